Context: an optimization exercise on an open-source flow, tuned for small area, a short achievable clock period and few clock cycles. The choices shown serve that exercise and are no tape-out recipe.
Function was checked by simulation only, so behaviour that the tests miss may differ from the original.
Runs are listed by start time; runs that overlapped did not see each other's results, and the first one shown may already differ from the original design.
Not every run is shown, and edits may drop behaviour that the tests do not exercise.

**run.sh**
```bash
#!/bin/bash
# synth_recipe.tcl (not shown) runs the flow's synth.tcl, then flattens the netlist and writes it again
# the make line also repeats each setting of config.mk as NAME=value (left out here)
make -C /OpenROAD-flow-scripts/flow DESIGN_CONFIG=/design/flow/config.mk WORK_HOME=/design/flow/orfs CLKGATE_MAP_FILE= SYNTH_SCRIPT=/design/flow/synth_recipe.tcl finish
```
**constraint.sdc**
```tcl
create_clock -name core_clock -period 8.0 [get_ports {clk}]
set_input_delay 1.6000 -clock core_clock [delete_from_list [all_inputs] [get_ports {clk}]]
set_output_delay 1.6000 -clock core_clock [all_outputs]
set_load 0.01 [all_outputs]
```
**config.mk**
```make
export PLATFORM = sky130hd
export DESIGN_NAME = mul_datapath
export DESIGN_NICKNAME = mul_datapath
export VERILOG_FILES = /design/flow/design.v
export SDC_FILE = /design/flow/constraint.sdc
export NUM_CORES = 4
export LEC_CHECK = 0
export ABC_AREA = 1
export CAP_MARGIN = 20
export CORE_MARGIN = 2
export CORE_UTILIZATION = 40
export SLEW_MARGIN = 20
export SYNTH_HIERARCHICAL = 1
export SYNTH_MINIMUM_KEEP_SIZE = 0
```
**design.v**
```verilog
 package mul_pkg;
  localparam int FpuMultiplier = 0;   
  localparam int WIDTH = 52;   
  localparam int MULCYCLES = (WIDTH+3)/4;   
  localparam int COUNTERWIDTH = $clog2(MULCYCLES)+1;   
  typedef enum logic [3:0] {
    PP_0,
    PP_A,
    PP_2A,
    PP_3A,
    PP_4A,
    PP_5A,
    PP_6A,
    PP_7A,
    PP_8A
  } booth_sel_t;
endpackage
 module FA (
    input logic a,
    input logic b,
    input logic cin,
    output logic sum,
    output logic cout
 );
 assign sum = a ^ b ^ cin;
 assign cout = (a & b) | (cin & (a ^ b));
 endmodule
module csa #(
    parameter int WIDTH = 8
)(
    input  logic [WIDTH+2:0] multiplicand_in,
    input  logic [WIDTH+2:0] pp_in,
    input  logic [WIDTH+2:0] carry_in,
    output logic [WIDTH+2:0] sum_out,
    output logic [WIDTH+2:0] carry_out
);
  generate
    for (genvar i = 0; i < WIDTH + 3; i++) begin : g_FA_instantiation
      FA fa (
          .a(multiplicand_in[i]),
          .b(pp_in[i]),
          .cin(carry_in[i]),
          .sum(sum_out[i]),
          .cout(carry_out[i])
      );
    end
  endgenerate
endmodule
 import mul_pkg::*;
module counter #(
    parameter int WIDTH = 4
)(
    input  logic clk,
    input  logic rst_n,
    input  logic start,
    output logic done
);
  logic [WIDTH-1:0] counter;
  always_ff @(posedge clk or negedge rst_n) begin
    if (!rst_n) begin
      counter <= 'h0;
    end else begin
      if (start) begin
        counter <= 'h0;
      end else begin
        counter <= counter + 'b1;
      end
    end
  end
  assign done = (int'(counter) == MULCYCLES+1) ? 1'b1 : 1'b0;
endmodule
import mul_pkg::*;
module booth_encoder (
    input logic [4:0] multiplier_in,
    output mul_pkg::booth_sel_t pp_sel,  
    output logic neg  
);
  always_comb begin
    neg = multiplier_in[4];
    unique case (multiplier_in)
      5'b00000: pp_sel = PP_0;
      5'b00001: pp_sel = PP_A;
      5'b00010: pp_sel = PP_A;
      5'b00011: pp_sel = PP_2A;
      5'b00100: pp_sel = PP_2A;
      5'b00101: pp_sel = PP_3A;
      5'b00110: pp_sel = PP_3A;
      5'b00111: pp_sel = PP_4A;
      5'b01000: pp_sel = PP_4A;
      5'b01001: pp_sel = PP_5A;
      5'b01010: pp_sel = PP_5A;
      5'b01011: pp_sel = PP_6A;
      5'b01100: pp_sel = PP_6A;
      5'b01101: pp_sel = PP_7A;
      5'b01110: pp_sel = PP_7A;
      5'b01111: pp_sel = PP_8A;
      5'b10000: pp_sel = PP_8A;
      5'b10001: pp_sel = PP_7A;
      5'b10010: pp_sel = PP_7A;
      5'b10011: pp_sel = PP_6A;
      5'b10100: pp_sel = PP_6A;
      5'b10101: pp_sel = PP_5A;
      5'b10110: pp_sel = PP_5A;
      5'b10111: pp_sel = PP_4A;
      5'b11000: pp_sel = PP_4A;
      5'b11001: pp_sel = PP_3A;
      5'b11010: pp_sel = PP_3A;
      5'b11011: pp_sel = PP_2A;
      5'b11100: pp_sel = PP_2A;
      5'b11101: pp_sel = PP_A;
      5'b11110: pp_sel = PP_A;
      5'b11111: pp_sel = PP_0;
      default:  pp_sel = PP_0;
    endcase
  end
endmodule
 import mul_pkg::*;
 module multiplicand_reg (
     input  logic clk,
     input  logic rst_n,
     input  logic load,
     input  logic signed [WIDTH-1:0] din,
     output logic signed [WIDTH-1:0] dout
 );
   reg signed [WIDTH-1:0] multiplicand;
   always_ff @(posedge clk or negedge rst_n) begin
     if (!rst_n) begin
       multiplicand <= 'h0;
     end else begin
         if (load) multiplicand <= din;
         else multiplicand <= multiplicand;
     end
   end
   assign dout = multiplicand;
endmodule
import mul_pkg::*;
 module multiplier_shift_reg (
    input logic clk,
    input logic rst_n,
    input logic load,
    input logic signed [WIDTH-1:0] din,
    output logic [3:0] dout,
    output logic last_bit
 );
    reg signed [WIDTH-1:0] multiplier;
    reg last_bit_reg;
    always_ff @(posedge clk or negedge rst_n) begin
        if (!rst_n) begin
            multiplier <= 'h0;
            last_bit_reg <= 1'b0;
        end else begin
            if(load) begin
                multiplier <= din;
                last_bit_reg <= 1'b0;
            end else begin
                multiplier <= {4'b0, multiplier[WIDTH-1:4]};
                last_bit_reg <= multiplier[3];
            end
        end
    end
    assign dout = multiplier[3:0];
    assign last_bit = last_bit_reg;
 endmodule
import mul_pkg::*;
module pp_carry_shift_reg (
    input logic clk,
    input logic rst_n,
    input logic load,
    input logic [WIDTH+2:0] pp_din,
    input logic [WIDTH+2:0] carry_din,
    output logic [(WIDTH<<1)-1:0] pp_dout,
    output logic [(WIDTH<<1)-1:0] carry_dout
);
  reg [(WIDTH<<1)-1:0] pp;   
  reg [(WIDTH<<1)-1:0] carry;
  always_ff @(posedge clk or negedge rst_n) begin
    if (!rst_n) begin
      pp <= 'h0;
      carry <= 'h0;
    end else begin
      if (load) begin
        pp <= 'h0;
        carry <= 'h0;
      end else begin
        pp <= {pp_din[WIDTH+2], pp_din, pp[WIDTH-1:4]};
        carry <= {carry_din, 1'b0, carry[WIDTH-1:4]};
      end
    end
  end
  assign pp_dout = pp;
  assign carry_dout = carry;
endmodule
import mul_pkg::*;
module pp_gen (
    input logic signed [WIDTH-1:0] multiplicand_in,
    input mul_pkg::booth_sel_t booth_sel,
    input logic neg_value,
    output logic signed [WIDTH+2:0] pp_out
);
  logic signed [WIDTH-1:0] not_PP;
  logic signed [WIDTH:0] PP_2, not_PP_2;
  logic signed [WIDTH+1:0] PP_3, PP_4, not_PP_3, not_PP_4;
  logic signed [WIDTH+2:0] PP_5, PP_6, PP_7, PP_8, not_PP_5, not_PP_6, not_PP_7, not_PP_8;
  always_comb begin
    not_PP = ~multiplicand_in + 1;
    PP_2 = multiplicand_in << 1;
    not_PP_2 = ~PP_2 + 1;
    PP_3 = PP_2 + multiplicand_in;
    not_PP_3 = ~PP_3 + 1;
    PP_4 = multiplicand_in << 2;
    not_PP_4 = ~PP_4 + 1;
    PP_5 = PP_4 + multiplicand_in;
    not_PP_5 = ~PP_5 + 1;
    PP_6 = PP_4 + PP_2;
    not_PP_6 = ~PP_6 + 1;
    PP_7 = PP_4 + PP_3;
    not_PP_7 = ~PP_7 + 1;
    PP_8 = multiplicand_in << 3;
    not_PP_8 = ~PP_8 + 1;
    case ({booth_sel, neg_value})
      {PP_0, 1'b0}, {PP_0, 1'b1} : pp_out = 'h0;
      {PP_A, 1'b0} : pp_out = {{3{multiplicand_in[WIDTH-1]}}, multiplicand_in};
      {PP_2A, 1'b0} : pp_out = {{2{PP_2[WIDTH]}}, PP_2};
      {PP_3A, 1'b0} : pp_out = {PP_3[WIDTH+1], PP_3};
      {PP_4A, 1'b0} : pp_out = {PP_4[WIDTH+1], PP_4};
      {PP_5A, 1'b0} : pp_out = PP_5;
      {PP_6A, 1'b0} : pp_out = PP_6;
      {PP_7A, 1'b0} : pp_out = PP_7;
      {PP_8A, 1'b0} : pp_out = PP_8;
      {PP_A, 1'b1} : pp_out = {{3{not_PP[WIDTH-1]}}, not_PP};
      {PP_2A, 1'b1} : pp_out = {{2{not_PP_2[WIDTH]}}, not_PP_2};
      {PP_3A, 1'b1} : pp_out = {not_PP_3[WIDTH+1], not_PP_3};
      {PP_4A, 1'b1} : pp_out = {not_PP_4[WIDTH+1], not_PP_4};
      {PP_5A, 1'b1} : pp_out = not_PP_5;
      {PP_6A, 1'b1} : pp_out = not_PP_6;
      {PP_7A, 1'b1} : pp_out = not_PP_7;
      {PP_8A, 1'b1} : pp_out = not_PP_8;
      default: pp_out = 'h0;
    endcase
  end
endmodule
module mul_datapath (
    input  logic clk,
    input  logic rst_n,
    input  logic start,
    input  logic signed [51:0] multiplicand_i,
    input  logic signed [51:0] multiplier_i,
    output logic signed [103:0] product_o,
    output logic signed [51:0] product_rounded_o,
    output logic done
);
  logic [51:0] a, b;
  assign a = multiplicand_i;
  assign b = multiplier_i;
  logic [25:0] one, two, neg;
  logic [52:0] pp0;
  logic [52:0] pp1;
  logic [52:0] pp2;
  logic [52:0] pp3;
  logic [52:0] pp4;
  logic [52:0] pp5;
  logic [52:0] pp6;
  logic [52:0] pp7;
  logic [52:0] pp8;
  logic [52:0] pp9;
  logic [52:0] pp10;
  logic [52:0] pp11;
  logic [52:0] pp12;
  logic [52:0] pp13;
  logic [52:0] pp14;
  logic [52:0] pp15;
  logic [52:0] pp16;
  logic [52:0] pp17;
  logic [52:0] pp18;
  logic [52:0] pp19;
  logic [52:0] pp20;
  logic [52:0] pp21;
  logic [52:0] pp22;
  logic [52:0] pp23;
  logic [52:0] pp24;
  logic [52:0] pp25;
  logic [392:0] cut_d, cut_q;
  logic [52:0] b_ext;
  assign b_ext = {b, 1'b0};
  logic [53:0] a_ext;   
  assign a_ext = {a[51], a, 1'b0};
  always_comb begin
    for (int i = 0; i < 26; i++) begin
      one[i] = b_ext[2*i+1] ^ b_ext[2*i];
      two[i] = (b_ext[2*i+2] & ~b_ext[2*i+1] & ~b_ext[2*i]) | (~b_ext[2*i+2] & b_ext[2*i+1] & b_ext[2*i]);
      neg[i] = b_ext[2*i+2];
    end
  end
  always_comb begin
    for (int j = 0; j < 52; j++)
      pp0[j] = ((one[0] & a_ext[j+1]) | (two[0] & a_ext[j])) ^ neg[0];
    pp0[52] = ~(((one[0] & a_ext[53]) | (two[0] & a_ext[52])) ^ neg[0]);
  end
  always_comb begin
    for (int j = 0; j < 52; j++)
      pp1[j] = ((one[1] & a_ext[j+1]) | (two[1] & a_ext[j])) ^ neg[1];
    pp1[52] = ~(((one[1] & a_ext[53]) | (two[1] & a_ext[52])) ^ neg[1]);
  end
  always_comb begin
    for (int j = 0; j < 52; j++)
      pp2[j] = ((one[2] & a_ext[j+1]) | (two[2] & a_ext[j])) ^ neg[2];
    pp2[52] = ~(((one[2] & a_ext[53]) | (two[2] & a_ext[52])) ^ neg[2]);
  end
  always_comb begin
    for (int j = 0; j < 52; j++)
      pp3[j] = ((one[3] & a_ext[j+1]) | (two[3] & a_ext[j])) ^ neg[3];
    pp3[52] = ~(((one[3] & a_ext[53]) | (two[3] & a_ext[52])) ^ neg[3]);
  end
  always_comb begin
    for (int j = 0; j < 52; j++)
      pp4[j] = ((one[4] & a_ext[j+1]) | (two[4] & a_ext[j])) ^ neg[4];
    pp4[52] = ~(((one[4] & a_ext[53]) | (two[4] & a_ext[52])) ^ neg[4]);
  end
  always_comb begin
    for (int j = 0; j < 52; j++)
      pp5[j] = ((one[5] & a_ext[j+1]) | (two[5] & a_ext[j])) ^ neg[5];
    pp5[52] = ~(((one[5] & a_ext[53]) | (two[5] & a_ext[52])) ^ neg[5]);
  end
  always_comb begin
    for (int j = 0; j < 52; j++)
      pp6[j] = ((one[6] & a_ext[j+1]) | (two[6] & a_ext[j])) ^ neg[6];
    pp6[52] = ~(((one[6] & a_ext[53]) | (two[6] & a_ext[52])) ^ neg[6]);
  end
  always_comb begin
    for (int j = 0; j < 52; j++)
      pp7[j] = ((one[7] & a_ext[j+1]) | (two[7] & a_ext[j])) ^ neg[7];
    pp7[52] = ~(((one[7] & a_ext[53]) | (two[7] & a_ext[52])) ^ neg[7]);
  end
  always_comb begin
    for (int j = 0; j < 52; j++)
      pp8[j] = ((one[8] & a_ext[j+1]) | (two[8] & a_ext[j])) ^ neg[8];
    pp8[52] = ~(((one[8] & a_ext[53]) | (two[8] & a_ext[52])) ^ neg[8]);
  end
  always_comb begin
    for (int j = 0; j < 52; j++)
      pp9[j] = ((one[9] & a_ext[j+1]) | (two[9] & a_ext[j])) ^ neg[9];
    pp9[52] = ~(((one[9] & a_ext[53]) | (two[9] & a_ext[52])) ^ neg[9]);
  end
  always_comb begin
    for (int j = 0; j < 52; j++)
      pp10[j] = ((one[10] & a_ext[j+1]) | (two[10] & a_ext[j])) ^ neg[10];
    pp10[52] = ~(((one[10] & a_ext[53]) | (two[10] & a_ext[52])) ^ neg[10]);
  end
  always_comb begin
    for (int j = 0; j < 52; j++)
      pp11[j] = ((one[11] & a_ext[j+1]) | (two[11] & a_ext[j])) ^ neg[11];
    pp11[52] = ~(((one[11] & a_ext[53]) | (two[11] & a_ext[52])) ^ neg[11]);
  end
  always_comb begin
    for (int j = 0; j < 52; j++)
      pp12[j] = ((one[12] & a_ext[j+1]) | (two[12] & a_ext[j])) ^ neg[12];
    pp12[52] = ~(((one[12] & a_ext[53]) | (two[12] & a_ext[52])) ^ neg[12]);
  end
  always_comb begin
    for (int j = 0; j < 52; j++)
      pp13[j] = ((one[13] & a_ext[j+1]) | (two[13] & a_ext[j])) ^ neg[13];
    pp13[52] = ~(((one[13] & a_ext[53]) | (two[13] & a_ext[52])) ^ neg[13]);
  end
  always_comb begin
    for (int j = 0; j < 52; j++)
      pp14[j] = ((one[14] & a_ext[j+1]) | (two[14] & a_ext[j])) ^ neg[14];
    pp14[52] = ~(((one[14] & a_ext[53]) | (two[14] & a_ext[52])) ^ neg[14]);
  end
  always_comb begin
    for (int j = 0; j < 52; j++)
      pp15[j] = ((one[15] & a_ext[j+1]) | (two[15] & a_ext[j])) ^ neg[15];
    pp15[52] = ~(((one[15] & a_ext[53]) | (two[15] & a_ext[52])) ^ neg[15]);
  end
  always_comb begin
    for (int j = 0; j < 52; j++)
      pp16[j] = ((one[16] & a_ext[j+1]) | (two[16] & a_ext[j])) ^ neg[16];
    pp16[52] = ~(((one[16] & a_ext[53]) | (two[16] & a_ext[52])) ^ neg[16]);
  end
  always_comb begin
    for (int j = 0; j < 52; j++)
      pp17[j] = ((one[17] & a_ext[j+1]) | (two[17] & a_ext[j])) ^ neg[17];
    pp17[52] = ~(((one[17] & a_ext[53]) | (two[17] & a_ext[52])) ^ neg[17]);
  end
  always_comb begin
    for (int j = 0; j < 52; j++)
      pp18[j] = ((one[18] & a_ext[j+1]) | (two[18] & a_ext[j])) ^ neg[18];
    pp18[52] = ~(((one[18] & a_ext[53]) | (two[18] & a_ext[52])) ^ neg[18]);
  end
  always_comb begin
    for (int j = 0; j < 52; j++)
      pp19[j] = ((one[19] & a_ext[j+1]) | (two[19] & a_ext[j])) ^ neg[19];
    pp19[52] = ~(((one[19] & a_ext[53]) | (two[19] & a_ext[52])) ^ neg[19]);
  end
  always_comb begin
    for (int j = 0; j < 52; j++)
      pp20[j] = ((one[20] & a_ext[j+1]) | (two[20] & a_ext[j])) ^ neg[20];
    pp20[52] = ~(((one[20] & a_ext[53]) | (two[20] & a_ext[52])) ^ neg[20]);
  end
  always_comb begin
    for (int j = 0; j < 52; j++)
      pp21[j] = ((one[21] & a_ext[j+1]) | (two[21] & a_ext[j])) ^ neg[21];
    pp21[52] = ~(((one[21] & a_ext[53]) | (two[21] & a_ext[52])) ^ neg[21]);
  end
  always_comb begin
    for (int j = 0; j < 52; j++)
      pp22[j] = ((one[22] & a_ext[j+1]) | (two[22] & a_ext[j])) ^ neg[22];
    pp22[52] = ~(((one[22] & a_ext[53]) | (two[22] & a_ext[52])) ^ neg[22]);
  end
  always_comb begin
    for (int j = 0; j < 52; j++)
      pp23[j] = ((one[23] & a_ext[j+1]) | (two[23] & a_ext[j])) ^ neg[23];
    pp23[52] = ~(((one[23] & a_ext[53]) | (two[23] & a_ext[52])) ^ neg[23]);
  end
  always_comb begin
    for (int j = 0; j < 52; j++)
      pp24[j] = ((one[24] & a_ext[j+1]) | (two[24] & a_ext[j])) ^ neg[24];
    pp24[52] = ~(((one[24] & a_ext[53]) | (two[24] & a_ext[52])) ^ neg[24]);
  end
  always_comb begin
    for (int j = 0; j < 52; j++)
      pp25[j] = ((one[25] & a_ext[j+1]) | (two[25] & a_ext[j])) ^ neg[25];
    pp25[52] = ~(((one[25] & a_ext[53]) | (two[25] & a_ext[52])) ^ neg[25]);
  end
  logic hs0, hc0;
  logic hs1, hc1;
  logic fs0, fc0;
  logic hs2, hc2;
  logic fs1, fc1;
  logic hs3, hc3;
  logic fs2, fc2;
  logic fs3, fc3;
  logic hs4, hc4;
  logic fs4, fc4;
  logic fs5, fc5;
  logic hs5, hc5;
  logic fs6, fc6;
  logic fs7, fc7;
  logic fs8, fc8;
  logic hs6, hc6;
  logic fs9, fc9;
  logic fs10, fc10;
  logic fs11, fc11;
  logic hs7, hc7;
  logic fs12, fc12;
  logic fs13, fc13;
  logic fs14, fc14;
  logic fs15, fc15;
  logic hs8, hc8;
  logic fs16, fc16;
  logic fs17, fc17;
  logic fs18, fc18;
  logic fs19, fc19;
  logic hs9, hc9;
  logic fs20, fc20;
  logic fs21, fc21;
  logic fs22, fc22;
  logic fs23, fc23;
  logic fs24, fc24;
  logic hs10, hc10;
  logic fs25, fc25;
  logic fs26, fc26;
  logic fs27, fc27;
  logic fs28, fc28;
  logic fs29, fc29;
  logic hs11, hc11;
  logic fs30, fc30;
  logic fs31, fc31;
  logic fs32, fc32;
  logic fs33, fc33;
  logic fs34, fc34;
  logic fs35, fc35;
  logic hs12, hc12;
  logic fs36, fc36;
  logic fs37, fc37;
  logic fs38, fc38;
  logic fs39, fc39;
  logic fs40, fc40;
  logic fs41, fc41;
  logic hs13, hc13;
  logic fs42, fc42;
  logic fs43, fc43;
  logic fs44, fc44;
  logic fs45, fc45;
  logic fs46, fc46;
  logic fs47, fc47;
  logic fs48, fc48;
  logic hs14, hc14;
  logic fs49, fc49;
  logic fs50, fc50;
  logic fs51, fc51;
  logic fs52, fc52;
  logic fs53, fc53;
  logic fs54, fc54;
  logic fs55, fc55;
  logic hs15, hc15;
  logic fs56, fc56;
  logic fs57, fc57;
  logic fs58, fc58;
  logic fs59, fc59;
  logic fs60, fc60;
  logic fs61, fc61;
  logic fs62, fc62;
  logic fs63, fc63;
  logic fs64, fc64;
  logic fs65, fc65;
  logic fs66, fc66;
  logic fs67, fc67;
  logic fs68, fc68;
  logic fs69, fc69;
  logic fs70, fc70;
  logic hs16, hc16;
  logic fs71, fc71;
  logic fs72, fc72;
  logic fs73, fc73;
  logic fs74, fc74;
  logic fs75, fc75;
  logic fs76, fc76;
  logic fs77, fc77;
  logic fs78, fc78;
  logic fs79, fc79;
  logic fs80, fc80;
  logic fs81, fc81;
  logic fs82, fc82;
  logic fs83, fc83;
  logic hs17, hc17;
  logic fs84, fc84;
  logic fs85, fc85;
  logic fs86, fc86;
  logic fs87, fc87;
  logic fs88, fc88;
  logic fs89, fc89;
  logic fs90, fc90;
  logic fs91, fc91;
  logic fs92, fc92;
  logic fs93, fc93;
  logic fs94, fc94;
  logic hs18, hc18;
  logic fs95, fc95;
  logic fs96, fc96;
  logic fs97, fc97;
  logic fs98, fc98;
  logic fs99, fc99;
  logic fs100, fc100;
  logic fs101, fc101;
  logic fs102, fc102;
  logic fs103, fc103;
  logic hs19, hc19;
  logic fs104, fc104;
  logic fs105, fc105;
  logic fs106, fc106;
  logic fs107, fc107;
  logic fs108, fc108;
  logic fs109, fc109;
  logic fs110, fc110;
  logic hs20, hc20;
  logic fs111, fc111;
  logic fs112, fc112;
  logic fs113, fc113;
  logic fs114, fc114;
  logic fs115, fc115;
  logic hs21, hc21;
  logic fs116, fc116;
  logic fs117, fc117;
  logic fs118, fc118;
  logic hs22, hc22;
  logic fs119, fc119;
  logic hs23, hc23;
  logic hs24, hc24;
  logic hs25, hc25;
  logic fs120, fc120;
  logic hs26, hc26;
  logic fs121, fc121;
  logic hs27, hc27;
  logic fs122, fc122;
  logic fs123, fc123;
  logic hs28, hc28;
  logic fs124, fc124;
  logic fs125, fc125;
  logic hs29, hc29;
  logic fs126, fc126;
  logic fs127, fc127;
  logic fs128, fc128;
  logic hs30, hc30;
  logic fs129, fc129;
  logic fs130, fc130;
  logic fs131, fc131;
  logic hs31, hc31;
  logic fs132, fc132;
  logic fs133, fc133;
  logic fs134, fc134;
  logic fs135, fc135;
  logic hs32, hc32;
  logic fs136, fc136;
  logic fs137, fc137;
  logic fs138, fc138;
  logic fs139, fc139;
  logic hs33, hc33;
  logic fs140, fc140;
  logic fs141, fc141;
  logic fs142, fc142;
  logic fs143, fc143;
  logic fs144, fc144;
  logic hs34, hc34;
  logic fs145, fc145;
  logic fs146, fc146;
  logic fs147, fc147;
  logic fs148, fc148;
  logic fs149, fc149;
  logic hs35, hc35;
  logic fs150, fc150;
  logic fs151, fc151;
  logic fs152, fc152;
  logic fs153, fc153;
  logic fs154, fc154;
  logic fs155, fc155;
  logic fs156, fc156;
  logic fs157, fc157;
  logic fs158, fc158;
  logic fs159, fc159;
  logic fs160, fc160;
  logic fs161, fc161;
  logic fs162, fc162;
  logic fs163, fc163;
  logic fs164, fc164;
  logic fs165, fc165;
  logic fs166, fc166;
  logic fs167, fc167;
  logic fs168, fc168;
  logic fs169, fc169;
  logic fs170, fc170;
  logic fs171, fc171;
  logic fs172, fc172;
  logic fs173, fc173;
  logic fs174, fc174;
  logic fs175, fc175;
  logic fs176, fc176;
  logic fs177, fc177;
  logic fs178, fc178;
  logic fs179, fc179;
  logic fs180, fc180;
  logic fs181, fc181;
  logic fs182, fc182;
  logic fs183, fc183;
  logic fs184, fc184;
  logic fs185, fc185;
  logic fs186, fc186;
  logic fs187, fc187;
  logic fs188, fc188;
  logic fs189, fc189;
  logic fs190, fc190;
  logic fs191, fc191;
  logic fs192, fc192;
  logic fs193, fc193;
  logic fs194, fc194;
  logic fs195, fc195;
  logic fs196, fc196;
  logic fs197, fc197;
  logic fs198, fc198;
  logic fs199, fc199;
  logic fs200, fc200;
  logic fs201, fc201;
  logic fs202, fc202;
  logic fs203, fc203;
  logic fs204, fc204;
  logic fs205, fc205;
  logic fs206, fc206;
  logic fs207, fc207;
  logic fs208, fc208;
  logic fs209, fc209;
  logic fs210, fc210;
  logic fs211, fc211;
  logic fs212, fc212;
  logic fs213, fc213;
  logic fs214, fc214;
  logic fs215, fc215;
  logic fs216, fc216;
  logic fs217, fc217;
  logic fs218, fc218;
  logic fs219, fc219;
  logic fs220, fc220;
  logic fs221, fc221;
  logic fs222, fc222;
  logic fs223, fc223;
  logic fs224, fc224;
  logic fs225, fc225;
  logic fs226, fc226;
  logic fs227, fc227;
  logic fs228, fc228;
  logic fs229, fc229;
  logic fs230, fc230;
  logic fs231, fc231;
  logic fs232, fc232;
  logic fs233, fc233;
  logic fs234, fc234;
  logic fs235, fc235;
  logic fs236, fc236;
  logic fs237, fc237;
  logic fs238, fc238;
  logic fs239, fc239;
  logic fs240, fc240;
  logic fs241, fc241;
  logic fs242, fc242;
  logic fs243, fc243;
  logic fs244, fc244;
  logic fs245, fc245;
  logic fs246, fc246;
  logic fs247, fc247;
  logic fs248, fc248;
  logic fs249, fc249;
  logic fs250, fc250;
  logic fs251, fc251;
  logic fs252, fc252;
  logic fs253, fc253;
  logic fs254, fc254;
  logic fs255, fc255;
  logic fs256, fc256;
  logic fs257, fc257;
  logic fs258, fc258;
  logic fs259, fc259;
  logic fs260, fc260;
  logic fs261, fc261;
  logic fs262, fc262;
  logic fs263, fc263;
  logic fs264, fc264;
  logic fs265, fc265;
  logic fs266, fc266;
  logic fs267, fc267;
  logic fs268, fc268;
  logic fs269, fc269;
  logic fs270, fc270;
  logic fs271, fc271;
  logic fs272, fc272;
  logic fs273, fc273;
  logic fs274, fc274;
  logic fs275, fc275;
  logic fs276, fc276;
  logic fs277, fc277;
  logic fs278, fc278;
  logic fs279, fc279;
  logic fs280, fc280;
  logic fs281, fc281;
  logic fs282, fc282;
  logic fs283, fc283;
  logic fs284, fc284;
  logic fs285, fc285;
  logic fs286, fc286;
  logic fs287, fc287;
  logic fs288, fc288;
  logic fs289, fc289;
  logic fs290, fc290;
  logic fs291, fc291;
  logic fs292, fc292;
  logic fs293, fc293;
  logic fs294, fc294;
  logic fs295, fc295;
  logic fs296, fc296;
  logic fs297, fc297;
  logic fs298, fc298;
  logic fs299, fc299;
  logic fs300, fc300;
  logic fs301, fc301;
  logic fs302, fc302;
  logic fs303, fc303;
  logic fs304, fc304;
  logic fs305, fc305;
  logic fs306, fc306;
  logic fs307, fc307;
  logic fs308, fc308;
  logic fs309, fc309;
  logic fs310, fc310;
  logic fs311, fc311;
  logic fs312, fc312;
  logic fs313, fc313;
  logic fs314, fc314;
  logic fs315, fc315;
  logic fs316, fc316;
  logic fs317, fc317;
  logic fs318, fc318;
  logic fs319, fc319;
  logic fs320, fc320;
  logic fs321, fc321;
  logic fs322, fc322;
  logic fs323, fc323;
  logic fs324, fc324;
  logic fs325, fc325;
  logic fs326, fc326;
  logic fs327, fc327;
  logic fs328, fc328;
  logic fs329, fc329;
  logic fs330, fc330;
  logic fs331, fc331;
  logic fs332, fc332;
  logic fs333, fc333;
  logic fs334, fc334;
  logic fs335, fc335;
  logic fs336, fc336;
  logic fs337, fc337;
  logic fs338, fc338;
  logic fs339, fc339;
  logic fs340, fc340;
  logic fs341, fc341;
  logic fs342, fc342;
  logic fs343, fc343;
  logic fs344, fc344;
  logic fs345, fc345;
  logic fs346, fc346;
  logic fs347, fc347;
  logic fs348, fc348;
  logic fs349, fc349;
  logic fs350, fc350;
  logic fs351, fc351;
  logic fs352, fc352;
  logic hs36, hc36;
  logic fs353, fc353;
  logic fs354, fc354;
  logic fs355, fc355;
  logic fs356, fc356;
  logic fs357, fc357;
  logic fs358, fc358;
  logic fs359, fc359;
  logic fs360, fc360;
  logic fs361, fc361;
  logic hs37, hc37;
  logic fs362, fc362;
  logic fs363, fc363;
  logic fs364, fc364;
  logic fs365, fc365;
  logic fs366, fc366;
  logic fs367, fc367;
  logic fs368, fc368;
  logic hs38, hc38;
  logic fs369, fc369;
  logic fs370, fc370;
  logic fs371, fc371;
  logic fs372, fc372;
  logic fs373, fc373;
  logic hs39, hc39;
  logic fs374, fc374;
  logic fs375, fc375;
  logic fs376, fc376;
  logic hs40, hc40;
  logic fs377, fc377;
  logic hs41, hc41;
  logic hs42, hc42;
  logic hs43, hc43;
  logic fs378, fc378;
  logic hs44, hc44;
  logic fs379, fc379;
  logic hs45, hc45;
  logic fs380, fc380;
  logic fs381, fc381;
  logic hs46, hc46;
  logic fs382, fc382;
  logic fs383, fc383;
  logic hs47, hc47;
  logic fs384, fc384;
  logic fs385, fc385;
  logic fs386, fc386;
  logic hs48, hc48;
  logic fs387, fc387;
  logic fs388, fc388;
  logic fs389, fc389;
  logic hs49, hc49;
  logic fs390, fc390;
  logic fs391, fc391;
  logic fs392, fc392;
  logic fs393, fc393;
  logic fs394, fc394;
  logic fs395, fc395;
  logic fs396, fc396;
  logic fs397, fc397;
  logic fs398, fc398;
  logic fs399, fc399;
  logic fs400, fc400;
  logic fs401, fc401;
  logic fs402, fc402;
  logic fs403, fc403;
  logic fs404, fc404;
  logic fs405, fc405;
  logic fs406, fc406;
  logic fs407, fc407;
  logic fs408, fc408;
  logic fs409, fc409;
  logic fs410, fc410;
  logic fs411, fc411;
  logic fs412, fc412;
  logic fs413, fc413;
  logic fs414, fc414;
  logic fs415, fc415;
  logic fs416, fc416;
  logic fs417, fc417;
  logic fs418, fc418;
  logic fs419, fc419;
  logic fs420, fc420;
  logic fs421, fc421;
  logic fs422, fc422;
  logic fs423, fc423;
  logic fs424, fc424;
  logic fs425, fc425;
  logic fs426, fc426;
  logic fs427, fc427;
  logic fs428, fc428;
  logic fs429, fc429;
  logic fs430, fc430;
  logic fs431, fc431;
  logic fs432, fc432;
  logic fs433, fc433;
  logic fs434, fc434;
  logic fs435, fc435;
  logic fs436, fc436;
  logic fs437, fc437;
  logic fs438, fc438;
  logic fs439, fc439;
  logic fs440, fc440;
  logic fs441, fc441;
  logic fs442, fc442;
  logic fs443, fc443;
  logic fs444, fc444;
  logic fs445, fc445;
  logic fs446, fc446;
  logic fs447, fc447;
  logic fs448, fc448;
  logic fs449, fc449;
  logic fs450, fc450;
  logic fs451, fc451;
  logic fs452, fc452;
  logic fs453, fc453;
  logic fs454, fc454;
  logic fs455, fc455;
  logic fs456, fc456;
  logic fs457, fc457;
  logic fs458, fc458;
  logic fs459, fc459;
  logic fs460, fc460;
  logic fs461, fc461;
  logic fs462, fc462;
  logic fs463, fc463;
  logic fs464, fc464;
  logic fs465, fc465;
  logic fs466, fc466;
  logic fs467, fc467;
  logic fs468, fc468;
  logic fs469, fc469;
  logic fs470, fc470;
  logic fs471, fc471;
  logic fs472, fc472;
  logic fs473, fc473;
  logic fs474, fc474;
  logic fs475, fc475;
  logic fs476, fc476;
  logic fs477, fc477;
  logic fs478, fc478;
  logic fs479, fc479;
  logic fs480, fc480;
  logic fs481, fc481;
  logic fs482, fc482;
  logic fs483, fc483;
  logic fs484, fc484;
  logic fs485, fc485;
  logic fs486, fc486;
  logic fs487, fc487;
  logic fs488, fc488;
  logic fs489, fc489;
  logic fs490, fc490;
  logic fs491, fc491;
  logic fs492, fc492;
  logic fs493, fc493;
  logic fs494, fc494;
  logic fs495, fc495;
  logic fs496, fc496;
  logic fs497, fc497;
  logic fs498, fc498;
  logic fs499, fc499;
  logic fs500, fc500;
  logic fs501, fc501;
  logic fs502, fc502;
  logic fs503, fc503;
  logic fs504, fc504;
  logic fs505, fc505;
  logic fs506, fc506;
  logic fs507, fc507;
  logic fs508, fc508;
  logic fs509, fc509;
  logic fs510, fc510;
  logic fs511, fc511;
  logic fs512, fc512;
  logic fs513, fc513;
  logic fs514, fc514;
  logic fs515, fc515;
  logic fs516, fc516;
  logic fs517, fc517;
  logic fs518, fc518;
  logic fs519, fc519;
  logic fs520, fc520;
  logic fs521, fc521;
  logic fs522, fc522;
  logic fs523, fc523;
  logic fs524, fc524;
  logic fs525, fc525;
  logic fs526, fc526;
  logic fs527, fc527;
  logic fs528, fc528;
  logic fs529, fc529;
  logic fs530, fc530;
  logic fs531, fc531;
  logic fs532, fc532;
  logic fs533, fc533;
  logic fs534, fc534;
  logic fs535, fc535;
  logic fs536, fc536;
  logic fs537, fc537;
  logic fs538, fc538;
  logic fs539, fc539;
  logic fs540, fc540;
  logic fs541, fc541;
  logic fs542, fc542;
  logic fs543, fc543;
  logic fs544, fc544;
  logic fs545, fc545;
  logic fs546, fc546;
  logic fs547, fc547;
  logic fs548, fc548;
  logic fs549, fc549;
  logic fs550, fc550;
  logic fs551, fc551;
  logic fs552, fc552;
  logic fs553, fc553;
  logic fs554, fc554;
  logic fs555, fc555;
  logic fs556, fc556;
  logic fs557, fc557;
  logic fs558, fc558;
  logic fs559, fc559;
  logic fs560, fc560;
  logic fs561, fc561;
  logic fs562, fc562;
  logic fs563, fc563;
  logic fs564, fc564;
  logic fs565, fc565;
  logic fs566, fc566;
  logic fs567, fc567;
  logic fs568, fc568;
  logic fs569, fc569;
  logic fs570, fc570;
  logic fs571, fc571;
  logic fs572, fc572;
  logic fs573, fc573;
  logic fs574, fc574;
  logic fs575, fc575;
  logic fs576, fc576;
  logic fs577, fc577;
  logic fs578, fc578;
  logic fs579, fc579;
  logic fs580, fc580;
  logic fs581, fc581;
  logic fs582, fc582;
  logic fs583, fc583;
  logic fs584, fc584;
  logic fs585, fc585;
  logic fs586, fc586;
  logic fs587, fc587;
  logic fs588, fc588;
  logic fs589, fc589;
  logic fs590, fc590;
  logic fs591, fc591;
  logic fs592, fc592;
  logic fs593, fc593;
  logic fs594, fc594;
  logic fs595, fc595;
  logic fs596, fc596;
  logic fs597, fc597;
  logic fs598, fc598;
  logic fs599, fc599;
  logic fs600, fc600;
  logic fs601, fc601;
  logic fs602, fc602;
  logic fs603, fc603;
  logic fs604, fc604;
  logic fs605, fc605;
  logic fs606, fc606;
  logic fs607, fc607;
  logic fs608, fc608;
  logic fs609, fc609;
  logic fs610, fc610;
  logic fs611, fc611;
  logic fs612, fc612;
  logic fs613, fc613;
  logic fs614, fc614;
  logic fs615, fc615;
  logic fs616, fc616;
  logic fs617, fc617;
  logic fs618, fc618;
  logic fs619, fc619;
  logic fs620, fc620;
  logic hs50, hc50;
  logic fs621, fc621;
  logic fs622, fc622;
  logic fs623, fc623;
  logic fs624, fc624;
  logic fs625, fc625;
  logic hs51, hc51;
  logic fs626, fc626;
  logic fs627, fc627;
  logic fs628, fc628;
  logic hs52, hc52;
  logic fs629, fc629;
  logic hs53, hc53;
  logic hs54, hc54;
  logic hs55, hc55;
  logic fs630, fc630;
  logic hs56, hc56;
  logic fs631, fc631;
  logic hs57, hc57;
  logic fs632, fc632;
  logic fs633, fc633;
  logic hs58, hc58;
  logic fs634, fc634;
  logic fs635, fc635;
  logic hs59, hc59;
  logic fs636, fc636;
  logic fs637, fc637;
  logic fs638, fc638;
  logic fs639, fc639;
  logic fs640, fc640;
  logic fs641, fc641;
  logic fs642, fc642;
  logic fs643, fc643;
  logic fs644, fc644;
  logic fs645, fc645;
  logic fs646, fc646;
  logic fs647, fc647;
  logic fs648, fc648;
  logic fs649, fc649;
  logic fs650, fc650;
  logic fs651, fc651;
  logic fs652, fc652;
  logic fs653, fc653;
  logic fs654, fc654;
  logic fs655, fc655;
  logic fs656, fc656;
  logic fs657, fc657;
  logic fs658, fc658;
  logic fs659, fc659;
  logic fs660, fc660;
  logic fs661, fc661;
  logic fs662, fc662;
  logic fs663, fc663;
  logic fs664, fc664;
  logic fs665, fc665;
  logic fs666, fc666;
  logic fs667, fc667;
  logic fs668, fc668;
  logic fs669, fc669;
  logic fs670, fc670;
  logic fs671, fc671;
  logic fs672, fc672;
  logic fs673, fc673;
  logic fs674, fc674;
  logic fs675, fc675;
  logic fs676, fc676;
  logic fs677, fc677;
  logic fs678, fc678;
  logic fs679, fc679;
  logic fs680, fc680;
  logic fs681, fc681;
  logic fs682, fc682;
  logic fs683, fc683;
  logic fs684, fc684;
  logic fs685, fc685;
  logic fs686, fc686;
  logic fs687, fc687;
  logic fs688, fc688;
  logic fs689, fc689;
  logic fs690, fc690;
  logic fs691, fc691;
  logic fs692, fc692;
  logic fs693, fc693;
  logic fs694, fc694;
  logic fs695, fc695;
  logic fs696, fc696;
  logic fs697, fc697;
  logic fs698, fc698;
  logic fs699, fc699;
  logic fs700, fc700;
  logic fs701, fc701;
  logic fs702, fc702;
  logic fs703, fc703;
  logic fs704, fc704;
  logic fs705, fc705;
  logic fs706, fc706;
  logic fs707, fc707;
  logic fs708, fc708;
  logic fs709, fc709;
  logic fs710, fc710;
  logic fs711, fc711;
  logic fs712, fc712;
  logic fs713, fc713;
  logic fs714, fc714;
  logic fs715, fc715;
  logic fs716, fc716;
  logic fs717, fc717;
  logic fs718, fc718;
  logic fs719, fc719;
  logic fs720, fc720;
  logic fs721, fc721;
  logic fs722, fc722;
  logic fs723, fc723;
  logic fs724, fc724;
  logic fs725, fc725;
  logic fs726, fc726;
  logic fs727, fc727;
  logic fs728, fc728;
  logic fs729, fc729;
  logic fs730, fc730;
  logic fs731, fc731;
  logic fs732, fc732;
  logic fs733, fc733;
  logic fs734, fc734;
  logic fs735, fc735;
  logic fs736, fc736;
  logic fs737, fc737;
  logic fs738, fc738;
  logic fs739, fc739;
  logic fs740, fc740;
  logic fs741, fc741;
  logic fs742, fc742;
  logic fs743, fc743;
  logic fs744, fc744;
  logic fs745, fc745;
  logic fs746, fc746;
  logic fs747, fc747;
  logic fs748, fc748;
  logic fs749, fc749;
  logic fs750, fc750;
  logic fs751, fc751;
  logic fs752, fc752;
  logic fs753, fc753;
  logic fs754, fc754;
  logic fs755, fc755;
  logic fs756, fc756;
  logic fs757, fc757;
  logic fs758, fc758;
  logic fs759, fc759;
  logic fs760, fc760;
  logic fs761, fc761;
  logic fs762, fc762;
  logic fs763, fc763;
  logic fs764, fc764;
  logic fs765, fc765;
  logic fs766, fc766;
  logic fs767, fc767;
  logic fs768, fc768;
  logic fs769, fc769;
  logic fs770, fc770;
  logic fs771, fc771;
  logic fs772, fc772;
  logic fs773, fc773;
  logic fs774, fc774;
  logic fs775, fc775;
  logic fs776, fc776;
  logic fs777, fc777;
  logic fs778, fc778;
  logic fs779, fc779;
  logic fs780, fc780;
  logic fs781, fc781;
  logic fs782, fc782;
  logic fs783, fc783;
  logic fs784, fc784;
  logic fs785, fc785;
  logic fs786, fc786;
  logic fs787, fc787;
  logic fs788, fc788;
  logic fs789, fc789;
  logic fs790, fc790;
  logic fs791, fc791;
  logic fs792, fc792;
  logic fs793, fc793;
  logic fs794, fc794;
  logic fs795, fc795;
  logic fs796, fc796;
  logic fs797, fc797;
  logic fs798, fc798;
  logic fs799, fc799;
  logic fs800, fc800;
  logic fs801, fc801;
  logic fs802, fc802;
  logic fs803, fc803;
  logic fs804, fc804;
  logic fs805, fc805;
  logic fs806, fc806;
  logic fs807, fc807;
  logic fs808, fc808;
  logic fs809, fc809;
  logic fs810, fc810;
  logic fs811, fc811;
  logic fs812, fc812;
  logic fs813, fc813;
  logic fs814, fc814;
  logic fs815, fc815;
  logic fs816, fc816;
  logic fs817, fc817;
  logic fs818, fc818;
  logic fs819, fc819;
  logic fs820, fc820;
  logic fs821, fc821;
  logic fs822, fc822;
  logic fs823, fc823;
  logic fs824, fc824;
  logic fs825, fc825;
  logic fs826, fc826;
  logic fs827, fc827;
  logic fs828, fc828;
  logic fs829, fc829;
  logic fs830, fc830;
  logic fs831, fc831;
  logic fs832, fc832;
  logic fs833, fc833;
  logic fs834, fc834;
  logic fs835, fc835;
  logic fs836, fc836;
  logic fs837, fc837;
  logic fs838, fc838;
  logic fs839, fc839;
  logic fs840, fc840;
  logic fs841, fc841;
  logic fs842, fc842;
  logic fs843, fc843;
  logic fs844, fc844;
  logic fs845, fc845;
  logic fs846, fc846;
  logic fs847, fc847;
  logic fs848, fc848;
  logic fs849, fc849;
  logic fs850, fc850;
  logic fs851, fc851;
  logic fs852, fc852;
  logic fs853, fc853;
  logic fs854, fc854;
  logic fs855, fc855;
  logic fs856, fc856;
  logic hs60, hc60;
  logic fs857, fc857;
  logic fs858, fc858;
  logic fs859, fc859;
  logic hs61, hc61;
  logic fs860, fc860;
  logic hs62, hc62;
  logic hs63, hc63;
  logic hs64, hc64;
  logic fs861, fc861;
  logic hs65, hc65;
  logic fs862, fc862;
  logic hs66, hc66;
  logic fs863, fc863;
  logic fs864, fc864;
  logic fs865, fc865;
  logic fs866, fc866;
  logic fs867, fc867;
  logic fs868, fc868;
  logic fs869, fc869;
  logic fs870, fc870;
  logic fs871, fc871;
  logic fs872, fc872;
  logic fs873, fc873;
  logic fs874, fc874;
  logic fs875, fc875;
  logic fs876, fc876;
  logic fs877, fc877;
  logic fs878, fc878;
  logic fs879, fc879;
  logic fs880, fc880;
  logic fs881, fc881;
  logic fs882, fc882;
  logic fs883, fc883;
  logic fs884, fc884;
  logic fs885, fc885;
  logic fs886, fc886;
  logic fs887, fc887;
  logic fs888, fc888;
  logic fs889, fc889;
  logic fs890, fc890;
  logic fs891, fc891;
  logic fs892, fc892;
  logic fs893, fc893;
  logic fs894, fc894;
  logic fs895, fc895;
  logic fs896, fc896;
  logic fs897, fc897;
  logic fs898, fc898;
  logic fs899, fc899;
  logic fs900, fc900;
  logic fs901, fc901;
  logic fs902, fc902;
  logic fs903, fc903;
  logic fs904, fc904;
  logic fs905, fc905;
  logic fs906, fc906;
  logic fs907, fc907;
  logic fs908, fc908;
  logic fs909, fc909;
  logic fs910, fc910;
  logic fs911, fc911;
  logic fs912, fc912;
  logic fs913, fc913;
  logic fs914, fc914;
  logic fs915, fc915;
  logic fs916, fc916;
  logic fs917, fc917;
  logic fs918, fc918;
  logic fs919, fc919;
  logic fs920, fc920;
  logic fs921, fc921;
  logic fs922, fc922;
  logic fs923, fc923;
  logic fs924, fc924;
  logic fs925, fc925;
  logic fs926, fc926;
  logic fs927, fc927;
  logic fs928, fc928;
  logic fs929, fc929;
  logic fs930, fc930;
  logic fs931, fc931;
  logic fs932, fc932;
  logic fs933, fc933;
  logic fs934, fc934;
  logic fs935, fc935;
  logic fs936, fc936;
  logic fs937, fc937;
  logic fs938, fc938;
  logic fs939, fc939;
  logic fs940, fc940;
  logic fs941, fc941;
  logic fs942, fc942;
  logic fs943, fc943;
  logic fs944, fc944;
  logic fs945, fc945;
  logic fs946, fc946;
  logic fs947, fc947;
  logic fs948, fc948;
  logic fs949, fc949;
  logic fs950, fc950;
  logic fs951, fc951;
  logic fs952, fc952;
  logic fs953, fc953;
  logic fs954, fc954;
  logic fs955, fc955;
  logic fs956, fc956;
  logic fs957, fc957;
  logic fs958, fc958;
  logic fs959, fc959;
  logic fs960, fc960;
  logic fs961, fc961;
  logic fs962, fc962;
  logic fs963, fc963;
  logic fs964, fc964;
  logic fs965, fc965;
  logic fs966, fc966;
  logic fs967, fc967;
  logic fs968, fc968;
  logic fs969, fc969;
  logic fs970, fc970;
  logic fs971, fc971;
  logic fs972, fc972;
  logic fs973, fc973;
  logic fs974, fc974;
  logic fs975, fc975;
  logic fs976, fc976;
  logic fs977, fc977;
  logic fs978, fc978;
  logic fs979, fc979;
  logic fs980, fc980;
  logic fs981, fc981;
  logic fs982, fc982;
  logic fs983, fc983;
  logic fs984, fc984;
  logic fs985, fc985;
  logic fs986, fc986;
  logic fs987, fc987;
  logic fs988, fc988;
  logic fs989, fc989;
  logic fs990, fc990;
  logic fs991, fc991;
  logic fs992, fc992;
  logic fs993, fc993;
  logic fs994, fc994;
  logic fs995, fc995;
  logic fs996, fc996;
  logic fs997, fc997;
  logic fs998, fc998;
  logic fs999, fc999;
  logic fs1000, fc1000;
  logic fs1001, fc1001;
  logic fs1002, fc1002;
  logic fs1003, fc1003;
  logic fs1004, fc1004;
  logic fs1005, fc1005;
  logic fs1006, fc1006;
  logic fs1007, fc1007;
  logic fs1008, fc1008;
  logic fs1009, fc1009;
  logic fs1010, fc1010;
  logic fs1011, fc1011;
  logic fs1012, fc1012;
  logic fs1013, fc1013;
  logic fs1014, fc1014;
  logic fs1015, fc1015;
  logic fs1016, fc1016;
  logic fs1017, fc1017;
  logic fs1018, fc1018;
  logic fs1019, fc1019;
  logic fs1020, fc1020;
  logic fs1021, fc1021;
  logic fs1022, fc1022;
  logic fs1023, fc1023;
  logic fs1024, fc1024;
  logic fs1025, fc1025;
  logic fs1026, fc1026;
  logic fs1027, fc1027;
  logic fs1028, fc1028;
  logic fs1029, fc1029;
  logic fs1030, fc1030;
  logic fs1031, fc1031;
  logic fs1032, fc1032;
  logic fs1033, fc1033;
  logic hs67, hc67;
  logic fs1034, fc1034;
  logic hs68, hc68;
  logic hs69, hc69;
  logic hs70, hc70;
  logic fs1035, fc1035;
  logic fs1036, fc1036;
  logic fs1037, fc1037;
  logic fs1038, fc1038;
  logic fs1039, fc1039;
  logic fs1040, fc1040;
  logic fs1041, fc1041;
  logic fs1042, fc1042;
  logic fs1043, fc1043;
  logic fs1044, fc1044;
  logic fs1045, fc1045;
  logic fs1046, fc1046;
  logic fs1047, fc1047;
  logic fs1048, fc1048;
  logic fs1049, fc1049;
  logic fs1050, fc1050;
  logic fs1051, fc1051;
  logic fs1052, fc1052;
  logic fs1053, fc1053;
  logic fs1054, fc1054;
  logic fs1055, fc1055;
  logic fs1056, fc1056;
  logic fs1057, fc1057;
  logic fs1058, fc1058;
  logic fs1059, fc1059;
  logic fs1060, fc1060;
  logic fs1061, fc1061;
  logic fs1062, fc1062;
  logic fs1063, fc1063;
  logic fs1064, fc1064;
  logic fs1065, fc1065;
  logic fs1066, fc1066;
  logic fs1067, fc1067;
  logic fs1068, fc1068;
  logic fs1069, fc1069;
  logic fs1070, fc1070;
  logic fs1071, fc1071;
  logic fs1072, fc1072;
  logic fs1073, fc1073;
  logic fs1074, fc1074;
  logic fs1075, fc1075;
  logic fs1076, fc1076;
  logic fs1077, fc1077;
  logic fs1078, fc1078;
  logic fs1079, fc1079;
  logic fs1080, fc1080;
  logic fs1081, fc1081;
  logic fs1082, fc1082;
  logic fs1083, fc1083;
  logic fs1084, fc1084;
  logic fs1085, fc1085;
  logic fs1086, fc1086;
  logic fs1087, fc1087;
  logic fs1088, fc1088;
  logic fs1089, fc1089;
  logic fs1090, fc1090;
  logic fs1091, fc1091;
  logic fs1092, fc1092;
  logic fs1093, fc1093;
  logic fs1094, fc1094;
  logic fs1095, fc1095;
  logic fs1096, fc1096;
  logic fs1097, fc1097;
  logic fs1098, fc1098;
  logic fs1099, fc1099;
  logic fs1100, fc1100;
  logic fs1101, fc1101;
  logic fs1102, fc1102;
  logic fs1103, fc1103;
  logic fs1104, fc1104;
  logic fs1105, fc1105;
  logic fs1106, fc1106;
  logic fs1107, fc1107;
  logic fs1108, fc1108;
  logic fs1109, fc1109;
  logic fs1110, fc1110;
  logic fs1111, fc1111;
  logic fs1112, fc1112;
  logic fs1113, fc1113;
  logic fs1114, fc1114;
  logic fs1115, fc1115;
  logic fs1116, fc1116;
  logic fs1117, fc1117;
  logic fs1118, fc1118;
  logic fs1119, fc1119;
  logic fs1120, fc1120;
  logic fs1121, fc1121;
  logic fs1122, fc1122;
  logic fs1123, fc1123;
  logic fs1124, fc1124;
  logic fs1125, fc1125;
  logic fs1126, fc1126;
  logic fs1127, fc1127;
  logic hs71, hc71;
  logic hs72, hc72;
  logic hs73, hc73;
  logic fs1128, fc1128;
  logic fs1129, fc1129;
  logic fs1130, fc1130;
  logic fs1131, fc1131;
  logic fs1132, fc1132;
  logic fs1133, fc1133;
  logic fs1134, fc1134;
  logic fs1135, fc1135;
  logic fs1136, fc1136;
  logic fs1137, fc1137;
  logic fs1138, fc1138;
  logic fs1139, fc1139;
  logic fs1140, fc1140;
  logic fs1141, fc1141;
  logic fs1142, fc1142;
  logic fs1143, fc1143;
  logic fs1144, fc1144;
  logic fs1145, fc1145;
  logic fs1146, fc1146;
  logic fs1147, fc1147;
  logic fs1148, fc1148;
  logic fs1149, fc1149;
  logic fs1150, fc1150;
  logic fs1151, fc1151;
  logic fs1152, fc1152;
  logic fs1153, fc1153;
  logic fs1154, fc1154;
  logic fs1155, fc1155;
  logic fs1156, fc1156;
  logic fs1157, fc1157;
  logic fs1158, fc1158;
  logic fs1159, fc1159;
  logic fs1160, fc1160;
  logic fs1161, fc1161;
  logic fs1162, fc1162;
  logic fs1163, fc1163;
  logic fs1164, fc1164;
  logic fs1165, fc1165;
  logic fs1166, fc1166;
  logic fs1167, fc1167;
  logic fs1168, fc1168;
  logic fs1169, fc1169;
  logic fs1170, fc1170;
  logic fs1171, fc1171;
  logic fs1172, fc1172;
  logic fs1173, fc1173;
  logic fs1174, fc1174;
  logic fs1175, fc1175;
  logic fs1176, fc1176;
  logic fs1177, fc1177;
  logic fs1178, fc1178;
  logic fs1179, fc1179;
  logic fs1180, fc1180;
  logic fs1181, fc1181;
  logic fs1182, fc1182;
  logic fs1183, fc1183;
  logic fs1184, fc1184;
  logic fs1185, fc1185;
  logic fs1186, fc1186;
  logic fs1187, fc1187;
  logic fs1188, fc1188;
  logic fs1189, fc1189;
  logic fs1190, fc1190;
  logic fs1191, fc1191;
  logic fs1192, fc1192;
  logic fs1193, fc1193;
  logic fs1194, fc1194;
  logic fs1195, fc1195;
  logic fs1196, fc1196;
  logic fs1197, fc1197;
  logic fs1198, fc1198;
  logic fs1199, fc1199;
  logic fs1200, fc1200;
  logic fs1201, fc1201;
  logic fs1202, fc1202;
  logic fs1203, fc1203;
  logic fs1204, fc1204;
  logic fs1205, fc1205;
  logic fs1206, fc1206;
  logic fs1207, fc1207;
  logic fs1208, fc1208;
  logic fs1209, fc1209;
  logic fs1210, fc1210;
  logic fs1211, fc1211;
  logic fs1212, fc1212;
  logic fs1213, fc1213;
  logic fs1214, fc1214;
  logic fs1215, fc1215;
  logic fs1216, fc1216;
  logic fs1217, fc1217;
  logic fs1218, fc1218;
  logic fs1219, fc1219;
  logic fs1220, fc1220;
  logic fs1221, fc1221;
  logic fs1222, fc1222;
  logic fs1223, fc1223;
  logic fs1224, fc1224;
  logic hs74, hc74;
  assign hs0 = neg[18] ^ pp0[36];
  assign hc0 = neg[18] & pp0[36];
  assign hs1 = pp0[37] ^ pp1[35];
  assign hc1 = pp0[37] & pp1[35];
  FA u_fa0 (.a(neg[19]), .b(pp0[38]), .cin(pp1[36]), .sum(fs0), .cout(fc0));
  assign hs2 = pp2[34] ^ pp3[32];
  assign hc2 = pp2[34] & pp3[32];
  FA u_fa1 (.a(pp0[39]), .b(pp1[37]), .cin(pp2[35]), .sum(fs1), .cout(fc1));
  assign hs3 = pp3[33] ^ pp4[31];
  assign hc3 = pp3[33] & pp4[31];
  FA u_fa2 (.a(neg[20]), .b(pp0[40]), .cin(pp1[38]), .sum(fs2), .cout(fc2));
  FA u_fa3 (.a(pp2[36]), .b(pp3[34]), .cin(pp4[32]), .sum(fs3), .cout(fc3));
  assign hs4 = pp5[30] ^ pp6[28];
  assign hc4 = pp5[30] & pp6[28];
  FA u_fa4 (.a(pp0[41]), .b(pp1[39]), .cin(pp2[37]), .sum(fs4), .cout(fc4));
  FA u_fa5 (.a(pp3[35]), .b(pp4[33]), .cin(pp5[31]), .sum(fs5), .cout(fc5));
  assign hs5 = pp6[29] ^ pp7[27];
  assign hc5 = pp6[29] & pp7[27];
  FA u_fa6 (.a(neg[21]), .b(pp0[42]), .cin(pp1[40]), .sum(fs6), .cout(fc6));
  FA u_fa7 (.a(pp2[38]), .b(pp3[36]), .cin(pp4[34]), .sum(fs7), .cout(fc7));
  FA u_fa8 (.a(pp5[32]), .b(pp6[30]), .cin(pp7[28]), .sum(fs8), .cout(fc8));
  assign hs6 = pp8[26] ^ pp9[24];
  assign hc6 = pp8[26] & pp9[24];
  FA u_fa9 (.a(pp0[43]), .b(pp1[41]), .cin(pp2[39]), .sum(fs9), .cout(fc9));
  FA u_fa10 (.a(pp3[37]), .b(pp4[35]), .cin(pp5[33]), .sum(fs10), .cout(fc10));
  FA u_fa11 (.a(pp6[31]), .b(pp7[29]), .cin(pp8[27]), .sum(fs11), .cout(fc11));
  assign hs7 = pp9[25] ^ pp10[23];
  assign hc7 = pp9[25] & pp10[23];
  FA u_fa12 (.a(neg[22]), .b(pp0[44]), .cin(pp1[42]), .sum(fs12), .cout(fc12));
  FA u_fa13 (.a(pp2[40]), .b(pp3[38]), .cin(pp4[36]), .sum(fs13), .cout(fc13));
  FA u_fa14 (.a(pp5[34]), .b(pp6[32]), .cin(pp7[30]), .sum(fs14), .cout(fc14));
  FA u_fa15 (.a(pp8[28]), .b(pp9[26]), .cin(pp10[24]), .sum(fs15), .cout(fc15));
  assign hs8 = pp11[22] ^ pp12[20];
  assign hc8 = pp11[22] & pp12[20];
  FA u_fa16 (.a(pp0[45]), .b(pp1[43]), .cin(pp2[41]), .sum(fs16), .cout(fc16));
  FA u_fa17 (.a(pp3[39]), .b(pp4[37]), .cin(pp5[35]), .sum(fs17), .cout(fc17));
  FA u_fa18 (.a(pp6[33]), .b(pp7[31]), .cin(pp8[29]), .sum(fs18), .cout(fc18));
  FA u_fa19 (.a(pp9[27]), .b(pp10[25]), .cin(pp11[23]), .sum(fs19), .cout(fc19));
  assign hs9 = pp12[21] ^ pp13[19];
  assign hc9 = pp12[21] & pp13[19];
  FA u_fa20 (.a(neg[23]), .b(pp0[46]), .cin(pp1[44]), .sum(fs20), .cout(fc20));
  FA u_fa21 (.a(pp2[42]), .b(pp3[40]), .cin(pp4[38]), .sum(fs21), .cout(fc21));
  FA u_fa22 (.a(pp5[36]), .b(pp6[34]), .cin(pp7[32]), .sum(fs22), .cout(fc22));
  FA u_fa23 (.a(pp8[30]), .b(pp9[28]), .cin(pp10[26]), .sum(fs23), .cout(fc23));
  FA u_fa24 (.a(pp11[24]), .b(pp12[22]), .cin(pp13[20]), .sum(fs24), .cout(fc24));
  assign hs10 = pp14[18] ^ pp15[16];
  assign hc10 = pp14[18] & pp15[16];
  FA u_fa25 (.a(pp0[47]), .b(pp1[45]), .cin(pp2[43]), .sum(fs25), .cout(fc25));
  FA u_fa26 (.a(pp3[41]), .b(pp4[39]), .cin(pp5[37]), .sum(fs26), .cout(fc26));
  FA u_fa27 (.a(pp6[35]), .b(pp7[33]), .cin(pp8[31]), .sum(fs27), .cout(fc27));
  FA u_fa28 (.a(pp9[29]), .b(pp10[27]), .cin(pp11[25]), .sum(fs28), .cout(fc28));
  FA u_fa29 (.a(pp12[23]), .b(pp13[21]), .cin(pp14[19]), .sum(fs29), .cout(fc29));
  assign hs11 = pp15[17] ^ pp16[15];
  assign hc11 = pp15[17] & pp16[15];
  FA u_fa30 (.a(neg[24]), .b(pp0[48]), .cin(pp1[46]), .sum(fs30), .cout(fc30));
  FA u_fa31 (.a(pp2[44]), .b(pp3[42]), .cin(pp4[40]), .sum(fs31), .cout(fc31));
  FA u_fa32 (.a(pp5[38]), .b(pp6[36]), .cin(pp7[34]), .sum(fs32), .cout(fc32));
  FA u_fa33 (.a(pp8[32]), .b(pp9[30]), .cin(pp10[28]), .sum(fs33), .cout(fc33));
  FA u_fa34 (.a(pp11[26]), .b(pp12[24]), .cin(pp13[22]), .sum(fs34), .cout(fc34));
  FA u_fa35 (.a(pp14[20]), .b(pp15[18]), .cin(pp16[16]), .sum(fs35), .cout(fc35));
  assign hs12 = pp17[14] ^ pp18[12];
  assign hc12 = pp17[14] & pp18[12];
  FA u_fa36 (.a(pp0[49]), .b(pp1[47]), .cin(pp2[45]), .sum(fs36), .cout(fc36));
  FA u_fa37 (.a(pp3[43]), .b(pp4[41]), .cin(pp5[39]), .sum(fs37), .cout(fc37));
  FA u_fa38 (.a(pp6[37]), .b(pp7[35]), .cin(pp8[33]), .sum(fs38), .cout(fc38));
  FA u_fa39 (.a(pp9[31]), .b(pp10[29]), .cin(pp11[27]), .sum(fs39), .cout(fc39));
  FA u_fa40 (.a(pp12[25]), .b(pp13[23]), .cin(pp14[21]), .sum(fs40), .cout(fc40));
  FA u_fa41 (.a(pp15[19]), .b(pp16[17]), .cin(pp17[15]), .sum(fs41), .cout(fc41));
  assign hs13 = pp18[13] ^ pp19[11];
  assign hc13 = pp18[13] & pp19[11];
  FA u_fa42 (.a(neg[25]), .b(pp0[50]), .cin(pp1[48]), .sum(fs42), .cout(fc42));
  FA u_fa43 (.a(pp2[46]), .b(pp3[44]), .cin(pp4[42]), .sum(fs43), .cout(fc43));
  FA u_fa44 (.a(pp5[40]), .b(pp6[38]), .cin(pp7[36]), .sum(fs44), .cout(fc44));
  FA u_fa45 (.a(pp8[34]), .b(pp9[32]), .cin(pp10[30]), .sum(fs45), .cout(fc45));
  FA u_fa46 (.a(pp11[28]), .b(pp12[26]), .cin(pp13[24]), .sum(fs46), .cout(fc46));
  FA u_fa47 (.a(pp14[22]), .b(pp15[20]), .cin(pp16[18]), .sum(fs47), .cout(fc47));
  FA u_fa48 (.a(pp17[16]), .b(pp18[14]), .cin(pp19[12]), .sum(fs48), .cout(fc48));
  assign hs14 = pp20[10] ^ pp21[8];
  assign hc14 = pp20[10] & pp21[8];
  FA u_fa49 (.a(pp0[51]), .b(pp1[49]), .cin(pp2[47]), .sum(fs49), .cout(fc49));
  FA u_fa50 (.a(pp3[45]), .b(pp4[43]), .cin(pp5[41]), .sum(fs50), .cout(fc50));
  FA u_fa51 (.a(pp6[39]), .b(pp7[37]), .cin(pp8[35]), .sum(fs51), .cout(fc51));
  FA u_fa52 (.a(pp9[33]), .b(pp10[31]), .cin(pp11[29]), .sum(fs52), .cout(fc52));
  FA u_fa53 (.a(pp12[27]), .b(pp13[25]), .cin(pp14[23]), .sum(fs53), .cout(fc53));
  FA u_fa54 (.a(pp15[21]), .b(pp16[19]), .cin(pp17[17]), .sum(fs54), .cout(fc54));
  FA u_fa55 (.a(pp18[15]), .b(pp19[13]), .cin(pp20[11]), .sum(fs55), .cout(fc55));
  assign hs15 = pp21[9] ^ pp22[7];
  assign hc15 = pp21[9] & pp22[7];
  assign fs56 = ~(pp0[52] ^ pp1[50]);
  assign fc56 = pp0[52] | pp1[50];
  FA u_fa57 (.a(pp2[48]), .b(pp3[46]), .cin(pp4[44]), .sum(fs57), .cout(fc57));
  FA u_fa58 (.a(pp5[42]), .b(pp6[40]), .cin(pp7[38]), .sum(fs58), .cout(fc58));
  FA u_fa59 (.a(pp8[36]), .b(pp9[34]), .cin(pp10[32]), .sum(fs59), .cout(fc59));
  FA u_fa60 (.a(pp11[30]), .b(pp12[28]), .cin(pp13[26]), .sum(fs60), .cout(fc60));
  FA u_fa61 (.a(pp14[24]), .b(pp15[22]), .cin(pp16[20]), .sum(fs61), .cout(fc61));
  FA u_fa62 (.a(pp17[18]), .b(pp18[16]), .cin(pp19[14]), .sum(fs62), .cout(fc62));
  FA u_fa63 (.a(pp20[12]), .b(pp21[10]), .cin(pp22[8]), .sum(fs63), .cout(fc63));
  assign fs64 = ~(pp1[51] ^ pp2[49]);
  assign fc64 = pp1[51] | pp2[49];
  FA u_fa65 (.a(pp3[47]), .b(pp4[45]), .cin(pp5[43]), .sum(fs65), .cout(fc65));
  FA u_fa66 (.a(pp6[41]), .b(pp7[39]), .cin(pp8[37]), .sum(fs66), .cout(fc66));
  FA u_fa67 (.a(pp9[35]), .b(pp10[33]), .cin(pp11[31]), .sum(fs67), .cout(fc67));
  FA u_fa68 (.a(pp12[29]), .b(pp13[27]), .cin(pp14[25]), .sum(fs68), .cout(fc68));
  FA u_fa69 (.a(pp15[23]), .b(pp16[21]), .cin(pp17[19]), .sum(fs69), .cout(fc69));
  FA u_fa70 (.a(pp18[17]), .b(pp19[15]), .cin(pp20[13]), .sum(fs70), .cout(fc70));
  assign hs16 = pp21[11] ^ pp22[9];
  assign hc16 = pp21[11] & pp22[9];
  FA u_fa71 (.a(pp1[52]), .b(pp2[50]), .cin(pp3[48]), .sum(fs71), .cout(fc71));
  FA u_fa72 (.a(pp4[46]), .b(pp5[44]), .cin(pp6[42]), .sum(fs72), .cout(fc72));
  FA u_fa73 (.a(pp7[40]), .b(pp8[38]), .cin(pp9[36]), .sum(fs73), .cout(fc73));
  FA u_fa74 (.a(pp10[34]), .b(pp11[32]), .cin(pp12[30]), .sum(fs74), .cout(fc74));
  FA u_fa75 (.a(pp13[28]), .b(pp14[26]), .cin(pp15[24]), .sum(fs75), .cout(fc75));
  FA u_fa76 (.a(pp16[22]), .b(pp17[20]), .cin(pp18[18]), .sum(fs76), .cout(fc76));
  FA u_fa77 (.a(pp19[16]), .b(pp20[14]), .cin(pp21[12]), .sum(fs77), .cout(fc77));
  assign fs78 = ~(pp2[51] ^ pp3[49]);
  assign fc78 = pp2[51] | pp3[49];
  FA u_fa79 (.a(pp4[47]), .b(pp5[45]), .cin(pp6[43]), .sum(fs79), .cout(fc79));
  FA u_fa80 (.a(pp7[41]), .b(pp8[39]), .cin(pp9[37]), .sum(fs80), .cout(fc80));
  FA u_fa81 (.a(pp10[35]), .b(pp11[33]), .cin(pp12[31]), .sum(fs81), .cout(fc81));
  FA u_fa82 (.a(pp13[29]), .b(pp14[27]), .cin(pp15[25]), .sum(fs82), .cout(fc82));
  FA u_fa83 (.a(pp16[23]), .b(pp17[21]), .cin(pp18[19]), .sum(fs83), .cout(fc83));
  assign hs17 = pp19[17] ^ pp20[15];
  assign hc17 = pp19[17] & pp20[15];
  FA u_fa84 (.a(pp2[52]), .b(pp3[50]), .cin(pp4[48]), .sum(fs84), .cout(fc84));
  FA u_fa85 (.a(pp5[46]), .b(pp6[44]), .cin(pp7[42]), .sum(fs85), .cout(fc85));
  FA u_fa86 (.a(pp8[40]), .b(pp9[38]), .cin(pp10[36]), .sum(fs86), .cout(fc86));
  FA u_fa87 (.a(pp11[34]), .b(pp12[32]), .cin(pp13[30]), .sum(fs87), .cout(fc87));
  FA u_fa88 (.a(pp14[28]), .b(pp15[26]), .cin(pp16[24]), .sum(fs88), .cout(fc88));
  FA u_fa89 (.a(pp17[22]), .b(pp18[20]), .cin(pp19[18]), .sum(fs89), .cout(fc89));
  assign fs90 = ~(pp3[51] ^ pp4[49]);
  assign fc90 = pp3[51] | pp4[49];
  FA u_fa91 (.a(pp5[47]), .b(pp6[45]), .cin(pp7[43]), .sum(fs91), .cout(fc91));
  FA u_fa92 (.a(pp8[41]), .b(pp9[39]), .cin(pp10[37]), .sum(fs92), .cout(fc92));
  FA u_fa93 (.a(pp11[35]), .b(pp12[33]), .cin(pp13[31]), .sum(fs93), .cout(fc93));
  FA u_fa94 (.a(pp14[29]), .b(pp15[27]), .cin(pp16[25]), .sum(fs94), .cout(fc94));
  assign hs18 = pp17[23] ^ pp18[21];
  assign hc18 = pp17[23] & pp18[21];
  FA u_fa95 (.a(pp3[52]), .b(pp4[50]), .cin(pp5[48]), .sum(fs95), .cout(fc95));
  FA u_fa96 (.a(pp6[46]), .b(pp7[44]), .cin(pp8[42]), .sum(fs96), .cout(fc96));
  FA u_fa97 (.a(pp9[40]), .b(pp10[38]), .cin(pp11[36]), .sum(fs97), .cout(fc97));
  FA u_fa98 (.a(pp12[34]), .b(pp13[32]), .cin(pp14[30]), .sum(fs98), .cout(fc98));
  FA u_fa99 (.a(pp15[28]), .b(pp16[26]), .cin(pp17[24]), .sum(fs99), .cout(fc99));
  assign fs100 = ~(pp4[51] ^ pp5[49]);
  assign fc100 = pp4[51] | pp5[49];
  FA u_fa101 (.a(pp6[47]), .b(pp7[45]), .cin(pp8[43]), .sum(fs101), .cout(fc101));
  FA u_fa102 (.a(pp9[41]), .b(pp10[39]), .cin(pp11[37]), .sum(fs102), .cout(fc102));
  FA u_fa103 (.a(pp12[35]), .b(pp13[33]), .cin(pp14[31]), .sum(fs103), .cout(fc103));
  assign hs19 = pp15[29] ^ pp16[27];
  assign hc19 = pp15[29] & pp16[27];
  FA u_fa104 (.a(pp4[52]), .b(pp5[50]), .cin(pp6[48]), .sum(fs104), .cout(fc104));
  FA u_fa105 (.a(pp7[46]), .b(pp8[44]), .cin(pp9[42]), .sum(fs105), .cout(fc105));
  FA u_fa106 (.a(pp10[40]), .b(pp11[38]), .cin(pp12[36]), .sum(fs106), .cout(fc106));
  FA u_fa107 (.a(pp13[34]), .b(pp14[32]), .cin(pp15[30]), .sum(fs107), .cout(fc107));
  assign fs108 = ~(pp5[51] ^ pp6[49]);
  assign fc108 = pp5[51] | pp6[49];
  FA u_fa109 (.a(pp7[47]), .b(pp8[45]), .cin(pp9[43]), .sum(fs109), .cout(fc109));
  FA u_fa110 (.a(pp10[41]), .b(pp11[39]), .cin(pp12[37]), .sum(fs110), .cout(fc110));
  assign hs20 = pp13[35] ^ pp14[33];
  assign hc20 = pp13[35] & pp14[33];
  FA u_fa111 (.a(pp5[52]), .b(pp6[50]), .cin(pp7[48]), .sum(fs111), .cout(fc111));
  FA u_fa112 (.a(pp8[46]), .b(pp9[44]), .cin(pp10[42]), .sum(fs112), .cout(fc112));
  FA u_fa113 (.a(pp11[40]), .b(pp12[38]), .cin(pp13[36]), .sum(fs113), .cout(fc113));
  assign fs114 = ~(pp6[51] ^ pp7[49]);
  assign fc114 = pp6[51] | pp7[49];
  FA u_fa115 (.a(pp8[47]), .b(pp9[45]), .cin(pp10[43]), .sum(fs115), .cout(fc115));
  assign hs21 = pp11[41] ^ pp12[39];
  assign hc21 = pp11[41] & pp12[39];
  FA u_fa116 (.a(pp6[52]), .b(pp7[50]), .cin(pp8[48]), .sum(fs116), .cout(fc116));
  FA u_fa117 (.a(pp9[46]), .b(pp10[44]), .cin(pp11[42]), .sum(fs117), .cout(fc117));
  assign fs118 = ~(pp7[51] ^ pp8[49]);
  assign fc118 = pp7[51] | pp8[49];
  assign hs22 = pp9[47] ^ pp10[45];
  assign hc22 = pp9[47] & pp10[45];
  FA u_fa119 (.a(pp7[52]), .b(pp8[50]), .cin(pp9[48]), .sum(fs119), .cout(fc119));
  assign hs23 = ~pp8[51];
  assign hc23 = pp8[51];
  assign hs24 = neg[12] ^ pp0[24];
  assign hc24 = neg[12] & pp0[24];
  assign hs25 = pp0[25] ^ pp1[23];
  assign hc25 = pp0[25] & pp1[23];
  FA u_fa120 (.a(neg[13]), .b(pp0[26]), .cin(pp1[24]), .sum(fs120), .cout(fc120));
  assign hs26 = pp2[22] ^ pp3[20];
  assign hc26 = pp2[22] & pp3[20];
  FA u_fa121 (.a(pp0[27]), .b(pp1[25]), .cin(pp2[23]), .sum(fs121), .cout(fc121));
  assign hs27 = pp3[21] ^ pp4[19];
  assign hc27 = pp3[21] & pp4[19];
  FA u_fa122 (.a(neg[14]), .b(pp0[28]), .cin(pp1[26]), .sum(fs122), .cout(fc122));
  FA u_fa123 (.a(pp2[24]), .b(pp3[22]), .cin(pp4[20]), .sum(fs123), .cout(fc123));
  assign hs28 = pp5[18] ^ pp6[16];
  assign hc28 = pp5[18] & pp6[16];
  FA u_fa124 (.a(pp0[29]), .b(pp1[27]), .cin(pp2[25]), .sum(fs124), .cout(fc124));
  FA u_fa125 (.a(pp3[23]), .b(pp4[21]), .cin(pp5[19]), .sum(fs125), .cout(fc125));
  assign hs29 = pp6[17] ^ pp7[15];
  assign hc29 = pp6[17] & pp7[15];
  FA u_fa126 (.a(neg[15]), .b(pp0[30]), .cin(pp1[28]), .sum(fs126), .cout(fc126));
  FA u_fa127 (.a(pp2[26]), .b(pp3[24]), .cin(pp4[22]), .sum(fs127), .cout(fc127));
  FA u_fa128 (.a(pp5[20]), .b(pp6[18]), .cin(pp7[16]), .sum(fs128), .cout(fc128));
  assign hs30 = pp8[14] ^ pp9[12];
  assign hc30 = pp8[14] & pp9[12];
  FA u_fa129 (.a(pp0[31]), .b(pp1[29]), .cin(pp2[27]), .sum(fs129), .cout(fc129));
  FA u_fa130 (.a(pp3[25]), .b(pp4[23]), .cin(pp5[21]), .sum(fs130), .cout(fc130));
  FA u_fa131 (.a(pp6[19]), .b(pp7[17]), .cin(pp8[15]), .sum(fs131), .cout(fc131));
  assign hs31 = pp9[13] ^ pp10[11];
  assign hc31 = pp9[13] & pp10[11];
  FA u_fa132 (.a(neg[16]), .b(pp0[32]), .cin(pp1[30]), .sum(fs132), .cout(fc132));
  FA u_fa133 (.a(pp2[28]), .b(pp3[26]), .cin(pp4[24]), .sum(fs133), .cout(fc133));
  FA u_fa134 (.a(pp5[22]), .b(pp6[20]), .cin(pp7[18]), .sum(fs134), .cout(fc134));
  FA u_fa135 (.a(pp8[16]), .b(pp9[14]), .cin(pp10[12]), .sum(fs135), .cout(fc135));
  assign hs32 = pp11[10] ^ pp12[8];
  assign hc32 = pp11[10] & pp12[8];
  FA u_fa136 (.a(pp0[33]), .b(pp1[31]), .cin(pp2[29]), .sum(fs136), .cout(fc136));
  FA u_fa137 (.a(pp3[27]), .b(pp4[25]), .cin(pp5[23]), .sum(fs137), .cout(fc137));
  FA u_fa138 (.a(pp6[21]), .b(pp7[19]), .cin(pp8[17]), .sum(fs138), .cout(fc138));
  FA u_fa139 (.a(pp9[15]), .b(pp10[13]), .cin(pp11[11]), .sum(fs139), .cout(fc139));
  assign hs33 = pp12[9] ^ pp13[7];
  assign hc33 = pp12[9] & pp13[7];
  FA u_fa140 (.a(neg[17]), .b(pp0[34]), .cin(pp1[32]), .sum(fs140), .cout(fc140));
  FA u_fa141 (.a(pp2[30]), .b(pp3[28]), .cin(pp4[26]), .sum(fs141), .cout(fc141));
  FA u_fa142 (.a(pp5[24]), .b(pp6[22]), .cin(pp7[20]), .sum(fs142), .cout(fc142));
  FA u_fa143 (.a(pp8[18]), .b(pp9[16]), .cin(pp10[14]), .sum(fs143), .cout(fc143));
  FA u_fa144 (.a(pp11[12]), .b(pp12[10]), .cin(pp13[8]), .sum(fs144), .cout(fc144));
  assign hs34 = pp14[6] ^ pp15[4];
  assign hc34 = pp14[6] & pp15[4];
  FA u_fa145 (.a(pp0[35]), .b(pp1[33]), .cin(pp2[31]), .sum(fs145), .cout(fc145));
  FA u_fa146 (.a(pp3[29]), .b(pp4[27]), .cin(pp5[25]), .sum(fs146), .cout(fc146));
  FA u_fa147 (.a(pp6[23]), .b(pp7[21]), .cin(pp8[19]), .sum(fs147), .cout(fc147));
  FA u_fa148 (.a(pp9[17]), .b(pp10[15]), .cin(pp11[13]), .sum(fs148), .cout(fc148));
  FA u_fa149 (.a(pp12[11]), .b(pp13[9]), .cin(pp14[7]), .sum(fs149), .cout(fc149));
  assign hs35 = pp15[5] ^ pp16[3];
  assign hc35 = pp15[5] & pp16[3];
  FA u_fa150 (.a(pp1[34]), .b(pp2[32]), .cin(pp3[30]), .sum(fs150), .cout(fc150));
  FA u_fa151 (.a(pp4[28]), .b(pp5[26]), .cin(pp6[24]), .sum(fs151), .cout(fc151));
  FA u_fa152 (.a(pp7[22]), .b(pp8[20]), .cin(pp9[18]), .sum(fs152), .cout(fc152));
  FA u_fa153 (.a(pp10[16]), .b(pp11[14]), .cin(pp12[12]), .sum(fs153), .cout(fc153));
  FA u_fa154 (.a(pp13[10]), .b(pp14[8]), .cin(pp15[6]), .sum(fs154), .cout(fc154));
  FA u_fa155 (.a(pp16[4]), .b(pp17[2]), .cin(pp18[0]), .sum(fs155), .cout(fc155));
  FA u_fa156 (.a(pp2[33]), .b(pp3[31]), .cin(pp4[29]), .sum(fs156), .cout(fc156));
  FA u_fa157 (.a(pp5[27]), .b(pp6[25]), .cin(pp7[23]), .sum(fs157), .cout(fc157));
  FA u_fa158 (.a(pp8[21]), .b(pp9[19]), .cin(pp10[17]), .sum(fs158), .cout(fc158));
  FA u_fa159 (.a(pp11[15]), .b(pp12[13]), .cin(pp13[11]), .sum(fs159), .cout(fc159));
  FA u_fa160 (.a(pp14[9]), .b(pp15[7]), .cin(pp16[5]), .sum(fs160), .cout(fc160));
  FA u_fa161 (.a(pp17[3]), .b(pp18[1]), .cin(hc0), .sum(fs161), .cout(fc161));
  FA u_fa162 (.a(pp4[30]), .b(pp5[28]), .cin(pp6[26]), .sum(fs162), .cout(fc162));
  FA u_fa163 (.a(pp7[24]), .b(pp8[22]), .cin(pp9[20]), .sum(fs163), .cout(fc163));
  FA u_fa164 (.a(pp10[18]), .b(pp11[16]), .cin(pp12[14]), .sum(fs164), .cout(fc164));
  FA u_fa165 (.a(pp13[12]), .b(pp14[10]), .cin(pp15[8]), .sum(fs165), .cout(fc165));
  FA u_fa166 (.a(pp16[6]), .b(pp17[4]), .cin(pp18[2]), .sum(fs166), .cout(fc166));
  FA u_fa167 (.a(pp19[0]), .b(hc1), .cin(hs2), .sum(fs167), .cout(fc167));
  FA u_fa168 (.a(pp5[29]), .b(pp6[27]), .cin(pp7[25]), .sum(fs168), .cout(fc168));
  FA u_fa169 (.a(pp8[23]), .b(pp9[21]), .cin(pp10[19]), .sum(fs169), .cout(fc169));
  FA u_fa170 (.a(pp11[17]), .b(pp12[15]), .cin(pp13[13]), .sum(fs170), .cout(fc170));
  FA u_fa171 (.a(pp14[11]), .b(pp15[9]), .cin(pp16[7]), .sum(fs171), .cout(fc171));
  FA u_fa172 (.a(pp17[5]), .b(pp18[3]), .cin(pp19[1]), .sum(fs172), .cout(fc172));
  FA u_fa173 (.a(hc2), .b(hs3), .cin(fc0), .sum(fs173), .cout(fc173));
  FA u_fa174 (.a(pp7[26]), .b(pp8[24]), .cin(pp9[22]), .sum(fs174), .cout(fc174));
  FA u_fa175 (.a(pp10[20]), .b(pp11[18]), .cin(pp12[16]), .sum(fs175), .cout(fc175));
  FA u_fa176 (.a(pp13[14]), .b(pp14[12]), .cin(pp15[10]), .sum(fs176), .cout(fc176));
  FA u_fa177 (.a(pp16[8]), .b(pp17[6]), .cin(pp18[4]), .sum(fs177), .cout(fc177));
  FA u_fa178 (.a(pp19[2]), .b(pp20[0]), .cin(hc3), .sum(fs178), .cout(fc178));
  FA u_fa179 (.a(hs4), .b(fc1), .cin(fs2), .sum(fs179), .cout(fc179));
  FA u_fa180 (.a(pp8[25]), .b(pp9[23]), .cin(pp10[21]), .sum(fs180), .cout(fc180));
  FA u_fa181 (.a(pp11[19]), .b(pp12[17]), .cin(pp13[15]), .sum(fs181), .cout(fc181));
  FA u_fa182 (.a(pp14[13]), .b(pp15[11]), .cin(pp16[9]), .sum(fs182), .cout(fc182));
  FA u_fa183 (.a(pp17[7]), .b(pp18[5]), .cin(pp19[3]), .sum(fs183), .cout(fc183));
  FA u_fa184 (.a(pp20[1]), .b(hc4), .cin(hs5), .sum(fs184), .cout(fc184));
  FA u_fa185 (.a(fc2), .b(fc3), .cin(fs4), .sum(fs185), .cout(fc185));
  FA u_fa186 (.a(pp10[22]), .b(pp11[20]), .cin(pp12[18]), .sum(fs186), .cout(fc186));
  FA u_fa187 (.a(pp13[16]), .b(pp14[14]), .cin(pp15[12]), .sum(fs187), .cout(fc187));
  FA u_fa188 (.a(pp16[10]), .b(pp17[8]), .cin(pp18[6]), .sum(fs188), .cout(fc188));
  FA u_fa189 (.a(pp19[4]), .b(pp20[2]), .cin(pp21[0]), .sum(fs189), .cout(fc189));
  FA u_fa190 (.a(hc5), .b(hs6), .cin(fc4), .sum(fs190), .cout(fc190));
  FA u_fa191 (.a(fc5), .b(fs6), .cin(fs7), .sum(fs191), .cout(fc191));
  FA u_fa192 (.a(pp11[21]), .b(pp12[19]), .cin(pp13[17]), .sum(fs192), .cout(fc192));
  FA u_fa193 (.a(pp14[15]), .b(pp15[13]), .cin(pp16[11]), .sum(fs193), .cout(fc193));
  FA u_fa194 (.a(pp17[9]), .b(pp18[7]), .cin(pp19[5]), .sum(fs194), .cout(fc194));
  FA u_fa195 (.a(pp20[3]), .b(pp21[1]), .cin(hc6), .sum(fs195), .cout(fc195));
  FA u_fa196 (.a(hs7), .b(fc6), .cin(fc7), .sum(fs196), .cout(fc196));
  FA u_fa197 (.a(fc8), .b(fs9), .cin(fs10), .sum(fs197), .cout(fc197));
  FA u_fa198 (.a(pp13[18]), .b(pp14[16]), .cin(pp15[14]), .sum(fs198), .cout(fc198));
  FA u_fa199 (.a(pp16[12]), .b(pp17[10]), .cin(pp18[8]), .sum(fs199), .cout(fc199));
  FA u_fa200 (.a(pp19[6]), .b(pp20[4]), .cin(pp21[2]), .sum(fs200), .cout(fc200));
  FA u_fa201 (.a(pp22[0]), .b(hc7), .cin(hs8), .sum(fs201), .cout(fc201));
  FA u_fa202 (.a(fc9), .b(fc10), .cin(fc11), .sum(fs202), .cout(fc202));
  FA u_fa203 (.a(fs12), .b(fs13), .cin(fs14), .sum(fs203), .cout(fc203));
  FA u_fa204 (.a(pp14[17]), .b(pp15[15]), .cin(pp16[13]), .sum(fs204), .cout(fc204));
  FA u_fa205 (.a(pp17[11]), .b(pp18[9]), .cin(pp19[7]), .sum(fs205), .cout(fc205));
  FA u_fa206 (.a(pp20[5]), .b(pp21[3]), .cin(pp22[1]), .sum(fs206), .cout(fc206));
  FA u_fa207 (.a(hc8), .b(hs9), .cin(fc12), .sum(fs207), .cout(fc207));
  FA u_fa208 (.a(fc13), .b(fc14), .cin(fc15), .sum(fs208), .cout(fc208));
  FA u_fa209 (.a(fs16), .b(fs17), .cin(fs18), .sum(fs209), .cout(fc209));
  FA u_fa210 (.a(pp16[14]), .b(pp17[12]), .cin(pp18[10]), .sum(fs210), .cout(fc210));
  FA u_fa211 (.a(pp19[8]), .b(pp20[6]), .cin(pp21[4]), .sum(fs211), .cout(fc211));
  FA u_fa212 (.a(pp22[2]), .b(pp23[0]), .cin(hc9), .sum(fs212), .cout(fc212));
  FA u_fa213 (.a(hs10), .b(fc16), .cin(fc17), .sum(fs213), .cout(fc213));
  FA u_fa214 (.a(fc18), .b(fc19), .cin(fs20), .sum(fs214), .cout(fc214));
  FA u_fa215 (.a(fs21), .b(fs22), .cin(fs23), .sum(fs215), .cout(fc215));
  FA u_fa216 (.a(pp17[13]), .b(pp18[11]), .cin(pp19[9]), .sum(fs216), .cout(fc216));
  FA u_fa217 (.a(pp20[7]), .b(pp21[5]), .cin(pp22[3]), .sum(fs217), .cout(fc217));
  FA u_fa218 (.a(pp23[1]), .b(hc10), .cin(hs11), .sum(fs218), .cout(fc218));
  FA u_fa219 (.a(fc20), .b(fc21), .cin(fc22), .sum(fs219), .cout(fc219));
  FA u_fa220 (.a(fc23), .b(fc24), .cin(fs25), .sum(fs220), .cout(fc220));
  FA u_fa221 (.a(fs26), .b(fs27), .cin(fs28), .sum(fs221), .cout(fc221));
  FA u_fa222 (.a(pp19[10]), .b(pp20[8]), .cin(pp21[6]), .sum(fs222), .cout(fc222));
  FA u_fa223 (.a(pp22[4]), .b(pp23[2]), .cin(pp24[0]), .sum(fs223), .cout(fc223));
  FA u_fa224 (.a(hc11), .b(hs12), .cin(fc25), .sum(fs224), .cout(fc224));
  FA u_fa225 (.a(fc26), .b(fc27), .cin(fc28), .sum(fs225), .cout(fc225));
  FA u_fa226 (.a(fc29), .b(fs30), .cin(fs31), .sum(fs226), .cout(fc226));
  FA u_fa227 (.a(fs32), .b(fs33), .cin(fs34), .sum(fs227), .cout(fc227));
  FA u_fa228 (.a(pp20[9]), .b(pp21[7]), .cin(pp22[5]), .sum(fs228), .cout(fc228));
  FA u_fa229 (.a(pp23[3]), .b(pp24[1]), .cin(hc12), .sum(fs229), .cout(fc229));
  FA u_fa230 (.a(hs13), .b(fc30), .cin(fc31), .sum(fs230), .cout(fc230));
  FA u_fa231 (.a(fc32), .b(fc33), .cin(fc34), .sum(fs231), .cout(fc231));
  FA u_fa232 (.a(fc35), .b(fs36), .cin(fs37), .sum(fs232), .cout(fc232));
  FA u_fa233 (.a(fs38), .b(fs39), .cin(fs40), .sum(fs233), .cout(fc233));
  FA u_fa234 (.a(pp22[6]), .b(pp23[4]), .cin(pp24[2]), .sum(fs234), .cout(fc234));
  FA u_fa235 (.a(pp25[0]), .b(hc13), .cin(hs14), .sum(fs235), .cout(fc235));
  FA u_fa236 (.a(fc36), .b(fc37), .cin(fc38), .sum(fs236), .cout(fc236));
  FA u_fa237 (.a(fc39), .b(fc40), .cin(fc41), .sum(fs237), .cout(fc237));
  FA u_fa238 (.a(fs42), .b(fs43), .cin(fs44), .sum(fs238), .cout(fc238));
  FA u_fa239 (.a(fs45), .b(fs46), .cin(fs47), .sum(fs239), .cout(fc239));
  FA u_fa240 (.a(pp23[5]), .b(pp24[3]), .cin(pp25[1]), .sum(fs240), .cout(fc240));
  FA u_fa241 (.a(hc14), .b(hs15), .cin(fc42), .sum(fs241), .cout(fc241));
  FA u_fa242 (.a(fc43), .b(fc44), .cin(fc45), .sum(fs242), .cout(fc242));
  FA u_fa243 (.a(fc46), .b(fc47), .cin(fc48), .sum(fs243), .cout(fc243));
  FA u_fa244 (.a(fs49), .b(fs50), .cin(fs51), .sum(fs244), .cout(fc244));
  FA u_fa245 (.a(fs52), .b(fs53), .cin(fs54), .sum(fs245), .cout(fc245));
  FA u_fa246 (.a(pp23[6]), .b(pp24[4]), .cin(pp25[2]), .sum(fs246), .cout(fc246));
  FA u_fa247 (.a(hc15), .b(fc49), .cin(fc50), .sum(fs247), .cout(fc247));
  FA u_fa248 (.a(fc51), .b(fc52), .cin(fc53), .sum(fs248), .cout(fc248));
  FA u_fa249 (.a(fc54), .b(fc55), .cin(fs56), .sum(fs249), .cout(fc249));
  FA u_fa250 (.a(fs57), .b(fs58), .cin(fs59), .sum(fs250), .cout(fc250));
  FA u_fa251 (.a(fs60), .b(fs61), .cin(fs62), .sum(fs251), .cout(fc251));
  FA u_fa252 (.a(pp23[7]), .b(pp24[5]), .cin(pp25[3]), .sum(fs252), .cout(fc252));
  FA u_fa253 (.a(hs16), .b(fc56), .cin(fc57), .sum(fs253), .cout(fc253));
  FA u_fa254 (.a(fc58), .b(fc59), .cin(fc60), .sum(fs254), .cout(fc254));
  FA u_fa255 (.a(fc61), .b(fc62), .cin(fc63), .sum(fs255), .cout(fc255));
  FA u_fa256 (.a(fs64), .b(fs65), .cin(fs66), .sum(fs256), .cout(fc256));
  FA u_fa257 (.a(fs67), .b(fs68), .cin(fs69), .sum(fs257), .cout(fc257));
  FA u_fa258 (.a(pp22[10]), .b(pp23[8]), .cin(pp24[6]), .sum(fs258), .cout(fc258));
  FA u_fa259 (.a(pp25[4]), .b(hc16), .cin(fc64), .sum(fs259), .cout(fc259));
  FA u_fa260 (.a(fc65), .b(fc66), .cin(fc67), .sum(fs260), .cout(fc260));
  FA u_fa261 (.a(fc68), .b(fc69), .cin(fc70), .sum(fs261), .cout(fc261));
  FA u_fa262 (.a(fs71), .b(fs72), .cin(fs73), .sum(fs262), .cout(fc262));
  FA u_fa263 (.a(fs74), .b(fs75), .cin(fs76), .sum(fs263), .cout(fc263));
  FA u_fa264 (.a(pp21[13]), .b(pp22[11]), .cin(pp23[9]), .sum(fs264), .cout(fc264));
  FA u_fa265 (.a(pp24[7]), .b(pp25[5]), .cin(hs17), .sum(fs265), .cout(fc265));
  FA u_fa266 (.a(fc71), .b(fc72), .cin(fc73), .sum(fs266), .cout(fc266));
  FA u_fa267 (.a(fc74), .b(fc75), .cin(fc76), .sum(fs267), .cout(fc267));
  FA u_fa268 (.a(fc77), .b(fs78), .cin(fs79), .sum(fs268), .cout(fc268));
  FA u_fa269 (.a(fs80), .b(fs81), .cin(fs82), .sum(fs269), .cout(fc269));
  FA u_fa270 (.a(pp20[16]), .b(pp21[14]), .cin(pp22[12]), .sum(fs270), .cout(fc270));
  FA u_fa271 (.a(pp23[10]), .b(pp24[8]), .cin(pp25[6]), .sum(fs271), .cout(fc271));
  FA u_fa272 (.a(hc17), .b(fc78), .cin(fc79), .sum(fs272), .cout(fc272));
  FA u_fa273 (.a(fc80), .b(fc81), .cin(fc82), .sum(fs273), .cout(fc273));
  FA u_fa274 (.a(fc83), .b(fs84), .cin(fs85), .sum(fs274), .cout(fc274));
  FA u_fa275 (.a(fs86), .b(fs87), .cin(fs88), .sum(fs275), .cout(fc275));
  FA u_fa276 (.a(pp19[19]), .b(pp20[17]), .cin(pp21[15]), .sum(fs276), .cout(fc276));
  FA u_fa277 (.a(pp22[13]), .b(pp23[11]), .cin(pp24[9]), .sum(fs277), .cout(fc277));
  FA u_fa278 (.a(pp25[7]), .b(hs18), .cin(fc84), .sum(fs278), .cout(fc278));
  FA u_fa279 (.a(fc85), .b(fc86), .cin(fc87), .sum(fs279), .cout(fc279));
  FA u_fa280 (.a(fc88), .b(fc89), .cin(fs90), .sum(fs280), .cout(fc280));
  FA u_fa281 (.a(fs91), .b(fs92), .cin(fs93), .sum(fs281), .cout(fc281));
  FA u_fa282 (.a(pp18[22]), .b(pp19[20]), .cin(pp20[18]), .sum(fs282), .cout(fc282));
  FA u_fa283 (.a(pp21[16]), .b(pp22[14]), .cin(pp23[12]), .sum(fs283), .cout(fc283));
  FA u_fa284 (.a(pp24[10]), .b(pp25[8]), .cin(hc18), .sum(fs284), .cout(fc284));
  FA u_fa285 (.a(fc90), .b(fc91), .cin(fc92), .sum(fs285), .cout(fc285));
  FA u_fa286 (.a(fc93), .b(fc94), .cin(fs95), .sum(fs286), .cout(fc286));
  FA u_fa287 (.a(fs96), .b(fs97), .cin(fs98), .sum(fs287), .cout(fc287));
  FA u_fa288 (.a(pp17[25]), .b(pp18[23]), .cin(pp19[21]), .sum(fs288), .cout(fc288));
  FA u_fa289 (.a(pp20[19]), .b(pp21[17]), .cin(pp22[15]), .sum(fs289), .cout(fc289));
  FA u_fa290 (.a(pp23[13]), .b(pp24[11]), .cin(pp25[9]), .sum(fs290), .cout(fc290));
  FA u_fa291 (.a(hs19), .b(fc95), .cin(fc96), .sum(fs291), .cout(fc291));
  FA u_fa292 (.a(fc97), .b(fc98), .cin(fc99), .sum(fs292), .cout(fc292));
  FA u_fa293 (.a(fs100), .b(fs101), .cin(fs102), .sum(fs293), .cout(fc293));
  FA u_fa294 (.a(pp16[28]), .b(pp17[26]), .cin(pp18[24]), .sum(fs294), .cout(fc294));
  FA u_fa295 (.a(pp19[22]), .b(pp20[20]), .cin(pp21[18]), .sum(fs295), .cout(fc295));
  FA u_fa296 (.a(pp22[16]), .b(pp23[14]), .cin(pp24[12]), .sum(fs296), .cout(fc296));
  FA u_fa297 (.a(pp25[10]), .b(hc19), .cin(fc100), .sum(fs297), .cout(fc297));
  FA u_fa298 (.a(fc101), .b(fc102), .cin(fc103), .sum(fs298), .cout(fc298));
  FA u_fa299 (.a(fs104), .b(fs105), .cin(fs106), .sum(fs299), .cout(fc299));
  FA u_fa300 (.a(pp15[31]), .b(pp16[29]), .cin(pp17[27]), .sum(fs300), .cout(fc300));
  FA u_fa301 (.a(pp18[25]), .b(pp19[23]), .cin(pp20[21]), .sum(fs301), .cout(fc301));
  FA u_fa302 (.a(pp21[19]), .b(pp22[17]), .cin(pp23[15]), .sum(fs302), .cout(fc302));
  FA u_fa303 (.a(pp24[13]), .b(pp25[11]), .cin(hs20), .sum(fs303), .cout(fc303));
  FA u_fa304 (.a(fc104), .b(fc105), .cin(fc106), .sum(fs304), .cout(fc304));
  FA u_fa305 (.a(fc107), .b(fs108), .cin(fs109), .sum(fs305), .cout(fc305));
  FA u_fa306 (.a(pp14[34]), .b(pp15[32]), .cin(pp16[30]), .sum(fs306), .cout(fc306));
  FA u_fa307 (.a(pp17[28]), .b(pp18[26]), .cin(pp19[24]), .sum(fs307), .cout(fc307));
  FA u_fa308 (.a(pp20[22]), .b(pp21[20]), .cin(pp22[18]), .sum(fs308), .cout(fc308));
  FA u_fa309 (.a(pp23[16]), .b(pp24[14]), .cin(pp25[12]), .sum(fs309), .cout(fc309));
  FA u_fa310 (.a(hc20), .b(fc108), .cin(fc109), .sum(fs310), .cout(fc310));
  FA u_fa311 (.a(fc110), .b(fs111), .cin(fs112), .sum(fs311), .cout(fc311));
  FA u_fa312 (.a(pp13[37]), .b(pp14[35]), .cin(pp15[33]), .sum(fs312), .cout(fc312));
  FA u_fa313 (.a(pp16[31]), .b(pp17[29]), .cin(pp18[27]), .sum(fs313), .cout(fc313));
  FA u_fa314 (.a(pp19[25]), .b(pp20[23]), .cin(pp21[21]), .sum(fs314), .cout(fc314));
  FA u_fa315 (.a(pp22[19]), .b(pp23[17]), .cin(pp24[15]), .sum(fs315), .cout(fc315));
  FA u_fa316 (.a(pp25[13]), .b(hs21), .cin(fc111), .sum(fs316), .cout(fc316));
  FA u_fa317 (.a(fc112), .b(fc113), .cin(fs114), .sum(fs317), .cout(fc317));
  FA u_fa318 (.a(pp12[40]), .b(pp13[38]), .cin(pp14[36]), .sum(fs318), .cout(fc318));
  FA u_fa319 (.a(pp15[34]), .b(pp16[32]), .cin(pp17[30]), .sum(fs319), .cout(fc319));
  FA u_fa320 (.a(pp18[28]), .b(pp19[26]), .cin(pp20[24]), .sum(fs320), .cout(fc320));
  FA u_fa321 (.a(pp21[22]), .b(pp22[20]), .cin(pp23[18]), .sum(fs321), .cout(fc321));
  FA u_fa322 (.a(pp24[16]), .b(pp25[14]), .cin(hc21), .sum(fs322), .cout(fc322));
  FA u_fa323 (.a(fc114), .b(fc115), .cin(fs116), .sum(fs323), .cout(fc323));
  FA u_fa324 (.a(pp11[43]), .b(pp12[41]), .cin(pp13[39]), .sum(fs324), .cout(fc324));
  FA u_fa325 (.a(pp14[37]), .b(pp15[35]), .cin(pp16[33]), .sum(fs325), .cout(fc325));
  FA u_fa326 (.a(pp17[31]), .b(pp18[29]), .cin(pp19[27]), .sum(fs326), .cout(fc326));
  FA u_fa327 (.a(pp20[25]), .b(pp21[23]), .cin(pp22[21]), .sum(fs327), .cout(fc327));
  FA u_fa328 (.a(pp23[19]), .b(pp24[17]), .cin(pp25[15]), .sum(fs328), .cout(fc328));
  FA u_fa329 (.a(hs22), .b(fc116), .cin(fc117), .sum(fs329), .cout(fc329));
  FA u_fa330 (.a(pp10[46]), .b(pp11[44]), .cin(pp12[42]), .sum(fs330), .cout(fc330));
  FA u_fa331 (.a(pp13[40]), .b(pp14[38]), .cin(pp15[36]), .sum(fs331), .cout(fc331));
  FA u_fa332 (.a(pp16[34]), .b(pp17[32]), .cin(pp18[30]), .sum(fs332), .cout(fc332));
  FA u_fa333 (.a(pp19[28]), .b(pp20[26]), .cin(pp21[24]), .sum(fs333), .cout(fc333));
  FA u_fa334 (.a(pp22[22]), .b(pp23[20]), .cin(pp24[18]), .sum(fs334), .cout(fc334));
  FA u_fa335 (.a(pp25[16]), .b(hc22), .cin(fc118), .sum(fs335), .cout(fc335));
  FA u_fa336 (.a(pp9[49]), .b(pp10[47]), .cin(pp11[45]), .sum(fs336), .cout(fc336));
  FA u_fa337 (.a(pp12[43]), .b(pp13[41]), .cin(pp14[39]), .sum(fs337), .cout(fc337));
  FA u_fa338 (.a(pp15[37]), .b(pp16[35]), .cin(pp17[33]), .sum(fs338), .cout(fc338));
  FA u_fa339 (.a(pp18[31]), .b(pp19[29]), .cin(pp20[27]), .sum(fs339), .cout(fc339));
  FA u_fa340 (.a(pp21[25]), .b(pp22[23]), .cin(pp23[21]), .sum(fs340), .cout(fc340));
  FA u_fa341 (.a(pp24[19]), .b(pp25[17]), .cin(hs23), .sum(fs341), .cout(fc341));
  FA u_fa342 (.a(pp8[52]), .b(pp9[50]), .cin(pp10[48]), .sum(fs342), .cout(fc342));
  FA u_fa343 (.a(pp11[46]), .b(pp12[44]), .cin(pp13[42]), .sum(fs343), .cout(fc343));
  FA u_fa344 (.a(pp14[40]), .b(pp15[38]), .cin(pp16[36]), .sum(fs344), .cout(fc344));
  FA u_fa345 (.a(pp17[34]), .b(pp18[32]), .cin(pp19[30]), .sum(fs345), .cout(fc345));
  FA u_fa346 (.a(pp20[28]), .b(pp21[26]), .cin(pp22[24]), .sum(fs346), .cout(fc346));
  FA u_fa347 (.a(pp23[22]), .b(pp24[20]), .cin(pp25[18]), .sum(fs347), .cout(fc347));
  assign fs348 = ~(pp9[51] ^ pp10[49]);
  assign fc348 = pp9[51] | pp10[49];
  FA u_fa349 (.a(pp11[47]), .b(pp12[45]), .cin(pp13[43]), .sum(fs349), .cout(fc349));
  FA u_fa350 (.a(pp14[41]), .b(pp15[39]), .cin(pp16[37]), .sum(fs350), .cout(fc350));
  FA u_fa351 (.a(pp17[35]), .b(pp18[33]), .cin(pp19[31]), .sum(fs351), .cout(fc351));
  FA u_fa352 (.a(pp20[29]), .b(pp21[27]), .cin(pp22[25]), .sum(fs352), .cout(fc352));
  assign hs36 = pp23[23] ^ pp24[21];
  assign hc36 = pp23[23] & pp24[21];
  FA u_fa353 (.a(pp9[52]), .b(pp10[50]), .cin(pp11[48]), .sum(fs353), .cout(fc353));
  FA u_fa354 (.a(pp12[46]), .b(pp13[44]), .cin(pp14[42]), .sum(fs354), .cout(fc354));
  FA u_fa355 (.a(pp15[40]), .b(pp16[38]), .cin(pp17[36]), .sum(fs355), .cout(fc355));
  FA u_fa356 (.a(pp18[34]), .b(pp19[32]), .cin(pp20[30]), .sum(fs356), .cout(fc356));
  FA u_fa357 (.a(pp21[28]), .b(pp22[26]), .cin(pp23[24]), .sum(fs357), .cout(fc357));
  assign fs358 = ~(pp10[51] ^ pp11[49]);
  assign fc358 = pp10[51] | pp11[49];
  FA u_fa359 (.a(pp12[47]), .b(pp13[45]), .cin(pp14[43]), .sum(fs359), .cout(fc359));
  FA u_fa360 (.a(pp15[41]), .b(pp16[39]), .cin(pp17[37]), .sum(fs360), .cout(fc360));
  FA u_fa361 (.a(pp18[35]), .b(pp19[33]), .cin(pp20[31]), .sum(fs361), .cout(fc361));
  assign hs37 = pp21[29] ^ pp22[27];
  assign hc37 = pp21[29] & pp22[27];
  FA u_fa362 (.a(pp10[52]), .b(pp11[50]), .cin(pp12[48]), .sum(fs362), .cout(fc362));
  FA u_fa363 (.a(pp13[46]), .b(pp14[44]), .cin(pp15[42]), .sum(fs363), .cout(fc363));
  FA u_fa364 (.a(pp16[40]), .b(pp17[38]), .cin(pp18[36]), .sum(fs364), .cout(fc364));
  FA u_fa365 (.a(pp19[34]), .b(pp20[32]), .cin(pp21[30]), .sum(fs365), .cout(fc365));
  assign fs366 = ~(pp11[51] ^ pp12[49]);
  assign fc366 = pp11[51] | pp12[49];
  FA u_fa367 (.a(pp13[47]), .b(pp14[45]), .cin(pp15[43]), .sum(fs367), .cout(fc367));
  FA u_fa368 (.a(pp16[41]), .b(pp17[39]), .cin(pp18[37]), .sum(fs368), .cout(fc368));
  assign hs38 = pp19[35] ^ pp20[33];
  assign hc38 = pp19[35] & pp20[33];
  FA u_fa369 (.a(pp11[52]), .b(pp12[50]), .cin(pp13[48]), .sum(fs369), .cout(fc369));
  FA u_fa370 (.a(pp14[46]), .b(pp15[44]), .cin(pp16[42]), .sum(fs370), .cout(fc370));
  FA u_fa371 (.a(pp17[40]), .b(pp18[38]), .cin(pp19[36]), .sum(fs371), .cout(fc371));
  assign fs372 = ~(pp12[51] ^ pp13[49]);
  assign fc372 = pp12[51] | pp13[49];
  FA u_fa373 (.a(pp14[47]), .b(pp15[45]), .cin(pp16[43]), .sum(fs373), .cout(fc373));
  assign hs39 = pp17[41] ^ pp18[39];
  assign hc39 = pp17[41] & pp18[39];
  FA u_fa374 (.a(pp12[52]), .b(pp13[50]), .cin(pp14[48]), .sum(fs374), .cout(fc374));
  FA u_fa375 (.a(pp15[46]), .b(pp16[44]), .cin(pp17[42]), .sum(fs375), .cout(fc375));
  assign fs376 = ~(pp13[51] ^ pp14[49]);
  assign fc376 = pp13[51] | pp14[49];
  assign hs40 = pp15[47] ^ pp16[45];
  assign hc40 = pp15[47] & pp16[45];
  FA u_fa377 (.a(pp13[52]), .b(pp14[50]), .cin(pp15[48]), .sum(fs377), .cout(fc377));
  assign hs41 = ~pp14[51];
  assign hc41 = pp14[51];
  assign hs42 = neg[8] ^ pp0[16];
  assign hc42 = neg[8] & pp0[16];
  assign hs43 = pp0[17] ^ pp1[15];
  assign hc43 = pp0[17] & pp1[15];
  FA u_fa378 (.a(neg[9]), .b(pp0[18]), .cin(pp1[16]), .sum(fs378), .cout(fc378));
  assign hs44 = pp2[14] ^ pp3[12];
  assign hc44 = pp2[14] & pp3[12];
  FA u_fa379 (.a(pp0[19]), .b(pp1[17]), .cin(pp2[15]), .sum(fs379), .cout(fc379));
  assign hs45 = pp3[13] ^ pp4[11];
  assign hc45 = pp3[13] & pp4[11];
  FA u_fa380 (.a(neg[10]), .b(pp0[20]), .cin(pp1[18]), .sum(fs380), .cout(fc380));
  FA u_fa381 (.a(pp2[16]), .b(pp3[14]), .cin(pp4[12]), .sum(fs381), .cout(fc381));
  assign hs46 = pp5[10] ^ pp6[8];
  assign hc46 = pp5[10] & pp6[8];
  FA u_fa382 (.a(pp0[21]), .b(pp1[19]), .cin(pp2[17]), .sum(fs382), .cout(fc382));
  FA u_fa383 (.a(pp3[15]), .b(pp4[13]), .cin(pp5[11]), .sum(fs383), .cout(fc383));
  assign hs47 = pp6[9] ^ pp7[7];
  assign hc47 = pp6[9] & pp7[7];
  FA u_fa384 (.a(neg[11]), .b(pp0[22]), .cin(pp1[20]), .sum(fs384), .cout(fc384));
  FA u_fa385 (.a(pp2[18]), .b(pp3[16]), .cin(pp4[14]), .sum(fs385), .cout(fc385));
  FA u_fa386 (.a(pp5[12]), .b(pp6[10]), .cin(pp7[8]), .sum(fs386), .cout(fc386));
  assign hs48 = pp8[6] ^ pp9[4];
  assign hc48 = pp8[6] & pp9[4];
  FA u_fa387 (.a(pp0[23]), .b(pp1[21]), .cin(pp2[19]), .sum(fs387), .cout(fc387));
  FA u_fa388 (.a(pp3[17]), .b(pp4[15]), .cin(pp5[13]), .sum(fs388), .cout(fc388));
  FA u_fa389 (.a(pp6[11]), .b(pp7[9]), .cin(pp8[7]), .sum(fs389), .cout(fc389));
  assign hs49 = pp9[5] ^ pp10[3];
  assign hc49 = pp9[5] & pp10[3];
  FA u_fa390 (.a(pp1[22]), .b(pp2[20]), .cin(pp3[18]), .sum(fs390), .cout(fc390));
  FA u_fa391 (.a(pp4[16]), .b(pp5[14]), .cin(pp6[12]), .sum(fs391), .cout(fc391));
  FA u_fa392 (.a(pp7[10]), .b(pp8[8]), .cin(pp9[6]), .sum(fs392), .cout(fc392));
  FA u_fa393 (.a(pp10[4]), .b(pp11[2]), .cin(pp12[0]), .sum(fs393), .cout(fc393));
  FA u_fa394 (.a(pp2[21]), .b(pp3[19]), .cin(pp4[17]), .sum(fs394), .cout(fc394));
  FA u_fa395 (.a(pp5[15]), .b(pp6[13]), .cin(pp7[11]), .sum(fs395), .cout(fc395));
  FA u_fa396 (.a(pp8[9]), .b(pp9[7]), .cin(pp10[5]), .sum(fs396), .cout(fc396));
  FA u_fa397 (.a(pp11[3]), .b(pp12[1]), .cin(hc24), .sum(fs397), .cout(fc397));
  FA u_fa398 (.a(pp4[18]), .b(pp5[16]), .cin(pp6[14]), .sum(fs398), .cout(fc398));
  FA u_fa399 (.a(pp7[12]), .b(pp8[10]), .cin(pp9[8]), .sum(fs399), .cout(fc399));
  FA u_fa400 (.a(pp10[6]), .b(pp11[4]), .cin(pp12[2]), .sum(fs400), .cout(fc400));
  FA u_fa401 (.a(pp13[0]), .b(hc25), .cin(hs26), .sum(fs401), .cout(fc401));
  FA u_fa402 (.a(pp5[17]), .b(pp6[15]), .cin(pp7[13]), .sum(fs402), .cout(fc402));
  FA u_fa403 (.a(pp8[11]), .b(pp9[9]), .cin(pp10[7]), .sum(fs403), .cout(fc403));
  FA u_fa404 (.a(pp11[5]), .b(pp12[3]), .cin(pp13[1]), .sum(fs404), .cout(fc404));
  FA u_fa405 (.a(hc26), .b(hs27), .cin(fc120), .sum(fs405), .cout(fc405));
  FA u_fa406 (.a(pp7[14]), .b(pp8[12]), .cin(pp9[10]), .sum(fs406), .cout(fc406));
  FA u_fa407 (.a(pp10[8]), .b(pp11[6]), .cin(pp12[4]), .sum(fs407), .cout(fc407));
  FA u_fa408 (.a(pp13[2]), .b(pp14[0]), .cin(hc27), .sum(fs408), .cout(fc408));
  FA u_fa409 (.a(hs28), .b(fc121), .cin(fs122), .sum(fs409), .cout(fc409));
  FA u_fa410 (.a(pp8[13]), .b(pp9[11]), .cin(pp10[9]), .sum(fs410), .cout(fc410));
  FA u_fa411 (.a(pp11[7]), .b(pp12[5]), .cin(pp13[3]), .sum(fs411), .cout(fc411));
  FA u_fa412 (.a(pp14[1]), .b(hc28), .cin(hs29), .sum(fs412), .cout(fc412));
  FA u_fa413 (.a(fc122), .b(fc123), .cin(fs124), .sum(fs413), .cout(fc413));
  FA u_fa414 (.a(pp10[10]), .b(pp11[8]), .cin(pp12[6]), .sum(fs414), .cout(fc414));
  FA u_fa415 (.a(pp13[4]), .b(pp14[2]), .cin(pp15[0]), .sum(fs415), .cout(fc415));
  FA u_fa416 (.a(hc29), .b(hs30), .cin(fc124), .sum(fs416), .cout(fc416));
  FA u_fa417 (.a(fc125), .b(fs126), .cin(fs127), .sum(fs417), .cout(fc417));
  FA u_fa418 (.a(pp11[9]), .b(pp12[7]), .cin(pp13[5]), .sum(fs418), .cout(fc418));
  FA u_fa419 (.a(pp14[3]), .b(pp15[1]), .cin(hc30), .sum(fs419), .cout(fc419));
  FA u_fa420 (.a(hs31), .b(fc126), .cin(fc127), .sum(fs420), .cout(fc420));
  FA u_fa421 (.a(fc128), .b(fs129), .cin(fs130), .sum(fs421), .cout(fc421));
  FA u_fa422 (.a(pp13[6]), .b(pp14[4]), .cin(pp15[2]), .sum(fs422), .cout(fc422));
  FA u_fa423 (.a(pp16[0]), .b(hc31), .cin(hs32), .sum(fs423), .cout(fc423));
  FA u_fa424 (.a(fc129), .b(fc130), .cin(fc131), .sum(fs424), .cout(fc424));
  FA u_fa425 (.a(fs132), .b(fs133), .cin(fs134), .sum(fs425), .cout(fc425));
  FA u_fa426 (.a(pp14[5]), .b(pp15[3]), .cin(pp16[1]), .sum(fs426), .cout(fc426));
  FA u_fa427 (.a(hc32), .b(hs33), .cin(fc132), .sum(fs427), .cout(fc427));
  FA u_fa428 (.a(fc133), .b(fc134), .cin(fc135), .sum(fs428), .cout(fc428));
  FA u_fa429 (.a(fs136), .b(fs137), .cin(fs138), .sum(fs429), .cout(fc429));
  FA u_fa430 (.a(pp16[2]), .b(pp17[0]), .cin(hc33), .sum(fs430), .cout(fc430));
  FA u_fa431 (.a(hs34), .b(fc136), .cin(fc137), .sum(fs431), .cout(fc431));
  FA u_fa432 (.a(fc138), .b(fc139), .cin(fs140), .sum(fs432), .cout(fc432));
  FA u_fa433 (.a(fs141), .b(fs142), .cin(fs143), .sum(fs433), .cout(fc433));
  FA u_fa434 (.a(pp17[1]), .b(hc34), .cin(hs35), .sum(fs434), .cout(fc434));
  FA u_fa435 (.a(fc140), .b(fc141), .cin(fc142), .sum(fs435), .cout(fc435));
  FA u_fa436 (.a(fc143), .b(fc144), .cin(fs145), .sum(fs436), .cout(fc436));
  FA u_fa437 (.a(fs146), .b(fs147), .cin(fs148), .sum(fs437), .cout(fc437));
  FA u_fa438 (.a(hc35), .b(hs0), .cin(fc145), .sum(fs438), .cout(fc438));
  FA u_fa439 (.a(fc146), .b(fc147), .cin(fc148), .sum(fs439), .cout(fc439));
  FA u_fa440 (.a(fc149), .b(fs150), .cin(fs151), .sum(fs440), .cout(fc440));
  FA u_fa441 (.a(fs152), .b(fs153), .cin(fs154), .sum(fs441), .cout(fc441));
  FA u_fa442 (.a(hs1), .b(fc150), .cin(fc151), .sum(fs442), .cout(fc442));
  FA u_fa443 (.a(fc152), .b(fc153), .cin(fc154), .sum(fs443), .cout(fc443));
  FA u_fa444 (.a(fc155), .b(fs156), .cin(fs157), .sum(fs444), .cout(fc444));
  FA u_fa445 (.a(fs158), .b(fs159), .cin(fs160), .sum(fs445), .cout(fc445));
  FA u_fa446 (.a(fc156), .b(fc157), .cin(fc158), .sum(fs446), .cout(fc446));
  FA u_fa447 (.a(fc159), .b(fc160), .cin(fs162), .sum(fs447), .cout(fc447));
  FA u_fa448 (.a(fs163), .b(fs164), .cin(fs165), .sum(fs448), .cout(fc448));
  FA u_fa449 (.a(fs166), .b(fs0), .cin(fc161), .sum(fs449), .cout(fc449));
  FA u_fa450 (.a(fc162), .b(fc163), .cin(fc164), .sum(fs450), .cout(fc450));
  FA u_fa451 (.a(fc165), .b(fc166), .cin(fs168), .sum(fs451), .cout(fc451));
  FA u_fa452 (.a(fs169), .b(fs170), .cin(fs171), .sum(fs452), .cout(fc452));
  FA u_fa453 (.a(fs172), .b(fs1), .cin(fc167), .sum(fs453), .cout(fc453));
  FA u_fa454 (.a(fc168), .b(fc169), .cin(fc170), .sum(fs454), .cout(fc454));
  FA u_fa455 (.a(fc171), .b(fc172), .cin(fs174), .sum(fs455), .cout(fc455));
  FA u_fa456 (.a(fs175), .b(fs176), .cin(fs177), .sum(fs456), .cout(fc456));
  FA u_fa457 (.a(fs3), .b(fs178), .cin(fc173), .sum(fs457), .cout(fc457));
  FA u_fa458 (.a(fc174), .b(fc175), .cin(fc176), .sum(fs458), .cout(fc458));
  FA u_fa459 (.a(fc177), .b(fs180), .cin(fs181), .sum(fs459), .cout(fc459));
  FA u_fa460 (.a(fs182), .b(fs183), .cin(fs5), .sum(fs460), .cout(fc460));
  FA u_fa461 (.a(fc178), .b(fs184), .cin(fc179), .sum(fs461), .cout(fc461));
  FA u_fa462 (.a(fc180), .b(fc181), .cin(fc182), .sum(fs462), .cout(fc462));
  FA u_fa463 (.a(fc183), .b(fs186), .cin(fs187), .sum(fs463), .cout(fc463));
  FA u_fa464 (.a(fs188), .b(fs189), .cin(fs8), .sum(fs464), .cout(fc464));
  FA u_fa465 (.a(fc184), .b(fc185), .cin(fs190), .sum(fs465), .cout(fc465));
  FA u_fa466 (.a(fc186), .b(fc187), .cin(fc188), .sum(fs466), .cout(fc466));
  FA u_fa467 (.a(fc189), .b(fs192), .cin(fs193), .sum(fs467), .cout(fc467));
  FA u_fa468 (.a(fs194), .b(fs11), .cin(fs195), .sum(fs468), .cout(fc468));
  FA u_fa469 (.a(fc190), .b(fc191), .cin(fs196), .sum(fs469), .cout(fc469));
  FA u_fa470 (.a(fc192), .b(fc193), .cin(fc194), .sum(fs470), .cout(fc470));
  FA u_fa471 (.a(fs198), .b(fs199), .cin(fs200), .sum(fs471), .cout(fc471));
  FA u_fa472 (.a(fs15), .b(fc195), .cin(fs201), .sum(fs472), .cout(fc472));
  FA u_fa473 (.a(fc196), .b(fc197), .cin(fs202), .sum(fs473), .cout(fc473));
  FA u_fa474 (.a(fc198), .b(fc199), .cin(fc200), .sum(fs474), .cout(fc474));
  FA u_fa475 (.a(fs204), .b(fs205), .cin(fs206), .sum(fs475), .cout(fc475));
  FA u_fa476 (.a(fs19), .b(fc201), .cin(fc202), .sum(fs476), .cout(fc476));
  FA u_fa477 (.a(fs207), .b(fc203), .cin(fs208), .sum(fs477), .cout(fc477));
  FA u_fa478 (.a(fc204), .b(fc205), .cin(fc206), .sum(fs478), .cout(fc478));
  FA u_fa479 (.a(fs210), .b(fs211), .cin(fs24), .sum(fs479), .cout(fc479));
  FA u_fa480 (.a(fs212), .b(fc207), .cin(fc208), .sum(fs480), .cout(fc480));
  FA u_fa481 (.a(fc209), .b(fs213), .cin(fs214), .sum(fs481), .cout(fc481));
  FA u_fa482 (.a(fc210), .b(fc211), .cin(fs216), .sum(fs482), .cout(fc482));
  FA u_fa483 (.a(fs217), .b(fs29), .cin(fc212), .sum(fs483), .cout(fc483));
  FA u_fa484 (.a(fs218), .b(fc213), .cin(fc214), .sum(fs484), .cout(fc484));
  FA u_fa485 (.a(fc215), .b(fs219), .cin(fs220), .sum(fs485), .cout(fc485));
  FA u_fa486 (.a(fc216), .b(fc217), .cin(fs222), .sum(fs486), .cout(fc486));
  FA u_fa487 (.a(fs223), .b(fs35), .cin(fc218), .sum(fs487), .cout(fc487));
  FA u_fa488 (.a(fc219), .b(fc220), .cin(fs224), .sum(fs488), .cout(fc488));
  FA u_fa489 (.a(fc221), .b(fs225), .cin(fs226), .sum(fs489), .cout(fc489));
  FA u_fa490 (.a(fc222), .b(fc223), .cin(fs228), .sum(fs490), .cout(fc490));
  FA u_fa491 (.a(fs41), .b(fs229), .cin(fc224), .sum(fs491), .cout(fc491));
  FA u_fa492 (.a(fc225), .b(fc226), .cin(fc227), .sum(fs492), .cout(fc492));
  FA u_fa493 (.a(fs230), .b(fs231), .cin(fs232), .sum(fs493), .cout(fc493));
  FA u_fa494 (.a(fc228), .b(fs234), .cin(fs48), .sum(fs494), .cout(fc494));
  FA u_fa495 (.a(fc229), .b(fs235), .cin(fc230), .sum(fs495), .cout(fc495));
  FA u_fa496 (.a(fc231), .b(fc232), .cin(fc233), .sum(fs496), .cout(fc496));
  FA u_fa497 (.a(fs236), .b(fs237), .cin(fs238), .sum(fs497), .cout(fc497));
  FA u_fa498 (.a(fc234), .b(fs240), .cin(fs55), .sum(fs498), .cout(fc498));
  FA u_fa499 (.a(fc235), .b(fc236), .cin(fc237), .sum(fs499), .cout(fc499));
  FA u_fa500 (.a(fs241), .b(fc238), .cin(fc239), .sum(fs500), .cout(fc500));
  FA u_fa501 (.a(fs242), .b(fs243), .cin(fs244), .sum(fs501), .cout(fc501));
  FA u_fa502 (.a(fc240), .b(fs246), .cin(fs63), .sum(fs502), .cout(fc502));
  FA u_fa503 (.a(fc241), .b(fc242), .cin(fc243), .sum(fs503), .cout(fc503));
  FA u_fa504 (.a(fc244), .b(fc245), .cin(fs247), .sum(fs504), .cout(fc504));
  FA u_fa505 (.a(fs248), .b(fs249), .cin(fs250), .sum(fs505), .cout(fc505));
  FA u_fa506 (.a(fc246), .b(fs252), .cin(fs70), .sum(fs506), .cout(fc506));
  FA u_fa507 (.a(fc247), .b(fc248), .cin(fc249), .sum(fs507), .cout(fc507));
  FA u_fa508 (.a(fc250), .b(fc251), .cin(fs253), .sum(fs508), .cout(fc508));
  FA u_fa509 (.a(fs254), .b(fs255), .cin(fs256), .sum(fs509), .cout(fc509));
  FA u_fa510 (.a(fc252), .b(fs258), .cin(fs77), .sum(fs510), .cout(fc510));
  FA u_fa511 (.a(fc253), .b(fc254), .cin(fc255), .sum(fs511), .cout(fc511));
  FA u_fa512 (.a(fs259), .b(fc256), .cin(fc257), .sum(fs512), .cout(fc512));
  FA u_fa513 (.a(fs260), .b(fs261), .cin(fs262), .sum(fs513), .cout(fc513));
  FA u_fa514 (.a(fc258), .b(fs264), .cin(fs83), .sum(fs514), .cout(fc514));
  FA u_fa515 (.a(fs265), .b(fc259), .cin(fc260), .sum(fs515), .cout(fc515));
  FA u_fa516 (.a(fc261), .b(fc262), .cin(fc263), .sum(fs516), .cout(fc516));
  FA u_fa517 (.a(fs266), .b(fs267), .cin(fs268), .sum(fs517), .cout(fc517));
  FA u_fa518 (.a(fc264), .b(fs270), .cin(fs271), .sum(fs518), .cout(fc518));
  FA u_fa519 (.a(fs89), .b(fc265), .cin(fc266), .sum(fs519), .cout(fc519));
  FA u_fa520 (.a(fc267), .b(fc268), .cin(fc269), .sum(fs520), .cout(fc520));
  FA u_fa521 (.a(fs272), .b(fs273), .cin(fs274), .sum(fs521), .cout(fc521));
  FA u_fa522 (.a(fc270), .b(fc271), .cin(fs276), .sum(fs522), .cout(fc522));
  FA u_fa523 (.a(fs277), .b(fs94), .cin(fc272), .sum(fs523), .cout(fc523));
  FA u_fa524 (.a(fc273), .b(fs278), .cin(fc274), .sum(fs524), .cout(fc524));
  FA u_fa525 (.a(fc275), .b(fs279), .cin(fs280), .sum(fs525), .cout(fc525));
  FA u_fa526 (.a(fc276), .b(fc277), .cin(fs282), .sum(fs526), .cout(fc526));
  FA u_fa527 (.a(fs283), .b(fs99), .cin(fs284), .sum(fs527), .cout(fc527));
  FA u_fa528 (.a(fc278), .b(fc279), .cin(fc280), .sum(fs528), .cout(fc528));
  FA u_fa529 (.a(fc281), .b(fs285), .cin(fs286), .sum(fs529), .cout(fc529));
  FA u_fa530 (.a(fc282), .b(fc283), .cin(fs288), .sum(fs530), .cout(fc530));
  FA u_fa531 (.a(fs289), .b(fs290), .cin(fs103), .sum(fs531), .cout(fc531));
  FA u_fa532 (.a(fc284), .b(fc285), .cin(fc286), .sum(fs532), .cout(fc532));
  FA u_fa533 (.a(fc287), .b(fs291), .cin(fs292), .sum(fs533), .cout(fc533));
  FA u_fa534 (.a(fc288), .b(fc289), .cin(fc290), .sum(fs534), .cout(fc534));
  FA u_fa535 (.a(fs294), .b(fs295), .cin(fs296), .sum(fs535), .cout(fc535));
  FA u_fa536 (.a(fs107), .b(fc291), .cin(fc292), .sum(fs536), .cout(fc536));
  FA u_fa537 (.a(fs297), .b(fc293), .cin(fs298), .sum(fs537), .cout(fc537));
  FA u_fa538 (.a(fc294), .b(fc295), .cin(fc296), .sum(fs538), .cout(fc538));
  FA u_fa539 (.a(fs300), .b(fs301), .cin(fs302), .sum(fs539), .cout(fc539));
  FA u_fa540 (.a(fs110), .b(fs303), .cin(fc297), .sum(fs540), .cout(fc540));
  FA u_fa541 (.a(fc298), .b(fc299), .cin(fs304), .sum(fs541), .cout(fc541));
  FA u_fa542 (.a(fc300), .b(fc301), .cin(fc302), .sum(fs542), .cout(fc542));
  FA u_fa543 (.a(fs306), .b(fs307), .cin(fs308), .sum(fs543), .cout(fc543));
  FA u_fa544 (.a(fs309), .b(fs113), .cin(fc303), .sum(fs544), .cout(fc544));
  FA u_fa545 (.a(fc304), .b(fc305), .cin(fs310), .sum(fs545), .cout(fc545));
  FA u_fa546 (.a(fc306), .b(fc307), .cin(fc308), .sum(fs546), .cout(fc546));
  FA u_fa547 (.a(fc309), .b(fs312), .cin(fs313), .sum(fs547), .cout(fc547));
  FA u_fa548 (.a(fs314), .b(fs315), .cin(fs115), .sum(fs548), .cout(fc548));
  FA u_fa549 (.a(fc310), .b(fs316), .cin(fc311), .sum(fs549), .cout(fc549));
  FA u_fa550 (.a(fc312), .b(fc313), .cin(fc314), .sum(fs550), .cout(fc550));
  FA u_fa551 (.a(fc315), .b(fs318), .cin(fs319), .sum(fs551), .cout(fc551));
  FA u_fa552 (.a(fs320), .b(fs321), .cin(fs117), .sum(fs552), .cout(fc552));
  FA u_fa553 (.a(fs322), .b(fc316), .cin(fc317), .sum(fs553), .cout(fc553));
  FA u_fa554 (.a(fc318), .b(fc319), .cin(fc320), .sum(fs554), .cout(fc554));
  FA u_fa555 (.a(fc321), .b(fs324), .cin(fs325), .sum(fs555), .cout(fc555));
  FA u_fa556 (.a(fs326), .b(fs327), .cin(fs328), .sum(fs556), .cout(fc556));
  FA u_fa557 (.a(fs118), .b(fc322), .cin(fc323), .sum(fs557), .cout(fc557));
  FA u_fa558 (.a(fc324), .b(fc325), .cin(fc326), .sum(fs558), .cout(fc558));
  FA u_fa559 (.a(fc327), .b(fc328), .cin(fs330), .sum(fs559), .cout(fc559));
  FA u_fa560 (.a(fs331), .b(fs332), .cin(fs333), .sum(fs560), .cout(fc560));
  FA u_fa561 (.a(fs334), .b(fs119), .cin(fc329), .sum(fs561), .cout(fc561));
  FA u_fa562 (.a(fc330), .b(fc331), .cin(fc332), .sum(fs562), .cout(fc562));
  FA u_fa563 (.a(fc333), .b(fc334), .cin(fc119), .sum(fs563), .cout(fc563));
  FA u_fa564 (.a(fs336), .b(fs337), .cin(fs338), .sum(fs564), .cout(fc564));
  FA u_fa565 (.a(fs339), .b(fs340), .cin(fs341), .sum(fs565), .cout(fc565));
  FA u_fa566 (.a(hc23), .b(fc336), .cin(fc337), .sum(fs566), .cout(fc566));
  FA u_fa567 (.a(fc338), .b(fc339), .cin(fc340), .sum(fs567), .cout(fc567));
  FA u_fa568 (.a(fs342), .b(fs343), .cin(fs344), .sum(fs568), .cout(fc568));
  FA u_fa569 (.a(fs345), .b(fs346), .cin(fs347), .sum(fs569), .cout(fc569));
  FA u_fa570 (.a(pp25[19]), .b(hs36), .cin(fc342), .sum(fs570), .cout(fc570));
  FA u_fa571 (.a(fc343), .b(fc344), .cin(fc345), .sum(fs571), .cout(fc571));
  FA u_fa572 (.a(fc346), .b(fc347), .cin(fs348), .sum(fs572), .cout(fc572));
  FA u_fa573 (.a(fs349), .b(fs350), .cin(fs351), .sum(fs573), .cout(fc573));
  FA u_fa574 (.a(pp24[22]), .b(pp25[20]), .cin(hc36), .sum(fs574), .cout(fc574));
  FA u_fa575 (.a(fc348), .b(fc349), .cin(fc350), .sum(fs575), .cout(fc575));
  FA u_fa576 (.a(fc351), .b(fc352), .cin(fs353), .sum(fs576), .cout(fc576));
  FA u_fa577 (.a(fs354), .b(fs355), .cin(fs356), .sum(fs577), .cout(fc577));
  FA u_fa578 (.a(pp23[25]), .b(pp24[23]), .cin(pp25[21]), .sum(fs578), .cout(fc578));
  FA u_fa579 (.a(hs37), .b(fc353), .cin(fc354), .sum(fs579), .cout(fc579));
  FA u_fa580 (.a(fc355), .b(fc356), .cin(fc357), .sum(fs580), .cout(fc580));
  FA u_fa581 (.a(fs358), .b(fs359), .cin(fs360), .sum(fs581), .cout(fc581));
  FA u_fa582 (.a(pp22[28]), .b(pp23[26]), .cin(pp24[24]), .sum(fs582), .cout(fc582));
  FA u_fa583 (.a(pp25[22]), .b(hc37), .cin(fc358), .sum(fs583), .cout(fc583));
  FA u_fa584 (.a(fc359), .b(fc360), .cin(fc361), .sum(fs584), .cout(fc584));
  FA u_fa585 (.a(fs362), .b(fs363), .cin(fs364), .sum(fs585), .cout(fc585));
  FA u_fa586 (.a(pp21[31]), .b(pp22[29]), .cin(pp23[27]), .sum(fs586), .cout(fc586));
  FA u_fa587 (.a(pp24[25]), .b(pp25[23]), .cin(hs38), .sum(fs587), .cout(fc587));
  FA u_fa588 (.a(fc362), .b(fc363), .cin(fc364), .sum(fs588), .cout(fc588));
  FA u_fa589 (.a(fc365), .b(fs366), .cin(fs367), .sum(fs589), .cout(fc589));
  FA u_fa590 (.a(pp20[34]), .b(pp21[32]), .cin(pp22[30]), .sum(fs590), .cout(fc590));
  FA u_fa591 (.a(pp23[28]), .b(pp24[26]), .cin(pp25[24]), .sum(fs591), .cout(fc591));
  FA u_fa592 (.a(hc38), .b(fc366), .cin(fc367), .sum(fs592), .cout(fc592));
  FA u_fa593 (.a(fc368), .b(fs369), .cin(fs370), .sum(fs593), .cout(fc593));
  FA u_fa594 (.a(pp19[37]), .b(pp20[35]), .cin(pp21[33]), .sum(fs594), .cout(fc594));
  FA u_fa595 (.a(pp22[31]), .b(pp23[29]), .cin(pp24[27]), .sum(fs595), .cout(fc595));
  FA u_fa596 (.a(pp25[25]), .b(hs39), .cin(fc369), .sum(fs596), .cout(fc596));
  FA u_fa597 (.a(fc370), .b(fc371), .cin(fs372), .sum(fs597), .cout(fc597));
  FA u_fa598 (.a(pp18[40]), .b(pp19[38]), .cin(pp20[36]), .sum(fs598), .cout(fc598));
  FA u_fa599 (.a(pp21[34]), .b(pp22[32]), .cin(pp23[30]), .sum(fs599), .cout(fc599));
  FA u_fa600 (.a(pp24[28]), .b(pp25[26]), .cin(hc39), .sum(fs600), .cout(fc600));
  FA u_fa601 (.a(fc372), .b(fc373), .cin(fs374), .sum(fs601), .cout(fc601));
  FA u_fa602 (.a(pp17[43]), .b(pp18[41]), .cin(pp19[39]), .sum(fs602), .cout(fc602));
  FA u_fa603 (.a(pp20[37]), .b(pp21[35]), .cin(pp22[33]), .sum(fs603), .cout(fc603));
  FA u_fa604 (.a(pp23[31]), .b(pp24[29]), .cin(pp25[27]), .sum(fs604), .cout(fc604));
  FA u_fa605 (.a(hs40), .b(fc374), .cin(fc375), .sum(fs605), .cout(fc605));
  FA u_fa606 (.a(pp16[46]), .b(pp17[44]), .cin(pp18[42]), .sum(fs606), .cout(fc606));
  FA u_fa607 (.a(pp19[40]), .b(pp20[38]), .cin(pp21[36]), .sum(fs607), .cout(fc607));
  FA u_fa608 (.a(pp22[34]), .b(pp23[32]), .cin(pp24[30]), .sum(fs608), .cout(fc608));
  FA u_fa609 (.a(pp25[28]), .b(hc40), .cin(fc376), .sum(fs609), .cout(fc609));
  FA u_fa610 (.a(pp15[49]), .b(pp16[47]), .cin(pp17[45]), .sum(fs610), .cout(fc610));
  FA u_fa611 (.a(pp18[43]), .b(pp19[41]), .cin(pp20[39]), .sum(fs611), .cout(fc611));
  FA u_fa612 (.a(pp21[37]), .b(pp22[35]), .cin(pp23[33]), .sum(fs612), .cout(fc612));
  FA u_fa613 (.a(pp24[31]), .b(pp25[29]), .cin(hs41), .sum(fs613), .cout(fc613));
  FA u_fa614 (.a(pp14[52]), .b(pp15[50]), .cin(pp16[48]), .sum(fs614), .cout(fc614));
  FA u_fa615 (.a(pp17[46]), .b(pp18[44]), .cin(pp19[42]), .sum(fs615), .cout(fc615));
  FA u_fa616 (.a(pp20[40]), .b(pp21[38]), .cin(pp22[36]), .sum(fs616), .cout(fc616));
  FA u_fa617 (.a(pp23[34]), .b(pp24[32]), .cin(pp25[30]), .sum(fs617), .cout(fc617));
  assign fs618 = ~(pp15[51] ^ pp16[49]);
  assign fc618 = pp15[51] | pp16[49];
  FA u_fa619 (.a(pp17[47]), .b(pp18[45]), .cin(pp19[43]), .sum(fs619), .cout(fc619));
  FA u_fa620 (.a(pp20[41]), .b(pp21[39]), .cin(pp22[37]), .sum(fs620), .cout(fc620));
  assign hs50 = pp23[35] ^ pp24[33];
  assign hc50 = pp23[35] & pp24[33];
  FA u_fa621 (.a(pp15[52]), .b(pp16[50]), .cin(pp17[48]), .sum(fs621), .cout(fc621));
  FA u_fa622 (.a(pp18[46]), .b(pp19[44]), .cin(pp20[42]), .sum(fs622), .cout(fc622));
  FA u_fa623 (.a(pp21[40]), .b(pp22[38]), .cin(pp23[36]), .sum(fs623), .cout(fc623));
  assign fs624 = ~(pp16[51] ^ pp17[49]);
  assign fc624 = pp16[51] | pp17[49];
  FA u_fa625 (.a(pp18[47]), .b(pp19[45]), .cin(pp20[43]), .sum(fs625), .cout(fc625));
  assign hs51 = pp21[41] ^ pp22[39];
  assign hc51 = pp21[41] & pp22[39];
  FA u_fa626 (.a(pp16[52]), .b(pp17[50]), .cin(pp18[48]), .sum(fs626), .cout(fc626));
  FA u_fa627 (.a(pp19[46]), .b(pp20[44]), .cin(pp21[42]), .sum(fs627), .cout(fc627));
  assign fs628 = ~(pp17[51] ^ pp18[49]);
  assign fc628 = pp17[51] | pp18[49];
  assign hs52 = pp19[47] ^ pp20[45];
  assign hc52 = pp19[47] & pp20[45];
  FA u_fa629 (.a(pp17[52]), .b(pp18[50]), .cin(pp19[48]), .sum(fs629), .cout(fc629));
  assign hs53 = ~pp18[51];
  assign hc53 = pp18[51];
  assign hs54 = neg[5] ^ pp0[10];
  assign hc54 = neg[5] & pp0[10];
  assign hs55 = pp0[11] ^ pp1[9];
  assign hc55 = pp0[11] & pp1[9];
  FA u_fa630 (.a(neg[6]), .b(pp0[12]), .cin(pp1[10]), .sum(fs630), .cout(fc630));
  assign hs56 = pp2[8] ^ pp3[6];
  assign hc56 = pp2[8] & pp3[6];
  FA u_fa631 (.a(pp0[13]), .b(pp1[11]), .cin(pp2[9]), .sum(fs631), .cout(fc631));
  assign hs57 = pp3[7] ^ pp4[5];
  assign hc57 = pp3[7] & pp4[5];
  FA u_fa632 (.a(neg[7]), .b(pp0[14]), .cin(pp1[12]), .sum(fs632), .cout(fc632));
  FA u_fa633 (.a(pp2[10]), .b(pp3[8]), .cin(pp4[6]), .sum(fs633), .cout(fc633));
  assign hs58 = pp5[4] ^ pp6[2];
  assign hc58 = pp5[4] & pp6[2];
  FA u_fa634 (.a(pp0[15]), .b(pp1[13]), .cin(pp2[11]), .sum(fs634), .cout(fc634));
  FA u_fa635 (.a(pp3[9]), .b(pp4[7]), .cin(pp5[5]), .sum(fs635), .cout(fc635));
  assign hs59 = pp6[3] ^ pp7[1];
  assign hc59 = pp6[3] & pp7[1];
  FA u_fa636 (.a(pp1[14]), .b(pp2[12]), .cin(pp3[10]), .sum(fs636), .cout(fc636));
  FA u_fa637 (.a(pp4[8]), .b(pp5[6]), .cin(pp6[4]), .sum(fs637), .cout(fc637));
  FA u_fa638 (.a(pp7[2]), .b(pp8[0]), .cin(hs42), .sum(fs638), .cout(fc638));
  FA u_fa639 (.a(pp2[13]), .b(pp3[11]), .cin(pp4[9]), .sum(fs639), .cout(fc639));
  FA u_fa640 (.a(pp5[7]), .b(pp6[5]), .cin(pp7[3]), .sum(fs640), .cout(fc640));
  FA u_fa641 (.a(pp8[1]), .b(hc42), .cin(hs43), .sum(fs641), .cout(fc641));
  FA u_fa642 (.a(pp4[10]), .b(pp5[8]), .cin(pp6[6]), .sum(fs642), .cout(fc642));
  FA u_fa643 (.a(pp7[4]), .b(pp8[2]), .cin(pp9[0]), .sum(fs643), .cout(fc643));
  FA u_fa644 (.a(hc43), .b(hs44), .cin(fs378), .sum(fs644), .cout(fc644));
  FA u_fa645 (.a(pp5[9]), .b(pp6[7]), .cin(pp7[5]), .sum(fs645), .cout(fc645));
  FA u_fa646 (.a(pp8[3]), .b(pp9[1]), .cin(hc44), .sum(fs646), .cout(fc646));
  FA u_fa647 (.a(hs45), .b(fc378), .cin(fs379), .sum(fs647), .cout(fc647));
  FA u_fa648 (.a(pp7[6]), .b(pp8[4]), .cin(pp9[2]), .sum(fs648), .cout(fc648));
  FA u_fa649 (.a(pp10[0]), .b(hc45), .cin(hs46), .sum(fs649), .cout(fc649));
  FA u_fa650 (.a(fc379), .b(fs380), .cin(fs381), .sum(fs650), .cout(fc650));
  FA u_fa651 (.a(pp8[5]), .b(pp9[3]), .cin(pp10[1]), .sum(fs651), .cout(fc651));
  FA u_fa652 (.a(hc46), .b(hs47), .cin(fc380), .sum(fs652), .cout(fc652));
  FA u_fa653 (.a(fc381), .b(fs382), .cin(fs383), .sum(fs653), .cout(fc653));
  FA u_fa654 (.a(pp10[2]), .b(pp11[0]), .cin(hc47), .sum(fs654), .cout(fc654));
  FA u_fa655 (.a(hs48), .b(fc382), .cin(fc383), .sum(fs655), .cout(fc655));
  FA u_fa656 (.a(fs384), .b(fs385), .cin(fs386), .sum(fs656), .cout(fc656));
  FA u_fa657 (.a(pp11[1]), .b(hc48), .cin(hs49), .sum(fs657), .cout(fc657));
  FA u_fa658 (.a(fc384), .b(fc385), .cin(fc386), .sum(fs658), .cout(fc658));
  FA u_fa659 (.a(fs387), .b(fs388), .cin(fs389), .sum(fs659), .cout(fc659));
  FA u_fa660 (.a(hc49), .b(hs24), .cin(fc387), .sum(fs660), .cout(fc660));
  FA u_fa661 (.a(fc388), .b(fc389), .cin(fs390), .sum(fs661), .cout(fc661));
  FA u_fa662 (.a(fs391), .b(fs392), .cin(fs393), .sum(fs662), .cout(fc662));
  FA u_fa663 (.a(hs25), .b(fc390), .cin(fc391), .sum(fs663), .cout(fc663));
  FA u_fa664 (.a(fc392), .b(fc393), .cin(fs394), .sum(fs664), .cout(fc664));
  FA u_fa665 (.a(fs395), .b(fs396), .cin(fs397), .sum(fs665), .cout(fc665));
  FA u_fa666 (.a(fc394), .b(fc395), .cin(fc396), .sum(fs666), .cout(fc666));
  FA u_fa667 (.a(fs398), .b(fs399), .cin(fs400), .sum(fs667), .cout(fc667));
  FA u_fa668 (.a(fs120), .b(fc397), .cin(fs401), .sum(fs668), .cout(fc668));
  FA u_fa669 (.a(fc398), .b(fc399), .cin(fc400), .sum(fs669), .cout(fc669));
  FA u_fa670 (.a(fs402), .b(fs403), .cin(fs404), .sum(fs670), .cout(fc670));
  FA u_fa671 (.a(fs121), .b(fc401), .cin(fs405), .sum(fs671), .cout(fc671));
  FA u_fa672 (.a(fc402), .b(fc403), .cin(fc404), .sum(fs672), .cout(fc672));
  FA u_fa673 (.a(fs406), .b(fs407), .cin(fs123), .sum(fs673), .cout(fc673));
  FA u_fa674 (.a(fs408), .b(fc405), .cin(fs409), .sum(fs674), .cout(fc674));
  FA u_fa675 (.a(fc406), .b(fc407), .cin(fs410), .sum(fs675), .cout(fc675));
  FA u_fa676 (.a(fs411), .b(fs125), .cin(fc408), .sum(fs676), .cout(fc676));
  FA u_fa677 (.a(fs412), .b(fc409), .cin(fs413), .sum(fs677), .cout(fc677));
  FA u_fa678 (.a(fc410), .b(fc411), .cin(fs414), .sum(fs678), .cout(fc678));
  FA u_fa679 (.a(fs415), .b(fs128), .cin(fc412), .sum(fs679), .cout(fc679));
  FA u_fa680 (.a(fc413), .b(fs416), .cin(fs417), .sum(fs680), .cout(fc680));
  FA u_fa681 (.a(fc414), .b(fc415), .cin(fs418), .sum(fs681), .cout(fc681));
  FA u_fa682 (.a(fs131), .b(fs419), .cin(fc416), .sum(fs682), .cout(fc682));
  FA u_fa683 (.a(fc417), .b(fs420), .cin(fs421), .sum(fs683), .cout(fc683));
  FA u_fa684 (.a(fc418), .b(fs422), .cin(fs135), .sum(fs684), .cout(fc684));
  FA u_fa685 (.a(fc419), .b(fs423), .cin(fc420), .sum(fs685), .cout(fc685));
  FA u_fa686 (.a(fc421), .b(fs424), .cin(fs425), .sum(fs686), .cout(fc686));
  FA u_fa687 (.a(fc422), .b(fs426), .cin(fs139), .sum(fs687), .cout(fc687));
  FA u_fa688 (.a(fc423), .b(fc424), .cin(fs427), .sum(fs688), .cout(fc688));
  FA u_fa689 (.a(fc425), .b(fs428), .cin(fs429), .sum(fs689), .cout(fc689));
  FA u_fa690 (.a(fc426), .b(fs144), .cin(fs430), .sum(fs690), .cout(fc690));
  FA u_fa691 (.a(fc427), .b(fc428), .cin(fc429), .sum(fs691), .cout(fc691));
  FA u_fa692 (.a(fs431), .b(fs432), .cin(fs433), .sum(fs692), .cout(fc692));
  FA u_fa693 (.a(fs149), .b(fc430), .cin(fs434), .sum(fs693), .cout(fc693));
  FA u_fa694 (.a(fc431), .b(fc432), .cin(fc433), .sum(fs694), .cout(fc694));
  FA u_fa695 (.a(fs435), .b(fs436), .cin(fs437), .sum(fs695), .cout(fc695));
  FA u_fa696 (.a(fs155), .b(fc434), .cin(fc435), .sum(fs696), .cout(fc696));
  FA u_fa697 (.a(fc436), .b(fs438), .cin(fc437), .sum(fs697), .cout(fc697));
  FA u_fa698 (.a(fs439), .b(fs440), .cin(fs441), .sum(fs698), .cout(fc698));
  FA u_fa699 (.a(fs161), .b(fc438), .cin(fc439), .sum(fs699), .cout(fc699));
  FA u_fa700 (.a(fc440), .b(fc441), .cin(fs442), .sum(fs700), .cout(fc700));
  FA u_fa701 (.a(fs443), .b(fs444), .cin(fs445), .sum(fs701), .cout(fc701));
  FA u_fa702 (.a(fs167), .b(fc442), .cin(fc443), .sum(fs702), .cout(fc702));
  FA u_fa703 (.a(fc444), .b(fc445), .cin(fs446), .sum(fs703), .cout(fc703));
  FA u_fa704 (.a(fs447), .b(fs448), .cin(fs449), .sum(fs704), .cout(fc704));
  FA u_fa705 (.a(fc446), .b(fc447), .cin(fs173), .sum(fs705), .cout(fc705));
  FA u_fa706 (.a(fc448), .b(fs450), .cin(fs451), .sum(fs706), .cout(fc706));
  FA u_fa707 (.a(fs452), .b(fc449), .cin(fs453), .sum(fs707), .cout(fc707));
  FA u_fa708 (.a(fc450), .b(fc451), .cin(fc452), .sum(fs708), .cout(fc708));
  FA u_fa709 (.a(fs454), .b(fs455), .cin(fs179), .sum(fs709), .cout(fc709));
  FA u_fa710 (.a(fs456), .b(fc453), .cin(fs457), .sum(fs710), .cout(fc710));
  FA u_fa711 (.a(fc454), .b(fc455), .cin(fc456), .sum(fs711), .cout(fc711));
  FA u_fa712 (.a(fs458), .b(fs185), .cin(fs459), .sum(fs712), .cout(fc712));
  FA u_fa713 (.a(fs460), .b(fc457), .cin(fs461), .sum(fs713), .cout(fc713));
  FA u_fa714 (.a(fc458), .b(fc459), .cin(fc460), .sum(fs714), .cout(fc714));
  FA u_fa715 (.a(fs462), .b(fs463), .cin(fs464), .sum(fs715), .cout(fc715));
  FA u_fa716 (.a(fs191), .b(fc461), .cin(fs465), .sum(fs716), .cout(fc716));
  FA u_fa717 (.a(fc462), .b(fc463), .cin(fc464), .sum(fs717), .cout(fc717));
  FA u_fa718 (.a(fs466), .b(fs467), .cin(fs197), .sum(fs718), .cout(fc718));
  FA u_fa719 (.a(fs468), .b(fc465), .cin(fs469), .sum(fs719), .cout(fc719));
  FA u_fa720 (.a(fc466), .b(fc467), .cin(fs470), .sum(fs720), .cout(fc720));
  FA u_fa721 (.a(fs471), .b(fs203), .cin(fc468), .sum(fs721), .cout(fc721));
  FA u_fa722 (.a(fs472), .b(fc469), .cin(fs473), .sum(fs722), .cout(fc722));
  FA u_fa723 (.a(fc470), .b(fc471), .cin(fs474), .sum(fs723), .cout(fc723));
  FA u_fa724 (.a(fs475), .b(fs209), .cin(fc472), .sum(fs724), .cout(fc724));
  FA u_fa725 (.a(fs476), .b(fc473), .cin(fs477), .sum(fs725), .cout(fc725));
  FA u_fa726 (.a(fc474), .b(fc475), .cin(fs478), .sum(fs726), .cout(fc726));
  FA u_fa727 (.a(fs479), .b(fs215), .cin(fc476), .sum(fs727), .cout(fc727));
  FA u_fa728 (.a(fs480), .b(fc477), .cin(fs481), .sum(fs728), .cout(fc728));
  FA u_fa729 (.a(fc478), .b(fc479), .cin(fs482), .sum(fs729), .cout(fc729));
  FA u_fa730 (.a(fs221), .b(fs483), .cin(fc480), .sum(fs730), .cout(fc730));
  FA u_fa731 (.a(fc481), .b(fs484), .cin(fs485), .sum(fs731), .cout(fc731));
  FA u_fa732 (.a(fc482), .b(fs486), .cin(fs227), .sum(fs732), .cout(fc732));
  FA u_fa733 (.a(fc483), .b(fs487), .cin(fc484), .sum(fs733), .cout(fc733));
  FA u_fa734 (.a(fc485), .b(fs488), .cin(fs489), .sum(fs734), .cout(fc734));
  FA u_fa735 (.a(fc486), .b(fs490), .cin(fs233), .sum(fs735), .cout(fc735));
  FA u_fa736 (.a(fc487), .b(fs491), .cin(fc488), .sum(fs736), .cout(fc736));
  FA u_fa737 (.a(fc489), .b(fs492), .cin(fs493), .sum(fs737), .cout(fc737));
  FA u_fa738 (.a(fc490), .b(fs494), .cin(fs239), .sum(fs738), .cout(fc738));
  FA u_fa739 (.a(fc491), .b(fs495), .cin(fc492), .sum(fs739), .cout(fc739));
  FA u_fa740 (.a(fc493), .b(fs496), .cin(fs497), .sum(fs740), .cout(fc740));
  FA u_fa741 (.a(fc494), .b(fs498), .cin(fs245), .sum(fs741), .cout(fc741));
  FA u_fa742 (.a(fc495), .b(fc496), .cin(fc497), .sum(fs742), .cout(fc742));
  FA u_fa743 (.a(fs499), .b(fs500), .cin(fs501), .sum(fs743), .cout(fc743));
  FA u_fa744 (.a(fc498), .b(fs502), .cin(fs251), .sum(fs744), .cout(fc744));
  FA u_fa745 (.a(fc499), .b(fc500), .cin(fc501), .sum(fs745), .cout(fc745));
  FA u_fa746 (.a(fs503), .b(fs504), .cin(fs505), .sum(fs746), .cout(fc746));
  FA u_fa747 (.a(fc502), .b(fs506), .cin(fs257), .sum(fs747), .cout(fc747));
  FA u_fa748 (.a(fc503), .b(fc504), .cin(fc505), .sum(fs748), .cout(fc748));
  FA u_fa749 (.a(fs507), .b(fs508), .cin(fs509), .sum(fs749), .cout(fc749));
  FA u_fa750 (.a(fc506), .b(fs510), .cin(fs263), .sum(fs750), .cout(fc750));
  FA u_fa751 (.a(fc507), .b(fc508), .cin(fc509), .sum(fs751), .cout(fc751));
  FA u_fa752 (.a(fs511), .b(fs512), .cin(fs513), .sum(fs752), .cout(fc752));
  FA u_fa753 (.a(fc510), .b(fs514), .cin(fs269), .sum(fs753), .cout(fc753));
  FA u_fa754 (.a(fc511), .b(fs515), .cin(fc512), .sum(fs754), .cout(fc754));
  FA u_fa755 (.a(fc513), .b(fs516), .cin(fs517), .sum(fs755), .cout(fc755));
  FA u_fa756 (.a(fc514), .b(fs518), .cin(fs275), .sum(fs756), .cout(fc756));
  FA u_fa757 (.a(fc515), .b(fs519), .cin(fc516), .sum(fs757), .cout(fc757));
  FA u_fa758 (.a(fc517), .b(fs520), .cin(fs521), .sum(fs758), .cout(fc758));
  FA u_fa759 (.a(fc518), .b(fs522), .cin(fs281), .sum(fs759), .cout(fc759));
  FA u_fa760 (.a(fc519), .b(fs523), .cin(fc520), .sum(fs760), .cout(fc760));
  FA u_fa761 (.a(fc521), .b(fs524), .cin(fs525), .sum(fs761), .cout(fc761));
  FA u_fa762 (.a(fc522), .b(fs526), .cin(fs287), .sum(fs762), .cout(fc762));
  FA u_fa763 (.a(fs527), .b(fc523), .cin(fc524), .sum(fs763), .cout(fc763));
  FA u_fa764 (.a(fc525), .b(fs528), .cin(fs529), .sum(fs764), .cout(fc764));
  FA u_fa765 (.a(fc526), .b(fs530), .cin(fs531), .sum(fs765), .cout(fc765));
  FA u_fa766 (.a(fs293), .b(fc527), .cin(fc528), .sum(fs766), .cout(fc766));
  FA u_fa767 (.a(fc529), .b(fs532), .cin(fs533), .sum(fs767), .cout(fc767));
  FA u_fa768 (.a(fc530), .b(fc531), .cin(fs534), .sum(fs768), .cout(fc768));
  FA u_fa769 (.a(fs535), .b(fs299), .cin(fc532), .sum(fs769), .cout(fc769));
  FA u_fa770 (.a(fc533), .b(fs536), .cin(fs537), .sum(fs770), .cout(fc770));
  FA u_fa771 (.a(fc534), .b(fc535), .cin(fs538), .sum(fs771), .cout(fc771));
  FA u_fa772 (.a(fs539), .b(fs305), .cin(fs540), .sum(fs772), .cout(fc772));
  FA u_fa773 (.a(fc536), .b(fc537), .cin(fs541), .sum(fs773), .cout(fc773));
  FA u_fa774 (.a(fc538), .b(fc539), .cin(fs542), .sum(fs774), .cout(fc774));
  FA u_fa775 (.a(fs543), .b(fs311), .cin(fs544), .sum(fs775), .cout(fc775));
  FA u_fa776 (.a(fc540), .b(fc541), .cin(fs545), .sum(fs776), .cout(fc776));
  FA u_fa777 (.a(fc542), .b(fc543), .cin(fs546), .sum(fs777), .cout(fc777));
  FA u_fa778 (.a(fs317), .b(fs547), .cin(fs548), .sum(fs778), .cout(fc778));
  FA u_fa779 (.a(fc544), .b(fc545), .cin(fs549), .sum(fs779), .cout(fc779));
  FA u_fa780 (.a(fc546), .b(fc547), .cin(fc548), .sum(fs780), .cout(fc780));
  FA u_fa781 (.a(fs550), .b(fs323), .cin(fs551), .sum(fs781), .cout(fc781));
  FA u_fa782 (.a(fs552), .b(fc549), .cin(fs553), .sum(fs782), .cout(fc782));
  FA u_fa783 (.a(fc550), .b(fc551), .cin(fc552), .sum(fs783), .cout(fc783));
  FA u_fa784 (.a(fs554), .b(fs329), .cin(fs555), .sum(fs784), .cout(fc784));
  FA u_fa785 (.a(fs556), .b(fc553), .cin(fs557), .sum(fs785), .cout(fc785));
  FA u_fa786 (.a(fc554), .b(fs335), .cin(fc555), .sum(fs786), .cout(fc786));
  FA u_fa787 (.a(fc556), .b(fs558), .cin(fs559), .sum(fs787), .cout(fc787));
  FA u_fa788 (.a(fs560), .b(fc557), .cin(fs561), .sum(fs788), .cout(fc788));
  FA u_fa789 (.a(fc335), .b(fc558), .cin(fc559), .sum(fs789), .cout(fc789));
  FA u_fa790 (.a(fc560), .b(fs562), .cin(fs563), .sum(fs790), .cout(fc790));
  FA u_fa791 (.a(fs564), .b(fs565), .cin(fc561), .sum(fs791), .cout(fc791));
  FA u_fa792 (.a(fc341), .b(fc562), .cin(fc563), .sum(fs792), .cout(fc792));
  FA u_fa793 (.a(fc564), .b(fs566), .cin(fs567), .sum(fs793), .cout(fc793));
  FA u_fa794 (.a(fs568), .b(fs569), .cin(fc565), .sum(fs794), .cout(fc794));
  FA u_fa795 (.a(fs352), .b(fc566), .cin(fc567), .sum(fs795), .cout(fc795));
  FA u_fa796 (.a(fs570), .b(fc568), .cin(fc569), .sum(fs796), .cout(fc796));
  FA u_fa797 (.a(fs571), .b(fs572), .cin(fs573), .sum(fs797), .cout(fc797));
  FA u_fa798 (.a(fs357), .b(fs574), .cin(fc570), .sum(fs798), .cout(fc798));
  FA u_fa799 (.a(fc571), .b(fc572), .cin(fc573), .sum(fs799), .cout(fc799));
  FA u_fa800 (.a(fs575), .b(fs576), .cin(fs577), .sum(fs800), .cout(fc800));
  FA u_fa801 (.a(fs578), .b(fs361), .cin(fc574), .sum(fs801), .cout(fc801));
  FA u_fa802 (.a(fc575), .b(fc576), .cin(fc577), .sum(fs802), .cout(fc802));
  FA u_fa803 (.a(fs579), .b(fs580), .cin(fs581), .sum(fs803), .cout(fc803));
  FA u_fa804 (.a(fc578), .b(fs582), .cin(fs365), .sum(fs804), .cout(fc804));
  FA u_fa805 (.a(fc579), .b(fc580), .cin(fs583), .sum(fs805), .cout(fc805));
  FA u_fa806 (.a(fc581), .b(fs584), .cin(fs585), .sum(fs806), .cout(fc806));
  FA u_fa807 (.a(fc582), .b(fs586), .cin(fs368), .sum(fs807), .cout(fc807));
  FA u_fa808 (.a(fs587), .b(fc583), .cin(fc584), .sum(fs808), .cout(fc808));
  FA u_fa809 (.a(fc585), .b(fs588), .cin(fs589), .sum(fs809), .cout(fc809));
  FA u_fa810 (.a(fc586), .b(fs590), .cin(fs591), .sum(fs810), .cout(fc810));
  FA u_fa811 (.a(fs371), .b(fc587), .cin(fc588), .sum(fs811), .cout(fc811));
  FA u_fa812 (.a(fc589), .b(fs592), .cin(fs593), .sum(fs812), .cout(fc812));
  FA u_fa813 (.a(fc590), .b(fc591), .cin(fs594), .sum(fs813), .cout(fc813));
  FA u_fa814 (.a(fs595), .b(fs373), .cin(fc592), .sum(fs814), .cout(fc814));
  FA u_fa815 (.a(fs596), .b(fc593), .cin(fs597), .sum(fs815), .cout(fc815));
  FA u_fa816 (.a(fc594), .b(fc595), .cin(fs598), .sum(fs816), .cout(fc816));
  FA u_fa817 (.a(fs599), .b(fs375), .cin(fs600), .sum(fs817), .cout(fc817));
  FA u_fa818 (.a(fc596), .b(fc597), .cin(fs601), .sum(fs818), .cout(fc818));
  FA u_fa819 (.a(fc598), .b(fc599), .cin(fs602), .sum(fs819), .cout(fc819));
  FA u_fa820 (.a(fs603), .b(fs604), .cin(fs376), .sum(fs820), .cout(fc820));
  FA u_fa821 (.a(fc600), .b(fc601), .cin(fs605), .sum(fs821), .cout(fc821));
  FA u_fa822 (.a(fc602), .b(fc603), .cin(fc604), .sum(fs822), .cout(fc822));
  FA u_fa823 (.a(fs606), .b(fs607), .cin(fs608), .sum(fs823), .cout(fc823));
  FA u_fa824 (.a(fs377), .b(fc605), .cin(fs609), .sum(fs824), .cout(fc824));
  FA u_fa825 (.a(fc606), .b(fc607), .cin(fc608), .sum(fs825), .cout(fc825));
  FA u_fa826 (.a(fc377), .b(fs610), .cin(fs611), .sum(fs826), .cout(fc826));
  FA u_fa827 (.a(fs612), .b(fs613), .cin(fc609), .sum(fs827), .cout(fc827));
  FA u_fa828 (.a(hc41), .b(fc610), .cin(fc611), .sum(fs828), .cout(fc828));
  FA u_fa829 (.a(fc612), .b(fs614), .cin(fs615), .sum(fs829), .cout(fc829));
  FA u_fa830 (.a(fs616), .b(fs617), .cin(fc613), .sum(fs830), .cout(fc830));
  FA u_fa831 (.a(pp25[31]), .b(hs50), .cin(fc614), .sum(fs831), .cout(fc831));
  FA u_fa832 (.a(fc615), .b(fc616), .cin(fc617), .sum(fs832), .cout(fc832));
  FA u_fa833 (.a(fs618), .b(fs619), .cin(fs620), .sum(fs833), .cout(fc833));
  FA u_fa834 (.a(pp24[34]), .b(pp25[32]), .cin(hc50), .sum(fs834), .cout(fc834));
  FA u_fa835 (.a(fc618), .b(fc619), .cin(fc620), .sum(fs835), .cout(fc835));
  FA u_fa836 (.a(fs621), .b(fs622), .cin(fs623), .sum(fs836), .cout(fc836));
  FA u_fa837 (.a(pp23[37]), .b(pp24[35]), .cin(pp25[33]), .sum(fs837), .cout(fc837));
  FA u_fa838 (.a(hs51), .b(fc621), .cin(fc622), .sum(fs838), .cout(fc838));
  FA u_fa839 (.a(fc623), .b(fs624), .cin(fs625), .sum(fs839), .cout(fc839));
  FA u_fa840 (.a(pp22[40]), .b(pp23[38]), .cin(pp24[36]), .sum(fs840), .cout(fc840));
  FA u_fa841 (.a(pp25[34]), .b(hc51), .cin(fc624), .sum(fs841), .cout(fc841));
  FA u_fa842 (.a(fc625), .b(fs626), .cin(fs627), .sum(fs842), .cout(fc842));
  FA u_fa843 (.a(pp21[43]), .b(pp22[41]), .cin(pp23[39]), .sum(fs843), .cout(fc843));
  FA u_fa844 (.a(pp24[37]), .b(pp25[35]), .cin(hs52), .sum(fs844), .cout(fc844));
  FA u_fa845 (.a(fc626), .b(fc627), .cin(fs628), .sum(fs845), .cout(fc845));
  FA u_fa846 (.a(pp20[46]), .b(pp21[44]), .cin(pp22[42]), .sum(fs846), .cout(fc846));
  FA u_fa847 (.a(pp23[40]), .b(pp24[38]), .cin(pp25[36]), .sum(fs847), .cout(fc847));
  FA u_fa848 (.a(hc52), .b(fc628), .cin(fs629), .sum(fs848), .cout(fc848));
  FA u_fa849 (.a(pp19[49]), .b(pp20[47]), .cin(pp21[45]), .sum(fs849), .cout(fc849));
  FA u_fa850 (.a(pp22[43]), .b(pp23[41]), .cin(pp24[39]), .sum(fs850), .cout(fc850));
  FA u_fa851 (.a(pp25[37]), .b(hs53), .cin(fc629), .sum(fs851), .cout(fc851));
  FA u_fa852 (.a(pp18[52]), .b(pp19[50]), .cin(pp20[48]), .sum(fs852), .cout(fc852));
  FA u_fa853 (.a(pp21[46]), .b(pp22[44]), .cin(pp23[42]), .sum(fs853), .cout(fc853));
  FA u_fa854 (.a(pp24[40]), .b(pp25[38]), .cin(hc53), .sum(fs854), .cout(fc854));
  assign fs855 = ~(pp19[51] ^ pp20[49]);
  assign fc855 = pp19[51] | pp20[49];
  FA u_fa856 (.a(pp21[47]), .b(pp22[45]), .cin(pp23[43]), .sum(fs856), .cout(fc856));
  assign hs60 = pp24[41] ^ pp25[39];
  assign hc60 = pp24[41] & pp25[39];
  FA u_fa857 (.a(pp19[52]), .b(pp20[50]), .cin(pp21[48]), .sum(fs857), .cout(fc857));
  FA u_fa858 (.a(pp22[46]), .b(pp23[44]), .cin(pp24[42]), .sum(fs858), .cout(fc858));
  assign fs859 = ~(pp20[51] ^ pp21[49]);
  assign fc859 = pp20[51] | pp21[49];
  assign hs61 = pp22[47] ^ pp23[45];
  assign hc61 = pp22[47] & pp23[45];
  FA u_fa860 (.a(pp20[52]), .b(pp21[50]), .cin(pp22[48]), .sum(fs860), .cout(fc860));
  assign hs62 = ~pp21[51];
  assign hc62 = pp21[51];
  assign hs63 = neg[3] ^ pp0[6];
  assign hc63 = neg[3] & pp0[6];
  assign hs64 = pp0[7] ^ pp1[5];
  assign hc64 = pp0[7] & pp1[5];
  FA u_fa861 (.a(neg[4]), .b(pp0[8]), .cin(pp1[6]), .sum(fs861), .cout(fc861));
  assign hs65 = pp2[4] ^ pp3[2];
  assign hc65 = pp2[4] & pp3[2];
  FA u_fa862 (.a(pp0[9]), .b(pp1[7]), .cin(pp2[5]), .sum(fs862), .cout(fc862));
  assign hs66 = pp3[3] ^ pp4[1];
  assign hc66 = pp3[3] & pp4[1];
  FA u_fa863 (.a(pp1[8]), .b(pp2[6]), .cin(pp3[4]), .sum(fs863), .cout(fc863));
  FA u_fa864 (.a(pp4[2]), .b(pp5[0]), .cin(hs54), .sum(fs864), .cout(fc864));
  FA u_fa865 (.a(pp2[7]), .b(pp3[5]), .cin(pp4[3]), .sum(fs865), .cout(fc865));
  FA u_fa866 (.a(pp5[1]), .b(hc54), .cin(hs55), .sum(fs866), .cout(fc866));
  FA u_fa867 (.a(pp4[4]), .b(pp5[2]), .cin(pp6[0]), .sum(fs867), .cout(fc867));
  FA u_fa868 (.a(hc55), .b(hs56), .cin(fs630), .sum(fs868), .cout(fc868));
  FA u_fa869 (.a(pp5[3]), .b(pp6[1]), .cin(hc56), .sum(fs869), .cout(fc869));
  FA u_fa870 (.a(hs57), .b(fc630), .cin(fs631), .sum(fs870), .cout(fc870));
  FA u_fa871 (.a(pp7[0]), .b(hc57), .cin(hs58), .sum(fs871), .cout(fc871));
  FA u_fa872 (.a(fc631), .b(fs632), .cin(fs633), .sum(fs872), .cout(fc872));
  FA u_fa873 (.a(hc58), .b(hs59), .cin(fc632), .sum(fs873), .cout(fc873));
  FA u_fa874 (.a(fc633), .b(fs634), .cin(fs635), .sum(fs874), .cout(fc874));
  FA u_fa875 (.a(hc59), .b(fc634), .cin(fc635), .sum(fs875), .cout(fc875));
  FA u_fa876 (.a(fs636), .b(fs637), .cin(fs638), .sum(fs876), .cout(fc876));
  FA u_fa877 (.a(fc636), .b(fc637), .cin(fs639), .sum(fs877), .cout(fc877));
  FA u_fa878 (.a(fs640), .b(fc638), .cin(fs641), .sum(fs878), .cout(fc878));
  FA u_fa879 (.a(fc639), .b(fc640), .cin(fs642), .sum(fs879), .cout(fc879));
  FA u_fa880 (.a(fs643), .b(fc641), .cin(fs644), .sum(fs880), .cout(fc880));
  FA u_fa881 (.a(fc642), .b(fc643), .cin(fs645), .sum(fs881), .cout(fc881));
  FA u_fa882 (.a(fs646), .b(fc644), .cin(fs647), .sum(fs882), .cout(fc882));
  FA u_fa883 (.a(fc645), .b(fs648), .cin(fc646), .sum(fs883), .cout(fc883));
  FA u_fa884 (.a(fs649), .b(fc647), .cin(fs650), .sum(fs884), .cout(fc884));
  FA u_fa885 (.a(fc648), .b(fs651), .cin(fc649), .sum(fs885), .cout(fc885));
  FA u_fa886 (.a(fs652), .b(fc650), .cin(fs653), .sum(fs886), .cout(fc886));
  FA u_fa887 (.a(fc651), .b(fs654), .cin(fc652), .sum(fs887), .cout(fc887));
  FA u_fa888 (.a(fc653), .b(fs655), .cin(fs656), .sum(fs888), .cout(fc888));
  FA u_fa889 (.a(fc654), .b(fs657), .cin(fc655), .sum(fs889), .cout(fc889));
  FA u_fa890 (.a(fc656), .b(fs658), .cin(fs659), .sum(fs890), .cout(fc890));
  FA u_fa891 (.a(fc657), .b(fc658), .cin(fs660), .sum(fs891), .cout(fc891));
  FA u_fa892 (.a(fc659), .b(fs661), .cin(fs662), .sum(fs892), .cout(fc892));
  FA u_fa893 (.a(fc660), .b(fc661), .cin(fc662), .sum(fs893), .cout(fc893));
  FA u_fa894 (.a(fs663), .b(fs664), .cin(fs665), .sum(fs894), .cout(fc894));
  FA u_fa895 (.a(fc663), .b(fc664), .cin(fs666), .sum(fs895), .cout(fc895));
  FA u_fa896 (.a(fs667), .b(fc665), .cin(fs668), .sum(fs896), .cout(fc896));
  FA u_fa897 (.a(fc666), .b(fc667), .cin(fs669), .sum(fs897), .cout(fc897));
  FA u_fa898 (.a(fs670), .b(fc668), .cin(fs671), .sum(fs898), .cout(fc898));
  FA u_fa899 (.a(fc669), .b(fc670), .cin(fs672), .sum(fs899), .cout(fc899));
  FA u_fa900 (.a(fs673), .b(fc671), .cin(fs674), .sum(fs900), .cout(fc900));
  FA u_fa901 (.a(fc672), .b(fc673), .cin(fs675), .sum(fs901), .cout(fc901));
  FA u_fa902 (.a(fs676), .b(fc674), .cin(fs677), .sum(fs902), .cout(fc902));
  FA u_fa903 (.a(fc675), .b(fs678), .cin(fc676), .sum(fs903), .cout(fc903));
  FA u_fa904 (.a(fs679), .b(fc677), .cin(fs680), .sum(fs904), .cout(fc904));
  FA u_fa905 (.a(fc678), .b(fs681), .cin(fc679), .sum(fs905), .cout(fc905));
  FA u_fa906 (.a(fs682), .b(fc680), .cin(fs683), .sum(fs906), .cout(fc906));
  FA u_fa907 (.a(fc681), .b(fs684), .cin(fc682), .sum(fs907), .cout(fc907));
  FA u_fa908 (.a(fs685), .b(fc683), .cin(fs686), .sum(fs908), .cout(fc908));
  FA u_fa909 (.a(fc684), .b(fs687), .cin(fc685), .sum(fs909), .cout(fc909));
  FA u_fa910 (.a(fc686), .b(fs688), .cin(fs689), .sum(fs910), .cout(fc910));
  FA u_fa911 (.a(fc687), .b(fs690), .cin(fc688), .sum(fs911), .cout(fc911));
  FA u_fa912 (.a(fc689), .b(fs691), .cin(fs692), .sum(fs912), .cout(fc912));
  FA u_fa913 (.a(fc690), .b(fs693), .cin(fc691), .sum(fs913), .cout(fc913));
  FA u_fa914 (.a(fc692), .b(fs694), .cin(fs695), .sum(fs914), .cout(fc914));
  FA u_fa915 (.a(fc693), .b(fc694), .cin(fs696), .sum(fs915), .cout(fc915));
  FA u_fa916 (.a(fc695), .b(fs697), .cin(fs698), .sum(fs916), .cout(fc916));
  FA u_fa917 (.a(fc696), .b(fc697), .cin(fs699), .sum(fs917), .cout(fc917));
  FA u_fa918 (.a(fc698), .b(fs700), .cin(fs701), .sum(fs918), .cout(fc918));
  FA u_fa919 (.a(fc699), .b(fc700), .cin(fs702), .sum(fs919), .cout(fc919));
  FA u_fa920 (.a(fc701), .b(fs703), .cin(fs704), .sum(fs920), .cout(fc920));
  FA u_fa921 (.a(fc702), .b(fc703), .cin(fs705), .sum(fs921), .cout(fc921));
  FA u_fa922 (.a(fc704), .b(fs706), .cin(fs707), .sum(fs922), .cout(fc922));
  FA u_fa923 (.a(fc705), .b(fc706), .cin(fs708), .sum(fs923), .cout(fc923));
  FA u_fa924 (.a(fs709), .b(fc707), .cin(fs710), .sum(fs924), .cout(fc924));
  FA u_fa925 (.a(fc708), .b(fc709), .cin(fs711), .sum(fs925), .cout(fc925));
  FA u_fa926 (.a(fs712), .b(fc710), .cin(fs713), .sum(fs926), .cout(fc926));
  FA u_fa927 (.a(fc711), .b(fc712), .cin(fs714), .sum(fs927), .cout(fc927));
  FA u_fa928 (.a(fs715), .b(fc713), .cin(fs716), .sum(fs928), .cout(fc928));
  FA u_fa929 (.a(fc714), .b(fc715), .cin(fs717), .sum(fs929), .cout(fc929));
  FA u_fa930 (.a(fs718), .b(fc716), .cin(fs719), .sum(fs930), .cout(fc930));
  FA u_fa931 (.a(fc717), .b(fc718), .cin(fs720), .sum(fs931), .cout(fc931));
  FA u_fa932 (.a(fs721), .b(fc719), .cin(fs722), .sum(fs932), .cout(fc932));
  FA u_fa933 (.a(fc720), .b(fc721), .cin(fs723), .sum(fs933), .cout(fc933));
  FA u_fa934 (.a(fs724), .b(fc722), .cin(fs725), .sum(fs934), .cout(fc934));
  FA u_fa935 (.a(fc723), .b(fs726), .cin(fc724), .sum(fs935), .cout(fc935));
  FA u_fa936 (.a(fs727), .b(fc725), .cin(fs728), .sum(fs936), .cout(fc936));
  FA u_fa937 (.a(fc726), .b(fs729), .cin(fc727), .sum(fs937), .cout(fc937));
  FA u_fa938 (.a(fs730), .b(fc728), .cin(fs731), .sum(fs938), .cout(fc938));
  FA u_fa939 (.a(fc729), .b(fs732), .cin(fc730), .sum(fs939), .cout(fc939));
  FA u_fa940 (.a(fs733), .b(fc731), .cin(fs734), .sum(fs940), .cout(fc940));
  FA u_fa941 (.a(fc732), .b(fs735), .cin(fc733), .sum(fs941), .cout(fc941));
  FA u_fa942 (.a(fs736), .b(fc734), .cin(fs737), .sum(fs942), .cout(fc942));
  FA u_fa943 (.a(fc735), .b(fs738), .cin(fc736), .sum(fs943), .cout(fc943));
  FA u_fa944 (.a(fs739), .b(fc737), .cin(fs740), .sum(fs944), .cout(fc944));
  FA u_fa945 (.a(fc738), .b(fs741), .cin(fc739), .sum(fs945), .cout(fc945));
  FA u_fa946 (.a(fc740), .b(fs742), .cin(fs743), .sum(fs946), .cout(fc946));
  FA u_fa947 (.a(fc741), .b(fs744), .cin(fc742), .sum(fs947), .cout(fc947));
  FA u_fa948 (.a(fc743), .b(fs745), .cin(fs746), .sum(fs948), .cout(fc948));
  FA u_fa949 (.a(fc744), .b(fs747), .cin(fc745), .sum(fs949), .cout(fc949));
  FA u_fa950 (.a(fc746), .b(fs748), .cin(fs749), .sum(fs950), .cout(fc950));
  FA u_fa951 (.a(fc747), .b(fs750), .cin(fc748), .sum(fs951), .cout(fc951));
  FA u_fa952 (.a(fc749), .b(fs751), .cin(fs752), .sum(fs952), .cout(fc952));
  FA u_fa953 (.a(fc750), .b(fs753), .cin(fc751), .sum(fs953), .cout(fc953));
  FA u_fa954 (.a(fs754), .b(fc752), .cin(fs755), .sum(fs954), .cout(fc954));
  FA u_fa955 (.a(fc753), .b(fs756), .cin(fc754), .sum(fs955), .cout(fc955));
  FA u_fa956 (.a(fs757), .b(fc755), .cin(fs758), .sum(fs956), .cout(fc956));
  FA u_fa957 (.a(fc756), .b(fs759), .cin(fc757), .sum(fs957), .cout(fc957));
  FA u_fa958 (.a(fs760), .b(fc758), .cin(fs761), .sum(fs958), .cout(fc958));
  FA u_fa959 (.a(fc759), .b(fs762), .cin(fc760), .sum(fs959), .cout(fc959));
  FA u_fa960 (.a(fs763), .b(fc761), .cin(fs764), .sum(fs960), .cout(fc960));
  FA u_fa961 (.a(fc762), .b(fs765), .cin(fc763), .sum(fs961), .cout(fc961));
  FA u_fa962 (.a(fs766), .b(fc764), .cin(fs767), .sum(fs962), .cout(fc962));
  FA u_fa963 (.a(fc765), .b(fs768), .cin(fc766), .sum(fs963), .cout(fc963));
  FA u_fa964 (.a(fs769), .b(fc767), .cin(fs770), .sum(fs964), .cout(fc964));
  FA u_fa965 (.a(fc768), .b(fs771), .cin(fs772), .sum(fs965), .cout(fc965));
  FA u_fa966 (.a(fc769), .b(fc770), .cin(fs773), .sum(fs966), .cout(fc966));
  FA u_fa967 (.a(fc771), .b(fs774), .cin(fs775), .sum(fs967), .cout(fc967));
  FA u_fa968 (.a(fc772), .b(fc773), .cin(fs776), .sum(fs968), .cout(fc968));
  FA u_fa969 (.a(fc774), .b(fs777), .cin(fc775), .sum(fs969), .cout(fc969));
  FA u_fa970 (.a(fs778), .b(fc776), .cin(fs779), .sum(fs970), .cout(fc970));
  FA u_fa971 (.a(fc777), .b(fc778), .cin(fs780), .sum(fs971), .cout(fc971));
  FA u_fa972 (.a(fs781), .b(fc779), .cin(fs782), .sum(fs972), .cout(fc972));
  FA u_fa973 (.a(fc780), .b(fc781), .cin(fs783), .sum(fs973), .cout(fc973));
  FA u_fa974 (.a(fs784), .b(fc782), .cin(fs785), .sum(fs974), .cout(fc974));
  FA u_fa975 (.a(fc783), .b(fc784), .cin(fs786), .sum(fs975), .cout(fc975));
  FA u_fa976 (.a(fs787), .b(fc785), .cin(fs788), .sum(fs976), .cout(fc976));
  FA u_fa977 (.a(fc786), .b(fc787), .cin(fs789), .sum(fs977), .cout(fc977));
  FA u_fa978 (.a(fs790), .b(fc788), .cin(fs791), .sum(fs978), .cout(fc978));
  FA u_fa979 (.a(fc789), .b(fc790), .cin(fs792), .sum(fs979), .cout(fc979));
  FA u_fa980 (.a(fs793), .b(fs794), .cin(fc791), .sum(fs980), .cout(fc980));
  FA u_fa981 (.a(fc792), .b(fc793), .cin(fs795), .sum(fs981), .cout(fc981));
  FA u_fa982 (.a(fs796), .b(fs797), .cin(fc794), .sum(fs982), .cout(fc982));
  FA u_fa983 (.a(fs798), .b(fc795), .cin(fc796), .sum(fs983), .cout(fc983));
  FA u_fa984 (.a(fc797), .b(fs799), .cin(fs800), .sum(fs984), .cout(fc984));
  FA u_fa985 (.a(fs801), .b(fc798), .cin(fc799), .sum(fs985), .cout(fc985));
  FA u_fa986 (.a(fc800), .b(fs802), .cin(fs803), .sum(fs986), .cout(fc986));
  FA u_fa987 (.a(fs804), .b(fc801), .cin(fc802), .sum(fs987), .cout(fc987));
  FA u_fa988 (.a(fc803), .b(fs805), .cin(fs806), .sum(fs988), .cout(fc988));
  FA u_fa989 (.a(fc804), .b(fs807), .cin(fc805), .sum(fs989), .cout(fc989));
  FA u_fa990 (.a(fs808), .b(fc806), .cin(fs809), .sum(fs990), .cout(fc990));
  FA u_fa991 (.a(fc807), .b(fs810), .cin(fc808), .sum(fs991), .cout(fc991));
  FA u_fa992 (.a(fs811), .b(fc809), .cin(fs812), .sum(fs992), .cout(fc992));
  FA u_fa993 (.a(fc810), .b(fs813), .cin(fc811), .sum(fs993), .cout(fc993));
  FA u_fa994 (.a(fs814), .b(fc812), .cin(fs815), .sum(fs994), .cout(fc994));
  FA u_fa995 (.a(fc813), .b(fs816), .cin(fs817), .sum(fs995), .cout(fc995));
  FA u_fa996 (.a(fc814), .b(fc815), .cin(fs818), .sum(fs996), .cout(fc996));
  FA u_fa997 (.a(fc816), .b(fs819), .cin(fs820), .sum(fs997), .cout(fc997));
  FA u_fa998 (.a(fc817), .b(fc818), .cin(fs821), .sum(fs998), .cout(fc998));
  FA u_fa999 (.a(fc819), .b(fc820), .cin(fs822), .sum(fs999), .cout(fc999));
  FA u_fa1000 (.a(fs823), .b(fc821), .cin(fs824), .sum(fs1000), .cout(fc1000));
  FA u_fa1001 (.a(fc822), .b(fc823), .cin(fs825), .sum(fs1001), .cout(fc1001));
  FA u_fa1002 (.a(fs826), .b(fs827), .cin(fc824), .sum(fs1002), .cout(fc1002));
  FA u_fa1003 (.a(fc825), .b(fc826), .cin(fs828), .sum(fs1003), .cout(fc1003));
  FA u_fa1004 (.a(fs829), .b(fs830), .cin(fc827), .sum(fs1004), .cout(fc1004));
  FA u_fa1005 (.a(fc828), .b(fs831), .cin(fc829), .sum(fs1005), .cout(fc1005));
  FA u_fa1006 (.a(fs832), .b(fs833), .cin(fc830), .sum(fs1006), .cout(fc1006));
  FA u_fa1007 (.a(fs834), .b(fc831), .cin(fc832), .sum(fs1007), .cout(fc1007));
  FA u_fa1008 (.a(fc833), .b(fs835), .cin(fs836), .sum(fs1008), .cout(fc1008));
  FA u_fa1009 (.a(fs837), .b(fc834), .cin(fc835), .sum(fs1009), .cout(fc1009));
  FA u_fa1010 (.a(fc836), .b(fs838), .cin(fs839), .sum(fs1010), .cout(fc1010));
  FA u_fa1011 (.a(fc837), .b(fs840), .cin(fc838), .sum(fs1011), .cout(fc1011));
  FA u_fa1012 (.a(fs841), .b(fc839), .cin(fs842), .sum(fs1012), .cout(fc1012));
  FA u_fa1013 (.a(fc840), .b(fs843), .cin(fs844), .sum(fs1013), .cout(fc1013));
  FA u_fa1014 (.a(fc841), .b(fc842), .cin(fs845), .sum(fs1014), .cout(fc1014));
  FA u_fa1015 (.a(fc843), .b(fs846), .cin(fs847), .sum(fs1015), .cout(fc1015));
  FA u_fa1016 (.a(fc844), .b(fc845), .cin(fs848), .sum(fs1016), .cout(fc1016));
  FA u_fa1017 (.a(fc846), .b(fc847), .cin(fs849), .sum(fs1017), .cout(fc1017));
  FA u_fa1018 (.a(fs850), .b(fc848), .cin(fs851), .sum(fs1018), .cout(fc1018));
  FA u_fa1019 (.a(fc849), .b(fc850), .cin(fs852), .sum(fs1019), .cout(fc1019));
  FA u_fa1020 (.a(fs853), .b(fs854), .cin(fc851), .sum(fs1020), .cout(fc1020));
  FA u_fa1021 (.a(hs60), .b(fc852), .cin(fc853), .sum(fs1021), .cout(fc1021));
  FA u_fa1022 (.a(fs855), .b(fs856), .cin(fc854), .sum(fs1022), .cout(fc1022));
  FA u_fa1023 (.a(pp25[40]), .b(hc60), .cin(fc855), .sum(fs1023), .cout(fc1023));
  FA u_fa1024 (.a(fc856), .b(fs857), .cin(fs858), .sum(fs1024), .cout(fc1024));
  FA u_fa1025 (.a(pp24[43]), .b(pp25[41]), .cin(hs61), .sum(fs1025), .cout(fc1025));
  FA u_fa1026 (.a(fc857), .b(fc858), .cin(fs859), .sum(fs1026), .cout(fc1026));
  FA u_fa1027 (.a(pp23[46]), .b(pp24[44]), .cin(pp25[42]), .sum(fs1027), .cout(fc1027));
  FA u_fa1028 (.a(hc61), .b(fc859), .cin(fs860), .sum(fs1028), .cout(fc1028));
  FA u_fa1029 (.a(pp22[49]), .b(pp23[47]), .cin(pp24[45]), .sum(fs1029), .cout(fc1029));
  FA u_fa1030 (.a(pp25[43]), .b(hs62), .cin(fc860), .sum(fs1030), .cout(fc1030));
  FA u_fa1031 (.a(pp21[52]), .b(pp22[50]), .cin(pp23[48]), .sum(fs1031), .cout(fc1031));
  FA u_fa1032 (.a(pp24[46]), .b(pp25[44]), .cin(hc62), .sum(fs1032), .cout(fc1032));
  assign fs1033 = ~(pp22[51] ^ pp23[49]);
  assign fc1033 = pp22[51] | pp23[49];
  assign hs67 = pp24[47] ^ pp25[45];
  assign hc67 = pp24[47] & pp25[45];
  FA u_fa1034 (.a(pp22[52]), .b(pp23[50]), .cin(pp24[48]), .sum(fs1034), .cout(fc1034));
  assign hs68 = ~pp23[51];
  assign hc68 = pp23[51];
  assign cut_d[0] = neg[0];
  assign cut_d[1] = pp0[0];
  assign cut_d[2] = pp0[1];
  assign cut_d[3] = neg[1];
  assign cut_d[4] = pp0[2];
  assign cut_d[5] = pp1[0];
  assign cut_d[6] = pp0[3];
  assign cut_d[7] = pp1[1];
  assign cut_d[8] = neg[2];
  assign cut_d[9] = pp0[4];
  assign cut_d[10] = pp1[2];
  assign cut_d[11] = pp2[0];
  assign cut_d[12] = pp0[5];
  assign cut_d[13] = pp1[3];
  assign cut_d[14] = pp2[1];
  assign cut_d[15] = hs63;
  assign cut_d[16] = pp1[4];
  assign cut_d[17] = pp2[2];
  assign cut_d[18] = pp3[0];
  assign cut_d[19] = hc63;
  assign cut_d[20] = hs64;
  assign cut_d[21] = pp2[3];
  assign cut_d[22] = pp3[1];
  assign cut_d[23] = hc64;
  assign cut_d[24] = fs861;
  assign cut_d[25] = hs65;
  assign cut_d[26] = pp4[0];
  assign cut_d[27] = fc861;
  assign cut_d[28] = hc65;
  assign cut_d[29] = fs862;
  assign cut_d[30] = hs66;
  assign cut_d[31] = fc862;
  assign cut_d[32] = hc66;
  assign cut_d[33] = fs863;
  assign cut_d[34] = fs864;
  assign cut_d[35] = fc863;
  assign cut_d[36] = fc864;
  assign cut_d[37] = fs865;
  assign cut_d[38] = fs866;
  assign cut_d[39] = fc865;
  assign cut_d[40] = fc866;
  assign cut_d[41] = fs867;
  assign cut_d[42] = fs868;
  assign cut_d[43] = fc867;
  assign cut_d[44] = fc868;
  assign cut_d[45] = fs869;
  assign cut_d[46] = fs870;
  assign cut_d[47] = fc869;
  assign cut_d[48] = fc870;
  assign cut_d[49] = fs871;
  assign cut_d[50] = fs872;
  assign cut_d[51] = fc871;
  assign cut_d[52] = fc872;
  assign cut_d[53] = fs873;
  assign cut_d[54] = fs874;
  assign cut_d[55] = fc873;
  assign cut_d[56] = fc874;
  assign cut_d[57] = fs875;
  assign cut_d[58] = fs876;
  assign cut_d[59] = fc875;
  assign cut_d[60] = fc876;
  assign cut_d[61] = fs877;
  assign cut_d[62] = fs878;
  assign cut_d[63] = fc877;
  assign cut_d[64] = fc878;
  assign cut_d[65] = fs879;
  assign cut_d[66] = fs880;
  assign cut_d[67] = fc879;
  assign cut_d[68] = fc880;
  assign cut_d[69] = fs881;
  assign cut_d[70] = fs882;
  assign cut_d[71] = fc881;
  assign cut_d[72] = fc882;
  assign cut_d[73] = fs883;
  assign cut_d[74] = fs884;
  assign cut_d[75] = fc883;
  assign cut_d[76] = fc884;
  assign cut_d[77] = fs885;
  assign cut_d[78] = fs886;
  assign cut_d[79] = fc885;
  assign cut_d[80] = fc886;
  assign cut_d[81] = fs887;
  assign cut_d[82] = fs888;
  assign cut_d[83] = fc887;
  assign cut_d[84] = fc888;
  assign cut_d[85] = fs889;
  assign cut_d[86] = fs890;
  assign cut_d[87] = fc889;
  assign cut_d[88] = fc890;
  assign cut_d[89] = fs891;
  assign cut_d[90] = fs892;
  assign cut_d[91] = fc891;
  assign cut_d[92] = fc892;
  assign cut_d[93] = fs893;
  assign cut_d[94] = fs894;
  assign cut_d[95] = fc893;
  assign cut_d[96] = fc894;
  assign cut_d[97] = fs895;
  assign cut_d[98] = fs896;
  assign cut_d[99] = fc895;
  assign cut_d[100] = fc896;
  assign cut_d[101] = fs897;
  assign cut_d[102] = fs898;
  assign cut_d[103] = fc897;
  assign cut_d[104] = fc898;
  assign cut_d[105] = fs899;
  assign cut_d[106] = fs900;
  assign cut_d[107] = fc899;
  assign cut_d[108] = fc900;
  assign cut_d[109] = fs901;
  assign cut_d[110] = fs902;
  assign cut_d[111] = fc901;
  assign cut_d[112] = fc902;
  assign cut_d[113] = fs903;
  assign cut_d[114] = fs904;
  assign cut_d[115] = fc903;
  assign cut_d[116] = fc904;
  assign cut_d[117] = fs905;
  assign cut_d[118] = fs906;
  assign cut_d[119] = fc905;
  assign cut_d[120] = fc906;
  assign cut_d[121] = fs907;
  assign cut_d[122] = fs908;
  assign cut_d[123] = fc907;
  assign cut_d[124] = fc908;
  assign cut_d[125] = fs909;
  assign cut_d[126] = fs910;
  assign cut_d[127] = fc909;
  assign cut_d[128] = fc910;
  assign cut_d[129] = fs911;
  assign cut_d[130] = fs912;
  assign cut_d[131] = fc911;
  assign cut_d[132] = fc912;
  assign cut_d[133] = fs913;
  assign cut_d[134] = fs914;
  assign cut_d[135] = fc913;
  assign cut_d[136] = fc914;
  assign cut_d[137] = fs915;
  assign cut_d[138] = fs916;
  assign cut_d[139] = fc915;
  assign cut_d[140] = fc916;
  assign cut_d[141] = fs917;
  assign cut_d[142] = fs918;
  assign cut_d[143] = fc917;
  assign cut_d[144] = fc918;
  assign cut_d[145] = fs919;
  assign cut_d[146] = fs920;
  assign cut_d[147] = fc919;
  assign cut_d[148] = fc920;
  assign cut_d[149] = fs921;
  assign cut_d[150] = fs922;
  assign cut_d[151] = fc921;
  assign cut_d[152] = fc922;
  assign cut_d[153] = fs923;
  assign cut_d[154] = fs924;
  assign cut_d[155] = fc923;
  assign cut_d[156] = fc924;
  assign cut_d[157] = fs925;
  assign cut_d[158] = fs926;
  assign cut_d[159] = fc925;
  assign cut_d[160] = fc926;
  assign cut_d[161] = fs927;
  assign cut_d[162] = fs928;
  assign cut_d[163] = fc927;
  assign cut_d[164] = fc928;
  assign cut_d[165] = fs929;
  assign cut_d[166] = fs930;
  assign cut_d[167] = fc929;
  assign cut_d[168] = fc930;
  assign cut_d[169] = fs931;
  assign cut_d[170] = fs932;
  assign cut_d[171] = fc931;
  assign cut_d[172] = fc932;
  assign cut_d[173] = fs933;
  assign cut_d[174] = fs934;
  assign cut_d[175] = fc933;
  assign cut_d[176] = fc934;
  assign cut_d[177] = fs935;
  assign cut_d[178] = fs936;
  assign cut_d[179] = fc935;
  assign cut_d[180] = fc936;
  assign cut_d[181] = fs937;
  assign cut_d[182] = fs938;
  assign cut_d[183] = fc937;
  assign cut_d[184] = fc938;
  assign cut_d[185] = fs939;
  assign cut_d[186] = fs940;
  assign cut_d[187] = fc939;
  assign cut_d[188] = fc940;
  assign cut_d[189] = fs941;
  assign cut_d[190] = fs942;
  assign cut_d[191] = fc941;
  assign cut_d[192] = fc942;
  assign cut_d[193] = fs943;
  assign cut_d[194] = fs944;
  assign cut_d[195] = fc943;
  assign cut_d[196] = fc944;
  assign cut_d[197] = fs945;
  assign cut_d[198] = fs946;
  assign cut_d[199] = fc945;
  assign cut_d[200] = fc946;
  assign cut_d[201] = fs947;
  assign cut_d[202] = fs948;
  assign cut_d[203] = fc947;
  assign cut_d[204] = fc948;
  assign cut_d[205] = fs949;
  assign cut_d[206] = fs950;
  assign cut_d[207] = fc949;
  assign cut_d[208] = fc950;
  assign cut_d[209] = fs951;
  assign cut_d[210] = fs952;
  assign cut_d[211] = fc951;
  assign cut_d[212] = fc952;
  assign cut_d[213] = fs953;
  assign cut_d[214] = fs954;
  assign cut_d[215] = fc953;
  assign cut_d[216] = fc954;
  assign cut_d[217] = fs955;
  assign cut_d[218] = fs956;
  assign cut_d[219] = fc955;
  assign cut_d[220] = fc956;
  assign cut_d[221] = fs957;
  assign cut_d[222] = fs958;
  assign cut_d[223] = fc957;
  assign cut_d[224] = fc958;
  assign cut_d[225] = fs959;
  assign cut_d[226] = fs960;
  assign cut_d[227] = fc959;
  assign cut_d[228] = fc960;
  assign cut_d[229] = fs961;
  assign cut_d[230] = fs962;
  assign cut_d[231] = fc961;
  assign cut_d[232] = fc962;
  assign cut_d[233] = fs963;
  assign cut_d[234] = fs964;
  assign cut_d[235] = fc963;
  assign cut_d[236] = fc964;
  assign cut_d[237] = fs965;
  assign cut_d[238] = fs966;
  assign cut_d[239] = fc965;
  assign cut_d[240] = fc966;
  assign cut_d[241] = fs967;
  assign cut_d[242] = fs968;
  assign cut_d[243] = fc967;
  assign cut_d[244] = fc968;
  assign cut_d[245] = fs969;
  assign cut_d[246] = fs970;
  assign cut_d[247] = fc969;
  assign cut_d[248] = fc970;
  assign cut_d[249] = fs971;
  assign cut_d[250] = fs972;
  assign cut_d[251] = fc971;
  assign cut_d[252] = fc972;
  assign cut_d[253] = fs973;
  assign cut_d[254] = fs974;
  assign cut_d[255] = fc973;
  assign cut_d[256] = fc974;
  assign cut_d[257] = fs975;
  assign cut_d[258] = fs976;
  assign cut_d[259] = fc975;
  assign cut_d[260] = fc976;
  assign cut_d[261] = fs977;
  assign cut_d[262] = fs978;
  assign cut_d[263] = fc977;
  assign cut_d[264] = fc978;
  assign cut_d[265] = fs979;
  assign cut_d[266] = fs980;
  assign cut_d[267] = fc979;
  assign cut_d[268] = fc980;
  assign cut_d[269] = fs981;
  assign cut_d[270] = fs982;
  assign cut_d[271] = fc981;
  assign cut_d[272] = fc982;
  assign cut_d[273] = fs983;
  assign cut_d[274] = fs984;
  assign cut_d[275] = fc983;
  assign cut_d[276] = fc984;
  assign cut_d[277] = fs985;
  assign cut_d[278] = fs986;
  assign cut_d[279] = fc985;
  assign cut_d[280] = fc986;
  assign cut_d[281] = fs987;
  assign cut_d[282] = fs988;
  assign cut_d[283] = fc987;
  assign cut_d[284] = fc988;
  assign cut_d[285] = fs989;
  assign cut_d[286] = fs990;
  assign cut_d[287] = fc989;
  assign cut_d[288] = fc990;
  assign cut_d[289] = fs991;
  assign cut_d[290] = fs992;
  assign cut_d[291] = fc991;
  assign cut_d[292] = fc992;
  assign cut_d[293] = fs993;
  assign cut_d[294] = fs994;
  assign cut_d[295] = fc993;
  assign cut_d[296] = fc994;
  assign cut_d[297] = fs995;
  assign cut_d[298] = fs996;
  assign cut_d[299] = fc995;
  assign cut_d[300] = fc996;
  assign cut_d[301] = fs997;
  assign cut_d[302] = fs998;
  assign cut_d[303] = fc997;
  assign cut_d[304] = fc998;
  assign cut_d[305] = fs999;
  assign cut_d[306] = fs1000;
  assign cut_d[307] = fc999;
  assign cut_d[308] = fc1000;
  assign cut_d[309] = fs1001;
  assign cut_d[310] = fs1002;
  assign cut_d[311] = fc1001;
  assign cut_d[312] = fc1002;
  assign cut_d[313] = fs1003;
  assign cut_d[314] = fs1004;
  assign cut_d[315] = fc1003;
  assign cut_d[316] = fc1004;
  assign cut_d[317] = fs1005;
  assign cut_d[318] = fs1006;
  assign cut_d[319] = fc1005;
  assign cut_d[320] = fc1006;
  assign cut_d[321] = fs1007;
  assign cut_d[322] = fs1008;
  assign cut_d[323] = fc1007;
  assign cut_d[324] = fc1008;
  assign cut_d[325] = fs1009;
  assign cut_d[326] = fs1010;
  assign cut_d[327] = fc1009;
  assign cut_d[328] = fc1010;
  assign cut_d[329] = fs1011;
  assign cut_d[330] = fs1012;
  assign cut_d[331] = fc1011;
  assign cut_d[332] = fc1012;
  assign cut_d[333] = fs1013;
  assign cut_d[334] = fs1014;
  assign cut_d[335] = fc1013;
  assign cut_d[336] = fc1014;
  assign cut_d[337] = fs1015;
  assign cut_d[338] = fs1016;
  assign cut_d[339] = fc1015;
  assign cut_d[340] = fc1016;
  assign cut_d[341] = fs1017;
  assign cut_d[342] = fs1018;
  assign cut_d[343] = fc1017;
  assign cut_d[344] = fc1018;
  assign cut_d[345] = fs1019;
  assign cut_d[346] = fs1020;
  assign cut_d[347] = fc1019;
  assign cut_d[348] = fc1020;
  assign cut_d[349] = fs1021;
  assign cut_d[350] = fs1022;
  assign cut_d[351] = fc1021;
  assign cut_d[352] = fc1022;
  assign cut_d[353] = fs1023;
  assign cut_d[354] = fs1024;
  assign cut_d[355] = fc1023;
  assign cut_d[356] = fc1024;
  assign cut_d[357] = fs1025;
  assign cut_d[358] = fs1026;
  assign cut_d[359] = fc1025;
  assign cut_d[360] = fc1026;
  assign cut_d[361] = fs1027;
  assign cut_d[362] = fs1028;
  assign cut_d[363] = fc1027;
  assign cut_d[364] = fc1028;
  assign cut_d[365] = fs1029;
  assign cut_d[366] = fs1030;
  assign cut_d[367] = fc1029;
  assign cut_d[368] = fc1030;
  assign cut_d[369] = fs1031;
  assign cut_d[370] = fs1032;
  assign cut_d[371] = fc1031;
  assign cut_d[372] = fc1032;
  assign cut_d[373] = fs1033;
  assign cut_d[374] = hs67;
  assign cut_d[375] = fc1033;
  assign cut_d[376] = hc67;
  assign cut_d[377] = fs1034;
  assign cut_d[378] = pp25[46];
  assign cut_d[379] = fc1034;
  assign cut_d[380] = hs68;
  assign cut_d[381] = pp24[49];
  assign cut_d[382] = pp25[47];
  assign cut_d[383] = hc68;
  assign cut_d[384] = pp23[52];
  assign cut_d[385] = pp24[50];
  assign cut_d[386] = pp25[48];
  assign cut_d[387] = pp24[51];
  assign cut_d[388] = pp25[49];
  assign cut_d[389] = pp24[52];
  assign cut_d[390] = pp25[50];
  assign cut_d[391] = pp25[51];
  assign cut_d[392] = pp25[52];
  assign hs69 = cut_q[8] ^ cut_q[9];
  assign hc69 = cut_q[8] & cut_q[9];
  assign hs70 = cut_q[12] ^ cut_q[13];
  assign hc70 = cut_q[12] & cut_q[13];
  FA u_fa1035 (.a(cut_q[15]), .b(cut_q[16]), .cin(cut_q[17]), .sum(fs1035), .cout(fc1035));
  FA u_fa1036 (.a(cut_q[19]), .b(cut_q[20]), .cin(cut_q[21]), .sum(fs1036), .cout(fc1036));
  FA u_fa1037 (.a(cut_q[23]), .b(cut_q[24]), .cin(cut_q[25]), .sum(fs1037), .cout(fc1037));
  FA u_fa1038 (.a(cut_q[27]), .b(cut_q[28]), .cin(cut_q[29]), .sum(fs1038), .cout(fc1038));
  FA u_fa1039 (.a(cut_q[31]), .b(cut_q[32]), .cin(cut_q[33]), .sum(fs1039), .cout(fc1039));
  FA u_fa1040 (.a(cut_q[35]), .b(cut_q[36]), .cin(cut_q[37]), .sum(fs1040), .cout(fc1040));
  FA u_fa1041 (.a(cut_q[39]), .b(cut_q[40]), .cin(cut_q[41]), .sum(fs1041), .cout(fc1041));
  FA u_fa1042 (.a(cut_q[43]), .b(cut_q[44]), .cin(cut_q[45]), .sum(fs1042), .cout(fc1042));
  FA u_fa1043 (.a(cut_q[47]), .b(cut_q[48]), .cin(cut_q[49]), .sum(fs1043), .cout(fc1043));
  FA u_fa1044 (.a(cut_q[51]), .b(cut_q[52]), .cin(cut_q[53]), .sum(fs1044), .cout(fc1044));
  FA u_fa1045 (.a(cut_q[55]), .b(cut_q[56]), .cin(cut_q[57]), .sum(fs1045), .cout(fc1045));
  FA u_fa1046 (.a(cut_q[59]), .b(cut_q[60]), .cin(cut_q[61]), .sum(fs1046), .cout(fc1046));
  FA u_fa1047 (.a(cut_q[63]), .b(cut_q[64]), .cin(cut_q[65]), .sum(fs1047), .cout(fc1047));
  FA u_fa1048 (.a(cut_q[67]), .b(cut_q[68]), .cin(cut_q[69]), .sum(fs1048), .cout(fc1048));
  FA u_fa1049 (.a(cut_q[71]), .b(cut_q[72]), .cin(cut_q[73]), .sum(fs1049), .cout(fc1049));
  FA u_fa1050 (.a(cut_q[75]), .b(cut_q[76]), .cin(cut_q[77]), .sum(fs1050), .cout(fc1050));
  FA u_fa1051 (.a(cut_q[79]), .b(cut_q[80]), .cin(cut_q[81]), .sum(fs1051), .cout(fc1051));
  FA u_fa1052 (.a(cut_q[83]), .b(cut_q[84]), .cin(cut_q[85]), .sum(fs1052), .cout(fc1052));
  FA u_fa1053 (.a(cut_q[87]), .b(cut_q[88]), .cin(cut_q[89]), .sum(fs1053), .cout(fc1053));
  FA u_fa1054 (.a(cut_q[91]), .b(cut_q[92]), .cin(cut_q[93]), .sum(fs1054), .cout(fc1054));
  FA u_fa1055 (.a(cut_q[95]), .b(cut_q[96]), .cin(cut_q[97]), .sum(fs1055), .cout(fc1055));
  FA u_fa1056 (.a(cut_q[99]), .b(cut_q[100]), .cin(cut_q[101]), .sum(fs1056), .cout(fc1056));
  FA u_fa1057 (.a(cut_q[103]), .b(cut_q[104]), .cin(cut_q[105]), .sum(fs1057), .cout(fc1057));
  FA u_fa1058 (.a(cut_q[107]), .b(cut_q[108]), .cin(cut_q[109]), .sum(fs1058), .cout(fc1058));
  FA u_fa1059 (.a(cut_q[111]), .b(cut_q[112]), .cin(cut_q[113]), .sum(fs1059), .cout(fc1059));
  FA u_fa1060 (.a(cut_q[115]), .b(cut_q[116]), .cin(cut_q[117]), .sum(fs1060), .cout(fc1060));
  FA u_fa1061 (.a(cut_q[119]), .b(cut_q[120]), .cin(cut_q[121]), .sum(fs1061), .cout(fc1061));
  FA u_fa1062 (.a(cut_q[123]), .b(cut_q[124]), .cin(cut_q[125]), .sum(fs1062), .cout(fc1062));
  FA u_fa1063 (.a(cut_q[127]), .b(cut_q[128]), .cin(cut_q[129]), .sum(fs1063), .cout(fc1063));
  FA u_fa1064 (.a(cut_q[131]), .b(cut_q[132]), .cin(cut_q[133]), .sum(fs1064), .cout(fc1064));
  FA u_fa1065 (.a(cut_q[135]), .b(cut_q[136]), .cin(cut_q[137]), .sum(fs1065), .cout(fc1065));
  FA u_fa1066 (.a(cut_q[139]), .b(cut_q[140]), .cin(cut_q[141]), .sum(fs1066), .cout(fc1066));
  FA u_fa1067 (.a(cut_q[143]), .b(cut_q[144]), .cin(cut_q[145]), .sum(fs1067), .cout(fc1067));
  FA u_fa1068 (.a(cut_q[147]), .b(cut_q[148]), .cin(cut_q[149]), .sum(fs1068), .cout(fc1068));
  FA u_fa1069 (.a(cut_q[151]), .b(cut_q[152]), .cin(cut_q[153]), .sum(fs1069), .cout(fc1069));
  FA u_fa1070 (.a(cut_q[155]), .b(cut_q[156]), .cin(cut_q[157]), .sum(fs1070), .cout(fc1070));
  FA u_fa1071 (.a(cut_q[159]), .b(cut_q[160]), .cin(cut_q[161]), .sum(fs1071), .cout(fc1071));
  FA u_fa1072 (.a(cut_q[163]), .b(cut_q[164]), .cin(cut_q[165]), .sum(fs1072), .cout(fc1072));
  FA u_fa1073 (.a(cut_q[167]), .b(cut_q[168]), .cin(cut_q[169]), .sum(fs1073), .cout(fc1073));
  FA u_fa1074 (.a(cut_q[171]), .b(cut_q[172]), .cin(cut_q[173]), .sum(fs1074), .cout(fc1074));
  FA u_fa1075 (.a(cut_q[175]), .b(cut_q[176]), .cin(cut_q[177]), .sum(fs1075), .cout(fc1075));
  FA u_fa1076 (.a(cut_q[179]), .b(cut_q[180]), .cin(cut_q[181]), .sum(fs1076), .cout(fc1076));
  FA u_fa1077 (.a(cut_q[183]), .b(cut_q[184]), .cin(cut_q[185]), .sum(fs1077), .cout(fc1077));
  FA u_fa1078 (.a(cut_q[187]), .b(cut_q[188]), .cin(cut_q[189]), .sum(fs1078), .cout(fc1078));
  FA u_fa1079 (.a(cut_q[191]), .b(cut_q[192]), .cin(cut_q[193]), .sum(fs1079), .cout(fc1079));
  FA u_fa1080 (.a(cut_q[195]), .b(cut_q[196]), .cin(cut_q[197]), .sum(fs1080), .cout(fc1080));
  FA u_fa1081 (.a(cut_q[199]), .b(cut_q[200]), .cin(cut_q[201]), .sum(fs1081), .cout(fc1081));
  FA u_fa1082 (.a(cut_q[203]), .b(cut_q[204]), .cin(cut_q[205]), .sum(fs1082), .cout(fc1082));
  FA u_fa1083 (.a(cut_q[207]), .b(cut_q[208]), .cin(cut_q[209]), .sum(fs1083), .cout(fc1083));
  FA u_fa1084 (.a(cut_q[211]), .b(cut_q[212]), .cin(cut_q[213]), .sum(fs1084), .cout(fc1084));
  FA u_fa1085 (.a(cut_q[215]), .b(cut_q[216]), .cin(cut_q[217]), .sum(fs1085), .cout(fc1085));
  FA u_fa1086 (.a(cut_q[219]), .b(cut_q[220]), .cin(cut_q[221]), .sum(fs1086), .cout(fc1086));
  FA u_fa1087 (.a(cut_q[223]), .b(cut_q[224]), .cin(cut_q[225]), .sum(fs1087), .cout(fc1087));
  FA u_fa1088 (.a(cut_q[227]), .b(cut_q[228]), .cin(cut_q[229]), .sum(fs1088), .cout(fc1088));
  FA u_fa1089 (.a(cut_q[231]), .b(cut_q[232]), .cin(cut_q[233]), .sum(fs1089), .cout(fc1089));
  FA u_fa1090 (.a(cut_q[235]), .b(cut_q[236]), .cin(cut_q[237]), .sum(fs1090), .cout(fc1090));
  FA u_fa1091 (.a(cut_q[239]), .b(cut_q[240]), .cin(cut_q[241]), .sum(fs1091), .cout(fc1091));
  FA u_fa1092 (.a(cut_q[243]), .b(cut_q[244]), .cin(cut_q[245]), .sum(fs1092), .cout(fc1092));
  FA u_fa1093 (.a(cut_q[247]), .b(cut_q[248]), .cin(cut_q[249]), .sum(fs1093), .cout(fc1093));
  FA u_fa1094 (.a(cut_q[251]), .b(cut_q[252]), .cin(cut_q[253]), .sum(fs1094), .cout(fc1094));
  FA u_fa1095 (.a(cut_q[255]), .b(cut_q[256]), .cin(cut_q[257]), .sum(fs1095), .cout(fc1095));
  FA u_fa1096 (.a(cut_q[259]), .b(cut_q[260]), .cin(cut_q[261]), .sum(fs1096), .cout(fc1096));
  FA u_fa1097 (.a(cut_q[263]), .b(cut_q[264]), .cin(cut_q[265]), .sum(fs1097), .cout(fc1097));
  FA u_fa1098 (.a(cut_q[267]), .b(cut_q[268]), .cin(cut_q[269]), .sum(fs1098), .cout(fc1098));
  FA u_fa1099 (.a(cut_q[271]), .b(cut_q[272]), .cin(cut_q[273]), .sum(fs1099), .cout(fc1099));
  FA u_fa1100 (.a(cut_q[275]), .b(cut_q[276]), .cin(cut_q[277]), .sum(fs1100), .cout(fc1100));
  FA u_fa1101 (.a(cut_q[279]), .b(cut_q[280]), .cin(cut_q[281]), .sum(fs1101), .cout(fc1101));
  FA u_fa1102 (.a(cut_q[283]), .b(cut_q[284]), .cin(cut_q[285]), .sum(fs1102), .cout(fc1102));
  FA u_fa1103 (.a(cut_q[287]), .b(cut_q[288]), .cin(cut_q[289]), .sum(fs1103), .cout(fc1103));
  FA u_fa1104 (.a(cut_q[291]), .b(cut_q[292]), .cin(cut_q[293]), .sum(fs1104), .cout(fc1104));
  FA u_fa1105 (.a(cut_q[295]), .b(cut_q[296]), .cin(cut_q[297]), .sum(fs1105), .cout(fc1105));
  FA u_fa1106 (.a(cut_q[299]), .b(cut_q[300]), .cin(cut_q[301]), .sum(fs1106), .cout(fc1106));
  FA u_fa1107 (.a(cut_q[303]), .b(cut_q[304]), .cin(cut_q[305]), .sum(fs1107), .cout(fc1107));
  FA u_fa1108 (.a(cut_q[307]), .b(cut_q[308]), .cin(cut_q[309]), .sum(fs1108), .cout(fc1108));
  FA u_fa1109 (.a(cut_q[311]), .b(cut_q[312]), .cin(cut_q[313]), .sum(fs1109), .cout(fc1109));
  FA u_fa1110 (.a(cut_q[315]), .b(cut_q[316]), .cin(cut_q[317]), .sum(fs1110), .cout(fc1110));
  FA u_fa1111 (.a(cut_q[319]), .b(cut_q[320]), .cin(cut_q[321]), .sum(fs1111), .cout(fc1111));
  FA u_fa1112 (.a(cut_q[323]), .b(cut_q[324]), .cin(cut_q[325]), .sum(fs1112), .cout(fc1112));
  FA u_fa1113 (.a(cut_q[327]), .b(cut_q[328]), .cin(cut_q[329]), .sum(fs1113), .cout(fc1113));
  FA u_fa1114 (.a(cut_q[331]), .b(cut_q[332]), .cin(cut_q[333]), .sum(fs1114), .cout(fc1114));
  FA u_fa1115 (.a(cut_q[335]), .b(cut_q[336]), .cin(cut_q[337]), .sum(fs1115), .cout(fc1115));
  FA u_fa1116 (.a(cut_q[339]), .b(cut_q[340]), .cin(cut_q[341]), .sum(fs1116), .cout(fc1116));
  FA u_fa1117 (.a(cut_q[343]), .b(cut_q[344]), .cin(cut_q[345]), .sum(fs1117), .cout(fc1117));
  FA u_fa1118 (.a(cut_q[347]), .b(cut_q[348]), .cin(cut_q[349]), .sum(fs1118), .cout(fc1118));
  FA u_fa1119 (.a(cut_q[351]), .b(cut_q[352]), .cin(cut_q[353]), .sum(fs1119), .cout(fc1119));
  FA u_fa1120 (.a(cut_q[355]), .b(cut_q[356]), .cin(cut_q[357]), .sum(fs1120), .cout(fc1120));
  FA u_fa1121 (.a(cut_q[359]), .b(cut_q[360]), .cin(cut_q[361]), .sum(fs1121), .cout(fc1121));
  FA u_fa1122 (.a(cut_q[363]), .b(cut_q[364]), .cin(cut_q[365]), .sum(fs1122), .cout(fc1122));
  FA u_fa1123 (.a(cut_q[367]), .b(cut_q[368]), .cin(cut_q[369]), .sum(fs1123), .cout(fc1123));
  FA u_fa1124 (.a(cut_q[371]), .b(cut_q[372]), .cin(cut_q[373]), .sum(fs1124), .cout(fc1124));
  FA u_fa1125 (.a(cut_q[375]), .b(cut_q[376]), .cin(cut_q[377]), .sum(fs1125), .cout(fc1125));
  FA u_fa1126 (.a(cut_q[379]), .b(cut_q[380]), .cin(cut_q[381]), .sum(fs1126), .cout(fc1126));
  FA u_fa1127 (.a(cut_q[383]), .b(cut_q[384]), .cin(cut_q[385]), .sum(fs1127), .cout(fc1127));
  assign hs71 = ~cut_q[387];
  assign hc71 = cut_q[387];
  assign hs72 = cut_q[3] ^ cut_q[4];
  assign hc72 = cut_q[3] & cut_q[4];
  assign hs73 = cut_q[6] ^ cut_q[7];
  assign hc73 = cut_q[6] & cut_q[7];
  FA u_fa1128 (.a(cut_q[10]), .b(cut_q[11]), .cin(hs69), .sum(fs1128), .cout(fc1128));
  FA u_fa1129 (.a(cut_q[14]), .b(hc69), .cin(hs70), .sum(fs1129), .cout(fc1129));
  FA u_fa1130 (.a(cut_q[18]), .b(hc70), .cin(fs1035), .sum(fs1130), .cout(fc1130));
  FA u_fa1131 (.a(cut_q[22]), .b(fc1035), .cin(fs1036), .sum(fs1131), .cout(fc1131));
  FA u_fa1132 (.a(cut_q[26]), .b(fc1036), .cin(fs1037), .sum(fs1132), .cout(fc1132));
  FA u_fa1133 (.a(cut_q[30]), .b(fc1037), .cin(fs1038), .sum(fs1133), .cout(fc1133));
  FA u_fa1134 (.a(cut_q[34]), .b(fc1038), .cin(fs1039), .sum(fs1134), .cout(fc1134));
  FA u_fa1135 (.a(cut_q[38]), .b(fc1039), .cin(fs1040), .sum(fs1135), .cout(fc1135));
  FA u_fa1136 (.a(cut_q[42]), .b(fc1040), .cin(fs1041), .sum(fs1136), .cout(fc1136));
  FA u_fa1137 (.a(cut_q[46]), .b(fc1041), .cin(fs1042), .sum(fs1137), .cout(fc1137));
  FA u_fa1138 (.a(cut_q[50]), .b(fc1042), .cin(fs1043), .sum(fs1138), .cout(fc1138));
  FA u_fa1139 (.a(cut_q[54]), .b(fc1043), .cin(fs1044), .sum(fs1139), .cout(fc1139));
  FA u_fa1140 (.a(cut_q[58]), .b(fc1044), .cin(fs1045), .sum(fs1140), .cout(fc1140));
  FA u_fa1141 (.a(cut_q[62]), .b(fc1045), .cin(fs1046), .sum(fs1141), .cout(fc1141));
  FA u_fa1142 (.a(cut_q[66]), .b(fc1046), .cin(fs1047), .sum(fs1142), .cout(fc1142));
  FA u_fa1143 (.a(cut_q[70]), .b(fc1047), .cin(fs1048), .sum(fs1143), .cout(fc1143));
  FA u_fa1144 (.a(cut_q[74]), .b(fc1048), .cin(fs1049), .sum(fs1144), .cout(fc1144));
  FA u_fa1145 (.a(cut_q[78]), .b(fc1049), .cin(fs1050), .sum(fs1145), .cout(fc1145));
  FA u_fa1146 (.a(cut_q[82]), .b(fc1050), .cin(fs1051), .sum(fs1146), .cout(fc1146));
  FA u_fa1147 (.a(cut_q[86]), .b(fc1051), .cin(fs1052), .sum(fs1147), .cout(fc1147));
  FA u_fa1148 (.a(cut_q[90]), .b(fc1052), .cin(fs1053), .sum(fs1148), .cout(fc1148));
  FA u_fa1149 (.a(cut_q[94]), .b(fc1053), .cin(fs1054), .sum(fs1149), .cout(fc1149));
  FA u_fa1150 (.a(cut_q[98]), .b(fc1054), .cin(fs1055), .sum(fs1150), .cout(fc1150));
  FA u_fa1151 (.a(cut_q[102]), .b(fc1055), .cin(fs1056), .sum(fs1151), .cout(fc1151));
  FA u_fa1152 (.a(cut_q[106]), .b(fc1056), .cin(fs1057), .sum(fs1152), .cout(fc1152));
  FA u_fa1153 (.a(cut_q[110]), .b(fc1057), .cin(fs1058), .sum(fs1153), .cout(fc1153));
  FA u_fa1154 (.a(cut_q[114]), .b(fc1058), .cin(fs1059), .sum(fs1154), .cout(fc1154));
  FA u_fa1155 (.a(cut_q[118]), .b(fc1059), .cin(fs1060), .sum(fs1155), .cout(fc1155));
  FA u_fa1156 (.a(cut_q[122]), .b(fc1060), .cin(fs1061), .sum(fs1156), .cout(fc1156));
  FA u_fa1157 (.a(cut_q[126]), .b(fc1061), .cin(fs1062), .sum(fs1157), .cout(fc1157));
  FA u_fa1158 (.a(cut_q[130]), .b(fc1062), .cin(fs1063), .sum(fs1158), .cout(fc1158));
  FA u_fa1159 (.a(cut_q[134]), .b(fc1063), .cin(fs1064), .sum(fs1159), .cout(fc1159));
  FA u_fa1160 (.a(cut_q[138]), .b(fc1064), .cin(fs1065), .sum(fs1160), .cout(fc1160));
  FA u_fa1161 (.a(cut_q[142]), .b(fc1065), .cin(fs1066), .sum(fs1161), .cout(fc1161));
  FA u_fa1162 (.a(cut_q[146]), .b(fc1066), .cin(fs1067), .sum(fs1162), .cout(fc1162));
  FA u_fa1163 (.a(cut_q[150]), .b(fc1067), .cin(fs1068), .sum(fs1163), .cout(fc1163));
  FA u_fa1164 (.a(cut_q[154]), .b(fc1068), .cin(fs1069), .sum(fs1164), .cout(fc1164));
  FA u_fa1165 (.a(cut_q[158]), .b(fc1069), .cin(fs1070), .sum(fs1165), .cout(fc1165));
  FA u_fa1166 (.a(cut_q[162]), .b(fc1070), .cin(fs1071), .sum(fs1166), .cout(fc1166));
  FA u_fa1167 (.a(cut_q[166]), .b(fc1071), .cin(fs1072), .sum(fs1167), .cout(fc1167));
  FA u_fa1168 (.a(cut_q[170]), .b(fc1072), .cin(fs1073), .sum(fs1168), .cout(fc1168));
  FA u_fa1169 (.a(cut_q[174]), .b(fc1073), .cin(fs1074), .sum(fs1169), .cout(fc1169));
  FA u_fa1170 (.a(cut_q[178]), .b(fc1074), .cin(fs1075), .sum(fs1170), .cout(fc1170));
  FA u_fa1171 (.a(cut_q[182]), .b(fc1075), .cin(fs1076), .sum(fs1171), .cout(fc1171));
  FA u_fa1172 (.a(cut_q[186]), .b(fc1076), .cin(fs1077), .sum(fs1172), .cout(fc1172));
  FA u_fa1173 (.a(cut_q[190]), .b(fc1077), .cin(fs1078), .sum(fs1173), .cout(fc1173));
  FA u_fa1174 (.a(cut_q[194]), .b(fc1078), .cin(fs1079), .sum(fs1174), .cout(fc1174));
  FA u_fa1175 (.a(cut_q[198]), .b(fc1079), .cin(fs1080), .sum(fs1175), .cout(fc1175));
  FA u_fa1176 (.a(cut_q[202]), .b(fc1080), .cin(fs1081), .sum(fs1176), .cout(fc1176));
  FA u_fa1177 (.a(cut_q[206]), .b(fc1081), .cin(fs1082), .sum(fs1177), .cout(fc1177));
  FA u_fa1178 (.a(cut_q[210]), .b(fc1082), .cin(fs1083), .sum(fs1178), .cout(fc1178));
  FA u_fa1179 (.a(cut_q[214]), .b(fc1083), .cin(fs1084), .sum(fs1179), .cout(fc1179));
  FA u_fa1180 (.a(cut_q[218]), .b(fc1084), .cin(fs1085), .sum(fs1180), .cout(fc1180));
  FA u_fa1181 (.a(cut_q[222]), .b(fc1085), .cin(fs1086), .sum(fs1181), .cout(fc1181));
  FA u_fa1182 (.a(cut_q[226]), .b(fc1086), .cin(fs1087), .sum(fs1182), .cout(fc1182));
  FA u_fa1183 (.a(cut_q[230]), .b(fc1087), .cin(fs1088), .sum(fs1183), .cout(fc1183));
  FA u_fa1184 (.a(cut_q[234]), .b(fc1088), .cin(fs1089), .sum(fs1184), .cout(fc1184));
  FA u_fa1185 (.a(cut_q[238]), .b(fc1089), .cin(fs1090), .sum(fs1185), .cout(fc1185));
  FA u_fa1186 (.a(cut_q[242]), .b(fc1090), .cin(fs1091), .sum(fs1186), .cout(fc1186));
  FA u_fa1187 (.a(cut_q[246]), .b(fc1091), .cin(fs1092), .sum(fs1187), .cout(fc1187));
  FA u_fa1188 (.a(cut_q[250]), .b(fc1092), .cin(fs1093), .sum(fs1188), .cout(fc1188));
  FA u_fa1189 (.a(cut_q[254]), .b(fc1093), .cin(fs1094), .sum(fs1189), .cout(fc1189));
  FA u_fa1190 (.a(cut_q[258]), .b(fc1094), .cin(fs1095), .sum(fs1190), .cout(fc1190));
  FA u_fa1191 (.a(cut_q[262]), .b(fc1095), .cin(fs1096), .sum(fs1191), .cout(fc1191));
  FA u_fa1192 (.a(cut_q[266]), .b(fc1096), .cin(fs1097), .sum(fs1192), .cout(fc1192));
  FA u_fa1193 (.a(cut_q[270]), .b(fc1097), .cin(fs1098), .sum(fs1193), .cout(fc1193));
  FA u_fa1194 (.a(cut_q[274]), .b(fc1098), .cin(fs1099), .sum(fs1194), .cout(fc1194));
  FA u_fa1195 (.a(cut_q[278]), .b(fc1099), .cin(fs1100), .sum(fs1195), .cout(fc1195));
  FA u_fa1196 (.a(cut_q[282]), .b(fc1100), .cin(fs1101), .sum(fs1196), .cout(fc1196));
  FA u_fa1197 (.a(cut_q[286]), .b(fc1101), .cin(fs1102), .sum(fs1197), .cout(fc1197));
  FA u_fa1198 (.a(cut_q[290]), .b(fc1102), .cin(fs1103), .sum(fs1198), .cout(fc1198));
  FA u_fa1199 (.a(cut_q[294]), .b(fc1103), .cin(fs1104), .sum(fs1199), .cout(fc1199));
  FA u_fa1200 (.a(cut_q[298]), .b(fc1104), .cin(fs1105), .sum(fs1200), .cout(fc1200));
  FA u_fa1201 (.a(cut_q[302]), .b(fc1105), .cin(fs1106), .sum(fs1201), .cout(fc1201));
  FA u_fa1202 (.a(cut_q[306]), .b(fc1106), .cin(fs1107), .sum(fs1202), .cout(fc1202));
  FA u_fa1203 (.a(cut_q[310]), .b(fc1107), .cin(fs1108), .sum(fs1203), .cout(fc1203));
  FA u_fa1204 (.a(cut_q[314]), .b(fc1108), .cin(fs1109), .sum(fs1204), .cout(fc1204));
  FA u_fa1205 (.a(cut_q[318]), .b(fc1109), .cin(fs1110), .sum(fs1205), .cout(fc1205));
  FA u_fa1206 (.a(cut_q[322]), .b(fc1110), .cin(fs1111), .sum(fs1206), .cout(fc1206));
  FA u_fa1207 (.a(cut_q[326]), .b(fc1111), .cin(fs1112), .sum(fs1207), .cout(fc1207));
  FA u_fa1208 (.a(cut_q[330]), .b(fc1112), .cin(fs1113), .sum(fs1208), .cout(fc1208));
  FA u_fa1209 (.a(cut_q[334]), .b(fc1113), .cin(fs1114), .sum(fs1209), .cout(fc1209));
  FA u_fa1210 (.a(cut_q[338]), .b(fc1114), .cin(fs1115), .sum(fs1210), .cout(fc1210));
  FA u_fa1211 (.a(cut_q[342]), .b(fc1115), .cin(fs1116), .sum(fs1211), .cout(fc1211));
  FA u_fa1212 (.a(cut_q[346]), .b(fc1116), .cin(fs1117), .sum(fs1212), .cout(fc1212));
  FA u_fa1213 (.a(cut_q[350]), .b(fc1117), .cin(fs1118), .sum(fs1213), .cout(fc1213));
  FA u_fa1214 (.a(cut_q[354]), .b(fc1118), .cin(fs1119), .sum(fs1214), .cout(fc1214));
  FA u_fa1215 (.a(cut_q[358]), .b(fc1119), .cin(fs1120), .sum(fs1215), .cout(fc1215));
  FA u_fa1216 (.a(cut_q[362]), .b(fc1120), .cin(fs1121), .sum(fs1216), .cout(fc1216));
  FA u_fa1217 (.a(cut_q[366]), .b(fc1121), .cin(fs1122), .sum(fs1217), .cout(fc1217));
  FA u_fa1218 (.a(cut_q[370]), .b(fc1122), .cin(fs1123), .sum(fs1218), .cout(fc1218));
  FA u_fa1219 (.a(cut_q[374]), .b(fc1123), .cin(fs1124), .sum(fs1219), .cout(fc1219));
  FA u_fa1220 (.a(cut_q[378]), .b(fc1124), .cin(fs1125), .sum(fs1220), .cout(fc1220));
  FA u_fa1221 (.a(cut_q[382]), .b(fc1125), .cin(fs1126), .sum(fs1221), .cout(fc1221));
  FA u_fa1222 (.a(cut_q[386]), .b(fc1126), .cin(fs1127), .sum(fs1222), .cout(fc1222));
  FA u_fa1223 (.a(cut_q[388]), .b(hs71), .cin(fc1127), .sum(fs1223), .cout(fc1223));
  FA u_fa1224 (.a(cut_q[389]), .b(cut_q[390]), .cin(hc71), .sum(fs1224), .cout(fc1224));
  assign hs74 = ~cut_q[391];
  assign hc74 = cut_q[391];
  logic [103:0] opx, opy;
  assign opx = {1'b1, cut_q[392], hs74, fs1224, fc1222, fc1221, fc1220, fc1219, fc1218, fc1217, fc1216, fc1215, fc1214, fc1213, fc1212, fc1211, fc1210, fc1209, fc1208, fc1207, fc1206, fc1205, fc1204, fc1203, fc1202, fc1201, fc1200, fc1199, fc1198, fc1197, fc1196, fc1195, fc1194, fc1193, fc1192, fc1191, fc1190, fc1189, fc1188, fc1187, fc1186, fc1185, fc1184, fc1183, fc1182, fc1181, fc1180, fc1179, fc1178, fc1177, fc1176, fc1175, fc1174, fc1173, fc1172, fc1171, fc1170, fc1169, fc1168, fc1167, fc1166, fc1165, fc1164, fc1163, fc1162, fc1161, fc1160, fc1159, fc1158, fc1157, fc1156, fc1155, fc1154, fc1153, fc1152, fc1151, fc1150, fc1149, fc1148, fc1147, fc1146, fc1145, fc1144, fc1143, fc1142, fc1141, fc1140, fc1139, fc1138, fc1137, fc1136, fc1135, fc1134, fc1133, fc1132, fc1131, fc1130, fc1129, fc1128, hc73, hc72, cut_q[5], cut_q[2], cut_q[0]};
  assign opy = {1'b0, hc74, fc1224, fc1223, fs1223, fs1222, fs1221, fs1220, fs1219, fs1218, fs1217, fs1216, fs1215, fs1214, fs1213, fs1212, fs1211, fs1210, fs1209, fs1208, fs1207, fs1206, fs1205, fs1204, fs1203, fs1202, fs1201, fs1200, fs1199, fs1198, fs1197, fs1196, fs1195, fs1194, fs1193, fs1192, fs1191, fs1190, fs1189, fs1188, fs1187, fs1186, fs1185, fs1184, fs1183, fs1182, fs1181, fs1180, fs1179, fs1178, fs1177, fs1176, fs1175, fs1174, fs1173, fs1172, fs1171, fs1170, fs1169, fs1168, fs1167, fs1166, fs1165, fs1164, fs1163, fs1162, fs1161, fs1160, fs1159, fs1158, fs1157, fs1156, fs1155, fs1154, fs1153, fs1152, fs1151, fs1150, fs1149, fs1148, fs1147, fs1146, fs1145, fs1144, fs1143, fs1142, fs1141, fs1140, fs1139, fs1138, fs1137, fs1136, fs1135, fs1134, fs1133, fs1132, fs1131, fs1130, fs1129, fs1128, hs73, hs72, 1'b0, cut_q[1]};
  always_ff @(posedge clk) cut_q <= cut_d;
  logic done_q;
  always_ff @(posedge clk or negedge rst_n) begin
    if (!rst_n) done_q <= 1'b0;
    else done_q <= start;
  end
  assign product_o = opx + opy;
  assign product_rounded_o = '0;
  assign done = done_q;
endmodule
```
==> run notes, run 1 <==
outcome=timing/DRC/antenna clean; largest net degree at the start of global routing=53; Ports=264; max_slew headroom=14.3%; drt pass-1 iters=7; Die X=418 um; Crit path arrival time=5.40 ns; total number of vias=62900; first-pass GRT wire length=467 mm; initial drt markers=9552; Largest stage delay, worst path=0.79 ns; layout cells sized above 1=7.77%; crit path max fanout=4; Mean Syn Cell Area=8.88 sq um; starting density of the core=40.4%; synthesis-to-layout area growth=8.30%; Non-Filler Instances=9792; HPWL Detailed=240 mm; Total Die Area=0.175 sq mm; Setup Buffers After CTS=0; initial antenna violation count=15; cell count after synthesis=7725; Routed WL per cell=33.9 um; area of the core=0.170 sq mm; Tot GR Track Use=37.4%; TritonCTS Buffers=48; crit path cell chain=fa_1, fa_1, ha_1, nand2_1, nor2_1, nand2_1, nor2_1, inv_1, nor2_1, nand3_1, nand3_1, nand2_1, nand2_1, clkdlybuf4s50_1; Setup-failing EPs final=0; Yosys warning count=7; chip height=418 um; Critical Path RT=6.40 ns; Placed Cells=9688; DR DRC count=0; TritonCTS clock tree=built; PortBufs=211; RSZ-0062 raised after global routing=false; HP Class=primary input to asynchronous set/reset pin; Seq/Total Area, Yosys=11.5%; Worst Tran Pin Value=1.29 ns; Sink Count=394; final worst path period share=87.5%; most used cell, CP=nand2_1; CP Launch Type=flop; total congestion overflow=0; Synth cell types=41; Setup CP Type=flop to output port; Reg area=0.00789 sq mm; WL met1=114 mm; Hold Buf Count CTS=0; critical path's slowest cell=ha_1; Core Rows=151; Max Slew Vio Count=0; nets=9026; crit end category=output port; fmax=143 MHz; vias in the first global route=64100; gpl congestion=1.02; Max Used Layer=met5; root buf cell=clkbuf_16; Max H-tree Level=2; CTS Buffer Depth=3; final wirelength=332 mm; #FFs+latches synth=394; CTS resizes=0; Fillers=16500; setup TNS=0 ns; CTS clk-pin slew, worst paths=0.06 ns; routed wl met2=138 mm; final hold violation count=0; Multi-input gate area=0.0554 sq mm; max capacitance violation total=0; synthesized area=0.0686 sq mm; DR vias/cell=6.42; routed wl met3=49.6 mm; remaining antenna violation count=0; post-layout min period=7.00 ns
## layer usage
metal	vias to the layer above	global-route usage (%)
met1	30800	43.3
met5	-	0.528
li1	24800	-
met3	1693	16.8
met4	14	26.8
met2	5605	54.6
## logic make-up (layout without fill, tap and decap cells)
logic type | count (synthesis) | count (layout) | share of synthesized area [%]
simple gates | 1543 | 1543 | 9.40
compound gates | 1543 | 1543 | 13.9
flops | 394 | 394 | 11.5
buf+inv | 1434 | 1221 | 8.49
xor+xnor | 1414 | 1414 | 18.1
fa+ha+maj | 1396 | 1396 | 38.7
other cells | 1 | 63 | 0.00547
## through the flow
step	instance area (sq um)	setup WS, ns	utilization (%)	hold slack [ns]
final	74300	1.00	43.7	1.10
after global routing	74300	0.880	43.7	1.09
after global placement	72400	1.51	42.6	1.75
after floorplan	68800	2.85	-	1.30
after detailed placement	72500	1.49	42.7	1.75
after CTS	74200	1.26	43.7	1.08
## modules after synthesis (local to each module, per instance)
module | times used | cells inside
FA | 1206 | 1
mul_datapath | 1 | 6519
## synthesized netlist by cell type, drive strengths merged
master / instances / area, sq um
and2: 10 / 65.1
a21oi: 120 / 604
nor2: 299 / 1300
buf: 268 / 1440
o21ai: 44 / 220
nor3: 20 / 170
o31ai: 1 / 7.51
dfrtp: 1 / 25.0
conb: 1 / 3.75
o22ai: 1325 / 8290
nand3: 105 / 586
clkinv: 53 / 199
clkbuf: 463 / 1740
ha: 190 / 2380
nand3b: 5 / 48.8
xnor2: 10 / 87.6
and3: 1 / 6.26
dfxtp: 393 / 7870
inv: 650 / 2440
nand2: 1076 / 4100
nand4: 22 / 138
nor4: 4 / 25.0
or2: 1 / 6.26
o21bai: 20 / 150
fa: 1206 / 24100
xor2: 1404 / 12300
a21boi: 8 / 60.1
a211oi: 25 / 188
## registers in the layout, summed over array words and instances, names as in the netlist
register  count
cut_q       393
done_q        1
## critical path: cells and delay by family (launching register included)
kind          cells  cell delay [ns]
flops             1             0.31
buf+inv           2             0.64
fa+ha+maj         3             1.97
simple gates      9             1.75
## layout by cell type, fill, tap and decap left out, types with 17 or more instances in the layout
| cell type | instances |
|---|---|
| o22ai_1 | 1325 |
| inv_1 | 600 |
| nand2_1 | 1040 |
| o21ai_0 | 20 |
| clkbuf_16 | 48 |
| conb_1 | 52 |
| nand2_2 | 33 |
| clkinv_2 | 17 |
| dfxtp_1 | 393 |
| o21bai_1 | 20 |
| fa_1 | 1206 |
| inv_2 | 89 |
| nor2_1 | 237 |
| buf_4 | 232 |
| nand3_1 | 93 |
| a21oi_1 | 115 |
| o21ai_4 | 23 |
| ha_1 | 190 |
| a211oi_1 | 24 |
| clkdlybuf4s50_1 | 185 |
| nand4_1 | 22 |
| xor2_1 | 1401 |
| nor2_2 | 57 |
## final cells by class
cell class              count  area share (%)
clock inverters            29           0.468
multi-input cells        5948            74.6
diodes                     11          0.0371
flip-flops and latches    394            10.6
repair buffers            428            5.14
well taps                2218            3.74
clock buffers              61            1.80
inverters                 703            3.57
## how the worst max path moves through the flow
stage                     startpoint             to  depth (start not counted)
finish                    cut_q[211]  product_o[87]                         14
global route              cut_q[211]  product_o[87]                         14
CTS                       cut_q[211]  product_o[87]                         14
detailed placement  multiplier_i[25]     cut_q[242]                         11
global placement    multiplier_i[25]     cut_q[198]                         11
floorplan            multiplier_i[9]     cut_q[230]                         12
Testbench counts, summed over its fixed seeds: cycles 1,608.
Power of run 1 is left out: the tool's default activity adds up to more than one toggle a clock period on the data nets, which glitch-free logic cannot reach.
==> run 2, diff against run 1 <==
==> flow/run.sh (new file) <==
#!/bin/bash
# The standard layout, with plain buffers (buf_4) on the ports instead of the
# delay cells buffer_ports picks by default.
set -euo pipefail
export BUFFER_PORTS_ARGS="-buffer_cell sky130_fd_sc_hd__buf_4"
bash standard.sh finish > standard_flow.log 2>&1
==> standard.sh (new file) <==
#!/bin/bash
# synth_recipe.tcl (not shown) runs the flow's synth.tcl, then flattens the netlist and writes it again
# the make line also repeats each setting of config.mk as NAME=value (left out here)
make -C /OpenROAD-flow-scripts/flow DESIGN_CONFIG=/design/flow/config.mk WORK_HOME=/design/flow/orfs CLKGATE_MAP_FILE= SYNTH_SCRIPT=/design/flow/synth_recipe.tcl "${@:-finish}"
removed: run.sh
==> run 2 against run 1 <==
Via count shrank 0.57%. Fmax rose by 2.9%. Core utilization is 0.26 points lower. Flip-flop and latch count did not move. Sequential share of layout area increased by 0.064 points. Final area fell by 0.60%. Synthesized cell count unchanged. Non-clock buffer count is 1 higher. Critical path depth stayed put. Count of clock-buffer cells in the layout did not move. Cell count hardly changed. Area after synthesis unchanged.
==> run notes, run 2 <==
TritonCTS clock tree=built; cell count after synthesis=7725 (unchanged); setup TNS=0 ns (unchanged); outcome=timing/DRC/antenna clean; number of flops mapped to enable cells by yosys=0 (unchanged); Core Util, Final=43.5% (-0.26 points); Seq/Total Area, Yosys=11.5% (unchanged); Setup Buffers After CTS=0 (unchanged); Max H-tree Level=2 (unchanged); compound-cell area share of the yosys netlist=13.9% (unchanged); biggest regs=cut_q x393, done_q x1; HP Class=primary input to asynchronous set/reset pin; crit path cell chain=fa_1, fa_1, ha_1, nand2_1, nor2_1, nand2_1, nor2_1, inv_1, nor2_1, nand3_1, nand3_1, nand2_1, nand2_1, buf_4; nets=9029 (+0.033%); max_slew headroom=21.9% (+7.6 points); most numerous cell in the Yosys netlist=xor2_1; post-route cell area=0.0738 sq mm (-0.60%); drt pass-1 iters=10 (+3); CTS resizes=0 (unchanged); Worst Tran Pin Value=1.17 ns (-0.115 ns); main combinational cell family by area after synthesis=adder cells; Hold Buf Count CTS=0 (unchanged); Setup CP Type=flop to output port; Crit path arrival time=5.20 ns (-0.20 ns); Sink Count=394 (unchanged); Synth Area in Simple Gates=9.40% (unchanged); Synth Area in XOR/XNOR=18.1% (unchanged); mux cell area share after synthesis=0% (unchanged); Setup-failing EPs final=0 (unchanged); gpl congestion=1.08 (+5.2%); prevailing post-synth register cell=dfxtp_1; largest reg by FF count=cut_q; vias in the first global route=63800 (-0.47%); HPWL Detailed=241 mm (+0.35%); most frequent cells in the layout=1399 x xor2_1, 1325 x o22ai_1, 1206 x fa_1; TritonCTS Buffers=50 (+4.2%); Max Slew Vio Count=0 (unchanged); most common cell after layout, fill and taps aside=xor2_1; fmax=147 MHz (+2.9%); final wirelength=332 mm (about the same); crit path max fanout=4 (unchanged); Synth cell types=41 (unchanged); initial antenna violation count=24 (+9); DP Area=0.0719 sq mm (-0.73%); first-pass GRT wire length=468 mm (+0.17%); most used cell, CP=nand2_1; area of the core=0.170 sq mm (unchanged); #FFs+latches synth=394 (unchanged); Tot GR Track Use=37.5% (+0.12 points); initial drt markers=8646 (-9.5%); DR DRC count=0 (unchanged); crit end category=output port; post-layout min period=6.80 ns (-0.200 ns); final worst path period share=85.0% (-2.5 points); PortBufs=211 (unchanged); remaining antenna violation count=0 (unchanged); total number of vias=62500 (-0.57%); top post-synthesis cells by area=fa_1 35%, xor2_1 18%, o22ai_1 12%; layout cells sized above 1=10.3% (+2.5 points); flip-flop count of the largest register after layout=393 (unchanged); Critical Path RT=6.40 ns (about the same); RSZ-0062 raised after global routing=false; Routed WL per cell=33.9 um (about the same); total congestion overflow=0 (unchanged); final hold violation count=0 (unchanged); Total Die Area=0.175 sq mm (unchanged); adder-cell share of the synthesized area=38.7% (unchanged); critical path's slowest cell=fa_1; root buf cell=clkbuf_16; share of the synthesized area in the top cell type=35.2% (unchanged); CTS clk-pin slew, worst paths=0.06 ns (about the same); chip height=418 um (unchanged); Synth top cells by count=1404 x xor2_1, 1325 x o22ai_1, 1206 x fa_1, 1051 x nand2_1, 601 x inv_1; Die X=418 um (unchanged); starting density of the core=40.4% (unchanged); Ports=264 (unchanged); CTS Buffer Depth=3 (unchanged); Largest stage delay, worst path=0.94 ns (+0.15 ns); CP bufs+invs=2 (unchanged); largest net degree at the start of global routing=51 (-3.8%); Mean Syn Cell Area=8.88 sq um (unchanged); share of async-settable or async-resettable flops after synthesis=0.254% (unchanged); max capacitance violation total=0 (unchanged); CP delay by family, top=adder cells; DR vias/cell=6.38 (-0.64%); Yosys top cell by area=fa_1; Core Rows=151 (unchanged); synthesized area=0.0686 sq mm (unchanged); Yosys warning count=7 (unchanged); CP Launch Type=flop; synthesis-to-layout area growth=7.65%
==> run 2: cell count changes in the layout (fill, tap and decap cells not counted), moves of 3 or more <==
cell and change:
clkdlybuf4s50_1 -185, nand2_2 +3, clkbuf_8 -3, inv_6 +5, buf_4 +193, clkinvlp_4 -4, nand2_4 -3, clkinv_8 -3
buf_12 -4
==> run 2: stage by stage <==
stage / std cells / hold WS (ns) / setup slack [ns]
floorplan: 7776 / 1.30 / 2.85
global placement: 9690 / 1.37 / 1.56
detailed placement: 9690 / 1.38 / 1.50
CTS: 9784 / 0.671 / 1.60
global route: 9791 / 0.689 / 1.18
finish: 9799 / 0.689 / 1.20
==> run 2: final timing paths <==
kind / start / to / slack (ns) / depth (start not counted)
max: cut_q[212] / product_o[87] / 1.20 / 14
min: rst_n / done_q / 0.69 / 1
max in group asynchronous: rst_n / done_q / 7.23 / 1
min in group core_clock: start / done_q / 1.03 / 1
==> run 2: modules after synthesis (local to each module, per instance) <==
module / cell area (sq um) / cells inside / times used / flip-flops and latches
FA: 20.0 / 1 / 1206 / 0
mul_datapath: 44400 / 6519 / 1 / 394
==> run 2: metal layers <==
layer	global-route usage [%]	part of all wire (%)	up-vias
li1	-	-	24800
met1	43.6	35	30700
met5	0.250	0.051	-
met3	16.2	14	1648
met4	28.4	9.6	24
met2	54.5	41	5350
==> run 2: kinds of logic after synthesis <==
logic type / count (synthesis)
AO/OA/AOI/OAI: 1543
AND/OR/NAND/NOR: 1543
buffers and inverters: 1434
XOR/XNOR: 1414
adder cells (fa/ha/maj): 1396
flip-flops: 394
other: 1
==> run 2: layout make-up <==
type,count,area [sq um]
Inverter,703,2650
Tap cell,2218,2780
Multi-Input combinational cell,5948,55400
Antenna cell,13,32.5
Fill cell,16700,96000
Clock inverter,33,435
Clock buffer,61,1350
Sequential cell,394,7890
Timing Repair Buffer,429,3270
Power of run 2 is left out for the same reason.
==> run 3, diff against run 2 <==
--- a/design.v
+++ b/design.v
@@ -280,5 +280,5 @@
   logic [52:0] pp24;
   logic [52:0] pp25;
-  logic [392:0] cut_d, cut_q;
+  logic [300:0] cut_d, cut_q;
   logic [52:0] b_ext;
   assign b_ext = {b, 1'b0};
@@ -2914,4 +2914,103 @@
   assign hs68 = ~pp23[51];
   assign hc68 = pp23[51];
+  assign hs69 = neg[2] ^ pp0[4];
+  assign hc69 = neg[2] & pp0[4];
+  assign hs70 = pp0[5] ^ pp1[3];
+  assign hc70 = pp0[5] & pp1[3];
+  FA u_fa1035 (.a(pp1[4]), .b(pp2[2]), .cin(pp3[0]), .sum(fs1035), .cout(fc1035));
+  FA u_fa1036 (.a(pp2[3]), .b(pp3[1]), .cin(hc63), .sum(fs1036), .cout(fc1036));
+  FA u_fa1037 (.a(pp4[0]), .b(hc64), .cin(hs65), .sum(fs1037), .cout(fc1037));
+  FA u_fa1038 (.a(hc65), .b(hs66), .cin(fc861), .sum(fs1038), .cout(fc1038));
+  FA u_fa1039 (.a(hc66), .b(fc862), .cin(fs863), .sum(fs1039), .cout(fc1039));
+  FA u_fa1040 (.a(fc863), .b(fs865), .cin(fc864), .sum(fs1040), .cout(fc1040));
+  FA u_fa1041 (.a(fc865), .b(fs867), .cin(fc866), .sum(fs1041), .cout(fc1041));
+  FA u_fa1042 (.a(fc867), .b(fs869), .cin(fc868), .sum(fs1042), .cout(fc1042));
+  FA u_fa1043 (.a(fc869), .b(fs871), .cin(fc870), .sum(fs1043), .cout(fc1043));
+  FA u_fa1044 (.a(fc871), .b(fs873), .cin(fc872), .sum(fs1044), .cout(fc1044));
+  FA u_fa1045 (.a(fc873), .b(fc874), .cin(fs875), .sum(fs1045), .cout(fc1045));
+  FA u_fa1046 (.a(fc875), .b(fs877), .cin(fc876), .sum(fs1046), .cout(fc1046));
+  FA u_fa1047 (.a(fc877), .b(fs879), .cin(fc878), .sum(fs1047), .cout(fc1047));
+  FA u_fa1048 (.a(fc879), .b(fs881), .cin(fc880), .sum(fs1048), .cout(fc1048));
+  FA u_fa1049 (.a(fc881), .b(fs883), .cin(fc882), .sum(fs1049), .cout(fc1049));
+  FA u_fa1050 (.a(fc883), .b(fs885), .cin(fc884), .sum(fs1050), .cout(fc1050));
+  FA u_fa1051 (.a(fc885), .b(fs887), .cin(fc886), .sum(fs1051), .cout(fc1051));
+  FA u_fa1052 (.a(fc887), .b(fs889), .cin(fc888), .sum(fs1052), .cout(fc1052));
+  FA u_fa1053 (.a(fc889), .b(fc890), .cin(fs891), .sum(fs1053), .cout(fc1053));
+  FA u_fa1054 (.a(fc891), .b(fc892), .cin(fs893), .sum(fs1054), .cout(fc1054));
+  FA u_fa1055 (.a(fc893), .b(fs895), .cin(fc894), .sum(fs1055), .cout(fc1055));
+  FA u_fa1056 (.a(fc895), .b(fs897), .cin(fc896), .sum(fs1056), .cout(fc1056));
+  FA u_fa1057 (.a(fc897), .b(fs899), .cin(fc898), .sum(fs1057), .cout(fc1057));
+  FA u_fa1058 (.a(fc899), .b(fs901), .cin(fc900), .sum(fs1058), .cout(fc1058));
+  FA u_fa1059 (.a(fc901), .b(fs903), .cin(fc902), .sum(fs1059), .cout(fc1059));
+  FA u_fa1060 (.a(fc903), .b(fs905), .cin(fc904), .sum(fs1060), .cout(fc1060));
+  FA u_fa1061 (.a(fc905), .b(fs907), .cin(fc906), .sum(fs1061), .cout(fc1061));
+  FA u_fa1062 (.a(fc907), .b(fs909), .cin(fc908), .sum(fs1062), .cout(fc1062));
+  FA u_fa1063 (.a(fc909), .b(fs911), .cin(fc910), .sum(fs1063), .cout(fc1063));
+  FA u_fa1064 (.a(fc911), .b(fs913), .cin(fc912), .sum(fs1064), .cout(fc1064));
+  FA u_fa1065 (.a(fc913), .b(fc914), .cin(fs915), .sum(fs1065), .cout(fc1065));
+  FA u_fa1066 (.a(fc915), .b(fs917), .cin(fc916), .sum(fs1066), .cout(fc1066));
+  FA u_fa1067 (.a(fc917), .b(fc918), .cin(fs919), .sum(fs1067), .cout(fc1067));
+  FA u_fa1068 (.a(fc919), .b(fc920), .cin(fs921), .sum(fs1068), .cout(fc1068));
+  FA u_fa1069 (.a(fc921), .b(fs923), .cin(fc922), .sum(fs1069), .cout(fc1069));
+  FA u_fa1070 (.a(fc923), .b(fs925), .cin(fc924), .sum(fs1070), .cout(fc1070));
+  FA u_fa1071 (.a(fc925), .b(fs927), .cin(fc926), .sum(fs1071), .cout(fc1071));
+  FA u_fa1072 (.a(fc927), .b(fs929), .cin(fc928), .sum(fs1072), .cout(fc1072));
+  FA u_fa1073 (.a(fc929), .b(fs931), .cin(fc930), .sum(fs1073), .cout(fc1073));
+  FA u_fa1074 (.a(fc931), .b(fs933), .cin(fc932), .sum(fs1074), .cout(fc1074));
+  FA u_fa1075 (.a(fc933), .b(fs935), .cin(fc934), .sum(fs1075), .cout(fc1075));
+  FA u_fa1076 (.a(fc935), .b(fs937), .cin(fc936), .sum(fs1076), .cout(fc1076));
+  FA u_fa1077 (.a(fc937), .b(fs939), .cin(fc938), .sum(fs1077), .cout(fc1077));
+  FA u_fa1078 (.a(fc939), .b(fs941), .cin(fc940), .sum(fs1078), .cout(fc1078));
+  FA u_fa1079 (.a(fc941), .b(fs943), .cin(fc942), .sum(fs1079), .cout(fc1079));
+  FA u_fa1080 (.a(fc943), .b(fs945), .cin(fc944), .sum(fs1080), .cout(fc1080));
+  FA u_fa1081 (.a(fc945), .b(fs947), .cin(fc946), .sum(fs1081), .cout(fc1081));
+  FA u_fa1082 (.a(fc947), .b(fs949), .cin(fc948), .sum(fs1082), .cout(fc1082));
+  FA u_fa1083 (.a(fc949), .b(fs951), .cin(fc950), .sum(fs1083), .cout(fc1083));
+  FA u_fa1084 (.a(fc951), .b(fs953), .cin(fc952), .sum(fs1084), .cout(fc1084));
+  FA u_fa1085 (.a(fc953), .b(fs955), .cin(fc954), .sum(fs1085), .cout(fc1085));
+  FA u_fa1086 (.a(fc955), .b(fs957), .cin(fc956), .sum(fs1086), .cout(fc1086));
+  FA u_fa1087 (.a(fc957), .b(fs959), .cin(fc958), .sum(fs1087), .cout(fc1087));
+  FA u_fa1088 (.a(fc959), .b(fs961), .cin(fc960), .sum(fs1088), .cout(fc1088));
+  FA u_fa1089 (.a(fc961), .b(fs963), .cin(fc962), .sum(fs1089), .cout(fc1089));
+  FA u_fa1090 (.a(fc963), .b(fs965), .cin(fc964), .sum(fs1090), .cout(fc1090));
+  FA u_fa1091 (.a(fs967), .b(fc965), .cin(fc966), .sum(fs1091), .cout(fc1091));
+  FA u_fa1092 (.a(fc967), .b(fs969), .cin(fc968), .sum(fs1092), .cout(fc1092));
+  FA u_fa1093 (.a(fc969), .b(fs971), .cin(fc970), .sum(fs1093), .cout(fc1093));
+  FA u_fa1094 (.a(fc971), .b(fs973), .cin(fc972), .sum(fs1094), .cout(fc1094));
+  FA u_fa1095 (.a(fc973), .b(fs975), .cin(fc974), .sum(fs1095), .cout(fc1095));
+  FA u_fa1096 (.a(fc975), .b(fs977), .cin(fc976), .sum(fs1096), .cout(fc1096));
+  FA u_fa1097 (.a(fc977), .b(fs979), .cin(fs980), .sum(fs1097), .cout(fc1097));
+  FA u_fa1098 (.a(fc979), .b(fs981), .cin(fs982), .sum(fs1098), .cout(fc1098));
+  FA u_fa1099 (.a(fc981), .b(fs983), .cin(fc982), .sum(fs1099), .cout(fc1099));
+  FA u_fa1100 (.a(fc983), .b(fs985), .cin(fc984), .sum(fs1100), .cout(fc1100));
+  FA u_fa1101 (.a(fc985), .b(fs987), .cin(fc986), .sum(fs1101), .cout(fc1101));
+  FA u_fa1102 (.a(fc987), .b(fs989), .cin(fc988), .sum(fs1102), .cout(fc1102));
+  FA u_fa1103 (.a(fc989), .b(fs991), .cin(fc990), .sum(fs1103), .cout(fc1103));
+  FA u_fa1104 (.a(fc991), .b(fs993), .cin(fc992), .sum(fs1104), .cout(fc1104));
+  FA u_fa1105 (.a(fs995), .b(fc993), .cin(fc994), .sum(fs1105), .cout(fc1105));
+  FA u_fa1106 (.a(fs997), .b(fc995), .cin(fc996), .sum(fs1106), .cout(fc1106));
+  FA u_fa1107 (.a(fc997), .b(fs999), .cin(fc998), .sum(fs1107), .cout(fc1107));
+  FA u_fa1108 (.a(fc999), .b(fs1001), .cin(fs1002), .sum(fs1108), .cout(fc1108));
+  FA u_fa1109 (.a(fc1001), .b(fs1003), .cin(fs1004), .sum(fs1109), .cout(fc1109));
+  FA u_fa1110 (.a(fc1003), .b(fs1005), .cin(fs1006), .sum(fs1110), .cout(fc1110));
+  FA u_fa1111 (.a(fc1005), .b(fs1007), .cin(fc1006), .sum(fs1111), .cout(fc1111));
+  FA u_fa1112 (.a(fc1007), .b(fs1009), .cin(fc1008), .sum(fs1112), .cout(fc1112));
+  FA u_fa1113 (.a(fc1009), .b(fs1011), .cin(fc1010), .sum(fs1113), .cout(fc1113));
+  FA u_fa1114 (.a(fs1013), .b(fc1011), .cin(fc1012), .sum(fs1114), .cout(fc1114));
+  FA u_fa1115 (.a(fs1015), .b(fc1013), .cin(fc1014), .sum(fs1115), .cout(fc1115));
+  FA u_fa1116 (.a(fc1015), .b(fs1017), .cin(fc1016), .sum(fs1116), .cout(fc1116));
+  FA u_fa1117 (.a(fc1017), .b(fs1019), .cin(fs1020), .sum(fs1117), .cout(fc1117));
+  FA u_fa1118 (.a(fc1019), .b(fs1021), .cin(fs1022), .sum(fs1118), .cout(fc1118));
+  FA u_fa1119 (.a(fc1021), .b(fs1023), .cin(fs1024), .sum(fs1119), .cout(fc1119));
+  FA u_fa1120 (.a(fs1025), .b(fc1023), .cin(fc1024), .sum(fs1120), .cout(fc1120));
+  FA u_fa1121 (.a(fs1027), .b(fc1025), .cin(fc1026), .sum(fs1121), .cout(fc1121));
+  FA u_fa1122 (.a(fc1027), .b(fs1029), .cin(fc1028), .sum(fs1122), .cout(fc1122));
+  FA u_fa1123 (.a(fc1029), .b(fs1031), .cin(fs1032), .sum(fs1123), .cout(fc1123));
+  FA u_fa1124 (.a(hs67), .b(fc1031), .cin(fs1033), .sum(fs1124), .cout(fc1124));
+  FA u_fa1125 (.a(pp25[46]), .b(hc67), .cin(fc1033), .sum(fs1125), .cout(fc1125));
+  FA u_fa1126 (.a(pp24[49]), .b(pp25[47]), .cin(hs68), .sum(fs1126), .cout(fc1126));
+  FA u_fa1127 (.a(pp23[52]), .b(pp24[50]), .cin(pp25[48]), .sum(fs1127), .cout(fc1127));
+  assign hs71 = ~pp24[51];
+  assign hc71 = pp24[51];
   assign cut_d[0] = neg[0];
   assign cut_d[1] = pp0[0];
@@ -2922,594 +3021,403 @@
   assign cut_d[6] = pp0[3];
   assign cut_d[7] = pp1[1];
-  assign cut_d[8] = neg[2];
-  assign cut_d[9] = pp0[4];
-  assign cut_d[10] = pp1[2];
-  assign cut_d[11] = pp2[0];
-  assign cut_d[12] = pp0[5];
-  assign cut_d[13] = pp1[3];
-  assign cut_d[14] = pp2[1];
-  assign cut_d[15] = hs63;
-  assign cut_d[16] = pp1[4];
-  assign cut_d[17] = pp2[2];
-  assign cut_d[18] = pp3[0];
-  assign cut_d[19] = hc63;
-  assign cut_d[20] = hs64;
-  assign cut_d[21] = pp2[3];
-  assign cut_d[22] = pp3[1];
-  assign cut_d[23] = hc64;
-  assign cut_d[24] = fs861;
-  assign cut_d[25] = hs65;
-  assign cut_d[26] = pp4[0];
-  assign cut_d[27] = fc861;
-  assign cut_d[28] = hc65;
-  assign cut_d[29] = fs862;
-  assign cut_d[30] = hs66;
-  assign cut_d[31] = fc862;
-  assign cut_d[32] = hc66;
-  assign cut_d[33] = fs863;
-  assign cut_d[34] = fs864;
-  assign cut_d[35] = fc863;
-  assign cut_d[36] = fc864;
-  assign cut_d[37] = fs865;
-  assign cut_d[38] = fs866;
-  assign cut_d[39] = fc865;
-  assign cut_d[40] = fc866;
-  assign cut_d[41] = fs867;
-  assign cut_d[42] = fs868;
-  assign cut_d[43] = fc867;
-  assign cut_d[44] = fc868;
-  assign cut_d[45] = fs869;
-  assign cut_d[46] = fs870;
-  assign cut_d[47] = fc869;
-  assign cut_d[48] = fc870;
-  assign cut_d[49] = fs871;
-  assign cut_d[50] = fs872;
-  assign cut_d[51] = fc871;
-  assign cut_d[52] = fc872;
-  assign cut_d[53] = fs873;
-  assign cut_d[54] = fs874;
-  assign cut_d[55] = fc873;
-  assign cut_d[56] = fc874;
-  assign cut_d[57] = fs875;
-  assign cut_d[58] = fs876;
-  assign cut_d[59] = fc875;
-  assign cut_d[60] = fc876;
-  assign cut_d[61] = fs877;
-  assign cut_d[62] = fs878;
-  assign cut_d[63] = fc877;
-  assign cut_d[64] = fc878;
-  assign cut_d[65] = fs879;
-  assign cut_d[66] = fs880;
-  assign cut_d[67] = fc879;
-  assign cut_d[68] = fc880;
-  assign cut_d[69] = fs881;
-  assign cut_d[70] = fs882;
-  assign cut_d[71] = fc881;
-  assign cut_d[72] = fc882;
-  assign cut_d[73] = fs883;
-  assign cut_d[74] = fs884;
-  assign cut_d[75] = fc883;
-  assign cut_d[76] = fc884;
-  assign cut_d[77] = fs885;
-  assign cut_d[78] = fs886;
-  assign cut_d[79] = fc885;
-  assign cut_d[80] = fc886;
-  assign cut_d[81] = fs887;
-  assign cut_d[82] = fs888;
-  assign cut_d[83] = fc887;
-  assign cut_d[84] = fc888;
-  assign cut_d[85] = fs889;
-  assign cut_d[86] = fs890;
-  assign cut_d[87] = fc889;
-  assign cut_d[88] = fc890;
-  assign cut_d[89] = fs891;
-  assign cut_d[90] = fs892;
-  assign cut_d[91] = fc891;
-  assign cut_d[92] = fc892;
-  assign cut_d[93] = fs893;
-  assign cut_d[94] = fs894;
-  assign cut_d[95] = fc893;
-  assign cut_d[96] = fc894;
-  assign cut_d[97] = fs895;
-  assign cut_d[98] = fs896;
-  assign cut_d[99] = fc895;
-  assign cut_d[100] = fc896;
-  assign cut_d[101] = fs897;
-  assign cut_d[102] = fs898;
-  assign cut_d[103] = fc897;
-  assign cut_d[104] = fc898;
-  assign cut_d[105] = fs899;
-  assign cut_d[106] = fs900;
-  assign cut_d[107] = fc899;
-  assign cut_d[108] = fc900;
-  assign cut_d[109] = fs901;
-  assign cut_d[110] = fs902;
-  assign cut_d[111] = fc901;
-  assign cut_d[112] = fc902;
-  assign cut_d[113] = fs903;
-  assign cut_d[114] = fs904;
-  assign cut_d[115] = fc903;
-  assign cut_d[116] = fc904;
-  assign cut_d[117] = fs905;
-  assign cut_d[118] = fs906;
-  assign cut_d[119] = fc905;
-  assign cut_d[120] = fc906;
-  assign cut_d[121] = fs907;
-  assign cut_d[122] = fs908;
-  assign cut_d[123] = fc907;
-  assign cut_d[124] = fc908;
-  assign cut_d[125] = fs909;
-  assign cut_d[126] = fs910;
-  assign cut_d[127] = fc909;
-  assign cut_d[128] = fc910;
-  assign cut_d[129] = fs911;
-  assign cut_d[130] = fs912;
-  assign cut_d[131] = fc911;
-  assign cut_d[132] = fc912;
-  assign cut_d[133] = fs913;
-  assign cut_d[134] = fs914;
-  assign cut_d[135] = fc913;
-  assign cut_d[136] = fc914;
-  assign cut_d[137] = fs915;
-  assign cut_d[138] = fs916;
-  assign cut_d[139] = fc915;
-  assign cut_d[140] = fc916;
-  assign cut_d[141] = fs917;
-  assign cut_d[142] = fs918;
-  assign cut_d[143] = fc917;
-  assign cut_d[144] = fc918;
-  assign cut_d[145] = fs919;
-  assign cut_d[146] = fs920;
-  assign cut_d[147] = fc919;
-  assign cut_d[148] = fc920;
-  assign cut_d[149] = fs921;
-  assign cut_d[150] = fs922;
-  assign cut_d[151] = fc921;
-  assign cut_d[152] = fc922;
-  assign cut_d[153] = fs923;
-  assign cut_d[154] = fs924;
-  assign cut_d[155] = fc923;
-  assign cut_d[156] = fc924;
-  assign cut_d[157] = fs925;
-  assign cut_d[158] = fs926;
-  assign cut_d[159] = fc925;
-  assign cut_d[160] = fc926;
-  assign cut_d[161] = fs927;
-  assign cut_d[162] = fs928;
-  assign cut_d[163] = fc927;
-  assign cut_d[164] = fc928;
-  assign cut_d[165] = fs929;
-  assign cut_d[166] = fs930;
-  assign cut_d[167] = fc929;
-  assign cut_d[168] = fc930;
-  assign cut_d[169] = fs931;
-  assign cut_d[170] = fs932;
-  assign cut_d[171] = fc931;
-  assign cut_d[172] = fc932;
-  assign cut_d[173] = fs933;
-  assign cut_d[174] = fs934;
-  assign cut_d[175] = fc933;
-  assign cut_d[176] = fc934;
-  assign cut_d[177] = fs935;
-  assign cut_d[178] = fs936;
-  assign cut_d[179] = fc935;
-  assign cut_d[180] = fc936;
-  assign cut_d[181] = fs937;
-  assign cut_d[182] = fs938;
-  assign cut_d[183] = fc937;
-  assign cut_d[184] = fc938;
-  assign cut_d[185] = fs939;
-  assign cut_d[186] = fs940;
-  assign cut_d[187] = fc939;
-  assign cut_d[188] = fc940;
-  assign cut_d[189] = fs941;
-  assign cut_d[190] = fs942;
-  assign cut_d[191] = fc941;
-  assign cut_d[192] = fc942;
-  assign cut_d[193] = fs943;
-  assign cut_d[194] = fs944;
-  assign cut_d[195] = fc943;
-  assign cut_d[196] = fc944;
-  assign cut_d[197] = fs945;
-  assign cut_d[198] = fs946;
-  assign cut_d[199] = fc945;
-  assign cut_d[200] = fc946;
-  assign cut_d[201] = fs947;
-  assign cut_d[202] = fs948;
-  assign cut_d[203] = fc947;
-  assign cut_d[204] = fc948;
-  assign cut_d[205] = fs949;
-  assign cut_d[206] = fs950;
-  assign cut_d[207] = fc949;
-  assign cut_d[208] = fc950;
-  assign cut_d[209] = fs951;
-  assign cut_d[210] = fs952;
-  assign cut_d[211] = fc951;
-  assign cut_d[212] = fc952;
-  assign cut_d[213] = fs953;
-  assign cut_d[214] = fs954;
-  assign cut_d[215] = fc953;
-  assign cut_d[216] = fc954;
-  assign cut_d[217] = fs955;
-  assign cut_d[218] = fs956;
-  assign cut_d[219] = fc955;
-  assign cut_d[220] = fc956;
-  assign cut_d[221] = fs957;
-  assign cut_d[222] = fs958;
-  assign cut_d[223] = fc957;
-  assign cut_d[224] = fc958;
-  assign cut_d[225] = fs959;
-  assign cut_d[226] = fs960;
-  assign cut_d[227] = fc959;
-  assign cut_d[228] = fc960;
-  assign cut_d[229] = fs961;
-  assign cut_d[230] = fs962;
-  assign cut_d[231] = fc961;
-  assign cut_d[232] = fc962;
-  assign cut_d[233] = fs963;
-  assign cut_d[234] = fs964;
-  assign cut_d[235] = fc963;
-  assign cut_d[236] = fc964;
-  assign cut_d[237] = fs965;
-  assign cut_d[238] = fs966;
-  assign cut_d[239] = fc965;
-  assign cut_d[240] = fc966;
-  assign cut_d[241] = fs967;
-  assign cut_d[242] = fs968;
-  assign cut_d[243] = fc967;
-  assign cut_d[244] = fc968;
-  assign cut_d[245] = fs969;
-  assign cut_d[246] = fs970;
-  assign cut_d[247] = fc969;
-  assign cut_d[248] = fc970;
-  assign cut_d[249] = fs971;
-  assign cut_d[250] = fs972;
-  assign cut_d[251] = fc971;
-  assign cut_d[252] = fc972;
-  assign cut_d[253] = fs973;
-  assign cut_d[254] = fs974;
-  assign cut_d[255] = fc973;
-  assign cut_d[256] = fc974;
-  assign cut_d[257] = fs975;
-  assign cut_d[258] = fs976;
-  assign cut_d[259] = fc975;
-  assign cut_d[260] = fc976;
-  assign cut_d[261] = fs977;
-  assign cut_d[262] = fs978;
-  assign cut_d[263] = fc977;
-  assign cut_d[264] = fc978;
-  assign cut_d[265] = fs979;
-  assign cut_d[266] = fs980;
-  assign cut_d[267] = fc979;
-  assign cut_d[268] = fc980;
-  assign cut_d[269] = fs981;
-  assign cut_d[270] = fs982;
-  assign cut_d[271] = fc981;
-  assign cut_d[272] = fc982;
-  assign cut_d[273] = fs983;
-  assign cut_d[274] = fs984;
-  assign cut_d[275] = fc983;
-  assign cut_d[276] = fc984;
-  assign cut_d[277] = fs985;
-  assign cut_d[278] = fs986;
-  assign cut_d[279] = fc985;
-  assign cut_d[280] = fc986;
-  assign cut_d[281] = fs987;
-  assign cut_d[282] = fs988;
-  assign cut_d[283] = fc987;
-  assign cut_d[284] = fc988;
-  assign cut_d[285] = fs989;
-  assign cut_d[286] = fs990;
-  assign cut_d[287] = fc989;
-  assign cut_d[288] = fc990;
-  assign cut_d[289] = fs991;
-  assign cut_d[290] = fs992;
-  assign cut_d[291] = fc991;
-  assign cut_d[292] = fc992;
-  assign cut_d[293] = fs993;
-  assign cut_d[294] = fs994;
-  assign cut_d[295] = fc993;
-  assign cut_d[296] = fc994;
-  assign cut_d[297] = fs995;
-  assign cut_d[298] = fs996;
-  assign cut_d[299] = fc995;
-  assign cut_d[300] = fc996;
-  assign cut_d[301] = fs997;
-  assign cut_d[302] = fs998;
-  assign cut_d[303] = fc997;
-  assign cut_d[304] = fc998;
-  assign cut_d[305] = fs999;
-  assign cut_d[306] = fs1000;
-  assign cut_d[307] = fc999;
-  assign cut_d[308] = fc1000;
-  assign cut_d[309] = fs1001;
-  assign cut_d[310] = fs1002;
-  assign cut_d[311] = fc1001;
-  assign cut_d[312] = fc1002;
-  assign cut_d[313] = fs1003;
-  assign cut_d[314] = fs1004;
-  assign cut_d[315] = fc1003;
-  assign cut_d[316] = fc1004;
-  assign cut_d[317] = fs1005;
-  assign cut_d[318] = fs1006;
-  assign cut_d[319] = fc1005;
-  assign cut_d[320] = fc1006;
-  assign cut_d[321] = fs1007;
-  assign cut_d[322] = fs1008;
-  assign cut_d[323] = fc1007;
-  assign cut_d[324] = fc1008;
-  assign cut_d[325] = fs1009;
-  assign cut_d[326] = fs1010;
-  assign cut_d[327] = fc1009;
-  assign cut_d[328] = fc1010;
-  assign cut_d[329] = fs1011;
-  assign cut_d[330] = fs1012;
-  assign cut_d[331] = fc1011;
-  assign cut_d[332] = fc1012;
-  assign cut_d[333] = fs1013;
-  assign cut_d[334] = fs1014;
-  assign cut_d[335] = fc1013;
-  assign cut_d[336] = fc1014;
-  assign cut_d[337] = fs1015;
-  assign cut_d[338] = fs1016;
-  assign cut_d[339] = fc1015;
-  assign cut_d[340] = fc1016;
-  assign cut_d[341] = fs1017;
-  assign cut_d[342] = fs1018;
-  assign cut_d[343] = fc1017;
-  assign cut_d[344] = fc1018;
-  assign cut_d[345] = fs1019;
-  assign cut_d[346] = fs1020;
-  assign cut_d[347] = fc1019;
-  assign cut_d[348] = fc1020;
-  assign cut_d[349] = fs1021;
-  assign cut_d[350] = fs1022;
-  assign cut_d[351] = fc1021;
-  assign cut_d[352] = fc1022;
-  assign cut_d[353] = fs1023;
-  assign cut_d[354] = fs1024;
-  assign cut_d[355] = fc1023;
-  assign cut_d[356] = fc1024;
-  assign cut_d[357] = fs1025;
-  assign cut_d[358] = fs1026;
-  assign cut_d[359] = fc1025;
-  assign cut_d[360] = fc1026;
-  assign cut_d[361] = fs1027;
-  assign cut_d[362] = fs1028;
-  assign cut_d[363] = fc1027;
-  assign cut_d[364] = fc1028;
-  assign cut_d[365] = fs1029;
-  assign cut_d[366] = fs1030;
-  assign cut_d[367] = fc1029;
-  assign cut_d[368] = fc1030;
-  assign cut_d[369] = fs1031;
-  assign cut_d[370] = fs1032;
-  assign cut_d[371] = fc1031;
-  assign cut_d[372] = fc1032;
-  assign cut_d[373] = fs1033;
-  assign cut_d[374] = hs67;
-  assign cut_d[375] = fc1033;
-  assign cut_d[376] = hc67;
-  assign cut_d[377] = fs1034;
-  assign cut_d[378] = pp25[46];
-  assign cut_d[379] = fc1034;
-  assign cut_d[380] = hs68;
-  assign cut_d[381] = pp24[49];
-  assign cut_d[382] = pp25[47];
-  assign cut_d[383] = hc68;
-  assign cut_d[384] = pp23[52];
-  assign cut_d[385] = pp24[50];
-  assign cut_d[386] = pp25[48];
-  assign cut_d[387] = pp24[51];
-  assign cut_d[388] = pp25[49];
-  assign cut_d[389] = pp24[52];
-  assign cut_d[390] = pp25[50];
-  assign cut_d[391] = pp25[51];
-  assign cut_d[392] = pp25[52];
-  assign hs69 = cut_q[8] ^ cut_q[9];
-  assign hc69 = cut_q[8] & cut_q[9];
-  assign hs70 = cut_q[12] ^ cut_q[13];
-  assign hc70 = cut_q[12] & cut_q[13];
-  FA u_fa1035 (.a(cut_q[15]), .b(cut_q[16]), .cin(cut_q[17]), .sum(fs1035), .cout(fc1035));
-  FA u_fa1036 (.a(cut_q[19]), .b(cut_q[20]), .cin(cut_q[21]), .sum(fs1036), .cout(fc1036));
-  FA u_fa1037 (.a(cut_q[23]), .b(cut_q[24]), .cin(cut_q[25]), .sum(fs1037), .cout(fc1037));
-  FA u_fa1038 (.a(cut_q[27]), .b(cut_q[28]), .cin(cut_q[29]), .sum(fs1038), .cout(fc1038));
-  FA u_fa1039 (.a(cut_q[31]), .b(cut_q[32]), .cin(cut_q[33]), .sum(fs1039), .cout(fc1039));
-  FA u_fa1040 (.a(cut_q[35]), .b(cut_q[36]), .cin(cut_q[37]), .sum(fs1040), .cout(fc1040));
-  FA u_fa1041 (.a(cut_q[39]), .b(cut_q[40]), .cin(cut_q[41]), .sum(fs1041), .cout(fc1041));
-  FA u_fa1042 (.a(cut_q[43]), .b(cut_q[44]), .cin(cut_q[45]), .sum(fs1042), .cout(fc1042));
-  FA u_fa1043 (.a(cut_q[47]), .b(cut_q[48]), .cin(cut_q[49]), .sum(fs1043), .cout(fc1043));
-  FA u_fa1044 (.a(cut_q[51]), .b(cut_q[52]), .cin(cut_q[53]), .sum(fs1044), .cout(fc1044));
-  FA u_fa1045 (.a(cut_q[55]), .b(cut_q[56]), .cin(cut_q[57]), .sum(fs1045), .cout(fc1045));
-  FA u_fa1046 (.a(cut_q[59]), .b(cut_q[60]), .cin(cut_q[61]), .sum(fs1046), .cout(fc1046));
-  FA u_fa1047 (.a(cut_q[63]), .b(cut_q[64]), .cin(cut_q[65]), .sum(fs1047), .cout(fc1047));
-  FA u_fa1048 (.a(cut_q[67]), .b(cut_q[68]), .cin(cut_q[69]), .sum(fs1048), .cout(fc1048));
-  FA u_fa1049 (.a(cut_q[71]), .b(cut_q[72]), .cin(cut_q[73]), .sum(fs1049), .cout(fc1049));
-  FA u_fa1050 (.a(cut_q[75]), .b(cut_q[76]), .cin(cut_q[77]), .sum(fs1050), .cout(fc1050));
-  FA u_fa1051 (.a(cut_q[79]), .b(cut_q[80]), .cin(cut_q[81]), .sum(fs1051), .cout(fc1051));
-  FA u_fa1052 (.a(cut_q[83]), .b(cut_q[84]), .cin(cut_q[85]), .sum(fs1052), .cout(fc1052));
-  FA u_fa1053 (.a(cut_q[87]), .b(cut_q[88]), .cin(cut_q[89]), .sum(fs1053), .cout(fc1053));
-  FA u_fa1054 (.a(cut_q[91]), .b(cut_q[92]), .cin(cut_q[93]), .sum(fs1054), .cout(fc1054));
-  FA u_fa1055 (.a(cut_q[95]), .b(cut_q[96]), .cin(cut_q[97]), .sum(fs1055), .cout(fc1055));
-  FA u_fa1056 (.a(cut_q[99]), .b(cut_q[100]), .cin(cut_q[101]), .sum(fs1056), .cout(fc1056));
-  FA u_fa1057 (.a(cut_q[103]), .b(cut_q[104]), .cin(cut_q[105]), .sum(fs1057), .cout(fc1057));
-  FA u_fa1058 (.a(cut_q[107]), .b(cut_q[108]), .cin(cut_q[109]), .sum(fs1058), .cout(fc1058));
-  FA u_fa1059 (.a(cut_q[111]), .b(cut_q[112]), .cin(cut_q[113]), .sum(fs1059), .cout(fc1059));
-  FA u_fa1060 (.a(cut_q[115]), .b(cut_q[116]), .cin(cut_q[117]), .sum(fs1060), .cout(fc1060));
-  FA u_fa1061 (.a(cut_q[119]), .b(cut_q[120]), .cin(cut_q[121]), .sum(fs1061), .cout(fc1061));
-  FA u_fa1062 (.a(cut_q[123]), .b(cut_q[124]), .cin(cut_q[125]), .sum(fs1062), .cout(fc1062));
-  FA u_fa1063 (.a(cut_q[127]), .b(cut_q[128]), .cin(cut_q[129]), .sum(fs1063), .cout(fc1063));
-  FA u_fa1064 (.a(cut_q[131]), .b(cut_q[132]), .cin(cut_q[133]), .sum(fs1064), .cout(fc1064));
-  FA u_fa1065 (.a(cut_q[135]), .b(cut_q[136]), .cin(cut_q[137]), .sum(fs1065), .cout(fc1065));
-  FA u_fa1066 (.a(cut_q[139]), .b(cut_q[140]), .cin(cut_q[141]), .sum(fs1066), .cout(fc1066));
-  FA u_fa1067 (.a(cut_q[143]), .b(cut_q[144]), .cin(cut_q[145]), .sum(fs1067), .cout(fc1067));
-  FA u_fa1068 (.a(cut_q[147]), .b(cut_q[148]), .cin(cut_q[149]), .sum(fs1068), .cout(fc1068));
-  FA u_fa1069 (.a(cut_q[151]), .b(cut_q[152]), .cin(cut_q[153]), .sum(fs1069), .cout(fc1069));
-  FA u_fa1070 (.a(cut_q[155]), .b(cut_q[156]), .cin(cut_q[157]), .sum(fs1070), .cout(fc1070));
-  FA u_fa1071 (.a(cut_q[159]), .b(cut_q[160]), .cin(cut_q[161]), .sum(fs1071), .cout(fc1071));
-  FA u_fa1072 (.a(cut_q[163]), .b(cut_q[164]), .cin(cut_q[165]), .sum(fs1072), .cout(fc1072));
-  FA u_fa1073 (.a(cut_q[167]), .b(cut_q[168]), .cin(cut_q[169]), .sum(fs1073), .cout(fc1073));
-  FA u_fa1074 (.a(cut_q[171]), .b(cut_q[172]), .cin(cut_q[173]), .sum(fs1074), .cout(fc1074));
-  FA u_fa1075 (.a(cut_q[175]), .b(cut_q[176]), .cin(cut_q[177]), .sum(fs1075), .cout(fc1075));
-  FA u_fa1076 (.a(cut_q[179]), .b(cut_q[180]), .cin(cut_q[181]), .sum(fs1076), .cout(fc1076));
-  FA u_fa1077 (.a(cut_q[183]), .b(cut_q[184]), .cin(cut_q[185]), .sum(fs1077), .cout(fc1077));
-  FA u_fa1078 (.a(cut_q[187]), .b(cut_q[188]), .cin(cut_q[189]), .sum(fs1078), .cout(fc1078));
-  FA u_fa1079 (.a(cut_q[191]), .b(cut_q[192]), .cin(cut_q[193]), .sum(fs1079), .cout(fc1079));
-  FA u_fa1080 (.a(cut_q[195]), .b(cut_q[196]), .cin(cut_q[197]), .sum(fs1080), .cout(fc1080));
-  FA u_fa1081 (.a(cut_q[199]), .b(cut_q[200]), .cin(cut_q[201]), .sum(fs1081), .cout(fc1081));
-  FA u_fa1082 (.a(cut_q[203]), .b(cut_q[204]), .cin(cut_q[205]), .sum(fs1082), .cout(fc1082));
-  FA u_fa1083 (.a(cut_q[207]), .b(cut_q[208]), .cin(cut_q[209]), .sum(fs1083), .cout(fc1083));
-  FA u_fa1084 (.a(cut_q[211]), .b(cut_q[212]), .cin(cut_q[213]), .sum(fs1084), .cout(fc1084));
-  FA u_fa1085 (.a(cut_q[215]), .b(cut_q[216]), .cin(cut_q[217]), .sum(fs1085), .cout(fc1085));
-  FA u_fa1086 (.a(cut_q[219]), .b(cut_q[220]), .cin(cut_q[221]), .sum(fs1086), .cout(fc1086));
-  FA u_fa1087 (.a(cut_q[223]), .b(cut_q[224]), .cin(cut_q[225]), .sum(fs1087), .cout(fc1087));
-  FA u_fa1088 (.a(cut_q[227]), .b(cut_q[228]), .cin(cut_q[229]), .sum(fs1088), .cout(fc1088));
-  FA u_fa1089 (.a(cut_q[231]), .b(cut_q[232]), .cin(cut_q[233]), .sum(fs1089), .cout(fc1089));
-  FA u_fa1090 (.a(cut_q[235]), .b(cut_q[236]), .cin(cut_q[237]), .sum(fs1090), .cout(fc1090));
-  FA u_fa1091 (.a(cut_q[239]), .b(cut_q[240]), .cin(cut_q[241]), .sum(fs1091), .cout(fc1091));
-  FA u_fa1092 (.a(cut_q[243]), .b(cut_q[244]), .cin(cut_q[245]), .sum(fs1092), .cout(fc1092));
-  FA u_fa1093 (.a(cut_q[247]), .b(cut_q[248]), .cin(cut_q[249]), .sum(fs1093), .cout(fc1093));
-  FA u_fa1094 (.a(cut_q[251]), .b(cut_q[252]), .cin(cut_q[253]), .sum(fs1094), .cout(fc1094));
-  FA u_fa1095 (.a(cut_q[255]), .b(cut_q[256]), .cin(cut_q[257]), .sum(fs1095), .cout(fc1095));
-  FA u_fa1096 (.a(cut_q[259]), .b(cut_q[260]), .cin(cut_q[261]), .sum(fs1096), .cout(fc1096));
-  FA u_fa1097 (.a(cut_q[263]), .b(cut_q[264]), .cin(cut_q[265]), .sum(fs1097), .cout(fc1097));
-  FA u_fa1098 (.a(cut_q[267]), .b(cut_q[268]), .cin(cut_q[269]), .sum(fs1098), .cout(fc1098));
-  FA u_fa1099 (.a(cut_q[271]), .b(cut_q[272]), .cin(cut_q[273]), .sum(fs1099), .cout(fc1099));
-  FA u_fa1100 (.a(cut_q[275]), .b(cut_q[276]), .cin(cut_q[277]), .sum(fs1100), .cout(fc1100));
-  FA u_fa1101 (.a(cut_q[279]), .b(cut_q[280]), .cin(cut_q[281]), .sum(fs1101), .cout(fc1101));
-  FA u_fa1102 (.a(cut_q[283]), .b(cut_q[284]), .cin(cut_q[285]), .sum(fs1102), .cout(fc1102));
-  FA u_fa1103 (.a(cut_q[287]), .b(cut_q[288]), .cin(cut_q[289]), .sum(fs1103), .cout(fc1103));
-  FA u_fa1104 (.a(cut_q[291]), .b(cut_q[292]), .cin(cut_q[293]), .sum(fs1104), .cout(fc1104));
-  FA u_fa1105 (.a(cut_q[295]), .b(cut_q[296]), .cin(cut_q[297]), .sum(fs1105), .cout(fc1105));
-  FA u_fa1106 (.a(cut_q[299]), .b(cut_q[300]), .cin(cut_q[301]), .sum(fs1106), .cout(fc1106));
-  FA u_fa1107 (.a(cut_q[303]), .b(cut_q[304]), .cin(cut_q[305]), .sum(fs1107), .cout(fc1107));
-  FA u_fa1108 (.a(cut_q[307]), .b(cut_q[308]), .cin(cut_q[309]), .sum(fs1108), .cout(fc1108));
-  FA u_fa1109 (.a(cut_q[311]), .b(cut_q[312]), .cin(cut_q[313]), .sum(fs1109), .cout(fc1109));
-  FA u_fa1110 (.a(cut_q[315]), .b(cut_q[316]), .cin(cut_q[317]), .sum(fs1110), .cout(fc1110));
-  FA u_fa1111 (.a(cut_q[319]), .b(cut_q[320]), .cin(cut_q[321]), .sum(fs1111), .cout(fc1111));
-  FA u_fa1112 (.a(cut_q[323]), .b(cut_q[324]), .cin(cut_q[325]), .sum(fs1112), .cout(fc1112));
-  FA u_fa1113 (.a(cut_q[327]), .b(cut_q[328]), .cin(cut_q[329]), .sum(fs1113), .cout(fc1113));
-  FA u_fa1114 (.a(cut_q[331]), .b(cut_q[332]), .cin(cut_q[333]), .sum(fs1114), .cout(fc1114));
-  FA u_fa1115 (.a(cut_q[335]), .b(cut_q[336]), .cin(cut_q[337]), .sum(fs1115), .cout(fc1115));
-  FA u_fa1116 (.a(cut_q[339]), .b(cut_q[340]), .cin(cut_q[341]), .sum(fs1116), .cout(fc1116));
-  FA u_fa1117 (.a(cut_q[343]), .b(cut_q[344]), .cin(cut_q[345]), .sum(fs1117), .cout(fc1117));
-  FA u_fa1118 (.a(cut_q[347]), .b(cut_q[348]), .cin(cut_q[349]), .sum(fs1118), .cout(fc1118));
-  FA u_fa1119 (.a(cut_q[351]), .b(cut_q[352]), .cin(cut_q[353]), .sum(fs1119), .cout(fc1119));
-  FA u_fa1120 (.a(cut_q[355]), .b(cut_q[356]), .cin(cut_q[357]), .sum(fs1120), .cout(fc1120));
-  FA u_fa1121 (.a(cut_q[359]), .b(cut_q[360]), .cin(cut_q[361]), .sum(fs1121), .cout(fc1121));
-  FA u_fa1122 (.a(cut_q[363]), .b(cut_q[364]), .cin(cut_q[365]), .sum(fs1122), .cout(fc1122));
-  FA u_fa1123 (.a(cut_q[367]), .b(cut_q[368]), .cin(cut_q[369]), .sum(fs1123), .cout(fc1123));
-  FA u_fa1124 (.a(cut_q[371]), .b(cut_q[372]), .cin(cut_q[373]), .sum(fs1124), .cout(fc1124));
-  FA u_fa1125 (.a(cut_q[375]), .b(cut_q[376]), .cin(cut_q[377]), .sum(fs1125), .cout(fc1125));
-  FA u_fa1126 (.a(cut_q[379]), .b(cut_q[380]), .cin(cut_q[381]), .sum(fs1126), .cout(fc1126));
-  FA u_fa1127 (.a(cut_q[383]), .b(cut_q[384]), .cin(cut_q[385]), .sum(fs1127), .cout(fc1127));
-  assign hs71 = ~cut_q[387];
-  assign hc71 = cut_q[387];
+  assign cut_d[8] = hs69;
+  assign cut_d[9] = pp1[2];
+  assign cut_d[10] = pp2[0];
+  assign cut_d[11] = hc69;
+  assign cut_d[12] = hs70;
+  assign cut_d[13] = pp2[1];
+  assign cut_d[14] = hc70;
+  assign cut_d[15] = fs1035;
+  assign cut_d[16] = hs63;
+  assign cut_d[17] = fc1035;
+  assign cut_d[18] = fs1036;
+  assign cut_d[19] = hs64;
+  assign cut_d[20] = fc1036;
+  assign cut_d[21] = fs1037;
+  assign cut_d[22] = fs861;
+  assign cut_d[23] = fc1037;
+  assign cut_d[24] = fs1038;
+  assign cut_d[25] = fs862;
+  assign cut_d[26] = fc1038;
+  assign cut_d[27] = fs1039;
+  assign cut_d[28] = fs864;
+  assign cut_d[29] = fc1039;
+  assign cut_d[30] = fs1040;
+  assign cut_d[31] = fs866;
+  assign cut_d[32] = fc1040;
+  assign cut_d[33] = fs1041;
+  assign cut_d[34] = fs868;
+  assign cut_d[35] = fc1041;
+  assign cut_d[36] = fs1042;
+  assign cut_d[37] = fs870;
+  assign cut_d[38] = fc1042;
+  assign cut_d[39] = fs1043;
+  assign cut_d[40] = fs872;
+  assign cut_d[41] = fc1043;
+  assign cut_d[42] = fs1044;
+  assign cut_d[43] = fs874;
+  assign cut_d[44] = fc1044;
+  assign cut_d[45] = fs1045;
+  assign cut_d[46] = fs876;
+  assign cut_d[47] = fc1045;
+  assign cut_d[48] = fs1046;
+  assign cut_d[49] = fs878;
+  assign cut_d[50] = fc1046;
+  assign cut_d[51] = fs1047;
+  assign cut_d[52] = fs880;
+  assign cut_d[53] = fc1047;
+  assign cut_d[54] = fs1048;
+  assign cut_d[55] = fs882;
+  assign cut_d[56] = fc1048;
+  assign cut_d[57] = fs1049;
+  assign cut_d[58] = fs884;
+  assign cut_d[59] = fc1049;
+  assign cut_d[60] = fs1050;
+  assign cut_d[61] = fs886;
+  assign cut_d[62] = fc1050;
+  assign cut_d[63] = fs1051;
+  assign cut_d[64] = fs888;
+  assign cut_d[65] = fc1051;
+  assign cut_d[66] = fs1052;
+  assign cut_d[67] = fs890;
+  assign cut_d[68] = fc1052;
+  assign cut_d[69] = fs1053;
+  assign cut_d[70] = fs892;
+  assign cut_d[71] = fc1053;
+  assign cut_d[72] = fs1054;
+  assign cut_d[73] = fs894;
+  assign cut_d[74] = fc1054;
+  assign cut_d[75] = fs1055;
+  assign cut_d[76] = fs896;
+  assign cut_d[77] = fc1055;
+  assign cut_d[78] = fs1056;
+  assign cut_d[79] = fs898;
+  assign cut_d[80] = fc1056;
+  assign cut_d[81] = fs1057;
+  assign cut_d[82] = fs900;
+  assign cut_d[83] = fc1057;
+  assign cut_d[84] = fs1058;
+  assign cut_d[85] = fs902;
+  assign cut_d[86] = fc1058;
+  assign cut_d[87] = fs1059;
+  assign cut_d[88] = fs904;
+  assign cut_d[89] = fc1059;
+  assign cut_d[90] = fs1060;
+  assign cut_d[91] = fs906;
+  assign cut_d[92] = fc1060;
+  assign cut_d[93] = fs1061;
+  assign cut_d[94] = fs908;
+  assign cut_d[95] = fc1061;
+  assign cut_d[96] = fs1062;
+  assign cut_d[97] = fs910;
+  assign cut_d[98] = fc1062;
+  assign cut_d[99] = fs1063;
+  assign cut_d[100] = fs912;
+  assign cut_d[101] = fc1063;
+  assign cut_d[102] = fs1064;
+  assign cut_d[103] = fs914;
+  assign cut_d[104] = fc1064;
+  assign cut_d[105] = fs1065;
+  assign cut_d[106] = fs916;
+  assign cut_d[107] = fc1065;
+  assign cut_d[108] = fs1066;
+  assign cut_d[109] = fs918;
+  assign cut_d[110] = fc1066;
+  assign cut_d[111] = fs1067;
+  assign cut_d[112] = fs920;
+  assign cut_d[113] = fc1067;
+  assign cut_d[114] = fs1068;
+  assign cut_d[115] = fs922;
+  assign cut_d[116] = fc1068;
+  assign cut_d[117] = fs1069;
+  assign cut_d[118] = fs924;
+  assign cut_d[119] = fc1069;
+  assign cut_d[120] = fs1070;
+  assign cut_d[121] = fs926;
+  assign cut_d[122] = fc1070;
+  assign cut_d[123] = fs1071;
+  assign cut_d[124] = fs928;
+  assign cut_d[125] = fc1071;
+  assign cut_d[126] = fs1072;
+  assign cut_d[127] = fs930;
+  assign cut_d[128] = fc1072;
+  assign cut_d[129] = fs1073;
+  assign cut_d[130] = fs932;
+  assign cut_d[131] = fc1073;
+  assign cut_d[132] = fs1074;
+  assign cut_d[133] = fs934;
+  assign cut_d[134] = fc1074;
+  assign cut_d[135] = fs1075;
+  assign cut_d[136] = fs936;
+  assign cut_d[137] = fc1075;
+  assign cut_d[138] = fs1076;
+  assign cut_d[139] = fs938;
+  assign cut_d[140] = fc1076;
+  assign cut_d[141] = fs1077;
+  assign cut_d[142] = fs940;
+  assign cut_d[143] = fc1077;
+  assign cut_d[144] = fs1078;
+  assign cut_d[145] = fs942;
+  assign cut_d[146] = fc1078;
+  assign cut_d[147] = fs1079;
+  assign cut_d[148] = fs944;
+  assign cut_d[149] = fc1079;
+  assign cut_d[150] = fs1080;
+  assign cut_d[151] = fs946;
+  assign cut_d[152] = fc1080;
+  assign cut_d[153] = fs1081;
+  assign cut_d[154] = fs948;
+  assign cut_d[155] = fc1081;
+  assign cut_d[156] = fs1082;
+  assign cut_d[157] = fs950;
+  assign cut_d[158] = fc1082;
+  assign cut_d[159] = fs1083;
+  assign cut_d[160] = fs952;
+  assign cut_d[161] = fc1083;
+  assign cut_d[162] = fs1084;
+  assign cut_d[163] = fs954;
+  assign cut_d[164] = fc1084;
+  assign cut_d[165] = fs1085;
+  assign cut_d[166] = fs956;
+  assign cut_d[167] = fc1085;
+  assign cut_d[168] = fs1086;
+  assign cut_d[169] = fs958;
+  assign cut_d[170] = fc1086;
+  assign cut_d[171] = fs1087;
+  assign cut_d[172] = fs960;
+  assign cut_d[173] = fc1087;
+  assign cut_d[174] = fs1088;
+  assign cut_d[175] = fs962;
+  assign cut_d[176] = fc1088;
+  assign cut_d[177] = fs1089;
+  assign cut_d[178] = fs964;
+  assign cut_d[179] = fc1089;
+  assign cut_d[180] = fs1090;
+  assign cut_d[181] = fs966;
+  assign cut_d[182] = fc1090;
+  assign cut_d[183] = fs1091;
+  assign cut_d[184] = fs968;
+  assign cut_d[185] = fc1091;
+  assign cut_d[186] = fs1092;
+  assign cut_d[187] = fs970;
+  assign cut_d[188] = fc1092;
+  assign cut_d[189] = fs1093;
+  assign cut_d[190] = fs972;
+  assign cut_d[191] = fc1093;
+  assign cut_d[192] = fs1094;
+  assign cut_d[193] = fs974;
+  assign cut_d[194] = fc1094;
+  assign cut_d[195] = fs1095;
+  assign cut_d[196] = fs976;
+  assign cut_d[197] = fc1095;
+  assign cut_d[198] = fs1096;
+  assign cut_d[199] = fs978;
+  assign cut_d[200] = fc1096;
+  assign cut_d[201] = fs1097;
+  assign cut_d[202] = fc978;
+  assign cut_d[203] = fc1097;
+  assign cut_d[204] = fs1098;
+  assign cut_d[205] = fc980;
+  assign cut_d[206] = fc1098;
+  assign cut_d[207] = fs1099;
+  assign cut_d[208] = fs984;
+  assign cut_d[209] = fc1099;
+  assign cut_d[210] = fs1100;
+  assign cut_d[211] = fs986;
+  assign cut_d[212] = fc1100;
+  assign cut_d[213] = fs1101;
+  assign cut_d[214] = fs988;
+  assign cut_d[215] = fc1101;
+  assign cut_d[216] = fs1102;
+  assign cut_d[217] = fs990;
+  assign cut_d[218] = fc1102;
+  assign cut_d[219] = fs1103;
+  assign cut_d[220] = fs992;
+  assign cut_d[221] = fc1103;
+  assign cut_d[222] = fs1104;
+  assign cut_d[223] = fs994;
+  assign cut_d[224] = fc1104;
+  assign cut_d[225] = fs1105;
+  assign cut_d[226] = fs996;
+  assign cut_d[227] = fc1105;
+  assign cut_d[228] = fs1106;
+  assign cut_d[229] = fs998;
+  assign cut_d[230] = fc1106;
+  assign cut_d[231] = fs1107;
+  assign cut_d[232] = fs1000;
+  assign cut_d[233] = fc1107;
+  assign cut_d[234] = fs1108;
+  assign cut_d[235] = fc1000;
+  assign cut_d[236] = fc1108;
+  assign cut_d[237] = fs1109;
+  assign cut_d[238] = fc1002;
+  assign cut_d[239] = fc1109;
+  assign cut_d[240] = fs1110;
+  assign cut_d[241] = fc1004;
+  assign cut_d[242] = fc1110;
+  assign cut_d[243] = fs1111;
+  assign cut_d[244] = fs1008;
+  assign cut_d[245] = fc1111;
+  assign cut_d[246] = fs1112;
+  assign cut_d[247] = fs1010;
+  assign cut_d[248] = fc1112;
+  assign cut_d[249] = fs1113;
+  assign cut_d[250] = fs1012;
+  assign cut_d[251] = fc1113;
+  assign cut_d[252] = fs1114;
+  assign cut_d[253] = fs1014;
+  assign cut_d[254] = fc1114;
+  assign cut_d[255] = fs1115;
+  assign cut_d[256] = fs1016;
+  assign cut_d[257] = fc1115;
+  assign cut_d[258] = fs1116;
+  assign cut_d[259] = fs1018;
+  assign cut_d[260] = fc1116;
+  assign cut_d[261] = fs1117;
+  assign cut_d[262] = fc1018;
+  assign cut_d[263] = fc1117;
+  assign cut_d[264] = fs1118;
+  assign cut_d[265] = fc1020;
+  assign cut_d[266] = fc1118;
+  assign cut_d[267] = fs1119;
+  assign cut_d[268] = fc1022;
+  assign cut_d[269] = fc1119;
+  assign cut_d[270] = fs1120;
+  assign cut_d[271] = fs1026;
+  assign cut_d[272] = fc1120;
+  assign cut_d[273] = fs1121;
+  assign cut_d[274] = fs1028;
+  assign cut_d[275] = fc1121;
+  assign cut_d[276] = fs1122;
+  assign cut_d[277] = fs1030;
+  assign cut_d[278] = fc1122;
+  assign cut_d[279] = fs1123;
+  assign cut_d[280] = fc1030;
+  assign cut_d[281] = fc1123;
+  assign cut_d[282] = fs1124;
+  assign cut_d[283] = fc1032;
+  assign cut_d[284] = fc1124;
+  assign cut_d[285] = fs1125;
+  assign cut_d[286] = fs1034;
+  assign cut_d[287] = fc1125;
+  assign cut_d[288] = fs1126;
+  assign cut_d[289] = fc1034;
+  assign cut_d[290] = fc1126;
+  assign cut_d[291] = fs1127;
+  assign cut_d[292] = hc68;
+  assign cut_d[293] = fc1127;
+  assign cut_d[294] = hs71;
+  assign cut_d[295] = pp25[49];
+  assign cut_d[296] = hc71;
+  assign cut_d[297] = pp24[52];
+  assign cut_d[298] = pp25[50];
+  assign cut_d[299] = pp25[51];
+  assign cut_d[300] = pp25[52];
   assign hs72 = cut_q[3] ^ cut_q[4];
   assign hc72 = cut_q[3] & cut_q[4];
   assign hs73 = cut_q[6] ^ cut_q[7];
   assign hc73 = cut_q[6] & cut_q[7];
-  FA u_fa1128 (.a(cut_q[10]), .b(cut_q[11]), .cin(hs69), .sum(fs1128), .cout(fc1128));
-  FA u_fa1129 (.a(cut_q[14]), .b(hc69), .cin(hs70), .sum(fs1129), .cout(fc1129));
-  FA u_fa1130 (.a(cut_q[18]), .b(hc70), .cin(fs1035), .sum(fs1130), .cout(fc1130));
-  FA u_fa1131 (.a(cut_q[22]), .b(fc1035), .cin(fs1036), .sum(fs1131), .cout(fc1131));
-  FA u_fa1132 (.a(cut_q[26]), .b(fc1036), .cin(fs1037), .sum(fs1132), .cout(fc1132));
-  FA u_fa1133 (.a(cut_q[30]), .b(fc1037), .cin(fs1038), .sum(fs1133), .cout(fc1133));
-  FA u_fa1134 (.a(cut_q[34]), .b(fc1038), .cin(fs1039), .sum(fs1134), .cout(fc1134));
-  FA u_fa1135 (.a(cut_q[38]), .b(fc1039), .cin(fs1040), .sum(fs1135), .cout(fc1135));
-  FA u_fa1136 (.a(cut_q[42]), .b(fc1040), .cin(fs1041), .sum(fs1136), .cout(fc1136));
-  FA u_fa1137 (.a(cut_q[46]), .b(fc1041), .cin(fs1042), .sum(fs1137), .cout(fc1137));
-  FA u_fa1138 (.a(cut_q[50]), .b(fc1042), .cin(fs1043), .sum(fs1138), .cout(fc1138));
-  FA u_fa1139 (.a(cut_q[54]), .b(fc1043), .cin(fs1044), .sum(fs1139), .cout(fc1139));
-  FA u_fa1140 (.a(cut_q[58]), .b(fc1044), .cin(fs1045), .sum(fs1140), .cout(fc1140));
-  FA u_fa1141 (.a(cut_q[62]), .b(fc1045), .cin(fs1046), .sum(fs1141), .cout(fc1141));
-  FA u_fa1142 (.a(cut_q[66]), .b(fc1046), .cin(fs1047), .sum(fs1142), .cout(fc1142));
-  FA u_fa1143 (.a(cut_q[70]), .b(fc1047), .cin(fs1048), .sum(fs1143), .cout(fc1143));
-  FA u_fa1144 (.a(cut_q[74]), .b(fc1048), .cin(fs1049), .sum(fs1144), .cout(fc1144));
-  FA u_fa1145 (.a(cut_q[78]), .b(fc1049), .cin(fs1050), .sum(fs1145), .cout(fc1145));
-  FA u_fa1146 (.a(cut_q[82]), .b(fc1050), .cin(fs1051), .sum(fs1146), .cout(fc1146));
-  FA u_fa1147 (.a(cut_q[86]), .b(fc1051), .cin(fs1052), .sum(fs1147), .cout(fc1147));
-  FA u_fa1148 (.a(cut_q[90]), .b(fc1052), .cin(fs1053), .sum(fs1148), .cout(fc1148));
-  FA u_fa1149 (.a(cut_q[94]), .b(fc1053), .cin(fs1054), .sum(fs1149), .cout(fc1149));
-  FA u_fa1150 (.a(cut_q[98]), .b(fc1054), .cin(fs1055), .sum(fs1150), .cout(fc1150));
-  FA u_fa1151 (.a(cut_q[102]), .b(fc1055), .cin(fs1056), .sum(fs1151), .cout(fc1151));
-  FA u_fa1152 (.a(cut_q[106]), .b(fc1056), .cin(fs1057), .sum(fs1152), .cout(fc1152));
-  FA u_fa1153 (.a(cut_q[110]), .b(fc1057), .cin(fs1058), .sum(fs1153), .cout(fc1153));
-  FA u_fa1154 (.a(cut_q[114]), .b(fc1058), .cin(fs1059), .sum(fs1154), .cout(fc1154));
-  FA u_fa1155 (.a(cut_q[118]), .b(fc1059), .cin(fs1060), .sum(fs1155), .cout(fc1155));
-  FA u_fa1156 (.a(cut_q[122]), .b(fc1060), .cin(fs1061), .sum(fs1156), .cout(fc1156));
-  FA u_fa1157 (.a(cut_q[126]), .b(fc1061), .cin(fs1062), .sum(fs1157), .cout(fc1157));
-  FA u_fa1158 (.a(cut_q[130]), .b(fc1062), .cin(fs1063), .sum(fs1158), .cout(fc1158));
-  FA u_fa1159 (.a(cut_q[134]), .b(fc1063), .cin(fs1064), .sum(fs1159), .cout(fc1159));
-  FA u_fa1160 (.a(cut_q[138]), .b(fc1064), .cin(fs1065), .sum(fs1160), .cout(fc1160));
-  FA u_fa1161 (.a(cut_q[142]), .b(fc1065), .cin(fs1066), .sum(fs1161), .cout(fc1161));
-  FA u_fa1162 (.a(cut_q[146]), .b(fc1066), .cin(fs1067), .sum(fs1162), .cout(fc1162));
-  FA u_fa1163 (.a(cut_q[150]), .b(fc1067), .cin(fs1068), .sum(fs1163), .cout(fc1163));
-  FA u_fa1164 (.a(cut_q[154]), .b(fc1068), .cin(fs1069), .sum(fs1164), .cout(fc1164));
-  FA u_fa1165 (.a(cut_q[158]), .b(fc1069), .cin(fs1070), .sum(fs1165), .cout(fc1165));
-  FA u_fa1166 (.a(cut_q[162]), .b(fc1070), .cin(fs1071), .sum(fs1166), .cout(fc1166));
-  FA u_fa1167 (.a(cut_q[166]), .b(fc1071), .cin(fs1072), .sum(fs1167), .cout(fc1167));
-  FA u_fa1168 (.a(cut_q[170]), .b(fc1072), .cin(fs1073), .sum(fs1168), .cout(fc1168));
-  FA u_fa1169 (.a(cut_q[174]), .b(fc1073), .cin(fs1074), .sum(fs1169), .cout(fc1169));
-  FA u_fa1170 (.a(cut_q[178]), .b(fc1074), .cin(fs1075), .sum(fs1170), .cout(fc1170));
-  FA u_fa1171 (.a(cut_q[182]), .b(fc1075), .cin(fs1076), .sum(fs1171), .cout(fc1171));
-  FA u_fa1172 (.a(cut_q[186]), .b(fc1076), .cin(fs1077), .sum(fs1172), .cout(fc1172));
-  FA u_fa1173 (.a(cut_q[190]), .b(fc1077), .cin(fs1078), .sum(fs1173), .cout(fc1173));
-  FA u_fa1174 (.a(cut_q[194]), .b(fc1078), .cin(fs1079), .sum(fs1174), .cout(fc1174));
-  FA u_fa1175 (.a(cut_q[198]), .b(fc1079), .cin(fs1080), .sum(fs1175), .cout(fc1175));
-  FA u_fa1176 (.a(cut_q[202]), .b(fc1080), .cin(fs1081), .sum(fs1176), .cout(fc1176));
-  FA u_fa1177 (.a(cut_q[206]), .b(fc1081), .cin(fs1082), .sum(fs1177), .cout(fc1177));
-  FA u_fa1178 (.a(cut_q[210]), .b(fc1082), .cin(fs1083), .sum(fs1178), .cout(fc1178));
-  FA u_fa1179 (.a(cut_q[214]), .b(fc1083), .cin(fs1084), .sum(fs1179), .cout(fc1179));
-  FA u_fa1180 (.a(cut_q[218]), .b(fc1084), .cin(fs1085), .sum(fs1180), .cout(fc1180));
-  FA u_fa1181 (.a(cut_q[222]), .b(fc1085), .cin(fs1086), .sum(fs1181), .cout(fc1181));
-  FA u_fa1182 (.a(cut_q[226]), .b(fc1086), .cin(fs1087), .sum(fs1182), .cout(fc1182));
-  FA u_fa1183 (.a(cut_q[230]), .b(fc1087), .cin(fs1088), .sum(fs1183), .cout(fc1183));
-  FA u_fa1184 (.a(cut_q[234]), .b(fc1088), .cin(fs1089), .sum(fs1184), .cout(fc1184));
-  FA u_fa1185 (.a(cut_q[238]), .b(fc1089), .cin(fs1090), .sum(fs1185), .cout(fc1185));
-  FA u_fa1186 (.a(cut_q[242]), .b(fc1090), .cin(fs1091), .sum(fs1186), .cout(fc1186));
-  FA u_fa1187 (.a(cut_q[246]), .b(fc1091), .cin(fs1092), .sum(fs1187), .cout(fc1187));
-  FA u_fa1188 (.a(cut_q[250]), .b(fc1092), .cin(fs1093), .sum(fs1188), .cout(fc1188));
-  FA u_fa1189 (.a(cut_q[254]), .b(fc1093), .cin(fs1094), .sum(fs1189), .cout(fc1189));
-  FA u_fa1190 (.a(cut_q[258]), .b(fc1094), .cin(fs1095), .sum(fs1190), .cout(fc1190));
-  FA u_fa1191 (.a(cut_q[262]), .b(fc1095), .cin(fs1096), .sum(fs1191), .cout(fc1191));
-  FA u_fa1192 (.a(cut_q[266]), .b(fc1096), .cin(fs1097), .sum(fs1192), .cout(fc1192));
-  FA u_fa1193 (.a(cut_q[270]), .b(fc1097), .cin(fs1098), .sum(fs1193), .cout(fc1193));
-  FA u_fa1194 (.a(cut_q[274]), .b(fc1098), .cin(fs1099), .sum(fs1194), .cout(fc1194));
-  FA u_fa1195 (.a(cut_q[278]), .b(fc1099), .cin(fs1100), .sum(fs1195), .cout(fc1195));
-  FA u_fa1196 (.a(cut_q[282]), .b(fc1100), .cin(fs1101), .sum(fs1196), .cout(fc1196));
-  FA u_fa1197 (.a(cut_q[286]), .b(fc1101), .cin(fs1102), .sum(fs1197), .cout(fc1197));
-  FA u_fa1198 (.a(cut_q[290]), .b(fc1102), .cin(fs1103), .sum(fs1198), .cout(fc1198));
-  FA u_fa1199 (.a(cut_q[294]), .b(fc1103), .cin(fs1104), .sum(fs1199), .cout(fc1199));
-  FA u_fa1200 (.a(cut_q[298]), .b(fc1104), .cin(fs1105), .sum(fs1200), .cout(fc1200));
-  FA u_fa1201 (.a(cut_q[302]), .b(fc1105), .cin(fs1106), .sum(fs1201), .cout(fc1201));
-  FA u_fa1202 (.a(cut_q[306]), .b(fc1106), .cin(fs1107), .sum(fs1202), .cout(fc1202));
-  FA u_fa1203 (.a(cut_q[310]), .b(fc1107), .cin(fs1108), .sum(fs1203), .cout(fc1203));
-  FA u_fa1204 (.a(cut_q[314]), .b(fc1108), .cin(fs1109), .sum(fs1204), .cout(fc1204));
-  FA u_fa1205 (.a(cut_q[318]), .b(fc1109), .cin(fs1110), .sum(fs1205), .cout(fc1205));
-  FA u_fa1206 (.a(cut_q[322]), .b(fc1110), .cin(fs1111), .sum(fs1206), .cout(fc1206));
-  FA u_fa1207 (.a(cut_q[326]), .b(fc1111), .cin(fs1112), .sum(fs1207), .cout(fc1207));
-  FA u_fa1208 (.a(cut_q[330]), .b(fc1112), .cin(fs1113), .sum(fs1208), .cout(fc1208));
-  FA u_fa1209 (.a(cut_q[334]), .b(fc1113), .cin(fs1114), .sum(fs1209), .cout(fc1209));
-  FA u_fa1210 (.a(cut_q[338]), .b(fc1114), .cin(fs1115), .sum(fs1210), .cout(fc1210));
-  FA u_fa1211 (.a(cut_q[342]), .b(fc1115), .cin(fs1116), .sum(fs1211), .cout(fc1211));
-  FA u_fa1212 (.a(cut_q[346]), .b(fc1116), .cin(fs1117), .sum(fs1212), .cout(fc1212));
-  FA u_fa1213 (.a(cut_q[350]), .b(fc1117), .cin(fs1118), .sum(fs1213), .cout(fc1213));
-  FA u_fa1214 (.a(cut_q[354]), .b(fc1118), .cin(fs1119), .sum(fs1214), .cout(fc1214));
-  FA u_fa1215 (.a(cut_q[358]), .b(fc1119), .cin(fs1120), .sum(fs1215), .cout(fc1215));
-  FA u_fa1216 (.a(cut_q[362]), .b(fc1120), .cin(fs1121), .sum(fs1216), .cout(fc1216));
-  FA u_fa1217 (.a(cut_q[366]), .b(fc1121), .cin(fs1122), .sum(fs1217), .cout(fc1217));
-  FA u_fa1218 (.a(cut_q[370]), .b(fc1122), .cin(fs1123), .sum(fs1218), .cout(fc1218));
-  FA u_fa1219 (.a(cut_q[374]), .b(fc1123), .cin(fs1124), .sum(fs1219), .cout(fc1219));
-  FA u_fa1220 (.a(cut_q[378]), .b(fc1124), .cin(fs1125), .sum(fs1220), .cout(fc1220));
-  FA u_fa1221 (.a(cut_q[382]), .b(fc1125), .cin(fs1126), .sum(fs1221), .cout(fc1221));
-  FA u_fa1222 (.a(cut_q[386]), .b(fc1126), .cin(fs1127), .sum(fs1222), .cout(fc1222));
-  FA u_fa1223 (.a(cut_q[388]), .b(hs71), .cin(fc1127), .sum(fs1223), .cout(fc1223));
-  FA u_fa1224 (.a(cut_q[389]), .b(cut_q[390]), .cin(hc71), .sum(fs1224), .cout(fc1224));
-  assign hs74 = ~cut_q[391];
-  assign hc74 = cut_q[391];
+  FA u_fa1128 (.a(cut_q[8]), .b(cut_q[9]), .cin(cut_q[10]), .sum(fs1128), .cout(fc1128));
+  FA u_fa1129 (.a(cut_q[11]), .b(cut_q[12]), .cin(cut_q[13]), .sum(fs1129), .cout(fc1129));
+  FA u_fa1130 (.a(cut_q[14]), .b(cut_q[15]), .cin(cut_q[16]), .sum(fs1130), .cout(fc1130));
+  FA u_fa1131 (.a(cut_q[17]), .b(cut_q[18]), .cin(cut_q[19]), .sum(fs1131), .cout(fc1131));
+  FA u_fa1132 (.a(cut_q[20]), .b(cut_q[21]), .cin(cut_q[22]), .sum(fs1132), .cout(fc1132));
+  FA u_fa1133 (.a(cut_q[23]), .b(cut_q[24]), .cin(cut_q[25]), .sum(fs1133), .cout(fc1133));
+  FA u_fa1134 (.a(cut_q[26]), .b(cut_q[27]), .cin(cut_q[28]), .sum(fs1134), .cout(fc1134));
+  FA u_fa1135 (.a(cut_q[29]), .b(cut_q[30]), .cin(cut_q[31]), .sum(fs1135), .cout(fc1135));
+  FA u_fa1136 (.a(cut_q[32]), .b(cut_q[33]), .cin(cut_q[34]), .sum(fs1136), .cout(fc1136));
+  FA u_fa1137 (.a(cut_q[35]), .b(cut_q[36]), .cin(cut_q[37]), .sum(fs1137), .cout(fc1137));
+  FA u_fa1138 (.a(cut_q[38]), .b(cut_q[39]), .cin(cut_q[40]), .sum(fs1138), .cout(fc1138));
+  FA u_fa1139 (.a(cut_q[41]), .b(cut_q[42]), .cin(cut_q[43]), .sum(fs1139), .cout(fc1139));
+  FA u_fa1140 (.a(cut_q[44]), .b(cut_q[45]), .cin(cut_q[46]), .sum(fs1140), .cout(fc1140));
+  FA u_fa1141 (.a(cut_q[47]), .b(cut_q[48]), .cin(cut_q[49]), .sum(fs1141), .cout(fc1141));
+  FA u_fa1142 (.a(cut_q[50]), .b(cut_q[51]), .cin(cut_q[52]), .sum(fs1142), .cout(fc1142));
+  FA u_fa1143 (.a(cut_q[53]), .b(cut_q[54]), .cin(cut_q[55]), .sum(fs1143), .cout(fc1143));
+  FA u_fa1144 (.a(cut_q[56]), .b(cut_q[57]), .cin(cut_q[58]), .sum(fs1144), .cout(fc1144));
+  FA u_fa1145 (.a(cut_q[59]), .b(cut_q[60]), .cin(cut_q[61]), .sum(fs1145), .cout(fc1145));
+  FA u_fa1146 (.a(cut_q[62]), .b(cut_q[63]), .cin(cut_q[64]), .sum(fs1146), .cout(fc1146));
+  FA u_fa1147 (.a(cut_q[65]), .b(cut_q[66]), .cin(cut_q[67]), .sum(fs1147), .cout(fc1147));
+  FA u_fa1148 (.a(cut_q[68]), .b(cut_q[69]), .cin(cut_q[70]), .sum(fs1148), .cout(fc1148));
+  FA u_fa1149 (.a(cut_q[71]), .b(cut_q[72]), .cin(cut_q[73]), .sum(fs1149), .cout(fc1149));
+  FA u_fa1150 (.a(cut_q[74]), .b(cut_q[75]), .cin(cut_q[76]), .sum(fs1150), .cout(fc1150));
+  FA u_fa1151 (.a(cut_q[77]), .b(cut_q[78]), .cin(cut_q[79]), .sum(fs1151), .cout(fc1151));
+  FA u_fa1152 (.a(cut_q[80]), .b(cut_q[81]), .cin(cut_q[82]), .sum(fs1152), .cout(fc1152));
+  FA u_fa1153 (.a(cut_q[83]), .b(cut_q[84]), .cin(cut_q[85]), .sum(fs1153), .cout(fc1153));
+  FA u_fa1154 (.a(cut_q[86]), .b(cut_q[87]), .cin(cut_q[88]), .sum(fs1154), .cout(fc1154));
+  FA u_fa1155 (.a(cut_q[89]), .b(cut_q[90]), .cin(cut_q[91]), .sum(fs1155), .cout(fc1155));
+  FA u_fa1156 (.a(cut_q[92]), .b(cut_q[93]), .cin(cut_q[94]), .sum(fs1156), .cout(fc1156));
+  FA u_fa1157 (.a(cut_q[95]), .b(cut_q[96]), .cin(cut_q[97]), .sum(fs1157), .cout(fc1157));
+  FA u_fa1158 (.a(cut_q[98]), .b(cut_q[99]), .cin(cut_q[100]), .sum(fs1158), .cout(fc1158));
+  FA u_fa1159 (.a(cut_q[101]), .b(cut_q[102]), .cin(cut_q[103]), .sum(fs1159), .cout(fc1159));
+  FA u_fa1160 (.a(cut_q[104]), .b(cut_q[105]), .cin(cut_q[106]), .sum(fs1160), .cout(fc1160));
+  FA u_fa1161 (.a(cut_q[107]), .b(cut_q[108]), .cin(cut_q[109]), .sum(fs1161), .cout(fc1161));
+  FA u_fa1162 (.a(cut_q[110]), .b(cut_q[111]), .cin(cut_q[112]), .sum(fs1162), .cout(fc1162));
+  FA u_fa1163 (.a(cut_q[113]), .b(cut_q[114]), .cin(cut_q[115]), .sum(fs1163), .cout(fc1163));
+  FA u_fa1164 (.a(cut_q[116]), .b(cut_q[117]), .cin(cut_q[118]), .sum(fs1164), .cout(fc1164));
+  FA u_fa1165 (.a(cut_q[119]), .b(cut_q[120]), .cin(cut_q[121]), .sum(fs1165), .cout(fc1165));
+  FA u_fa1166 (.a(cut_q[122]), .b(cut_q[123]), .cin(cut_q[124]), .sum(fs1166), .cout(fc1166));
+  FA u_fa1167 (.a(cut_q[125]), .b(cut_q[126]), .cin(cut_q[127]), .sum(fs1167), .cout(fc1167));
+  FA u_fa1168 (.a(cut_q[128]), .b(cut_q[129]), .cin(cut_q[130]), .sum(fs1168), .cout(fc1168));
+  FA u_fa1169 (.a(cut_q[131]), .b(cut_q[132]), .cin(cut_q[133]), .sum(fs1169), .cout(fc1169));
+  FA u_fa1170 (.a(cut_q[134]), .b(cut_q[135]), .cin(cut_q[136]), .sum(fs1170), .cout(fc1170));
+  FA u_fa1171 (.a(cut_q[137]), .b(cut_q[138]), .cin(cut_q[139]), .sum(fs1171), .cout(fc1171));
+  FA u_fa1172 (.a(cut_q[140]), .b(cut_q[141]), .cin(cut_q[142]), .sum(fs1172), .cout(fc1172));
+  FA u_fa1173 (.a(cut_q[143]), .b(cut_q[144]), .cin(cut_q[145]), .sum(fs1173), .cout(fc1173));
+  FA u_fa1174 (.a(cut_q[146]), .b(cut_q[147]), .cin(cut_q[148]), .sum(fs1174), .cout(fc1174));
+  FA u_fa1175 (.a(cut_q[149]), .b(cut_q[150]), .cin(cut_q[151]), .sum(fs1175), .cout(fc1175));
+  FA u_fa1176 (.a(cut_q[152]), .b(cut_q[153]), .cin(cut_q[154]), .sum(fs1176), .cout(fc1176));
+  FA u_fa1177 (.a(cut_q[155]), .b(cut_q[156]), .cin(cut_q[157]), .sum(fs1177), .cout(fc1177));
+  FA u_fa1178 (.a(cut_q[158]), .b(cut_q[159]), .cin(cut_q[160]), .sum(fs1178), .cout(fc1178));
+  FA u_fa1179 (.a(cut_q[161]), .b(cut_q[162]), .cin(cut_q[163]), .sum(fs1179), .cout(fc1179));
+  FA u_fa1180 (.a(cut_q[164]), .b(cut_q[165]), .cin(cut_q[166]), .sum(fs1180), .cout(fc1180));
+  FA u_fa1181 (.a(cut_q[167]), .b(cut_q[168]), .cin(cut_q[169]), .sum(fs1181), .cout(fc1181));
+  FA u_fa1182 (.a(cut_q[170]), .b(cut_q[171]), .cin(cut_q[172]), .sum(fs1182), .cout(fc1182));
+  FA u_fa1183 (.a(cut_q[173]), .b(cut_q[174]), .cin(cut_q[175]), .sum(fs1183), .cout(fc1183));
+  FA u_fa1184 (.a(cut_q[176]), .b(cut_q[177]), .cin(cut_q[178]), .sum(fs1184), .cout(fc1184));
+  FA u_fa1185 (.a(cut_q[179]), .b(cut_q[180]), .cin(cut_q[181]), .sum(fs1185), .cout(fc1185));
+  FA u_fa1186 (.a(cut_q[182]), .b(cut_q[183]), .cin(cut_q[184]), .sum(fs1186), .cout(fc1186));
+  FA u_fa1187 (.a(cut_q[185]), .b(cut_q[186]), .cin(cut_q[187]), .sum(fs1187), .cout(fc1187));
+  FA u_fa1188 (.a(cut_q[188]), .b(cut_q[189]), .cin(cut_q[190]), .sum(fs1188), .cout(fc1188));
+  FA u_fa1189 (.a(cut_q[191]), .b(cut_q[192]), .cin(cut_q[193]), .sum(fs1189), .cout(fc1189));
+  FA u_fa1190 (.a(cut_q[194]), .b(cut_q[195]), .cin(cut_q[196]), .sum(fs1190), .cout(fc1190));
+  FA u_fa1191 (.a(cut_q[197]), .b(cut_q[198]), .cin(cut_q[199]), .sum(fs1191), .cout(fc1191));
+  FA u_fa1192 (.a(cut_q[200]), .b(cut_q[201]), .cin(cut_q[202]), .sum(fs1192), .cout(fc1192));
+  FA u_fa1193 (.a(cut_q[203]), .b(cut_q[204]), .cin(cut_q[205]), .sum(fs1193), .cout(fc1193));
+  FA u_fa1194 (.a(cut_q[206]), .b(cut_q[207]), .cin(cut_q[208]), .sum(fs1194), .cout(fc1194));
+  FA u_fa1195 (.a(cut_q[209]), .b(cut_q[210]), .cin(cut_q[211]), .sum(fs1195), .cout(fc1195));
+  FA u_fa1196 (.a(cut_q[212]), .b(cut_q[213]), .cin(cut_q[214]), .sum(fs1196), .cout(fc1196));
+  FA u_fa1197 (.a(cut_q[215]), .b(cut_q[216]), .cin(cut_q[217]), .sum(fs1197), .cout(fc1197));
+  FA u_fa1198 (.a(cut_q[218]), .b(cut_q[219]), .cin(cut_q[220]), .sum(fs1198), .cout(fc1198));
+  FA u_fa1199 (.a(cut_q[221]), .b(cut_q[222]), .cin(cut_q[223]), .sum(fs1199), .cout(fc1199));
+  FA u_fa1200 (.a(cut_q[224]), .b(cut_q[225]), .cin(cut_q[226]), .sum(fs1200), .cout(fc1200));
+  FA u_fa1201 (.a(cut_q[227]), .b(cut_q[228]), .cin(cut_q[229]), .sum(fs1201), .cout(fc1201));
+  FA u_fa1202 (.a(cut_q[230]), .b(cut_q[231]), .cin(cut_q[232]), .sum(fs1202), .cout(fc1202));
+  FA u_fa1203 (.a(cut_q[233]), .b(cut_q[234]), .cin(cut_q[235]), .sum(fs1203), .cout(fc1203));
+  FA u_fa1204 (.a(cut_q[236]), .b(cut_q[237]), .cin(cut_q[238]), .sum(fs1204), .cout(fc1204));
+  FA u_fa1205 (.a(cut_q[239]), .b(cut_q[240]), .cin(cut_q[241]), .sum(fs1205), .cout(fc1205));
+  FA u_fa1206 (.a(cut_q[242]), .b(cut_q[243]), .cin(cut_q[244]), .sum(fs1206), .cout(fc1206));
+  FA u_fa1207 (.a(cut_q[245]), .b(cut_q[246]), .cin(cut_q[247]), .sum(fs1207), .cout(fc1207));
+  FA u_fa1208 (.a(cut_q[248]), .b(cut_q[249]), .cin(cut_q[250]), .sum(fs1208), .cout(fc1208));
+  FA u_fa1209 (.a(cut_q[251]), .b(cut_q[252]), .cin(cut_q[253]), .sum(fs1209), .cout(fc1209));
+  FA u_fa1210 (.a(cut_q[254]), .b(cut_q[255]), .cin(cut_q[256]), .sum(fs1210), .cout(fc1210));
+  FA u_fa1211 (.a(cut_q[257]), .b(cut_q[258]), .cin(cut_q[259]), .sum(fs1211), .cout(fc1211));
+  FA u_fa1212 (.a(cut_q[260]), .b(cut_q[261]), .cin(cut_q[262]), .sum(fs1212), .cout(fc1212));
+  FA u_fa1213 (.a(cut_q[263]), .b(cut_q[264]), .cin(cut_q[265]), .sum(fs1213), .cout(fc1213));
+  FA u_fa1214 (.a(cut_q[266]), .b(cut_q[267]), .cin(cut_q[268]), .sum(fs1214), .cout(fc1214));
+  FA u_fa1215 (.a(cut_q[269]), .b(cut_q[270]), .cin(cut_q[271]), .sum(fs1215), .cout(fc1215));
+  FA u_fa1216 (.a(cut_q[272]), .b(cut_q[273]), .cin(cut_q[274]), .sum(fs1216), .cout(fc1216));
+  FA u_fa1217 (.a(cut_q[275]), .b(cut_q[276]), .cin(cut_q[277]), .sum(fs1217), .cout(fc1217));
+  FA u_fa1218 (.a(cut_q[278]), .b(cut_q[279]), .cin(cut_q[280]), .sum(fs1218), .cout(fc1218));
+  FA u_fa1219 (.a(cut_q[281]), .b(cut_q[282]), .cin(cut_q[283]), .sum(fs1219), .cout(fc1219));
+  FA u_fa1220 (.a(cut_q[284]), .b(cut_q[285]), .cin(cut_q[286]), .sum(fs1220), .cout(fc1220));
+  FA u_fa1221 (.a(cut_q[287]), .b(cut_q[288]), .cin(cut_q[289]), .sum(fs1221), .cout(fc1221));
+  FA u_fa1222 (.a(cut_q[290]), .b(cut_q[291]), .cin(cut_q[292]), .sum(fs1222), .cout(fc1222));
+  FA u_fa1223 (.a(cut_q[293]), .b(cut_q[294]), .cin(cut_q[295]), .sum(fs1223), .cout(fc1223));
+  FA u_fa1224 (.a(cut_q[296]), .b(cut_q[297]), .cin(cut_q[298]), .sum(fs1224), .cout(fc1224));
+  assign hs74 = ~cut_q[299];
+  assign hc74 = cut_q[299];
   logic [103:0] opx, opy;
-  assign opx = {1'b1, cut_q[392], hs74, fs1224, fc1222, fc1221, fc1220, fc1219, fc1218, fc1217, fc1216, fc1215, fc1214, fc1213, fc1212, fc1211, fc1210, fc1209, fc1208, fc1207, fc1206, fc1205, fc1204, fc1203, fc1202, fc1201, fc1200, fc1199, fc1198, fc1197, fc1196, fc1195, fc1194, fc1193, fc1192, fc1191, fc1190, fc1189, fc1188, fc1187, fc1186, fc1185, fc1184, fc1183, fc1182, fc1181, fc1180, fc1179, fc1178, fc1177, fc1176, fc1175, fc1174, fc1173, fc1172, fc1171, fc1170, fc1169, fc1168, fc1167, fc1166, fc1165, fc1164, fc1163, fc1162, fc1161, fc1160, fc1159, fc1158, fc1157, fc1156, fc1155, fc1154, fc1153, fc1152, fc1151, fc1150, fc1149, fc1148, fc1147, fc1146, fc1145, fc1144, fc1143, fc1142, fc1141, fc1140, fc1139, fc1138, fc1137, fc1136, fc1135, fc1134, fc1133, fc1132, fc1131, fc1130, fc1129, fc1128, hc73, hc72, cut_q[5], cut_q[2], cut_q[0]};
-  assign opy = {1'b0, hc74, fc1224, fc1223, fs1223, fs1222, fs1221, fs1220, fs1219, fs1218, fs1217, fs1216, fs1215, fs1214, fs1213, fs1212, fs1211, fs1210, fs1209, fs1208, fs1207, fs1206, fs1205, fs1204, fs1203, fs1202, fs1201, fs1200, fs1199, fs1198, fs1197, fs1196, fs1195, fs1194, fs1193, fs1192, fs1191, fs1190, fs1189, fs1188, fs1187, fs1186, fs1185, fs1184, fs1183, fs1182, fs1181, fs1180, fs1179, fs1178, fs1177, fs1176, fs1175, fs1174, fs1173, fs1172, fs1171, fs1170, fs1169, fs1168, fs1167, fs1166, fs1165, fs1164, fs1163, fs1162, fs1161, fs1160, fs1159, fs1158, fs1157, fs1156, fs1155, fs1154, fs1153, fs1152, fs1151, fs1150, fs1149, fs1148, fs1147, fs1146, fs1145, fs1144, fs1143, fs1142, fs1141, fs1140, fs1139, fs1138, fs1137, fs1136, fs1135, fs1134, fs1133, fs1132, fs1131, fs1130, fs1129, fs1128, hs73, hs72, 1'b0, cut_q[1]};
+  assign opx = {1'b1, cut_q[300], hs74, fc1223, fc1222, fc1221, fc1220, fc1219, fc1218, fc1217, fc1216, fc1215, fc1214, fc1213, fc1212, fc1211, fc1210, fc1209, fc1208, fc1207, fc1206, fc1205, fc1204, fc1203, fc1202, fc1201, fc1200, fc1199, fc1198, fc1197, fc1196, fc1195, fc1194, fc1193, fc1192, fc1191, fc1190, fc1189, fc1188, fc1187, fc1186, fc1185, fc1184, fc1183, fc1182, fc1181, fc1180, fc1179, fc1178, fc1177, fc1176, fc1175, fc1174, fc1173, fc1172, fc1171, fc1170, fc1169, fc1168, fc1167, fc1166, fc1165, fc1164, fc1163, fc1162, fc1161, fc1160, fc1159, fc1158, fc1157, fc1156, fc1155, fc1154, fc1153, fc1152, fc1151, fc1150, fc1149, fc1148, fc1147, fc1146, fc1145, fc1144, fc1143, fc1142, fc1141, fc1140, fc1139, fc1138, fc1137, fc1136, fc1135, fc1134, fc1133, fc1132, fc1131, fc1130, fc1129, fc1128, hc73, hc72, cut_q[5], cut_q[2], cut_q[0]};
+  assign opy = {1'b0, hc74, fc1224, fs1224, fs1223, fs1222, fs1221, fs1220, fs1219, fs1218, fs1217, fs1216, fs1215, fs1214, fs1213, fs1212, fs1211, fs1210, fs1209, fs1208, fs1207, fs1206, fs1205, fs1204, fs1203, fs1202, fs1201, fs1200, fs1199, fs1198, fs1197, fs1196, fs1195, fs1194, fs1193, fs1192, fs1191, fs1190, fs1189, fs1188, fs1187, fs1186, fs1185, fs1184, fs1183, fs1182, fs1181, fs1180, fs1179, fs1178, fs1177, fs1176, fs1175, fs1174, fs1173, fs1172, fs1171, fs1170, fs1169, fs1168, fs1167, fs1166, fs1165, fs1164, fs1163, fs1162, fs1161, fs1160, fs1159, fs1158, fs1157, fs1156, fs1155, fs1154, fs1153, fs1152, fs1151, fs1150, fs1149, fs1148, fs1147, fs1146, fs1145, fs1144, fs1143, fs1142, fs1141, fs1140, fs1139, fs1138, fs1137, fs1136, fs1135, fs1134, fs1133, fs1132, fs1131, fs1130, fs1129, fs1128, hs73, hs72, 1'b0, cut_q[1]};
   always_ff @(posedge clk) cut_q <= cut_d;
   logic done_q;
--- a/config.mk
+++ b/config.mk
@@ -10,4 +10,5 @@
 export CORE_MARGIN = 2
 export CORE_UTILIZATION = 40
+export SETUP_SLACK_MARGIN = 3
 export SLEW_MARGIN = 20
 export SYNTH_HIERARCHICAL = 1
==> run 3 against run 2 <==
Cell count is 2.0% higher. Final area increased by 12%. Worst hold slack better by 0.060 ns. Synthesized cell count decreased by 1.2%. Core utilization up 6.4 points. Fmax increased by 30%. Via count rose by 4.5%. Still clean. Worst setup slack better by 1.6 ns. Count of clock-buffer cells in the layout fell by 7.
==> run notes, run 3 <==
CTS Buffer Depth=3 (unchanged); Max H-tree Level=2 (unchanged); most used cell, CP=fa_1; CP Launch Type=primary input; crit end category=flop; drt pass-1 iters=10 (unchanged); Worst Tran Pin Value=1.25 ns (+0.0837 ns); crit path cell chain=buf_4, inv_2, buf_4, o22ai_1, xor2_1, fa_1, fa_1, fa_1, fa_2, fa_2; chip height=412 um (-1.4%); Synth cell types=41 (unchanged); largest net degree at the start of global routing=54 (+5.9%); Setup-failing EPs final=0 (unchanged); synthesis-to-layout area growth=23.7%; Yosys warning count=7 (unchanged); total number of vias=65400 (+4.5%); Fillers=15300 (-8.0%); RSZ-0062 raised after global routing=true; starting density of the core=40.3% (about the same); Crit path arrival time=5.78 ns (+0.58 ns); Synth top cells by count=1401 x xor2_1, 1325 x o22ai_1, 1206 x fa_1, 1051 x nand2_1, 600 x inv_1; Max Slew Vio Count=0 (unchanged); PortBufs=211 (unchanged); Mean Syn Cell Area=8.74 sq um (-1.6%); Yosys top cell by area=fa_1; final worst path period share=65.6% (-19 points); Placed Cells=9588 (-1.1%); Largest stage delay, worst path=0.62 ns (-0.32 ns); gpl congestion=1.03 (-4.7%); max capacitance violation total=0 (unchanged); layout cells sized above 1=26.5% (+16 points); critical path's slowest cell=fa_2; setup TNS=0 ns (unchanged); DR DRC count=0 (unchanged); HP Class=primary input to asynchronous set/reset pin; Core Util, Final=49.9% (+6.4 points); remaining antenna violation count=0 (unchanged); post-layout min period=5.25 ns (-1.55 ns); DR vias/cell=6.54 (+2.5%); Non-Filler Instances=9995 (+2.0%); largest reg by FF count=cut_q; root buf cell=clkbuf_16; Setup CP Type=primary input to flop; worst slack at placement=1.44 ns (-0.0661 ns); max_slew headroom=16.1% (-5.7 points); most common cell after layout, fill and taps aside=xor2_1; CP Depth=10 (-4); Seq/Total Area, Yosys=9.07% (-2.4 points); #FFs+latches synth=302 (-23%); most numerous cell in the Yosys netlist=xor2_1; final wirelength=366 mm (+10%); share of async-settable or async-resettable flops after synthesis=0.331% (+0.077 points); setup slack after layout=2.75 ns (+1.55 ns); vias in the first global route=65000 (+1.9%); CP delay by family, top=adder cells; synthesized area=0.0667 sq mm (-2.7%); top post-synthesis cells by area=fa_1 36%, xor2_1 18%, o22ai_1 12%; outcome=timing/DRC/antenna clean; CP bufs+invs=3 (+1); TritonCTS clock tree=built; number of flops mapped to enable cells by yosys=0 (unchanged); Core Rows=149 (-1.3%); crit path max fanout=10 (+6); CTS clk-pin slew, worst paths=0.06 ns (about the same); Tot GR Track Use=41.2% (+3.7 points); area of the core=0.165 sq mm (-2.6%); HPWL Detailed=252 mm (+4.8%); Critical Path RT=8.53 ns (+2.13 ns); total congestion overflow=0 (unchanged); cell count after synthesis=7635 (-1.2%); fmax=191 MHz (+30%); first-pass GRT wire length=494 mm (+5.6%); most frequent cells in the layout=1350 x xor2_1, 1197 x o22ai_1, 1011 x fa_1; final hold violation count=0 (unchanged); Die X=412 um (-1.4%); Routed WL per cell=36.6 um (+8.0%); initial antenna violation count=20 (-17%); flip-flop count of the largest register after layout=301 (-23%); biggest regs=cut_q x301, done_q x1; Sink Count=302 (-23%); initial drt markers=10300 (+19%); Ports=264 (unchanged); TritonCTS Buffers=43 (-14%); prevailing post-synth register cell=dfxtp_1; Total Die Area=0.170 sq mm (-2.7%); share of the synthesized area in the top cell type=36.2% (+0.99 points); nets=9270 (+2.7%)
## run 3: cell types whose count changed in the layout (fill, tap and decap cells not counted), sizes merged, moves of 4 or more
| cell | delta |
|---|---|
| bufinv | +9 |
| nand2 | +10 |
| o21ai | +5 |
| clkinvlp | +8 |
| o21bai | -4 |
| dfxtp | -92 |
| buf | +293 |
| diode | -6 |
| inv | -25 |
| bufbuf | +7 |
| clkbuf | +4 |
| nor2 | +15 |
## run 3: what timing repair did
| action | CTS | global route |
|---|---|---|
| endpoints found under the setup margin | 289 | 164 |
| gates resized for setup | 857 | 694 |
| setup buffers | 149 | 127 |
| pin swaps | 174 | 312 |
| hold buffers | 0 | 0 |
| cloned | 25 | 22 |
## run 3: logic make-up after synthesis
logic type / share of synthesized area [%]
simple gates: 9.74
compound gates: 14.2
buf+inv: 8.64
xor+xnor: 18.6
fa+ha+maj: 39.7
flops: 9.07
other cells: 0.00562
## run 3: metal layers
| layer | track usage [%] | routed length [um] | vias up |
|---|---|---|---|
| met5 | 1.33 | 1070 | - |
| met4 | 24.4 | 30000 | 42 |
| met3 | 20.2 | 59800 | 1664 |
| met2 | 58.3 | 146000 | 6151 |
| met1 | 50.2 | 129000 | 32300 |
| li1 | - | - | 25200 |
## run 3: final cells by class
| type | count | area [sq um] | share of cell area (%) |
|---|---|---|---|
| antenna | 7 | 17.5 | 0.0212 |
| clock buffer | 54 | 1170 | 1.41 |
| clock inverter | 23 | 287 | 0.347 |
| inverter | 691 | 3250 | 3.93 |
| multi-input combinational | 5977 | 61100 | 74.0 |
| sequential | 302 | 6100 | 7.39 |
| tap | 2189 | 2740 | 3.32 |
| timing repair buffer | 740 | 7800 | 9.45 |
| timing repair inverter | 12 | 108 | 0.130 |
## run 3: per-stage QoR
stage          cell area (sq um)  hold slack, ns
6_report                   82500           0.749
5_1_grt                    82500           0.731
4_1_cts                    78200           0.714
3_5_place_dp               71200            1.38
3_3_place_gp               71200            1.38
2_1_floorplan              68900            1.30
## run 3: per-module statistics from Yosys, one instance, submodules excluded
module | cells inside | times used | area (sq um)
mul_datapath | 6429 | 1 | 42600
FA | 1 | 1206 | 20.0
## run 3: how the worst max path moves through the flow
stage | startpoint | endpoint | slack [ns]
2_1_floorplan | multiplier_i[13] | cut_q[150] | 2.66
3_3_place_gp | multiplier_i[25] | cut_q[180] | 1.44
3_5_place_dp | multiplier_i[25] | cut_q[180] | 1.44
4_1_cts | cut_q[144] | product_o[56] | 2.93
5_1_grt | multiplier_i[37] | cut_q[171] | 2.87
6_report | multiplicand_i[6] | cut_q[159] | 2.75
Testbench counts for the RTL of run 3, summed over its fixed seeds: cycles 1,608.
Power of run 3 is left out for the same reason.
==> run 4, diff against run 3 <==
--- a/config.mk
+++ b/config.mk
@@ -10,5 +10,5 @@
 export CORE_MARGIN = 2
 export CORE_UTILIZATION = 40
-export SETUP_SLACK_MARGIN = 3
+export SETUP_SLACK_MARGIN = 4
 export SLEW_MARGIN = 20
 export SYNTH_HIERARCHICAL = 1
==> run 4 against run 3 <==
Core utilization increased by 6.3 points. Final area is 13% higher. Via count up 1.9%. Critical path depth rose by 2. Count of clock-buffer cells in the layout decreased by 2. Still clean on timing, DRC and antenna. Area after synthesis is the same. Sequential share of layout area is 0.80 points lower. Routed wire length increased by 3.4%. Critical endpoint is now product_o[52].
==> run notes, run 4 <==
outcome=timing/DRC/antenna clean; most numerous cell in the Yosys netlist=xor2_1; Core Rows=149 (unchanged); PortBufs=211 (unchanged); root buf cell=clkbuf_16; setup TNS=0 ns (unchanged); flip-flop count of the largest register after layout=301 (unchanged); first-pass GRT wire length=517 mm (+4.7%); vias in the first global route=67400 (+3.8%); worst setup path startpoint=cut_q[146]; total number of vias=66600 (+1.9%); critical path's slowest cell=fa_2; total congestion overflow=0 (unchanged); Tot GR Track Use=43.2% (+2.0 points); CTS clk-pin slew, worst paths=0.06 ns (about the same); synthesized area=0.0667 sq mm (unchanged); global-route met1 utilization=51.9% (+1.7 points); Critical Path RT=6.40 ns (-2.13 ns); initial antenna violation count=14 (-30%); Yosys warning count=7 (unchanged); Routed WL per cell=36.9 um (+0.78%); met3 Track Usage GR=20.0% (-0.23 points); starting density of the core=40.3% (unchanged); max capacitance violation total=0 (unchanged); remaining antenna violation count=0 (unchanged); Largest stage delay, worst path=0.62 ns (about the same); Seq/Total Area, Yosys=9.07% (unchanged); DR DRC count=0 (unchanged); Max H-tree Level=2 (unchanged); final hold violation count=0 (unchanged); Total Die Area=0.170 sq mm (unchanged); CTS Buffer Depth=3 (unchanged); Worst Tran Pin Value=1.27 ns (+0.0163 ns); Setup CP Type=flop to output port; crit end category=output port; share of async-settable or async-resettable flops after synthesis=0.331% (unchanged); fmax=194 MHz (+1.9%); Sink Count=302 (unchanged); Ports=264 (unchanged); crit path cell chain=fa_2, ha_4, nand2_4, buf_12, nor2_4, buf_12, nand2_8, nor2_4, and3_4, a21oi_2, xnor2_2, buf_4; prevailing post-synth register cell=dfxtp_1; DR vias/cell=6.49 (-0.67%); synthesis-to-layout area growth=39.4%; Crit path arrival time=3.55 ns (-2.23 ns); RSZ-0062 raised after global routing=true; share of the synthesized area in the top cell type=36.2% (unchanged); most frequent cells in the layout=1235 x xor2_1, 1017 x o22ai_1, 648 x fa_1; max_slew headroom=15.0% (-1.1 points); grt met2 use=61.8% (+3.6 points); final wirelength=378 mm (+3.4%); initial drt markers=9961 (-3.6%); Max Slew Vio Count=0 (unchanged); Yosys top cell by area=fa_1; TritonCTS Buffers=43 (unchanged); HPWL Detailed=253 mm (+0.17%); Synth top cells by count=1401 x xor2_1, 1325 x o22ai_1, 1206 x fa_1, 1051 x nand2_1, 600 x inv_1; GR peak layer=met2; layout cells sized above 1=43.0% (+16 points); cell count after synthesis=7635 (unchanged); chip height=412 um (unchanged); Setup-failing EPs final=0 (unchanged); largest reg by FF count=cut_q; nets=9518 (+2.7%); Core Util, Final=56.2% (+6.3 points); TritonCTS clock tree=built; crit path max fanout=4 (-6); HP Class=primary input to asynchronous set/reset pin; most common cell after layout, fill and taps aside=xor2_1; number of flops mapped to enable cells by yosys=0 (unchanged); post-layout min period=5.15 ns (-0.100 ns); Die X=412 um (unchanged); drt pass-1 iters=10 (unchanged); Fillers=13900 (-9.3%); final worst path period share=64.3% (-1.3 points); biggest regs=cut_q x301, done_q x1; top post-synthesis cells by area=fa_1 36%, xor2_1 18%, o22ai_1 12%; largest net degree at the start of global routing=54 (unchanged); CP Launch Type=flop; gpl congestion=1.01 (-1.3%); Synth cell types=41 (unchanged); area of the core=0.165 sq mm (unchanged); #FFs+latches synth=302 (unchanged); Mean Syn Cell Area=8.74 sq um (unchanged)
run 4: cell counts after synthesis:
No cell type changed its count.
run 4: stage by stage:
stage               hold WS (ns)  instance area, sq um  cells  worst slack (ns)
detailed placement          1.38                 72000   9584              1.44
global route               0.714                 93000  10200              2.83
floorplan                   1.30                 70400   7686              2.66
global placement            1.38                 72000   9583              1.46
finish                     0.726                 93000  10300              2.85
CTS                        0.703                 87700  10100              2.98
run 4: worst paths after layout:
| path | to | slack [ns] | cells after the start |
|---|---|---|---|
| max | product_o[52] | 2.85 | 12 |
| min | done_q | 0.73 | 1 |
| max in group asynchronous | done_q | 7.19 | 1 |
| min in group core_clock | done_q | 1.08 | 1 |
run 4: area by class of cell:
| cell class | count | area [sq um] | share of cell area, % |
|---|---|---|---|
| multi-input cells | 5980 | 67400 | 72.5 |
| clock buffers | 52 | 1150 | 1.24 |
| well taps | 2189 | 2740 | 2.94 |
| diodes | 18 | 45.0 | 0.0484 |
| repair buffers | 980 | 11700 | 12.6 |
| repair inverters | 17 | 215 | 0.231 |
| clock inverters | 25 | 318 | 0.342 |
| inverters | 691 | 3290 | 3.54 |
| flip-flops and latches | 302 | 6130 | 6.59 |
run 4: timing repair:
item / in CTS / in global routing
pin swaps: 651 / 658
buffers inserted: 388 / 126
gates resized for setup: 2358 / 889
hold buffers: 0 / 0
gates cloned: 51 / 10
setup endpoints to repair: 356 / 331
run 4: cells by family after synthesis:
| kind of cell | after synthesis | share of synthesized area, % |
|---|---|---|
| other cells | 1 | 0.00562 |
| fa+ha+maj | 1396 | 39.7 |
| xor+xnor | 1414 | 18.6 |
| flops | 302 | 9.07 |
| simple gates | 1561 | 9.74 |
| buf+inv | 1422 | 8.64 |
| compound gates | 1539 | 14.2 |
run 4: critical path, delay by kind of cell (launching register included):
kind                     cells  cell delay [ns]
AO/OA/AOI/OAI                1             0.07
XOR/XNOR                     1             0.27
adder cells (fa/ha/maj)      2             1.03
buffers and inverters        3             0.44
flip-flops                   1             0.36
AND/OR/NAND/NOR              5             0.67
run 4: Yosys stat by module, one instance, submodules excluded:
module / cells inside / times used / flip-flops and latches / area, sq um
FA: 1 / 1206 / 0 / 20.0
mul_datapath: 6429 / 1 / 302 / 42600
run 4: per-layer routing:
layer | part of all wire (%) | vias up
met5 | 0.12 | -
met4 | 8.8 | 20
met3 | 16 | 1778
met2 | 41 | 5952
met1 | 35 | 33200
li1 | - | 25700
Power of run 4 is left out for the same reason.
==> run 5, diff against run 4 <==
--- a/design.v
+++ b/design.v
@@ -3420,4 +3420,1108 @@
   assign opx = {1'b1, cut_q[300], hs74, fc1223, fc1222, fc1221, fc1220, fc1219, fc1218, fc1217, fc1216, fc1215, fc1214, fc1213, fc1212, fc1211, fc1210, fc1209, fc1208, fc1207, fc1206, fc1205, fc1204, fc1203, fc1202, fc1201, fc1200, fc1199, fc1198, fc1197, fc1196, fc1195, fc1194, fc1193, fc1192, fc1191, fc1190, fc1189, fc1188, fc1187, fc1186, fc1185, fc1184, fc1183, fc1182, fc1181, fc1180, fc1179, fc1178, fc1177, fc1176, fc1175, fc1174, fc1173, fc1172, fc1171, fc1170, fc1169, fc1168, fc1167, fc1166, fc1165, fc1164, fc1163, fc1162, fc1161, fc1160, fc1159, fc1158, fc1157, fc1156, fc1155, fc1154, fc1153, fc1152, fc1151, fc1150, fc1149, fc1148, fc1147, fc1146, fc1145, fc1144, fc1143, fc1142, fc1141, fc1140, fc1139, fc1138, fc1137, fc1136, fc1135, fc1134, fc1133, fc1132, fc1131, fc1130, fc1129, fc1128, hc73, hc72, cut_q[5], cut_q[2], cut_q[0]};
   assign opy = {1'b0, hc74, fc1224, fs1224, fs1223, fs1222, fs1221, fs1220, fs1219, fs1218, fs1217, fs1216, fs1215, fs1214, fs1213, fs1212, fs1211, fs1210, fs1209, fs1208, fs1207, fs1206, fs1205, fs1204, fs1203, fs1202, fs1201, fs1200, fs1199, fs1198, fs1197, fs1196, fs1195, fs1194, fs1193, fs1192, fs1191, fs1190, fs1189, fs1188, fs1187, fs1186, fs1185, fs1184, fs1183, fs1182, fs1181, fs1180, fs1179, fs1178, fs1177, fs1176, fs1175, fs1174, fs1173, fs1172, fs1171, fs1170, fs1169, fs1168, fs1167, fs1166, fs1165, fs1164, fs1163, fs1162, fs1161, fs1160, fs1159, fs1158, fs1157, fs1156, fs1155, fs1154, fs1153, fs1152, fs1151, fs1150, fs1149, fs1148, fs1147, fs1146, fs1145, fs1144, fs1143, fs1142, fs1141, fs1140, fs1139, fs1138, fs1137, fs1136, fs1135, fs1134, fs1133, fs1132, fs1131, fs1130, fs1129, fs1128, hs73, hs72, 1'b0, cut_q[1]};
+  logic [103:0] sum_out;
+  logic [103:0] pg_p, pg_g;
+  assign pg_p = opx ^ opy;
+  assign pg_g = opx & opy;
+  logic sg0_1, sp0_1;
+  assign sg0_1 = pg_g[1] | (pg_p[1] & pg_g[0]);
+  assign sp0_1 = pg_p[1] & pg_p[0];
+  logic sg0_3, sp0_3;
+  assign sg0_3 = pg_g[3] | (pg_p[3] & pg_g[2]);
+  assign sp0_3 = pg_p[3] & pg_p[2];
+  logic sg0_5, sp0_5;
+  assign sg0_5 = pg_g[5] | (pg_p[5] & pg_g[4]);
+  assign sp0_5 = pg_p[5] & pg_p[4];
+  logic sg0_7, sp0_7;
+  assign sg0_7 = pg_g[7] | (pg_p[7] & pg_g[6]);
+  assign sp0_7 = pg_p[7] & pg_p[6];
+  logic sg0_9, sp0_9;
+  assign sg0_9 = pg_g[9] | (pg_p[9] & pg_g[8]);
+  assign sp0_9 = pg_p[9] & pg_p[8];
+  logic sg0_11, sp0_11;
+  assign sg0_11 = pg_g[11] | (pg_p[11] & pg_g[10]);
+  assign sp0_11 = pg_p[11] & pg_p[10];
+  logic sg0_13, sp0_13;
+  assign sg0_13 = pg_g[13] | (pg_p[13] & pg_g[12]);
+  assign sp0_13 = pg_p[13] & pg_p[12];
+  logic sg0_15, sp0_15;
+  assign sg0_15 = pg_g[15] | (pg_p[15] & pg_g[14]);
+  assign sp0_15 = pg_p[15] & pg_p[14];
+  logic sg0_17, sp0_17;
+  assign sg0_17 = pg_g[17] | (pg_p[17] & pg_g[16]);
+  assign sp0_17 = pg_p[17] & pg_p[16];
+  logic sg0_19, sp0_19;
+  assign sg0_19 = pg_g[19] | (pg_p[19] & pg_g[18]);
+  assign sp0_19 = pg_p[19] & pg_p[18];
+  logic sg0_21, sp0_21;
+  assign sg0_21 = pg_g[21] | (pg_p[21] & pg_g[20]);
+  assign sp0_21 = pg_p[21] & pg_p[20];
+  logic sg0_23, sp0_23;
+  assign sg0_23 = pg_g[23] | (pg_p[23] & pg_g[22]);
+  assign sp0_23 = pg_p[23] & pg_p[22];
+  logic sg0_25, sp0_25;
+  assign sg0_25 = pg_g[25] | (pg_p[25] & pg_g[24]);
+  assign sp0_25 = pg_p[25] & pg_p[24];
+  logic sg0_27, sp0_27;
+  assign sg0_27 = pg_g[27] | (pg_p[27] & pg_g[26]);
+  assign sp0_27 = pg_p[27] & pg_p[26];
+  logic sg0_29, sp0_29;
+  assign sg0_29 = pg_g[29] | (pg_p[29] & pg_g[28]);
+  assign sp0_29 = pg_p[29] & pg_p[28];
+  logic sg0_31, sp0_31;
+  assign sg0_31 = pg_g[31] | (pg_p[31] & pg_g[30]);
+  assign sp0_31 = pg_p[31] & pg_p[30];
+  logic sg0_33, sp0_33;
+  assign sg0_33 = pg_g[33] | (pg_p[33] & pg_g[32]);
+  assign sp0_33 = pg_p[33] & pg_p[32];
+  logic sg0_35, sp0_35;
+  assign sg0_35 = pg_g[35] | (pg_p[35] & pg_g[34]);
+  assign sp0_35 = pg_p[35] & pg_p[34];
+  logic sg0_37, sp0_37;
+  assign sg0_37 = pg_g[37] | (pg_p[37] & pg_g[36]);
+  assign sp0_37 = pg_p[37] & pg_p[36];
+  logic sg0_39, sp0_39;
+  assign sg0_39 = pg_g[39] | (pg_p[39] & pg_g[38]);
+  assign sp0_39 = pg_p[39] & pg_p[38];
+  logic sg0_41, sp0_41;
+  assign sg0_41 = pg_g[41] | (pg_p[41] & pg_g[40]);
+  assign sp0_41 = pg_p[41] & pg_p[40];
+  logic sg0_43, sp0_43;
+  assign sg0_43 = pg_g[43] | (pg_p[43] & pg_g[42]);
+  assign sp0_43 = pg_p[43] & pg_p[42];
+  logic sg0_45, sp0_45;
+  assign sg0_45 = pg_g[45] | (pg_p[45] & pg_g[44]);
+  assign sp0_45 = pg_p[45] & pg_p[44];
+  logic sg0_47, sp0_47;
+  assign sg0_47 = pg_g[47] | (pg_p[47] & pg_g[46]);
+  assign sp0_47 = pg_p[47] & pg_p[46];
+  logic sg0_49, sp0_49;
+  assign sg0_49 = pg_g[49] | (pg_p[49] & pg_g[48]);
+  assign sp0_49 = pg_p[49] & pg_p[48];
+  logic sg0_51, sp0_51;
+  assign sg0_51 = pg_g[51] | (pg_p[51] & pg_g[50]);
+  assign sp0_51 = pg_p[51] & pg_p[50];
+  logic sg0_53, sp0_53;
+  assign sg0_53 = pg_g[53] | (pg_p[53] & pg_g[52]);
+  assign sp0_53 = pg_p[53] & pg_p[52];
+  logic sg0_55, sp0_55;
+  assign sg0_55 = pg_g[55] | (pg_p[55] & pg_g[54]);
+  assign sp0_55 = pg_p[55] & pg_p[54];
+  logic sg0_57, sp0_57;
+  assign sg0_57 = pg_g[57] | (pg_p[57] & pg_g[56]);
+  assign sp0_57 = pg_p[57] & pg_p[56];
+  logic sg0_59, sp0_59;
+  assign sg0_59 = pg_g[59] | (pg_p[59] & pg_g[58]);
+  assign sp0_59 = pg_p[59] & pg_p[58];
+  logic sg0_61, sp0_61;
+  assign sg0_61 = pg_g[61] | (pg_p[61] & pg_g[60]);
+  assign sp0_61 = pg_p[61] & pg_p[60];
+  logic sg0_63, sp0_63;
+  assign sg0_63 = pg_g[63] | (pg_p[63] & pg_g[62]);
+  assign sp0_63 = pg_p[63] & pg_p[62];
+  logic sg0_65, sp0_65;
+  assign sg0_65 = pg_g[65] | (pg_p[65] & pg_g[64]);
+  assign sp0_65 = pg_p[65] & pg_p[64];
+  logic sg0_67, sp0_67;
+  assign sg0_67 = pg_g[67] | (pg_p[67] & pg_g[66]);
+  assign sp0_67 = pg_p[67] & pg_p[66];
+  logic sg0_69, sp0_69;
+  assign sg0_69 = pg_g[69] | (pg_p[69] & pg_g[68]);
+  assign sp0_69 = pg_p[69] & pg_p[68];
+  logic sg0_71, sp0_71;
+  assign sg0_71 = pg_g[71] | (pg_p[71] & pg_g[70]);
+  assign sp0_71 = pg_p[71] & pg_p[70];
+  logic sg0_73, sp0_73;
+  assign sg0_73 = pg_g[73] | (pg_p[73] & pg_g[72]);
+  assign sp0_73 = pg_p[73] & pg_p[72];
+  logic sg0_75, sp0_75;
+  assign sg0_75 = pg_g[75] | (pg_p[75] & pg_g[74]);
+  assign sp0_75 = pg_p[75] & pg_p[74];
+  logic sg0_77, sp0_77;
+  assign sg0_77 = pg_g[77] | (pg_p[77] & pg_g[76]);
+  assign sp0_77 = pg_p[77] & pg_p[76];
+  logic sg0_79, sp0_79;
+  assign sg0_79 = pg_g[79] | (pg_p[79] & pg_g[78]);
+  assign sp0_79 = pg_p[79] & pg_p[78];
+  logic sg0_81, sp0_81;
+  assign sg0_81 = pg_g[81] | (pg_p[81] & pg_g[80]);
+  assign sp0_81 = pg_p[81] & pg_p[80];
+  logic sg0_83, sp0_83;
+  assign sg0_83 = pg_g[83] | (pg_p[83] & pg_g[82]);
+  assign sp0_83 = pg_p[83] & pg_p[82];
+  logic sg0_85, sp0_85;
+  assign sg0_85 = pg_g[85] | (pg_p[85] & pg_g[84]);
+  assign sp0_85 = pg_p[85] & pg_p[84];
+  logic sg0_87, sp0_87;
+  assign sg0_87 = pg_g[87] | (pg_p[87] & pg_g[86]);
+  assign sp0_87 = pg_p[87] & pg_p[86];
+  logic sg0_89, sp0_89;
+  assign sg0_89 = pg_g[89] | (pg_p[89] & pg_g[88]);
+  assign sp0_89 = pg_p[89] & pg_p[88];
+  logic sg0_91, sp0_91;
+  assign sg0_91 = pg_g[91] | (pg_p[91] & pg_g[90]);
+  assign sp0_91 = pg_p[91] & pg_p[90];
+  logic sg0_93, sp0_93;
+  assign sg0_93 = pg_g[93] | (pg_p[93] & pg_g[92]);
+  assign sp0_93 = pg_p[93] & pg_p[92];
+  logic sg0_95, sp0_95;
+  assign sg0_95 = pg_g[95] | (pg_p[95] & pg_g[94]);
+  assign sp0_95 = pg_p[95] & pg_p[94];
+  logic sg0_97, sp0_97;
+  assign sg0_97 = pg_g[97] | (pg_p[97] & pg_g[96]);
+  assign sp0_97 = pg_p[97] & pg_p[96];
+  logic sg0_99, sp0_99;
+  assign sg0_99 = pg_g[99] | (pg_p[99] & pg_g[98]);
+  assign sp0_99 = pg_p[99] & pg_p[98];
+  logic sg0_101, sp0_101;
+  assign sg0_101 = pg_g[101] | (pg_p[101] & pg_g[100]);
+  assign sp0_101 = pg_p[101] & pg_p[100];
+  logic sg0_103, sp0_103;
+  assign sg0_103 = pg_g[103] | (pg_p[103] & pg_g[102]);
+  assign sp0_103 = pg_p[103] & pg_p[102];
+  logic sg1_2, sp1_2;
+  assign sg1_2 = pg_g[2] | (pg_p[2] & sg0_1);
+  assign sp1_2 = pg_p[2] & sp0_1;
+  logic sg1_3, sp1_3;
+  assign sg1_3 = sg0_3 | (sp0_3 & sg0_1);
+  assign sp1_3 = sp0_3 & sp0_1;
+  logic sg1_6, sp1_6;
+  assign sg1_6 = pg_g[6] | (pg_p[6] & sg0_5);
+  assign sp1_6 = pg_p[6] & sp0_5;
+  logic sg1_7, sp1_7;
+  assign sg1_7 = sg0_7 | (sp0_7 & sg0_5);
+  assign sp1_7 = sp0_7 & sp0_5;
+  logic sg1_10, sp1_10;
+  assign sg1_10 = pg_g[10] | (pg_p[10] & sg0_9);
+  assign sp1_10 = pg_p[10] & sp0_9;
+  logic sg1_11, sp1_11;
+  assign sg1_11 = sg0_11 | (sp0_11 & sg0_9);
+  assign sp1_11 = sp0_11 & sp0_9;
+  logic sg1_14, sp1_14;
+  assign sg1_14 = pg_g[14] | (pg_p[14] & sg0_13);
+  assign sp1_14 = pg_p[14] & sp0_13;
+  logic sg1_15, sp1_15;
+  assign sg1_15 = sg0_15 | (sp0_15 & sg0_13);
+  assign sp1_15 = sp0_15 & sp0_13;
+  logic sg1_18, sp1_18;
+  assign sg1_18 = pg_g[18] | (pg_p[18] & sg0_17);
+  assign sp1_18 = pg_p[18] & sp0_17;
+  logic sg1_19, sp1_19;
+  assign sg1_19 = sg0_19 | (sp0_19 & sg0_17);
+  assign sp1_19 = sp0_19 & sp0_17;
+  logic sg1_22, sp1_22;
+  assign sg1_22 = pg_g[22] | (pg_p[22] & sg0_21);
+  assign sp1_22 = pg_p[22] & sp0_21;
+  logic sg1_23, sp1_23;
+  assign sg1_23 = sg0_23 | (sp0_23 & sg0_21);
+  assign sp1_23 = sp0_23 & sp0_21;
+  logic sg1_26, sp1_26;
+  assign sg1_26 = pg_g[26] | (pg_p[26] & sg0_25);
+  assign sp1_26 = pg_p[26] & sp0_25;
+  logic sg1_27, sp1_27;
+  assign sg1_27 = sg0_27 | (sp0_27 & sg0_25);
+  assign sp1_27 = sp0_27 & sp0_25;
+  logic sg1_30, sp1_30;
+  assign sg1_30 = pg_g[30] | (pg_p[30] & sg0_29);
+  assign sp1_30 = pg_p[30] & sp0_29;
+  logic sg1_31, sp1_31;
+  assign sg1_31 = sg0_31 | (sp0_31 & sg0_29);
+  assign sp1_31 = sp0_31 & sp0_29;
+  logic sg1_34, sp1_34;
+  assign sg1_34 = pg_g[34] | (pg_p[34] & sg0_33);
+  assign sp1_34 = pg_p[34] & sp0_33;
+  logic sg1_35, sp1_35;
+  assign sg1_35 = sg0_35 | (sp0_35 & sg0_33);
+  assign sp1_35 = sp0_35 & sp0_33;
+  logic sg1_38, sp1_38;
+  assign sg1_38 = pg_g[38] | (pg_p[38] & sg0_37);
+  assign sp1_38 = pg_p[38] & sp0_37;
+  logic sg1_39, sp1_39;
+  assign sg1_39 = sg0_39 | (sp0_39 & sg0_37);
+  assign sp1_39 = sp0_39 & sp0_37;
+  logic sg1_42, sp1_42;
+  assign sg1_42 = pg_g[42] | (pg_p[42] & sg0_41);
+  assign sp1_42 = pg_p[42] & sp0_41;
+  logic sg1_43, sp1_43;
+  assign sg1_43 = sg0_43 | (sp0_43 & sg0_41);
+  assign sp1_43 = sp0_43 & sp0_41;
+  logic sg1_46, sp1_46;
+  assign sg1_46 = pg_g[46] | (pg_p[46] & sg0_45);
+  assign sp1_46 = pg_p[46] & sp0_45;
+  logic sg1_47, sp1_47;
+  assign sg1_47 = sg0_47 | (sp0_47 & sg0_45);
+  assign sp1_47 = sp0_47 & sp0_45;
+  logic sg1_50, sp1_50;
+  assign sg1_50 = pg_g[50] | (pg_p[50] & sg0_49);
+  assign sp1_50 = pg_p[50] & sp0_49;
+  logic sg1_51, sp1_51;
+  assign sg1_51 = sg0_51 | (sp0_51 & sg0_49);
+  assign sp1_51 = sp0_51 & sp0_49;
+  logic sg1_54, sp1_54;
+  assign sg1_54 = pg_g[54] | (pg_p[54] & sg0_53);
+  assign sp1_54 = pg_p[54] & sp0_53;
+  logic sg1_55, sp1_55;
+  assign sg1_55 = sg0_55 | (sp0_55 & sg0_53);
+  assign sp1_55 = sp0_55 & sp0_53;
+  logic sg1_58, sp1_58;
+  assign sg1_58 = pg_g[58] | (pg_p[58] & sg0_57);
+  assign sp1_58 = pg_p[58] & sp0_57;
+  logic sg1_59, sp1_59;
+  assign sg1_59 = sg0_59 | (sp0_59 & sg0_57);
+  assign sp1_59 = sp0_59 & sp0_57;
+  logic sg1_62, sp1_62;
+  assign sg1_62 = pg_g[62] | (pg_p[62] & sg0_61);
+  assign sp1_62 = pg_p[62] & sp0_61;
+  logic sg1_63, sp1_63;
+  assign sg1_63 = sg0_63 | (sp0_63 & sg0_61);
+  assign sp1_63 = sp0_63 & sp0_61;
+  logic sg1_66, sp1_66;
+  assign sg1_66 = pg_g[66] | (pg_p[66] & sg0_65);
+  assign sp1_66 = pg_p[66] & sp0_65;
+  logic sg1_67, sp1_67;
+  assign sg1_67 = sg0_67 | (sp0_67 & sg0_65);
+  assign sp1_67 = sp0_67 & sp0_65;
+  logic sg1_70, sp1_70;
+  assign sg1_70 = pg_g[70] | (pg_p[70] & sg0_69);
+  assign sp1_70 = pg_p[70] & sp0_69;
+  logic sg1_71, sp1_71;
+  assign sg1_71 = sg0_71 | (sp0_71 & sg0_69);
+  assign sp1_71 = sp0_71 & sp0_69;
+  logic sg1_74, sp1_74;
+  assign sg1_74 = pg_g[74] | (pg_p[74] & sg0_73);
+  assign sp1_74 = pg_p[74] & sp0_73;
+  logic sg1_75, sp1_75;
+  assign sg1_75 = sg0_75 | (sp0_75 & sg0_73);
+  assign sp1_75 = sp0_75 & sp0_73;
+  logic sg1_78, sp1_78;
+  assign sg1_78 = pg_g[78] | (pg_p[78] & sg0_77);
+  assign sp1_78 = pg_p[78] & sp0_77;
+  logic sg1_79, sp1_79;
+  assign sg1_79 = sg0_79 | (sp0_79 & sg0_77);
+  assign sp1_79 = sp0_79 & sp0_77;
+  logic sg1_82, sp1_82;
+  assign sg1_82 = pg_g[82] | (pg_p[82] & sg0_81);
+  assign sp1_82 = pg_p[82] & sp0_81;
+  logic sg1_83, sp1_83;
+  assign sg1_83 = sg0_83 | (sp0_83 & sg0_81);
+  assign sp1_83 = sp0_83 & sp0_81;
+  logic sg1_86, sp1_86;
+  assign sg1_86 = pg_g[86] | (pg_p[86] & sg0_85);
+  assign sp1_86 = pg_p[86] & sp0_85;
+  logic sg1_87, sp1_87;
+  assign sg1_87 = sg0_87 | (sp0_87 & sg0_85);
+  assign sp1_87 = sp0_87 & sp0_85;
+  logic sg1_90, sp1_90;
+  assign sg1_90 = pg_g[90] | (pg_p[90] & sg0_89);
+  assign sp1_90 = pg_p[90] & sp0_89;
+  logic sg1_91, sp1_91;
+  assign sg1_91 = sg0_91 | (sp0_91 & sg0_89);
+  assign sp1_91 = sp0_91 & sp0_89;
+  logic sg1_94, sp1_94;
+  assign sg1_94 = pg_g[94] | (pg_p[94] & sg0_93);
+  assign sp1_94 = pg_p[94] & sp0_93;
+  logic sg1_95, sp1_95;
+  assign sg1_95 = sg0_95 | (sp0_95 & sg0_93);
+  assign sp1_95 = sp0_95 & sp0_93;
+  logic sg1_98, sp1_98;
+  assign sg1_98 = pg_g[98] | (pg_p[98] & sg0_97);
+  assign sp1_98 = pg_p[98] & sp0_97;
+  logic sg1_99, sp1_99;
+  assign sg1_99 = sg0_99 | (sp0_99 & sg0_97);
+  assign sp1_99 = sp0_99 & sp0_97;
+  logic sg1_102, sp1_102;
+  assign sg1_102 = pg_g[102] | (pg_p[102] & sg0_101);
+  assign sp1_102 = pg_p[102] & sp0_101;
+  logic sg1_103, sp1_103;
+  assign sg1_103 = sg0_103 | (sp0_103 & sg0_101);
+  assign sp1_103 = sp0_103 & sp0_101;
+  logic sg2_4, sp2_4;
+  assign sg2_4 = pg_g[4] | (pg_p[4] & sg1_3);
+  assign sp2_4 = pg_p[4] & sp1_3;
+  logic sg2_5, sp2_5;
+  assign sg2_5 = sg0_5 | (sp0_5 & sg1_3);
+  assign sp2_5 = sp0_5 & sp1_3;
+  logic sg2_6, sp2_6;
+  assign sg2_6 = sg1_6 | (sp1_6 & sg1_3);
+  assign sp2_6 = sp1_6 & sp1_3;
+  logic sg2_7, sp2_7;
+  assign sg2_7 = sg1_7 | (sp1_7 & sg1_3);
+  assign sp2_7 = sp1_7 & sp1_3;
+  logic sg2_12, sp2_12;
+  assign sg2_12 = pg_g[12] | (pg_p[12] & sg1_11);
+  assign sp2_12 = pg_p[12] & sp1_11;
+  logic sg2_13, sp2_13;
+  assign sg2_13 = sg0_13 | (sp0_13 & sg1_11);
+  assign sp2_13 = sp0_13 & sp1_11;
+  logic sg2_14, sp2_14;
+  assign sg2_14 = sg1_14 | (sp1_14 & sg1_11);
+  assign sp2_14 = sp1_14 & sp1_11;
+  logic sg2_15, sp2_15;
+  assign sg2_15 = sg1_15 | (sp1_15 & sg1_11);
+  assign sp2_15 = sp1_15 & sp1_11;
+  logic sg2_20, sp2_20;
+  assign sg2_20 = pg_g[20] | (pg_p[20] & sg1_19);
+  assign sp2_20 = pg_p[20] & sp1_19;
+  logic sg2_21, sp2_21;
+  assign sg2_21 = sg0_21 | (sp0_21 & sg1_19);
+  assign sp2_21 = sp0_21 & sp1_19;
+  logic sg2_22, sp2_22;
+  assign sg2_22 = sg1_22 | (sp1_22 & sg1_19);
+  assign sp2_22 = sp1_22 & sp1_19;
+  logic sg2_23, sp2_23;
+  assign sg2_23 = sg1_23 | (sp1_23 & sg1_19);
+  assign sp2_23 = sp1_23 & sp1_19;
+  logic sg2_28, sp2_28;
+  assign sg2_28 = pg_g[28] | (pg_p[28] & sg1_27);
+  assign sp2_28 = pg_p[28] & sp1_27;
+  logic sg2_29, sp2_29;
+  assign sg2_29 = sg0_29 | (sp0_29 & sg1_27);
+  assign sp2_29 = sp0_29 & sp1_27;
+  logic sg2_30, sp2_30;
+  assign sg2_30 = sg1_30 | (sp1_30 & sg1_27);
+  assign sp2_30 = sp1_30 & sp1_27;
+  logic sg2_31, sp2_31;
+  assign sg2_31 = sg1_31 | (sp1_31 & sg1_27);
+  assign sp2_31 = sp1_31 & sp1_27;
+  logic sg2_36, sp2_36;
+  assign sg2_36 = pg_g[36] | (pg_p[36] & sg1_35);
+  assign sp2_36 = pg_p[36] & sp1_35;
+  logic sg2_37, sp2_37;
+  assign sg2_37 = sg0_37 | (sp0_37 & sg1_35);
+  assign sp2_37 = sp0_37 & sp1_35;
+  logic sg2_38, sp2_38;
+  assign sg2_38 = sg1_38 | (sp1_38 & sg1_35);
+  assign sp2_38 = sp1_38 & sp1_35;
+  logic sg2_39, sp2_39;
+  assign sg2_39 = sg1_39 | (sp1_39 & sg1_35);
+  assign sp2_39 = sp1_39 & sp1_35;
+  logic sg2_44, sp2_44;
+  assign sg2_44 = pg_g[44] | (pg_p[44] & sg1_43);
+  assign sp2_44 = pg_p[44] & sp1_43;
+  logic sg2_45, sp2_45;
+  assign sg2_45 = sg0_45 | (sp0_45 & sg1_43);
+  assign sp2_45 = sp0_45 & sp1_43;
+  logic sg2_46, sp2_46;
+  assign sg2_46 = sg1_46 | (sp1_46 & sg1_43);
+  assign sp2_46 = sp1_46 & sp1_43;
+  logic sg2_47, sp2_47;
+  assign sg2_47 = sg1_47 | (sp1_47 & sg1_43);
+  assign sp2_47 = sp1_47 & sp1_43;
+  logic sg2_52, sp2_52;
+  assign sg2_52 = pg_g[52] | (pg_p[52] & sg1_51);
+  assign sp2_52 = pg_p[52] & sp1_51;
+  logic sg2_53, sp2_53;
+  assign sg2_53 = sg0_53 | (sp0_53 & sg1_51);
+  assign sp2_53 = sp0_53 & sp1_51;
+  logic sg2_54, sp2_54;
+  assign sg2_54 = sg1_54 | (sp1_54 & sg1_51);
+  assign sp2_54 = sp1_54 & sp1_51;
+  logic sg2_55, sp2_55;
+  assign sg2_55 = sg1_55 | (sp1_55 & sg1_51);
+  assign sp2_55 = sp1_55 & sp1_51;
+  logic sg2_60, sp2_60;
+  assign sg2_60 = pg_g[60] | (pg_p[60] & sg1_59);
+  assign sp2_60 = pg_p[60] & sp1_59;
+  logic sg2_61, sp2_61;
+  assign sg2_61 = sg0_61 | (sp0_61 & sg1_59);
+  assign sp2_61 = sp0_61 & sp1_59;
+  logic sg2_62, sp2_62;
+  assign sg2_62 = sg1_62 | (sp1_62 & sg1_59);
+  assign sp2_62 = sp1_62 & sp1_59;
+  logic sg2_63, sp2_63;
+  assign sg2_63 = sg1_63 | (sp1_63 & sg1_59);
+  assign sp2_63 = sp1_63 & sp1_59;
+  logic sg2_68, sp2_68;
+  assign sg2_68 = pg_g[68] | (pg_p[68] & sg1_67);
+  assign sp2_68 = pg_p[68] & sp1_67;
+  logic sg2_69, sp2_69;
+  assign sg2_69 = sg0_69 | (sp0_69 & sg1_67);
+  assign sp2_69 = sp0_69 & sp1_67;
+  logic sg2_70, sp2_70;
+  assign sg2_70 = sg1_70 | (sp1_70 & sg1_67);
+  assign sp2_70 = sp1_70 & sp1_67;
+  logic sg2_71, sp2_71;
+  assign sg2_71 = sg1_71 | (sp1_71 & sg1_67);
+  assign sp2_71 = sp1_71 & sp1_67;
+  logic sg2_76, sp2_76;
+  assign sg2_76 = pg_g[76] | (pg_p[76] & sg1_75);
+  assign sp2_76 = pg_p[76] & sp1_75;
+  logic sg2_77, sp2_77;
+  assign sg2_77 = sg0_77 | (sp0_77 & sg1_75);
+  assign sp2_77 = sp0_77 & sp1_75;
+  logic sg2_78, sp2_78;
+  assign sg2_78 = sg1_78 | (sp1_78 & sg1_75);
+  assign sp2_78 = sp1_78 & sp1_75;
+  logic sg2_79, sp2_79;
+  assign sg2_79 = sg1_79 | (sp1_79 & sg1_75);
+  assign sp2_79 = sp1_79 & sp1_75;
+  logic sg2_84, sp2_84;
+  assign sg2_84 = pg_g[84] | (pg_p[84] & sg1_83);
+  assign sp2_84 = pg_p[84] & sp1_83;
+  logic sg2_85, sp2_85;
+  assign sg2_85 = sg0_85 | (sp0_85 & sg1_83);
+  assign sp2_85 = sp0_85 & sp1_83;
+  logic sg2_86, sp2_86;
+  assign sg2_86 = sg1_86 | (sp1_86 & sg1_83);
+  assign sp2_86 = sp1_86 & sp1_83;
+  logic sg2_87, sp2_87;
+  assign sg2_87 = sg1_87 | (sp1_87 & sg1_83);
+  assign sp2_87 = sp1_87 & sp1_83;
+  logic sg2_92, sp2_92;
+  assign sg2_92 = pg_g[92] | (pg_p[92] & sg1_91);
+  assign sp2_92 = pg_p[92] & sp1_91;
+  logic sg2_93, sp2_93;
+  assign sg2_93 = sg0_93 | (sp0_93 & sg1_91);
+  assign sp2_93 = sp0_93 & sp1_91;
+  logic sg2_94, sp2_94;
+  assign sg2_94 = sg1_94 | (sp1_94 & sg1_91);
+  assign sp2_94 = sp1_94 & sp1_91;
+  logic sg2_95, sp2_95;
+  assign sg2_95 = sg1_95 | (sp1_95 & sg1_91);
+  assign sp2_95 = sp1_95 & sp1_91;
+  logic sg2_100, sp2_100;
+  assign sg2_100 = pg_g[100] | (pg_p[100] & sg1_99);
+  assign sp2_100 = pg_p[100] & sp1_99;
+  logic sg2_101, sp2_101;
+  assign sg2_101 = sg0_101 | (sp0_101 & sg1_99);
+  assign sp2_101 = sp0_101 & sp1_99;
+  logic sg2_102, sp2_102;
+  assign sg2_102 = sg1_102 | (sp1_102 & sg1_99);
+  assign sp2_102 = sp1_102 & sp1_99;
+  logic sg2_103, sp2_103;
+  assign sg2_103 = sg1_103 | (sp1_103 & sg1_99);
+  assign sp2_103 = sp1_103 & sp1_99;
+  logic sg3_8, sp3_8;
+  assign sg3_8 = pg_g[8] | (pg_p[8] & sg2_7);
+  assign sp3_8 = pg_p[8] & sp2_7;
+  logic sg3_9, sp3_9;
+  assign sg3_9 = sg0_9 | (sp0_9 & sg2_7);
+  assign sp3_9 = sp0_9 & sp2_7;
+  logic sg3_10, sp3_10;
+  assign sg3_10 = sg1_10 | (sp1_10 & sg2_7);
+  assign sp3_10 = sp1_10 & sp2_7;
+  logic sg3_11, sp3_11;
+  assign sg3_11 = sg1_11 | (sp1_11 & sg2_7);
+  assign sp3_11 = sp1_11 & sp2_7;
+  logic sg3_12, sp3_12;
+  assign sg3_12 = sg2_12 | (sp2_12 & sg2_7);
+  assign sp3_12 = sp2_12 & sp2_7;
+  logic sg3_13, sp3_13;
+  assign sg3_13 = sg2_13 | (sp2_13 & sg2_7);
+  assign sp3_13 = sp2_13 & sp2_7;
+  logic sg3_14, sp3_14;
+  assign sg3_14 = sg2_14 | (sp2_14 & sg2_7);
+  assign sp3_14 = sp2_14 & sp2_7;
+  logic sg3_15, sp3_15;
+  assign sg3_15 = sg2_15 | (sp2_15 & sg2_7);
+  assign sp3_15 = sp2_15 & sp2_7;
+  logic sg3_24, sp3_24;
+  assign sg3_24 = pg_g[24] | (pg_p[24] & sg2_23);
+  assign sp3_24 = pg_p[24] & sp2_23;
+  logic sg3_25, sp3_25;
+  assign sg3_25 = sg0_25 | (sp0_25 & sg2_23);
+  assign sp3_25 = sp0_25 & sp2_23;
+  logic sg3_26, sp3_26;
+  assign sg3_26 = sg1_26 | (sp1_26 & sg2_23);
+  assign sp3_26 = sp1_26 & sp2_23;
+  logic sg3_27, sp3_27;
+  assign sg3_27 = sg1_27 | (sp1_27 & sg2_23);
+  assign sp3_27 = sp1_27 & sp2_23;
+  logic sg3_28, sp3_28;
+  assign sg3_28 = sg2_28 | (sp2_28 & sg2_23);
+  assign sp3_28 = sp2_28 & sp2_23;
+  logic sg3_29, sp3_29;
+  assign sg3_29 = sg2_29 | (sp2_29 & sg2_23);
+  assign sp3_29 = sp2_29 & sp2_23;
+  logic sg3_30, sp3_30;
+  assign sg3_30 = sg2_30 | (sp2_30 & sg2_23);
+  assign sp3_30 = sp2_30 & sp2_23;
+  logic sg3_31, sp3_31;
+  assign sg3_31 = sg2_31 | (sp2_31 & sg2_23);
+  assign sp3_31 = sp2_31 & sp2_23;
+  logic sg3_40, sp3_40;
+  assign sg3_40 = pg_g[40] | (pg_p[40] & sg2_39);
+  assign sp3_40 = pg_p[40] & sp2_39;
+  logic sg3_41, sp3_41;
+  assign sg3_41 = sg0_41 | (sp0_41 & sg2_39);
+  assign sp3_41 = sp0_41 & sp2_39;
+  logic sg3_42, sp3_42;
+  assign sg3_42 = sg1_42 | (sp1_42 & sg2_39);
+  assign sp3_42 = sp1_42 & sp2_39;
+  logic sg3_43, sp3_43;
+  assign sg3_43 = sg1_43 | (sp1_43 & sg2_39);
+  assign sp3_43 = sp1_43 & sp2_39;
+  logic sg3_44, sp3_44;
+  assign sg3_44 = sg2_44 | (sp2_44 & sg2_39);
+  assign sp3_44 = sp2_44 & sp2_39;
+  logic sg3_45, sp3_45;
+  assign sg3_45 = sg2_45 | (sp2_45 & sg2_39);
+  assign sp3_45 = sp2_45 & sp2_39;
+  logic sg3_46, sp3_46;
+  assign sg3_46 = sg2_46 | (sp2_46 & sg2_39);
+  assign sp3_46 = sp2_46 & sp2_39;
+  logic sg3_47, sp3_47;
+  assign sg3_47 = sg2_47 | (sp2_47 & sg2_39);
+  assign sp3_47 = sp2_47 & sp2_39;
+  logic sg3_56, sp3_56;
+  assign sg3_56 = pg_g[56] | (pg_p[56] & sg2_55);
+  assign sp3_56 = pg_p[56] & sp2_55;
+  logic sg3_57, sp3_57;
+  assign sg3_57 = sg0_57 | (sp0_57 & sg2_55);
+  assign sp3_57 = sp0_57 & sp2_55;
+  logic sg3_58, sp3_58;
+  assign sg3_58 = sg1_58 | (sp1_58 & sg2_55);
+  assign sp3_58 = sp1_58 & sp2_55;
+  logic sg3_59, sp3_59;
+  assign sg3_59 = sg1_59 | (sp1_59 & sg2_55);
+  assign sp3_59 = sp1_59 & sp2_55;
+  logic sg3_60, sp3_60;
+  assign sg3_60 = sg2_60 | (sp2_60 & sg2_55);
+  assign sp3_60 = sp2_60 & sp2_55;
+  logic sg3_61, sp3_61;
+  assign sg3_61 = sg2_61 | (sp2_61 & sg2_55);
+  assign sp3_61 = sp2_61 & sp2_55;
+  logic sg3_62, sp3_62;
+  assign sg3_62 = sg2_62 | (sp2_62 & sg2_55);
+  assign sp3_62 = sp2_62 & sp2_55;
+  logic sg3_63, sp3_63;
+  assign sg3_63 = sg2_63 | (sp2_63 & sg2_55);
+  assign sp3_63 = sp2_63 & sp2_55;
+  logic sg3_72, sp3_72;
+  assign sg3_72 = pg_g[72] | (pg_p[72] & sg2_71);
+  assign sp3_72 = pg_p[72] & sp2_71;
+  logic sg3_73, sp3_73;
+  assign sg3_73 = sg0_73 | (sp0_73 & sg2_71);
+  assign sp3_73 = sp0_73 & sp2_71;
+  logic sg3_74, sp3_74;
+  assign sg3_74 = sg1_74 | (sp1_74 & sg2_71);
+  assign sp3_74 = sp1_74 & sp2_71;
+  logic sg3_75, sp3_75;
+  assign sg3_75 = sg1_75 | (sp1_75 & sg2_71);
+  assign sp3_75 = sp1_75 & sp2_71;
+  logic sg3_76, sp3_76;
+  assign sg3_76 = sg2_76 | (sp2_76 & sg2_71);
+  assign sp3_76 = sp2_76 & sp2_71;
+  logic sg3_77, sp3_77;
+  assign sg3_77 = sg2_77 | (sp2_77 & sg2_71);
+  assign sp3_77 = sp2_77 & sp2_71;
+  logic sg3_78, sp3_78;
+  assign sg3_78 = sg2_78 | (sp2_78 & sg2_71);
+  assign sp3_78 = sp2_78 & sp2_71;
+  logic sg3_79, sp3_79;
+  assign sg3_79 = sg2_79 | (sp2_79 & sg2_71);
+  assign sp3_79 = sp2_79 & sp2_71;
+  logic sg3_88, sp3_88;
+  assign sg3_88 = pg_g[88] | (pg_p[88] & sg2_87);
+  assign sp3_88 = pg_p[88] & sp2_87;
+  logic sg3_89, sp3_89;
+  assign sg3_89 = sg0_89 | (sp0_89 & sg2_87);
+  assign sp3_89 = sp0_89 & sp2_87;
+  logic sg3_90, sp3_90;
+  assign sg3_90 = sg1_90 | (sp1_90 & sg2_87);
+  assign sp3_90 = sp1_90 & sp2_87;
+  logic sg3_91, sp3_91;
+  assign sg3_91 = sg1_91 | (sp1_91 & sg2_87);
+  assign sp3_91 = sp1_91 & sp2_87;
+  logic sg3_92, sp3_92;
+  assign sg3_92 = sg2_92 | (sp2_92 & sg2_87);
+  assign sp3_92 = sp2_92 & sp2_87;
+  logic sg3_93, sp3_93;
+  assign sg3_93 = sg2_93 | (sp2_93 & sg2_87);
+  assign sp3_93 = sp2_93 & sp2_87;
+  logic sg3_94, sp3_94;
+  assign sg3_94 = sg2_94 | (sp2_94 & sg2_87);
+  assign sp3_94 = sp2_94 & sp2_87;
+  logic sg3_95, sp3_95;
+  assign sg3_95 = sg2_95 | (sp2_95 & sg2_87);
+  assign sp3_95 = sp2_95 & sp2_87;
+  logic sg4_16, sp4_16;
+  assign sg4_16 = pg_g[16] | (pg_p[16] & sg3_15);
+  assign sp4_16 = pg_p[16] & sp3_15;
+  logic sg4_17, sp4_17;
+  assign sg4_17 = sg0_17 | (sp0_17 & sg3_15);
+  assign sp4_17 = sp0_17 & sp3_15;
+  logic sg4_18, sp4_18;
+  assign sg4_18 = sg1_18 | (sp1_18 & sg3_15);
+  assign sp4_18 = sp1_18 & sp3_15;
+  logic sg4_19, sp4_19;
+  assign sg4_19 = sg1_19 | (sp1_19 & sg3_15);
+  assign sp4_19 = sp1_19 & sp3_15;
+  logic sg4_20, sp4_20;
+  assign sg4_20 = sg2_20 | (sp2_20 & sg3_15);
+  assign sp4_20 = sp2_20 & sp3_15;
+  logic sg4_21, sp4_21;
+  assign sg4_21 = sg2_21 | (sp2_21 & sg3_15);
+  assign sp4_21 = sp2_21 & sp3_15;
+  logic sg4_22, sp4_22;
+  assign sg4_22 = sg2_22 | (sp2_22 & sg3_15);
+  assign sp4_22 = sp2_22 & sp3_15;
+  logic sg4_23, sp4_23;
+  assign sg4_23 = sg2_23 | (sp2_23 & sg3_15);
+  assign sp4_23 = sp2_23 & sp3_15;
+  logic sg4_24, sp4_24;
+  assign sg4_24 = sg3_24 | (sp3_24 & sg3_15);
+  assign sp4_24 = sp3_24 & sp3_15;
+  logic sg4_25, sp4_25;
+  assign sg4_25 = sg3_25 | (sp3_25 & sg3_15);
+  assign sp4_25 = sp3_25 & sp3_15;
+  logic sg4_26, sp4_26;
+  assign sg4_26 = sg3_26 | (sp3_26 & sg3_15);
+  assign sp4_26 = sp3_26 & sp3_15;
+  logic sg4_27, sp4_27;
+  assign sg4_27 = sg3_27 | (sp3_27 & sg3_15);
+  assign sp4_27 = sp3_27 & sp3_15;
+  logic sg4_28, sp4_28;
+  assign sg4_28 = sg3_28 | (sp3_28 & sg3_15);
+  assign sp4_28 = sp3_28 & sp3_15;
+  logic sg4_29, sp4_29;
+  assign sg4_29 = sg3_29 | (sp3_29 & sg3_15);
+  assign sp4_29 = sp3_29 & sp3_15;
+  logic sg4_30, sp4_30;
+  assign sg4_30 = sg3_30 | (sp3_30 & sg3_15);
+  assign sp4_30 = sp3_30 & sp3_15;
+  logic sg4_31, sp4_31;
+  assign sg4_31 = sg3_31 | (sp3_31 & sg3_15);
+  assign sp4_31 = sp3_31 & sp3_15;
+  logic sg4_48, sp4_48;
+  assign sg4_48 = pg_g[48] | (pg_p[48] & sg3_47);
+  assign sp4_48 = pg_p[48] & sp3_47;
+  logic sg4_49, sp4_49;
+  assign sg4_49 = sg0_49 | (sp0_49 & sg3_47);
+  assign sp4_49 = sp0_49 & sp3_47;
+  logic sg4_50, sp4_50;
+  assign sg4_50 = sg1_50 | (sp1_50 & sg3_47);
+  assign sp4_50 = sp1_50 & sp3_47;
+  logic sg4_51, sp4_51;
+  assign sg4_51 = sg1_51 | (sp1_51 & sg3_47);
+  assign sp4_51 = sp1_51 & sp3_47;
+  logic sg4_52, sp4_52;
+  assign sg4_52 = sg2_52 | (sp2_52 & sg3_47);
+  assign sp4_52 = sp2_52 & sp3_47;
+  logic sg4_53, sp4_53;
+  assign sg4_53 = sg2_53 | (sp2_53 & sg3_47);
+  assign sp4_53 = sp2_53 & sp3_47;
+  logic sg4_54, sp4_54;
+  assign sg4_54 = sg2_54 | (sp2_54 & sg3_47);
+  assign sp4_54 = sp2_54 & sp3_47;
+  logic sg4_55, sp4_55;
+  assign sg4_55 = sg2_55 | (sp2_55 & sg3_47);
+  assign sp4_55 = sp2_55 & sp3_47;
+  logic sg4_56, sp4_56;
+  assign sg4_56 = sg3_56 | (sp3_56 & sg3_47);
+  assign sp4_56 = sp3_56 & sp3_47;
+  logic sg4_57, sp4_57;
+  assign sg4_57 = sg3_57 | (sp3_57 & sg3_47);
+  assign sp4_57 = sp3_57 & sp3_47;
+  logic sg4_58, sp4_58;
+  assign sg4_58 = sg3_58 | (sp3_58 & sg3_47);
+  assign sp4_58 = sp3_58 & sp3_47;
+  logic sg4_59, sp4_59;
+  assign sg4_59 = sg3_59 | (sp3_59 & sg3_47);
+  assign sp4_59 = sp3_59 & sp3_47;
+  logic sg4_60, sp4_60;
+  assign sg4_60 = sg3_60 | (sp3_60 & sg3_47);
+  assign sp4_60 = sp3_60 & sp3_47;
+  logic sg4_61, sp4_61;
+  assign sg4_61 = sg3_61 | (sp3_61 & sg3_47);
+  assign sp4_61 = sp3_61 & sp3_47;
+  logic sg4_62, sp4_62;
+  assign sg4_62 = sg3_62 | (sp3_62 & sg3_47);
+  assign sp4_62 = sp3_62 & sp3_47;
+  logic sg4_63, sp4_63;
+  assign sg4_63 = sg3_63 | (sp3_63 & sg3_47);
+  assign sp4_63 = sp3_63 & sp3_47;
+  logic sg4_80, sp4_80;
+  assign sg4_80 = pg_g[80] | (pg_p[80] & sg3_79);
+  assign sp4_80 = pg_p[80] & sp3_79;
+  logic sg4_81, sp4_81;
+  assign sg4_81 = sg0_81 | (sp0_81 & sg3_79);
+  assign sp4_81 = sp0_81 & sp3_79;
+  logic sg4_82, sp4_82;
+  assign sg4_82 = sg1_82 | (sp1_82 & sg3_79);
+  assign sp4_82 = sp1_82 & sp3_79;
+  logic sg4_83, sp4_83;
+  assign sg4_83 = sg1_83 | (sp1_83 & sg3_79);
+  assign sp4_83 = sp1_83 & sp3_79;
+  logic sg4_84, sp4_84;
+  assign sg4_84 = sg2_84 | (sp2_84 & sg3_79);
+  assign sp4_84 = sp2_84 & sp3_79;
+  logic sg4_85, sp4_85;
+  assign sg4_85 = sg2_85 | (sp2_85 & sg3_79);
+  assign sp4_85 = sp2_85 & sp3_79;
+  logic sg4_86, sp4_86;
+  assign sg4_86 = sg2_86 | (sp2_86 & sg3_79);
+  assign sp4_86 = sp2_86 & sp3_79;
+  logic sg4_87, sp4_87;
+  assign sg4_87 = sg2_87 | (sp2_87 & sg3_79);
+  assign sp4_87 = sp2_87 & sp3_79;
+  logic sg4_88, sp4_88;
+  assign sg4_88 = sg3_88 | (sp3_88 & sg3_79);
+  assign sp4_88 = sp3_88 & sp3_79;
+  logic sg4_89, sp4_89;
+  assign sg4_89 = sg3_89 | (sp3_89 & sg3_79);
+  assign sp4_89 = sp3_89 & sp3_79;
+  logic sg4_90, sp4_90;
+  assign sg4_90 = sg3_90 | (sp3_90 & sg3_79);
+  assign sp4_90 = sp3_90 & sp3_79;
+  logic sg4_91, sp4_91;
+  assign sg4_91 = sg3_91 | (sp3_91 & sg3_79);
+  assign sp4_91 = sp3_91 & sp3_79;
+  logic sg4_92, sp4_92;
+  assign sg4_92 = sg3_92 | (sp3_92 & sg3_79);
+  assign sp4_92 = sp3_92 & sp3_79;
+  logic sg4_93, sp4_93;
+  assign sg4_93 = sg3_93 | (sp3_93 & sg3_79);
+  assign sp4_93 = sp3_93 & sp3_79;
+  logic sg4_94, sp4_94;
+  assign sg4_94 = sg3_94 | (sp3_94 & sg3_79);
+  assign sp4_94 = sp3_94 & sp3_79;
+  logic sg4_95, sp4_95;
+  assign sg4_95 = sg3_95 | (sp3_95 & sg3_79);
+  assign sp4_95 = sp3_95 & sp3_79;
+  logic sg5_32, sp5_32;
+  assign sg5_32 = pg_g[32] | (pg_p[32] & sg4_31);
+  assign sp5_32 = pg_p[32] & sp4_31;
+  logic sg5_33, sp5_33;
+  assign sg5_33 = sg0_33 | (sp0_33 & sg4_31);
+  assign sp5_33 = sp0_33 & sp4_31;
+  logic sg5_34, sp5_34;
+  assign sg5_34 = sg1_34 | (sp1_34 & sg4_31);
+  assign sp5_34 = sp1_34 & sp4_31;
+  logic sg5_35, sp5_35;
+  assign sg5_35 = sg1_35 | (sp1_35 & sg4_31);
+  assign sp5_35 = sp1_35 & sp4_31;
+  logic sg5_36, sp5_36;
+  assign sg5_36 = sg2_36 | (sp2_36 & sg4_31);
+  assign sp5_36 = sp2_36 & sp4_31;
+  logic sg5_37, sp5_37;
+  assign sg5_37 = sg2_37 | (sp2_37 & sg4_31);
+  assign sp5_37 = sp2_37 & sp4_31;
+  logic sg5_38, sp5_38;
+  assign sg5_38 = sg2_38 | (sp2_38 & sg4_31);
+  assign sp5_38 = sp2_38 & sp4_31;
+  logic sg5_39, sp5_39;
+  assign sg5_39 = sg2_39 | (sp2_39 & sg4_31);
+  assign sp5_39 = sp2_39 & sp4_31;
+  logic sg5_40, sp5_40;
+  assign sg5_40 = sg3_40 | (sp3_40 & sg4_31);
+  assign sp5_40 = sp3_40 & sp4_31;
+  logic sg5_41, sp5_41;
+  assign sg5_41 = sg3_41 | (sp3_41 & sg4_31);
+  assign sp5_41 = sp3_41 & sp4_31;
+  logic sg5_42, sp5_42;
+  assign sg5_42 = sg3_42 | (sp3_42 & sg4_31);
+  assign sp5_42 = sp3_42 & sp4_31;
+  logic sg5_43, sp5_43;
+  assign sg5_43 = sg3_43 | (sp3_43 & sg4_31);
+  assign sp5_43 = sp3_43 & sp4_31;
+  logic sg5_44, sp5_44;
+  assign sg5_44 = sg3_44 | (sp3_44 & sg4_31);
+  assign sp5_44 = sp3_44 & sp4_31;
+  logic sg5_45, sp5_45;
+  assign sg5_45 = sg3_45 | (sp3_45 & sg4_31);
+  assign sp5_45 = sp3_45 & sp4_31;
+  logic sg5_46, sp5_46;
+  assign sg5_46 = sg3_46 | (sp3_46 & sg4_31);
+  assign sp5_46 = sp3_46 & sp4_31;
+  logic sg5_47, sp5_47;
+  assign sg5_47 = sg3_47 | (sp3_47 & sg4_31);
+  assign sp5_47 = sp3_47 & sp4_31;
+  logic sg5_48, sp5_48;
+  assign sg5_48 = sg4_48 | (sp4_48 & sg4_31);
+  assign sp5_48 = sp4_48 & sp4_31;
+  logic sg5_49, sp5_49;
+  assign sg5_49 = sg4_49 | (sp4_49 & sg4_31);
+  assign sp5_49 = sp4_49 & sp4_31;
+  logic sg5_50, sp5_50;
+  assign sg5_50 = sg4_50 | (sp4_50 & sg4_31);
+  assign sp5_50 = sp4_50 & sp4_31;
+  logic sg5_51, sp5_51;
+  assign sg5_51 = sg4_51 | (sp4_51 & sg4_31);
+  assign sp5_51 = sp4_51 & sp4_31;
+  logic sg5_52, sp5_52;
+  assign sg5_52 = sg4_52 | (sp4_52 & sg4_31);
+  assign sp5_52 = sp4_52 & sp4_31;
+  logic sg5_53, sp5_53;
+  assign sg5_53 = sg4_53 | (sp4_53 & sg4_31);
+  assign sp5_53 = sp4_53 & sp4_31;
+  logic sg5_54, sp5_54;
+  assign sg5_54 = sg4_54 | (sp4_54 & sg4_31);
+  assign sp5_54 = sp4_54 & sp4_31;
+  logic sg5_55, sp5_55;
+  assign sg5_55 = sg4_55 | (sp4_55 & sg4_31);
+  assign sp5_55 = sp4_55 & sp4_31;
+  logic sg5_56, sp5_56;
+  assign sg5_56 = sg4_56 | (sp4_56 & sg4_31);
+  assign sp5_56 = sp4_56 & sp4_31;
+  logic sg5_57, sp5_57;
+  assign sg5_57 = sg4_57 | (sp4_57 & sg4_31);
+  assign sp5_57 = sp4_57 & sp4_31;
+  logic sg5_58, sp5_58;
+  assign sg5_58 = sg4_58 | (sp4_58 & sg4_31);
+  assign sp5_58 = sp4_58 & sp4_31;
+  logic sg5_59, sp5_59;
+  assign sg5_59 = sg4_59 | (sp4_59 & sg4_31);
+  assign sp5_59 = sp4_59 & sp4_31;
+  logic sg5_60, sp5_60;
+  assign sg5_60 = sg4_60 | (sp4_60 & sg4_31);
+  assign sp5_60 = sp4_60 & sp4_31;
+  logic sg5_61, sp5_61;
+  assign sg5_61 = sg4_61 | (sp4_61 & sg4_31);
+  assign sp5_61 = sp4_61 & sp4_31;
+  logic sg5_62, sp5_62;
+  assign sg5_62 = sg4_62 | (sp4_62 & sg4_31);
+  assign sp5_62 = sp4_62 & sp4_31;
+  logic sg5_63, sp5_63;
+  assign sg5_63 = sg4_63 | (sp4_63 & sg4_31);
+  assign sp5_63 = sp4_63 & sp4_31;
+  logic sg5_96, sp5_96;
+  assign sg5_96 = pg_g[96] | (pg_p[96] & sg4_95);
+  assign sp5_96 = pg_p[96] & sp4_95;
+  logic sg5_97, sp5_97;
+  assign sg5_97 = sg0_97 | (sp0_97 & sg4_95);
+  assign sp5_97 = sp0_97 & sp4_95;
+  logic sg5_98, sp5_98;
+  assign sg5_98 = sg1_98 | (sp1_98 & sg4_95);
+  assign sp5_98 = sp1_98 & sp4_95;
+  logic sg5_99, sp5_99;
+  assign sg5_99 = sg1_99 | (sp1_99 & sg4_95);
+  assign sp5_99 = sp1_99 & sp4_95;
+  logic sg5_100, sp5_100;
+  assign sg5_100 = sg2_100 | (sp2_100 & sg4_95);
+  assign sp5_100 = sp2_100 & sp4_95;
+  logic sg5_101, sp5_101;
+  assign sg5_101 = sg2_101 | (sp2_101 & sg4_95);
+  assign sp5_101 = sp2_101 & sp4_95;
+  logic sg5_102, sp5_102;
+  assign sg5_102 = sg2_102 | (sp2_102 & sg4_95);
+  assign sp5_102 = sp2_102 & sp4_95;
+  logic sg5_103, sp5_103;
+  assign sg5_103 = sg2_103 | (sp2_103 & sg4_95);
+  assign sp5_103 = sp2_103 & sp4_95;
+  logic sg6_64, sp6_64;
+  assign sg6_64 = pg_g[64] | (pg_p[64] & sg5_63);
+  assign sp6_64 = pg_p[64] & sp5_63;
+  logic sg6_65, sp6_65;
+  assign sg6_65 = sg0_65 | (sp0_65 & sg5_63);
+  assign sp6_65 = sp0_65 & sp5_63;
+  logic sg6_66, sp6_66;
+  assign sg6_66 = sg1_66 | (sp1_66 & sg5_63);
+  assign sp6_66 = sp1_66 & sp5_63;
+  logic sg6_67, sp6_67;
+  assign sg6_67 = sg1_67 | (sp1_67 & sg5_63);
+  assign sp6_67 = sp1_67 & sp5_63;
+  logic sg6_68, sp6_68;
+  assign sg6_68 = sg2_68 | (sp2_68 & sg5_63);
+  assign sp6_68 = sp2_68 & sp5_63;
+  logic sg6_69, sp6_69;
+  assign sg6_69 = sg2_69 | (sp2_69 & sg5_63);
+  assign sp6_69 = sp2_69 & sp5_63;
+  logic sg6_70, sp6_70;
+  assign sg6_70 = sg2_70 | (sp2_70 & sg5_63);
+  assign sp6_70 = sp2_70 & sp5_63;
+  logic sg6_71, sp6_71;
+  assign sg6_71 = sg2_71 | (sp2_71 & sg5_63);
+  assign sp6_71 = sp2_71 & sp5_63;
+  logic sg6_72, sp6_72;
+  assign sg6_72 = sg3_72 | (sp3_72 & sg5_63);
+  assign sp6_72 = sp3_72 & sp5_63;
+  logic sg6_73, sp6_73;
+  assign sg6_73 = sg3_73 | (sp3_73 & sg5_63);
+  assign sp6_73 = sp3_73 & sp5_63;
+  logic sg6_74, sp6_74;
+  assign sg6_74 = sg3_74 | (sp3_74 & sg5_63);
+  assign sp6_74 = sp3_74 & sp5_63;
+  logic sg6_75, sp6_75;
+  assign sg6_75 = sg3_75 | (sp3_75 & sg5_63);
+  assign sp6_75 = sp3_75 & sp5_63;
+  logic sg6_76, sp6_76;
+  assign sg6_76 = sg3_76 | (sp3_76 & sg5_63);
+  assign sp6_76 = sp3_76 & sp5_63;
+  logic sg6_77, sp6_77;
+  assign sg6_77 = sg3_77 | (sp3_77 & sg5_63);
+  assign sp6_77 = sp3_77 & sp5_63;
+  logic sg6_78, sp6_78;
+  assign sg6_78 = sg3_78 | (sp3_78 & sg5_63);
+  assign sp6_78 = sp3_78 & sp5_63;
+  logic sg6_79, sp6_79;
+  assign sg6_79 = sg3_79 | (sp3_79 & sg5_63);
+  assign sp6_79 = sp3_79 & sp5_63;
+  logic sg6_80, sp6_80;
+  assign sg6_80 = sg4_80 | (sp4_80 & sg5_63);
+  assign sp6_80 = sp4_80 & sp5_63;
+  logic sg6_81, sp6_81;
+  assign sg6_81 = sg4_81 | (sp4_81 & sg5_63);
+  assign sp6_81 = sp4_81 & sp5_63;
+  logic sg6_82, sp6_82;
+  assign sg6_82 = sg4_82 | (sp4_82 & sg5_63);
+  assign sp6_82 = sp4_82 & sp5_63;
+  logic sg6_83, sp6_83;
+  assign sg6_83 = sg4_83 | (sp4_83 & sg5_63);
+  assign sp6_83 = sp4_83 & sp5_63;
+  logic sg6_84, sp6_84;
+  assign sg6_84 = sg4_84 | (sp4_84 & sg5_63);
+  assign sp6_84 = sp4_84 & sp5_63;
+  logic sg6_85, sp6_85;
+  assign sg6_85 = sg4_85 | (sp4_85 & sg5_63);
+  assign sp6_85 = sp4_85 & sp5_63;
+  logic sg6_86, sp6_86;
+  assign sg6_86 = sg4_86 | (sp4_86 & sg5_63);
+  assign sp6_86 = sp4_86 & sp5_63;
+  logic sg6_87, sp6_87;
+  assign sg6_87 = sg4_87 | (sp4_87 & sg5_63);
+  assign sp6_87 = sp4_87 & sp5_63;
+  logic sg6_88, sp6_88;
+  assign sg6_88 = sg4_88 | (sp4_88 & sg5_63);
+  assign sp6_88 = sp4_88 & sp5_63;
+  logic sg6_89, sp6_89;
+  assign sg6_89 = sg4_89 | (sp4_89 & sg5_63);
+  assign sp6_89 = sp4_89 & sp5_63;
+  logic sg6_90, sp6_90;
+  assign sg6_90 = sg4_90 | (sp4_90 & sg5_63);
+  assign sp6_90 = sp4_90 & sp5_63;
+  logic sg6_91, sp6_91;
+  assign sg6_91 = sg4_91 | (sp4_91 & sg5_63);
+  assign sp6_91 = sp4_91 & sp5_63;
+  logic sg6_92, sp6_92;
+  assign sg6_92 = sg4_92 | (sp4_92 & sg5_63);
+  assign sp6_92 = sp4_92 & sp5_63;
+  logic sg6_93, sp6_93;
+  assign sg6_93 = sg4_93 | (sp4_93 & sg5_63);
+  assign sp6_93 = sp4_93 & sp5_63;
+  logic sg6_94, sp6_94;
+  assign sg6_94 = sg4_94 | (sp4_94 & sg5_63);
+  assign sp6_94 = sp4_94 & sp5_63;
+  logic sg6_95, sp6_95;
+  assign sg6_95 = sg4_95 | (sp4_95 & sg5_63);
+  assign sp6_95 = sp4_95 & sp5_63;
+  logic sg6_96, sp6_96;
+  assign sg6_96 = sg5_96 | (sp5_96 & sg5_63);
+  assign sp6_96 = sp5_96 & sp5_63;
+  logic sg6_97, sp6_97;
+  assign sg6_97 = sg5_97 | (sp5_97 & sg5_63);
+  assign sp6_97 = sp5_97 & sp5_63;
+  logic sg6_98, sp6_98;
+  assign sg6_98 = sg5_98 | (sp5_98 & sg5_63);
+  assign sp6_98 = sp5_98 & sp5_63;
+  logic sg6_99, sp6_99;
+  assign sg6_99 = sg5_99 | (sp5_99 & sg5_63);
+  assign sp6_99 = sp5_99 & sp5_63;
+  logic sg6_100, sp6_100;
+  assign sg6_100 = sg5_100 | (sp5_100 & sg5_63);
+  assign sp6_100 = sp5_100 & sp5_63;
+  logic sg6_101, sp6_101;
+  assign sg6_101 = sg5_101 | (sp5_101 & sg5_63);
+  assign sp6_101 = sp5_101 & sp5_63;
+  logic sg6_102, sp6_102;
+  assign sg6_102 = sg5_102 | (sp5_102 & sg5_63);
+  assign sp6_102 = sp5_102 & sp5_63;
+  logic sg6_103, sp6_103;
+  assign sg6_103 = sg5_103 | (sp5_103 & sg5_63);
+  assign sp6_103 = sp5_103 & sp5_63;
+  assign sum_out[0] = pg_p[0];
+  assign sum_out[1] = pg_p[1] ^ pg_g[0];
+  assign sum_out[2] = pg_p[2] ^ sg0_1;
+  assign sum_out[3] = pg_p[3] ^ sg1_2;
+  assign sum_out[4] = pg_p[4] ^ sg1_3;
+  assign sum_out[5] = pg_p[5] ^ sg2_4;
+  assign sum_out[6] = pg_p[6] ^ sg2_5;
+  assign sum_out[7] = pg_p[7] ^ sg2_6;
+  assign sum_out[8] = pg_p[8] ^ sg2_7;
+  assign sum_out[9] = pg_p[9] ^ sg3_8;
+  assign sum_out[10] = pg_p[10] ^ sg3_9;
+  assign sum_out[11] = pg_p[11] ^ sg3_10;
+  assign sum_out[12] = pg_p[12] ^ sg3_11;
+  assign sum_out[13] = pg_p[13] ^ sg3_12;
+  assign sum_out[14] = pg_p[14] ^ sg3_13;
+  assign sum_out[15] = pg_p[15] ^ sg3_14;
+  assign sum_out[16] = pg_p[16] ^ sg3_15;
+  assign sum_out[17] = pg_p[17] ^ sg4_16;
+  assign sum_out[18] = pg_p[18] ^ sg4_17;
+  assign sum_out[19] = pg_p[19] ^ sg4_18;
+  assign sum_out[20] = pg_p[20] ^ sg4_19;
+  assign sum_out[21] = pg_p[21] ^ sg4_20;
+  assign sum_out[22] = pg_p[22] ^ sg4_21;
+  assign sum_out[23] = pg_p[23] ^ sg4_22;
+  assign sum_out[24] = pg_p[24] ^ sg4_23;
+  assign sum_out[25] = pg_p[25] ^ sg4_24;
+  assign sum_out[26] = pg_p[26] ^ sg4_25;
+  assign sum_out[27] = pg_p[27] ^ sg4_26;
+  assign sum_out[28] = pg_p[28] ^ sg4_27;
+  assign sum_out[29] = pg_p[29] ^ sg4_28;
+  assign sum_out[30] = pg_p[30] ^ sg4_29;
+  assign sum_out[31] = pg_p[31] ^ sg4_30;
+  assign sum_out[32] = pg_p[32] ^ sg4_31;
+  assign sum_out[33] = pg_p[33] ^ sg5_32;
+  assign sum_out[34] = pg_p[34] ^ sg5_33;
+  assign sum_out[35] = pg_p[35] ^ sg5_34;
+  assign sum_out[36] = pg_p[36] ^ sg5_35;
+  assign sum_out[37] = pg_p[37] ^ sg5_36;
+  assign sum_out[38] = pg_p[38] ^ sg5_37;
+  assign sum_out[39] = pg_p[39] ^ sg5_38;
+  assign sum_out[40] = pg_p[40] ^ sg5_39;
+  assign sum_out[41] = pg_p[41] ^ sg5_40;
+  assign sum_out[42] = pg_p[42] ^ sg5_41;
+  assign sum_out[43] = pg_p[43] ^ sg5_42;
+  assign sum_out[44] = pg_p[44] ^ sg5_43;
+  assign sum_out[45] = pg_p[45] ^ sg5_44;
+  assign sum_out[46] = pg_p[46] ^ sg5_45;
+  assign sum_out[47] = pg_p[47] ^ sg5_46;
+  assign sum_out[48] = pg_p[48] ^ sg5_47;
+  assign sum_out[49] = pg_p[49] ^ sg5_48;
+  assign sum_out[50] = pg_p[50] ^ sg5_49;
+  assign sum_out[51] = pg_p[51] ^ sg5_50;
+  assign sum_out[52] = pg_p[52] ^ sg5_51;
+  assign sum_out[53] = pg_p[53] ^ sg5_52;
+  assign sum_out[54] = pg_p[54] ^ sg5_53;
+  assign sum_out[55] = pg_p[55] ^ sg5_54;
+  assign sum_out[56] = pg_p[56] ^ sg5_55;
+  assign sum_out[57] = pg_p[57] ^ sg5_56;
+  assign sum_out[58] = pg_p[58] ^ sg5_57;
+  assign sum_out[59] = pg_p[59] ^ sg5_58;
+  assign sum_out[60] = pg_p[60] ^ sg5_59;
+  assign sum_out[61] = pg_p[61] ^ sg5_60;
+  assign sum_out[62] = pg_p[62] ^ sg5_61;
+  assign sum_out[63] = pg_p[63] ^ sg5_62;
+  assign sum_out[64] = pg_p[64] ^ sg5_63;
+  assign sum_out[65] = pg_p[65] ^ sg6_64;
+  assign sum_out[66] = pg_p[66] ^ sg6_65;
+  assign sum_out[67] = pg_p[67] ^ sg6_66;
+  assign sum_out[68] = pg_p[68] ^ sg6_67;
+  assign sum_out[69] = pg_p[69] ^ sg6_68;
+  assign sum_out[70] = pg_p[70] ^ sg6_69;
+  assign sum_out[71] = pg_p[71] ^ sg6_70;
+  assign sum_out[72] = pg_p[72] ^ sg6_71;
+  assign sum_out[73] = pg_p[73] ^ sg6_72;
+  assign sum_out[74] = pg_p[74] ^ sg6_73;
+  assign sum_out[75] = pg_p[75] ^ sg6_74;
+  assign sum_out[76] = pg_p[76] ^ sg6_75;
+  assign sum_out[77] = pg_p[77] ^ sg6_76;
+  assign sum_out[78] = pg_p[78] ^ sg6_77;
+  assign sum_out[79] = pg_p[79] ^ sg6_78;
+  assign sum_out[80] = pg_p[80] ^ sg6_79;
+  assign sum_out[81] = pg_p[81] ^ sg6_80;
+  assign sum_out[82] = pg_p[82] ^ sg6_81;
+  assign sum_out[83] = pg_p[83] ^ sg6_82;
+  assign sum_out[84] = pg_p[84] ^ sg6_83;
+  assign sum_out[85] = pg_p[85] ^ sg6_84;
+  assign sum_out[86] = pg_p[86] ^ sg6_85;
+  assign sum_out[87] = pg_p[87] ^ sg6_86;
+  assign sum_out[88] = pg_p[88] ^ sg6_87;
+  assign sum_out[89] = pg_p[89] ^ sg6_88;
+  assign sum_out[90] = pg_p[90] ^ sg6_89;
+  assign sum_out[91] = pg_p[91] ^ sg6_90;
+  assign sum_out[92] = pg_p[92] ^ sg6_91;
+  assign sum_out[93] = pg_p[93] ^ sg6_92;
+  assign sum_out[94] = pg_p[94] ^ sg6_93;
+  assign sum_out[95] = pg_p[95] ^ sg6_94;
+  assign sum_out[96] = pg_p[96] ^ sg6_95;
+  assign sum_out[97] = pg_p[97] ^ sg6_96;
+  assign sum_out[98] = pg_p[98] ^ sg6_97;
+  assign sum_out[99] = pg_p[99] ^ sg6_98;
+  assign sum_out[100] = pg_p[100] ^ sg6_99;
+  assign sum_out[101] = pg_p[101] ^ sg6_100;
+  assign sum_out[102] = pg_p[102] ^ sg6_101;
+  assign sum_out[103] = pg_p[103] ^ sg6_102;
   always_ff @(posedge clk) cut_q <= cut_d;
   logic done_q;
@@ -3426,5 +4530,5 @@
     else done_q <= start;
   end
-  assign product_o = opx + opy;
+  assign product_o = sum_out;
   assign product_rounded_o = '0;
   assign done = done_q;
--- a/config.mk
+++ b/config.mk
@@ -10,5 +10,5 @@
 export CORE_MARGIN = 2
 export CORE_UTILIZATION = 40
-export SETUP_SLACK_MARGIN = 4
+export SETUP_SLACK_MARGIN = 3
 export SLEW_MARGIN = 20
 export SYNTH_HIERARCHICAL = 1
==> run 5 against run 4 <==
Still clean on timing, DRC and antenna. Area after synthesis is 7.5% lower. Final area is 18% lower. Flip-flop and latch count stayed put. Non-clock buffer count is 263 lower. First-iteration DRC count is 12% lower. Worst hold slack worse by 0.020 ns. Core utilization is 6.7 points lower. Critical path depth stayed put. Routed wire length is 24% lower. Synthesized cell count is 16% lower. Critical endpoint is now product_o[64]. Worst setup slack worse by 0.11 ns.
==> run notes, run 5 <==
Setup-failing EPs final=0 (unchanged); DR DRC count=0 (unchanged); synthesis-to-layout area growth=23.4%; final hold violation count=0 (unchanged); top post-synthesis cells by area=fa_1 39%, xor2_1 20%, o22ai_1 13%; layout cells sized above 1=24.9% (-18 points); crit path max fanout=3 (-1); #FFs+latches synth=302 (unchanged); chip height=397 um (-3.8%); Ports=264 (unchanged); largest reg by FF count=cut_q; Hold Buf Count CTS=0 (unchanged); CTS clk-pin slew, worst paths=0.07 ns (about the same); TritonCTS clock tree=built; Crit path arrival time=3.65 ns (+0.10 ns); gpl congestion=0.973 (-3.9%); remaining antenna violation count=0 (unchanged); crit end category=output port; drt pass-1 iters=10 (unchanged); total congestion overflow=0 (unchanged); Worst Tran Pin Value=0.845 ns (-0.426 ns); Total Die Area=0.157 sq mm (-7.4%); PortBufs=211 (unchanged); setup TNS=0 ns (unchanged); post-layout min period=5.25 ns (+0.108 ns); max capacitance violation total=0 (unchanged); root buf cell=clkbuf_16; post-route cell area=0.0762 sq mm (-18%); Critical Path RT=6.40 ns (about the same); share of async-settable or async-resettable flops after synthesis=0.331% (unchanged); Tot GR Track Use=35.1% (-8.1 points); DP Area=0.0658 sq mm (-8.6%); fmax=190 MHz (-2.1%); CP Launch Type=flop; synthesized area=0.0617 sq mm (-7.5%); initial antenna violation count=9 (-5); CTS Buffer Depth=3 (unchanged); Setup CP Type=flop to output port; Max H-tree Level=2 (unchanged); vias in the first global route=58500 (-13%); biggest regs=cut_q x301, done_q x1; Core Util, Final=49.6% (-6.7 points); Synth cell types=38 (-7.3%); final worst path period share=65.7% (+1.4 points); nets=8093 (-15%); Die X=397 um (-3.8%); RSZ-0062 raised after global routing=true; most frequent cells in the layout=1355 x xor2_1, 1213 x o22ai_1, 1002 x fa_1; largest net degree at the start of global routing=53 (-1.9%); cell count after synthesis=6448 (-16%); Mean Syn Cell Area=9.57 sq um (+9.5%); Yosys warning count=7 (unchanged); prevailing post-synth register cell=dfxtp_1; Seq/Total Area, Yosys=9.80% (+0.74 points); Routed WL per cell=33.3 um (-9.7%); outcome=timing/DRC/antenna clean; starting density of the core=40.2% (-0.19 points); final wirelength=289 mm (-24%); HPWL Detailed=174 mm (-31%); most numerous cell in the Yosys netlist=xor2_1; number of flops mapped to enable cells by yosys=0 (unchanged); DR vias/cell=6.62 (+2.0%); TritonCTS Buffers=40 (-7.0%); Synth top cells by count=1389 x xor2_1, 1325 x o22ai_1, 1212 x fa_1, 627 x clkbuf_1, 476 x nand2_1; Yosys top cell by area=fa_1; flip-flop count of the largest register after layout=301 (unchanged); most common cell after layout, fill and taps aside=xor2_1; max_slew headroom=43.7% (+29 points); area of the core=0.154 sq mm (-7.1%); initial drt markers=8722 (-12%); Max Slew Vio Count=0 (unchanged); first-pass GRT wire length=406 mm (-22%); Sink Count=302 (unchanged); Core Rows=144 (-3.4%); total number of vias=57400 (-14%); HP Class=primary input to asynchronous set/reset pin; share of the synthesized area in the top cell type=39.3% (+3.1 points)
-- run 5: changes by cell type in the layout (fill, tap and decap cells not counted), sizes merged, moves of 8 or more --
cell and delta:
nor2 -176, a21oi +10, diode -15, buf -272
o21ai -8, nand3 -21, nand2 -551, nand4 -20
and2 -9, nor3 -8, clkinvlp +8, clkinv +25
inv -392, xor2 -12
-- run 5: how the worst max path moves through the flow --
stage | from | to | slack (ns) | cells after the start
finish | cut_q[187] | product_o[64] | 2.75 | 12
global route | cut_q[187] | product_o[64] | 2.69 | 12
CTS | cut_q[24] | product_o[64] | 2.73 | 14
detailed placement | multiplicand_i[29] | cut_q[168] | 1.41 | 11
global placement | multiplier_i[29] | cut_q[180] | 1.31 | 11
floorplan | multiplier_i[9] | cut_q[153] | 2.69 | 13
-- run 5: layout make-up --
class	instances	area, sq um
Multi-Input combinational cell	5180	56800
Clock inverter	25	364
Inverter	342	1590
Antenna cell	3	7.51
Tap cell	2044	2560
Timing Repair Buffer	717	7710
Fill cell	13600	77500
Timing Repair inverter	1	7.51
Sequential cell	302	6060
Clock buffer	49	1060
-- run 5: per-module statistics from Yosys, one instance, submodules excluded --
| module | cells | area (sq um) | flip-flops and latches |
|---|---|---|---|
| FA | 1 | 20.0 | 0 |
| mul_datapath | 5242 | 37600 | 302 |
-- run 5: logic make-up after synthesis --
| group | count (synthesis) | share of synthesized area (%) |
|---|---|---|
| compound gates | 1534 | 15.4 |
| fa+ha+maj | 1402 | 43.2 |
| flops | 302 | 9.80 |
| buf+inv | 1081 | 7.03 |
| other cells | 1 | 0.00608 |
| xor+xnor | 1395 | 19.8 |
| simple gates | 733 | 4.80 |
-- run 5: critical path: stages, from the launching register on --
cell	delay, ns
dfxtp_1	0.33
fa_2	0.73
ha_4	0.26
nand2_1	0.09
nor2_1	0.06
inv_1	0.12
nor2_2	0.07
nand2_1	0.08
nand2_1	0.08
a21oi_4	0.25
nand2_8	0.18
fa_2	0.61
buf_6	0.11
-- run 5: timing repair --
item / 4_1_cts / 5_1_grt
endpoints found under the setup margin: 274 / 171
cloned: 65 / 22
setup buffers: 123 / 178
endpoints found under the hold margin: 0 / 0
resized for setup: 485 / 520
pin swaps: 107 / 260
-- run 5: routing by layer --
layer	wire, um	vias to the layer above	GRT usage, %
met3	44400	1718	15.6
met2	118000	5295	50.0
li1	-	22000	-
met4	28400	12	25.0
met5	137	-	0
met1	98100	28400	42.0
-- run 5: through the flow --
| step | setup slack, ns | cells | hold WS (ns) |
|---|---|---|---|
| after floorplan | 2.69 | 6499 | 1.30 |
| after global placement | 1.31 | 8194 | 1.38 |
| after detailed placement | 1.41 | 8198 | 1.38 |
| after CTS | 2.73 | 8460 | 0.691 |
| after global routing | 2.69 | 8662 | 0.689 |
| final | 2.75 | 8663 | 0.706 |
Testbench counts for the RTL of run 5, summed over its fixed seeds: cycles 1,608.
Power of run 5 is not shown: the default activity estimate is doubtful for this run.
==> run 6: too many edits to list; what changed since run 5 <==
design.v: 4535 -> 4482 lines; modules unchanged: 8
  mul_datapath: edited, 4294 -> 4241 lines, shown in part
==> module mul_datapath as of run 6, first 64 of 4241 lines <==
module mul_datapath (
    input  logic clk,
    input  logic rst_n,
    input  logic start,
    input  logic signed [51:0] multiplicand_i,
    input  logic signed [51:0] multiplier_i,
    output logic signed [103:0] product_o,
    output logic signed [51:0] product_rounded_o,
    output logic done
);
  logic [51:0] a, b;
  assign a = multiplicand_i;
  assign b = multiplier_i;
  logic [25:0] one, two, neg;
  logic [52:0] pp0;
  logic [52:0] pp1;
  logic [52:0] pp2;
  logic [52:0] pp3;
  logic [52:0] pp4;
  logic [52:0] pp5;
  logic [52:0] pp6;
  logic [52:0] pp7;
  logic [52:0] pp8;
  logic [52:0] pp9;
  logic [52:0] pp10;
  logic [52:0] pp11;
  logic [52:0] pp12;
  logic [52:0] pp13;
  logic [52:0] pp14;
  logic [52:0] pp15;
  logic [52:0] pp16;
  logic [52:0] pp17;
  logic [52:0] pp18;
  logic [52:0] pp19;
  logic [52:0] pp20;
  logic [52:0] pp21;
  logic [52:0] pp22;
  logic [52:0] pp23;
  logic [52:0] pp24;
  logic [52:0] pp25;
  logic [248:0] cut_d, cut_q;
  logic [52:0] b_ext;
  assign b_ext = {b, 1'b0};
  logic [53:0] a_ext;   
  assign a_ext = {a[51], a, 1'b0};
  always_comb begin
    for (int i = 0; i < 26; i++) begin
      one[i] = b_ext[2*i+1] ^ b_ext[2*i];
      two[i] = (b_ext[2*i+2] & ~b_ext[2*i+1] & ~b_ext[2*i]) | (~b_ext[2*i+2] & b_ext[2*i+1] & b_ext[2*i]);
      neg[i] = b_ext[2*i+2];
    end
  end
  always_comb begin
    for (int j = 0; j < 52; j++)
      pp0[j] = ((one[0] & a_ext[j+1]) | (two[0] & a_ext[j])) ^ neg[0];
    pp0[52] = ~(((one[0] & a_ext[53]) | (two[0] & a_ext[52])) ^ neg[0]);
  end
  always_comb begin
    for (int j = 0; j < 52; j++)
      pp1[j] = ((one[1] & a_ext[j+1]) | (two[1] & a_ext[j])) ^ neg[1];
    pp1[52] = ~(((one[1] & a_ext[53]) | (two[1] & a_ext[52])) ^ neg[1]);
  end
  always_comb begin
    for (int j = 0; j < 52; j++)
==> run 6 against run 5 <==
Still clean. Die area is 1.5% lower. Area after synthesis is 1.5% lower. Sequential share of layout area is 1.3 points lower. Critical path depth is 1 higher. Via count is 0.81% higher. Critical path type unchanged. Critical endpoint unchanged.
==> run notes, run 6 <==
outcome=timing/DRC/antenna clean; prevailing post-synth register cell=dfxtp_1; initial antenna violation count=23 (+14); most frequent cells in the layout=1343 x xor2_1, 1222 x o22ai_1, 986 x fa_1; Crit path arrival time=3.90 ns (+0.25 ns); DP Area=0.0652 sq mm (-1.0%); TritonCTS Buffers=37 (-7.5%); post-layout min period=5.50 ns (+0.246 ns); Setup-failing EPs final=0 (unchanged); DR vias/cell=6.74 (+1.7%); largest reg by FF count=cut_q; CTS Buffer Depth=3 (unchanged); gpl congestion=0.961 (-1.2%); Ports=264 (unchanged); Core Rows=143 (-0.69%); synthesized area=0.0608 sq mm (-1.5%); flip-flop count of the largest register after layout=249 (-17%); crit end category=output port; Hold Buf Count CTS=0 (unchanged); max capacitance violation total=0 (unchanged); number of flops mapped to enable cells by yosys=0 (unchanged); nets=8028 (-0.80%); share of async-settable or async-resettable flops after synthesis=0.400% (+0.069 points); CTS clk-pin slew, worst paths=0.07 ns (about the same); largest net degree at the start of global routing=53 (unchanged); Synth top cells by count=1389 x xor2_1, 1325 x o22ai_1, 1212 x fa_1, 646 x clkbuf_1, 451 x nand2_1; Routed WL per cell=33.7 um (+1.3%); Total Die Area=0.155 sq mm (-1.5%); final worst path period share=68.8% (+3.1 points); top post-synthesis cells by area=fa_1 40%, xor2_1 20%, o22ai_1 14%; total number of vias=57900 (+0.81%); root buf cell=clkbuf_16; initial drt markers=9889 (+13%); post-route cell area=0.0748 sq mm (-1.8%); vias in the first global route=57000 (-2.5%); Die X=394 um (-0.76%); total congestion overflow=0 (unchanged); starting density of the core=40.1% (about the same); Seq/Total Area, Yosys=8.24% (-1.6 points); Largest stage delay, worst path=0.57 ns (-0.16 ns); first-pass GRT wire length=395 mm (-2.7%); crit path max fanout=5 (+2); fmax=182 MHz (-4.5%); layout cells sized above 1=24.2% (-0.70 points); drt pass-1 iters=12 (+2); area of the core=0.151 sq mm (-1.5%); #FFs+latches synth=250 (-17%); TritonCTS clock tree=built; share of the synthesized area in the top cell type=39.9% (+0.61 points); DR DRC count=0 (unchanged); max_slew headroom=46.6% (+2.9 points); HPWL Detailed=171 mm (-1.8%); biggest regs=cut_q x249, done_q x1; Sink Count=250 (-17%); CP Launch Type=flop; Setup CP Type=flop to output port; Fillers=13500 (-1.0%); critical path's slowest cell=fa_2; crit path cell chain=fa_1, fa_1, ha_4, a21o_1, nor2_2, nand2_4, nand2_2, nand2_2, a21oi_2, nand2_4, buf_12, fa_2, buf_6; PortBufs=211 (unchanged); most numerous cell in the Yosys netlist=xor2_1; Tot GR Track Use=34.4% (-0.70 points); cell count after synthesis=6395 (-0.82%); CP bufs+invs=2 (unchanged); most common cell after layout, fill and taps aside=xor2_1; Yosys warning count=7 (unchanged); RSZ-0062 raised after global routing=true; Mean Syn Cell Area=9.50 sq um (-0.72%); final hold violation count=0 (unchanged); remaining antenna violation count=0 (unchanged); Synth cell types=41 (+7.9%); chip height=394 um (-0.76%); Critical Path RT=6.40 ns (about the same); Worst Tran Pin Value=0.802 ns (-0.0429 ns); CP delay by family, top=adder cells; synthesis-to-layout area growth=23.2%; Max Slew Vio Count=0 (unchanged); final wirelength=290 mm (+0.40%); HP Class=primary input to asynchronous set/reset pin; Yosys top cell by area=fa_1; setup TNS=0 ns (unchanged); Max H-tree Level=2 (unchanged)
[run 6: Yosys stat by module (local to each module, per instance)]
module | copies in the design | cells inside
mul_datapath | 1 | 5189
FA | 1206 | 1
[run 6: worst max-delay path by stage]
stage                     slack, ns       endpoint  depth (start not counted)                from
after floorplan                2.69     cut_q[217]                         13    multiplier_i[17]
after CTS                      2.45  product_o[65]                         17            cut_q[5]
after global placement         1.45     cut_q[217]                         11  multiplicand_i[14]
after global routing           2.36  product_o[67]                         19           cut_q[23]
final                          2.50  product_o[64]                         13           cut_q[15]
after detailed placement       1.42      cut_q[59]                         12    multiplier_i[23]
[run 6: per-layer routing]
layer / track usage, % / wire, um / vias to the layer above
met5: 0.216 / 786 / -
met4: 23.9 / 29000 / 42
met3: 14.8 / 46700 / 1878
met2: 49.0 / 117000 / 5674
met1: 41.8 / 96600 / 28500
li1: - / - / 21800
[run 6: final cells by class]
cell class / count / area, sq um / area share (%)
timing repair inverter: 2 / 16.3 / 0.0217
antenna: 10 / 25.0 / 0.0334
tap: 2030 / 2540 / 3.39
clock buffer: 43 / 968 / 1.29
multi-input combinational: 5155 / 55900 / 74.7
clock inverter: 23 / 264 / 0.353
timing repair buffer: 728 / 8570 / 11.5
inverter: 345 / 1570 / 2.10
sequential: 250 / 5010 / 6.70
[run 6: kinds of logic after synthesis]
kind of cell	Yosys count	synth area share (%)
AND/OR/NAND/NOR	724	4.97
other	1	0.00617
XOR/XNOR	1397	20.1
buffers and inverters	1084	7.13
flip-flops	250	8.24
adder cells (fa/ha/maj)	1402	43.8
AO/OA/AOI/OAI	1537	15.7
[run 6: per-stage QoR]
| stage | util [%] | setup WS, ns | instances | hold slack, ns |
|---|---|---|---|---|
| 2_1_floorplan | - | 2.69 | 6446 | 1.30 |
| 3_3_place_gp | 43.1 | 1.45 | 8147 | 1.38 |
| 3_5_place_dp | 43.1 | 1.42 | 8148 | 1.38 |
| 4_1_cts | 46.6 | 2.45 | 8411 | 0.698 |
| 5_1_grt | 49.4 | 2.36 | 8584 | 0.700 |
| 6_report | 49.4 | 2.50 | 8586 | 0.711 |
[run 6: timing repair]
item,CTS,global route
endpoints found under the setup margin,258,162
gates resized for setup,432,481
gates cloned,55,29
pin swaps,114,218
buffers inserted,142,136
hold endpoints to repair,0,0
Testbench counts for the RTL of run 6, summed over its fixed seeds: cycles 1,608.
Power of run 6 is not shown: the default activity estimate is doubtful for this run.
==> run 7, diff against run 6 <==
==> design.v: back to that of run 5 <==
--- a/config.mk
+++ b/config.mk
@@ -14,2 +14,3 @@
 export SYNTH_HIERARCHICAL = 1
 export SYNTH_MINIMUM_KEEP_SIZE = 0
+export TNS_END_PERCENT = 10
==> run 7 against run 6 <==
Routed wire length decreased by 0.62%. Critical path depth up 2. Worst setup slack gained 0.19 ns. First-iteration DRC count down 7.5%. Count of clock-buffer cells in the layout increased by 9. Core utilization fell by 1.1 points. Synthesized cell count is 0.83% higher. Final area down 0.66%. Critical path type unchanged. Largest cell class unchanged.
==> run notes, run 7 <==
biggest regs=cut_q x301, done_q x1; Ports=264 (unchanged); root buf cell=clkbuf_16; cell count after synthesis=6448 (+0.83%); Seq/Total Area, Yosys=9.80% (+1.6 points); top post-synthesis cells by area=fa_1 39%, xor2_1 20%, o22ai_1 13%; chip height=397 um (+0.77%); PortBufs=211 (unchanged); total congestion overflow=0 (unchanged); Total Die Area=0.157 sq mm (+1.5%); Setup-failing EPs final=0 (unchanged); first-pass GRT wire length=399 mm (+1.0%); share of async-settable or async-resettable flops after synthesis=0.331% (-0.069 points); Placed Cells=8197 (+0.60%); most numerous cell in the Yosys netlist=xor2_1; HP Class=primary input to asynchronous set/reset pin; setup TNS=0 ns (unchanged); Fillers=13800 (+2.5%); crit path capture=product_o[64]; Sink Count=302 (+21%); synthesis-to-layout area growth=20.5%; CP Launch Type=flop; initial antenna violation count=8 (-65%); Max H-tree Level=2 (unchanged); synthesized area=0.0617 sq mm (+1.6%); prevailing post-synth register cell=dfxtp_1; drt pass-1 iters=22 (+10); Yosys top cell by area=fa_1; initial drt markers=9146 (-7.5%); crit path max fanout=4 (-1); final worst path period share=66.4% (-2.4 points); largest net degree at the start of global routing=53 (unchanged); max capacitance violation total=0 (unchanged); DR DRC count=0 (unchanged); outcome=timing/DRC/antenna clean; nets=8047 (+0.24%); starting density of the core=40.2% (about the same); layout cells sized above 1=20.9% (-3.4 points); Core Rows=144 (+0.70%); total number of vias=57200 (-1.1%); remaining antenna violation count=0 (unchanged); Critical Path RT=6.40 ns (about the same); TritonCTS Buffers=41 (+11%); TritonCTS clock tree=built; Non-Filler Instances=8621 (+0.41%); max_slew headroom=35.9% (-11 points); CTS Buffer Depth=3 (unchanged); Crit path arrival time=3.71 ns (-0.19 ns); number of flops mapped to enable cells by yosys=0 (unchanged); Hold Buf Count CTS=0 (unchanged); RSZ-0062 raised after global routing=true; Mean Syn Cell Area=9.57 sq um (+0.72%); gpl congestion=0.983 (+2.3%); Max Slew Vio Count=0 (unchanged); most common cell after layout, fill and taps aside=xor2_1; most frequent cells in the layout=1373 x xor2_1, 1278 x o22ai_1, 1074 x fa_1; crit end category=output port; share of the synthesized area in the top cell type=39.3% (-0.61 points); Setup CP Type=flop to output port; area of the core=0.154 sq mm (+1.5%); flip-flop count of the largest register after layout=301 (+21%); Die X=397 um (+0.77%); Tot GR Track Use=34.4% (about the same); Synth top cells by count=1389 x xor2_1, 1325 x o22ai_1, 1212 x fa_1, 627 x clkbuf_1, 476 x nand2_1; CTS clk-pin slew, worst paths=0.08 ns (about the same); final wirelength=288 mm (-0.62%); fmax=188 MHz (+3.6%); Synth cell types=38 (-7.3%); largest reg by FF count=cut_q; vias in the first global route=57000 (+0.051%); HPWL Detailed=174 mm (+2.0%); Worst Tran Pin Value=0.961 ns (+0.160 ns); final hold violation count=0 (unchanged); #FFs+latches synth=302 (+21%); post-layout min period=5.31 ns (-0.190 ns); Routed WL per cell=33.4 um (-1.0%); worst setup path startpoint=cut_q[19]; Yosys warning count=7 (unchanged); DR vias/cell=6.64 (-1.5%)
## run 7: cell types whose count changed after synthesis, moves of 3 or more
cell	delta
dfxtp_1	+52
nand2_1	+25
clkbuf_1	-19
buf_1	+13
nand2_2	-10
inv_1	+9
inv_2	-9
buf_2	+6
nor2_1	+6
a21oi_2	-5
nand4_1	-4
a221oi_1	+3
clkinv_1	-3
nand2_4	-3
## run 7: layer usage
metal	up-vias	routed length, um	global-route usage [%]
met5	-	163	0.339
met4	10	28000	23.7
met2	5393	116000	49.0
met1	28300	98800	42.4
met3	1671	44600	13.8
li1	21900	-	-
## run 7: worst min path at each step
| stage | cells past startpoint | endpoint |
|---|---|---|
| 3_5_place_dp | 1 | done_q |
| 4_1_cts | 1 | done_q |
| 2_1_floorplan | 0 | done_q |
| 5_1_grt | 1 | done_q |
| 3_3_place_gp | 1 | done_q |
| 6_report | 1 | done_q |
## run 7: final cells by class
| cell class | instances | area, sq um | area share (%) |
|---|---|---|---|
| timing repair buffer | 682 | 7290 | 9.81 |
| inverter | 342 | 1540 | 2.07 |
| sequential | 302 | 6060 | 8.15 |
| clock inverter | 23 | 355 | 0.478 |
| multi-input combinational | 5169 | 55400 | 74.5 |
| tap | 2044 | 2560 | 3.44 |
| clock buffer | 52 | 1130 | 1.52 |
| antenna | 7 | 17.5 | 0.0236 |
## run 7: timing repair
item                       4_1_cts  5_1_grt
gates resized for setup        354      501
buffers inserted               109      164
gates cloned                    40       29
pin swaps                       98      190
setup endpoints to repair      276      228
## run 7: worst max-delay path, cell delays in order, from the launching register on
cell	delay (ns)
dfxtp_2	0.32
fa_1	0.60
ha_4	0.23
nand2_1	0.06
nand2_1	0.06
a21oi_2	0.12
nand2_2	0.11
nand2_2	0.09
nand2_4	0.10
nand2_4	0.10
nand2_8	0.12
nand2_4	0.12
nand2_8	0.12
buf_12	0.18
fa_2	0.55
buf_6	0.11
## run 7: per-module statistics from Yosys, one instance, submodules excluded
module	cells inside	cell area, sq um
FA	1	20.0
mul_datapath	5242	37600
## run 7: stage by stage
step / hold slack, ns / instance area, sq um / worst slack (ns) / util, %
after global routing: 0.676 / 74300 / 2.59 / 48.4
after floorplan: 1.30 / 63600 / 2.68 / -
after global placement: 1.38 / 65200 / 1.34 / 42.4
after CTS: 0.680 / 70100 / 2.64 / 45.6
after detailed placement: 1.38 / 65300 / 1.27 / 42.5
final: 0.697 / 74300 / 2.69 / 48.4
## run 7: kinds of logic (layout without fill, tap and decap cells)
logic type,count (synthesis),after routing,share of synthesized area [%]
XOR/XNOR,1395,1395,19.8
adder cells (fa/ha/maj),1402,1402,43.2
AO/OA/AOI/OAI,1534,1552,15.4
AND/OR/NAND/NOR,733,768,4.80
other,1,59,0.00608
buffers and inverters,1081,1099,7.03
flip-flops,302,302,9.80
Testbench counts for the RTL of run 7, summed over its fixed seeds: cycles 1,608.
Power of run 7 is not shown: the default activity estimate is doubtful for this run.
--- run 8: outline of the changes from run 7 ---
design.v: 4535 -> 4412 lines; modules unchanged: 8
  mul_datapath: edited, 4294 -> 4162 lines, shown in part
  HA: new, 9 lines
==> module mul_datapath as of run 8, first 64 of 4162 lines <==
module mul_datapath (
    input  logic clk,
    input  logic rst_n,
    input  logic start,
    input  logic signed [51:0] multiplicand_i,
    input  logic signed [51:0] multiplier_i,
    output logic signed [103:0] product_o,
    output logic signed [51:0] product_rounded_o,
    output logic done
);
  logic [51:0] a, b;
  assign a = multiplicand_i;
  assign b = multiplier_i;
  logic [25:0] one, two, neg;
  logic [52:0] pp0;
  logic [52:0] pp1;
  logic [52:0] pp2;
  logic [52:0] pp3;
  logic [52:0] pp4;
  logic [52:0] pp5;
  logic [52:0] pp6;
  logic [52:0] pp7;
  logic [52:0] pp8;
  logic [52:0] pp9;
  logic [52:0] pp10;
  logic [52:0] pp11;
  logic [52:0] pp12;
  logic [52:0] pp13;
  logic [52:0] pp14;
  logic [52:0] pp15;
  logic [52:0] pp16;
  logic [52:0] pp17;
  logic [52:0] pp18;
  logic [52:0] pp19;
  logic [52:0] pp20;
  logic [52:0] pp21;
  logic [52:0] pp22;
  logic [52:0] pp23;
  logic [52:0] pp24;
  logic [52:0] pp25;
  logic [237:0] cut_d, cut_q;
  logic [52:0] b_ext;
  assign b_ext = {b, 1'b0};
  logic [53:0] a_ext;   
  assign a_ext = {a[51], a, 1'b0};
  always_comb begin
    for (int i = 0; i < 26; i++) begin
      one[i] = b_ext[2*i+1] ^ b_ext[2*i];
      two[i] = (b_ext[2*i+2] & ~b_ext[2*i+1] & ~b_ext[2*i]) | (~b_ext[2*i+2] & b_ext[2*i+1] & b_ext[2*i]);
      neg[i] = b_ext[2*i+2];
    end
  end
  always_comb begin
    for (int j = 0; j < 52; j++)
      pp0[j] = ((one[0] & a_ext[j+1]) | (two[0] & a_ext[j])) ^ neg[0];
    pp0[52] = ~(((one[0] & a_ext[53]) | (two[0] & a_ext[52])) ^ neg[0]);
  end
  always_comb begin
    for (int j = 0; j < 52; j++)
      pp1[j] = ((one[1] & a_ext[j+1]) | (two[1] & a_ext[j])) ^ neg[1];
    pp1[52] = ~(((one[1] & a_ext[53]) | (two[1] & a_ext[52])) ^ neg[1]);
  end
  always_comb begin
    for (int j = 0; j < 52; j++)
==> module HA as of run 8 <==
module HA (
    input  logic a,
    input  logic b,
    output logic sum,
    output logic cout
);
  assign sum = a ^ b;
  assign cout = a & b;
endmodule
--- a/config.mk
+++ b/config.mk
@@ -14,3 +14,2 @@
 export SYNTH_HIERARCHICAL = 1
 export SYNTH_MINIMUM_KEEP_SIZE = 0
-export TNS_END_PERCENT = 10
==> run 8 against run 7 <==
Core utilization up 3.8 points. First-iteration DRC count up 4.4%. Synthesized cell count up 0.96%. Fmax down 1.3%. Via count up 4.4%. Final area up 6.2%. Routed wire length up 5.9%. Global-route usage up 2.7 points. Area after synthesis down 1.5%. Flip-flop and latch count down 63. Highest routed layer unchanged.
==> run notes, run 8 <==
PortBufs=211 (unchanged); remaining antenna violation count=0 (unchanged); post-layout min period=5.38 ns (+0.0693 ns); vias in the first global route=59500 (+4.3%); total congestion overflow=0 (unchanged); chip height=394 um (-0.76%); Synth Area in XOR/XNOR=19.4% (-0.38 points); CP Launch Type=primary input; Largest stage delay, worst path=1.08 ns (+0.48 ns); Sink Count=239 (-21%); mux cell area share after synthesis=0% (unchanged); largest reg by FF count=cut_q; starting density of the core=40.1% (about the same); Max H-tree Level=2 (unchanged); Yosys top cell by area=fa_1; Setup-failing EPs final=0 (unchanged); root buf cell=clkbuf_16; nets=8143 (+1.2%); first-pass GRT wire length=420 mm (+5.3%); Routed WL per cell=35.0 um (+4.9%); TritonCTS clock tree=built; CP delay by family, top=adder cells; Crit path arrival time=5.86 ns (+2.15 ns); Yosys warning count=7 (unchanged); share of async-settable or async-resettable flops after synthesis=0.418% (+0.087 points); Setup CP Type=primary input to flop; HP Class=primary input to asynchronous set/reset pin; RSZ-0062 raised after global routing=true; most numerous cell in the Yosys netlist=xor2_1; DR vias/cell=6.87 (+3.4%); HPWL Detailed=178 mm (+2.4%); biggest regs=cut_q x238, done_q x1; Core Rows=143 (-0.69%); drt pass-1 iters=16 (-27%); Multi-input gate area=0.0583 sq mm (+5.2%); max capacitance violation total=0 (unchanged); Ports=264 (unchanged); TritonCTS Buffers=34 (-17%); compound-cell area share of the yosys netlist=16.0% (+0.56 points); CTS Buffer Depth=3 (unchanged); Seq/Total Area, Yosys=7.88% (-1.9 points); #FFs+latches synth=239 (-21%); final worst path period share=67.2% (+0.87 points); number of flops mapped to enable cells by yosys=0 (unchanged); flip-flop count of the largest register after layout=238 (-21%); Fillers=12900 (-6.3%); crit end category=flop; crit path max fanout=25 (+21); Total Die Area=0.155 sq mm (-1.5%); Die X=394 um (-0.76%); max_slew headroom=18.7% (-17 points); Non-Filler Instances=8704 (+0.96%); Synth top cells by count=1339 x xor2_1, 1275 x o22ai_1, 1212 x fa_1, 574 x clkbuf_1, 515 x nand2_1; setup TNS=0 ns (unchanged); final hold violation count=0 (unchanged); Tot GR Track Use=37.1% (+2.7 points); most used cell, CP=fa_1; Mean Syn Cell Area=9.34 sq um (-2.5%); Reg area=0.00480 sq mm (-21%); Synth Area in Simple Gates=5.46% (+0.66 points); Critical Path RT=8.48 ns (+2.08 ns); synthesized area=0.0608 sq mm (-1.5%); most common cell after layout, fill and taps aside=xor2_1; most frequent cells in the layout=1228 x xor2_1, 964 x o22ai_1, 850 x fa_1; main combinational cell family by area after synthesis=adder cells; Worst Tran Pin Value=1.22 ns (+0.256 ns); largest net degree at the start of global routing=74 (+40%); outcome=timing/DRC/antenna clean; total number of vias=59800 (+4.4%); Max Slew Vio Count=0 (unchanged); Placed Cells=8260 (+0.77%); CP bufs+invs=2 (unchanged); crit path cell chain=buf_12, buf_4, a211oi_2, a21oi_1, fa_1, fa_1, fa_1, fa_1, fa_1; initial antenna violation count=18 (+10); top post-synthesis cells by area=fa_1 40%, xor2_1 19%, o22ai_1 13%; critical path's slowest cell=a211oi_2; prevailing post-synth register cell=dfxtp_1; DR DRC count=0 (unchanged); cell count after synthesis=6510 (+0.96%); synthesis-to-layout area growth=30.0%; final wirelength=305 mm (+5.9%); fmax=186 MHz (-1.3%); layout cells sized above 1=31.4% (+11 points); share of the synthesized area in the top cell type=39.9% (+0.61 points); gpl congestion=0.982 (-0.13%); area of the core=0.151 sq mm (-1.5%); CTS clk-pin slew, worst paths=0.07 ns (about the same); initial drt markers=9544 (+4.4%); Synth cell types=38 (unchanged); CP Depth=9 (-6); adder-cell share of the synthesized area=43.8% (+0.67 points)
==> run 8: cells by family after synthesis <==
kind of cell / after synthesis
compound gates: 1587
xor+xnor: 1347
fa+ha+maj: 1402
buf+inv: 1110
flops: 239
other cells: 1
simple gates: 824
==> run 8: metal layers <==
metal / vias up / routed length (um) / GRT usage [%]
li1: 22000 / - / -
met1: 29500 / 99500 / 43.5
met2: 6188 / 122000 / 52.2
met3: 2023 / 51800 / 18.0
met4: 21 / 30900 / 27.4
met5: - / 468 / 0.400
==> run 8: Yosys stat by module (local to each module, per instance) <==
module | cells inside | flip-flops and latches | area (sq um) | copies in the design
FA | 1 | 0 | 20.0 | 1206
HA | 1 | 0 | 12.5 | 68
mul_datapath | 5236 | 239 | 35800 | 1
==> run 8: metrics by stage <==
stage          area, sq um  worst slack, ns  util, %  hold WS [ns]
2_1_floorplan        64900             2.61        -          1.30
3_3_place_gp         66200             1.42     43.7          1.38
3_5_place_dp         66200             1.36     43.7          1.38
4_1_cts              74300             2.79     49.1         0.720
5_1_grt              79000             2.62     52.2         0.713
6_report             79000             2.62     52.2         0.735
==> run 8: path summary, 6_finish.rpt <==
check	from	endpoint	slack, ns
min	rst_n	done_q	0.73
max in group asynchronous	rst_n	done_q	7.19
min in group core_clock	start	done_q	1.08
max	multiplier_i[31]	cut_q[219]	2.62
==> run 8: final cells by class <==
| cell class | instances | area share, % |
|---|---|---|
| diodes | 15 | 0.0475 |
| flip-flops and latches | 239 | 6.07 |
| multi-input cells | 5224 | 73.8 |
| well taps | 2030 | 3.22 |
| inverters | 365 | 2.50 |
| repair buffers | 758 | 12.7 |
| clock buffers | 43 | 1.20 |
| repair inverters | 12 | 0.204 |
| clock inverters | 18 | 0.314 |
==> run 8: repair_timing <==
item,4_1_cts,5_1_grt
gates cloned,73,25
endpoints found under the setup margin,262,164
endpoints found under the hold margin,0,0
gates resized for setup,771,636
pin swaps,232,333
buffers inserted,157,113
hold buffers,0,0
Testbench counts for the RTL of run 8, summed over its fixed seeds: cycles 1,608.
Power of run 8 is not shown: the default activity estimate is doubtful for this run.
==> run 9, diff against run 8 <==
--- a/config.mk
+++ b/config.mk
@@ -14,2 +14,3 @@
 export SYNTH_HIERARCHICAL = 1
 export SYNTH_MINIMUM_KEEP_SIZE = 0
+export TNS_END_PERCENT = 10
==> run 9 against run 8 <==
Area after synthesis stayed put. Cell count fell by 0.57%. Worst setup slack gained 0.12 ns. Highest routed layer unchanged. Critical path type unchanged. Worst hold slack worse by 0.020 ns. Routed wire length down 1.1%. Core utilization shrank 2.8 points. Die area did not move.
==> run notes, run 9 <==
outcome=timing/DRC/antenna clean; Setup CP Type=primary input to flop; CTS clk-pin slew, worst paths=0.07 ns (about the same); prevailing post-synth register cell=dfxtp_1; setup TNS=0 ns (unchanged); Yosys top cell by area=fa_1; final worst path period share=65.8% (-1.5 points); post-layout min period=5.26 ns (-0.118 ns); chip height=394 um (unchanged); Routed WL per cell=34.9 um (-0.50%); Synth top cells by count=1339 x xor2_1, 1275 x o22ai_1, 1212 x fa_1, 574 x clkbuf_1, 515 x nand2_1; worst slack at placement=1.20 ns (-0.155 ns); total congestion overflow=0 (unchanged); final wirelength=302 mm (-1.1%); share of async-settable or async-resettable flops after synthesis=0.418% (unchanged); max_slew headroom=23.9% (+5.2 points); remaining antenna violation count=0 (unchanged); setup slack after layout=2.74 ns (+0.118 ns); HPWL Detailed=180 mm (+1.2%); most numerous cell in the Yosys netlist=xor2_1; CTS Buffer Depth=3 (unchanged); vias in the first global route=58900 (-1.1%); DR vias/cell=6.85 (-0.22%); Synth cell types=38 (unchanged); Core Rows=143 (unchanged); largest reg by FF count=cut_q; root buf cell=clkbuf_16; total number of vias=59300 (-0.79%); largest net degree at the start of global routing=70 (-5.4%); PortBufs=211 (unchanged); number of flops mapped to enable cells by yosys=0 (unchanged); synthesized area=0.0608 sq mm (unchanged); first-pass GRT wire length=420 mm (about the same); crit path max fanout=34 (+36%); drt pass-1 iters=17 (+1); nets=8100 (-0.53%); final hold violation count=0 (unchanged); Ports=264 (unchanged); share of the synthesized area in the top cell type=39.9% (unchanged); synthesis-to-layout area growth=23.0%; max capacitance violation total=0 (unchanged); TritonCTS clock tree=built; Setup-failing EPs final=0 (unchanged); area of the core=0.151 sq mm (unchanged); initial drt markers=9994 (+4.7%); Worst Tran Pin Value=1.14 ns (-0.0801 ns); DR DRC count=0 (unchanged); CP Launch Type=primary input; most common cell after layout, fill and taps aside=xor2_1; top post-synthesis cells by area=fa_1 40%, xor2_1 19%, o22ai_1 13%; gpl congestion=0.986 (+0.39%); RSZ-0062 raised after global routing=true; most frequent cells in the layout=1291 x xor2_1, 1114 x o22ai_1, 1017 x fa_1; Mean Syn Cell Area=9.34 sq um (unchanged); Yosys warning count=7 (unchanged); cell count after synthesis=6510 (unchanged); Fillers=13400 (+3.9%); #FFs+latches synth=239 (unchanged); Max H-tree Level=2 (unchanged); Total Die Area=0.155 sq mm (unchanged); crit end category=flop; layout cells sized above 1=23.6% (-7.8 points); Tot GR Track Use=37.2% (+0.14 points); biggest regs=cut_q x238, done_q x1; fmax=190 MHz (+2.2%); Seq/Total Area, Yosys=7.88% (unchanged); TritonCTS Buffers=34 (unchanged); Critical Path RT=8.52 ns (+0.04 ns); Max Slew Vio Count=0 (unchanged); Crit path arrival time=5.78 ns (-0.08 ns); flip-flop count of the largest register after layout=238 (unchanged); starting density of the core=40.1% (unchanged); HP Class=primary input to asynchronous set/reset pin; Die X=394 um (unchanged); Sink Count=239 (unchanged); initial antenna violation count=17 (-1)
[run 9: metrics by stage]
step / util (%) / std cells / hold WS, ns / cell area [sq um]
4_1_cts: 47.6 / 8560 / 0.715 / 72100
6_report: 49.4 / 8654 / 0.714 / 74700
3_5_place_dp: 42.9 / 8269 / 1.38 / 65000
2_1_floorplan: - / 6561 / 1.30 / 62900
5_1_grt: 49.4 / 8647 / 0.699 / 74700
3_3_place_gp: 42.9 / 8269 / 1.38 / 65000
[run 9: what timing repair did]
item                       CTS  global route
pin swaps                  155           164
gates cloned                58            16
setup buffers              176            65
hold buffers                 0             0
resized for setup          662           354
setup endpoints to repair  265           216
[run 9: cells by family (layout without fill, tap and decap cells)]
logic type               after synthesis  after routing  synth area share, %
AND/OR/NAND/NOR                      824            827                 5.46
buffers and inverters               1110           1153                 7.45
adder cells (fa/ha/maj)             1402           1402                 43.8
other                                  1             64              0.00617
AO/OA/AOI/OAI                       1587           1592                 16.0
XOR/XNOR                            1347           1347                 19.4
flip-flops                           239            239                 7.88
[run 9: worst max-delay path, cell delays in order]
cell	delay (ns)
buf_4	0.14
inv_4	0.47
o22ai_2	0.18
xor2_1	0.20
fa_1	0.68
fa_2	0.47
fa_1	0.57
fa_2	0.48
fa_2	0.42
fa_1	0.45
[run 9: worst max path at each step]
| stage | to | cells past startpoint | start | slack, ns |
|---|---|---|---|---|
| 5_1_grt | cut_q[47] | 13 | multiplier_i[15] | 2.74 |
| 6_report | cut_q[47] | 10 | multiplicand_i[47] | 2.74 |
| 4_1_cts | product_o[64] | 13 | cut_q[2] | 2.82 |
| 3_3_place_gp | cut_q[20] | 11 | multiplier_i[3] | 1.29 |
| 2_1_floorplan | cut_q[204] | 14 | multiplier_i[5] | 2.60 |
| 3_5_place_dp | cut_q[23] | 11 | multiplier_i[3] | 1.20 |
[run 9: per-module statistics from Yosys, one instance, submodules excluded]
module        cells  copies in the design  area, sq um
FA                1                  1206         20.0
mul_datapath   5236                     1        35800
HA                1                    68         12.5
[run 9: cell type report]
class                           count  area (sq um)  share of cell area [%]
Antenna cell                       12          30.0                  0.0402
Multi-Input combinational cell   5220         55500                    74.3
Timing Repair Buffer              717          8600                    11.5
Tap cell                         2030          2540                    3.40
Inverter                          365          1870                    2.51
Timing Repair inverter             14           206                   0.276
Clock inverter                     19           263                   0.352
Sequential cell                   239          4800                    6.42
Clock buffer                       38           917                    1.23
[run 9: routing by layer]
metal	vias up	GRT usage [%]	wire, um
met2	6204	51.5	119000
met3	2093	19.2	50900
li1	22000	-	-
met4	36	28.0	31800
met1	29000	43.4	98600
met5	-	0.616	1070
Power of run 9 is not shown: the default activity estimate is doubtful for this run.
==> run 10, diff against run 9 <==
--- a/config.mk
+++ b/config.mk
@@ -10,5 +10,5 @@
 export CORE_MARGIN = 2
 export CORE_UTILIZATION = 40
-export SETUP_SLACK_MARGIN = 3
+export SETUP_SLACK_MARGIN = 3.5
 export SLEW_MARGIN = 20
 export SYNTH_HIERARCHICAL = 1
==> run 10 against run 9 <==
Still clean on timing, DRC and antenna. Die area did not move. Cell count rose by 0.47%. Flip-flop and latch count stayed put. Final area is 1.1% higher.
==> run notes, run 10 <==
prevailing post-synth register cell=dfxtp_1; Sink Count=239 (unchanged); drt pass-1 iters=22 (+5); HPWL Detailed=179 mm (-0.49%); #FFs+latches synth=239 (unchanged); vias in the first global route=58800 (-0.051%); DR DRC count=0 (unchanged); Seq/Total Area, Yosys=7.88% (unchanged); initial antenna violation count=21 (+4); Worst Tran Pin Value=1.27 ns (+0.134 ns); max_slew headroom=14.9% (-9.0 points); root buf cell=clkbuf_16; most frequent cells in the layout=1291 x xor2_1, 1118 x o22ai_1, 1031 x fa_1; max capacitance violation total=0 (unchanged); post-layout min period=5.29 ns (+0.0272 ns); area of the core=0.151 sq mm (unchanged); Total Die Area=0.155 sq mm (unchanged); cell count after synthesis=6510 (unchanged); Die X=394 um (unchanged); largest reg by FF count=cut_q; Core Rows=143 (unchanged); Setup-failing EPs final=0 (unchanged); Max Slew Vio Count=0 (unchanged); starting density of the core=40.1% (unchanged); final worst path period share=66.1% (+0.34 points); Crit path arrival time=5.81 ns (+0.03 ns); share of the synthesized area in the top cell type=39.9% (unchanged); Setup CP Type=primary input to flop; Routed WL per cell=35.5 um (+1.9%); Synth top cells by count=1339 x xor2_1, 1275 x o22ai_1, 1212 x fa_1, 574 x clkbuf_1, 515 x nand2_1; synthesis-to-layout area growth=24.3%; PortBufs=211 (unchanged); TritonCTS Buffers=36 (+5.9%); CP Launch Type=primary input; biggest regs=cut_q x238, done_q x1; CTS clk-pin slew, worst paths=0.06 ns (about the same); layout cells sized above 1=24.1% (+0.47 points); crit path cell chain=buf_4, inv_6, buf_6, a211oi_1, a21oi_1, fa_1, fa_1, fa_1, fa_1, fa_1, fa_1; most used cell, CP=fa_1; HP Class=primary input to asynchronous set/reset pin; remaining antenna violation count=0 (unchanged); Mean Syn Cell Area=9.34 sq um (unchanged); Ports=264 (unchanged); Synth cell types=38 (unchanged); Reg area=0.00480 sq mm (about the same); Largest stage delay, worst path=0.53 ns (-0.15 ns); final hold violation count=0 (unchanged); Critical Path RT=8.52 ns (about the same); Yosys top cell by area=fa_1; most numerous cell in the Yosys netlist=xor2_1; total number of vias=59600 (+0.51%); number of flops mapped to enable cells by yosys=0 (unchanged); top post-synthesis cells by area=fa_1 40%, xor2_1 19%, o22ai_1 13%; first-pass GRT wire length=425 mm (+1.3%); crit path max fanout=33 (-2.9%); CTS Buffer Depth=3 (unchanged); crit end category=flop; largest net degree at the start of global routing=78 (+11%); Tot GR Track Use=37.9% (+0.66 points); setup TNS=0 ns (unchanged); Yosys warning count=7 (unchanged); initial drt markers=10700 (+7.1%); outcome=timing/DRC/antenna clean; share of async-settable or async-resettable flops after synthesis=0.418% (unchanged); Hold Buf Count CTS=0 (unchanged); Max H-tree Level=2 (unchanged); DR vias/cell=6.85 (about the same); Fillers=13400 (-0.53%); TritonCTS clock tree=built; final wirelength=309 mm (+2.3%); RSZ-0062 raised after global routing=true; chip height=394 um (unchanged); flip-flop count of the largest register after layout=238 (unchanged); synthesized area=0.0608 sq mm (unchanged); most common cell after layout, fill and taps aside=xor2_1; gpl congestion=0.978 (-0.80%); critical path's slowest cell=fa_1; nets=8129 (+0.36%); fmax=189 MHz (-0.51%); total congestion overflow=0 (unchanged); Multi-input gate area=0.0557 sq mm (+0.36%)
## run 10: worst max-delay path, delay by kind of cell
kind / cells / cell delay, ns
adders and majority gates: 6 / 2.77
buffers and inverters: 3 / 0.82
AOI/OAI and AO/OA: 2 / 0.57
## run 10: worst max-delay path by stage
stage                     to  slack (ns)                from
4_1_cts        product_o[65]        2.82            cut_q[5]
2_1_floorplan     cut_q[204]        2.61    multiplier_i[13]
6_report           cut_q[56]        2.71  multiplicand_i[51]
5_1_grt            cut_q[68]        2.70    multiplier_i[19]
3_5_place_dp      cut_q[199]        1.35     multiplier_i[1]
3_3_place_gp      cut_q[199]        1.39     multiplier_i[1]
## run 10: cell type report
type | instances | area share [%]
repair inverters | 9 | 0.192
repair buffers | 746 | 12.1
clock inverters | 21 | 0.363
multi-input cells | 5223 | 73.7
well taps | 2030 | 3.36
inverters | 365 | 2.43
clock buffers | 45 | 1.36
flip-flops and latches | 239 | 6.35
diodes | 17 | 0.0563
## run 10: what timing repair did
action,CTS,global route
setup buffers,180,83
setup endpoints to repair,286,276
gates resized for setup,580,412
pin swaps,133,136
gates cloned,65,15
## run 10: through the flow
step                area, sq um  std cells  setup slack, ns  hold slack (ns)  utilization [%]
detailed placement        65100       8268             1.35             1.38             43.0
floorplan                 63000       6561             2.61             1.30                -
finish                    75600       8695             2.71            0.717             49.9
CTS                       72600       8579             2.82            0.709             47.9
global route              75500       8686             2.70            0.709             49.9
global placement          65100       8268             1.39             1.38             43.0
## run 10: per-layer routing
metal  track usage [%]  vias to the layer above  share of wire [%]
li1                  -                    22000                  -
met1              43.8                    29100                 33
met2              52.0                     6208                 39
met3              21.1                     2191                 17
met4              27.3                       46                 10
met5              4.03                        -               0.44
## run 10: logic make-up after synthesis
logic type / synth area share [%]
other: 0.00617
XOR/XNOR: 19.4
buffers and inverters: 7.45
adder cells (fa/ha/maj): 43.8
AND/OR/NAND/NOR: 5.46
AO/OA/AOI/OAI: 16.0
flip-flops: 7.88
## run 10: modules after synthesis, one instance, submodules excluded
module        cell area [sq um]  flops+latches  cells inside  times used
HA                         12.5              0             1          68
mul_datapath              35800            239          5236           1
FA                         20.0              0             1        1206
Power of run 10 is not shown: the default activity estimate is doubtful for this run.
==> run 11, diff against run 10 <==
==> design.v: back to that of run 5 <==
==> run 11 against run 10 <==
Non-clock buffer count decreased by 73. Still clean. Core utilization decreased by 1.1 points. Critical path type is now flop to output port. Cell count decreased by 0.91%. Worst hold slack got worse by 0.034 ns. Area after synthesis increased by 1.6%. First-iteration DRC count decreased by 7.5%. Flip-flop and latch count increased by 63.
==> run notes, run 11 <==
outcome=timing/DRC/antenna clean; prevailing post-synth register cell=dfxtp_1; HPWL Detailed=173 mm (-3.4%); Core Rows=144 (+0.70%); vias in the first global route=56200 (-4.4%); setup TNS=0 ns (unchanged); final worst path period share=65.7% (-0.43 points); Crit path arrival time=3.65 ns (-2.16 ns); Yosys warning count=7 (unchanged); area of the core=0.154 sq mm (+1.5%); remaining antenna violation count=0 (unchanged); Synth top cells by count=1389 x xor2_1, 1325 x o22ai_1, 1212 x fa_1, 627 x clkbuf_1, 476 x nand2_1; Max Slew Vio Count=0 (unchanged); nets=8045 (-1.0%); final hold violation count=0 (unchanged); first-pass GRT wire length=386 mm (-9.1%); total number of vias=57600 (-3.3%); most common cell after layout, fill and taps aside=xor2_1; gpl congestion=0.957 (-2.1%); top post-synthesis cells by area=fa_1 39%, xor2_1 20%, o22ai_1 13%; initial drt markers=9903 (-7.5%); number of flops mapped to enable cells by yosys=0 (unchanged); Setup-failing EPs final=0 (unchanged); Mean Syn Cell Area=9.57 sq um (+2.5%); most numerous cell in the Yosys netlist=xor2_1; biggest regs=cut_q x301, done_q x1; Seq/Total Area, Yosys=9.80% (+1.9 points); TritonCTS Buffers=40 (+11%); starting density of the core=40.2% (about the same); synthesis-to-layout area growth=21.5%; HP Class=primary input to asynchronous set/reset pin; Setup CP Type=flop to output port; Critical Path RT=6.40 ns (-2.12 ns); share of async-settable or async-resettable flops after synthesis=0.331% (-0.087 points); fmax=190 MHz (+0.66%); #FFs+latches synth=302 (+26%); largest net degree at the start of global routing=53 (-32%); Core Util, Final=48.8% (-1.1 points); final wirelength=288 mm (-6.6%); largest reg by FF count=cut_q; Max H-tree Level=2 (unchanged); Sink Count=302 (+26%); synthesized area=0.0617 sq mm (+1.6%); TritonCTS clock tree=built; CTS clk-pin slew, worst paths=0.06 ns (about the same); Hold Buf Count CTS=0 (unchanged); Total Die Area=0.157 sq mm (+1.5%); cell count after synthesis=6448 (-0.95%); Tot GR Track Use=33.1% (-4.7 points); crit path max fanout=10 (-70%); total congestion overflow=0 (unchanged); Synth cell types=38 (unchanged); crit end category=output port; layout cells sized above 1=22.0% (-2.1 points); most frequent cells in the layout=1367 x xor2_1, 1271 x o22ai_1, 1067 x fa_1; Fin Hold WS=0.683 ns (-0.0338 ns); Die X=397 um (+0.76%); share of the synthesized area in the top cell type=39.3% (-0.61 points); Routed WL per cell=33.5 um (-5.8%); RSZ-0062 raised after global routing=true; root buf cell=clkbuf_16; chip height=397 um (+0.76%); CP Launch Type=flop; Ports=264 (unchanged); post-layout min period=5.25 ns (-0.0347 ns); drt pass-1 iters=11 (-50%); DR vias/cell=6.69 (-2.4%); max_slew headroom=45.3% (+30 points); initial antenna violation count=7 (-67%); DR DRC count=0 (unchanged); CTS Buffer Depth=3 (unchanged); Yosys top cell by area=fa_1; max capacitance violation total=0 (unchanged); Worst Tran Pin Value=0.821 ns (-0.451 ns); PortBufs=211 (unchanged); flip-flop count of the largest register after layout=301 (+26%)
## run 11: cell count changes in the layout (fill, tap and decap cells not counted), sizes merged, moves of 49 or more
cell,change
nor2,-49
dfxtp,+63
a21oi,-51
clkinv,-49
buf,-66
xor2,+50
o22ai,+50
## run 11: critical path, stage by stage, from the launching register on
cell and delay, ns:
dfxtp_2 0.32, fa_1 0.59, ha_4 0.23, nand2_2 0.06, nand2_2 0.07, a21oi_2 0.15
nand2_2 0.09, nand2_2 0.09, nand2_4 0.10, nand2_4 0.11, nand2_8 0.14, buf_4 0.18
clkbuf_16 0.18, fa_2 0.34, xor2_1 0.16, buf_4 0.14
## run 11: repair_timing
item                                    4_1_cts  5_1_grt
pin swaps                                    56      202
resized for setup                           222      729
setup buffers                                72      194
endpoints found under the setup margin      326      307
cloned                                       24       62
## run 11: final cells by class
type                            count  area [sq um]
Antenna cell                        6          15.0
Clock buffer                       50          1100
Clock inverter                     22           300
Fill cell                       13700         78700
Inverter                          342          1590
Multi-Input combinational cell   5176         55900
Sequential cell                   302          6070
Tap cell                         2044          2560
Timing Repair Buffer              673          7410
Timing Repair inverter              1          6.26
## run 11: final timing paths
path,from,end,slack [ns],cells past startpoint
max,cut_q[13],product_o[33],2.75,15
min,rst_n,done_q,0.68,1
max in group asynchronous,rst_n,done_q,7.24,1
min in group core_clock,start,done_q,1.03,1
## run 11: through the flow
stage / instances / setup slack, ns / cell area (sq um)
global route: 8614 / 2.62 / 75000
global placement: 8185 / 1.44 / 65200
CTS: 8354 / 2.72 / 68700
floorplan: 6499 / 2.68 / 63700
finish: 8616 / 2.75 / 75000
detailed placement: 8186 / 1.48 / 65200
## run 11: routing by layer
metal	wire [um]	global-route usage [%]	vias to the layer above
met5	857	0.123	-
met4	28700	20.8	22
li1	-	-	21900
met3	45900	11.2	1751
met1	98200	42.3	28300
met2	115000	48.0	5648
## run 11: modules after synthesis (local to each module, per instance)
module / area [sq um] / flip-flops and latches / cells
mul_datapath: 37600 / 302 / 5242
FA: 20.0 / 0 / 1
## run 11: cell families after synthesis
group,Yosys count,share of synthesized area [%]
AO/OA/AOI/OAI,1534,15.4
other,1,0.00608
XOR/XNOR,1395,19.8
flip-flops,302,9.80
buffers and inverters,1081,7.03
AND/OR/NAND/NOR,733,4.80
adder cells (fa/ha/maj),1402,43.2
Testbench counts for the RTL of run 11, summed over its fixed seeds: cycles 1,608.
Power of run 11 is not shown: the default activity estimate is doubtful for this run.
==> run 12, diff against run 11 <==
==> flow/run.sh (replaced) <==
#!/bin/bash
# The standard layout, with plain buffers (buf_2) on the ports instead of the
# delay cells buffer_ports picks by default.
set -euo pipefail
export BUFFER_PORTS_ARGS="-buffer_cell sky130_fd_sc_hd__buf_2"
bash standard.sh finish > standard_flow.log 2>&1
--- a/config.mk
+++ b/config.mk
@@ -10,5 +10,5 @@
 export CORE_MARGIN = 2
 export CORE_UTILIZATION = 40
-export SETUP_SLACK_MARGIN = 3.5
+export SETUP_SLACK_MARGIN = 3
 export SLEW_MARGIN = 20
 export SYNTH_HIERARCHICAL = 1
==> run 12 against run 11 <==
Critical endpoint is now product_o[68]. Flip-flop and latch count did not move. Final area fell by 2.6%. Worst hold slack improved by 0.015 ns. Cell count fell by 0.39%. First-iteration DRC count fell by 2.2%. Worst setup slack got worse by 0.025 ns. Routed wire length fell by 1.8%.
==> run notes, run 12 <==
outcome=timing/DRC/antenna clean; initial antenna violation count=13 (+6); CP bufs+invs=4 (+1); max_slew headroom=39.8% (-5.4 points); Core Rows=144 (unchanged); most frequent cells in the layout=1377 x xor2_1, 1302 x o22ai_1, 1106 x fa_1; Max Slew Vio Count=0 (unchanged); CTS Buffer Depth=3 (unchanged); Tot GR Track Use=33.0% (-0.14 points); Critical Path RT=6.40 ns (about the same); crit path max fanout=7 (-3); DR vias/cell=6.61 (-1.2%); most common cell after layout, fill and taps aside=xor2_1; Largest stage delay, worst path=0.60 ns (about the same); PortBufs=211 (unchanged); RSZ-0062 raised after global routing=true; Hold Buf Count CTS=0 (unchanged); Synth cell types=38 (unchanged); crit end category=output port; total number of vias=56700 (-1.6%); DR DRC count=0 (unchanged); vias in the first global route=55900 (-0.60%); area of the core=0.154 sq mm (unchanged); Die X=397 um (unchanged); Mean Syn Cell Area=9.57 sq um (unchanged); prevailing post-synth register cell=dfxtp_1; layout cells sized above 1=19.4% (-2.7 points); chip height=397 um (unchanged); remaining antenna violation count=0 (unchanged); top post-synthesis cells by area=fa_1 39%, xor2_1 20%, o22ai_1 13%; first-pass GRT wire length=385 mm (-0.35%); gpl congestion=0.973 (+1.6%); Core Util, Final=47.5% (-1.3 points); flip-flop count of the largest register after layout=301 (unchanged); CP delay by family, top=simple AND/OR/NAND/NOR gates; biggest regs=cut_q x301, done_q x1; final hold violation count=0 (unchanged); CP Launch Type=flop; Setup-failing EPs final=0 (unchanged); Non-Filler Instances=8582 (-0.39%); HPWL Detailed=175 mm (+0.78%); largest net degree at the start of global routing=53 (unchanged); initial drt markers=9681 (-2.2%); Crit path arrival time=3.68 ns (+0.03 ns); root buf cell=clkbuf_16; Worst Tran Pin Value=0.897 ns (+0.0758 ns); CTS clk-pin slew, worst paths=0.08 ns (+0.02 ns); crit path cell chain=fa_1, ha_4, nand2_2, nand2_2, a21oi_2, nand2_2, nand2_2, nand2_4, nand2_4, nand2_8, nand2_8, nand2_8, buf_6, buf_6, buf_16, a21oi_4, nor2_2, buf_2; Total Die Area=0.157 sq mm (unchanged); TritonCTS Buffers=40 (unchanged); drt pass-1 iters=14 (+3); share of async-settable or async-resettable flops after synthesis=0.331% (unchanged); starting density of the core=40.2% (unchanged); Ports=264 (unchanged); most used cell, CP=nand2_2; Max H-tree Level=2 (unchanged); Setup CP Type=flop to output port; share of the synthesized area in the top cell type=39.3% (unchanged); fmax=189 MHz (-0.47%); #FFs+latches synth=302 (unchanged); setup TNS=0 ns (unchanged); CP Depth=18 (+3); critical path's slowest cell=fa_1; post-layout min period=5.28 ns (+0.0249 ns); largest reg by FF count=cut_q; Seq/Total Area, Yosys=9.80% (unchanged); Synth top cells by count=1389 x xor2_1, 1325 x o22ai_1, 1212 x fa_1, 627 x clkbuf_1, 476 x nand2_1; Sink Count=302 (unchanged); Placed Cells=8206 (+0.24%); max capacitance violation total=0 (unchanged); most numerous cell in the Yosys netlist=xor2_1; HP Class=primary input to asynchronous set/reset pin; nets=8005 (-0.50%); synthesis-to-layout area growth=18.4%; total congestion overflow=0 (unchanged); TritonCTS clock tree=built; Routed WL per cell=33.0 um (-1.4%); synthesized area=0.0617 sq mm (unchanged); number of flops mapped to enable cells by yosys=0 (unchanged); Yosys warning count=7 (unchanged); Yosys top cell by area=fa_1; final worst path period share=66.0% (+0.31 points); final wirelength=283 mm (-1.8%); Fillers=14000 (+2.0%); cell count after synthesis=6448 (unchanged)
run 12: cell count changes in the layout (fill, tap and decap cells not counted), moves of 18 or more:
cell / before / now
fa_1: 1067 / 1106
o22ai_1: 1271 / 1302
buf_2: 0 / 163
buf_4: 453 / 260
clkbuf_16: 66 / 47
fa_2: 145 / 106
o22ai_2: 46 / 22
nand2_1: 336 / 354
run 12: repair_timing:
action | CTS | global route
resized for setup | 249 | 523
gates cloned | 23 | 44
setup buffers | 64 | 161
setup endpoints to repair | 274 | 262
pin swaps | 68 | 150
run 12: cell type report:
class	count	area (sq um)	area share [%]
Antenna cell	10	25.0	0.0343
Sequential cell	302	6060	8.29
Inverter	342	1510	2.07
Clock buffer	49	1090	1.50
Timing Repair inverter	1	6.26	0.00856
Timing Repair Buffer	636	6300	8.62
Clock inverter	25	327	0.447
Multi-Input combinational cell	5173	55200	75.5
Tap cell	2044	2560	3.50
run 12: per-stage QoR:
stage | setup slack [ns] | instance area (sq um) | hold slack (ns)
2_1_floorplan | 2.68 | 63600 | 1.30
5_1_grt | 2.56 | 73000 | 0.692
6_report | 2.72 | 73000 | 0.698
3_5_place_dp | 1.39 | 64900 | 1.38
4_1_cts | 2.65 | 68600 | 0.684
3_3_place_gp | 1.44 | 64800 | 1.37
run 12: Yosys stat by module, one instance, submodules excluded:
module	area (sq um)	cells
mul_datapath	37600	5242
FA	20.0	1
run 12: final timing paths:
path	from	end	slack, ns
max	cut_q[13]	product_o[68]	2.72
min	rst_n	done_q	0.70
max in group asynchronous	rst_n	done_q	7.22
min in group core_clock	start	done_q	1.04
run 12: layer usage:
layer	GRT usage [%]	vias to the layer above	wire length, um
met4	21.1	21	26600
met1	41.9	28000	98600
met5	0	-	519
met3	10.7	1621	42500
li1	-	21800	-
met2	48.2	5309	115000
run 12: cell families (layout without fill, tap and decap cells):
kind of cell	count (synthesis)	count (layout)	share of synthesized area, %
AOI/OAI and AO/OA	1534	1555	15.4
adders and majority gates	1402	1402	43.2
xor gates and xnor gates	1395	1395	19.8
buffers and inverters	1081	1053	7.03
and+or+nand+nor	733	769	4.80
DFF	302	302	9.80
other	1	62	0.00608
Power of run 12 is not shown: the default activity estimate is doubtful for this run.

==> afterwards: timing with drivers on the ports <==
The results above use ideal ports. As a check the final layouts listed here were re-extracted and re-timed, cells and wires unchanged.
Step 1 sets driving cells, clkbuf_16 on the clock port and buf_2 on the other inputs (assumed; they add their load-dependent delay and slew).
Step 2, shift: input delay + t, output delay - t, t = (earliest + latest rising clock arrival at the registers) / 2. This alone moves slack from input paths to output paths.
Slacks: ideal ports / drivers / drivers and shift; pairs: ideal ports / drivers.
run | shift t [ns] | setup WS [ns] | worst slew at a driven data input, ns
run 1 | 0.762 | 1.002 / 0.911 / 1.078 | 0.33
run 2 | 0.789 | 1.202 / 1.111 / 1.122 | 0.28
run 3 | 0.737 | 2.754 / 2.603 / 1.866 | 0.44
run 4 | 0.754 | 2.854 / 2.762 / 2.007 | 0.33
run 5 | 0.728 | 2.746 / 2.656 / 1.928 | 0.41
run 6 | 0.734 | 2.500 / 2.415 / 1.865 | 0.55
run 7 | 0.736 | 2.690 / 2.602 / 1.970 | 0.38
run 8 | 0.718 | 2.620 / 2.616 / 1.898 | 0.35
run 9 | 0.714 | 2.738 / 2.607 / 1.893 | 0.37
run 10 | 0.744 | 2.711 / 2.583 / 1.838 | 0.36
run 11 | 0.770 | 2.746 / 2.599 / 1.829 | 0.39
run 12 | 0.726 | 2.721 / 2.638 / 1.927 | 0.39
After both steps every run listed still meets setup and hold. The setup slack of run 11, which loses most, moves by -0.147 ns with the drivers and by -0.917 ns with both steps.
